Context: an optimization exercise on an open-source flow, tuned for small area and a short achievable clock period. The choices shown serve that exercise and are no tape-out recipe. RTL that was checked went through simulation tests only; none was proved equivalent to the original. Order is by start time. A run may have started before the one above it ended, and the first run may already hold edits. The series may have gaps, and a smaller design here may also do less where the tests do not look. The RTL of runs 2 to 4, 7 to 12, 19 to 22 and 30 was laid out without a check of its function.

<file path="design/flow/constraint.sdc">
create_clock -name core_clock -period 9.5 [get_ports {clk}]
set_input_delay 1.9000 -clock core_clock [delete_from_list [all_inputs] [get_ports {clk}]]
set_output_delay 1.9000 -clock core_clock [all_outputs]
set_load 0.01 [all_outputs]
</file>
<file path="design/flow/run.sh">
#!/bin/bash
# synth_recipe.tcl (not shown) runs the flow's synth.tcl, then flattens the netlist and writes it again
# the make line also repeats each setting of config.mk as NAME=value (left out here)
make -C /OpenROAD-flow-scripts/flow DESIGN_CONFIG=/design/flow/config.mk WORK_HOME=/design/flow/orfs CLKGATE_MAP_FILE= SYNTH_SCRIPT=/design/flow/synth_recipe.tcl finish
</file>
<file path="design/flow/design.v">
`timescale 1ns/1ns
module datapath(
    input clk , rst , ldW1 , ldW2 , ldX1 , ldX2 , ldT , ldB,
    input signed [6:0] x1in, x2in,
    input signed [1:0] tin,
    output signed [1:0] tout,
    output eq
);
    reg signed [1:0] t ;
    reg signed [6:0] x1 , x2 ;
    reg signed [13:0] w1 , w2 , b ;
    localparam signed [13:0] posAlpha = 14'b00000011000000;
    localparam signed [13:0] negAlpha = 14'b11111101000000;
    wire signed [20:0] m1 , m2 , mw1 , mw2 ;
    wire signed [13:0] s , sw1 , sw2 , sb ;
    wire signed [13:0] alphaT ;
    assign alphaT = t[1] ? negAlpha : posAlpha ;
    assign m1 = x1 * w1 ;
    assign m2 = x2 * w2 ;
    assign s = m1[17:4] + m2[17:4] + b ;
    assign eq = ~(s[13] ^ t[1]) ;
    assign mw1 = x1 * alphaT ;
    assign mw2 = x2 * alphaT ;
    assign sw1 = mw1[17:4] + w1;
    assign sw2 = mw2[17:4] + w2;
    assign sb  = b + alphaT;
    always @(posedge clk, posedge rst) begin
        if (rst) begin
            w1 <= 0 ; w2 <= 0 ; b <= 0 ;
            x1 <= 0 ; x2 <= 0 ; t <= 0 ;
        end
        else begin
            x1 <= ldX1 ? x1in : x1;
            x2 <= ldX2 ? x2in : x2;
            t  <= ldT  ? tin  : t ;
            w1 <= ldW1 ? sw1 : w1 ;
            w2 <= ldW2 ? sw2 : w2 ;
            b  <= ldB  ? sb  : b  ;
        end
    end
    assign tout = { s[13] , 1'b1 } ;
endmodule  
`timescale 1ns/1ns
module controller(
  input clk , rst , eq , start , EOF , EOI ,
  output reg ldW1 , ldW2 , ldX1 , ldX2 , ldT , ldB , updating ,
  output learned
);
    reg [2:0] ns , ps;
    reg _learned ;
    assign learned = _learned ;
    localparam [2:0] idle = 0, starting = 1, toLearn = 2 , getX = 3, upadteWeight = 4 , getTestInput = 5 ;
    always @ (ps , eq , start , EOF , EOI , _learned) begin
        case (ps)
            idle      : ns = start ? starting : idle ;
            starting  : ns = _learned ? getTestInput : toLearn ;
            toLearn   : ns = getX ;
            getX      : begin
                if (EOF) begin
                    ns = starting;
                end else begin
                    if (eq)
                        ns = getX;
                    else
                        ns = upadteWeight;
                end
            end
            upadteWeight : ns = getX ;
            getTestInput : ns = EOI ? idle : getTestInput ;
            default: ns = idle;
        endcase
    end
    always @ (ps , eq) begin
        ldW1 = 0 ; ldW2 = 0 ; ldX1 = 0 ; ldX2 = 0 ; ldT = 0 ; ldB = 0 ; updating = 0 ;
        case (ps)
            getX: begin
                ldX1    = 1 ;
                ldX2    = 1 ;
                ldT     = 1 ;
                if (~eq) begin
                    updating = 1 ;
                end
            end
            upadteWeight: begin
                ldW1    = 1 ;
                ldW2    = 1 ;
                ldB     = 1 ;
            end
            getTestInput: begin
                ldX1 = 1 ;
                ldX2 = 1 ;
            end
            default: ;
        endcase
    end
    always @(posedge clk, posedge rst) begin
        if (rst) _learned <= 1'b0;
        else if (ns == toLearn) _learned <= 1'b1;
        else if (ns == upadteWeight) _learned <= 1'b0;
    end
    always @(posedge clk, posedge rst) begin
        if (rst) ps <= idle;
        else ps <= ns;
    end
endmodule  
`timescale 1ns/1ns
module neuron(
    input clk , rst , start , EOI , EOF ,
    input signed [6:0] x1 , x2 ,
    input signed [1:0] tin ,
    output learned , updating ,
    output signed [1:0] tout
);
    wire ldW1 , ldW2 , ldX1 , ldX2 , ldT , ldB , eq ;
    datapath dp(
        .clk(clk),
        .rst(rst),
        .ldW1(ldW1),
        .ldW2(ldW2),
        .ldX1(ldX1),
        .ldX2(ldX2),
        .ldT(ldT),
        .ldB(ldB),
        .eq(eq),
        .x1in(x1),
        .x2in(x2),
        .tin(tin),
        .tout(tout)
    );
    controller ct(
        .clk(clk),
        .rst(rst),
        .ldW1(ldW1),
        .ldW2(ldW2),
        .ldX1(ldX1),
        .ldX2(ldX2),
        .ldT(ldT),
        .ldB(ldB),
        .eq(eq),
        .EOF(EOF),
        .EOI(EOI),
        .start(start),
        .learned(learned),
        .updating(updating)
    );
endmodule  
</file>
<file path="design/flow/config.mk">
export PLATFORM = sky130hd
export DESIGN_NAME = neuron
export DESIGN_NICKNAME = neuron
export VERILOG_FILES = /design/flow/design.v
export SDC_FILE = /design/flow/constraint.sdc
export NUM_CORES = 4
export LEC_CHECK = 0
export CAP_MARGIN = 20
export CORE_MARGIN = 2
export CORE_UTILIZATION = 40
export SLEW_MARGIN = 20
</file>
==> summary.md, run 1 <==
| Metric | Value |
|---|---|
| Status | complete, no violations |
| Reg2reg setup slack | 2470 ps |
| Final instance area | 12600 um^2 |
| Yosys top cell area share | 30.3% |
| Req. time, crit path | 7600 ps |
| PnR worst setup slack | 477 ps |
| GRT Resource Usage Total | 16.1% |
| Crit path time final | 9020 ps |
| Global route overflow | 0 |
| Syn avg cell area | 9.32 um^2 |
| Final setup vio count | 0 |
| Max-cap violation count | 0 |
| Final period utilization | 95.0% |
| Slew Limit Fails | 0 |
| Die area | 30100 um^2 |
| RSZ-0062 raised after global routing | no |
| Commonest cells after routing, fill and taps aside | 237 x inv_1, 174 x fa_1, 158 x ha_1, 119 x and2_1, 63 x xnor2_1 |
| Synth cell types | 56 |
| Dpl ws | 142 ps |
| DP Wirelength | 18800 um |
| Setup bufs post-CTS | 0 |
| Layout cells sized above 1 | 6.21% |
| H-tree levels | 2 |
| Met2 global-route usage | 26.6% |
| GR met1 Demand/Resource | 23.9% |
| Worst-path fanout max | 10 |
| Initial antenna violation count | 0 |
| DR WL/cell | 13.6 um |
| Area after DPL | 12400 um^2 |
| I/O pin cnt | 25 |
| Clock Tree Buf Depth | 2 |
| Initial DRC Count | 292 |
| Top cells by area, synth | fa_1 30%, ha_1 17%, dfrtp_1 11% |
| Top Family by Delay on Critical Path | adder cells |
| Placer Congestion | 0.794 |
| Most Frequent Cell on Critical Path | fa_1 |
| Worst Skew | 6.66 ps |
| Placeable Area | 28500 um^2 |
| Number of synthesized register bits | 51 |
| Top Usage Layer GRT | met2 |
| Starting Density | 40.4% |
| Vias in the first global route | 8236 |
| Worst R2R End | ct.ps[0] |
| Worst-path clk slew | 70 ps |
| Reg2Reg Depth | 29 |
| First-pass GRT wire length | 40100 um |
| Async SR Flop Fraction | 100% |
| Sequential area share after synthesis | 11.1% |
| Nets | 1625 |
| Ant. Diodes | 0 |
| Reg-to-Reg Start | dp.x2[1] |
| PortBufs | 22 |
| Post-route antenna net violation count | 0 |
| Rows | 62 |
| Most common cell after layout, fill and taps aside | inv_1 |
| Die height | 174 um |
| TritonCTS clock tree | yes |
| CP max stage delay | 500 ps |
| Root Driver | clkbuf_16 |
| Worst path buffer plus inverter count | 7 |
| # hold bufs at CTS | 0 |
| Met3 Use GR | 1.27% |
| Hold Vio Cnt, Final | 0 |
| CTS buffer count | 5 |
| Most used DFF post-synth | dfrtp_1 |
| Detailed Routing Iterations Pass 1 | 6 |
| Worst Setup Start Kind | flop |
| Setup tns final | 0 ps |
| Syn. warnings | 2 |
| Hold_sp | dp.b[13] |
| Synth Cell Area | 11500 um^2 |
| Largest net degree at the start of global routing | 63 |
| Hold EP | dp.b[13] |
| Slew Limit Headroom | 48.2% |
| Worst EP arrival | 7120 ps |
| Post-Route Utilization | 44.1% |
| DRC | 0 |
| Vias/cell | 4.84 |
| Critical path depth | 29 |
| Worst-skew pair later-pin latency | 310 ps |
| Fmax | 0.111 GHz |
| Setup crit end kind | output pin |
| Worst setup path class | flop to output pin |
| Slowest library cell on the worst path | fa_1 |
| Via count | 8012 |
| DRT Wirelength | 22500 um |
| Clock sink total | 51 |
| Hold Crit Class | flop to flop |
| Yosys top cell by area | fa_1 |
| Post-synth EDFFs | 0 |
| Worst-Margin Slew | 775 ps |
| Area grow syn2layout | 9.22% |
| Cells after Synth | 1234 |
| Worst Hold Depth | 1 |
| Die W | 174 um |
[what timing repair did]
item                                    4_1_cts  5_1_grt
hold endpoints to repair                      0        0
endpoints found under the setup margin        2        2
resized for setup                             4        7
pin swaps                                     1        2
[through the flow]
stage,cells,hold slack (ps)
floorplan,1236,467
global placement,1649,481
detailed placement,1649,489
CTS,1657,499
global route,1657,512
finish,1657,502
[Yosys cell counts, drive strengths merged, types with 24 or more instances]
master  instances
a21oi          49
and2          119
clkbuf         24
dfrtp          51
fa            174
ha            158
inv           238
nand2          62
nor2           52
o21ai          48
xnor2          64
xor2           25
[routing by layer]
layer	routed length, um	part of all wire (%)	up-vias
li1	-	-	3992
met1	11500	51	3938
met2	10300	46	74
met3	497	2.2	8
met4	150	0.67	0
met5	0	0	-
[sequential cells by signal (all words and copies together) (netlist names)]
| signal | count |
|---|---|
| dp.x2 | 7 |
| dp.w2 | 12 |
| dp.x1 | 7 |
| dp.t | 1 |
| ct.ps | 3 |
| dp.b | 8 |
| ct._learned | 1 |
| dp.w1 | 12 |
[cells by family after synthesis]
| group | synth area share, % |
|---|---|
| adder cells (fa/ha/maj) | 47.5 |
| AND/OR/NAND/NOR | 13.4 |
| buffers and inverters | 8.78 |
| AO/OA/AOI/OAI | 9.83 |
| XOR/XNOR | 7.15 |
| flip-flops | 11.1 |
| multiplexers | 2.22 |
| other | 0.0326 |
[worst max path at each step]
stage | slack (ps) | start | end
6_report | 480 | dp.x2[1] | updating
5_1_grt | 30 | dp.x2[1] | updating
4_1_cts | 30 | dp.x2[2] | updating
3_5_place_dp | 140 | dp.x1[5] | updating
3_3_place_gp | 170 | dp.x1[5] | updating
2_1_floorplan | 830 | dp.x2[6] | updating
[final cells by class]
class                           count  area [um^2]
Sequential cell                    51         1280
Clock buffer                        8          156
Multi-Input combinational cell    917         9250
Inverter                          240          901
Fill cell                        2799        15900
Tap cell                          384          480
Timing Repair Buffer               57          488
Power of run 1 is left out: the tool's default activity adds up to more than one toggle a clock period on the data nets, which glitch-free logic cannot reach.
==> run 2, diff against run 1 <==
==> design/flow/design.v (replaced) <==
`timescale 1ns/1ns
module datapath(
    input clk , rst , ldW , ldX , ldT ,
    input signed [6:0] x1in , x2in ,
    input signed [1:0] tin ,
    output [1:0] tout ,
    output eq
);
    reg signed [6:0] x1 , x2 ;
    reg t1 ;
    reg signed [11:0] w1h , w2h ;
    reg [7:0] bh ;
    wire signed [18:0] p1 = x1 * w1h ;
    wire signed [18:0] p2 = x2 * w2h ;
    wire [13:0] s = p1[15:2] + p2[15:2] + {bh, 6'b000000} ;
    assign eq = ~(s[13] ^ t1) ;
    assign tout = { s[13] , 1'b1 } ;
    wire signed [11:0] d1 = {{5{x1[6]}}, x1} + {{4{x1[6]}}, x1, 1'b0} ;
    wire signed [11:0] d2 = {{5{x2[6]}}, x2} + {{4{x2[6]}}, x2, 1'b0} ;
    always @(posedge clk, posedge rst) begin
        if (rst) begin
            w1h <= 0 ; w2h <= 0 ; bh <= 0 ;
            x1 <= 0 ; x2 <= 0 ; t1 <= 0 ;
        end
        else begin
            if (ldX) begin x1 <= x1in ; x2 <= x2in ; end
            if (ldT) t1 <= tin[1] ;
            if (ldW) begin
                w1h <= t1 ? w1h - d1 : w1h + d1 ;
                w2h <= t1 ? w2h - d2 : w2h + d2 ;
                bh  <= t1 ? bh - 8'd3 : bh + 8'd3 ;
            end
        end
    end
endmodule
`timescale 1ns/1ns
module controller(
    input clk , rst , eq , start , EOF , EOI ,
    output ldW , ldX , ldT , updating ,
    output reg learned
);
    reg [2:0] ps, ns;
    localparam [2:0] idle = 0, starting = 1, toLearn = 2, getX = 3, update = 4, test = 5;
    always @(*) begin
        case (ps)
            idle     : ns = start ? starting : idle;
            starting : ns = learned ? test : toLearn;
            toLearn  : ns = getX;
            getX     : ns = EOF ? starting : (eq ? getX : update);
            update   : ns = getX;
            test     : ns = EOI ? idle : test;
            default  : ns = idle;
        endcase
    end
    assign ldX = (ps == getX) | (ps == test);
    assign ldT = (ps == getX);
    assign ldW = (ps == update);
    assign updating = (ps == getX) & ~eq;
    always @(posedge clk, posedge rst) begin
        if (rst) learned <= 1'b0;
        else if (ns == toLearn) learned <= 1'b1;
        else if (ns == update) learned <= 1'b0;
    end
    always @(posedge clk, posedge rst) begin
        if (rst) ps <= idle;
        else ps <= ns;
    end
endmodule
`timescale 1ns/1ns
module neuron(
    input clk , rst , start , EOI , EOF ,
    input signed [6:0] x1 , x2 ,
    input signed [1:0] tin ,
    output learned , updating ,
    output signed [1:0] tout
);
    wire ldW, ldX, ldT, eq;
    datapath dp(
        .clk(clk), .rst(rst), .ldW(ldW), .ldX(ldX), .ldT(ldT),
        .x1in(x1), .x2in(x2), .tin(tin), .tout(tout), .eq(eq)
    );
    controller ct(
        .clk(clk), .rst(rst), .eq(eq), .start(start), .EOF(EOF), .EOI(EOI),
        .ldW(ldW), .ldX(ldX), .ldT(ldT), .updating(updating), .learned(learned)
    );
endmodule
==> run 2 against run 1 <==
  * Highest routed layer unchanged
  * Via count fell by 14%
  * Still clean
  * Non-clock buffer count fell by 3
  * Flip-flop and latch count did not move
  * Clock skew barely moved
  * Global-route usage rose by 1.1 points
  * Cell count fell by 15%
  * Largest cell class unchanged
  * Critical endpoint unchanged
==> summary.md, run 2 <==
| Metric | Value |
|---|---|
| Setup crit end kind | output pin |
| Worst-path fanout max | 6 (-4) |
| TritonCTS clock tree | yes |
| Root Driver | clkbuf_16 |
| Slew Limit Headroom | 50.2% (+2.0 points) |
| Cells after Synth | 1049 (-15%) |
| Slew Limit Fails | 0 (unchanged) |
| Ant. Diodes | 0 (unchanged) |
| Clock Tree Buf Depth | 2 (unchanged) |
| Via count | 6893 (-14%) |
| Final instance area | 10500 um^2 (-16%) |
| Most Frequent Cell on Critical Path | inv_1 |
| Initial antenna violation count | 0 (unchanged) |
| Largest net degree at the start of global routing | 52 (-17%) |
| Most used DFF post-synth | dfrtp_1 |
| Starting Density | 40.7% (+0.30 points) |
| Hold Crit Class | flop to flop |
| Yosys top cell area share | 24.7% (-5.6 points) |
| RSZ-0062 raised after global routing | no |
| H-tree levels | 2 (unchanged) |
| Biggest regs | dp.w1h x12, dp.w2h x12, dp.bh x8 |
| Die height | 159 um (-8.7%) |
| First-pass GRT wire length | 34600 um (-14%) |
| DRC | 0 (unchanged) |
| Post-synth EDFFs | 0 (unchanged) |
| Slowest library cell on the worst path | fa_1 |
| Max-cap violation count | 0 (unchanged) |
| I/O pin cnt | 25 (unchanged) |
| Commonest cells after routing, fill and taps aside | 172 x inv_1, 122 x ha_1, 118 x fa_1, 103 x and2_1, 70 x nand2_1 |
| Die W | 159 um (-8.7%) |
| Die area | 25100 um^2 (-17%) |
| M1 wire length | 9720 um (-15%) |
| Top cells by area, synth | fa_1 25%, ha_1 16%, dfrtp_1 13% |
| Commonest cells post-synth | 173 x inv_1, 122 x ha_1, 118 x fa_1 |
| Async SR Flop Fraction | 100% (unchanged) |
| Global route overflow | 0 (unchanged) |
| Worst-path clk slew | 80 ps (about the same) |
| Hold Vio Cnt, Final | 0 (unchanged) |
| Syn avg cell area | 9.10 um^2 (-2.3%) |
| Synth cell types | 61 (+8.9%) |
| Detailed Routing Iterations Pass 1 | 4 (-2) |
| Fmax | 0.111 GHz (+0.12%) |
| Sequential area share after synthesis | 13.4% (+2.3 points) |
| Crit path time final | 9010 ps (-11.1 ps) |
| Placeable Area | 23500 um^2 (-18%) |
| DR WL/cell | 13.9 um (+2.2%) |
| Worst Skew | 6.64 ps (-0.0232 ps) |
| Worst EP arrival | 7110 ps (about the same) |
| Post-route antenna net violation count | 0 (unchanged) |
| CP max stage delay | 530 ps (+30 ps) |
| Number of synthesized register bits | 51 (unchanged) |
| Worst-skew pair later-pin latency | 300 ps (about the same) |
| Worst setup path class | flop to output pin |
| Synth Cell Area | 9550 um^2 (-17%) |
| Nets | 1345 (-17%) |
| DRT Wirelength | 19500 um (-13%) |
| Vias/cell | 4.91 (+1.5%) |
| DP Wirelength | 15800 um (-16%) |
| Initial DRC Count | 250 (-14%) |
| Worst Setup Start Kind | flop |
| Yosys top cell by area | fa_1 |
| Post-route insts no fill | 1404 (-15%) |
| Final period utilization | 94.9% (-0.12 points) |
| Placer Congestion | 0.793 (about the same) |
| Req. time, crit path | 7600 ps (about the same) |
| Rows | 56 (-9.7%) |
| Most common cell after layout, fill and taps aside | inv_1 |
| GRT Resource Usage Total | 17.2% (+1.1 points) |
| # hold bufs at CTS | 0 (unchanged) |
| Setup tns final | 0 ps (unchanged) |
| Syn. warnings | 2 (unchanged) |
| # fillers | 2304 (-18%) |
| Clock sink total | 51 (unchanged) |
| Final setup vio count | 0 (unchanged) |
| DR WL met2 | 8870 um (-14%) |
| Status | complete, no violations |
| Vias in the first global route | 7140 (-13%) |
| Worst-Margin Slew | 746 ps (-28.6 ps) |
| Placed cell count | 1392 (-16%) |
| Area after DPL | 10300 um^2 (-17%) |
| PortBufs | 22 (unchanged) |
| Top sig layer | met4 |
| Layout cells sized above 1 | 7.56% (+1.4 points) |
| Area grow syn2layout | 10.2% |
| CTS buffer count | 5 (unchanged) |
| WL met3 | 725 um (+46%) |
| Most common cell in the netlist | inv_1 |
[run 2: cell types whose count changed in the layout (fill, tap and decap cells not counted), moves of 9 or more]
cell,change
nand2_1,+9
o21ai_1,+9
ha_1,-36
inv_1,-65
fa_1,-56
o21ai_0,-17
and2_1,-16
[run 2: cell type report]
cell class / count / area, um^2 / share of cell area (%)
multi-input cells: 798 / 7540 / 71.6
flip-flops and latches: 51 / 1280 / 12.2
inverters: 174 / 653 / 6.21
repair buffers: 54 / 465 / 4.42
well taps: 319 / 399 / 3.79
clock buffers: 6 / 129 / 1.22
clock inverters: 2 / 60.1 / 0.571
[run 2: kinds of logic (layout without fill, tap and decap cells)]
family,after synthesis,after routing,share of synthesized area (%)
compound gates,158,158,11.1
xor+xnor,92,92,8.67
fa+ha+maj,240,240,40.7
buf+inv,200,236,7.95
flops,51,51,13.4
mux,21,21,2.44
other cells,1,1,0.0393
simple gates,286,286,15.7
[run 2: through the flow]
| stage | utilization [%] | hold slack, ps | worst slack (ps) |
|---|---|---|---|
| 2_1_floorplan | - | 462 | 991 |
| 3_3_place_gp | 43.8 | 492 | 343 |
| 3_5_place_dp | 43.8 | 495 | 249 |
| 4_1_cts | 44.7 | 514 | 32.5 |
| 5_1_grt | 44.8 | 548 | 148 |
| 6_report | 44.8 | 509 | 488 |
[run 2: routing by layer]
layer | up-vias | track usage (%)
li1 | 3433 | -
met1 | 3364 | 25.1
met2 | 88 | 28.2
met3 | 8 | 1.85
met4 | 0 | 2.70
met5 | - | 0
[run 2: path summary, 6_finish.rpt]
check                           startpoint  cells after the start    endpoint  slack, ps
max in group asynchronous              rst                      3   dp.w2h[2]       6830
worst min-delay path              dp.bh[7]                      1    dp.bh[7]        510
worst min register to register    dp.bh[7]                      1    dp.bh[7]        510
min in group asynchronous              rst                      3  ct.learned       2130
worst max register to register    dp.x2[3]                     30  ct.learned       2380
worst max-delay path              dp.x2[3]                     29    updating        490
[run 2: critical path, delay by kind of cell (launching register included)]
kind / cells / cell delay, ps
simple gates: 5 / 610
fa+ha+maj: 7 / 3220
flops: 1 / 460
xor+xnor: 3 / 650
compound gates: 7 / 1390
buf+inv: 7 / 460
[run 2: what timing repair did]
action	in CTS	in global routing
pin swaps	0	1
endpoints found under the setup margin	1	2
cloned	0	0
buffers inserted	1	3
resized for setup	4	7
Power of run 2 is left out for the same reason.
==> run 3, diff against run 2 <==
--- a/design/flow/design.v
+++ b/design/flow/design.v
@@ -9,28 +9,281 @@
     reg signed [6:0] x1 , x2 ;
     reg t1 ;
-    reg signed [11:0] w1h , w2h ;
-    reg [7:0] bh ;
-    wire signed [18:0] p1 = x1 * w1h ;
-    wire signed [18:0] p2 = x2 * w2h ;
-    wire [13:0] s = p1[15:2] + p2[15:2] + {bh, 6'b000000} ;
+    reg [11:0] w1h , w2h , wsum ;
+    reg [7:0] bhp ;
+    reg [7:0] u ;           
+    wire [11:0] m = {12{t1}} ;
+    wire [11:0] x1e = {{5{x1[6]}}, x1} , x2e = {{5{x2[6]}}, x2} , ue = {{4{u[7]}}, u} ;
+    wire [11:0] w1u = ((w1h ^ m) + x1e + {x1e[10:0], 1'b0}) ^ m ;
+    wire [11:0] w2u = ((w2h ^ m) + x2e + {x2e[10:0], 1'b0}) ^ m ;
+    wire [11:0] wsu = ((wsum ^ m) + ue + {ue[10:0], 1'b0}) ^ m ;
+    wire [7:0] bhu = t1 ? bhp - 8'd3 : bhp + 8'd3 ;
+    wire [6:0] x1n = ldX ? x1in : x1 ;
+    wire [6:0] x2n = ldX ? x2in : x2 ;
+    wire [7:0] un = ldX ? {x1in[6], x1in} + {x2in[6], x2in} : u ;
+    wire [11:0] w1n = ldW ? w1u : w1h ;
+    wire [11:0] w2n = ldW ? w2u : w2h ;
+    wire [11:0] wsn = ldW ? wsu : wsum ;
+    wire [7:0] bhn = ldW ? bhu : bhp ;
+    always @(posedge clk, posedge rst) begin
+        if (rst) begin
+            x1 <= 0 ; x2 <= 0 ; u <= 0 ; t1 <= 0 ;
+            w1h <= 0 ; w2h <= 0 ; wsum <= 0 ; bhp <= 8'd16 ;
+        end else begin
+            x1 <= x1n ; x2 <= x2n ; u <= un ;
+            w1h <= w1n ; w2h <= w2n ; wsum <= wsn ; bhp <= bhn ;
+            if (ldT) t1 <= tin[1] ;
+        end
+    end
+    wire sa0 = x1n[0] & ~x2n[0];
+    wire sb0 = ~x1n[0] & x2n[0];
+    wire sc0 = x1n[0] & x2n[0];
+    wire sa1 = x1n[1] & ~x2n[1];
+    wire sb1 = ~x1n[1] & x2n[1];
+    wire sc1 = x1n[1] & x2n[1];
+    wire sa2 = x1n[2] & ~x2n[2];
+    wire sb2 = ~x1n[2] & x2n[2];
+    wire sc2 = x1n[2] & x2n[2];
+    wire sa3 = x1n[3] & ~x2n[3];
+    wire sb3 = ~x1n[3] & x2n[3];
+    wire sc3 = x1n[3] & x2n[3];
+    wire sa4 = x1n[4] & ~x2n[4];
+    wire sb4 = ~x1n[4] & x2n[4];
+    wire sc4 = x1n[4] & x2n[4];
+    wire sa5 = x1n[5] & ~x2n[5];
+    wire sb5 = ~x1n[5] & x2n[5];
+    wire sc5 = x1n[5] & x2n[5];
+    wire sa6 = x1n[6] & ~x2n[6];
+    wire sb6 = ~x1n[6] & x2n[6];
+    wire sc6 = x1n[6] & x2n[6];
+    wire ws12 = (w1n[11] == w2n[11]) ? w1n[11] : wsn[11];
+    wire n1 = (sa0 & w1n[2] | sb0 & w2n[2] | sc0 & wsn[2]);
+    wire n2 = (sa0 & w1n[3] | sb0 & w2n[3] | sc0 & wsn[3]);
+    wire n3 = (sa0 & w1n[4] | sb0 & w2n[4] | sc0 & wsn[4]);
+    wire n4 = (sa0 & w1n[5] | sb0 & w2n[5] | sc0 & wsn[5]);
+    wire n5 = (sa0 & w1n[6] | sb0 & w2n[6] | sc0 & wsn[6]);
+    wire n6 = (sa0 & w1n[7] | sb0 & w2n[7] | sc0 & wsn[7]);
+    wire n7 = (sa0 & w1n[8] | sb0 & w2n[8] | sc0 & wsn[8]);
+    wire n8 = (sa0 & w1n[9] | sb0 & w2n[9] | sc0 & wsn[9]);
+    wire n9 = (sa0 & w1n[10] | sb0 & w2n[10] | sc0 & wsn[10]);
+    wire n10 = (sa0 & w1n[11] | sb0 & w2n[11] | sc0 & wsn[11]);
+    wire n11 = ~(sa0 & w1n[11] | sb0 & w2n[11] | sc0 & ws12);
+    wire n12 = (sa1 & w1n[1] | sb1 & w2n[1] | sc1 & wsn[1]);
+    wire n13 = (sa1 & w1n[2] | sb1 & w2n[2] | sc1 & wsn[2]);
+    wire n14 = (sa1 & w1n[3] | sb1 & w2n[3] | sc1 & wsn[3]);
+    wire n15 = (sa1 & w1n[4] | sb1 & w2n[4] | sc1 & wsn[4]);
+    wire n16 = (sa1 & w1n[5] | sb1 & w2n[5] | sc1 & wsn[5]);
+    wire n17 = (sa1 & w1n[6] | sb1 & w2n[6] | sc1 & wsn[6]);
+    wire n18 = (sa1 & w1n[7] | sb1 & w2n[7] | sc1 & wsn[7]);
+    wire n19 = (sa1 & w1n[8] | sb1 & w2n[8] | sc1 & wsn[8]);
+    wire n20 = (sa1 & w1n[9] | sb1 & w2n[9] | sc1 & wsn[9]);
+    wire n21 = (sa1 & w1n[10] | sb1 & w2n[10] | sc1 & wsn[10]);
+    wire n22 = (sa1 & w1n[11] | sb1 & w2n[11] | sc1 & wsn[11]);
+    wire n23 = ~(sa1 & w1n[11] | sb1 & w2n[11] | sc1 & ws12);
+    wire n24 = (sa2 & w1n[0] | sb2 & w2n[0] | sc2 & wsn[0]);
+    wire n25 = (sa2 & w1n[1] | sb2 & w2n[1] | sc2 & wsn[1]);
+    wire n26 = (sa2 & w1n[2] | sb2 & w2n[2] | sc2 & wsn[2]);
+    wire n27 = (sa2 & w1n[3] | sb2 & w2n[3] | sc2 & wsn[3]);
+    wire n28 = (sa2 & w1n[4] | sb2 & w2n[4] | sc2 & wsn[4]);
+    wire n29 = (sa2 & w1n[5] | sb2 & w2n[5] | sc2 & wsn[5]);
+    wire n30 = (sa2 & w1n[6] | sb2 & w2n[6] | sc2 & wsn[6]);
+    wire n31 = (sa2 & w1n[7] | sb2 & w2n[7] | sc2 & wsn[7]);
+    wire n32 = (sa2 & w1n[8] | sb2 & w2n[8] | sc2 & wsn[8]);
+    wire n33 = (sa2 & w1n[9] | sb2 & w2n[9] | sc2 & wsn[9]);
+    wire n34 = (sa2 & w1n[10] | sb2 & w2n[10] | sc2 & wsn[10]);
+    wire n35 = (sa2 & w1n[11] | sb2 & w2n[11] | sc2 & wsn[11]);
+    wire n36 = ~(sa2 & w1n[11] | sb2 & w2n[11] | sc2 & ws12);
+    wire n37 = (sa3 & w1n[0] | sb3 & w2n[0] | sc3 & wsn[0]);
+    wire n38 = (sa3 & w1n[1] | sb3 & w2n[1] | sc3 & wsn[1]);
+    wire n39 = (sa3 & w1n[2] | sb3 & w2n[2] | sc3 & wsn[2]);
+    wire n40 = (sa3 & w1n[3] | sb3 & w2n[3] | sc3 & wsn[3]);
+    wire n41 = (sa3 & w1n[4] | sb3 & w2n[4] | sc3 & wsn[4]);
+    wire n42 = (sa3 & w1n[5] | sb3 & w2n[5] | sc3 & wsn[5]);
+    wire n43 = (sa3 & w1n[6] | sb3 & w2n[6] | sc3 & wsn[6]);
+    wire n44 = (sa3 & w1n[7] | sb3 & w2n[7] | sc3 & wsn[7]);
+    wire n45 = (sa3 & w1n[8] | sb3 & w2n[8] | sc3 & wsn[8]);
+    wire n46 = (sa3 & w1n[9] | sb3 & w2n[9] | sc3 & wsn[9]);
+    wire n47 = (sa3 & w1n[10] | sb3 & w2n[10] | sc3 & wsn[10]);
+    wire n48 = (sa3 & w1n[11] | sb3 & w2n[11] | sc3 & wsn[11]);
+    wire n49 = ~(sa3 & w1n[11] | sb3 & w2n[11] | sc3 & ws12);
+    wire n50 = (sa4 & w1n[0] | sb4 & w2n[0] | sc4 & wsn[0]);
+    wire n51 = (sa4 & w1n[1] | sb4 & w2n[1] | sc4 & wsn[1]);
+    wire n52 = (sa4 & w1n[2] | sb4 & w2n[2] | sc4 & wsn[2]);
+    wire n53 = (sa4 & w1n[3] | sb4 & w2n[3] | sc4 & wsn[3]);
+    wire n54 = (sa4 & w1n[4] | sb4 & w2n[4] | sc4 & wsn[4]);
+    wire n55 = (sa4 & w1n[5] | sb4 & w2n[5] | sc4 & wsn[5]);
+    wire n56 = (sa4 & w1n[6] | sb4 & w2n[6] | sc4 & wsn[6]);
+    wire n57 = (sa4 & w1n[7] | sb4 & w2n[7] | sc4 & wsn[7]);
+    wire n58 = (sa4 & w1n[8] | sb4 & w2n[8] | sc4 & wsn[8]);
+    wire n59 = (sa4 & w1n[9] | sb4 & w2n[9] | sc4 & wsn[9]);
+    wire n60 = (sa4 & w1n[10] | sb4 & w2n[10] | sc4 & wsn[10]);
+    wire n61 = (sa4 & w1n[11] | sb4 & w2n[11] | sc4 & wsn[11]);
+    wire n62 = (sa5 & w1n[0] | sb5 & w2n[0] | sc5 & wsn[0]);
+    wire n63 = (sa5 & w1n[1] | sb5 & w2n[1] | sc5 & wsn[1]);
+    wire n64 = (sa5 & w1n[2] | sb5 & w2n[2] | sc5 & wsn[2]);
+    wire n65 = (sa5 & w1n[3] | sb5 & w2n[3] | sc5 & wsn[3]);
+    wire n66 = (sa5 & w1n[4] | sb5 & w2n[4] | sc5 & wsn[4]);
+    wire n67 = (sa5 & w1n[5] | sb5 & w2n[5] | sc5 & wsn[5]);
+    wire n68 = (sa5 & w1n[6] | sb5 & w2n[6] | sc5 & wsn[6]);
+    wire n69 = (sa5 & w1n[7] | sb5 & w2n[7] | sc5 & wsn[7]);
+    wire n70 = (sa5 & w1n[8] | sb5 & w2n[8] | sc5 & wsn[8]);
+    wire n71 = (sa5 & w1n[9] | sb5 & w2n[9] | sc5 & wsn[9]);
+    wire n72 = (sa5 & w1n[10] | sb5 & w2n[10] | sc5 & wsn[10]);
+    wire n73 = ~(sa6 & w1n[0] | sb6 & w2n[0] | sc6 & wsn[0]);
+    wire n74 = ~(sa6 & w1n[1] | sb6 & w2n[1] | sc6 & wsn[1]);
+    wire n75 = ~(sa6 & w1n[2] | sb6 & w2n[2] | sc6 & wsn[2]);
+    wire n76 = ~(sa6 & w1n[3] | sb6 & w2n[3] | sc6 & wsn[3]);
+    wire n77 = ~(sa6 & w1n[4] | sb6 & w2n[4] | sc6 & wsn[4]);
+    wire n78 = ~(sa6 & w1n[5] | sb6 & w2n[5] | sc6 & wsn[5]);
+    wire n79 = ~(sa6 & w1n[6] | sb6 & w2n[6] | sc6 & wsn[6]);
+    wire n80 = ~(sa6 & w1n[7] | sb6 & w2n[7] | sc6 & wsn[7]);
+    wire n81 = ~(sa6 & w1n[8] | sb6 & w2n[8] | sc6 & wsn[8]);
+    wire n82 = ~(sa6 & w1n[9] | sb6 & w2n[9] | sc6 & wsn[9]);
+    wire [2:0] tlo = {1'b0, (x1n[0] ? w1n[1:0] : 2'b00) + (x2n[0] ? w2n[1:0] : 2'b00)}
+                   + {1'b0, (x1n[1] & w1n[0]) ^ (x2n[1] & w2n[0]), 1'b0};
+    wire [1:0] m1 = x1n[1:0] * w1n[1:0];
+    wire [1:0] m2 = x2n[1:0] * w2n[1:0];
+    wire [3:0] kq = {1'b0, tlo} + 4'd4 - {2'b0, m1} - {2'b0, m2};
+    wire n83 = 1'b1 ^ n1 ^ n12;
+    wire n84 = 1'b1 & n1 | 1'b1 & n12 | n1 & n12;
+    wire n85 = n24 ^ kq[2] ^ n83;
+    wire n86 = n24 & kq[2] | n24 & n83 | kq[2] & n83;
+    wire n87 = 1'b1 ^ n2 ^ n13;
+    wire n88 = 1'b1 & n2 | 1'b1 & n13 | n2 & n13;
+    wire n89 = n25 ^ n37 ^ kq[3];
+    wire n90 = n25 & n37 | n25 & kq[3] | n37 & kq[3];
+    wire n91 = n84 ^ n87 ^ n89;
+    wire n92 = n84 & n87 | n84 & n89 | n87 & n89;
+    wire n93 = 1'b1 ^ n3 ^ n14;
+    wire n94 = 1'b1 & n3 | 1'b1 & n14 | n3 & n14;
+    wire n95 = n26 ^ n38 ^ n50;
+    wire n96 = n26 & n38 | n26 & n50 | n38 & n50;
+    wire n97 = n88 ^ n93 ^ n95;
+    wire n98 = n88 & n93 | n88 & n95 | n93 & n95;
+    wire n99 = n90 ^ n97 ^ n92;
+    wire n100 = n90 & n97 | n90 & n92 | n97 & n92;
+    wire n101 = 1'b1 ^ n4 ^ n15;
+    wire n102 = 1'b1 & n4 | 1'b1 & n15 | n4 & n15;
+    wire n103 = n27 ^ n39 ^ n51;
+    wire n104 = n27 & n39 | n27 & n51 | n39 & n51;
+    wire n105 = n62 ^ n94 ^ n96;
+    wire n106 = n62 & n94 | n62 & n96 | n94 & n96;
+    wire n107 = n101 ^ n103 ^ n105;
+    wire n108 = n101 & n103 | n101 & n105 | n103 & n105;
+    wire n109 = n98 ^ n107 ^ n100;
+    wire n110 = n98 & n107 | n98 & n100 | n107 & n100;
+    wire n111 = n5 ^ n16 ^ n28;
+    wire n112 = n5 & n16 | n5 & n28 | n16 & n28;
+    wire n113 = n40 ^ n52 ^ n63;
+    wire n114 = n40 & n52 | n40 & n63 | n52 & n63;
+    wire n115 = n73 ^ n102 ^ n104;
+    wire n116 = n73 & n102 | n73 & n104 | n102 & n104;
+    wire n117 = n111 ^ n113 ^ n106;
+    wire n118 = n111 & n113 | n111 & n106 | n113 & n106;
+    wire n119 = n115 ^ n108 ^ n117;
+    wire n120 = n115 & n108 | n115 & n117 | n108 & n117;
+    wire n121 = n6 ^ n17 ^ n29;
+    wire n122 = n6 & n17 | n6 & n29 | n17 & n29;
+    wire n123 = n41 ^ n53 ^ n64;
+    wire n124 = n41 & n53 | n41 & n64 | n53 & n64;
+    wire n125 = n74 ^ n112 ^ n114;
+    wire n126 = n74 & n112 | n74 & n114 | n112 & n114;
+    wire n127 = n121 ^ n123 ^ n116;
+    wire n128 = n121 & n123 | n121 & n116 | n123 & n116;
+    wire n129 = n125 ^ n118 ^ n127;
+    wire n130 = n125 & n118 | n125 & n127 | n118 & n127;
+    wire n131 = bhn[0] ^ n7 ^ n18;
+    wire n132 = bhn[0] & n7 | bhn[0] & n18 | n7 & n18;
+    wire n133 = n30 ^ n42 ^ n54;
+    wire n134 = n30 & n42 | n30 & n54 | n42 & n54;
+    wire n135 = n65 ^ n75 ^ n122;
+    wire n136 = n65 & n75 | n65 & n122 | n75 & n122;
+    wire n137 = n124 ^ n131 ^ n133;
+    wire n138 = n124 & n131 | n124 & n133 | n131 & n133;
+    wire n139 = n126 ^ n135 ^ n137;
+    wire n140 = n126 & n135 | n126 & n137 | n135 & n137;
+    wire n141 = n128 ^ n139 ^ n130;
+    wire n142 = n128 & n139 | n128 & n130 | n139 & n130;
+    wire n143 = bhn[1] ^ n8 ^ n19;
+    wire n144 = bhn[1] & n8 | bhn[1] & n19 | n8 & n19;
+    wire n145 = n31 ^ n43 ^ n55;
+    wire n146 = n31 & n43 | n31 & n55 | n43 & n55;
+    wire n147 = n66 ^ n76 ^ n132;
+    wire n148 = n66 & n76 | n66 & n132 | n76 & n132;
+    wire n149 = n134 ^ n143 ^ n145;
+    wire n150 = n134 & n143 | n134 & n145 | n143 & n145;
+    wire n151 = n136 ^ n147 ^ n138;
+    wire n152 = n136 & n147 | n136 & n138 | n147 & n138;
+    wire n153 = n149 ^ n140 ^ n151;
+    wire n154 = n149 & n140 | n149 & n151 | n140 & n151;
+    wire n155 = bhn[2] ^ n9 ^ n20;
+    wire n156 = bhn[2] & n9 | bhn[2] & n20 | n9 & n20;
+    wire n157 = n32 ^ n44 ^ n56;
+    wire n158 = n32 & n44 | n32 & n56 | n44 & n56;
+    wire n159 = n67 ^ n77 ^ n144;
+    wire n160 = n67 & n77 | n67 & n144 | n77 & n144;
+    wire n161 = n146 ^ n155 ^ n157;
+    wire n162 = n146 & n155 | n146 & n157 | n155 & n157;
+    wire n163 = n148 ^ n159 ^ n150;
+    wire n164 = n148 & n159 | n148 & n150 | n159 & n150;
+    wire n165 = n161 ^ n152 ^ n163;
+    wire n166 = n161 & n152 | n161 & n163 | n152 & n163;
+    wire n167 = bhn[3] ^ n10 ^ n21;
+    wire n168 = bhn[3] & n10 | bhn[3] & n21 | n10 & n21;
+    wire n169 = n33 ^ n45 ^ n57;
+    wire n170 = n33 & n45 | n33 & n57 | n45 & n57;
+    wire n171 = n68 ^ n78 ^ n156;
+    wire n172 = n68 & n78 | n68 & n156 | n78 & n156;
+    wire n173 = n158 ^ n167 ^ n169;
+    wire n174 = n158 & n167 | n158 & n169 | n167 & n169;
+    wire n175 = n160 ^ n171 ^ n162;
+    wire n176 = n160 & n171 | n160 & n162 | n171 & n162;
+    wire n177 = n173 ^ n164 ^ n175;
+    wire n178 = n173 & n164 | n173 & n175 | n164 & n175;
+    wire n179 = bhn[4] ^ n11 ^ n22;
+    wire n180 = bhn[4] & n11 | bhn[4] & n22 | n11 & n22;
+    wire n181 = n34 ^ n46 ^ n58;
+    wire n182 = n34 & n46 | n34 & n58 | n46 & n58;
+    wire n183 = n69 ^ n79 ^ n168;
+    wire n184 = n69 & n79 | n69 & n168 | n79 & n168;
+    wire n185 = n170 ^ n179 ^ n181;
+    wire n186 = n170 & n179 | n170 & n181 | n179 & n181;
+    wire n187 = n172 ^ n183 ^ n174;
+    wire n188 = n172 & n183 | n172 & n174 | n183 & n174;
+    wire n189 = n185 ^ n176 ^ n187;
+    wire n190 = n185 & n176 | n185 & n187 | n176 & n187;
+    wire n191 = bhn[5] ^ n23 ^ n35;
+    wire n192 = bhn[5] & n23 | bhn[5] & n35 | n23 & n35;
+    wire n193 = n47 ^ n59 ^ n70;
+    wire n194 = n47 & n59 | n47 & n70 | n59 & n70;
+    wire n195 = n80 ^ n180 ^ n182;
+    wire n196 = n80 & n180 | n80 & n182 | n180 & n182;
+    wire n197 = n191 ^ n193 ^ n184;
+    wire n198 = n191 & n193 | n191 & n184 | n193 & n184;
+    wire n199 = n195 ^ n186 ^ n188;
+    wire n200 = n195 & n186 | n195 & n188 | n186 & n188;
+    wire n201 = n197 ^ n190 ^ n199;
+    wire n202 = n197 & n190 | n197 & n199 | n190 & n199;
+    wire n203 = bhn[6] ^ n36 ^ n48;
+    wire n204 = bhn[6] & n36 | bhn[6] & n48 | n36 & n48;
+    wire n205 = n60 ^ n71 ^ n81;
+    wire n206 = n60 & n71 | n60 & n81 | n71 & n81;
+    wire n207 = n192 ^ n194 ^ n203;
+    wire n208 = n192 & n194 | n192 & n203 | n194 & n203;
+    wire n209 = n205 ^ n196 ^ n207;
+    wire n210 = n205 & n196 | n205 & n207 | n196 & n207;
+    wire n211 = n198 ^ n209 ^ n200;
+    wire n212 = n198 & n209 | n198 & n200 | n209 & n200;
+    wire n213 = bhn[7] ^ n49 ^ n61;
+    wire n214 = n72 ^ n82 ^ n204;
+    wire n215 = n206 ^ n213 ^ n214;
+    wire n216 = n208 ^ n210 ^ n215;
+    reg [13:0] csa , csb ;
+    always @(posedge clk, posedge rst) begin
+        if (rst) begin csa <= 0 ; csb <= 0 ; end
+        else begin csa <= {n212, n202, n201, n178, n166, n154, n142, n141, n120, n110, n109, n99, n86, n85} ; csb <= {n216, n211, 1'b0, n189, n177, n165, n153, 1'b0, n129, n119, 1'b0, 1'b0, n91, 1'b0} ; end
+    end
+    wire [13:0] s = csa + csb ;
     assign eq = ~(s[13] ^ t1) ;
     assign tout = { s[13] , 1'b1 } ;
-    wire signed [11:0] d1 = {{5{x1[6]}}, x1} + {{4{x1[6]}}, x1, 1'b0} ;
-    wire signed [11:0] d2 = {{5{x2[6]}}, x2} + {{4{x2[6]}}, x2, 1'b0} ;
-    always @(posedge clk, posedge rst) begin
-        if (rst) begin
-            w1h <= 0 ; w2h <= 0 ; bh <= 0 ;
-            x1 <= 0 ; x2 <= 0 ; t1 <= 0 ;
-        end
-        else begin
-            if (ldX) begin x1 <= x1in ; x2 <= x2in ; end
-            if (ldT) t1 <= tin[1] ;
-            if (ldW) begin
-                w1h <= t1 ? w1h - d1 : w1h + d1 ;
-                w2h <= t1 ? w2h - d2 : w2h + d2 ;
-                bh  <= t1 ? bh - 8'd3 : bh + 8'd3 ;
-            end
-        end
-    end
 endmodule
 `timescale 1ns/1ns
--- a/design/flow/config.mk
+++ b/design/flow/config.mk
@@ -9,3 +9,4 @@
 export CORE_MARGIN = 2
 export CORE_UTILIZATION = 40
+export SETUP_SLACK_MARGIN = 5
 export SLEW_MARGIN = 20
==> run 3 against run 2 <==
  * Critical endpoint is now dp.csb[13]
  * Wire length increased by 53%
  * Still clean
  * Cell area up 16%
  * Core utilization increased by 5.1 points
  * Sequential share of layout area increased by 7.0 points
  * Critical path type is now flop to flop
  * Worst hold slack worse by 17 ps
==> summary.md, run 3 <==
| Metric | Value |
|---|---|
| Starting Density | 40.9% (+0.17 points) |
| Yosys top cell area share | 23.1% (-1.6 points) |
| DRT Wirelength | 29700 um (+53%) |
| Final period utilization | 64.2% (-31 points) |
| GRT Resource Usage Total | 23.4% (+6.2 points) |
| Most flops, register | dp.csa |
| Nets | 1377 (+2.4%) |
| # fillers | 2244 (-2.6%) |
| Worst EP arrival | 6340 ps (-770 ps) |
| Post-synth EDFFs | 0 (unchanged) |
| Initial antenna violation count | 0 (unchanged) |
| Clock Tree Buf Depth | 2 (unchanged) |
| DRC | 0 (unchanged) |
| Commonest cells post-synth | 159 x inv_1, 101 x nand2_1, 92 x dfrtp_1 |
| Hold Vio Cnt, Final | 0 (unchanged) |
| Worst Setup Start Kind | flop |
| Req. time, crit path | 9740 ps (+2140 ps) |
| Most common cell after layout, fill and taps aside | inv_1 |
| PnR worst setup slack | 3400 ps (+2910 ps) |
| Vias/cell | 5.44 (+11%) |
| Root Driver | clkbuf_16 |
| Detailed Routing Iterations Pass 1 | 5 (+1) |
| Top cells by area, synth | dfrtp_1 23%, fa_1 17%, ha_1 8.2% |
| Ant. Diodes | 0 (unchanged) |
| Crit path time final | 6100 ps (-2910 ps) |
| Final setup vio count | 0 (unchanged) |
| Setup tns final | 0 ps (unchanged) |
| First-pass GRT wire length | 47000 um (+36%) |
| Worst-path fanout max | 6 (unchanged) |
| Most common cell in the netlist | inv_1 |
| Global route overflow | 0 (unchanged) |
| Post-Route Utilization | 50.0% (+5.1 points) |
| Number of synthesized register bits | 93 (+82%) |
| Placer Congestion | 0.959 (+21%) |
| Async SR Flop Fraction | 100% (unchanged) |
| Max reg flops | 13 |
| Most used DFF post-synth | dfrtp_1 |
| Setup crit end kind | flop |
| Fmax | 0.164 GHz (+48%) |
| Slew Limit Fails | 0 (unchanged) |
| Placed cell count | 1459 (+4.8%) |
| I/O pin cnt | 25 (unchanged) |
| Status | complete, no violations |
| Die W | 162 um (+2.1%) |
| Die height | 162 um (+2.1%) |
| Yosys top cell by area | dfrtp_1 |
| RSZ-0062 raised after global routing | yes |
| TritonCTS clock tree | yes |
| Placeable Area | 24400 um^2 (+3.9%) |
| Slew Limit Headroom | 40.7% (-9.5 points) |
| Dpl ws | 2340 ps (+2090 ps) |
| H-tree levels | 3 (+1) |
| Max-cap violation count | 0 (unchanged) |
| Vias in the first global route | 8279 (+16%) |
| Reg2reg setup slack | 3400 ps (+1020 ps) |
| DR WL/cell | 19.4 um (+40%) |
| Post-route insts no fill | 1535 (+9.3%) |
| Worst-skew pair later-pin latency | 370 ps (+70 ps) |
| Synth Cell Area | 9960 um^2 (+4.3%) |
| Sequential area share after synthesis | 23.4% (+10 points) |
| Largest net degree at the start of global routing | 67 (+29%) |
| Cells after Synth | 1135 (+8.2%) |
| Area grow syn2layout | 22.4% |
| Commonest cells after routing, fill and taps aside | 139 x inv_1, 99 x nand2_1, 91 x dfrtp_1, 76 x xnor2_1, 72 x a21oi_1 |
| Worst setup path class | flop to flop |
| Syn avg cell area | 8.78 um^2 (-3.6%) |
| Clock sink total | 93 (+82%) |
| Die area | 26200 um^2 (+4.2%) |
| CTS buffer count | 9 (+4) |
| Syn. warnings | 2 (unchanged) |
| Post-route antenna net violation count | 0 (unchanged) |
| Worst Skew | 16.4 ps (+9.79 ps) |
| Hold Crit Class | flop to flop |
| Rows | 57 (+1.8%) |
| PortBufs | 22 (unchanged) |
| Worst-Margin Slew | 889 ps (+143 ps) |
| Layout cells sized above 1 | 22.7% (+15 points) |
| Synth cell types | 66 (+8.2%) |
| DP Wirelength | 21100 um (+34%) |
| Via count | 8345 (+21%) |
| Worst-path clk slew | 70 ps (about the same) |
| Initial DRC Count | 853 (+240%) |
==> run 3: cell types whose count changed in the layout (fill, tap and decap cells not counted), sizes merged, moves of 33 or more <==
cell,previous run,this run
and2,103,2
ha,122,65
buf,32,80
a21oi,43,90
dfrtp,51,92
o21ai,40,81
mux2i,3,38
fa,118,85
==> run 3: routing by layer <==
layer  up-vias  global-route usage, %  part of all wire [%]
met5         -                      0                     0
met4         0                   7.72                   2.9
met1      4014                   32.0                    42
li1       3919                      -                     -
met2       359                   37.2                    46
met3        53                   4.98                   8.5
==> run 3: worst max-delay path, stage by stage, from the launching register on <==
cell	delay [ps]
dfrtp_4	560
buf_6	180
buf_4	140
xor2_1	150
ha_1	240
ha_4	180
fa_2	440
a211oi_4	280
o21ai_2	90
a31oi_1	200
xnor2_1	180
nor2_2	90
xnor2_2	240
inv_2	90
ha_4	250
a21oi_4	130
o21ai_2	80
a22oi_2	170
fa_1	450
inv_1	80
fa_1	420
fa_2	360
xnor2_2	140
xnor2_1	170
xnor2_1	150
xnor2_1	140
xnor3_1	240
xnor2_1	130
==> run 3: area by class of cell <==
type,instances,area (um^2),area share (%)
Timing Repair Buffer,99,888,7.29
Clock buffer,10,239,1.96
Multi-Input combinational cell,836,7630,62.6
Clock inverter,6,52.6,0.431
Inverter,167,647,5.31
Tap cell,324,405,3.33
Sequential cell,93,2330,19.1
==> run 3: worst paths after layout <==
kind,from,cells after the start,to
hold / removal,dp.bhp[7],1,dp.bhp[7]
setup reg to reg,dp.t1,27,dp.csb[13]
min in group asynchronous,rst,2,dp.csa[3]
max in group asynchronous,rst,3,dp.t1
hold reg to reg,dp.bhp[7],1,dp.bhp[7]
setup / recovery,dp.t1,27,dp.csb[13]
==> run 3: kinds of logic (layout without fill, tap and decap cells) <==
kind of cell,after synthesis,in the layout,share of synthesized area [%]
other,1,1,0.0376
adder cells (fa/ha/maj),150,150,25.2
AND/OR/NAND/NOR,243,243,10.9
multiplexers,43,43,4.76
AO/OA/AOI/OAI,275,275,16.5
buffers and inverters,206,282,8.14
XOR/XNOR,124,124,11.1
flip-flops,93,93,23.4
==> run 3: through the flow <==
stage	area (um^2)	hold slack (ps)
floorplan	10300	450
global route	12200	510
global placement	10800	468
detailed placement	10800	478
CTS	12000	495
finish	12200	492
==> run 3: what timing repair did <==
item                       in CTS  in global routing
pin swaps                      61                 23
hold buffers                    0                  0
gates resized for setup       118                 38
setup endpoints to repair      24                 22
setup buffers                  54                  6
hold endpoints to repair        0                  0
Power of run 3 is left out for the same reason.
==> run 4, diff against run 3 <==
--- a/design/flow/config.mk
+++ b/design/flow/config.mk
@@ -9,4 +9,3 @@
 export CORE_MARGIN = 2
 export CORE_UTILIZATION = 40
-export SETUP_SLACK_MARGIN = 5
 export SLEW_MARGIN = 20
==> run 4 against run 3 <==
  * Sequential share of layout area increased by 2.3 points
  * Via count decreased by 6.0%
  * Area after synthesis unchanged
  * Flip-flop and latch count unchanged
  * Non-clock buffer count decreased by 59
  * Highest routed layer unchanged
  * Critical path type unchanged
  * Setup slack got worse by 1600 ps
  * Count of clock-buffer cells in the layout unchanged
  * Synthesized cell count unchanged
  * Clock skew decreased by 4.3 ps
  * First-iteration DRC count decreased by 12%
  * Critical path depth decreased by 1
  * Cell area decreased by 11%
==> summary.md, run 4 <==
| Metric | Value |
|---|---|
| Max reg flops | 13 (unchanged) |
| PortBufs | 22 (unchanged) |
| Slew Limit Headroom | 35.2% (-5.5 points) |
| Worst Setup Start Kind | flop |
| Area grow syn2layout | 9.09% |
| Number of synthesized register bits | 93 (unchanged) |
| Sequential area share after synthesis | 23.4% (unchanged) |
| DR WL/cell | 17.8 um (-8.0%) |
| M1 wire length | 11900 um (-5.6%) |
| Top cells by area, synth | dfrtp_1 23%, fa_1 17%, ha_1 8.2% |
| Via count | 7846 (-6.0%) |
| Final setup vio count | 0 (unchanged) |
| Root Driver | clkbuf_16 |
| DR WL met2 | 12400 um (-10%) |
| Placer Congestion | 0.933 (-2.7%) |
| Vias in the first global route | 7584 (-8.4%) |
| Placeable Area | 24400 um^2 (unchanged) |
| CTS buffer count | 9 (unchanged) |
| Syn. warnings | 2 (unchanged) |
| Rows | 57 (unchanged) |
| Ant. Diodes | 0 (unchanged) |
| H-tree levels | 3 (unchanged) |
| Initial antenna violation count | 0 (unchanged) |
| Most used DFF post-synth | dfrtp_1 |
| Req. time, crit path | 9740 ps (about the same) |
| Worst-Margin Slew | 972 ps (+82.4 ps) |
| Most flops, register | dp.csa |
| Most common cell after layout, fill and taps aside | inv_1 |
| Worst Skew | 12.1 ps (-4.32 ps) |
| Layout cells sized above 1 | 5.64% (-17 points) |
| Hold Crit Class | flop to flop |
| DRT Wirelength | 26300 um (-12%) |
| Die area | 26200 um^2 (unchanged) |
| Hold Vio Cnt, Final | 0 (unchanged) |
| Async SR Flop Fraction | 100% (unchanged) |
| Top sig layer | met4 |
| Worst setup path class | flop to flop |
| Hold Slack | 489 ps (-2.56 ps) |
| WL met3 | 1700 um (-32%) |
| Synth Cell Area | 9960 um^2 (unchanged) |
| Yosys top cell area share | 23.1% (unchanged) |
| First-pass GRT wire length | 42900 um (-8.8%) |
| Synth cell types | 66 (unchanged) |
| Setup bufs post-CTS | 0 (-100%) |
| Starting Density | 40.9% (unchanged) |
| Fmax | 0.129 GHz (-21%) |
| Final period utilization | 81.4% (+17 points) |
| GRT Resource Usage Total | 21.1% (-2.3 points) |
| # hold bufs at CTS | 0 (unchanged) |
| Nets | 1318 (-4.3%) |
| Yosys top cell by area | dfrtp_1 |
| Worst-path clk slew | 80 ps (about the same) |
| Syn avg cell area | 8.78 um^2 (unchanged) |
| Cells after Synth | 1135 (unchanged) |
| Global route overflow | 0 (unchanged) |
| Worst EP arrival | 7980 ps (+1640 ps) |
| Crit path time final | 7740 ps (+1630 ps) |
| DP Wirelength | 20500 um (-3.3%) |
| Worst-skew pair later-pin latency | 370 ps (about the same) |
| Gates resized, CTS repair | 0 (-100%) |
| Setup crit end kind | flop |
| Die height | 162 um (unchanged) |
| Most common cell in the netlist | inv_1 |
| Clock Tree Buf Depth | 2 (unchanged) |
| Sequential cell area | 2330 um^2 (unchanged) |
| Post-synth EDFFs | 0 (unchanged) |
| Setup tns final | 0 ps (unchanged) |
| Initial DRC Count | 747 (-12%) |
| Post-route antenna net violation count | 0 (unchanged) |
| Commonest cells post-synth | 159 x inv_1, 101 x nand2_1, 92 x dfrtp_1 |
| I/O pin cnt | 25 (unchanged) |
| DRC | 0 (unchanged) |
| Vias/cell | 5.32 (-2.2%) |
| # fillers | 2402 (+7.0%) |
| Status | complete, no violations |
| Detailed Routing Iterations Pass 1 | 5 (unchanged) |
| Clock sink total | 93 (unchanged) |
| Worst-path fanout max | 47 (+41) |
| Slew Limit Fails | 0 (unchanged) |
| Largest net degree at the start of global routing | 62 (-7.5%) |
| Die W | 162 um (unchanged) |
| Multi-input logic area | 6830 um^2 (-10%) |
| TritonCTS clock tree | yes |
| Max-cap violation count | 0 (unchanged) |
| Commonest cells after routing, fill and taps aside | 158 x inv_1, 100 x nand2_1, 91 x xnor2_1, 91 x dfrtp_1, 89 x a21oi_1 |
| RSZ-0062 raised after global routing | no |
==> run 4: cell type report <==
cell class,instances,share of cell area [%]
repair buffers,40,3.27
clock inverters,6,0.702
multi-input cells,836,62.9
inverters,167,5.79
well taps,324,3.73
flip-flops and latches,93,21.5
clock buffers,10,2.20
==> run 4: logic make-up after synthesis <==
kind of cell             after synthesis  share of synthesized area [%]
AO/OA/AOI/OAI                        275                           16.5
AND/OR/NAND/NOR                      243                           10.9
buffers and inverters                206                           8.14
adder cells (fa/ha/maj)              150                           25.2
XOR/XNOR                             124                           11.1
flip-flops                            93                           23.4
multiplexers                          43                           4.76
other                                  1                         0.0376
==> run 4: worst paths after layout <==
kind | end | depth (start not counted) | start | slack [ps]
worst max register to register | dp.csb[13] | 26 | dp.t1 | 1760
max in group asynchronous | dp.w2h[9] | 3 | rst | 6460
min in group asynchronous | dp.t1 | 2 | rst | 1880
worst max-delay path | dp.csb[13] | 26 | dp.t1 | 1760
worst min-delay path | dp.u[4] | 2 | dp.u[4] | 490
worst min register to register | dp.u[4] | 2 | dp.u[4] | 490
==> run 4: metrics by stage <==
step | setup slack (ps) | utilization, % | instances | instance area, um^2
after floorplan | 1750 | - | 1135 | 9960
final | 1760 | 44.6 | 1476 | 10900
after detailed placement | 1780 | 43.3 | 1460 | 10600
after global placement | 1850 | 43.3 | 1460 | 10600
after global routing | 1190 | 44.6 | 1476 | 10900
after CTS | 1730 | 44.6 | 1476 | 10900
==> run 4: critical path, cell delays in order (launching register included) <==
cell and delay [ps]:
dfrtp_4 940, xnor2_1 210, fa_1 560, inv_1 40
ha_1 220, fa_1 440, a211oi_1 420, o21ai_1 180
a31oi_1 190, xnor2_1 170, nor2_1 80, xnor2_1 470
inv_1 200, ha_1 330, a21oi_1 280, o21ai_0 130
a22oi_1 210, fa_1 450, inv_1 80, fa_1 420
fa_1 390, xnor2_1 180, xnor2_1 150, xnor2_1 160
xnor2_1 140, xnor3_1 410, xnor2_1 130
==> run 4: layer usage <==
| layer | vias to the layer above | track usage, % |
|---|---|---|
| met4 | 0 | 4.10 |
| met1 | 3761 | 29.7 |
| met3 | 29 | 4.09 |
| li1 | 3796 | - |
| met2 | 260 | 34.1 |
| met5 | - | 0 |
Power of run 4 is left out for the same reason.
==> run 5, diff against run 4 <==
==> design/flow/design.v (replaced) <==
`timescale 1ns/1ns
module datapath(
    input clk , rst , ldX , ldT , upd ,
    input signed [6:0] x1in , x2in ,
    input signed [1:0] tin ,
    output [1:0] tout ,
    output eq
);
    reg signed [6:0] x1 , x2 ;
    reg t1 ;
    reg [11:0] w1h , w2h ;
    reg [7:0] bhp ;
    wire [11:0] m = {12{tin[1]}} ;
    wire [11:0] x1e = {{5{x1in[6]}}, x1in} , x2e = {{5{x2in[6]}}, x2in} ;
    wire [11:0] p1 = w1h ^ m , p2 = w2h ^ m ;
    wire [11:0] s1 = p1 ^ x1e ^ {x1e[10:0], 1'b0} ;
    wire [11:0] c1 = p1 & x1e | p1 & {x1e[10:0], 1'b0} | x1e & {x1e[10:0], 1'b0} ;
    wire [11:0] s2 = p2 ^ x2e ^ {x2e[10:0], 1'b0} ;
    wire [11:0] c2 = p2 & x2e | p2 & {x2e[10:0], 1'b0} | x2e & {x2e[10:0], 1'b0} ;
    wire [11:0] w1u = (s1 + {c1[10:0], 1'b0}) ^ m ;
    wire [11:0] w2u = (s2 + {c2[10:0], 1'b0}) ^ m ;
    wire [7:0] bhu = tin[1] ? bhp - 8'd3 : bhp + 8'd3 ;
    wire [6:0] x1n = ldX ? x1in : x1 ;
    wire [6:0] x2n = ldX ? x2in : x2 ;
    wire [12:0] ws = {w1h[11], w1h} + {w2h[11], w2h} ;
    always @(posedge clk, posedge rst) begin
        if (rst) begin
            x1 <= 0 ; x2 <= 0 ; t1 <= 0 ;
            w1h <= 0 ; w2h <= 0 ; bhp <= 8'd16 ;
        end else begin
            x1 <= x1n ; x2 <= x2n ;
            if (ldT) t1 <= tin[1] ;
            if (upd) begin
                w1h <= w1u ; w2h <= w2u ; bhp <= bhu ;
            end
        end
    end
    wire sa0 = x1n[0] & ~x2n[0];
    wire sb0 = ~x1n[0] & x2n[0];
    wire sc0 = x1n[0] & x2n[0];
    wire sa1 = x1n[1] & ~x2n[1];
    wire sb1 = ~x1n[1] & x2n[1];
    wire sc1 = x1n[1] & x2n[1];
    wire sa2 = x1n[2] & ~x2n[2];
    wire sb2 = ~x1n[2] & x2n[2];
    wire sc2 = x1n[2] & x2n[2];
    wire sa3 = x1n[3] & ~x2n[3];
    wire sb3 = ~x1n[3] & x2n[3];
    wire sc3 = x1n[3] & x2n[3];
    wire sa4 = x1n[4] & ~x2n[4];
    wire sb4 = ~x1n[4] & x2n[4];
    wire sc4 = x1n[4] & x2n[4];
    wire sa5 = x1n[5] & ~x2n[5];
    wire sb5 = ~x1n[5] & x2n[5];
    wire sc5 = x1n[5] & x2n[5];
    wire sa6 = x1n[6] & ~x2n[6];
    wire sb6 = ~x1n[6] & x2n[6];
    wire sc6 = x1n[6] & x2n[6];
    wire n1 = (sa0 & w1h[2] | sb0 & w2h[2] | sc0 & ws[2]);
    wire n2 = (sa0 & w1h[3] | sb0 & w2h[3] | sc0 & ws[3]);
    wire n3 = (sa0 & w1h[4] | sb0 & w2h[4] | sc0 & ws[4]);
    wire n4 = (sa0 & w1h[5] | sb0 & w2h[5] | sc0 & ws[5]);
    wire n5 = (sa0 & w1h[6] | sb0 & w2h[6] | sc0 & ws[6]);
    wire n6 = (sa0 & w1h[7] | sb0 & w2h[7] | sc0 & ws[7]);
    wire n7 = (sa0 & w1h[8] | sb0 & w2h[8] | sc0 & ws[8]);
    wire n8 = (sa0 & w1h[9] | sb0 & w2h[9] | sc0 & ws[9]);
    wire n9 = (sa0 & w1h[10] | sb0 & w2h[10] | sc0 & ws[10]);
    wire n10 = (sa0 & w1h[11] | sb0 & w2h[11] | sc0 & ws[11]);
    wire n11 = ~(sa0 & w1h[11] | sb0 & w2h[11] | sc0 & ws[12]);
    wire n12 = (sa1 & w1h[1] | sb1 & w2h[1] | sc1 & ws[1]);
    wire n13 = (sa1 & w1h[2] | sb1 & w2h[2] | sc1 & ws[2]);
    wire n14 = (sa1 & w1h[3] | sb1 & w2h[3] | sc1 & ws[3]);
    wire n15 = (sa1 & w1h[4] | sb1 & w2h[4] | sc1 & ws[4]);
    wire n16 = (sa1 & w1h[5] | sb1 & w2h[5] | sc1 & ws[5]);
    wire n17 = (sa1 & w1h[6] | sb1 & w2h[6] | sc1 & ws[6]);
    wire n18 = (sa1 & w1h[7] | sb1 & w2h[7] | sc1 & ws[7]);
    wire n19 = (sa1 & w1h[8] | sb1 & w2h[8] | sc1 & ws[8]);
    wire n20 = (sa1 & w1h[9] | sb1 & w2h[9] | sc1 & ws[9]);
    wire n21 = (sa1 & w1h[10] | sb1 & w2h[10] | sc1 & ws[10]);
    wire n22 = (sa1 & w1h[11] | sb1 & w2h[11] | sc1 & ws[11]);
    wire n23 = ~(sa1 & w1h[11] | sb1 & w2h[11] | sc1 & ws[12]);
    wire n24 = (sa2 & w1h[0] | sb2 & w2h[0] | sc2 & ws[0]);
    wire n25 = (sa2 & w1h[1] | sb2 & w2h[1] | sc2 & ws[1]);
    wire n26 = (sa2 & w1h[2] | sb2 & w2h[2] | sc2 & ws[2]);
    wire n27 = (sa2 & w1h[3] | sb2 & w2h[3] | sc2 & ws[3]);
    wire n28 = (sa2 & w1h[4] | sb2 & w2h[4] | sc2 & ws[4]);
    wire n29 = (sa2 & w1h[5] | sb2 & w2h[5] | sc2 & ws[5]);
    wire n30 = (sa2 & w1h[6] | sb2 & w2h[6] | sc2 & ws[6]);
    wire n31 = (sa2 & w1h[7] | sb2 & w2h[7] | sc2 & ws[7]);
    wire n32 = (sa2 & w1h[8] | sb2 & w2h[8] | sc2 & ws[8]);
    wire n33 = (sa2 & w1h[9] | sb2 & w2h[9] | sc2 & ws[9]);
    wire n34 = (sa2 & w1h[10] | sb2 & w2h[10] | sc2 & ws[10]);
    wire n35 = (sa2 & w1h[11] | sb2 & w2h[11] | sc2 & ws[11]);
    wire n36 = ~(sa2 & w1h[11] | sb2 & w2h[11] | sc2 & ws[12]);
    wire n37 = (sa3 & w1h[0] | sb3 & w2h[0] | sc3 & ws[0]);
    wire n38 = (sa3 & w1h[1] | sb3 & w2h[1] | sc3 & ws[1]);
    wire n39 = (sa3 & w1h[2] | sb3 & w2h[2] | sc3 & ws[2]);
    wire n40 = (sa3 & w1h[3] | sb3 & w2h[3] | sc3 & ws[3]);
    wire n41 = (sa3 & w1h[4] | sb3 & w2h[4] | sc3 & ws[4]);
    wire n42 = (sa3 & w1h[5] | sb3 & w2h[5] | sc3 & ws[5]);
    wire n43 = (sa3 & w1h[6] | sb3 & w2h[6] | sc3 & ws[6]);
    wire n44 = (sa3 & w1h[7] | sb3 & w2h[7] | sc3 & ws[7]);
    wire n45 = (sa3 & w1h[8] | sb3 & w2h[8] | sc3 & ws[8]);
    wire n46 = (sa3 & w1h[9] | sb3 & w2h[9] | sc3 & ws[9]);
    wire n47 = (sa3 & w1h[10] | sb3 & w2h[10] | sc3 & ws[10]);
    wire n48 = (sa3 & w1h[11] | sb3 & w2h[11] | sc3 & ws[11]);
    wire n49 = ~(sa3 & w1h[11] | sb3 & w2h[11] | sc3 & ws[12]);
    wire n50 = (sa4 & w1h[0] | sb4 & w2h[0] | sc4 & ws[0]);
    wire n51 = (sa4 & w1h[1] | sb4 & w2h[1] | sc4 & ws[1]);
    wire n52 = (sa4 & w1h[2] | sb4 & w2h[2] | sc4 & ws[2]);
    wire n53 = (sa4 & w1h[3] | sb4 & w2h[3] | sc4 & ws[3]);
    wire n54 = (sa4 & w1h[4] | sb4 & w2h[4] | sc4 & ws[4]);
    wire n55 = (sa4 & w1h[5] | sb4 & w2h[5] | sc4 & ws[5]);
    wire n56 = (sa4 & w1h[6] | sb4 & w2h[6] | sc4 & ws[6]);
    wire n57 = (sa4 & w1h[7] | sb4 & w2h[7] | sc4 & ws[7]);
    wire n58 = (sa4 & w1h[8] | sb4 & w2h[8] | sc4 & ws[8]);
    wire n59 = (sa4 & w1h[9] | sb4 & w2h[9] | sc4 & ws[9]);
    wire n60 = (sa4 & w1h[10] | sb4 & w2h[10] | sc4 & ws[10]);
    wire n61 = (sa4 & w1h[11] | sb4 & w2h[11] | sc4 & ws[11]);
    wire n62 = (sa5 & w1h[0] | sb5 & w2h[0] | sc5 & ws[0]);
    wire n63 = (sa5 & w1h[1] | sb5 & w2h[1] | sc5 & ws[1]);
    wire n64 = (sa5 & w1h[2] | sb5 & w2h[2] | sc5 & ws[2]);
    wire n65 = (sa5 & w1h[3] | sb5 & w2h[3] | sc5 & ws[3]);
    wire n66 = (sa5 & w1h[4] | sb5 & w2h[4] | sc5 & ws[4]);
    wire n67 = (sa5 & w1h[5] | sb5 & w2h[5] | sc5 & ws[5]);
    wire n68 = (sa5 & w1h[6] | sb5 & w2h[6] | sc5 & ws[6]);
    wire n69 = (sa5 & w1h[7] | sb5 & w2h[7] | sc5 & ws[7]);
    wire n70 = (sa5 & w1h[8] | sb5 & w2h[8] | sc5 & ws[8]);
    wire n71 = (sa5 & w1h[9] | sb5 & w2h[9] | sc5 & ws[9]);
    wire n72 = (sa5 & w1h[10] | sb5 & w2h[10] | sc5 & ws[10]);
    wire n73 = ~(sa6 & w1h[0] | sb6 & w2h[0] | sc6 & ws[0]);
    wire n74 = ~(sa6 & w1h[1] | sb6 & w2h[1] | sc6 & ws[1]);
    wire n75 = ~(sa6 & w1h[2] | sb6 & w2h[2] | sc6 & ws[2]);
    wire n76 = ~(sa6 & w1h[3] | sb6 & w2h[3] | sc6 & ws[3]);
    wire n77 = ~(sa6 & w1h[4] | sb6 & w2h[4] | sc6 & ws[4]);
    wire n78 = ~(sa6 & w1h[5] | sb6 & w2h[5] | sc6 & ws[5]);
    wire n79 = ~(sa6 & w1h[6] | sb6 & w2h[6] | sc6 & ws[6]);
    wire n80 = ~(sa6 & w1h[7] | sb6 & w2h[7] | sc6 & ws[7]);
    wire n81 = ~(sa6 & w1h[8] | sb6 & w2h[8] | sc6 & ws[8]);
    wire n82 = ~(sa6 & w1h[9] | sb6 & w2h[9] | sc6 & ws[9]);
    wire [1:0] lo1 = {x1n[0] & w1h[1], x1n[0] & w1h[0]} ;
    wire [1:0] lo2 = {x2n[0] & w2h[1], x2n[0] & w2h[0]} ;
    wire [2:0] tlo = {1'b0, lo1 + lo2} + {1'b0, (x1n[1] & w1h[0]) ^ (x2n[1] & w2h[0]), 1'b0} ;
    wire [1:0] m1 = {(x1n[1] & w1h[0]) ^ (x1n[0] & w1h[1]), x1n[0] & w1h[0]} ;
    wire [1:0] m2 = {(x2n[1] & w2h[0]) ^ (x2n[0] & w2h[1]), x2n[0] & w2h[0]} ;
    wire [3:0] kq = {1'b0, tlo} + 4'd4 - {2'b0, m1} - {2'b0, m2} ;
    wire n83 = 1'b1 ^ n1 ^ n12;
    wire n84 = 1'b1 & n1 | 1'b1 & n12 | n1 & n12;
    wire n85 = n24 ^ kq[2] ^ n83;
    wire n86 = n24 & kq[2] | n24 & n83 | kq[2] & n83;
    wire n87 = 1'b1 ^ n2 ^ n13;
    wire n88 = 1'b1 & n2 | 1'b1 & n13 | n2 & n13;
    wire n89 = n25 ^ n37 ^ kq[3];
    wire n90 = n25 & n37 | n25 & kq[3] | n37 & kq[3];
    wire n91 = n84 ^ n87 ^ n89;
    wire n92 = n84 & n87 | n84 & n89 | n87 & n89;
    wire n93 = 1'b1 ^ n3 ^ n14;
    wire n94 = 1'b1 & n3 | 1'b1 & n14 | n3 & n14;
    wire n95 = n26 ^ n38 ^ n50;
    wire n96 = n26 & n38 | n26 & n50 | n38 & n50;
    wire n97 = n88 ^ n93 ^ n95;
    wire n98 = n88 & n93 | n88 & n95 | n93 & n95;
    wire n99 = n90 ^ n97 ^ n92;
    wire n100 = n90 & n97 | n90 & n92 | n97 & n92;
    wire n101 = 1'b1 ^ n4 ^ n15;
    wire n102 = 1'b1 & n4 | 1'b1 & n15 | n4 & n15;
    wire n103 = n27 ^ n39 ^ n51;
    wire n104 = n27 & n39 | n27 & n51 | n39 & n51;
    wire n105 = n62 ^ n94 ^ n96;
    wire n106 = n62 & n94 | n62 & n96 | n94 & n96;
    wire n107 = n101 ^ n103 ^ n105;
    wire n108 = n101 & n103 | n101 & n105 | n103 & n105;
    wire n109 = n98 ^ n107 ^ n100;
    wire n110 = n98 & n107 | n98 & n100 | n107 & n100;
    wire n111 = n5 ^ n16 ^ n28;
    wire n112 = n5 & n16 | n5 & n28 | n16 & n28;
    wire n113 = n40 ^ n52 ^ n63;
    wire n114 = n40 & n52 | n40 & n63 | n52 & n63;
    wire n115 = n73 ^ n102 ^ n104;
    wire n116 = n73 & n102 | n73 & n104 | n102 & n104;
    wire n117 = n111 ^ n113 ^ n106;
    wire n118 = n111 & n113 | n111 & n106 | n113 & n106;
    wire n119 = n115 ^ n108 ^ n117;
    wire n120 = n115 & n108 | n115 & n117 | n108 & n117;
    wire n121 = n6 ^ n17 ^ n29;
    wire n122 = n6 & n17 | n6 & n29 | n17 & n29;
    wire n123 = n41 ^ n53 ^ n64;
    wire n124 = n41 & n53 | n41 & n64 | n53 & n64;
    wire n125 = n74 ^ n112 ^ n114;
    wire n126 = n74 & n112 | n74 & n114 | n112 & n114;
    wire n127 = n121 ^ n123 ^ n116;
    wire n128 = n121 & n123 | n121 & n116 | n123 & n116;
    wire n129 = n125 ^ n118 ^ n127;
    wire n130 = n125 & n118 | n125 & n127 | n118 & n127;
    wire n131 = bhp[0] ^ n7 ^ n18;
    wire n132 = bhp[0] & n7 | bhp[0] & n18 | n7 & n18;
    wire n133 = n30 ^ n42 ^ n54;
    wire n134 = n30 & n42 | n30 & n54 | n42 & n54;
    wire n135 = n65 ^ n75 ^ n122;
    wire n136 = n65 & n75 | n65 & n122 | n75 & n122;
    wire n137 = n124 ^ n131 ^ n133;
    wire n138 = n124 & n131 | n124 & n133 | n131 & n133;
    wire n139 = n126 ^ n135 ^ n137;
    wire n140 = n126 & n135 | n126 & n137 | n135 & n137;
    wire n141 = n128 ^ n139 ^ n130;
    wire n142 = n128 & n139 | n128 & n130 | n139 & n130;
    wire n143 = bhp[1] ^ n8 ^ n19;
    wire n144 = bhp[1] & n8 | bhp[1] & n19 | n8 & n19;
    wire n145 = n31 ^ n43 ^ n55;
    wire n146 = n31 & n43 | n31 & n55 | n43 & n55;
    wire n147 = n66 ^ n76 ^ n132;
    wire n148 = n66 & n76 | n66 & n132 | n76 & n132;
    wire n149 = n134 ^ n143 ^ n145;
    wire n150 = n134 & n143 | n134 & n145 | n143 & n145;
    wire n151 = n136 ^ n147 ^ n138;
    wire n152 = n136 & n147 | n136 & n138 | n147 & n138;
    wire n153 = n149 ^ n140 ^ n151;
    wire n154 = n149 & n140 | n149 & n151 | n140 & n151;
    wire n155 = bhp[2] ^ n9 ^ n20;
    wire n156 = bhp[2] & n9 | bhp[2] & n20 | n9 & n20;
    wire n157 = n32 ^ n44 ^ n56;
    wire n158 = n32 & n44 | n32 & n56 | n44 & n56;
    wire n159 = n67 ^ n77 ^ n144;
    wire n160 = n67 & n77 | n67 & n144 | n77 & n144;
    wire n161 = n146 ^ n155 ^ n157;
    wire n162 = n146 & n155 | n146 & n157 | n155 & n157;
    wire n163 = n148 ^ n159 ^ n150;
    wire n164 = n148 & n159 | n148 & n150 | n159 & n150;
    wire n165 = n161 ^ n152 ^ n163;
    wire n166 = n161 & n152 | n161 & n163 | n152 & n163;
    wire n167 = bhp[3] ^ n10 ^ n21;
    wire n168 = bhp[3] & n10 | bhp[3] & n21 | n10 & n21;
    wire n169 = n33 ^ n45 ^ n57;
    wire n170 = n33 & n45 | n33 & n57 | n45 & n57;
    wire n171 = n68 ^ n78 ^ n156;
    wire n172 = n68 & n78 | n68 & n156 | n78 & n156;
    wire n173 = n158 ^ n167 ^ n169;
    wire n174 = n158 & n167 | n158 & n169 | n167 & n169;
    wire n175 = n160 ^ n171 ^ n162;
    wire n176 = n160 & n171 | n160 & n162 | n171 & n162;
    wire n177 = n173 ^ n164 ^ n175;
    wire n178 = n173 & n164 | n173 & n175 | n164 & n175;
    wire n179 = bhp[4] ^ n11 ^ n22;
    wire n180 = bhp[4] & n11 | bhp[4] & n22 | n11 & n22;
    wire n181 = n34 ^ n46 ^ n58;
    wire n182 = n34 & n46 | n34 & n58 | n46 & n58;
    wire n183 = n69 ^ n79 ^ n168;
    wire n184 = n69 & n79 | n69 & n168 | n79 & n168;
    wire n185 = n170 ^ n179 ^ n181;
    wire n186 = n170 & n179 | n170 & n181 | n179 & n181;
    wire n187 = n172 ^ n183 ^ n174;
    wire n188 = n172 & n183 | n172 & n174 | n183 & n174;
    wire n189 = n185 ^ n176 ^ n187;
    wire n190 = n185 & n176 | n185 & n187 | n176 & n187;
    wire n191 = bhp[5] ^ n23 ^ n35;
    wire n192 = bhp[5] & n23 | bhp[5] & n35 | n23 & n35;
    wire n193 = n47 ^ n59 ^ n70;
    wire n194 = n47 & n59 | n47 & n70 | n59 & n70;
    wire n195 = n80 ^ n180 ^ n182;
    wire n196 = n80 & n180 | n80 & n182 | n180 & n182;
    wire n197 = n191 ^ n193 ^ n184;
    wire n198 = n191 & n193 | n191 & n184 | n193 & n184;
    wire n199 = n195 ^ n186 ^ n188;
    wire n200 = n195 & n186 | n195 & n188 | n186 & n188;
    wire n201 = n197 ^ n190 ^ n199;
    wire n202 = n197 & n190 | n197 & n199 | n190 & n199;
    wire n203 = bhp[6] ^ n36 ^ n48;
    wire n204 = bhp[6] & n36 | bhp[6] & n48 | n36 & n48;
    wire n205 = n60 ^ n71 ^ n81;
    wire n206 = n60 & n71 | n60 & n81 | n71 & n81;
    wire n207 = n192 ^ n194 ^ n203;
    wire n208 = n192 & n194 | n192 & n203 | n194 & n203;
    wire n209 = n205 ^ n196 ^ n207;
    wire n210 = n205 & n196 | n205 & n207 | n196 & n207;
    wire n211 = n198 ^ n209 ^ n200;
    wire n212 = n198 & n209 | n198 & n200 | n209 & n200;
    wire n213 = bhp[7] ^ n49 ^ n61;
    wire n214 = n72 ^ n82 ^ n204;
    wire n215 = n206 ^ n213 ^ n214;
    wire n216 = n208 ^ n210 ^ n215;
    reg [13:0] csa , csb ;
    always @(posedge clk, posedge rst) begin
        if (rst) begin csa <= 0 ; csb <= 0 ; end
        else begin csa <= {n212, n202, n201, n178, n166, n154, n142, n141, n120, n110, n109, n99, n86, n85} ; csb <= {n216, n211, 1'b0, n189, n177, n165, n153, 1'b0, n129, n119, 1'b0, 1'b0, n91, 1'b0} ; end
    end
    wire [13:0] s = csa + csb ;
    assign eq = ~(s[13] ^ t1) ;
    assign tout = { s[13] , 1'b1 } ;
endmodule
`timescale 1ns/1ns
module controller(
    input clk , rst , eq , start , EOF , EOI ,
    output ldX , ldT , upd , updating ,
    output reg learned
);
    reg [2:0] ps, ns;
    localparam [2:0] idle = 0, starting = 1, toLearn = 2, getX = 3, update = 4, test = 5;
    always @(*) begin
        case (ps)
            idle     : ns = start ? starting : idle;
            starting : ns = learned ? test : toLearn;
            toLearn  : ns = getX;
            getX     : ns = EOF ? starting : (eq ? getX : update);
            update   : ns = getX;
            test     : ns = EOI ? idle : test;
            default  : ns = idle;
        endcase
    end
    assign ldX = (ps == getX) | (ps == test);
    assign ldT = (ps == getX);
    assign upd = (ps == getX) & ~EOF & ~eq;
    assign updating = (ps == getX) & ~eq;
    always @(posedge clk, posedge rst) begin
        if (rst) learned <= 1'b0;
        else if (ns == toLearn) learned <= 1'b1;
        else if (ns == update) learned <= 1'b0;
    end
    always @(posedge clk, posedge rst) begin
        if (rst) ps <= idle;
        else ps <= ns;
    end
endmodule
`timescale 1ns/1ns
module neuron(
    input clk , rst , start , EOI , EOF ,
    input signed [6:0] x1 , x2 ,
    input signed [1:0] tin ,
    output learned , updating ,
    output signed [1:0] tout
);
    wire ldX, ldT, upd, eq;
    datapath dp(
        .clk(clk), .rst(rst), .ldX(ldX), .ldT(ldT), .upd(upd),
        .x1in(x1), .x2in(x2), .tin(tin), .tout(tout), .eq(eq)
    );
    controller ct(
        .clk(clk), .rst(rst), .eq(eq), .start(start), .EOF(EOF), .EOI(EOI),
        .ldX(ldX), .ldT(ldT), .upd(upd), .updating(updating), .learned(learned)
    );
endmodule
==> run 5 against run 4 <==
  * Still clean
  * Register-to-register slack gained 2100 ps
  * Cell area shrank 14%
  * Area after synthesis shrank 14%
  * Synthesized cell count shrank 12%
  * Global-route usage shrank 0.71 points
  * Core utilization is essentially flat
  * Largest cell class unchanged
==> summary.md, run 5 <==
| Metric | Value |
|---|---|
| Status | complete, no violations |
| Worst-Margin Slew | 1040 ps (+71.1 ps) |
| Most flops, register | dp.csa |
| I/O pin cnt | 25 (unchanged) |
| Post-route insts no fill | 1270 (-14%) |
| GRT Resource Usage Total | 20.4% (-0.71 points) |
| Setup tns final | 0 ps (unchanged) |
| Syn avg cell area | 8.57 um^2 (-2.4%) |
| Die area | 22600 um^2 (-14%) |
| Detailed Routing Iterations Pass 1 | 5 (unchanged) |
| Hold Crit Class | flop to flop |
| Final setup vio count | 0 (unchanged) |
| Final period utilization | 71.5% (-9.9 points) |
| Worst-path clk slew | 60 ps (-20 ps) |
| Req. time, crit path | 9750 ps (about the same) |
| Slew Limit Fails | 0 (unchanged) |
| Area grow syn2layout | 9.24% |
| Multi-input logic area | 6000 um^2 (-12%) |
| Worst EP arrival | 7040 ps (-940 ps) |
| Worst-path cell chain | clkdlybuf4s50_1, inv_1, nor2_1, a21oi_1, inv_1, nor2_1, nand2_1, o21ai_0, fa_1, inv_1, fa_1, fa_1, xnor2_1, xnor2_1, xnor2_1, or3_1, nand2_1, xnor2_1, xnor2_1 |
| RSZ-0062 raised after global routing | no |
| M1 wire length | 9850 um (-17%) |
| Vias/cell | 5.26 (-1.1%) |
| DR WL/cell | 16.7 um (-6.5%) |
| Top cells by area, synth | dfrtp_1 21%, fa_1 18%, ha_1 8.0% |
| Via count | 6678 (-15%) |
| Top Family by Delay on Critical Path | simple AND/OR/NAND/NOR gates |
| DRC | 0 (unchanged) |
| Placeable Area | 21000 um^2 (-14%) |
| DP Wirelength | 16100 um (-21%) |
| Clock Tree Buf Depth | 2 (unchanged) |
| Placed cell count | 1253 (-14%) |
| Vias in the first global route | 6702 (-12%) |
| # fillers | 2033 (-15%) |
| Syn. warnings | 2 (unchanged) |
| First-pass GRT wire length | 35700 um (-17%) |
| Synth Cell Area | 8570 um^2 (-14%) |
| DR WL met2 | 9680 um (-22%) |
| Yosys top cell by area | dfrtp_1 |
| Post-route antenna net violation count | 0 (unchanged) |
| Sequential cell area | 1830 um^2 (-22%) |
| DRT Wirelength | 21200 um (-20%) |
| Number of synthesized register bits | 73 (-22%) |
| Async SR Flop Fraction | 100% (unchanged) |
| Hold Vio Cnt, Final | 0 (unchanged) |
| Gates resized, CTS repair | 0 (unchanged) |
| Layout cells sized above 1 | 6.03% (+0.39 points) |
| Clock sink total | 73 (-22%) |
| Worst Skew | 8.93 ps (-3.19 ps) |
| Crit path time final | 6790 ps (-941 ps) |
| Max-cap violation count | 0 (unchanged) |
| Die height | 150 um (-7.1%) |
| Slowest library cell on the worst path | a21oi_1 |
| PortBufs | 22 (unchanged) |
| Global route overflow | 0 (unchanged) |
| TritonCTS clock tree | yes |
| Top sig layer | met4 |
| Nets | 1143 (-13%) |
| Commonest cells post-synth | 126 x inv_1, 99 x a21oi_1, 88 x nand2_1 |
| Initial DRC Count | 476 (-36%) |
| H-tree levels | 3 (unchanged) |
| CTS buffer count | 9 (unchanged) |
| Worst path buffer plus inverter count | 4 (+1) |
| Die W | 150 um (-7.1%) |
| CP max stage delay | 800 ps (-140 ps) |
| Sequential area share after synthesis | 21.3% (-2.0 points) |
| Root Driver | clkbuf_16 |
| Initial antenna violation count | 0 (unchanged) |
| Placer Congestion | 0.866 (-7.2%) |
| Synth cell types | 63 (-4.5%) |
| Setup bufs post-CTS | 0 (unchanged) |
| Worst setup path class | input port to flop |
| WL met3 | 1050 um (-38%) |
| Worst Setup Start Kind | input port |
| Max reg flops | 13 (unchanged) |
| Post-synth EDFFs | 0 (unchanged) |
| Yosys top cell area share | 21.0% (-2.1 points) |
| Slew Limit Headroom | 30.5% (-4.7 points) |
| Setup crit end kind | flop |
| Worst-path fanout max | 12 (-74%) |
| Cells after Synth | 1000 (-12%) |
| Fmax | 0.147 GHz (+14%) |
| Most common cell in the netlist | inv_1 |
| Rows | 53 (-7.0%) |
| Starting Density | 40.8% (-0.094 points) |
| Worst-skew pair later-pin latency | 360 ps (about the same) |
| Most used DFF post-synth | dfrtp_1 |
| Commonest cells after routing, fill and taps aside | 125 x inv_1, 98 x a21oi_1, 88 x nand2_1, 78 x nor2_1, 77 x fa_1 |
| Biggest regs | dp.csa x13, dp.w1h x12, dp.w2h x12 |
| # hold bufs at CTS | 0 (unchanged) |
| Most common cell after layout, fill and taps aside | inv_1 |
| Most Frequent Cell on Critical Path | xnor2_1 |
| Largest net degree at the start of global routing | 74 (+19%) |
| Ant. Diodes | 0 (unchanged) |
run 5: cell types whose count changed after synthesis, sizes merged, moves of 12 or more:
cell and change:
a21oi +12, clkbuf +24, dfrtp -20, inv -35
nand2 -12, o22ai -24, xnor2 -24
run 5: final timing paths:
path	startpoint	end	slack, ps	cells after the start
setup / recovery	x1[3]	dp.csb[13]	2710	19
hold / removal	dp.t1	dp.t1	500	2
setup reg to reg	dp.w2h[0]	dp.csb[13]	3900	22
hold reg to reg	dp.t1	dp.t1	500	2
max in group asynchronous	rst	dp.bhp[4]	6890	4
min in group asynchronous	rst	ct.ps[2]	1960	3
run 5: kinds of logic (layout without fill, tap and decap cells):
logic type,after synthesis,in the layout,synth area share [%]
compound gates,242,242,16.6
simple gates,209,209,10.5
buf+inv,191,186,8.79
fa+ha+maj,132,132,26.0
xor+xnor,95,95,9.80
flops,73,73,21.3
mux,57,57,6.94
other cells,1,1,0.0438
run 5: area by class of cell:
cell class	instances	area share, %
Multi-Input combinational cell	736	64.1
Timing Repair Buffer	37	3.72
Clock buffer	9	2.41
Inverter	133	5.33
Clock inverter	7	1.27
Sequential cell	73	19.5
Tap cell	275	3.68
run 5: worst min-delay path, delay by kind of cell (launching register included):
| family | cells | cell delay, ps |
|---|---|---|
| AND/OR/NAND/NOR | 1 | 50 |
| flip-flops | 1 | 350 |
| AO/OA/AOI/OAI | 1 | 60 |
run 5: through the flow:
| step | utilization, % | worst slack [ps] | area (um^2) | hold WS [ps] |
|---|---|---|---|---|
| final | 44.5 | 2710 | 9360 | 498 |
| after detailed placement | 42.7 | 2380 | 8980 | 490 |
| after global placement | 42.7 | 2470 | 8980 | 483 |
| after global routing | 44.5 | 2280 | 9360 | 528 |
| after CTS | 44.4 | 2730 | 9330 | 503 |
| after floorplan | - | 3700 | 8570 | 465 |
run 5: routing by layer:
metal	GRT usage (%)	vias up
li1	-	3253
met1	28.2	3205
met2	32.8	184
met3	2.88	36
met4	7.17	0
met5	0	-
Power of run 5 is left out for the same reason.
==> run 6, diff against run 5 <==
--- a/design/flow/config.mk
+++ b/design/flow/config.mk
@@ -9,3 +9,4 @@
 export CORE_MARGIN = 2
 export CORE_UTILIZATION = 40
+export SETUP_SLACK_MARGIN = 5
 export SLEW_MARGIN = 20
==> run 6 against run 5 <==
  * Still clean on timing, DRC and antenna
  * Sequential share of layout area shrank 2.8 points
  * Flip-flop and latch count unchanged
  * Highest routed layer unchanged
  * Wire length up 15%
  * Setup slack improved by 1600 ps
  * Largest cell class unchanged
  * Cell area grew 17%
  * Count of clock-buffer cells in the layout is 1 higher
  * Core utilization rose by 7.8 points
  * First-iteration DRC count rose by 25%
  * Fmax rose by 32%
  * Area after synthesis unchanged
  * Critical endpoint unchanged
  * Cell count is 7.2% higher
==> summary.md, run 6 <==
| Metric | Value |
|---|---|
| Status | complete, no violations |
| Starting Density | 40.8% (unchanged) |
| Placer Congestion | 0.886 (+2.3%) |
| Worst path buffer plus inverter count | 4 (unchanged) |
| DRT Wirelength | 24200 um (+15%) |
| Async SR Flop Fraction | 100% (unchanged) |
| Syn. warnings | 2 (unchanged) |
| Placeable Area | 21000 um^2 (unchanged) |
| H-tree levels | 3 (unchanged) |
| Hold_sp | dp.bhp[7] |
| Max-cap violation count | 0 (unchanged) |
| PortBufs | 22 (unchanged) |
| Worst Skew | 11.6 ps (+2.71 ps) |
| Global route overflow | 0 (unchanged) |
| Root Driver | clkbuf_16 |
| Largest net degree at the start of global routing | 74 (unchanged) |
| Synth Cell Area | 8570 um^2 (unchanged) |
| DR WL/cell | 17.8 um (+6.9%) |
| Sequential area share after synthesis | 21.3% (unchanged) |
| Die height | 150 um (unchanged) |
| Setup crit end kind | flop |
| Hold EP | dp.bhp[7] |
| Detailed Routing Iterations Pass 1 | 5 (unchanged) |
| Die area | 22600 um^2 (unchanged) |
| Nets | 1233 (+7.9%) |
| Clock Tree Buf Depth | 2 (unchanged) |
| TritonCTS clock tree | yes |
| Slew Limit Headroom | 45.7% (+15 points) |
| Most flops, register | dp.csa |
| Worst-path clk slew | 60 ps (about the same) |
| Die W | 150 um (unchanged) |
| Layout cells sized above 1 | 30.9% (+25 points) |
| Req. time, crit path | 9750 ps (about the same) |
| I/O pin cnt | 25 (unchanged) |
| Reg2reg setup slack | 4510 ps (+610 ps) |
| Reg2Reg Depth | 22 (unchanged) |
| Via count | 7257 (+8.7%) |
| Vias in the first global route | 7335 (+9.4%) |
| Setup tns final | 0 ps (unchanged) |
| DP Wirelength | 16200 um (+0.60%) |
| Synth cell types | 63 (unchanged) |
| Number of synthesized register bits | 73 (unchanged) |
| # hold bufs at CTS | 0 (unchanged) |
| Area grow syn2layout | 28.3% |
| GRT Resource Usage Total | 22.8% (+2.4 points) |
| Crit path time final | 5160 ps (-1640 ps) |
| Worst-Margin Slew | 809 ps (-234 ps) |
| Commonest cells post-synth | 126 x inv_1, 99 x a21oi_1, 88 x nand2_1 |
| Fmax | 0.194 GHz (+32%) |
| Most common cell in the netlist | inv_1 |
| RSZ-0062 raised after global routing | yes |
| Max reg flops | 13 (unchanged) |
| Worst-path fanout max | 2 (-10) |
| Slowest library cell on the worst path | fa_1 |
| Vias/cell | 5.33 (+1.4%) |
| Most common cell after layout, fill and taps aside | inv_1 |
| Worst EP arrival | 5410 ps (-1630 ps) |
| Commonest cells after routing, fill and taps aside | 93 x inv_1, 81 x nand2_1, 77 x buf_4, 70 x a21oi_1, 64 x dfrtp_1 |
| Top cells by area, synth | dfrtp_1 21%, fa_1 18%, ha_1 8.0% |
| Yosys top cell by area | dfrtp_1 |
| Clock sink total | 73 (unchanged) |
| Post-route antenna net violation count | 0 (unchanged) |
| Post-synth EDFFs | 0 (unchanged) |
| Worst-path cell chain | buf_6, inv_4, nor2_2, a21oi_2, buf_4, clkinvlp_4, nor2_4, nand2_2, nand2_2, a31oi_4, fa_2, fa_1, fa_2, xnor2_2, xnor2_1, xnor2_1, or3_1, nand2_2, xnor2_2, xnor2_2 |
| Final setup vio count | 0 (unchanged) |
| Slew Limit Fails | 0 (unchanged) |
| Worst setup path class | input port to flop |
| Biggest regs | dp.csa x13, dp.w1h x12, dp.w2h x12 |
| Worst R2R End | dp.csb[13] |
| Top Family by Delay on Critical Path | adder cells |
| Hold Crit Class | flop to flop |
| Cells after Synth | 1000 (unchanged) |
| CP max stage delay | 500 ps (-300 ps) |
| Worst Hold Depth | 1 (-1) |
| DRC | 0 (unchanged) |
| CTS buffer count | 9 (unchanged) |
| Final period utilization | 54.3% (-17 points) |
| Rows | 53 (unchanged) |
| Syn avg cell area | 8.57 um^2 (unchanged) |
| Initial antenna violation count | 0 (unchanged) |
| Initial DRC Count | 594 (+25%) |
| First-pass GRT wire length | 39400 um (+10%) |
| Reg-to-Reg Start | dp.w2h[0] |
| Worst-skew pair later-pin latency | 350 ps (about the same) |
| Most used DFF post-synth | dfrtp_1 |
| Yosys top cell area share | 21.0% (unchanged) |
| Worst Setup Start Kind | input port |
| Hold Vio Cnt, Final | 0 (unchanged) |
-- run 6: cell count changes in the layout (fill, tap and decap cells not counted), moves of 16 or more --
cell | before | now
inv_1 | 125 | 93
fa_1 | 77 | 42
fa_2 | 0 | 35
a21oi_2 | 4 | 22
clkdlybuf4s50_1 | 21 | 5
inv_2 | 7 | 26
o21ai_0 | 69 | 49
a21oi_1 | 98 | 70
buf_6 | 0 | 21
buf_4 | 14 | 77
-- run 6: worst max path at each step --
| stage | startpoint | endpoint | slack (ps) | cells past startpoint |
|---|---|---|---|---|
| final | x1[2] | dp.csb[13] | 4340 | 20 |
| after global routing | x1[2] | dp.csb[13] | 4240 | 20 |
| after CTS | x1[2] | dp.csb[13] | 4350 | 19 |
| after detailed placement | x1[6] | dp.csb[13] | 2970 | 15 |
| after global placement | x1[6] | dp.csb[13] | 2940 | 15 |
| after floorplan | x1[0] | dp.csa[3] | 4160 | 18 |
-- run 6: kinds of logic after synthesis --
kind of cell | after synthesis | share of synthesized area (%)
xor gates and xnor gates | 95 | 9.80
muxes | 57 | 6.94
adders and majority gates | 132 | 26.0
AOI/OAI and AO/OA | 242 | 16.6
DFF | 73 | 21.3
and+or+nand+nor | 209 | 10.5
other | 1 | 0.0438
buffers and inverters | 191 | 8.79
-- run 6: per-stage QoR --
stage	hold WS (ps)	cells	area (um^2)	setup WS, ps	utilization [%]
after CTS	498	1348	10700	4350	50.9
final	495	1361	11000	4340	52.3
after detailed placement	487	1249	9160	2970	43.6
after global routing	524	1360	11000	4240	52.3
after floorplan	465	1000	8890	4160	-
after global placement	483	1249	9160	2940	43.6
-- run 6: cell type report --
class	count	area [um^2]
diodes	1	2.50
clock buffers	10	229
clock inverters	6	67.6
fillers	1856	10000
inverters	133	573
multi-input cells	736	6740
flip-flops and latches	73	1840
well taps	275	344
repair buffers	127	1200
-- run 6: what timing repair did --
item                                    CTS  global route
endpoints found under the setup margin   31            24
pin swaps                                65            41
cloned                                    1             0
endpoints found under the hold margin     0             0
setup buffers                            82            12
resized for setup                       206            72
-- run 6: routing by layer --
layer / vias to the layer above / GRT usage [%] / share of wire [%]
met5: - / 0 / 0
met4: 0 / 9.29 / 3.8
met3: 78 / 5.27 / 7.9
met2: 260 / 35.0 / 45
met1: 3481 / 31.1 / 44
li1: 3438 / - / -
-- run 6: worst reg2reg max path, delay by kind of cell, from the launching register on --
kind,cells,cell delay (ps)
flops,1,390
fa+ha+maj,5,1920
simple gates,5,780
compound gates,6,960
xor+xnor,5,780
buf+inv,1,60
Power of run 6 is left out for the same reason.
==> run 7, diff against run 6 <==
==> design/flow/design.v (replaced) <==
`timescale 1ns/1ns
module datapath(
    input clk , rst , ldX , ldT , upd ,
    input signed [6:0] x1in , x2in ,
    input signed [1:0] tin ,
    output [1:0] tout ,
    output eq
);
    reg signed [6:0] x1 , x2 ;
    reg t1 ;
    reg [11:0] w1h , w2h ;
    reg [7:0] bhp ;
    wire ng = upd & tin[1] ;
    wire [11:0] w1n , w2n ;
    wire [7:0] bhn = bhp + {{6{ng}}, upd & ~tin[1], upd} ;
    wire [6:0] x1n = ldX ? x1in : x1 ;
    wire [6:0] x2n = ldX ? x2in : x2 ;
    always @(posedge clk, posedge rst) begin
        if (rst) begin
            x1 <= 0 ; x2 <= 0 ; t1 <= 0 ;
            w1h <= 0 ; w2h <= 0 ; bhp <= 8'd16 ;
        end else begin
            x1 <= x1n ; x2 <= x2n ;
            if (ldT) t1 <= tin[1] ;
            w1h <= w1n ; w2h <= w2n ; bhp <= bhn ;
        end
    end
    wire [1:0] lo1 = {x1n[0] & w1h[1], x1n[0] & w1h[0]} ;
    wire [1:0] lo2 = {x2n[0] & w2h[1], x2n[0] & w2h[0]} ;
    wire [2:0] tlo = {1'b0, lo1 + lo2} + {1'b0, (x1n[1] & w1h[0]) ^ (x2n[1] & w2h[0]), 1'b0} ;
    wire [1:0] m1 = {(x1n[1] & w1h[0]) ^ (x1n[0] & w1h[1]), x1n[0] & w1h[0]} ;
    wire [1:0] m2 = {(x2n[1] & w2h[0]) ^ (x2n[0] & w2h[1]), x2n[0] & w2h[0]} ;
    wire [3:0] kq = {1'b0, tlo} + 4'd4 - {2'b0, m1} - {2'b0, m2} ;
    wire n1 = x1in[0] ^ tin[1];
    wire n2 = upd & n1;
    wire n3 = x1in[1] ^ tin[1];
    wire n4 = upd & n3;
    wire n5 = x1in[2] ^ tin[1];
    wire n6 = upd & n5;
    wire n7 = x1in[3] ^ tin[1];
    wire n8 = upd & n7;
    wire n9 = x1in[4] ^ tin[1];
    wire n10 = upd & n9;
    wire n11 = x1in[5] ^ tin[1];
    wire n12 = upd & n11;
    wire n13 = x1in[6] ^ tin[1];
    wire n14 = upd & n13;
    wire n15, n16;
    fa u_n15 (.a(w1h[0]), .b(n2), .c(ng), .s(n15), .co(n16));
    wire n17, n18;
    fa u_n17 (.a(w1h[1]), .b(n4), .c(n2), .s(n17), .co(n18));
    wire n19, n20;
    fa u_n19 (.a(w1h[2]), .b(n6), .c(n4), .s(n19), .co(n20));
    wire n21, n22;
    fa u_n21 (.a(w1h[3]), .b(n8), .c(n6), .s(n21), .co(n22));
    wire n23, n24;
    fa u_n23 (.a(w1h[4]), .b(n10), .c(n8), .s(n23), .co(n24));
    wire n25, n26;
    fa u_n25 (.a(w1h[5]), .b(n12), .c(n10), .s(n25), .co(n26));
    wire n27, n28;
    fa u_n27 (.a(w1h[6]), .b(n14), .c(n12), .s(n27), .co(n28));
    wire n29, n30;
    fa u_n29 (.a(w1h[7]), .b(n14), .c(n14), .s(n29), .co(n30));
    wire n31, n32;
    fa u_n31 (.a(w1h[8]), .b(n14), .c(n14), .s(n31), .co(n32));
    wire n33, n34;
    fa u_n33 (.a(w1h[9]), .b(n14), .c(n14), .s(n33), .co(n34));
    wire n35, n36;
    fa u_n35 (.a(w1h[10]), .b(n14), .c(n14), .s(n35), .co(n36));
    wire n37 = w1h[11] ^ n14 ^ n14;
    wire n38 = n15 & ng;
    wire n39 = n17 & n16;
    wire n40 = n19 & n18;
    wire n41 = n21 & n20;
    wire n42 = n23 & n22;
    wire n43 = n25 & n24;
    wire n44 = n27 & n26;
    wire n45 = n29 & n28;
    wire n46 = n31 & n30;
    wire n47 = n33 & n32;
    wire n48 = n35 & n34;
    wire n49 = n37 & n36;
    wire n50 = n15 ^ ng;
    wire n51 = n17 ^ n16;
    wire n52 = n19 ^ n18;
    wire n53 = n21 ^ n20;
    wire n54 = n23 ^ n22;
    wire n55 = n25 ^ n24;
    wire n56 = n27 ^ n26;
    wire n57 = n29 ^ n28;
    wire n58 = n31 ^ n30;
    wire n59 = n33 ^ n32;
    wire n60 = n35 ^ n34;
    wire n61 = n37 ^ n36;
    wire n62 = n38 | n50 & ng;
    wire n63 = n39 | n51 & n62;
    wire n64 = n51 & n50;
    wire n65 = n41 | n53 & n40;
    wire n66 = n53 & n52;
    wire n67 = n43 | n55 & n42;
    wire n68 = n55 & n54;
    wire n69 = n45 | n57 & n44;
    wire n70 = n57 & n56;
    wire n71 = n47 | n59 & n46;
    wire n72 = n59 & n58;
    wire n73 = n49 | n61 & n48;
    wire n74 = n61 & n60;
    wire n75 = n40 | n52 & n63;
    wire n76 = n52 & n64;
    wire n77 = n65 | n66 & n63;
    wire n78 = n66 & n64;
    wire n79 = n44 | n56 & n67;
    wire n80 = n56 & n68;
    wire n81 = n69 | n70 & n67;
    wire n82 = n70 & n68;
    wire n83 = n48 | n60 & n71;
    wire n84 = n60 & n72;
    wire n85 = n73 | n74 & n71;
    wire n86 = n74 & n72;
    wire n87 = n42 | n54 & n77;
    wire n88 = n54 & n78;
    wire n89 = n67 | n68 & n77;
    wire n90 = n68 & n78;
    wire n91 = n79 | n80 & n77;
    wire n92 = n80 & n78;
    wire n93 = n81 | n82 & n77;
    wire n94 = n82 & n78;
    wire n95 = n46 | n58 & n93;
    wire n96 = n58 & n94;
    wire n97 = n71 | n72 & n93;
    wire n98 = n72 & n94;
    wire n99 = n83 | n84 & n93;
    wire n100 = n84 & n94;
    wire n101 = n85 | n86 & n93;
    wire n102 = n86 & n94;
    wire n103 = n50 ^ ng;
    wire n104 = n51 ^ n62;
    wire n105 = n52 ^ n63;
    wire n106 = n53 ^ n75;
    wire n107 = n54 ^ n77;
    wire n108 = n55 ^ n87;
    wire n109 = n56 ^ n89;
    wire n110 = n57 ^ n91;
    wire n111 = n58 ^ n93;
    wire n112 = n59 ^ n95;
    wire n113 = n60 ^ n97;
    wire n114 = n61 ^ n99;
    wire n115 = x2in[0] ^ tin[1];
    wire n116 = upd & n115;
    wire n117 = x2in[1] ^ tin[1];
    wire n118 = upd & n117;
    wire n119 = x2in[2] ^ tin[1];
    wire n120 = upd & n119;
    wire n121 = x2in[3] ^ tin[1];
    wire n122 = upd & n121;
    wire n123 = x2in[4] ^ tin[1];
    wire n124 = upd & n123;
    wire n125 = x2in[5] ^ tin[1];
    wire n126 = upd & n125;
    wire n127 = x2in[6] ^ tin[1];
    wire n128 = upd & n127;
    wire n129, n130;
    fa u_n129 (.a(w2h[0]), .b(n116), .c(ng), .s(n129), .co(n130));
    wire n131, n132;
    fa u_n131 (.a(w2h[1]), .b(n118), .c(n116), .s(n131), .co(n132));
    wire n133, n134;
    fa u_n133 (.a(w2h[2]), .b(n120), .c(n118), .s(n133), .co(n134));
    wire n135, n136;
    fa u_n135 (.a(w2h[3]), .b(n122), .c(n120), .s(n135), .co(n136));
    wire n137, n138;
    fa u_n137 (.a(w2h[4]), .b(n124), .c(n122), .s(n137), .co(n138));
    wire n139, n140;
    fa u_n139 (.a(w2h[5]), .b(n126), .c(n124), .s(n139), .co(n140));
    wire n141, n142;
    fa u_n141 (.a(w2h[6]), .b(n128), .c(n126), .s(n141), .co(n142));
    wire n143, n144;
    fa u_n143 (.a(w2h[7]), .b(n128), .c(n128), .s(n143), .co(n144));
    wire n145, n146;
    fa u_n145 (.a(w2h[8]), .b(n128), .c(n128), .s(n145), .co(n146));
    wire n147, n148;
    fa u_n147 (.a(w2h[9]), .b(n128), .c(n128), .s(n147), .co(n148));
    wire n149, n150;
    fa u_n149 (.a(w2h[10]), .b(n128), .c(n128), .s(n149), .co(n150));
    wire n151 = w2h[11] ^ n128 ^ n128;
    wire n152 = n129 & ng;
    wire n153 = n131 & n130;
    wire n154 = n133 & n132;
    wire n155 = n135 & n134;
    wire n156 = n137 & n136;
    wire n157 = n139 & n138;
    wire n158 = n141 & n140;
    wire n159 = n143 & n142;
    wire n160 = n145 & n144;
    wire n161 = n147 & n146;
    wire n162 = n149 & n148;
    wire n163 = n151 & n150;
    wire n164 = n129 ^ ng;
    wire n165 = n131 ^ n130;
    wire n166 = n133 ^ n132;
    wire n167 = n135 ^ n134;
    wire n168 = n137 ^ n136;
    wire n169 = n139 ^ n138;
    wire n170 = n141 ^ n140;
    wire n171 = n143 ^ n142;
    wire n172 = n145 ^ n144;
    wire n173 = n147 ^ n146;
    wire n174 = n149 ^ n148;
    wire n175 = n151 ^ n150;
    wire n176 = n152 | n164 & ng;
    wire n177 = n153 | n165 & n176;
    wire n178 = n165 & n164;
    wire n179 = n155 | n167 & n154;
    wire n180 = n167 & n166;
    wire n181 = n157 | n169 & n156;
    wire n182 = n169 & n168;
    wire n183 = n159 | n171 & n158;
    wire n184 = n171 & n170;
    wire n185 = n161 | n173 & n160;
    wire n186 = n173 & n172;
    wire n187 = n163 | n175 & n162;
    wire n188 = n175 & n174;
    wire n189 = n154 | n166 & n177;
    wire n190 = n166 & n178;
    wire n191 = n179 | n180 & n177;
    wire n192 = n180 & n178;
    wire n193 = n158 | n170 & n181;
    wire n194 = n170 & n182;
    wire n195 = n183 | n184 & n181;
    wire n196 = n184 & n182;
    wire n197 = n162 | n174 & n185;
    wire n198 = n174 & n186;
    wire n199 = n187 | n188 & n185;
    wire n200 = n188 & n186;
    wire n201 = n156 | n168 & n191;
    wire n202 = n168 & n192;
    wire n203 = n181 | n182 & n191;
    wire n204 = n182 & n192;
    wire n205 = n193 | n194 & n191;
    wire n206 = n194 & n192;
    wire n207 = n195 | n196 & n191;
    wire n208 = n196 & n192;
    wire n209 = n160 | n172 & n207;
    wire n210 = n172 & n208;
    wire n211 = n185 | n186 & n207;
    wire n212 = n186 & n208;
    wire n213 = n197 | n198 & n207;
    wire n214 = n198 & n208;
    wire n215 = n199 | n200 & n207;
    wire n216 = n200 & n208;
    wire n217 = n164 ^ ng;
    wire n218 = n165 ^ n176;
    wire n219 = n166 ^ n177;
    wire n220 = n167 ^ n189;
    wire n221 = n168 ^ n191;
    wire n222 = n169 ^ n201;
    wire n223 = n170 ^ n203;
    wire n224 = n171 ^ n205;
    wire n225 = n172 ^ n207;
    wire n226 = n173 ^ n209;
    wire n227 = n174 ^ n211;
    wire n228 = n175 ^ n213;
    wire n229 = w1h[0] & w2h[0];
    wire n230 = w1h[1] & w2h[1];
    wire n231 = w1h[2] & w2h[2];
    wire n232 = w1h[3] & w2h[3];
    wire n233 = w1h[4] & w2h[4];
    wire n234 = w1h[5] & w2h[5];
    wire n235 = w1h[6] & w2h[6];
    wire n236 = w1h[7] & w2h[7];
    wire n237 = w1h[8] & w2h[8];
    wire n238 = w1h[9] & w2h[9];
    wire n239 = w1h[10] & w2h[10];
    wire n240 = w1h[11] & w2h[11];
    wire n241 = w1h[11] & w2h[11];
    wire n242 = w1h[0] ^ w2h[0];
    wire n243 = w1h[1] ^ w2h[1];
    wire n244 = w1h[2] ^ w2h[2];
    wire n245 = w1h[3] ^ w2h[3];
    wire n246 = w1h[4] ^ w2h[4];
    wire n247 = w1h[5] ^ w2h[5];
    wire n248 = w1h[6] ^ w2h[6];
    wire n249 = w1h[7] ^ w2h[7];
    wire n250 = w1h[8] ^ w2h[8];
    wire n251 = w1h[9] ^ w2h[9];
    wire n252 = w1h[10] ^ w2h[10];
    wire n253 = w1h[11] ^ w2h[11];
    wire n254 = w1h[11] ^ w2h[11];
    wire n255 = n230 | n243 & n229;
    wire n256 = n243 & n242;
    wire n257 = n232 | n245 & n231;
    wire n258 = n245 & n244;
    wire n259 = n234 | n247 & n233;
    wire n260 = n247 & n246;
    wire n261 = n236 | n249 & n235;
    wire n262 = n249 & n248;
    wire n263 = n238 | n251 & n237;
    wire n264 = n251 & n250;
    wire n265 = n240 | n253 & n239;
    wire n266 = n253 & n252;
    wire n267 = n231 | n244 & n255;
    wire n268 = n244 & n256;
    wire n269 = n257 | n258 & n255;
    wire n270 = n258 & n256;
    wire n271 = n235 | n248 & n259;
    wire n272 = n248 & n260;
    wire n273 = n261 | n262 & n259;
    wire n274 = n262 & n260;
    wire n275 = n239 | n252 & n263;
    wire n276 = n252 & n264;
    wire n277 = n265 | n266 & n263;
    wire n278 = n266 & n264;
    wire n279 = n233 | n246 & n269;
    wire n280 = n246 & n270;
    wire n281 = n259 | n260 & n269;
    wire n282 = n260 & n270;
    wire n283 = n271 | n272 & n269;
    wire n284 = n272 & n270;
    wire n285 = n273 | n274 & n269;
    wire n286 = n274 & n270;
    wire n287 = n241 | n254 & n277;
    wire n288 = n254 & n278;
    wire n289 = n237 | n250 & n285;
    wire n290 = n250 & n286;
    wire n291 = n263 | n264 & n285;
    wire n292 = n264 & n286;
    wire n293 = n275 | n276 & n285;
    wire n294 = n276 & n286;
    wire n295 = n277 | n278 & n285;
    wire n296 = n278 & n286;
    wire n297 = n287 | n288 & n285;
    wire n298 = n288 & n286;
    wire n299 = n243 ^ n229;
    wire n300 = n244 ^ n255;
    wire n301 = n245 ^ n267;
    wire n302 = n246 ^ n269;
    wire n303 = n247 ^ n279;
    wire n304 = n248 ^ n281;
    wire n305 = n249 ^ n283;
    wire n306 = n250 ^ n285;
    wire n307 = n251 ^ n289;
    wire n308 = n252 ^ n291;
    wire n309 = n253 ^ n293;
    wire n310 = n254 ^ n295;
    wire n311 = x1n[0] ? (x2n[0] ? n300 : w1h[2]) : (x2n[0] & w2h[2]);
    wire n312 = x1n[0] ? (x2n[0] ? n301 : w1h[3]) : (x2n[0] & w2h[3]);
    wire n313 = x1n[0] ? (x2n[0] ? n302 : w1h[4]) : (x2n[0] & w2h[4]);
    wire n314 = x1n[0] ? (x2n[0] ? n303 : w1h[5]) : (x2n[0] & w2h[5]);
    wire n315 = x1n[0] ? (x2n[0] ? n304 : w1h[6]) : (x2n[0] & w2h[6]);
    wire n316 = x1n[0] ? (x2n[0] ? n305 : w1h[7]) : (x2n[0] & w2h[7]);
    wire n317 = x1n[0] ? (x2n[0] ? n306 : w1h[8]) : (x2n[0] & w2h[8]);
    wire n318 = x1n[0] ? (x2n[0] ? n307 : w1h[9]) : (x2n[0] & w2h[9]);
    wire n319 = x1n[0] ? (x2n[0] ? n308 : w1h[10]) : (x2n[0] & w2h[10]);
    wire n320 = x1n[0] ? (x2n[0] ? n309 : w1h[11]) : (x2n[0] & w2h[11]);
    wire n321 = x1n[0] ? (x2n[0] ? n310 : w1h[11]) : (x2n[0] & w2h[11]);
    wire n322 = ~n321;
    wire n323 = x1n[1] ? (x2n[1] ? n299 : w1h[1]) : (x2n[1] & w2h[1]);
    wire n324 = x1n[1] ? (x2n[1] ? n300 : w1h[2]) : (x2n[1] & w2h[2]);
    wire n325 = x1n[1] ? (x2n[1] ? n301 : w1h[3]) : (x2n[1] & w2h[3]);
    wire n326 = x1n[1] ? (x2n[1] ? n302 : w1h[4]) : (x2n[1] & w2h[4]);
    wire n327 = x1n[1] ? (x2n[1] ? n303 : w1h[5]) : (x2n[1] & w2h[5]);
    wire n328 = x1n[1] ? (x2n[1] ? n304 : w1h[6]) : (x2n[1] & w2h[6]);
    wire n329 = x1n[1] ? (x2n[1] ? n305 : w1h[7]) : (x2n[1] & w2h[7]);
    wire n330 = x1n[1] ? (x2n[1] ? n306 : w1h[8]) : (x2n[1] & w2h[8]);
    wire n331 = x1n[1] ? (x2n[1] ? n307 : w1h[9]) : (x2n[1] & w2h[9]);
    wire n332 = x1n[1] ? (x2n[1] ? n308 : w1h[10]) : (x2n[1] & w2h[10]);
    wire n333 = x1n[1] ? (x2n[1] ? n309 : w1h[11]) : (x2n[1] & w2h[11]);
    wire n334 = x1n[1] ? (x2n[1] ? n310 : w1h[11]) : (x2n[1] & w2h[11]);
    wire n335 = ~n334;
    wire n336 = x1n[2] ? (x2n[2] ? n242 : w1h[0]) : (x2n[2] & w2h[0]);
    wire n337 = x1n[2] ? (x2n[2] ? n299 : w1h[1]) : (x2n[2] & w2h[1]);
    wire n338 = x1n[2] ? (x2n[2] ? n300 : w1h[2]) : (x2n[2] & w2h[2]);
    wire n339 = x1n[2] ? (x2n[2] ? n301 : w1h[3]) : (x2n[2] & w2h[3]);
    wire n340 = x1n[2] ? (x2n[2] ? n302 : w1h[4]) : (x2n[2] & w2h[4]);
    wire n341 = x1n[2] ? (x2n[2] ? n303 : w1h[5]) : (x2n[2] & w2h[5]);
    wire n342 = x1n[2] ? (x2n[2] ? n304 : w1h[6]) : (x2n[2] & w2h[6]);
    wire n343 = x1n[2] ? (x2n[2] ? n305 : w1h[7]) : (x2n[2] & w2h[7]);
    wire n344 = x1n[2] ? (x2n[2] ? n306 : w1h[8]) : (x2n[2] & w2h[8]);
    wire n345 = x1n[2] ? (x2n[2] ? n307 : w1h[9]) : (x2n[2] & w2h[9]);
    wire n346 = x1n[2] ? (x2n[2] ? n308 : w1h[10]) : (x2n[2] & w2h[10]);
    wire n347 = x1n[2] ? (x2n[2] ? n309 : w1h[11]) : (x2n[2] & w2h[11]);
    wire n348 = x1n[2] ? (x2n[2] ? n310 : w1h[11]) : (x2n[2] & w2h[11]);
    wire n349 = ~n348;
    wire n350 = x1n[3] ? (x2n[3] ? n242 : w1h[0]) : (x2n[3] & w2h[0]);
    wire n351 = x1n[3] ? (x2n[3] ? n299 : w1h[1]) : (x2n[3] & w2h[1]);
    wire n352 = x1n[3] ? (x2n[3] ? n300 : w1h[2]) : (x2n[3] & w2h[2]);
    wire n353 = x1n[3] ? (x2n[3] ? n301 : w1h[3]) : (x2n[3] & w2h[3]);
    wire n354 = x1n[3] ? (x2n[3] ? n302 : w1h[4]) : (x2n[3] & w2h[4]);
    wire n355 = x1n[3] ? (x2n[3] ? n303 : w1h[5]) : (x2n[3] & w2h[5]);
    wire n356 = x1n[3] ? (x2n[3] ? n304 : w1h[6]) : (x2n[3] & w2h[6]);
    wire n357 = x1n[3] ? (x2n[3] ? n305 : w1h[7]) : (x2n[3] & w2h[7]);
    wire n358 = x1n[3] ? (x2n[3] ? n306 : w1h[8]) : (x2n[3] & w2h[8]);
    wire n359 = x1n[3] ? (x2n[3] ? n307 : w1h[9]) : (x2n[3] & w2h[9]);
    wire n360 = x1n[3] ? (x2n[3] ? n308 : w1h[10]) : (x2n[3] & w2h[10]);
    wire n361 = x1n[3] ? (x2n[3] ? n309 : w1h[11]) : (x2n[3] & w2h[11]);
    wire n362 = x1n[3] ? (x2n[3] ? n310 : w1h[11]) : (x2n[3] & w2h[11]);
    wire n363 = ~n362;
    wire n364 = x1n[4] ? (x2n[4] ? n242 : w1h[0]) : (x2n[4] & w2h[0]);
    wire n365 = x1n[4] ? (x2n[4] ? n299 : w1h[1]) : (x2n[4] & w2h[1]);
    wire n366 = x1n[4] ? (x2n[4] ? n300 : w1h[2]) : (x2n[4] & w2h[2]);
    wire n367 = x1n[4] ? (x2n[4] ? n301 : w1h[3]) : (x2n[4] & w2h[3]);
    wire n368 = x1n[4] ? (x2n[4] ? n302 : w1h[4]) : (x2n[4] & w2h[4]);
    wire n369 = x1n[4] ? (x2n[4] ? n303 : w1h[5]) : (x2n[4] & w2h[5]);
    wire n370 = x1n[4] ? (x2n[4] ? n304 : w1h[6]) : (x2n[4] & w2h[6]);
    wire n371 = x1n[4] ? (x2n[4] ? n305 : w1h[7]) : (x2n[4] & w2h[7]);
    wire n372 = x1n[4] ? (x2n[4] ? n306 : w1h[8]) : (x2n[4] & w2h[8]);
    wire n373 = x1n[4] ? (x2n[4] ? n307 : w1h[9]) : (x2n[4] & w2h[9]);
    wire n374 = x1n[4] ? (x2n[4] ? n308 : w1h[10]) : (x2n[4] & w2h[10]);
    wire n375 = x1n[4] ? (x2n[4] ? n309 : w1h[11]) : (x2n[4] & w2h[11]);
    wire n376 = x1n[5] ? (x2n[5] ? n242 : w1h[0]) : (x2n[5] & w2h[0]);
    wire n377 = x1n[5] ? (x2n[5] ? n299 : w1h[1]) : (x2n[5] & w2h[1]);
    wire n378 = x1n[5] ? (x2n[5] ? n300 : w1h[2]) : (x2n[5] & w2h[2]);
    wire n379 = x1n[5] ? (x2n[5] ? n301 : w1h[3]) : (x2n[5] & w2h[3]);
    wire n380 = x1n[5] ? (x2n[5] ? n302 : w1h[4]) : (x2n[5] & w2h[4]);
    wire n381 = x1n[5] ? (x2n[5] ? n303 : w1h[5]) : (x2n[5] & w2h[5]);
    wire n382 = x1n[5] ? (x2n[5] ? n304 : w1h[6]) : (x2n[5] & w2h[6]);
    wire n383 = x1n[5] ? (x2n[5] ? n305 : w1h[7]) : (x2n[5] & w2h[7]);
    wire n384 = x1n[5] ? (x2n[5] ? n306 : w1h[8]) : (x2n[5] & w2h[8]);
    wire n385 = x1n[5] ? (x2n[5] ? n307 : w1h[9]) : (x2n[5] & w2h[9]);
    wire n386 = x1n[5] ? (x2n[5] ? n308 : w1h[10]) : (x2n[5] & w2h[10]);
    wire n387 = x1n[6] ? (x2n[6] ? n242 : w1h[0]) : (x2n[6] & w2h[0]);
    wire n388 = ~n387;
    wire n389 = x1n[6] ? (x2n[6] ? n299 : w1h[1]) : (x2n[6] & w2h[1]);
    wire n390 = ~n389;
    wire n391 = x1n[6] ? (x2n[6] ? n300 : w1h[2]) : (x2n[6] & w2h[2]);
    wire n392 = ~n391;
    wire n393 = x1n[6] ? (x2n[6] ? n301 : w1h[3]) : (x2n[6] & w2h[3]);
    wire n394 = ~n393;
    wire n395 = x1n[6] ? (x2n[6] ? n302 : w1h[4]) : (x2n[6] & w2h[4]);
    wire n396 = ~n395;
    wire n397 = x1n[6] ? (x2n[6] ? n303 : w1h[5]) : (x2n[6] & w2h[5]);
    wire n398 = ~n397;
    wire n399 = x1n[6] ? (x2n[6] ? n304 : w1h[6]) : (x2n[6] & w2h[6]);
    wire n400 = ~n399;
    wire n401 = x1n[6] ? (x2n[6] ? n305 : w1h[7]) : (x2n[6] & w2h[7]);
    wire n402 = ~n401;
    wire n403 = x1n[6] ? (x2n[6] ? n306 : w1h[8]) : (x2n[6] & w2h[8]);
    wire n404 = ~n403;
    wire n405 = x1n[6] ? (x2n[6] ? n307 : w1h[9]) : (x2n[6] & w2h[9]);
    wire n406 = ~n405;
    wire n407 = 1'b1;
    wire n408 = 1'b1;
    wire n409 = 1'b1;
    wire n410 = 1'b1;
    wire n411, n412;
    fa u_n411 (.a(n407), .b(n311), .c(n323), .s(n411), .co(n412));
    wire n413, n414;
    fa u_n413 (.a(n336), .b(kq[2]), .c(n411), .s(n413), .co(n414));
    wire n415, n416;
    fa u_n415 (.a(n408), .b(n312), .c(n324), .s(n415), .co(n416));
    wire n417, n418;
    fa u_n417 (.a(n337), .b(n350), .c(kq[3]), .s(n417), .co(n418));
    wire n419, n420;
    fa u_n419 (.a(n412), .b(n415), .c(n417), .s(n419), .co(n420));
    wire n421, n422;
    fa u_n421 (.a(n409), .b(n313), .c(n325), .s(n421), .co(n422));
    wire n423, n424;
    fa u_n423 (.a(n338), .b(n351), .c(n364), .s(n423), .co(n424));
    wire n425, n426;
    fa u_n425 (.a(n416), .b(n421), .c(n423), .s(n425), .co(n426));
    wire n427, n428;
    fa u_n427 (.a(n418), .b(n425), .c(n420), .s(n427), .co(n428));
    wire n429, n430;
    fa u_n429 (.a(n410), .b(n314), .c(n326), .s(n429), .co(n430));
    wire n431, n432;
    fa u_n431 (.a(n339), .b(n352), .c(n365), .s(n431), .co(n432));
    wire n433, n434;
    fa u_n433 (.a(n376), .b(n422), .c(n424), .s(n433), .co(n434));
    wire n435, n436;
    fa u_n435 (.a(n429), .b(n431), .c(n433), .s(n435), .co(n436));
    wire n437, n438;
    fa u_n437 (.a(n426), .b(n435), .c(n428), .s(n437), .co(n438));
    wire n439, n440;
    fa u_n439 (.a(n315), .b(n327), .c(n340), .s(n439), .co(n440));
    wire n441, n442;
    fa u_n441 (.a(n353), .b(n366), .c(n377), .s(n441), .co(n442));
    wire n443, n444;
    fa u_n443 (.a(n388), .b(n430), .c(n432), .s(n443), .co(n444));
    wire n445, n446;
    fa u_n445 (.a(n439), .b(n441), .c(n434), .s(n445), .co(n446));
    wire n447, n448;
    fa u_n447 (.a(n443), .b(n436), .c(n445), .s(n447), .co(n448));
    wire n449, n450;
    fa u_n449 (.a(n316), .b(n328), .c(n341), .s(n449), .co(n450));
    wire n451, n452;
    fa u_n451 (.a(n354), .b(n367), .c(n378), .s(n451), .co(n452));
    wire n453, n454;
    fa u_n453 (.a(n390), .b(n440), .c(n442), .s(n453), .co(n454));
    wire n455, n456;
    fa u_n455 (.a(n449), .b(n451), .c(n444), .s(n455), .co(n456));
    wire n457, n458;
    fa u_n457 (.a(n453), .b(n446), .c(n455), .s(n457), .co(n458));
    wire n459, n460;
    fa u_n459 (.a(bhp[0]), .b(n317), .c(n329), .s(n459), .co(n460));
    wire n461, n462;
    fa u_n461 (.a(n342), .b(n355), .c(n368), .s(n461), .co(n462));
    wire n463, n464;
    fa u_n463 (.a(n379), .b(n392), .c(n450), .s(n463), .co(n464));
    wire n465, n466;
    fa u_n465 (.a(n452), .b(n459), .c(n461), .s(n465), .co(n466));
    wire n467, n468;
    fa u_n467 (.a(n454), .b(n463), .c(n465), .s(n467), .co(n468));
    wire n469, n470;
    fa u_n469 (.a(n456), .b(n467), .c(n458), .s(n469), .co(n470));
    wire n471, n472;
    fa u_n471 (.a(bhp[1]), .b(n318), .c(n330), .s(n471), .co(n472));
    wire n473, n474;
    fa u_n473 (.a(n343), .b(n356), .c(n369), .s(n473), .co(n474));
    wire n475, n476;
    fa u_n475 (.a(n380), .b(n394), .c(n460), .s(n475), .co(n476));
    wire n477, n478;
    fa u_n477 (.a(n462), .b(n471), .c(n473), .s(n477), .co(n478));
    wire n479, n480;
    fa u_n479 (.a(n464), .b(n475), .c(n466), .s(n479), .co(n480));
    wire n481, n482;
    fa u_n481 (.a(n477), .b(n468), .c(n479), .s(n481), .co(n482));
    wire n483, n484;
    fa u_n483 (.a(bhp[2]), .b(n319), .c(n331), .s(n483), .co(n484));
    wire n485, n486;
    fa u_n485 (.a(n344), .b(n357), .c(n370), .s(n485), .co(n486));
    wire n487, n488;
    fa u_n487 (.a(n381), .b(n396), .c(n472), .s(n487), .co(n488));
    wire n489, n490;
    fa u_n489 (.a(n474), .b(n483), .c(n485), .s(n489), .co(n490));
    wire n491, n492;
    fa u_n491 (.a(n476), .b(n487), .c(n478), .s(n491), .co(n492));
    wire n493, n494;
    fa u_n493 (.a(n489), .b(n480), .c(n491), .s(n493), .co(n494));
    wire n495, n496;
    fa u_n495 (.a(bhp[3]), .b(n320), .c(n332), .s(n495), .co(n496));
    wire n497, n498;
    fa u_n497 (.a(n345), .b(n358), .c(n371), .s(n497), .co(n498));
    wire n499, n500;
    fa u_n499 (.a(n382), .b(n398), .c(n484), .s(n499), .co(n500));
    wire n501, n502;
    fa u_n501 (.a(n486), .b(n495), .c(n497), .s(n501), .co(n502));
    wire n503, n504;
    fa u_n503 (.a(n488), .b(n499), .c(n490), .s(n503), .co(n504));
    wire n505, n506;
    fa u_n505 (.a(n501), .b(n492), .c(n503), .s(n505), .co(n506));
    wire n507, n508;
    fa u_n507 (.a(bhp[4]), .b(n322), .c(n333), .s(n507), .co(n508));
    wire n509, n510;
    fa u_n509 (.a(n346), .b(n359), .c(n372), .s(n509), .co(n510));
    wire n511, n512;
    fa u_n511 (.a(n383), .b(n400), .c(n496), .s(n511), .co(n512));
    wire n513, n514;
    fa u_n513 (.a(n498), .b(n507), .c(n509), .s(n513), .co(n514));
    wire n515, n516;
    fa u_n515 (.a(n500), .b(n511), .c(n502), .s(n515), .co(n516));
    wire n517, n518;
    fa u_n517 (.a(n513), .b(n504), .c(n515), .s(n517), .co(n518));
    wire n519, n520;
    fa u_n519 (.a(bhp[5]), .b(n335), .c(n347), .s(n519), .co(n520));
    wire n521, n522;
    fa u_n521 (.a(n360), .b(n373), .c(n384), .s(n521), .co(n522));
    wire n523, n524;
    fa u_n523 (.a(n402), .b(n508), .c(n510), .s(n523), .co(n524));
    wire n525, n526;
    fa u_n525 (.a(n519), .b(n521), .c(n512), .s(n525), .co(n526));
    wire n527, n528;
    fa u_n527 (.a(n523), .b(n514), .c(n516), .s(n527), .co(n528));
    wire n529, n530;
    fa u_n529 (.a(n525), .b(n518), .c(n527), .s(n529), .co(n530));
    wire n531, n532;
    fa u_n531 (.a(bhp[6]), .b(n349), .c(n361), .s(n531), .co(n532));
    wire n533, n534;
    fa u_n533 (.a(n374), .b(n385), .c(n404), .s(n533), .co(n534));
    wire n535, n536;
    fa u_n535 (.a(n520), .b(n522), .c(n531), .s(n535), .co(n536));
    wire n537, n538;
    fa u_n537 (.a(n533), .b(n524), .c(n535), .s(n537), .co(n538));
    wire n539, n540;
    fa u_n539 (.a(n526), .b(n537), .c(n528), .s(n539), .co(n540));
    wire n541 = bhp[7] ^ n363 ^ n375;
    wire n542 = n386 ^ n406 ^ n532;
    wire n543 = n534 ^ n541 ^ n542;
    wire n544 = n536 ^ n538 ^ n543;
    assign w1n = {n114, n113, n112, n111, n110, n109, n108, n107, n106, n105, n104, n103} ;
    assign w2n = {n228, n227, n226, n225, n224, n223, n222, n221, n220, n219, n218, n217} ;
    reg [22:0] cs ;
    always @(posedge clk, posedge rst) begin
        if (rst) cs <= 23'b11101101010101010101011 ;
        else cs <= {n529, n469, n437, n413, n427, n544, n540, n539, n530, n517, n506, n505, n494, n493, n482, n481, n470, n457, n448, n447, n438, n419, n414} ;
    end
    wire n545 = cs[0] & cs[1];
    wire n546 = cs[0] ^ cs[1];
    wire n547 = cs[2] & cs[3];
    wire n548 = cs[2] ^ cs[3];
    wire n549 = cs[4] & cs[5];
    wire n550 = cs[4] ^ cs[5];
    wire n551 = cs[6] & cs[7];
    wire n552 = cs[6] ^ cs[7];
    wire n553 = cs[8] & cs[9];
    wire n554 = cs[8] ^ cs[9];
    wire n555 = cs[10] & cs[11];
    wire n556 = cs[10] ^ cs[11];
    wire n557 = cs[12] & cs[13];
    wire n558 = cs[12] ^ cs[13];
    wire n559 = cs[14] & cs[15];
    wire n560 = cs[14] ^ cs[15];
    wire n561 = cs[16] & cs[17];
    wire n562 = cs[16] ^ cs[17];
    wire n563 = cs[18] & n545;
    wire n564 = cs[18] & n546;
    wire n565 = n564 & cs[19];
    wire n566 = n549 | n550 & n547;
    wire n567 = n550 & n548;
    wire n568 = n567 & cs[20];
    wire n569 = n566 | n568 & n563;
    wire n570 = n568 & n565;
    wire n571 = n553 | n554 & n551;
    wire n572 = n554 & n552;
    wire n573 = n572 & cs[21];
    wire n574 = n557 | n558 & n555;
    wire n575 = n558 & n556;
    wire n576 = n560 & cs[22];
    wire n577 = n559 | n576 & n574;
    wire n578 = n576 & n575;
    wire n579 = n577 | n578 & n571;
    wire n580 = n578 & n573;
    wire n581 = n579 | n580 & n569;
    wire n582 = n580 & n570;
    wire n583 = cs[16] ^ cs[17] ^ n581;
    assign eq = ~(n583 ^ t1) ;
    assign tout = { n583 , 1'b1 } ;
endmodule
module fa(input a, b, c, output s, co);
    assign s = a ^ b ^ c ;
    assign co = a & b | a & c | b & c ;
endmodule
`timescale 1ns/1ns
module controller(
    input clk , rst , eq , start , EOF , EOI ,
    output ldX , ldT , upd , updating ,
    output reg learned
);
    reg [2:0] ps, ns;
    localparam [2:0] idle = 0, starting = 1, toLearn = 2, getX = 3, update = 4, test = 5;
    always @(*) begin
        case (ps)
            idle     : ns = start ? starting : idle;
            starting : ns = learned ? test : toLearn;
            toLearn  : ns = getX;
            getX     : ns = EOF ? starting : (eq ? getX : update);
            update   : ns = getX;
            test     : ns = EOI ? idle : test;
            default  : ns = idle;
        endcase
    end
    assign ldX = (ps == getX) | (ps == test);
    assign ldT = (ps == getX);
    assign upd = (ps == getX) & ~EOF & ~eq;
    assign updating = (ps == getX) & ~eq;
    always @(posedge clk, posedge rst) begin
        if (rst) learned <= 1'b0;
        else if (ns == toLearn) learned <= 1'b1;
        else if (ns == update) learned <= 1'b0;
    end
    always @(posedge clk, posedge rst) begin
        if (rst) ps <= idle;
        else ps <= ns;
    end
endmodule
`timescale 1ns/1ns
module neuron(
    input clk , rst , start , EOI , EOF ,
    input signed [6:0] x1 , x2 ,
    input signed [1:0] tin ,
    output learned , updating ,
    output signed [1:0] tout
);
    wire ldX, ldT, upd, eq;
    datapath dp(
        .clk(clk), .rst(rst), .ldX(ldX), .ldT(ldT), .upd(upd),
        .x1in(x1), .x2in(x2), .tin(tin), .tout(tout), .eq(eq)
    );
    controller ct(
        .clk(clk), .rst(rst), .eq(eq), .start(start), .EOF(EOF), .EOI(EOI),
        .ldX(ldX), .ldT(ldT), .upd(upd), .updating(updating), .learned(learned)
    );
endmodule
--- a/design/flow/config.mk
+++ b/design/flow/config.mk
@@ -11,2 +11,3 @@
 export SETUP_SLACK_MARGIN = 5
 export SLEW_MARGIN = 20
+export SYNTH_HIERARCHICAL = 1
==> run 7 against run 6 <==
  * Highest routed layer unchanged
  * Critical path depth decreased by 5
  * Flip-flop and latch count did not move
  * Via count decreased by 11%
  * Count of clock-buffer cells in the layout is 1 lower
  * Die area fell by 9.9%
  * Critical path type unchanged
  * Still clean on timing, DRC and antenna
==> summary.md, run 7 <==
| Metric | Value |
|---|---|
| Worst-skew pair later-pin latency | 360 ps (about the same) |
| Starting Density | 41.0% (+0.27 points) |
| Worst setup path class | input port to flop |
| Placeable Area | 18800 um^2 (-11%) |
| Hold Crit Class | flop to flop |
| Synth cell types | 59 (-6.3%) |
| Vias/cell | 5.83 (+9.3%) |
| Worst Setup Start Kind | input port |
| Most common cell after layout, fill and taps aside | buf_4 |
| Post-route insts no fill | 1111 (-18%) |
| TritonCTS clock tree | yes |
| Syn avg cell area | 10.3 um^2 (+20%) |
| Status | complete, no violations |
| Yosys top cell by area | fa_1 |
| Sequential area share after synthesis | 24.0% (+2.6 points) |
| Crit path time final | 5060 ps (-102 ps) |
| Layout cells sized above 1 | 37.3% (+6.4 points) |
| Final period utilization | 53.2% (-1.1 points) |
| Post-synth EDFFs | 0 (unchanged) |
| Clock Tree Buf Depth | 2 (unchanged) |
| Cells after Synth | 751 (-25%) |
| Post-route antenna net violation count | 0 (unchanged) |
| Placer Congestion | 0.890 (+0.46%) |
| Die W | 143 um (-5.1%) |
| Vias in the first global route | 6761 (-7.8%) |
| Ant. Diodes | 0 (-1) |
| Nets | 1039 (-16%) |
| Biggest regs | dp.cs x22, dp.w1h x12, dp.w2h x12 |
| Hold Vio Cnt, Final | 0 (unchanged) |
| Async SR Flop Fraction | 100% (unchanged) |
| Top Usage Layer GRT | met2 |
| Req. time, crit path | 9800 ps (+50 ps) |
| Placed cell count | 972 (-22%) |
| Fmax | 0.198 GHz (+2.0%) |
| Via count | 6477 (-11%) |
| Clock sink total | 73 (unchanged) |
| Most used DFF post-synth | dfrtp_1 |
| Final setup vio count | 0 (unchanged) |
| Setup crit end kind | flop |
| Worst-path clk slew | 60 ps (about the same) |
| GR met1 Demand/Resource | 35.6% (+4.5 points) |
| Top cells by area, synth | fa_1 26%, dfrtp_1 19%, ha_1 7.3% |
| Area grow syn2layout | 33.0% |
| Largest net degree at the start of global routing | 70 (-5.4%) |
| Initial DRC Count | 681 (+15%) |
| DR WL/cell | 22.7 um (+27%) |
| DRC | 0 (unchanged) |
| PortBufs | 22 (unchanged) |
| I/O pin cnt | 25 (unchanged) |
| Synth Cell Area | 7700 um^2 (-10%) |
| Commonest cells post-synth | 101 x fa_1, 91 x nand2_1, 58 x dfrtp_1 |
| Slew Limit Headroom | 37.2% (-8.5 points) |
| Max-cap violation count | 0 (unchanged) |
| Worst-path fanout max | 3 (+1) |
| RSZ-0062 raised after global routing | yes |
| DRT Wirelength | 25200 um (+3.8%) |
| Worst-Margin Slew | 942 ps (+134 ps) |
| Worst EP arrival | 5350 ps (-60 ps) |
| Detailed Routing Iterations Pass 1 | 6 (+1) |
| GRT Resource Usage Total | 26.4% (+3.6 points) |
| Worst Skew | 13.7 ps (+2.07 ps) |
| Most common cell in the netlist | fa_1 |
| Number of synthesized register bits | 73 (unchanged) |
| Syn. warnings | 8 (+6) |
| Setup tns final | 0 ps (unchanged) |
| # fillers | 1551 (-16%) |
| H-tree levels | 3 (unchanged) |
| Met3 Use GR | 4.69% (-0.58 points) |
| Yosys top cell area share | 26.3% (+5.2 points) |
| Global route overflow | 0 (unchanged) |
| CTS buffer count | 9 (unchanged) |
| Commonest cells after routing, fill and taps aside | 96 x buf_4, 84 x nand2_1, 55 x fa_1, 52 x a22o_1, 46 x fa_2 |
| Die area | 20400 um^2 (-9.9%) |
| DP Wirelength | 15200 um (-6.4%) |
| Max reg flops | 22 (+9) |
| Initial antenna violation count | 0 (unchanged) |
| Root Driver | clkbuf_16 |
| First-pass GRT wire length | 39800 um (+0.84%) |
| Rows | 50 (-5.7%) |
| Slew Limit Fails | 0 (unchanged) |
| Most flops, register | dp.cs |
| Met2 global-route usage | 42.6% (+7.6 points) |
| Die height | 143 um (-5.1%) |
## run 7: cell count changes in the layout (fill, tap and decap cells not counted), sizes merged, moves of 11 or more
cell / previous run / this run
a21oi: 102 / 28
o21ai: 71 / 82
and2: 1 / 17
mux2i: 48 / 15
xnor2: 68 / 21
fa: 77 / 101
dfrtp: 72 / 58
a22o: 5 / 52
buf: 112 / 131
nor2: 80 / 22
dfstp: 1 / 15
inv: 130 / 38
## run 7: per-layer routing
layer | vias to the layer above | share of wire (%)
met1 | 3219 | 41
met3 | 96 | 7.8
met5 | - | 0
met4 | 0 | 4.6
li1 | 2829 | -
met2 | 333 | 47
## run 7: what timing repair did
item | CTS | global route
gates resized for setup | 172 | 52
hold endpoints to repair | 0 | 0
gates cloned | 9 | 0
hold buffers | 0 | 0
pin swaps | 54 | 50
buffers inserted | 91 | 23
setup endpoints to repair | 51 | 32
## run 7: cell families (layout without fill, tap and decap cells)
| family | Yosys count | after routing | share of synthesized area [%] |
|---|---|---|---|
| other | 1 | 5 | 0.0487 |
| DFF | 73 | 73 | 24.0 |
| and+or+nand+nor | 159 | 159 | 9.51 |
| buffers and inverters | 78 | 195 | 3.96 |
| muxes | 21 | 26 | 3.07 |
| AOI/OAI and AO/OA | 214 | 214 | 18.6 |
| xor gates and xnor gates | 59 | 59 | 7.23 |
| adders and majority gates | 146 | 146 | 33.6 |
## run 7: through the flow
step	instance area [um^2]	setup WS (ps)	utilization, %	hold WS [ps]
after floorplan	8110	4110	-	502
after global placement	8330	2910	44.4	514
after detailed placement	8330	2880	44.4	518
after CTS	9890	4360	52.7	569
after global routing	10200	4340	54.6	594
final	10200	4440	54.6	560
## run 7: layout make-up
cell class | count | area [um^2] | share of cell area [%]
Timing Repair Buffer | 145 | 1390 | 13.5
Clock buffer | 9 | 225 | 2.20
Sequential cell | 73 | 1860 | 18.2
Clock inverter | 7 | 83.8 | 0.819
Tap cell | 234 | 293 | 2.86
Multi-Input combinational cell | 609 | 6260 | 61.1
Inverter | 34 | 133 | 1.30
## run 7: critical path, stage by stage
cell     delay (ps)
buf_4           150
mux2i_4         170
inv_2            70
nand2_2          80
xnor2_1          80
ha_1            290
inv_2            40
fa_2            510
nor2b_4         150
a21oi_2          80
xnor2_2         140
fa_1            510
fa_2            350
fa_2            350
fa_1            490
## run 7: path summary, 6_finish.rpt
check	slack, ps	from	endpoint	depth (start not counted)
max	4440	x2[1]	dp.cs[20]	15
min	560	dp.bhp[0]	dp.bhp[0]	1
max reg2reg	4660	ct.ps[2]	dp.cs[20]	17
min reg2reg	560	dp.bhp[0]	dp.bhp[0]	1
max in group asynchronous	6640	rst	dp.w2h[7]	3
min in group asynchronous	1780	rst	ct.ps[2]	2
## run 7: modules after synthesis (local to each module, per instance), a selection
module | area [um^2] | times used | flops+latches | cells inside
controller | 263 | 1 | 4 | 31
datapath | 5700 | 1 | 69 | 633
fa | 20.0 | 87 | 0 | 1
Power of run 7 is left out for the same reason.
==> run 8, diff against run 7 <==
==> design/flow/design.v (replaced) <==
`timescale 1ns/1ns
module datapath(
    input clk , rst , ldX , ldT , upd ,
    input signed [6:0] x1in , x2in ,
    input signed [1:0] tin ,
    output [1:0] tout ,
    output eq
);
    reg signed [6:0] x1 , x2 ;
    reg t1 ;
    reg [11:0] w1h , w2h ;
    reg [7:0] bhp ;
    wire ng = tin[1] ;
    wire [11:0] w1n , w2n ;
    wire [7:0] bhn = bhp + {{6{ng}}, ~tin[1], 1'b1} ;
    wire [6:0] x1n = ldX ? x1in : x1 ;
    wire [6:0] x2n = ldX ? x2in : x2 ;
    always @(posedge clk, posedge rst) begin
        if (rst) begin
            x1 <= 0 ; x2 <= 0 ; t1 <= 0 ;
            w1h <= 0 ; w2h <= 0 ; bhp <= 8'd16 ;
        end else begin
            x1 <= x1n ; x2 <= x2n ;
            if (ldT) t1 <= tin[1] ;
            if (upd) begin w1h <= w1n ; w2h <= w2n ; bhp <= bhn ; end
        end
    end
    wire [1:0] lo1 = {x1n[0] & w1h[1], x1n[0] & w1h[0]} ;
    wire [1:0] lo2 = {x2n[0] & w2h[1], x2n[0] & w2h[0]} ;
    wire [2:0] tlo = {1'b0, lo1 + lo2} + {1'b0, (x1n[1] & w1h[0]) ^ (x2n[1] & w2h[0]), 1'b0} ;
    wire [1:0] m1 = {(x1n[1] & w1h[0]) ^ (x1n[0] & w1h[1]), x1n[0] & w1h[0]} ;
    wire [1:0] m2 = {(x2n[1] & w2h[0]) ^ (x2n[0] & w2h[1]), x2n[0] & w2h[0]} ;
    wire [3:0] kq = {1'b0, tlo} + 4'd4 - {2'b0, m1} - {2'b0, m2} ;
    wire n1 = x1in[0] ^ tin[1];
    wire n2 = x1in[1] ^ tin[1];
    wire n3 = x1in[2] ^ tin[1];
    wire n4 = x1in[3] ^ tin[1];
    wire n5 = x1in[4] ^ tin[1];
    wire n6 = x1in[5] ^ tin[1];
    wire n7 = x1in[6] ^ tin[1];
    wire n8, n9;
    fa u_n8 (.a(w1h[0]), .b(n1), .c(ng), .s(n8), .co(n9));
    wire n10, n11;
    fa u_n10 (.a(w1h[1]), .b(n2), .c(n1), .s(n10), .co(n11));
    wire n12, n13;
    fa u_n12 (.a(w1h[2]), .b(n3), .c(n2), .s(n12), .co(n13));
    wire n14, n15;
    fa u_n14 (.a(w1h[3]), .b(n4), .c(n3), .s(n14), .co(n15));
    wire n16, n17;
    fa u_n16 (.a(w1h[4]), .b(n5), .c(n4), .s(n16), .co(n17));
    wire n18, n19;
    fa u_n18 (.a(w1h[5]), .b(n6), .c(n5), .s(n18), .co(n19));
    wire n20, n21;
    fa u_n20 (.a(w1h[6]), .b(n7), .c(n6), .s(n20), .co(n21));
    wire n22, n23;
    fa u_n22 (.a(w1h[7]), .b(n7), .c(n7), .s(n22), .co(n23));
    wire n24, n25;
    fa u_n24 (.a(w1h[8]), .b(n7), .c(n7), .s(n24), .co(n25));
    wire n26, n27;
    fa u_n26 (.a(w1h[9]), .b(n7), .c(n7), .s(n26), .co(n27));
    wire n28, n29;
    fa u_n28 (.a(w1h[10]), .b(n7), .c(n7), .s(n28), .co(n29));
    wire n30 = w1h[11] ^ n7 ^ n7;
    wire n31 = n8 & ng;
    wire n32 = n10 & n9;
    wire n33 = n12 & n11;
    wire n34 = n14 & n13;
    wire n35 = n16 & n15;
    wire n36 = n18 & n17;
    wire n37 = n20 & n19;
    wire n38 = n22 & n21;
    wire n39 = n24 & n23;
    wire n40 = n26 & n25;
    wire n41 = n28 & n27;
    wire n42 = n30 & n29;
    wire n43 = n8 ^ ng;
    wire n44 = n10 ^ n9;
    wire n45 = n12 ^ n11;
    wire n46 = n14 ^ n13;
    wire n47 = n16 ^ n15;
    wire n48 = n18 ^ n17;
    wire n49 = n20 ^ n19;
    wire n50 = n22 ^ n21;
    wire n51 = n24 ^ n23;
    wire n52 = n26 ^ n25;
    wire n53 = n28 ^ n27;
    wire n54 = n30 ^ n29;
    wire n55 = n31 | n43 & ng;
    wire n56 = n32 | n44 & n55;
    wire n57 = n44 & n43;
    wire n58 = n34 | n46 & n33;
    wire n59 = n46 & n45;
    wire n60 = n36 | n48 & n35;
    wire n61 = n48 & n47;
    wire n62 = n38 | n50 & n37;
    wire n63 = n50 & n49;
    wire n64 = n40 | n52 & n39;
    wire n65 = n52 & n51;
    wire n66 = n42 | n54 & n41;
    wire n67 = n54 & n53;
    wire n68 = n33 | n45 & n56;
    wire n69 = n45 & n57;
    wire n70 = n58 | n59 & n56;
    wire n71 = n59 & n57;
    wire n72 = n37 | n49 & n60;
    wire n73 = n49 & n61;
    wire n74 = n62 | n63 & n60;
    wire n75 = n63 & n61;
    wire n76 = n41 | n53 & n64;
    wire n77 = n53 & n65;
    wire n78 = n66 | n67 & n64;
    wire n79 = n67 & n65;
    wire n80 = n35 | n47 & n70;
    wire n81 = n47 & n71;
    wire n82 = n60 | n61 & n70;
    wire n83 = n61 & n71;
    wire n84 = n72 | n73 & n70;
    wire n85 = n73 & n71;
    wire n86 = n74 | n75 & n70;
    wire n87 = n75 & n71;
    wire n88 = n39 | n51 & n86;
    wire n89 = n51 & n87;
    wire n90 = n64 | n65 & n86;
    wire n91 = n65 & n87;
    wire n92 = n76 | n77 & n86;
    wire n93 = n77 & n87;
    wire n94 = n78 | n79 & n86;
    wire n95 = n79 & n87;
    wire n96 = n43 ^ ng;
    wire n97 = n44 ^ n55;
    wire n98 = n45 ^ n56;
    wire n99 = n46 ^ n68;
    wire n100 = n47 ^ n70;
    wire n101 = n48 ^ n80;
    wire n102 = n49 ^ n82;
    wire n103 = n50 ^ n84;
    wire n104 = n51 ^ n86;
    wire n105 = n52 ^ n88;
    wire n106 = n53 ^ n90;
    wire n107 = n54 ^ n92;
    wire n108 = x2in[0] ^ tin[1];
    wire n109 = x2in[1] ^ tin[1];
    wire n110 = x2in[2] ^ tin[1];
    wire n111 = x2in[3] ^ tin[1];
    wire n112 = x2in[4] ^ tin[1];
    wire n113 = x2in[5] ^ tin[1];
    wire n114 = x2in[6] ^ tin[1];
    wire n115, n116;
    fa u_n115 (.a(w2h[0]), .b(n108), .c(ng), .s(n115), .co(n116));
    wire n117, n118;
    fa u_n117 (.a(w2h[1]), .b(n109), .c(n108), .s(n117), .co(n118));
    wire n119, n120;
    fa u_n119 (.a(w2h[2]), .b(n110), .c(n109), .s(n119), .co(n120));
    wire n121, n122;
    fa u_n121 (.a(w2h[3]), .b(n111), .c(n110), .s(n121), .co(n122));
    wire n123, n124;
    fa u_n123 (.a(w2h[4]), .b(n112), .c(n111), .s(n123), .co(n124));
    wire n125, n126;
    fa u_n125 (.a(w2h[5]), .b(n113), .c(n112), .s(n125), .co(n126));
    wire n127, n128;
    fa u_n127 (.a(w2h[6]), .b(n114), .c(n113), .s(n127), .co(n128));
    wire n129, n130;
    fa u_n129 (.a(w2h[7]), .b(n114), .c(n114), .s(n129), .co(n130));
    wire n131, n132;
    fa u_n131 (.a(w2h[8]), .b(n114), .c(n114), .s(n131), .co(n132));
    wire n133, n134;
    fa u_n133 (.a(w2h[9]), .b(n114), .c(n114), .s(n133), .co(n134));
    wire n135, n136;
    fa u_n135 (.a(w2h[10]), .b(n114), .c(n114), .s(n135), .co(n136));
    wire n137 = w2h[11] ^ n114 ^ n114;
    wire n138 = n115 & ng;
    wire n139 = n117 & n116;
    wire n140 = n119 & n118;
    wire n141 = n121 & n120;
    wire n142 = n123 & n122;
    wire n143 = n125 & n124;
    wire n144 = n127 & n126;
    wire n145 = n129 & n128;
    wire n146 = n131 & n130;
    wire n147 = n133 & n132;
    wire n148 = n135 & n134;
    wire n149 = n137 & n136;
    wire n150 = n115 ^ ng;
    wire n151 = n117 ^ n116;
    wire n152 = n119 ^ n118;
    wire n153 = n121 ^ n120;
    wire n154 = n123 ^ n122;
    wire n155 = n125 ^ n124;
    wire n156 = n127 ^ n126;
    wire n157 = n129 ^ n128;
    wire n158 = n131 ^ n130;
    wire n159 = n133 ^ n132;
    wire n160 = n135 ^ n134;
    wire n161 = n137 ^ n136;
    wire n162 = n138 | n150 & ng;
    wire n163 = n139 | n151 & n162;
    wire n164 = n151 & n150;
    wire n165 = n141 | n153 & n140;
    wire n166 = n153 & n152;
    wire n167 = n143 | n155 & n142;
    wire n168 = n155 & n154;
    wire n169 = n145 | n157 & n144;
    wire n170 = n157 & n156;
    wire n171 = n147 | n159 & n146;
    wire n172 = n159 & n158;
    wire n173 = n149 | n161 & n148;
    wire n174 = n161 & n160;
    wire n175 = n140 | n152 & n163;
    wire n176 = n152 & n164;
    wire n177 = n165 | n166 & n163;
    wire n178 = n166 & n164;
    wire n179 = n144 | n156 & n167;
    wire n180 = n156 & n168;
    wire n181 = n169 | n170 & n167;
    wire n182 = n170 & n168;
    wire n183 = n148 | n160 & n171;
    wire n184 = n160 & n172;
    wire n185 = n173 | n174 & n171;
    wire n186 = n174 & n172;
    wire n187 = n142 | n154 & n177;
    wire n188 = n154 & n178;
    wire n189 = n167 | n168 & n177;
    wire n190 = n168 & n178;
    wire n191 = n179 | n180 & n177;
    wire n192 = n180 & n178;
    wire n193 = n181 | n182 & n177;
    wire n194 = n182 & n178;
    wire n195 = n146 | n158 & n193;
    wire n196 = n158 & n194;
    wire n197 = n171 | n172 & n193;
    wire n198 = n172 & n194;
    wire n199 = n183 | n184 & n193;
    wire n200 = n184 & n194;
    wire n201 = n185 | n186 & n193;
    wire n202 = n186 & n194;
    wire n203 = n150 ^ ng;
    wire n204 = n151 ^ n162;
    wire n205 = n152 ^ n163;
    wire n206 = n153 ^ n175;
    wire n207 = n154 ^ n177;
    wire n208 = n155 ^ n187;
    wire n209 = n156 ^ n189;
    wire n210 = n157 ^ n191;
    wire n211 = n158 ^ n193;
    wire n212 = n159 ^ n195;
    wire n213 = n160 ^ n197;
    wire n214 = n161 ^ n199;
    wire n215 = w1h[0] & w2h[0];
    wire n216 = w1h[1] & w2h[1];
    wire n217 = w1h[2] & w2h[2];
    wire n218 = w1h[3] & w2h[3];
    wire n219 = w1h[4] & w2h[4];
    wire n220 = w1h[5] & w2h[5];
    wire n221 = w1h[6] & w2h[6];
    wire n222 = w1h[7] & w2h[7];
    wire n223 = w1h[8] & w2h[8];
    wire n224 = w1h[9] & w2h[9];
    wire n225 = w1h[10] & w2h[10];
    wire n226 = w1h[11] & w2h[11];
    wire n227 = w1h[11] & w2h[11];
    wire n228 = w1h[0] ^ w2h[0];
    wire n229 = w1h[1] ^ w2h[1];
    wire n230 = w1h[2] ^ w2h[2];
    wire n231 = w1h[3] ^ w2h[3];
    wire n232 = w1h[4] ^ w2h[4];
    wire n233 = w1h[5] ^ w2h[5];
    wire n234 = w1h[6] ^ w2h[6];
    wire n235 = w1h[7] ^ w2h[7];
    wire n236 = w1h[8] ^ w2h[8];
    wire n237 = w1h[9] ^ w2h[9];
    wire n238 = w1h[10] ^ w2h[10];
    wire n239 = w1h[11] ^ w2h[11];
    wire n240 = w1h[11] ^ w2h[11];
    wire n241 = n216 | n229 & n215;
    wire n242 = n229 & n228;
    wire n243 = n218 | n231 & n217;
    wire n244 = n231 & n230;
    wire n245 = n220 | n233 & n219;
    wire n246 = n233 & n232;
    wire n247 = n222 | n235 & n221;
    wire n248 = n235 & n234;
    wire n249 = n224 | n237 & n223;
    wire n250 = n237 & n236;
    wire n251 = n226 | n239 & n225;
    wire n252 = n239 & n238;
    wire n253 = n217 | n230 & n241;
    wire n254 = n230 & n242;
    wire n255 = n243 | n244 & n241;
    wire n256 = n244 & n242;
    wire n257 = n221 | n234 & n245;
    wire n258 = n234 & n246;
    wire n259 = n247 | n248 & n245;
    wire n260 = n248 & n246;
    wire n261 = n225 | n238 & n249;
    wire n262 = n238 & n250;
    wire n263 = n251 | n252 & n249;
    wire n264 = n252 & n250;
    wire n265 = n219 | n232 & n255;
    wire n266 = n232 & n256;
    wire n267 = n245 | n246 & n255;
    wire n268 = n246 & n256;
    wire n269 = n257 | n258 & n255;
    wire n270 = n258 & n256;
    wire n271 = n259 | n260 & n255;
    wire n272 = n260 & n256;
    wire n273 = n227 | n240 & n263;
    wire n274 = n240 & n264;
    wire n275 = n223 | n236 & n271;
    wire n276 = n236 & n272;
    wire n277 = n249 | n250 & n271;
    wire n278 = n250 & n272;
    wire n279 = n261 | n262 & n271;
    wire n280 = n262 & n272;
    wire n281 = n263 | n264 & n271;
    wire n282 = n264 & n272;
    wire n283 = n273 | n274 & n271;
    wire n284 = n274 & n272;
    wire n285 = n229 ^ n215;
    wire n286 = n230 ^ n241;
    wire n287 = n231 ^ n253;
    wire n288 = n232 ^ n255;
    wire n289 = n233 ^ n265;
    wire n290 = n234 ^ n267;
    wire n291 = n235 ^ n269;
    wire n292 = n236 ^ n271;
    wire n293 = n237 ^ n275;
    wire n294 = n238 ^ n277;
    wire n295 = n239 ^ n279;
    wire n296 = n240 ^ n281;
    wire n297 = x1n[0] ? (x2n[0] ? n286 : w1h[2]) : (x2n[0] & w2h[2]);
    wire n298 = x1n[0] ? (x2n[0] ? n287 : w1h[3]) : (x2n[0] & w2h[3]);
    wire n299 = x1n[0] ? (x2n[0] ? n288 : w1h[4]) : (x2n[0] & w2h[4]);
    wire n300 = x1n[0] ? (x2n[0] ? n289 : w1h[5]) : (x2n[0] & w2h[5]);
    wire n301 = x1n[0] ? (x2n[0] ? n290 : w1h[6]) : (x2n[0] & w2h[6]);
    wire n302 = x1n[0] ? (x2n[0] ? n291 : w1h[7]) : (x2n[0] & w2h[7]);
    wire n303 = x1n[0] ? (x2n[0] ? n292 : w1h[8]) : (x2n[0] & w2h[8]);
    wire n304 = x1n[0] ? (x2n[0] ? n293 : w1h[9]) : (x2n[0] & w2h[9]);
    wire n305 = x1n[0] ? (x2n[0] ? n294 : w1h[10]) : (x2n[0] & w2h[10]);
    wire n306 = x1n[0] ? (x2n[0] ? n295 : w1h[11]) : (x2n[0] & w2h[11]);
    wire n307 = x1n[0] ? (x2n[0] ? n296 : w1h[11]) : (x2n[0] & w2h[11]);
    wire n308 = ~n307;
    wire n309 = x1n[1] ? (x2n[1] ? n285 : w1h[1]) : (x2n[1] & w2h[1]);
    wire n310 = x1n[1] ? (x2n[1] ? n286 : w1h[2]) : (x2n[1] & w2h[2]);
    wire n311 = x1n[1] ? (x2n[1] ? n287 : w1h[3]) : (x2n[1] & w2h[3]);
    wire n312 = x1n[1] ? (x2n[1] ? n288 : w1h[4]) : (x2n[1] & w2h[4]);
    wire n313 = x1n[1] ? (x2n[1] ? n289 : w1h[5]) : (x2n[1] & w2h[5]);
    wire n314 = x1n[1] ? (x2n[1] ? n290 : w1h[6]) : (x2n[1] & w2h[6]);
    wire n315 = x1n[1] ? (x2n[1] ? n291 : w1h[7]) : (x2n[1] & w2h[7]);
    wire n316 = x1n[1] ? (x2n[1] ? n292 : w1h[8]) : (x2n[1] & w2h[8]);
    wire n317 = x1n[1] ? (x2n[1] ? n293 : w1h[9]) : (x2n[1] & w2h[9]);
    wire n318 = x1n[1] ? (x2n[1] ? n294 : w1h[10]) : (x2n[1] & w2h[10]);
    wire n319 = x1n[1] ? (x2n[1] ? n295 : w1h[11]) : (x2n[1] & w2h[11]);
    wire n320 = x1n[1] ? (x2n[1] ? n296 : w1h[11]) : (x2n[1] & w2h[11]);
    wire n321 = ~n320;
    wire n322 = x1n[2] ? (x2n[2] ? n228 : w1h[0]) : (x2n[2] & w2h[0]);
    wire n323 = x1n[2] ? (x2n[2] ? n285 : w1h[1]) : (x2n[2] & w2h[1]);
    wire n324 = x1n[2] ? (x2n[2] ? n286 : w1h[2]) : (x2n[2] & w2h[2]);
    wire n325 = x1n[2] ? (x2n[2] ? n287 : w1h[3]) : (x2n[2] & w2h[3]);
    wire n326 = x1n[2] ? (x2n[2] ? n288 : w1h[4]) : (x2n[2] & w2h[4]);
    wire n327 = x1n[2] ? (x2n[2] ? n289 : w1h[5]) : (x2n[2] & w2h[5]);
    wire n328 = x1n[2] ? (x2n[2] ? n290 : w1h[6]) : (x2n[2] & w2h[6]);
    wire n329 = x1n[2] ? (x2n[2] ? n291 : w1h[7]) : (x2n[2] & w2h[7]);
    wire n330 = x1n[2] ? (x2n[2] ? n292 : w1h[8]) : (x2n[2] & w2h[8]);
    wire n331 = x1n[2] ? (x2n[2] ? n293 : w1h[9]) : (x2n[2] & w2h[9]);
    wire n332 = x1n[2] ? (x2n[2] ? n294 : w1h[10]) : (x2n[2] & w2h[10]);
    wire n333 = x1n[2] ? (x2n[2] ? n295 : w1h[11]) : (x2n[2] & w2h[11]);
    wire n334 = x1n[2] ? (x2n[2] ? n296 : w1h[11]) : (x2n[2] & w2h[11]);
    wire n335 = ~n334;
    wire n336 = x1n[3] ? (x2n[3] ? n228 : w1h[0]) : (x2n[3] & w2h[0]);
    wire n337 = x1n[3] ? (x2n[3] ? n285 : w1h[1]) : (x2n[3] & w2h[1]);
    wire n338 = x1n[3] ? (x2n[3] ? n286 : w1h[2]) : (x2n[3] & w2h[2]);
    wire n339 = x1n[3] ? (x2n[3] ? n287 : w1h[3]) : (x2n[3] & w2h[3]);
    wire n340 = x1n[3] ? (x2n[3] ? n288 : w1h[4]) : (x2n[3] & w2h[4]);
    wire n341 = x1n[3] ? (x2n[3] ? n289 : w1h[5]) : (x2n[3] & w2h[5]);
    wire n342 = x1n[3] ? (x2n[3] ? n290 : w1h[6]) : (x2n[3] & w2h[6]);
    wire n343 = x1n[3] ? (x2n[3] ? n291 : w1h[7]) : (x2n[3] & w2h[7]);
    wire n344 = x1n[3] ? (x2n[3] ? n292 : w1h[8]) : (x2n[3] & w2h[8]);
    wire n345 = x1n[3] ? (x2n[3] ? n293 : w1h[9]) : (x2n[3] & w2h[9]);
    wire n346 = x1n[3] ? (x2n[3] ? n294 : w1h[10]) : (x2n[3] & w2h[10]);
    wire n347 = x1n[3] ? (x2n[3] ? n295 : w1h[11]) : (x2n[3] & w2h[11]);
    wire n348 = x1n[3] ? (x2n[3] ? n296 : w1h[11]) : (x2n[3] & w2h[11]);
    wire n349 = ~n348;
    wire n350 = x1n[4] ? (x2n[4] ? n228 : w1h[0]) : (x2n[4] & w2h[0]);
    wire n351 = x1n[4] ? (x2n[4] ? n285 : w1h[1]) : (x2n[4] & w2h[1]);
    wire n352 = x1n[4] ? (x2n[4] ? n286 : w1h[2]) : (x2n[4] & w2h[2]);
    wire n353 = x1n[4] ? (x2n[4] ? n287 : w1h[3]) : (x2n[4] & w2h[3]);
    wire n354 = x1n[4] ? (x2n[4] ? n288 : w1h[4]) : (x2n[4] & w2h[4]);
    wire n355 = x1n[4] ? (x2n[4] ? n289 : w1h[5]) : (x2n[4] & w2h[5]);
    wire n356 = x1n[4] ? (x2n[4] ? n290 : w1h[6]) : (x2n[4] & w2h[6]);
    wire n357 = x1n[4] ? (x2n[4] ? n291 : w1h[7]) : (x2n[4] & w2h[7]);
    wire n358 = x1n[4] ? (x2n[4] ? n292 : w1h[8]) : (x2n[4] & w2h[8]);
    wire n359 = x1n[4] ? (x2n[4] ? n293 : w1h[9]) : (x2n[4] & w2h[9]);
    wire n360 = x1n[4] ? (x2n[4] ? n294 : w1h[10]) : (x2n[4] & w2h[10]);
    wire n361 = x1n[4] ? (x2n[4] ? n295 : w1h[11]) : (x2n[4] & w2h[11]);
    wire n362 = x1n[5] ? (x2n[5] ? n228 : w1h[0]) : (x2n[5] & w2h[0]);
    wire n363 = x1n[5] ? (x2n[5] ? n285 : w1h[1]) : (x2n[5] & w2h[1]);
    wire n364 = x1n[5] ? (x2n[5] ? n286 : w1h[2]) : (x2n[5] & w2h[2]);
    wire n365 = x1n[5] ? (x2n[5] ? n287 : w1h[3]) : (x2n[5] & w2h[3]);
    wire n366 = x1n[5] ? (x2n[5] ? n288 : w1h[4]) : (x2n[5] & w2h[4]);
    wire n367 = x1n[5] ? (x2n[5] ? n289 : w1h[5]) : (x2n[5] & w2h[5]);
    wire n368 = x1n[5] ? (x2n[5] ? n290 : w1h[6]) : (x2n[5] & w2h[6]);
    wire n369 = x1n[5] ? (x2n[5] ? n291 : w1h[7]) : (x2n[5] & w2h[7]);
    wire n370 = x1n[5] ? (x2n[5] ? n292 : w1h[8]) : (x2n[5] & w2h[8]);
    wire n371 = x1n[5] ? (x2n[5] ? n293 : w1h[9]) : (x2n[5] & w2h[9]);
    wire n372 = x1n[5] ? (x2n[5] ? n294 : w1h[10]) : (x2n[5] & w2h[10]);
    wire n373 = x1n[6] ? (x2n[6] ? n228 : w1h[0]) : (x2n[6] & w2h[0]);
    wire n374 = ~n373;
    wire n375 = x1n[6] ? (x2n[6] ? n285 : w1h[1]) : (x2n[6] & w2h[1]);
    wire n376 = ~n375;
    wire n377 = x1n[6] ? (x2n[6] ? n286 : w1h[2]) : (x2n[6] & w2h[2]);
    wire n378 = ~n377;
    wire n379 = x1n[6] ? (x2n[6] ? n287 : w1h[3]) : (x2n[6] & w2h[3]);
    wire n380 = ~n379;
    wire n381 = x1n[6] ? (x2n[6] ? n288 : w1h[4]) : (x2n[6] & w2h[4]);
    wire n382 = ~n381;
    wire n383 = x1n[6] ? (x2n[6] ? n289 : w1h[5]) : (x2n[6] & w2h[5]);
    wire n384 = ~n383;
    wire n385 = x1n[6] ? (x2n[6] ? n290 : w1h[6]) : (x2n[6] & w2h[6]);
    wire n386 = ~n385;
    wire n387 = x1n[6] ? (x2n[6] ? n291 : w1h[7]) : (x2n[6] & w2h[7]);
    wire n388 = ~n387;
    wire n389 = x1n[6] ? (x2n[6] ? n292 : w1h[8]) : (x2n[6] & w2h[8]);
    wire n390 = ~n389;
    wire n391 = x1n[6] ? (x2n[6] ? n293 : w1h[9]) : (x2n[6] & w2h[9]);
    wire n392 = ~n391;
    wire n393 = 1'b1;
    wire n394 = 1'b1;
    wire n395 = 1'b1;
    wire n396 = 1'b1;
    wire n397, n398;
    fa u_n397 (.a(n393), .b(n297), .c(n309), .s(n397), .co(n398));
    wire n399, n400;
    fa u_n399 (.a(n322), .b(kq[2]), .c(n397), .s(n399), .co(n400));
    wire n401, n402;
    fa u_n401 (.a(n394), .b(n298), .c(n310), .s(n401), .co(n402));
    wire n403, n404;
    fa u_n403 (.a(n323), .b(n336), .c(kq[3]), .s(n403), .co(n404));
    wire n405, n406;
    fa u_n405 (.a(n398), .b(n401), .c(n403), .s(n405), .co(n406));
    wire n407, n408;
    fa u_n407 (.a(n395), .b(n299), .c(n311), .s(n407), .co(n408));
    wire n409, n410;
    fa u_n409 (.a(n324), .b(n337), .c(n350), .s(n409), .co(n410));
    wire n411, n412;
    fa u_n411 (.a(n402), .b(n407), .c(n409), .s(n411), .co(n412));
    wire n413, n414;
    fa u_n413 (.a(n404), .b(n411), .c(n406), .s(n413), .co(n414));
    wire n415, n416;
    fa u_n415 (.a(n396), .b(n300), .c(n312), .s(n415), .co(n416));
    wire n417, n418;
    fa u_n417 (.a(n325), .b(n338), .c(n351), .s(n417), .co(n418));
    wire n419, n420;
    fa u_n419 (.a(n362), .b(n408), .c(n410), .s(n419), .co(n420));
    wire n421, n422;
    fa u_n421 (.a(n415), .b(n417), .c(n419), .s(n421), .co(n422));
    wire n425, n426;
    fa u_n425 (.a(n301), .b(n313), .c(n326), .s(n425), .co(n426));
    wire n427, n428;
    fa u_n427 (.a(n339), .b(n352), .c(n363), .s(n427), .co(n428));
    wire n429, n430;
    fa u_n429 (.a(n374), .b(n416), .c(n418), .s(n429), .co(n430));
    wire n431, n432;
    fa u_n431 (.a(n425), .b(n427), .c(n420), .s(n431), .co(n432));
    wire n433, n434;
    fa u_n433 (.a(n429), .b(n422), .c(n431), .s(n433), .co(n434));
    wire n435, n436;
    fa u_n435 (.a(n302), .b(n314), .c(n327), .s(n435), .co(n436));
    wire n437, n438;
    fa u_n437 (.a(n340), .b(n353), .c(n364), .s(n437), .co(n438));
    wire n439, n440;
    fa u_n439 (.a(n376), .b(n426), .c(n428), .s(n439), .co(n440));
    wire n441, n442;
    fa u_n441 (.a(n435), .b(n437), .c(n430), .s(n441), .co(n442));
    wire n443, n444;
    fa u_n443 (.a(n439), .b(n432), .c(n441), .s(n443), .co(n444));
    wire n445, n446;
    fa u_n445 (.a(bhp[0]), .b(n303), .c(n315), .s(n445), .co(n446));
    wire n447, n448;
    fa u_n447 (.a(n328), .b(n341), .c(n354), .s(n447), .co(n448));
    wire n449, n450;
    fa u_n449 (.a(n365), .b(n378), .c(n436), .s(n449), .co(n450));
    wire n451, n452;
    fa u_n451 (.a(n438), .b(n445), .c(n447), .s(n451), .co(n452));
    wire n453, n454;
    fa u_n453 (.a(n440), .b(n449), .c(n451), .s(n453), .co(n454));
    wire n457, n458;
    fa u_n457 (.a(bhp[1]), .b(n304), .c(n316), .s(n457), .co(n458));
    wire n459, n460;
    fa u_n459 (.a(n329), .b(n342), .c(n355), .s(n459), .co(n460));
    wire n461, n462;
    fa u_n461 (.a(n366), .b(n380), .c(n446), .s(n461), .co(n462));
    wire n463, n464;
    fa u_n463 (.a(n448), .b(n457), .c(n459), .s(n463), .co(n464));
    wire n465, n466;
    fa u_n465 (.a(n450), .b(n461), .c(n452), .s(n465), .co(n466));
    wire n467, n468;
    fa u_n467 (.a(n463), .b(n454), .c(n465), .s(n467), .co(n468));
    wire n469, n470;
    fa u_n469 (.a(bhp[2]), .b(n305), .c(n317), .s(n469), .co(n470));
    wire n471, n472;
    fa u_n471 (.a(n330), .b(n343), .c(n356), .s(n471), .co(n472));
    wire n473, n474;
    fa u_n473 (.a(n367), .b(n382), .c(n458), .s(n473), .co(n474));
    wire n475, n476;
    fa u_n475 (.a(n460), .b(n469), .c(n471), .s(n475), .co(n476));
    wire n477, n478;
    fa u_n477 (.a(n462), .b(n473), .c(n464), .s(n477), .co(n478));
    wire n479, n480;
    fa u_n479 (.a(n475), .b(n466), .c(n477), .s(n479), .co(n480));
    wire n481, n482;
    fa u_n481 (.a(bhp[3]), .b(n306), .c(n318), .s(n481), .co(n482));
    wire n483, n484;
    fa u_n483 (.a(n331), .b(n344), .c(n357), .s(n483), .co(n484));
    wire n485, n486;
    fa u_n485 (.a(n368), .b(n384), .c(n470), .s(n485), .co(n486));
    wire n487, n488;
    fa u_n487 (.a(n472), .b(n481), .c(n483), .s(n487), .co(n488));
    wire n489, n490;
    fa u_n489 (.a(n474), .b(n485), .c(n476), .s(n489), .co(n490));
    wire n491, n492;
    fa u_n491 (.a(n487), .b(n478), .c(n489), .s(n491), .co(n492));
    wire n493, n494;
    fa u_n493 (.a(bhp[4]), .b(n308), .c(n319), .s(n493), .co(n494));
    wire n495, n496;
    fa u_n495 (.a(n332), .b(n345), .c(n358), .s(n495), .co(n496));
    wire n497, n498;
    fa u_n497 (.a(n369), .b(n386), .c(n482), .s(n497), .co(n498));
    wire n499, n500;
    fa u_n499 (.a(n484), .b(n493), .c(n495), .s(n499), .co(n500));
    wire n501, n502;
    fa u_n501 (.a(n486), .b(n497), .c(n488), .s(n501), .co(n502));
    wire n503, n504;
    fa u_n503 (.a(n499), .b(n490), .c(n501), .s(n503), .co(n504));
    wire n505, n506;
    fa u_n505 (.a(bhp[5]), .b(n321), .c(n333), .s(n505), .co(n506));
    wire n507, n508;
    fa u_n507 (.a(n346), .b(n359), .c(n370), .s(n507), .co(n508));
    wire n509, n510;
    fa u_n509 (.a(n388), .b(n494), .c(n496), .s(n509), .co(n510));
    wire n511, n512;
    fa u_n511 (.a(n505), .b(n507), .c(n498), .s(n511), .co(n512));
    wire n513, n514;
    fa u_n513 (.a(n509), .b(n500), .c(n502), .s(n513), .co(n514));
    wire n517, n518;
    fa u_n517 (.a(bhp[6]), .b(n335), .c(n347), .s(n517), .co(n518));
    wire n519, n520;
    fa u_n519 (.a(n360), .b(n371), .c(n390), .s(n519), .co(n520));
    wire n521, n522;
    fa u_n521 (.a(n506), .b(n508), .c(n517), .s(n521), .co(n522));
    wire n523, n524;
    fa u_n523 (.a(n519), .b(n510), .c(n521), .s(n523), .co(n524));
    wire n527 = bhp[7] ^ n349 ^ n361;
    wire n528 = n372 ^ n392 ^ n518;
    wire n529 = n520 ^ n527 ^ n528;
    wire n530 = n522 ^ n524 ^ n529;
    assign w1n = {n107, n106, n105, n104, n103, n102, n101, n100, n99, n98, n97, n96} ;
    assign w2n = {n214, n213, n212, n211, n210, n209, n208, n207, n206, n205, n204, n203} ;
    reg [26:0] cs ;
    always @(posedge clk, posedge rst) begin
        if (rst) cs <= 27'b011101010110111010001010010 ;
        else cs <= {n399, n413, n530, n503, n492, n491, n480, n479, n468, n467, n443, n434, n433, n405, n400, n514, n523, n512, n513, n504, n511, n444, n453, n442, n414, n421, n412} ;
    end
    wire n423, n424;
    fa u_n423 (.a(cs[0]), .b(cs[1]), .c(cs[2]), .s(n423), .co(n424));
    wire n455, n456;
    fa u_n455 (.a(cs[3]), .b(cs[4]), .c(cs[5]), .s(n455), .co(n456));
    wire n515, n516;
    fa u_n515 (.a(cs[6]), .b(cs[7]), .c(cs[8]), .s(n515), .co(n516));
    wire n525, n526;
    fa u_n525 (.a(cs[9]), .b(cs[10]), .c(cs[11]), .s(n525), .co(n526));
    wire n531 = cs[12] & cs[13];
    wire n532 = cs[12] ^ cs[13];
    wire n533 = n424 & cs[14];
    wire n534 = n424 ^ cs[14];
    wire n535 = cs[15] & cs[16];
    wire n536 = cs[15] ^ cs[16];
    wire n537 = n456 & cs[17];
    wire n538 = n456 ^ cs[17];
    wire n539 = cs[18] & cs[19];
    wire n540 = cs[18] ^ cs[19];
    wire n541 = cs[20] & cs[21];
    wire n542 = cs[20] ^ cs[21];
    wire n543 = cs[22] & cs[23];
    wire n544 = cs[22] ^ cs[23];
    wire n545 = n516 & n525;
    wire n546 = n516 ^ n525;
    wire n547 = n526 & cs[24];
    wire n548 = n526 ^ cs[24];
    wire n549 = cs[25] & n531;
    wire n550 = cs[25] & n532;
    wire n551 = n550 & cs[26];
    wire n552 = n535 | n536 & n533;
    wire n553 = n536 & n534;
    wire n554 = n553 & n423;
    wire n555 = n552 | n554 & n549;
    wire n556 = n554 & n551;
    wire n557 = n539 | n540 & n537;
    wire n558 = n540 & n538;
    wire n559 = n558 & n455;
    wire n560 = n543 | n544 & n541;
    wire n561 = n544 & n542;
    wire n562 = n546 & n515;
    wire n563 = n545 | n562 & n560;
    wire n564 = n562 & n561;
    wire n565 = n563 | n564 & n557;
    wire n566 = n564 & n559;
    wire n567 = n565 | n566 & n555;
    wire n568 = n566 & n556;
    wire n569 = n526 ^ cs[24] ^ n567;
    assign eq = ~(n569 ^ t1) ;
    assign tout = { n569 , 1'b1 } ;
endmodule
module fa(input a, b, c, output s, co);
    assign s = a ^ b ^ c ;
    assign co = a & b | a & c | b & c ;
endmodule
`timescale 1ns/1ns
module controller(
    input clk , rst , eq , start , EOF , EOI ,
    output ldX , ldT , upd , updating ,
    output reg learned
);
    reg [2:0] ps, ns;
    localparam [2:0] idle = 0, starting = 1, toLearn = 2, getX = 3, update = 4, test = 5;
    always @(*) begin
        case (ps)
            idle     : ns = start ? starting : idle;
            starting : ns = learned ? test : toLearn;
            toLearn  : ns = getX;
            getX     : ns = EOF ? starting : (eq ? getX : update);
            update   : ns = getX;
            test     : ns = EOI ? idle : test;
            default  : ns = idle;
        endcase
    end
    assign ldX = (ps == getX) | (ps == test);
    assign ldT = (ps == getX);
    assign upd = (ps == getX) & ~EOF & ~eq;
    assign updating = (ps == getX) & ~eq;
    always @(posedge clk, posedge rst) begin
        if (rst) learned <= 1'b0;
        else if (ns == toLearn) learned <= 1'b1;
        else if (ns == update) learned <= 1'b0;
    end
    always @(posedge clk, posedge rst) begin
        if (rst) ps <= idle;
        else ps <= ns;
    end
endmodule
`timescale 1ns/1ns
module neuron(
    input clk , rst , start , EOI , EOF ,
    input signed [6:0] x1 , x2 ,
    input signed [1:0] tin ,
    output learned , updating ,
    output signed [1:0] tout
);
    wire ldX, ldT, upd, eq;
    datapath dp(
        .clk(clk), .rst(rst), .ldX(ldX), .ldT(ldT), .upd(upd),
        .x1in(x1), .x2in(x2), .tin(tin), .tout(tout), .eq(eq)
    );
    controller ct(
        .clk(clk), .rst(rst), .eq(eq), .start(start), .EOF(EOF), .EOI(EOI),
        .ldX(ldX), .ldT(ldT), .upd(upd), .updating(updating), .learned(learned)
    );
endmodule
==> run 8 against run 7 <==
  * Critical path type unchanged
  * Global-route usage shrank 3.2 points
  * Fmax grew 0.55%
  * Area after synthesis grew 7.8%
  * First-iteration DRC count shrank 29%
  * Wire length shrank 5.6%
  * Core utilization shrank 3.1 points
  * Cell area grew 2.0%
  * Flip-flop and latch count grew 4
  * Sequential share of layout area grew 0.51 points
==> summary.md, run 8 <==
| Metric | Value |
|---|---|
| Worst setup path class | input port to flop |
| Post-route antenna net violation count | 0 (unchanged) |
| Detailed Routing Iterations Pass 1 | 5 (-1) |
| GRT Resource Usage Total | 23.2% (-3.2 points) |
| Most common cell in the netlist | fa_1 |
| Setup tns final | 0 ps (unchanged) |
| Sequential area share after synthesis | 23.4% (-0.52 points) |
| Area grow syn2layout | 25.8% |
| Final setup vio count | 0 (unchanged) |
| Slew Limit Fails | 0 (unchanged) |
| Cells after Synth | 868 (+16%) |
| DRC | 0 (unchanged) |
| Most used DFF post-synth | dfrtp_1 |
| Crit path time final | 5030 ps (-27.9 ps) |
| Layout cells sized above 1 | 31.2% (-6.1 points) |
| Worst Setup Start Kind | input port |
| Commonest cells after routing, fill and taps aside | 96 x nand2_1, 77 x buf_4, 68 x o21ai_0, 65 x a21oi_1, 64 x nor2_1 |
| # fillers | 1831 (+18%) |
| First-pass GRT wire length | 39100 um (-1.6%) |
| Number of synthesized register bits | 77 (+5.5%) |
| Worst-Margin Slew | 992 ps (+49.4 ps) |
| Top Usage Layer GRT | met2 |
| Die height | 148 um (+3.7%) |
| Synth cell types | 63 (+6.8%) |
| PortBufs | 22 (unchanged) |
| CTS buffer count | 9 (unchanged) |
| Worst-skew pair later-pin latency | 350 ps (about the same) |
| Die area | 21900 um^2 (+7.6%) |
| GR met1 Demand/Resource | 30.5% (-5.1 points) |
| Hold Crit Class | flop to flop |
| Clock sink total | 77 (+5.5%) |
| I/O pin cnt | 25 (unchanged) |
| Worst Skew | 8.23 ps (-5.48 ps) |
| Worst-path clk slew | 60 ps (about the same) |
| Via count | 6825 (+5.4%) |
| Biggest regs | dp.cs x26, dp.w1h x12, dp.w2h x12 |
| DRT Wirelength | 23800 um (-5.6%) |
| Ant. Diodes | 0 (unchanged) |
| Syn avg cell area | 9.56 um^2 (-6.7%) |
| Initial antenna violation count | 0 (unchanged) |
| Yosys top cell by area | fa_1 |
| Yosys top cell area share | 24.4% (-1.9 points) |
| Initial DRC Count | 486 (-29%) |
| Slew Limit Headroom | 33.9% (-3.3 points) |
| Setup crit end kind | flop |
| Placer Congestion | 0.876 (-1.6%) |
| Root Driver | clkbuf_16 |
| Largest net degree at the start of global routing | 74 (+5.7%) |
| Syn. warnings | 8 (unchanged) |
| Met2 global-route usage | 37.3% (-5.3 points) |
| Most common cell after layout, fill and taps aside | nand2_1 |
| Clock Tree Buf Depth | 2 (unchanged) |
| Max reg flops | 26 (+18%) |
| TritonCTS clock tree | yes |
| Final period utilization | 52.9% (-0.29 points) |
| Hold Vio Cnt, Final | 0 (unchanged) |
| Worst EP arrival | 5280 ps (-70 ps) |
| Post-Route Utilization | 51.4% (-3.1 points) |
| Status | complete, no violations |
| RSZ-0062 raised after global routing | yes |
| Placeable Area | 20300 um^2 (+8.2%) |
| Vias/cell | 5.59 (-4.1%) |
| DR WL/cell | 19.5 um (-14%) |
| # hold bufs at CTS | 0 (unchanged) |
| Rows | 52 (+4.0%) |
| Synth Cell Area | 8300 um^2 (+7.8%) |
| Top cells by area, synth | fa_1 24%, dfrtp_1 19%, ha_1 7.2% |
| Die W | 148 um (+3.7%) |
| Starting Density | 40.9% (-0.14 points) |
| DP Wirelength | 15500 um (+1.9%) |
| H-tree levels | 3 (unchanged) |
| Post-synth EDFFs | 0 (unchanged) |
| Max-cap violation count | 0 (unchanged) |
| Req. time, crit path | 9750 ps (-50 ps) |
| Worst-path fanout max | 4 (+1) |
| Nets | 1116 (+7.4%) |
| Vias in the first global route | 7153 (+5.8%) |
| Async SR Flop Fraction | 100% (unchanged) |
| Global route overflow | 0 (unchanged) |
| Met3 Use GR | 4.26% (-0.44 points) |
| Most flops, register | dp.cs |
| Fmax | 0.199 GHz (+0.55%) |
| Commonest cells post-synth | 101 x fa_1, 99 x nand2_1, 88 x o21ai_0 |
run 8: cell types whose count changed after synthesis, moves of 14 or more:
cell	previous run	this run
nor2_1	21	73
o21ai_0	41	88
a21oi_1	28	69
a22o_1	52	13
o21ai_1	38	1
xnor2_1	19	39
xor2_1	37	23
run 8: metrics by stage:
stage	hold WS (ps)	instance area, um^2	worst slack, ps	cells
final	506	10400	4470	1221
after global routing	545	10400	4330	1221
after CTS	513	10200	4490	1209
after detailed placement	502	8840	2880	1113
after global placement	503	8840	2860	1113
after floorplan	465	8660	4110	872
run 8: final timing paths:
check / startpoint / end / slack, ps / depth (start not counted)
min in group asynchronous: rst / ct.learned / 1790 / 2
min reg2reg: dp.bhp[7] / dp.bhp[7] / 510 / 1
min: dp.bhp[7] / dp.bhp[7] / 510 / 1
max reg2reg: dp.w1h[0] / dp.cs[24] / 4540 / 21
max in group asynchronous: rst / dp.w1h[1] / 6590 / 3
max: x2[2] / dp.cs[24] / 4470 / 16
run 8: worst max-delay path: stages:
cell and delay (ps):
clkdlybuf4s15_2 220, mux2i_4 190, inv_4 70, nor2_4 120, nand2_2 80, a21boi_4 170
fa_1 470, fa_1 520, fa_2 390, xnor2_2 140, xnor2_1 130, xnor2_1 220
xnor2_1 170, xnor2_1 160, xnor2_1 150, xnor2_1 180
run 8: modules after synthesis (local to each module, per instance), excerpt:
module / cells / flip-flops and latches
controller: 31 / 4
datapath: 750 / 73
fa: 1 / 0
run 8: what timing repair did:
item / 4_1_cts / 5_1_grt
endpoints found under the setup margin: 48 / 33
gates cloned: 8 / 0
setup buffers: 72 / 12
gates resized for setup: 173 / 38
pin swaps: 69 / 41
hold endpoints to repair: 0 / 0
run 8: layout make-up:
| cell class | instances | area (um^2) | area share, % |
|---|---|---|---|
| Timing Repair Buffer | 115 | 1040 | 10.0 |
| Inverter | 35 | 140 | 1.34 |
| Clock inverter | 2 | 10.0 | 0.0959 |
| Sequential cell | 77 | 1950 | 18.7 |
| Clock buffer | 14 | 254 | 2.43 |
| Multi-Input combinational cell | 708 | 6700 | 64.2 |
| Tap cell | 270 | 338 | 3.24 |
run 8: routing by layer:
layer  wire (um)  vias up
met2       11100      303
met1        9840     3330
met5           0        -
met3        1730       89
li1            -     3103
met4        1100        0
run 8: kinds of logic after synthesis:
group | count (synthesis) | share of synthesized area (%)
XOR/XNOR | 62 | 6.54
adder cells (fa/ha/maj) | 149 | 31.6
AO/OA/AOI/OAI | 235 | 17.7
flip-flops | 77 | 23.4
buffers and inverters | 93 | 4.67
AND/OR/NAND/NOR | 217 | 11.4
other | 1 | 0.0452
multiplexers | 34 | 4.58
Power of run 8 is left out for the same reason.
==> run 9, diff against run 8 <==
==> design/flow/design.v (replaced) <==
`timescale 1ns/1ns
module datapath(
    input clk , rst , ldX , ldT , upd ,
    input signed [6:0] x1in , x2in ,
    input signed [1:0] tin ,
    output [1:0] tout ,
    output eq
);
    reg signed [6:0] x1 , x2 ;
    reg t1 ;
    reg [11:0] w1h , w2h ;
    reg [7:0] bhp ;
    wire ng = upd & tin[1] ;
    wire [11:0] w1n , w2n ;
    wire [7:0] bhn = bhp + {{6{ng}}, upd & ~tin[1], upd} ;
    wire [6:0] x1n = ldX ? x1in : x1 ;
    wire [6:0] x2n = ldX ? x2in : x2 ;
    always @(posedge clk, posedge rst) begin
        if (rst) begin
            x1 <= 0 ; x2 <= 0 ; t1 <= 0 ;
            w1h <= 0 ; w2h <= 0 ; bhp <= 8'd16 ;
        end else begin
            x1 <= x1n ; x2 <= x2n ;
            if (ldT) t1 <= tin[1] ;
            w1h <= w1n ; w2h <= w2n ; bhp <= bhn ;
        end
    end
    wire [1:0] lo1 = {x1n[0] & w1h[1], x1n[0] & w1h[0]} ;
    wire [1:0] lo2 = {x2n[0] & w2h[1], x2n[0] & w2h[0]} ;
    wire [2:0] tlo = {1'b0, lo1 + lo2} + {1'b0, (x1n[1] & w1h[0]) ^ (x2n[1] & w2h[0]), 1'b0} ;
    wire [1:0] m1 = {(x1n[1] & w1h[0]) ^ (x1n[0] & w1h[1]), x1n[0] & w1h[0]} ;
    wire [1:0] m2 = {(x2n[1] & w2h[0]) ^ (x2n[0] & w2h[1]), x2n[0] & w2h[0]} ;
    wire [3:0] kq = {1'b0, tlo} + 4'd4 - {2'b0, m1} - {2'b0, m2} ;
    wire n1 = x1in[0] ^ tin[1];
    wire n2 = upd & n1;
    wire n3 = x1in[1] ^ tin[1];
    wire n4 = upd & n3;
    wire n5 = x1in[2] ^ tin[1];
    wire n6 = upd & n5;
    wire n7 = x1in[3] ^ tin[1];
    wire n8 = upd & n7;
    wire n9 = x1in[4] ^ tin[1];
    wire n10 = upd & n9;
    wire n11 = x1in[5] ^ tin[1];
    wire n12 = upd & n11;
    wire n13 = x1in[6] ^ tin[1];
    wire n14 = upd & n13;
    wire n15, n16;
    fa u_n15 (.a(w1h[0]), .b(n2), .c(ng), .s(n15), .co(n16));
    wire n17, n18;
    fa u_n17 (.a(w1h[1]), .b(n4), .c(n2), .s(n17), .co(n18));
    wire n19, n20;
    fa u_n19 (.a(w1h[2]), .b(n6), .c(n4), .s(n19), .co(n20));
    wire n21, n22;
    fa u_n21 (.a(w1h[3]), .b(n8), .c(n6), .s(n21), .co(n22));
    wire n23, n24;
    fa u_n23 (.a(w1h[4]), .b(n10), .c(n8), .s(n23), .co(n24));
    wire n25, n26;
    fa u_n25 (.a(w1h[5]), .b(n12), .c(n10), .s(n25), .co(n26));
    wire n27, n28;
    fa u_n27 (.a(w1h[6]), .b(n14), .c(n12), .s(n27), .co(n28));
    wire n29, n30;
    fa u_n29 (.a(w1h[7]), .b(n14), .c(n14), .s(n29), .co(n30));
    wire n31, n32;
    fa u_n31 (.a(w1h[8]), .b(n14), .c(n14), .s(n31), .co(n32));
    wire n33, n34;
    fa u_n33 (.a(w1h[9]), .b(n14), .c(n14), .s(n33), .co(n34));
    wire n35, n36;
    fa u_n35 (.a(w1h[10]), .b(n14), .c(n14), .s(n35), .co(n36));
    wire n37 = w1h[11] ^ n14 ^ n14;
    wire n38 = n15 & ng;
    wire n39 = n17 & n16;
    wire n40 = n19 & n18;
    wire n41 = n21 & n20;
    wire n42 = n23 & n22;
    wire n43 = n25 & n24;
    wire n44 = n27 & n26;
    wire n45 = n29 & n28;
    wire n46 = n31 & n30;
    wire n47 = n33 & n32;
    wire n48 = n35 & n34;
    wire n49 = n37 & n36;
    wire n50 = n15 ^ ng;
    wire n51 = n17 ^ n16;
    wire n52 = n19 ^ n18;
    wire n53 = n21 ^ n20;
    wire n54 = n23 ^ n22;
    wire n55 = n25 ^ n24;
    wire n56 = n27 ^ n26;
    wire n57 = n29 ^ n28;
    wire n58 = n31 ^ n30;
    wire n59 = n33 ^ n32;
    wire n60 = n35 ^ n34;
    wire n61 = n37 ^ n36;
    wire n62 = n38 | n50 & ng;
    wire n63 = n39 | n51 & n62;
    wire n64 = n51 & n50;
    wire n65 = n41 | n53 & n40;
    wire n66 = n53 & n52;
    wire n67 = n43 | n55 & n42;
    wire n68 = n55 & n54;
    wire n69 = n45 | n57 & n44;
    wire n70 = n57 & n56;
    wire n71 = n47 | n59 & n46;
    wire n72 = n59 & n58;
    wire n73 = n49 | n61 & n48;
    wire n74 = n61 & n60;
    wire n75 = n40 | n52 & n63;
    wire n76 = n52 & n64;
    wire n77 = n65 | n66 & n63;
    wire n78 = n66 & n64;
    wire n79 = n44 | n56 & n67;
    wire n80 = n56 & n68;
    wire n81 = n69 | n70 & n67;
    wire n82 = n70 & n68;
    wire n83 = n48 | n60 & n71;
    wire n84 = n60 & n72;
    wire n85 = n73 | n74 & n71;
    wire n86 = n74 & n72;
    wire n87 = n42 | n54 & n77;
    wire n88 = n54 & n78;
    wire n89 = n67 | n68 & n77;
    wire n90 = n68 & n78;
    wire n91 = n79 | n80 & n77;
    wire n92 = n80 & n78;
    wire n93 = n81 | n82 & n77;
    wire n94 = n82 & n78;
    wire n95 = n46 | n58 & n93;
    wire n96 = n58 & n94;
    wire n97 = n71 | n72 & n93;
    wire n98 = n72 & n94;
    wire n99 = n83 | n84 & n93;
    wire n100 = n84 & n94;
    wire n101 = n85 | n86 & n93;
    wire n102 = n86 & n94;
    wire n103 = n50 ^ ng;
    wire n104 = n51 ^ n62;
    wire n105 = n52 ^ n63;
    wire n106 = n53 ^ n75;
    wire n107 = n54 ^ n77;
    wire n108 = n55 ^ n87;
    wire n109 = n56 ^ n89;
    wire n110 = n57 ^ n91;
    wire n111 = n58 ^ n93;
    wire n112 = n59 ^ n95;
    wire n113 = n60 ^ n97;
    wire n114 = n61 ^ n99;
    wire n115 = x2in[0] ^ tin[1];
    wire n116 = upd & n115;
    wire n117 = x2in[1] ^ tin[1];
    wire n118 = upd & n117;
    wire n119 = x2in[2] ^ tin[1];
    wire n120 = upd & n119;
    wire n121 = x2in[3] ^ tin[1];
    wire n122 = upd & n121;
    wire n123 = x2in[4] ^ tin[1];
    wire n124 = upd & n123;
    wire n125 = x2in[5] ^ tin[1];
    wire n126 = upd & n125;
    wire n127 = x2in[6] ^ tin[1];
    wire n128 = upd & n127;
    wire n129, n130;
    fa u_n129 (.a(w2h[0]), .b(n116), .c(ng), .s(n129), .co(n130));
    wire n131, n132;
    fa u_n131 (.a(w2h[1]), .b(n118), .c(n116), .s(n131), .co(n132));
    wire n133, n134;
    fa u_n133 (.a(w2h[2]), .b(n120), .c(n118), .s(n133), .co(n134));
    wire n135, n136;
    fa u_n135 (.a(w2h[3]), .b(n122), .c(n120), .s(n135), .co(n136));
    wire n137, n138;
    fa u_n137 (.a(w2h[4]), .b(n124), .c(n122), .s(n137), .co(n138));
    wire n139, n140;
    fa u_n139 (.a(w2h[5]), .b(n126), .c(n124), .s(n139), .co(n140));
    wire n141, n142;
    fa u_n141 (.a(w2h[6]), .b(n128), .c(n126), .s(n141), .co(n142));
    wire n143, n144;
    fa u_n143 (.a(w2h[7]), .b(n128), .c(n128), .s(n143), .co(n144));
    wire n145, n146;
    fa u_n145 (.a(w2h[8]), .b(n128), .c(n128), .s(n145), .co(n146));
    wire n147, n148;
    fa u_n147 (.a(w2h[9]), .b(n128), .c(n128), .s(n147), .co(n148));
    wire n149, n150;
    fa u_n149 (.a(w2h[10]), .b(n128), .c(n128), .s(n149), .co(n150));
    wire n151 = w2h[11] ^ n128 ^ n128;
    wire n152 = n129 & ng;
    wire n153 = n131 & n130;
    wire n154 = n133 & n132;
    wire n155 = n135 & n134;
    wire n156 = n137 & n136;
    wire n157 = n139 & n138;
    wire n158 = n141 & n140;
    wire n159 = n143 & n142;
    wire n160 = n145 & n144;
    wire n161 = n147 & n146;
    wire n162 = n149 & n148;
    wire n163 = n151 & n150;
    wire n164 = n129 ^ ng;
    wire n165 = n131 ^ n130;
    wire n166 = n133 ^ n132;
    wire n167 = n135 ^ n134;
    wire n168 = n137 ^ n136;
    wire n169 = n139 ^ n138;
    wire n170 = n141 ^ n140;
    wire n171 = n143 ^ n142;
    wire n172 = n145 ^ n144;
    wire n173 = n147 ^ n146;
    wire n174 = n149 ^ n148;
    wire n175 = n151 ^ n150;
    wire n176 = n152 | n164 & ng;
    wire n177 = n153 | n165 & n176;
    wire n178 = n165 & n164;
    wire n179 = n155 | n167 & n154;
    wire n180 = n167 & n166;
    wire n181 = n157 | n169 & n156;
    wire n182 = n169 & n168;
    wire n183 = n159 | n171 & n158;
    wire n184 = n171 & n170;
    wire n185 = n161 | n173 & n160;
    wire n186 = n173 & n172;
    wire n187 = n163 | n175 & n162;
    wire n188 = n175 & n174;
    wire n189 = n154 | n166 & n177;
    wire n190 = n166 & n178;
    wire n191 = n179 | n180 & n177;
    wire n192 = n180 & n178;
    wire n193 = n158 | n170 & n181;
    wire n194 = n170 & n182;
    wire n195 = n183 | n184 & n181;
    wire n196 = n184 & n182;
    wire n197 = n162 | n174 & n185;
    wire n198 = n174 & n186;
    wire n199 = n187 | n188 & n185;
    wire n200 = n188 & n186;
    wire n201 = n156 | n168 & n191;
    wire n202 = n168 & n192;
    wire n203 = n181 | n182 & n191;
    wire n204 = n182 & n192;
    wire n205 = n193 | n194 & n191;
    wire n206 = n194 & n192;
    wire n207 = n195 | n196 & n191;
    wire n208 = n196 & n192;
    wire n209 = n160 | n172 & n207;
    wire n210 = n172 & n208;
    wire n211 = n185 | n186 & n207;
    wire n212 = n186 & n208;
    wire n213 = n197 | n198 & n207;
    wire n214 = n198 & n208;
    wire n215 = n199 | n200 & n207;
    wire n216 = n200 & n208;
    wire n217 = n164 ^ ng;
    wire n218 = n165 ^ n176;
    wire n219 = n166 ^ n177;
    wire n220 = n167 ^ n189;
    wire n221 = n168 ^ n191;
    wire n222 = n169 ^ n201;
    wire n223 = n170 ^ n203;
    wire n224 = n171 ^ n205;
    wire n225 = n172 ^ n207;
    wire n226 = n173 ^ n209;
    wire n227 = n174 ^ n211;
    wire n228 = n175 ^ n213;
    wire n229 = w1h[0] & w2h[0];
    wire n230 = w1h[1] & w2h[1];
    wire n231 = w1h[2] & w2h[2];
    wire n232 = w1h[3] & w2h[3];
    wire n233 = w1h[4] & w2h[4];
    wire n234 = w1h[5] & w2h[5];
    wire n235 = w1h[6] & w2h[6];
    wire n236 = w1h[7] & w2h[7];
    wire n237 = w1h[8] & w2h[8];
    wire n238 = w1h[9] & w2h[9];
    wire n239 = w1h[10] & w2h[10];
    wire n240 = w1h[11] & w2h[11];
    wire n241 = w1h[11] & w2h[11];
    wire n242 = w1h[0] ^ w2h[0];
    wire n243 = w1h[1] ^ w2h[1];
    wire n244 = w1h[2] ^ w2h[2];
    wire n245 = w1h[3] ^ w2h[3];
    wire n246 = w1h[4] ^ w2h[4];
    wire n247 = w1h[5] ^ w2h[5];
    wire n248 = w1h[6] ^ w2h[6];
    wire n249 = w1h[7] ^ w2h[7];
    wire n250 = w1h[8] ^ w2h[8];
    wire n251 = w1h[9] ^ w2h[9];
    wire n252 = w1h[10] ^ w2h[10];
    wire n253 = w1h[11] ^ w2h[11];
    wire n254 = w1h[11] ^ w2h[11];
    wire n255 = n230 | n243 & n229;
    wire n256 = n243 & n242;
    wire n257 = n232 | n245 & n231;
    wire n258 = n245 & n244;
    wire n259 = n234 | n247 & n233;
    wire n260 = n247 & n246;
    wire n261 = n236 | n249 & n235;
    wire n262 = n249 & n248;
    wire n263 = n238 | n251 & n237;
    wire n264 = n251 & n250;
    wire n265 = n240 | n253 & n239;
    wire n266 = n253 & n252;
    wire n267 = n231 | n244 & n255;
    wire n268 = n244 & n256;
    wire n269 = n257 | n258 & n255;
    wire n270 = n258 & n256;
    wire n271 = n235 | n248 & n259;
    wire n272 = n248 & n260;
    wire n273 = n261 | n262 & n259;
    wire n274 = n262 & n260;
    wire n275 = n239 | n252 & n263;
    wire n276 = n252 & n264;
    wire n277 = n265 | n266 & n263;
    wire n278 = n266 & n264;
    wire n279 = n233 | n246 & n269;
    wire n280 = n246 & n270;
    wire n281 = n259 | n260 & n269;
    wire n282 = n260 & n270;
    wire n283 = n271 | n272 & n269;
    wire n284 = n272 & n270;
    wire n285 = n273 | n274 & n269;
    wire n286 = n274 & n270;
    wire n287 = n241 | n254 & n277;
    wire n288 = n254 & n278;
    wire n289 = n237 | n250 & n285;
    wire n290 = n250 & n286;
    wire n291 = n263 | n264 & n285;
    wire n292 = n264 & n286;
    wire n293 = n275 | n276 & n285;
    wire n294 = n276 & n286;
    wire n295 = n277 | n278 & n285;
    wire n296 = n278 & n286;
    wire n297 = n287 | n288 & n285;
    wire n298 = n288 & n286;
    wire n299 = n243 ^ n229;
    wire n300 = n244 ^ n255;
    wire n301 = n245 ^ n267;
    wire n302 = n246 ^ n269;
    wire n303 = n247 ^ n279;
    wire n304 = n248 ^ n281;
    wire n305 = n249 ^ n283;
    wire n306 = n250 ^ n285;
    wire n307 = n251 ^ n289;
    wire n308 = n252 ^ n291;
    wire n309 = n253 ^ n293;
    wire n310 = n254 ^ n295;
    wire n311 = x1n[0] ? (x2n[0] ? n300 : w1h[2]) : (x2n[0] & w2h[2]);
    wire n312 = x1n[0] ? (x2n[0] ? n301 : w1h[3]) : (x2n[0] & w2h[3]);
    wire n313 = x1n[0] ? (x2n[0] ? n302 : w1h[4]) : (x2n[0] & w2h[4]);
    wire n314 = x1n[0] ? (x2n[0] ? n303 : w1h[5]) : (x2n[0] & w2h[5]);
    wire n315 = x1n[0] ? (x2n[0] ? n304 : w1h[6]) : (x2n[0] & w2h[6]);
    wire n316 = x1n[0] ? (x2n[0] ? n305 : w1h[7]) : (x2n[0] & w2h[7]);
    wire n317 = x1n[0] ? (x2n[0] ? n306 : w1h[8]) : (x2n[0] & w2h[8]);
    wire n318 = x1n[0] ? (x2n[0] ? n307 : w1h[9]) : (x2n[0] & w2h[9]);
    wire n319 = x1n[0] ? (x2n[0] ? n308 : w1h[10]) : (x2n[0] & w2h[10]);
    wire n320 = x1n[0] ? (x2n[0] ? n309 : w1h[11]) : (x2n[0] & w2h[11]);
    wire n321 = x1n[0] ? (x2n[0] ? n310 : w1h[11]) : (x2n[0] & w2h[11]);
    wire n322 = ~n321;
    wire n323 = x1n[1] ? (x2n[1] ? n299 : w1h[1]) : (x2n[1] & w2h[1]);
    wire n324 = x1n[1] ? (x2n[1] ? n300 : w1h[2]) : (x2n[1] & w2h[2]);
    wire n325 = x1n[1] ? (x2n[1] ? n301 : w1h[3]) : (x2n[1] & w2h[3]);
    wire n326 = x1n[1] ? (x2n[1] ? n302 : w1h[4]) : (x2n[1] & w2h[4]);
    wire n327 = x1n[1] ? (x2n[1] ? n303 : w1h[5]) : (x2n[1] & w2h[5]);
    wire n328 = x1n[1] ? (x2n[1] ? n304 : w1h[6]) : (x2n[1] & w2h[6]);
    wire n329 = x1n[1] ? (x2n[1] ? n305 : w1h[7]) : (x2n[1] & w2h[7]);
    wire n330 = x1n[1] ? (x2n[1] ? n306 : w1h[8]) : (x2n[1] & w2h[8]);
    wire n331 = x1n[1] ? (x2n[1] ? n307 : w1h[9]) : (x2n[1] & w2h[9]);
    wire n332 = x1n[1] ? (x2n[1] ? n308 : w1h[10]) : (x2n[1] & w2h[10]);
    wire n333 = x1n[1] ? (x2n[1] ? n309 : w1h[11]) : (x2n[1] & w2h[11]);
    wire n334 = x1n[1] ? (x2n[1] ? n310 : w1h[11]) : (x2n[1] & w2h[11]);
    wire n335 = ~n334;
    wire n336 = x1n[2] ? (x2n[2] ? n242 : w1h[0]) : (x2n[2] & w2h[0]);
    wire n337 = x1n[2] ? (x2n[2] ? n299 : w1h[1]) : (x2n[2] & w2h[1]);
    wire n338 = x1n[2] ? (x2n[2] ? n300 : w1h[2]) : (x2n[2] & w2h[2]);
    wire n339 = x1n[2] ? (x2n[2] ? n301 : w1h[3]) : (x2n[2] & w2h[3]);
    wire n340 = x1n[2] ? (x2n[2] ? n302 : w1h[4]) : (x2n[2] & w2h[4]);
    wire n341 = x1n[2] ? (x2n[2] ? n303 : w1h[5]) : (x2n[2] & w2h[5]);
    wire n342 = x1n[2] ? (x2n[2] ? n304 : w1h[6]) : (x2n[2] & w2h[6]);
    wire n343 = x1n[2] ? (x2n[2] ? n305 : w1h[7]) : (x2n[2] & w2h[7]);
    wire n344 = x1n[2] ? (x2n[2] ? n306 : w1h[8]) : (x2n[2] & w2h[8]);
    wire n345 = x1n[2] ? (x2n[2] ? n307 : w1h[9]) : (x2n[2] & w2h[9]);
    wire n346 = x1n[2] ? (x2n[2] ? n308 : w1h[10]) : (x2n[2] & w2h[10]);
    wire n347 = x1n[2] ? (x2n[2] ? n309 : w1h[11]) : (x2n[2] & w2h[11]);
    wire n348 = x1n[2] ? (x2n[2] ? n310 : w1h[11]) : (x2n[2] & w2h[11]);
    wire n349 = ~n348;
    wire n350 = x1n[3] ? (x2n[3] ? n242 : w1h[0]) : (x2n[3] & w2h[0]);
    wire n351 = x1n[3] ? (x2n[3] ? n299 : w1h[1]) : (x2n[3] & w2h[1]);
    wire n352 = x1n[3] ? (x2n[3] ? n300 : w1h[2]) : (x2n[3] & w2h[2]);
    wire n353 = x1n[3] ? (x2n[3] ? n301 : w1h[3]) : (x2n[3] & w2h[3]);
    wire n354 = x1n[3] ? (x2n[3] ? n302 : w1h[4]) : (x2n[3] & w2h[4]);
    wire n355 = x1n[3] ? (x2n[3] ? n303 : w1h[5]) : (x2n[3] & w2h[5]);
    wire n356 = x1n[3] ? (x2n[3] ? n304 : w1h[6]) : (x2n[3] & w2h[6]);
    wire n357 = x1n[3] ? (x2n[3] ? n305 : w1h[7]) : (x2n[3] & w2h[7]);
    wire n358 = x1n[3] ? (x2n[3] ? n306 : w1h[8]) : (x2n[3] & w2h[8]);
    wire n359 = x1n[3] ? (x2n[3] ? n307 : w1h[9]) : (x2n[3] & w2h[9]);
    wire n360 = x1n[3] ? (x2n[3] ? n308 : w1h[10]) : (x2n[3] & w2h[10]);
    wire n361 = x1n[3] ? (x2n[3] ? n309 : w1h[11]) : (x2n[3] & w2h[11]);
    wire n362 = x1n[3] ? (x2n[3] ? n310 : w1h[11]) : (x2n[3] & w2h[11]);
    wire n363 = ~n362;
    wire n364 = x1n[4] ? (x2n[4] ? n242 : w1h[0]) : (x2n[4] & w2h[0]);
    wire n365 = x1n[4] ? (x2n[4] ? n299 : w1h[1]) : (x2n[4] & w2h[1]);
    wire n366 = x1n[4] ? (x2n[4] ? n300 : w1h[2]) : (x2n[4] & w2h[2]);
    wire n367 = x1n[4] ? (x2n[4] ? n301 : w1h[3]) : (x2n[4] & w2h[3]);
    wire n368 = x1n[4] ? (x2n[4] ? n302 : w1h[4]) : (x2n[4] & w2h[4]);
    wire n369 = x1n[4] ? (x2n[4] ? n303 : w1h[5]) : (x2n[4] & w2h[5]);
    wire n370 = x1n[4] ? (x2n[4] ? n304 : w1h[6]) : (x2n[4] & w2h[6]);
    wire n371 = x1n[4] ? (x2n[4] ? n305 : w1h[7]) : (x2n[4] & w2h[7]);
    wire n372 = x1n[4] ? (x2n[4] ? n306 : w1h[8]) : (x2n[4] & w2h[8]);
    wire n373 = x1n[4] ? (x2n[4] ? n307 : w1h[9]) : (x2n[4] & w2h[9]);
    wire n374 = x1n[4] ? (x2n[4] ? n308 : w1h[10]) : (x2n[4] & w2h[10]);
    wire n375 = x1n[4] ? (x2n[4] ? n309 : w1h[11]) : (x2n[4] & w2h[11]);
    wire n376 = x1n[5] ? (x2n[5] ? n242 : w1h[0]) : (x2n[5] & w2h[0]);
    wire n377 = x1n[5] ? (x2n[5] ? n299 : w1h[1]) : (x2n[5] & w2h[1]);
    wire n378 = x1n[5] ? (x2n[5] ? n300 : w1h[2]) : (x2n[5] & w2h[2]);
    wire n379 = x1n[5] ? (x2n[5] ? n301 : w1h[3]) : (x2n[5] & w2h[3]);
    wire n380 = x1n[5] ? (x2n[5] ? n302 : w1h[4]) : (x2n[5] & w2h[4]);
    wire n381 = x1n[5] ? (x2n[5] ? n303 : w1h[5]) : (x2n[5] & w2h[5]);
    wire n382 = x1n[5] ? (x2n[5] ? n304 : w1h[6]) : (x2n[5] & w2h[6]);
    wire n383 = x1n[5] ? (x2n[5] ? n305 : w1h[7]) : (x2n[5] & w2h[7]);
    wire n384 = x1n[5] ? (x2n[5] ? n306 : w1h[8]) : (x2n[5] & w2h[8]);
    wire n385 = x1n[5] ? (x2n[5] ? n307 : w1h[9]) : (x2n[5] & w2h[9]);
    wire n386 = x1n[5] ? (x2n[5] ? n308 : w1h[10]) : (x2n[5] & w2h[10]);
    wire n387 = x1n[6] ? (x2n[6] ? n242 : w1h[0]) : (x2n[6] & w2h[0]);
    wire n388 = ~n387;
    wire n389 = x1n[6] ? (x2n[6] ? n299 : w1h[1]) : (x2n[6] & w2h[1]);
    wire n390 = ~n389;
    wire n391 = x1n[6] ? (x2n[6] ? n300 : w1h[2]) : (x2n[6] & w2h[2]);
    wire n392 = ~n391;
    wire n393 = x1n[6] ? (x2n[6] ? n301 : w1h[3]) : (x2n[6] & w2h[3]);
    wire n394 = ~n393;
    wire n395 = x1n[6] ? (x2n[6] ? n302 : w1h[4]) : (x2n[6] & w2h[4]);
    wire n396 = ~n395;
    wire n397 = x1n[6] ? (x2n[6] ? n303 : w1h[5]) : (x2n[6] & w2h[5]);
    wire n398 = ~n397;
    wire n399 = x1n[6] ? (x2n[6] ? n304 : w1h[6]) : (x2n[6] & w2h[6]);
    wire n400 = ~n399;
    wire n401 = x1n[6] ? (x2n[6] ? n305 : w1h[7]) : (x2n[6] & w2h[7]);
    wire n402 = ~n401;
    wire n403 = x1n[6] ? (x2n[6] ? n306 : w1h[8]) : (x2n[6] & w2h[8]);
    wire n404 = ~n403;
    wire n405 = x1n[6] ? (x2n[6] ? n307 : w1h[9]) : (x2n[6] & w2h[9]);
    wire n406 = ~n405;
    wire n407 = 1'b1;
    wire n408 = 1'b1;
    wire n409 = 1'b1;
    wire n410 = 1'b1;
    wire n411, n412;
    fa u_n411 (.a(n407), .b(n311), .c(n323), .s(n411), .co(n412));
    wire n413, n414;
    fa u_n413 (.a(n336), .b(kq[2]), .c(n411), .s(n413), .co(n414));
    wire n415, n416;
    fa u_n415 (.a(n408), .b(n312), .c(n324), .s(n415), .co(n416));
    wire n417, n418;
    fa u_n417 (.a(n337), .b(n350), .c(kq[3]), .s(n417), .co(n418));
    wire n419, n420;
    fa u_n419 (.a(n412), .b(n415), .c(n417), .s(n419), .co(n420));
    wire n421, n422;
    fa u_n421 (.a(n409), .b(n313), .c(n325), .s(n421), .co(n422));
    wire n423, n424;
    fa u_n423 (.a(n338), .b(n351), .c(n364), .s(n423), .co(n424));
    wire n425, n426;
    fa u_n425 (.a(n416), .b(n421), .c(n423), .s(n425), .co(n426));
    wire n427, n428;
    fa u_n427 (.a(n418), .b(n425), .c(n420), .s(n427), .co(n428));
    wire n429, n430;
    fa u_n429 (.a(n410), .b(n314), .c(n326), .s(n429), .co(n430));
    wire n431, n432;
    fa u_n431 (.a(n339), .b(n352), .c(n365), .s(n431), .co(n432));
    wire n433, n434;
    fa u_n433 (.a(n376), .b(n422), .c(n424), .s(n433), .co(n434));
    wire n435, n436;
    fa u_n435 (.a(n429), .b(n431), .c(n433), .s(n435), .co(n436));
    wire n439, n440;
    fa u_n439 (.a(n315), .b(n327), .c(n340), .s(n439), .co(n440));
    wire n441, n442;
    fa u_n441 (.a(n353), .b(n366), .c(n377), .s(n441), .co(n442));
    wire n443, n444;
    fa u_n443 (.a(n388), .b(n430), .c(n432), .s(n443), .co(n444));
    wire n445, n446;
    fa u_n445 (.a(n439), .b(n441), .c(n434), .s(n445), .co(n446));
    wire n447, n448;
    fa u_n447 (.a(n443), .b(n436), .c(n445), .s(n447), .co(n448));
    wire n449, n450;
    fa u_n449 (.a(n316), .b(n328), .c(n341), .s(n449), .co(n450));
    wire n451, n452;
    fa u_n451 (.a(n354), .b(n367), .c(n378), .s(n451), .co(n452));
    wire n453, n454;
    fa u_n453 (.a(n390), .b(n440), .c(n442), .s(n453), .co(n454));
    wire n455, n456;
    fa u_n455 (.a(n449), .b(n451), .c(n444), .s(n455), .co(n456));
    wire n457, n458;
    fa u_n457 (.a(n453), .b(n446), .c(n455), .s(n457), .co(n458));
    wire n459, n460;
    fa u_n459 (.a(bhp[0]), .b(n317), .c(n329), .s(n459), .co(n460));
    wire n461, n462;
    fa u_n461 (.a(n342), .b(n355), .c(n368), .s(n461), .co(n462));
    wire n463, n464;
    fa u_n463 (.a(n379), .b(n392), .c(n450), .s(n463), .co(n464));
    wire n465, n466;
    fa u_n465 (.a(n452), .b(n459), .c(n461), .s(n465), .co(n466));
    wire n467, n468;
    fa u_n467 (.a(n454), .b(n463), .c(n465), .s(n467), .co(n468));
    wire n471, n472;
    fa u_n471 (.a(bhp[1]), .b(n318), .c(n330), .s(n471), .co(n472));
    wire n473, n474;
    fa u_n473 (.a(n343), .b(n356), .c(n369), .s(n473), .co(n474));
    wire n475, n476;
    fa u_n475 (.a(n380), .b(n394), .c(n460), .s(n475), .co(n476));
    wire n477, n478;
    fa u_n477 (.a(n462), .b(n471), .c(n473), .s(n477), .co(n478));
    wire n479, n480;
    fa u_n479 (.a(n464), .b(n475), .c(n466), .s(n479), .co(n480));
    wire n481, n482;
    fa u_n481 (.a(n477), .b(n468), .c(n479), .s(n481), .co(n482));
    wire n483, n484;
    fa u_n483 (.a(bhp[2]), .b(n319), .c(n331), .s(n483), .co(n484));
    wire n485, n486;
    fa u_n485 (.a(n344), .b(n357), .c(n370), .s(n485), .co(n486));
    wire n487, n488;
    fa u_n487 (.a(n381), .b(n396), .c(n472), .s(n487), .co(n488));
    wire n489, n490;
    fa u_n489 (.a(n474), .b(n483), .c(n485), .s(n489), .co(n490));
    wire n491, n492;
    fa u_n491 (.a(n476), .b(n487), .c(n478), .s(n491), .co(n492));
    wire n493, n494;
    fa u_n493 (.a(n489), .b(n480), .c(n491), .s(n493), .co(n494));
    wire n495, n496;
    fa u_n495 (.a(bhp[3]), .b(n320), .c(n332), .s(n495), .co(n496));
    wire n497, n498;
    fa u_n497 (.a(n345), .b(n358), .c(n371), .s(n497), .co(n498));
    wire n499, n500;
    fa u_n499 (.a(n382), .b(n398), .c(n484), .s(n499), .co(n500));
    wire n501, n502;
    fa u_n501 (.a(n486), .b(n495), .c(n497), .s(n501), .co(n502));
    wire n503, n504;
    fa u_n503 (.a(n488), .b(n499), .c(n490), .s(n503), .co(n504));
    wire n505, n506;
    fa u_n505 (.a(n501), .b(n492), .c(n503), .s(n505), .co(n506));
    wire n507, n508;
    fa u_n507 (.a(bhp[4]), .b(n322), .c(n333), .s(n507), .co(n508));
    wire n509, n510;
    fa u_n509 (.a(n346), .b(n359), .c(n372), .s(n509), .co(n510));
    wire n511, n512;
    fa u_n511 (.a(n383), .b(n400), .c(n496), .s(n511), .co(n512));
    wire n513, n514;
    fa u_n513 (.a(n498), .b(n507), .c(n509), .s(n513), .co(n514));
    wire n515, n516;
    fa u_n515 (.a(n500), .b(n511), .c(n502), .s(n515), .co(n516));
    wire n517, n518;
    fa u_n517 (.a(n513), .b(n504), .c(n515), .s(n517), .co(n518));
    wire n519, n520;
    fa u_n519 (.a(bhp[5]), .b(n335), .c(n347), .s(n519), .co(n520));
    wire n521, n522;
    fa u_n521 (.a(n360), .b(n373), .c(n384), .s(n521), .co(n522));
    wire n523, n524;
    fa u_n523 (.a(n402), .b(n508), .c(n510), .s(n523), .co(n524));
    wire n525, n526;
    fa u_n525 (.a(n519), .b(n521), .c(n512), .s(n525), .co(n526));
    wire n527, n528;
    fa u_n527 (.a(n523), .b(n514), .c(n516), .s(n527), .co(n528));
    wire n531, n532;
    fa u_n531 (.a(bhp[6]), .b(n349), .c(n361), .s(n531), .co(n532));
    wire n533, n534;
    fa u_n533 (.a(n374), .b(n385), .c(n404), .s(n533), .co(n534));
    wire n535, n536;
    fa u_n535 (.a(n520), .b(n522), .c(n531), .s(n535), .co(n536));
    wire n537, n538;
    fa u_n537 (.a(n533), .b(n524), .c(n535), .s(n537), .co(n538));
    wire n541 = bhp[7] ^ n363 ^ n375;
    wire n542 = n386 ^ n406 ^ n532;
    wire n543 = n534 ^ n541 ^ n542;
    wire n544 = n536 ^ n538 ^ n543;
    assign w1n = {n114, n113, n112, n111, n110, n109, n108, n107, n106, n105, n104, n103} ;
    assign w2n = {n228, n227, n226, n225, n224, n223, n222, n221, n220, n219, n218, n217} ;
    reg [26:0] cs ;
    always @(posedge clk, posedge rst) begin
        if (rst) cs <= 27'b011101010110111010001010010 ;
        else cs <= {n413, n427, n544, n517, n506, n505, n494, n493, n482, n481, n457, n448, n447, n419, n414, n528, n537, n526, n527, n518, n525, n458, n467, n456, n428, n435, n426} ;
    end
    wire n437, n438;
    fa u_n437 (.a(cs[0]), .b(cs[1]), .c(cs[2]), .s(n437), .co(n438));
    wire n469, n470;
    fa u_n469 (.a(cs[3]), .b(cs[4]), .c(cs[5]), .s(n469), .co(n470));
    wire n529, n530;
    fa u_n529 (.a(cs[6]), .b(cs[7]), .c(cs[8]), .s(n529), .co(n530));
    wire n539, n540;
    fa u_n539 (.a(cs[9]), .b(cs[10]), .c(cs[11]), .s(n539), .co(n540));
    wire n545 = cs[12] & cs[13];
    wire n546 = cs[12] ^ cs[13];
    wire n547 = n438 & cs[14];
    wire n548 = n438 ^ cs[14];
    wire n549 = cs[15] & cs[16];
    wire n550 = cs[15] ^ cs[16];
    wire n551 = n470 & cs[17];
    wire n552 = n470 ^ cs[17];
    wire n553 = cs[18] & cs[19];
    wire n554 = cs[18] ^ cs[19];
    wire n555 = cs[20] & cs[21];
    wire n556 = cs[20] ^ cs[21];
    wire n557 = cs[22] & cs[23];
    wire n558 = cs[22] ^ cs[23];
    wire n559 = n530 & n539;
    wire n560 = n530 ^ n539;
    wire n561 = n540 & cs[24];
    wire n562 = n540 ^ cs[24];
    wire n563 = cs[25] & n545;
    wire n564 = cs[25] & n546;
    wire n565 = n564 & cs[26];
    wire n566 = n549 | n550 & n547;
    wire n567 = n550 & n548;
    wire n568 = n567 & n437;
    wire n569 = n566 | n568 & n563;
    wire n570 = n568 & n565;
    wire n571 = n553 | n554 & n551;
    wire n572 = n554 & n552;
    wire n573 = n572 & n469;
    wire n574 = n557 | n558 & n555;
    wire n575 = n558 & n556;
    wire n576 = n560 & n529;
    wire n577 = n559 | n576 & n574;
    wire n578 = n576 & n575;
    wire n579 = n577 | n578 & n571;
    wire n580 = n578 & n573;
    wire n581 = n579 | n580 & n569;
    wire n582 = n580 & n570;
    wire n583 = n540 ^ cs[24] ^ n581;
    assign eq = ~(n583 ^ t1) ;
    assign tout = { n583 , 1'b1 } ;
endmodule
module fa(input a, b, c, output s, co);
    assign s = a ^ b ^ c ;
    assign co = a & b | a & c | b & c ;
endmodule
`timescale 1ns/1ns
module controller(
    input clk , rst , eq , start , EOF , EOI ,
    output ldX , ldT , upd , updating ,
    output reg learned
);
    reg [2:0] ps, ns;
    localparam [2:0] idle = 0, starting = 1, toLearn = 2, getX = 3, update = 4, test = 5;
    always @(*) begin
        case (ps)
            idle     : ns = start ? starting : idle;
            starting : ns = learned ? test : toLearn;
            toLearn  : ns = getX;
            getX     : ns = EOF ? starting : (eq ? getX : update);
            update   : ns = getX;
            test     : ns = EOI ? idle : test;
            default  : ns = idle;
        endcase
    end
    assign ldX = (ps == getX) | (ps == test);
    assign ldT = (ps == getX);
    assign upd = (ps == getX) & ~EOF & ~eq;
    assign updating = (ps == getX) & ~eq;
    always @(posedge clk, posedge rst) begin
        if (rst) learned <= 1'b0;
        else if (ns == toLearn) learned <= 1'b1;
        else if (ns == update) learned <= 1'b0;
    end
    always @(posedge clk, posedge rst) begin
        if (rst) ps <= idle;
        else ps <= ns;
    end
endmodule
`timescale 1ns/1ns
module neuron(
    input clk , rst , start , EOI , EOF ,
    input signed [6:0] x1 , x2 ,
    input signed [1:0] tin ,
    output learned , updating ,
    output signed [1:0] tout
);
    wire ldX, ldT, upd, eq;
    datapath dp(
        .clk(clk), .rst(rst), .ldX(ldX), .ldT(ldT), .upd(upd),
        .x1in(x1), .x2in(x2), .tin(tin), .tout(tout), .eq(eq)
    );
    controller ct(
        .clk(clk), .rst(rst), .eq(eq), .start(start), .EOF(EOF), .EOI(EOI),
        .ldX(ldX), .ldT(ldT), .upd(upd), .updating(updating), .learned(learned)
    );
endmodule
==> run 9 against run 8 <==
  * Flip-flop and latch count unchanged
  * Cell area down 3.5%
  * Critical path type is now flop to output pin
  * First-iteration DRC count up 5.8%
  * Worst hold slack better by 51 ps
  * Sequential share of layout area up 0.74 points
  * Area after synthesis down 6.0%
  * Register-to-register slack worse by 180 ps
  * Synthesized cell count down 13%
  * Count of clock-buffer cells in the layout down 4
  * Via count down 5.5%
  * Clock skew up 3.2 ps
  * Non-clock buffer count up 5
==> summary.md, run 9 <==
| Metric | Value |
|---|---|
| Async SR Flop Fraction | 100% (unchanged) |
| Max-cap violation count | 0 (unchanged) |
| Synth cell types | 59 (-6.3%) |
| Post-route insts no fill | 1120 (-8.3%) |
| Worst-skew pair later-pin latency | 360 ps (about the same) |
| Syn avg cell area | 10.3 um^2 (+8.1%) |
| Die height | 144 um (-3.0%) |
| Worst setup path class | flop to output pin |
| Clock Tree Buf Depth | 2 (unchanged) |
| # hold bufs at CTS | 0 (unchanged) |
| DR WL/cell | 21.2 um (+9.0%) |
| Setup crit end kind | output pin |
| Final setup vio count | 0 (unchanged) |
| Crit path time final | 5140 ps (+116 ps) |
| Vias/cell | 5.76 (+3.0%) |
| Post-route antenna net violation count | 0 (unchanged) |
| Syn. warnings | 8 (unchanged) |
| Worst R2R End | dp.w2h[9] |
| Final instance area | 10100 um^2 (-3.5%) |
| TritonCTS clock tree | yes |
| Biggest regs | dp.cs x26, dp.w1h x12, dp.w2h x12 |
| Commonest cells post-synth | 101 x fa_1, 91 x nand2_1, 62 x dfrtp_1 |
| Most common cell after layout, fill and taps aside | nand2_1 |
| Die area | 20600 um^2 (-5.9%) |
| Worst-path fanout max | 2 (-2) |
| Post-synth EDFFs | 0 (unchanged) |
| Die W | 144 um (-3.0%) |
| DRC | 0 (unchanged) |
| Hold Vio Cnt, Final | 0 (unchanged) |
| # fillers | 1691 (-7.6%) |
| Starting Density | 40.5% (-0.41 points) |
| Status | complete, no violations |
| Worst-path clk slew | 70 ps (about the same) |
| Sequential area share after synthesis | 24.9% (+1.5 points) |
| Worst Setup Start Kind | flop |
| Area after DPL | 8450 um^2 (-4.5%) |
| Global route overflow | 0 (unchanged) |
| Reg2reg setup slack | 4360 ps (-180 ps) |
| GRT Resource Usage Total | 24.5% (+1.3 points) |
| Rows | 51 (-1.9%) |
| Reg-to-Reg Start | dp.cs[0] |
| Layout cells sized above 1 | 34.9% (+3.6 points) |
| Placer Congestion | 0.872 (-0.47%) |
| Initial DRC Count | 514 (+5.8%) |
| Slew Limit Headroom | 35.9% (+2.0 points) |
| Area grow syn2layout | 29.2% |
| DP Wirelength | 15200 um (-1.4%) |
| CTS buffer count | 9 (unchanged) |
| Most common cell in the netlist | fa_1 |
| Worst-Margin Slew | 961 ps (-30.4 ps) |
| Largest net degree at the start of global routing | 74 (unchanged) |
| Hold_sp | dp.bhp[0] |
| Hold Crit Class | flop to flop |
| Worst Hold Depth | 1 (unchanged) |
| H-tree levels | 3 (unchanged) |
| Cells after Synth | 755 (-13%) |
| RSZ-0062 raised after global routing | yes |
| Clock sink total | 77 (unchanged) |
| Fmax | 0.194 GHz (-2.3%) |
| Worst Skew | 11.4 ps (+3.21 ps) |
| Placed cell count | 1007 (-9.5%) |
| Max reg flops | 26 (unchanged) |
| Top cells by area, synth | fa_1 26%, dfrtp_1 20%, ha_1 7.2% |
| Synth Cell Area | 7800 um^2 (-6.0%) |
| Hold Slack | 557 ps (+51.1 ps) |
| PortBufs | 22 (unchanged) |
| Req. time, crit path | 7600 ps (-2150 ps) |
| Root Driver | clkbuf_16 |
| Placeable Area | 19300 um^2 (-5.1%) |
| Hold EP | dp.bhp[0] |
| First-pass GRT wire length | 37800 um (-3.4%) |
| Slew Limit Fails | 0 (unchanged) |
| Most flops, register | dp.cs |
| Vias in the first global route | 6835 (-4.4%) |
| Worst EP arrival | 3240 ps (-2040 ps) |
| Ant. Diodes | 0 (unchanged) |
| Most used DFF post-synth | dfrtp_1 |
| I/O pin cnt | 25 (unchanged) |
| Yosys top cell by area | fa_1 |
| Detailed Routing Iterations Pass 1 | 6 (+1) |
| Number of synthesized register bits | 77 (unchanged) |
| Final period utilization | 54.2% (+1.2 points) |
| Via count | 6449 (-5.5%) |
| DRT Wirelength | 23800 um (about the same) |
| Commonest cells after routing, fill and taps aside | 87 x nand2_1, 69 x buf_4, 52 x fa_2, 51 x dfrtp_1 |
| Reg2Reg Depth | 22 (+4.8%) |
| Setup tns final | 0 ps (unchanged) |
| Initial antenna violation count | 0 (unchanged) |
| Nets | 1017 (-8.9%) |
| Yosys top cell area share | 25.9% (+1.6 points) |
-- run 9: cell count changes in the layout (fill, tap and decap cells not counted), sizes merged, moves of 5 or more --
cell,previous run,this run
a21oi,71,28
nand2,99,91
a22o,13,52
xor2,23,37
and2,4,17
o21ai,91,82
nor2,74,22
mux2i,21,14
mux2,19,11
a21boi,6,1
xnor2,39,21
-- run 9: routing by layer --
layer,part of all wire [%],up-vias,track usage (%)
li1,-,2811,-
met5,0,-,0
met4,5.0,0,14.1
met1,40,3220,31.6
met3,7.9,92,4.07
met2,47,326,39.1
-- run 9: kinds of logic (layout without fill, tap and decap cells) --
group,Yosys count,in the layout,synth area share (%)
AO/OA/AOI/OAI,214,214,18.4
flip-flops,77,77,24.9
XOR/XNOR,59,59,7.14
multiplexers,21,25,3.03
adder cells (fa/ha/maj),146,146,33.1
AND/OR/NAND/NOR,159,159,9.38
buffers and inverters,78,170,3.91
other,1,5,0.0481
-- run 9: cell type report --
| class | instances | area, um^2 | area share (%) |
|---|---|---|---|
| multi-input combinational | 608 | 6230 | 61.8 |
| tap | 265 | 332 | 3.29 |
| sequential | 77 | 1960 | 19.4 |
| inverter | 34 | 136 | 1.35 |
| clock inverter | 6 | 38.8 | 0.385 |
| clock buffer | 10 | 239 | 2.37 |
| timing repair buffer | 120 | 1140 | 11.3 |
-- run 9: through the flow --
step	util (%)	setup slack, ps
3_3_place_gp	43.8	2940
4_1_cts	50.6	4260
5_1_grt	52.3	4080
2_1_floorplan	-	4450
6_report	52.3	4360
3_5_place_dp	43.8	2920
-- run 9: Yosys stat by module, one instance, submodules excluded, a selection --
module,area [um^2],flip-flops and latches
datapath,5800,73
fa,20.0,0
controller,263,4
-- run 9: critical path, stage by stage, from the launching register on --
cell,delay (ps)
dfrtp_1,380
fa_1,420
ha_1,280
a31o_1,220
a21oi_2,150
o21ai_2,80
a21o_1,220
a31oi_4,160
xnor2_2,140
buf_6,170
xnor2_4,80
buf_4,140
buf_6,100
buf_4,120
nor2_1,80
buf_2,140
-- run 9: repair_timing --
action                                  in CTS  in global routing
pin swaps                                   41                 44
cloned                                       6                  0
endpoints found under the setup margin      58                 42
gates resized for setup                    143                 65
buffers inserted                            71                 20
-- run 9: how the worst max path moves through the flow --
stage	from	end	slack, ps	cells past startpoint
detailed placement	x2[3]	dp.cs[24]	2920	14
global placement	x2[3]	dp.cs[24]	2940	14
floorplan	x2[0]	dp.cs[25]	4450	13
finish	dp.cs[0]	updating	4360	15
CTS	dp.cs[0]	dp.w2h[9]	4260	22
global route	dp.cs[1]	dp.w2h[9]	4080	22
Power of run 9 is left out for the same reason.
==> run 10, diff against run 9 <==
--- a/design/flow/design.v
+++ b/design/flow/design.v
@@ -68,5 +68,6 @@
     wire n35, n36;
     fa u_n35 (.a(w1h[10]), .b(n14), .c(n14), .s(n35), .co(n36));
-    wire n37 = w1h[11] ^ n14 ^ n14;
+    wire n37, n37_nc;
+    fa u_n37 (.a(w1h[11]), .b(n14), .c(n14), .s(n37), .co(n37_nc));
     wire n38 = n15 & ng;
     wire n39 = n17 & n16;
@@ -93,44 +94,65 @@
     wire n60 = n35 ^ n34;
     wire n61 = n37 ^ n36;
-    wire n62 = n38 | n50 & ng;
-    wire n63 = n39 | n51 & n62;
+    wire n62;
+    ao21 u_n62 (.g(n38), .p(n50), .c(ng), .y(n62));
+    wire n63;
+    ao21 u_n63 (.g(n39), .p(n51), .c(n62), .y(n63));
     wire n64 = n51 & n50;
-    wire n65 = n41 | n53 & n40;
+    wire n65;
+    ao21 u_n65 (.g(n41), .p(n53), .c(n40), .y(n65));
     wire n66 = n53 & n52;
-    wire n67 = n43 | n55 & n42;
+    wire n67;
+    ao21 u_n67 (.g(n43), .p(n55), .c(n42), .y(n67));
     wire n68 = n55 & n54;
-    wire n69 = n45 | n57 & n44;
+    wire n69;
+    ao21 u_n69 (.g(n45), .p(n57), .c(n44), .y(n69));
     wire n70 = n57 & n56;
-    wire n71 = n47 | n59 & n46;
+    wire n71;
+    ao21 u_n71 (.g(n47), .p(n59), .c(n46), .y(n71));
     wire n72 = n59 & n58;
-    wire n73 = n49 | n61 & n48;
+    wire n73;
+    ao21 u_n73 (.g(n49), .p(n61), .c(n48), .y(n73));
     wire n74 = n61 & n60;
-    wire n75 = n40 | n52 & n63;
+    wire n75;
+    ao21 u_n75 (.g(n40), .p(n52), .c(n63), .y(n75));
     wire n76 = n52 & n64;
-    wire n77 = n65 | n66 & n63;
+    wire n77;
+    ao21 u_n77 (.g(n65), .p(n66), .c(n63), .y(n77));
     wire n78 = n66 & n64;
-    wire n79 = n44 | n56 & n67;
+    wire n79;
+    ao21 u_n79 (.g(n44), .p(n56), .c(n67), .y(n79));
     wire n80 = n56 & n68;
-    wire n81 = n69 | n70 & n67;
+    wire n81;
+    ao21 u_n81 (.g(n69), .p(n70), .c(n67), .y(n81));
     wire n82 = n70 & n68;
-    wire n83 = n48 | n60 & n71;
+    wire n83;
+    ao21 u_n83 (.g(n48), .p(n60), .c(n71), .y(n83));
     wire n84 = n60 & n72;
-    wire n85 = n73 | n74 & n71;
+    wire n85;
+    ao21 u_n85 (.g(n73), .p(n74), .c(n71), .y(n85));
     wire n86 = n74 & n72;
-    wire n87 = n42 | n54 & n77;
+    wire n87;
+    ao21 u_n87 (.g(n42), .p(n54), .c(n77), .y(n87));
     wire n88 = n54 & n78;
-    wire n89 = n67 | n68 & n77;
+    wire n89;
+    ao21 u_n89 (.g(n67), .p(n68), .c(n77), .y(n89));
     wire n90 = n68 & n78;
-    wire n91 = n79 | n80 & n77;
+    wire n91;
+    ao21 u_n91 (.g(n79), .p(n80), .c(n77), .y(n91));
     wire n92 = n80 & n78;
-    wire n93 = n81 | n82 & n77;
+    wire n93;
+    ao21 u_n93 (.g(n81), .p(n82), .c(n77), .y(n93));
     wire n94 = n82 & n78;
-    wire n95 = n46 | n58 & n93;
+    wire n95;
+    ao21 u_n95 (.g(n46), .p(n58), .c(n93), .y(n95));
     wire n96 = n58 & n94;
-    wire n97 = n71 | n72 & n93;
+    wire n97;
+    ao21 u_n97 (.g(n71), .p(n72), .c(n93), .y(n97));
     wire n98 = n72 & n94;
-    wire n99 = n83 | n84 & n93;
+    wire n99;
+    ao21 u_n99 (.g(n83), .p(n84), .c(n93), .y(n99));
     wire n100 = n84 & n94;
-    wire n101 = n85 | n86 & n93;
+    wire n101;
+    ao21 u_n101 (.g(n85), .p(n86), .c(n93), .y(n101));
     wire n102 = n86 & n94;
     wire n103 = n50 ^ ng;
@@ -182,5 +204,6 @@
     wire n149, n150;
     fa u_n149 (.a(w2h[10]), .b(n128), .c(n128), .s(n149), .co(n150));
-    wire n151 = w2h[11] ^ n128 ^ n128;
+    wire n151, n151_nc;
+    fa u_n151 (.a(w2h[11]), .b(n128), .c(n128), .s(n151), .co(n151_nc));
     wire n152 = n129 & ng;
     wire n153 = n131 & n130;
@@ -207,44 +230,65 @@
     wire n174 = n149 ^ n148;
     wire n175 = n151 ^ n150;
-    wire n176 = n152 | n164 & ng;
-    wire n177 = n153 | n165 & n176;
+    wire n176;
+    ao21 u_n176 (.g(n152), .p(n164), .c(ng), .y(n176));
+    wire n177;
+    ao21 u_n177 (.g(n153), .p(n165), .c(n176), .y(n177));
     wire n178 = n165 & n164;
-    wire n179 = n155 | n167 & n154;
+    wire n179;
+    ao21 u_n179 (.g(n155), .p(n167), .c(n154), .y(n179));
     wire n180 = n167 & n166;
-    wire n181 = n157 | n169 & n156;
+    wire n181;
+    ao21 u_n181 (.g(n157), .p(n169), .c(n156), .y(n181));
     wire n182 = n169 & n168;
-    wire n183 = n159 | n171 & n158;
+    wire n183;
+    ao21 u_n183 (.g(n159), .p(n171), .c(n158), .y(n183));
     wire n184 = n171 & n170;
-    wire n185 = n161 | n173 & n160;
+    wire n185;
+    ao21 u_n185 (.g(n161), .p(n173), .c(n160), .y(n185));
     wire n186 = n173 & n172;
-    wire n187 = n163 | n175 & n162;
+    wire n187;
+    ao21 u_n187 (.g(n163), .p(n175), .c(n162), .y(n187));
     wire n188 = n175 & n174;
-    wire n189 = n154 | n166 & n177;
+    wire n189;
+    ao21 u_n189 (.g(n154), .p(n166), .c(n177), .y(n189));
     wire n190 = n166 & n178;
-    wire n191 = n179 | n180 & n177;
+    wire n191;
+    ao21 u_n191 (.g(n179), .p(n180), .c(n177), .y(n191));
     wire n192 = n180 & n178;
-    wire n193 = n158 | n170 & n181;
+    wire n193;
+    ao21 u_n193 (.g(n158), .p(n170), .c(n181), .y(n193));
     wire n194 = n170 & n182;
-    wire n195 = n183 | n184 & n181;
+    wire n195;
+    ao21 u_n195 (.g(n183), .p(n184), .c(n181), .y(n195));
     wire n196 = n184 & n182;
-    wire n197 = n162 | n174 & n185;
+    wire n197;
+    ao21 u_n197 (.g(n162), .p(n174), .c(n185), .y(n197));
     wire n198 = n174 & n186;
-    wire n199 = n187 | n188 & n185;
+    wire n199;
+    ao21 u_n199 (.g(n187), .p(n188), .c(n185), .y(n199));
     wire n200 = n188 & n186;
-    wire n201 = n156 | n168 & n191;
+    wire n201;
+    ao21 u_n201 (.g(n156), .p(n168), .c(n191), .y(n201));
     wire n202 = n168 & n192;
-    wire n203 = n181 | n182 & n191;
+    wire n203;
+    ao21 u_n203 (.g(n181), .p(n182), .c(n191), .y(n203));
     wire n204 = n182 & n192;
-    wire n205 = n193 | n194 & n191;
+    wire n205;
+    ao21 u_n205 (.g(n193), .p(n194), .c(n191), .y(n205));
     wire n206 = n194 & n192;
-    wire n207 = n195 | n196 & n191;
+    wire n207;
+    ao21 u_n207 (.g(n195), .p(n196), .c(n191), .y(n207));
     wire n208 = n196 & n192;
-    wire n209 = n160 | n172 & n207;
+    wire n209;
+    ao21 u_n209 (.g(n160), .p(n172), .c(n207), .y(n209));
     wire n210 = n172 & n208;
-    wire n211 = n185 | n186 & n207;
+    wire n211;
+    ao21 u_n211 (.g(n185), .p(n186), .c(n207), .y(n211));
     wire n212 = n186 & n208;
-    wire n213 = n197 | n198 & n207;
+    wire n213;
+    ao21 u_n213 (.g(n197), .p(n198), .c(n207), .y(n213));
     wire n214 = n198 & n208;
-    wire n215 = n199 | n200 & n207;
+    wire n215;
+    ao21 u_n215 (.g(n199), .p(n200), .c(n207), .y(n215));
     wire n216 = n200 & n208;
     wire n217 = n164 ^ ng;
@@ -286,47 +330,69 @@
     wire n253 = w1h[11] ^ w2h[11];
     wire n254 = w1h[11] ^ w2h[11];
-    wire n255 = n230 | n243 & n229;
+    wire n255;
+    ao21 u_n255 (.g(n230), .p(n243), .c(n229), .y(n255));
     wire n256 = n243 & n242;
-    wire n257 = n232 | n245 & n231;
+    wire n257;
+    ao21 u_n257 (.g(n232), .p(n245), .c(n231), .y(n257));
     wire n258 = n245 & n244;
-    wire n259 = n234 | n247 & n233;
+    wire n259;
+    ao21 u_n259 (.g(n234), .p(n247), .c(n233), .y(n259));
     wire n260 = n247 & n246;
-    wire n261 = n236 | n249 & n235;
+    wire n261;
+    ao21 u_n261 (.g(n236), .p(n249), .c(n235), .y(n261));
     wire n262 = n249 & n248;
-    wire n263 = n238 | n251 & n237;
+    wire n263;
+    ao21 u_n263 (.g(n238), .p(n251), .c(n237), .y(n263));
     wire n264 = n251 & n250;
-    wire n265 = n240 | n253 & n239;
+    wire n265;
+    ao21 u_n265 (.g(n240), .p(n253), .c(n239), .y(n265));
     wire n266 = n253 & n252;
-    wire n267 = n231 | n244 & n255;
+    wire n267;
+    ao21 u_n267 (.g(n231), .p(n244), .c(n255), .y(n267));
     wire n268 = n244 & n256;
-    wire n269 = n257 | n258 & n255;
+    wire n269;
+    ao21 u_n269 (.g(n257), .p(n258), .c(n255), .y(n269));
     wire n270 = n258 & n256;
-    wire n271 = n235 | n248 & n259;
+    wire n271;
+    ao21 u_n271 (.g(n235), .p(n248), .c(n259), .y(n271));
     wire n272 = n248 & n260;
-    wire n273 = n261 | n262 & n259;
+    wire n273;
+    ao21 u_n273 (.g(n261), .p(n262), .c(n259), .y(n273));
     wire n274 = n262 & n260;
-    wire n275 = n239 | n252 & n263;
+    wire n275;
+    ao21 u_n275 (.g(n239), .p(n252), .c(n263), .y(n275));
     wire n276 = n252 & n264;
-    wire n277 = n265 | n266 & n263;
+    wire n277;
+    ao21 u_n277 (.g(n265), .p(n266), .c(n263), .y(n277));
     wire n278 = n266 & n264;
-    wire n279 = n233 | n246 & n269;
+    wire n279;
+    ao21 u_n279 (.g(n233), .p(n246), .c(n269), .y(n279));
     wire n280 = n246 & n270;
-    wire n281 = n259 | n260 & n269;
+    wire n281;
+    ao21 u_n281 (.g(n259), .p(n260), .c(n269), .y(n281));
     wire n282 = n260 & n270;
-    wire n283 = n271 | n272 & n269;
+    wire n283;
+    ao21 u_n283 (.g(n271), .p(n272), .c(n269), .y(n283));
     wire n284 = n272 & n270;
-    wire n285 = n273 | n274 & n269;
+    wire n285;
+    ao21 u_n285 (.g(n273), .p(n274), .c(n269), .y(n285));
     wire n286 = n274 & n270;
-    wire n287 = n241 | n254 & n277;
+    wire n287;
+    ao21 u_n287 (.g(n241), .p(n254), .c(n277), .y(n287));
     wire n288 = n254 & n278;
-    wire n289 = n237 | n250 & n285;
+    wire n289;
+    ao21 u_n289 (.g(n237), .p(n250), .c(n285), .y(n289));
     wire n290 = n250 & n286;
-    wire n291 = n263 | n264 & n285;
+    wire n291;
+    ao21 u_n291 (.g(n263), .p(n264), .c(n285), .y(n291));
     wire n292 = n264 & n286;
-    wire n293 = n275 | n276 & n285;
+    wire n293;
+    ao21 u_n293 (.g(n275), .p(n276), .c(n285), .y(n293));
     wire n294 = n276 & n286;
-    wire n295 = n277 | n278 & n285;
+    wire n295;
+    ao21 u_n295 (.g(n277), .p(n278), .c(n285), .y(n295));
     wire n296 = n278 & n286;
-    wire n297 = n287 | n288 & n285;
+    wire n297;
+    ao21 u_n297 (.g(n287), .p(n288), .c(n285), .y(n297));
     wire n298 = n288 & n286;
     wire n299 = n243 ^ n229;
@@ -468,4 +534,6 @@
     wire n435, n436;
     fa u_n435 (.a(n429), .b(n431), .c(n433), .s(n435), .co(n436));
+    wire n437, n438;
+    fa u_n437 (.a(n426), .b(n435), .c(n428), .s(n437), .co(n438));
     wire n439, n440;
     fa u_n439 (.a(n315), .b(n327), .c(n340), .s(n439), .co(n440));
@@ -498,4 +566,6 @@
     wire n467, n468;
     fa u_n467 (.a(n454), .b(n463), .c(n465), .s(n467), .co(n468));
+    wire n469, n470;
+    fa u_n469 (.a(n456), .b(n467), .c(n458), .s(n469), .co(n470));
     wire n471, n472;
     fa u_n471 (.a(bhp[1]), .b(n318), .c(n330), .s(n471), .co(n472));
@@ -556,4 +626,6 @@
     wire n527, n528;
     fa u_n527 (.a(n523), .b(n514), .c(n516), .s(n527), .co(n528));
+    wire n529, n530;
+    fa u_n529 (.a(n525), .b(n518), .c(n527), .s(n529), .co(n530));
     wire n531, n532;
     fa u_n531 (.a(bhp[6]), .b(n349), .c(n361), .s(n531), .co(n532));
@@ -564,65 +636,74 @@
     wire n537, n538;
     fa u_n537 (.a(n533), .b(n524), .c(n535), .s(n537), .co(n538));
-    wire n541 = bhp[7] ^ n363 ^ n375;
-    wire n542 = n386 ^ n406 ^ n532;
-    wire n543 = n534 ^ n541 ^ n542;
-    wire n544 = n536 ^ n538 ^ n543;
+    wire n539, n540;
+    fa u_n539 (.a(n526), .b(n537), .c(n528), .s(n539), .co(n540));
+    wire n541, n541_nc;
+    fa u_n541 (.a(bhp[7]), .b(n363), .c(n375), .s(n541), .co(n541_nc));
+    wire n542, n542_nc;
+    fa u_n542 (.a(n386), .b(n406), .c(n532), .s(n542), .co(n542_nc));
+    wire n543, n543_nc;
+    fa u_n543 (.a(n534), .b(n541), .c(n542), .s(n543), .co(n543_nc));
+    wire n544, n544_nc;
+    fa u_n544 (.a(n536), .b(n538), .c(n543), .s(n544), .co(n544_nc));
     assign w1n = {n114, n113, n112, n111, n110, n109, n108, n107, n106, n105, n104, n103} ;
     assign w2n = {n228, n227, n226, n225, n224, n223, n222, n221, n220, n219, n218, n217} ;
-    reg [26:0] cs ;
+    reg [22:0] cs ;
     always @(posedge clk, posedge rst) begin
-        if (rst) cs <= 27'b011101010110111010001010010 ;
-        else cs <= {n413, n427, n544, n517, n506, n505, n494, n493, n482, n481, n457, n448, n447, n419, n414, n528, n537, n526, n527, n518, n525, n458, n467, n456, n428, n435, n426} ;
+        if (rst) cs <= 23'b11101101010101010101011 ;
+        else cs <= {n529, n469, n437, n413, n427, n544, n540, n539, n530, n517, n506, n505, n494, n493, n482, n481, n470, n457, n448, n447, n438, n419, n414} ;
     end
-    wire n437, n438;
-    fa u_n437 (.a(cs[0]), .b(cs[1]), .c(cs[2]), .s(n437), .co(n438));
-    wire n469, n470;
-    fa u_n469 (.a(cs[3]), .b(cs[4]), .c(cs[5]), .s(n469), .co(n470));
-    wire n529, n530;
-    fa u_n529 (.a(cs[6]), .b(cs[7]), .c(cs[8]), .s(n529), .co(n530));
-    wire n539, n540;
-    fa u_n539 (.a(cs[9]), .b(cs[10]), .c(cs[11]), .s(n539), .co(n540));
-    wire n545 = cs[12] & cs[13];
-    wire n546 = cs[12] ^ cs[13];
-    wire n547 = n438 & cs[14];
-    wire n548 = n438 ^ cs[14];
-    wire n549 = cs[15] & cs[16];
-    wire n550 = cs[15] ^ cs[16];
-    wire n551 = n470 & cs[17];
-    wire n552 = n470 ^ cs[17];
-    wire n553 = cs[18] & cs[19];
-    wire n554 = cs[18] ^ cs[19];
-    wire n555 = cs[20] & cs[21];
-    wire n556 = cs[20] ^ cs[21];
-    wire n557 = cs[22] & cs[23];
-    wire n558 = cs[22] ^ cs[23];
-    wire n559 = n530 & n539;
-    wire n560 = n530 ^ n539;
-    wire n561 = n540 & cs[24];
-    wire n562 = n540 ^ cs[24];
-    wire n563 = cs[25] & n545;
-    wire n564 = cs[25] & n546;
-    wire n565 = n564 & cs[26];
-    wire n566 = n549 | n550 & n547;
+    wire n545 = cs[0] & cs[1];
+    wire n546 = cs[0] ^ cs[1];
+    wire n547 = cs[2] & cs[3];
+    wire n548 = cs[2] ^ cs[3];
+    wire n549 = cs[4] & cs[5];
+    wire n550 = cs[4] ^ cs[5];
+    wire n551 = cs[6] & cs[7];
+    wire n552 = cs[6] ^ cs[7];
+    wire n553 = cs[8] & cs[9];
+    wire n554 = cs[8] ^ cs[9];
+    wire n555 = cs[10] & cs[11];
+    wire n556 = cs[10] ^ cs[11];
+    wire n557 = cs[12] & cs[13];
+    wire n558 = cs[12] ^ cs[13];
+    wire n559 = cs[14] & cs[15];
+    wire n560 = cs[14] ^ cs[15];
+    wire n561 = cs[16] & cs[17];
+    wire n562 = cs[16] ^ cs[17];
+    wire n563 = cs[18] & n545;
+    wire n564 = cs[18] & n546;
+    wire n565 = n564 & cs[19];
+    wire n566;
+    ao21 u_n566 (.g(n549), .p(n550), .c(n547), .y(n566));
     wire n567 = n550 & n548;
-    wire n568 = n567 & n437;
-    wire n569 = n566 | n568 & n563;
+    wire n568 = n567 & cs[20];
+    wire n569;
+    ao21 u_n569 (.g(n566), .p(n568), .c(n563), .y(n569));
     wire n570 = n568 & n565;
-    wire n571 = n553 | n554 & n551;
+    wire n571;
+    ao21 u_n571 (.g(n553), .p(n554), .c(n551), .y(n571));
     wire n572 = n554 & n552;
-    wire n573 = n572 & n469;
-    wire n574 = n557 | n558 & n555;
+    wire n573 = n572 & cs[21];
+    wire n574;
+    ao21 u_n574 (.g(n557), .p(n558), .c(n555), .y(n574));
     wire n575 = n558 & n556;
-    wire n576 = n560 & n529;
-    wire n577 = n559 | n576 & n574;
+    wire n576 = n560 & cs[22];
+    wire n577;
+    ao21 u_n577 (.g(n559), .p(n576), .c(n574), .y(n577));
     wire n578 = n576 & n575;
-    wire n579 = n577 | n578 & n571;
+    wire n579;
+    ao21 u_n579 (.g(n577), .p(n578), .c(n571), .y(n579));
     wire n580 = n578 & n573;
-    wire n581 = n579 | n580 & n569;
+    wire n581;
+    ao21 u_n581 (.g(n579), .p(n580), .c(n569), .y(n581));
     wire n582 = n580 & n570;
-    wire n583 = n540 ^ cs[24] ^ n581;
+    wire n583, n583_nc;
+    fa u_n583 (.a(cs[16]), .b(cs[17]), .c(n581), .s(n583), .co(n583_nc));
     assign eq = ~(n583 ^ t1) ;
     assign tout = { n583 , 1'b1 } ;
 endmodule
+module ao21(input g, p, c, output y);
+    assign y = g | p & c ;
+endmodule
 module fa(input a, b, c, output s, co);
     assign s = a ^ b ^ c ;
==> run 10 against run 9 <==
  * Synthesized cell count grew 12%
  * Count of clock-buffer cells in the layout grew 2
  * Global-route usage shrank 1.7 points
  * Cell area grew 1.5%
  * Non-clock buffer count grew 5
  * Core utilization grew 0.085 points
  * Worst hold slack gained 27 ps
  * Area after synthesis grew 2.4%
  * Clock skew shrank 6.4 ps
==> summary.md, run 10 <==
| Metric | Value |
|---|---|
| Setup crit end kind | flop |
| Top cells by area, synth | fa_1 24%, dfrtp_1 18%, ha_1 7.8% |
| Placeable Area | 19500 um^2 (+1.3%) |
| Initial antenna violation count | 0 (unchanged) |
| Worst-path clk slew | 60 ps (about the same) |
| Reg-to-Reg Start | ct.ps[2] |
| Fmax | 0.184 GHz (-5.5%) |
| Worst R2R End | dp.cs[20] |
| Commonest cells after routing, fill and taps aside | 85 x nand2_1, 80 x buf_4, 71 x nor2_1, 70 x o21ai_0, 65 x a21oi_1 |
| Worst EP arrival | 5740 ps (+2500 ps) |
| Setup tns final | 0 ps (unchanged) |
| Global route overflow | 0 (unchanged) |
| I/O pin cnt | 25 (unchanged) |
| Async SR Flop Fraction | 100% (unchanged) |
| Hold Crit Class | flop to flop |
| Worst Hold Depth | 1 (unchanged) |
| Biggest regs | dp.cs x22, dp.w1h x12, dp.w2h x12 |
| DP Wirelength | 15600 um (+2.3%) |
| H-tree levels | 3 (unchanged) |
| Initial DRC Count | 709 (+38%) |
| Worst-path fanout max | 2 (unchanged) |
| Ant. Diodes | 0 (unchanged) |
| Via count | 6735 (+4.4%) |
| Die area | 21100 um^2 (+2.3%) |
| Sequential area share after synthesis | 23.1% (-1.8 points) |
| Rows | 51 (unchanged) |
| DR WL/cell | 19.2 um (-9.4%) |
| Synth Cell Area | 7980 um^2 (+2.4%) |
| Max reg flops | 22 (-15%) |
| PortBufs | 22 (unchanged) |
| Root Driver | clkbuf_16 |
| Top Family by Delay on Critical Path | adder cells |
| Most Frequent Cell on Critical Path | fa_2 |
| Nets | 1119 (+10%) |
| Final setup vio count | 0 (unchanged) |
| Synth cell types | 52 (-12%) |
| Worst-skew pair later-pin latency | 350 ps (about the same) |
| Most flops, register | dp.cs |
| Worst-path cell chain | buf_8, mux2i_4, inv_2, nand2_2, xor2_1, ha_1, fa_2, inv_2, ha_4, inv_2, nor2_2, a41oi_2, o31a_1, xnor2_1, fa_1, fa_2, fa_2, fa_2 |
| CTS buffer count | 9 (unchanged) |
| Clock sink total | 73 (-5.2%) |
| Commonest cells post-synth | 96 x fa_1, 93 x nand2_1, 89 x o21ai_0 |
| # fillers | 1751 (+3.5%) |
| Worst Skew | 5.01 ps (-6.44 ps) |
| Layout cells sized above 1 | 28.9% (-5.9 points) |
| Req. time, crit path | 9790 ps (+2190 ps) |
| Worst-Margin Slew | 952 ps (-9.66 ps) |
| Post-route antenna net violation count | 0 (unchanged) |
| Detailed Routing Iterations Pass 1 | 5 (-1) |
| Most common cell after layout, fill and taps aside | nand2_1 |
| Vias in the first global route | 6800 (-0.51%) |
| Largest net degree at the start of global routing | 70 (-5.4%) |
| Cells after Synth | 848 (+12%) |
| Die height | 145 um (+1.1%) |
| Starting Density | 40.9% (+0.41 points) |
| Final period utilization | 57.3% (+3.1 points) |
| TritonCTS clock tree | yes |
| Syn avg cell area | 9.41 um^2 (-8.9%) |
| DRT Wirelength | 23500 um (-1.1%) |
| Worst path buffer plus inverter count | 4 (-1) |
| Reg2reg setup slack | 4300 ps (-60 ps) |
| Hold Vio Cnt, Final | 0 (unchanged) |
| Area grow syn2layout | 28.1% |
| RSZ-0062 raised after global routing | yes |
| Crit path time final | 5440 ps (+298 ps) |
| Vias/cell | 5.51 (-4.3%) |
| Yosys top cell by area | fa_1 |
| Reg2Reg Depth | 20 (-9.1%) |
| First-pass GRT wire length | 37200 um (-1.6%) |
| # hold bufs at CTS | 0 (unchanged) |
| Worst setup path class | input port to flop |
| DRC | 0 (unchanged) |
| Yosys top cell area share | 24.1% (-1.9 points) |
| Placer Congestion | 0.890 (+2.1%) |
| Max-cap violation count | 0 (unchanged) |
| GRT Resource Usage Total | 22.8% (-1.7 points) |
| Clock Tree Buf Depth | 2 (unchanged) |
| Status | complete, no violations |
| Die W | 145 um (+1.1%) |
| Slew Limit Fails | 0 (unchanged) |
| Hold EP | dp.bhp[0] |
| CP max stage delay | 520 ps (+100 ps) |
| Number of synthesized register bits | 73 (-5.2%) |
| Most used DFF post-synth | dfrtp_1 |
| Slowest library cell on the worst path | fa_2 |
| Slew Limit Headroom | 36.6% (+0.64 points) |
| Worst Setup Start Kind | input port |
| Post-synth EDFFs | 0 (unchanged) |
| Syn. warnings | 8 (unchanged) |
| Most common cell in the netlist | fa_1 |
| Hold_sp | dp.bhp[0] |
[run 10: cell count changes after synthesis, moves of 11 or more]
| cell | change |
|---|---|
| clkbuf_1 | -16 |
| o21ai_1 | -37 |
| buf_2 | +11 |
| o21ai_0 | +48 |
| a21oi_1 | +37 |
| a22oi_1 | -11 |
| a22o_1 | -51 |
| nor2_1 | +57 |
| a21o_1 | +51 |
| and2_1 | +17 |
[run 10: worst max path at each step]
stage           from   endpoint  depth (start not counted)
2_1_floorplan  x1[1]  dp.cs[20]                         17
3_3_place_gp   x1[1]  dp.cs[20]                         18
3_5_place_dp   x1[1]  dp.cs[20]                         18
4_1_cts        x2[1]  dp.cs[20]                         18
5_1_grt        x2[1]  dp.cs[20]                         18
6_report       x2[1]  dp.cs[20]                         18
[run 10: layer usage]
layer	track usage, %	vias to the layer above	routed length [um]
met4	11.3	0	1220
li1	-	3083	-
met1	29.8	3300	9630
met5	0	-	0
met3	4.59	76	1690
met2	36.2	276	11000
[run 10: stage by stage]
stage               instances  util [%]  area [um^2]  hold slack (ps)  setup slack, ps
finish                   1222      52.4        10200              584             4060
global route             1222      52.4        10200              599             3960
CTS                      1208      50.9         9940              586             4130
detailed placement       1110      43.7         8530              560             2740
global placement         1110      43.7         8530              552             2780
floorplan                 852         -         8120              478             3990
[run 10: Yosys stat by module, one instance, submodules excluded, a selection]
module,cells,area (um^2),flip-flops and latches
datapath,660,5370,69
controller,31,263,4
fa,1,20.0,0
ao21,1,7.51,0
[run 10: final cells by class]
type | count | area (um^2) | share of cell area [%]
clock buffers | 12 | 267 | 2.61
clock inverters | 4 | 73.8 | 0.722
inverters | 28 | 120 | 1.17
multi-input cells | 715 | 6470 | 63.2
flip-flops and latches | 73 | 1850 | 18.1
well taps | 265 | 332 | 3.24
repair buffers | 125 | 1110 | 10.9
[run 10: worst reg2reg max path, delay by kind of cell, from the launching register on]
| kind | cells | cell delay [ps] |
|---|---|---|
| compound gates | 2 | 340 |
| xor+xnor | 3 | 480 |
| fa+ha+maj | 7 | 2480 |
| buf+inv | 4 | 670 |
| flops | 1 | 490 |
| mux | 1 | 390 |
| simple gates | 3 | 280 |
[run 10: timing repair]
| action | in CTS | in global routing |
|---|---|---|
| endpoints found under the setup margin | 52 | 45 |
| cloned | 4 | 0 |
| setup buffers | 78 | 14 |
| pin swaps | 42 | 39 |
| resized for setup | 177 | 43 |
[run 10: cells by family after synthesis]
kind of cell | Yosys count | synth area share, %
and+or+nand+nor | 233 | 13.0
xor gates and xnor gates | 64 | 7.02
AOI/OAI and AO/OA | 245 | 18.3
DFF | 73 | 23.1
other | 1 | 0.0470
buffers and inverters | 66 | 3.67
adders and majority gates | 146 | 31.9
muxes | 20 | 2.95
Power of run 10 is left out for the same reason.
==> run 11, diff against run 10 <==
--- a/design/flow/design.v
+++ b/design/flow/design.v
@@ -534,6 +534,4 @@
     wire n435, n436;
     fa u_n435 (.a(n429), .b(n431), .c(n433), .s(n435), .co(n436));
-    wire n437, n438;
-    fa u_n437 (.a(n426), .b(n435), .c(n428), .s(n437), .co(n438));
     wire n439, n440;
     fa u_n439 (.a(n315), .b(n327), .c(n340), .s(n439), .co(n440));
@@ -566,6 +564,4 @@
     wire n467, n468;
     fa u_n467 (.a(n454), .b(n463), .c(n465), .s(n467), .co(n468));
-    wire n469, n470;
-    fa u_n469 (.a(n456), .b(n467), .c(n458), .s(n469), .co(n470));
     wire n471, n472;
     fa u_n471 (.a(bhp[1]), .b(n318), .c(n330), .s(n471), .co(n472));
@@ -626,6 +622,4 @@
     wire n527, n528;
     fa u_n527 (.a(n523), .b(n514), .c(n516), .s(n527), .co(n528));
-    wire n529, n530;
-    fa u_n529 (.a(n525), .b(n518), .c(n527), .s(n529), .co(n530));
     wire n531, n532;
     fa u_n531 (.a(bhp[6]), .b(n349), .c(n361), .s(n531), .co(n532));
@@ -636,6 +630,4 @@
     wire n537, n538;
     fa u_n537 (.a(n533), .b(n524), .c(n535), .s(n537), .co(n538));
-    wire n539, n540;
-    fa u_n539 (.a(n526), .b(n537), .c(n528), .s(n539), .co(n540));
     wire n541, n541_nc;
     fa u_n541 (.a(bhp[7]), .b(n363), .c(n375), .s(n541), .co(n541_nc));
@@ -648,34 +640,42 @@
     assign w1n = {n114, n113, n112, n111, n110, n109, n108, n107, n106, n105, n104, n103} ;
     assign w2n = {n228, n227, n226, n225, n224, n223, n222, n221, n220, n219, n218, n217} ;
-    reg [22:0] cs ;
+    reg [26:0] cs ;
     always @(posedge clk, posedge rst) begin
-        if (rst) cs <= 23'b11101101010101010101011 ;
-        else cs <= {n529, n469, n437, n413, n427, n544, n540, n539, n530, n517, n506, n505, n494, n493, n482, n481, n470, n457, n448, n447, n438, n419, n414} ;
+        if (rst) cs <= 27'b011101010110111010001010010 ;
+        else cs <= {n413, n427, n544, n517, n506, n505, n494, n493, n482, n481, n457, n448, n447, n419, n414, n528, n537, n526, n527, n518, n525, n458, n467, n456, n428, n435, n426} ;
     end
-    wire n545 = cs[0] & cs[1];
-    wire n546 = cs[0] ^ cs[1];
-    wire n547 = cs[2] & cs[3];
-    wire n548 = cs[2] ^ cs[3];
-    wire n549 = cs[4] & cs[5];
-    wire n550 = cs[4] ^ cs[5];
-    wire n551 = cs[6] & cs[7];
-    wire n552 = cs[6] ^ cs[7];
-    wire n553 = cs[8] & cs[9];
-    wire n554 = cs[8] ^ cs[9];
-    wire n555 = cs[10] & cs[11];
-    wire n556 = cs[10] ^ cs[11];
-    wire n557 = cs[12] & cs[13];
-    wire n558 = cs[12] ^ cs[13];
-    wire n559 = cs[14] & cs[15];
-    wire n560 = cs[14] ^ cs[15];
-    wire n561 = cs[16] & cs[17];
-    wire n562 = cs[16] ^ cs[17];
-    wire n563 = cs[18] & n545;
-    wire n564 = cs[18] & n546;
-    wire n565 = n564 & cs[19];
+    wire n437, n438;
+    fa u_n437 (.a(cs[0]), .b(cs[1]), .c(cs[2]), .s(n437), .co(n438));
+    wire n469, n470;
+    fa u_n469 (.a(cs[3]), .b(cs[4]), .c(cs[5]), .s(n469), .co(n470));
+    wire n529, n530;
+    fa u_n529 (.a(cs[6]), .b(cs[7]), .c(cs[8]), .s(n529), .co(n530));
+    wire n539, n540;
+    fa u_n539 (.a(cs[9]), .b(cs[10]), .c(cs[11]), .s(n539), .co(n540));
+    wire n545 = cs[12] & cs[13];
+    wire n546 = cs[12] ^ cs[13];
+    wire n547 = n438 & cs[14];
+    wire n548 = n438 ^ cs[14];
+    wire n549 = cs[15] & cs[16];
+    wire n550 = cs[15] ^ cs[16];
+    wire n551 = n470 & cs[17];
+    wire n552 = n470 ^ cs[17];
+    wire n553 = cs[18] & cs[19];
+    wire n554 = cs[18] ^ cs[19];
+    wire n555 = cs[20] & cs[21];
+    wire n556 = cs[20] ^ cs[21];
+    wire n557 = cs[22] & cs[23];
+    wire n558 = cs[22] ^ cs[23];
+    wire n559 = n530 & n539;
+    wire n560 = n530 ^ n539;
+    wire n561 = n540 & cs[24];
+    wire n562 = n540 ^ cs[24];
+    wire n563 = cs[25] & n545;
+    wire n564 = cs[25] & n546;
+    wire n565 = n564 & cs[26];
     wire n566;
     ao21 u_n566 (.g(n549), .p(n550), .c(n547), .y(n566));
     wire n567 = n550 & n548;
-    wire n568 = n567 & cs[20];
+    wire n568 = n567 & n437;
     wire n569;
     ao21 u_n569 (.g(n566), .p(n568), .c(n563), .y(n569));
@@ -684,9 +684,9 @@
     ao21 u_n571 (.g(n553), .p(n554), .c(n551), .y(n571));
     wire n572 = n554 & n552;
-    wire n573 = n572 & cs[21];
+    wire n573 = n572 & n469;
     wire n574;
     ao21 u_n574 (.g(n557), .p(n558), .c(n555), .y(n574));
     wire n575 = n558 & n556;
-    wire n576 = n560 & cs[22];
+    wire n576 = n560 & n529;
     wire n577;
     ao21 u_n577 (.g(n559), .p(n576), .c(n574), .y(n577));
@@ -699,5 +699,5 @@
     wire n582 = n580 & n570;
     wire n583, n583_nc;
-    fa u_n583 (.a(cs[16]), .b(cs[17]), .c(n581), .s(n583), .co(n583_nc));
+    fa u_n583 (.a(n540), .b(cs[24]), .c(n581), .s(n583), .co(n583_nc));
     assign eq = ~(n583 ^ t1) ;
     assign tout = { n583 , 1'b1 } ;
==> run 11 against run 10 <==
  * Fmax increased by 4.0%
  * Wire length increased by 6.1%
  * Highest routed layer unchanged
  * Still clean on timing, DRC and antenna
  * Global-route usage about the same
  * Register-to-register slack got worse by 30 ps
  * Worst hold slack got worse by 25 ps
  * Flip-flop and latch count increased by 4
  * Setup slack improved by 210 ps
  * Die area increased by 1.2%
  * Via count increased by 4.5%
  * Non-clock buffer count increased by 17
==> summary.md, run 11 <==
| Metric | Value |
|---|---|
| PnR worst setup slack | 4270 ps (+211 ps) |
| Worst EP arrival | 5470 ps (-270 ps) |
| Clock Tree Buf Depth | 2 (unchanged) |
| Slew Limit Fails | 0 (unchanged) |
| # hold bufs at CTS | 0 (unchanged) |
| Worst-skew pair later-pin latency | 360 ps (about the same) |
| Critical path depth | 21 (+3) |
| GRT Resource Usage Total | 22.8% (-0.049 points) |
| Syn avg cell area | 9.49 um^2 (+0.78%) |
| Reg-to-Reg Start | dp.cs[10] |
| Rows | 52 (+2.0%) |
| Nets | 1145 (+2.3%) |
| Worst-path fanout max | 4 (+2) |
| First-pass GRT wire length | 37500 um (+0.82%) |
| Sequential area share after synthesis | 24.1% (+0.95 points) |
| Max-cap violation count | 0 (unchanged) |
| Placer Congestion | 0.901 (+1.2%) |
| Die height | 146 um (+0.61%) |
| Yosys top cell by area | fa_1 |
| Yosys top cell area share | 23.8% (-0.30 points) |
| RSZ-0062 raised after global routing | yes |
| Hold Vio Cnt, Final | 0 (unchanged) |
| CTS buffer count | 9 (unchanged) |
| Detailed Routing Iterations Pass 1 | 6 (+1) |
| Synth cell types | 52 (unchanged) |
| Cells after Synth | 852 (+0.47%) |
| Top cells by area, synth | fa_1 24%, dfrtp_1 19%, ha_1 7.7% |
| GR met1 Demand/Resource | 31.1% (+1.4 points) |
| Met3 Use GR | 3.28% (-1.3 points) |
| Crit path time final | 5230 ps (-211 ps) |
| H-tree levels | 3 (unchanged) |
| Root Driver | clkbuf_16 |
| Post-synth EDFFs | 0 (unchanged) |
| Worst R2R End | dp.w1h[11] |
| Worst path buffer plus inverter count | 2 (-2) |
| Final setup vio count | 0 (unchanged) |
| Slew Limit Headroom | 45.0% (+8.4 points) |
| Most flops, register | dp.cs |
| Die W | 146 um (+0.61%) |
| CP max stage delay | 660 ps (+140 ps) |
| Vias in the first global route | 6760 (-0.59%) |
| Worst Setup Start Kind | flop |
| Critical Path End | dp.w1h[11] |
| TritonCTS clock tree | yes |
| Most common cell after layout, fill and taps aside | buf_4 |
| Top Usage Layer GRT | met2 |
| Initial DRC Count | 810 (+14%) |
| DR WL/cell | 19.9 um (+3.6%) |
| Post-Route Utilization | 53.4% (+1.0 points) |
| Area grow syn2layout | 32.4% |
| Dpl ws | 3080 ps (+339 ps) |
| Ant. Diodes | 0 (unchanged) |
| Worst-path clk slew | 60 ps (about the same) |
| Reg2Reg Depth | 21 (+5.0%) |
| Worst setup path class | flop to flop |
| DP Wirelength | 15600 um (+0.23%) |
| Worst Skew | 13.6 ps (+8.64 ps) |
| Layout cells sized above 1 | 32.0% (+3.0 points) |
| PortBufs | 22 (unchanged) |
| Die area | 21400 um^2 (+1.2%) |
| Most Frequent Cell on Critical Path | a21o_1 |
| I/O pin cnt | 25 (unchanged) |
| Hold Slack | 559 ps (-25.2 ps) |
| Slowest library cell on the worst path | fa_2 |
| Max reg flops | 26 (+18%) |
| Post-route antenna net violation count | 0 (unchanged) |
| Placeable Area | 20000 um^2 (+2.6%) |
| Worst-Margin Slew | 819 ps (-133 ps) |
| Starting Density | 40.3% (-0.55 points) |
| Req. time, crit path | 9740 ps (-50 ps) |
| Largest net degree at the start of global routing | 74 (+5.7%) |
| Vias/cell | 5.62 (+2.0%) |
| Setup tns final | 0 ps (unchanged) |
| Top Family by Delay on Critical Path | adder cells |
| Clock sink total | 77 (+5.5%) |
| Most used DFF post-synth | dfrtp_1 |
| Fmax | 0.191 GHz (+4.0%) |
| Number of synthesized register bits | 77 (+5.5%) |
| Commonest cells after routing, fill and taps aside | 93 x buf_4, 84 x nand2_1, 73 x o21ai_0, 73 x fa_1, 72 x nor2_1 |
| Met2 global-route usage | 36.8% (+0.54 points) |
| Syn. warnings | 8 (unchanged) |
| Hold Crit Class | flop to flop |
| Reg2reg setup slack | 4270 ps (-30 ps) |
| Biggest regs | dp.cs x26, dp.w1h x12, dp.w2h x12 |
| Setup crit end kind | flop |
| Worst setup path startpoint | dp.cs[10] |
| Final period utilization | 55.1% (-2.2 points) |
| Via count | 7039 (+4.5%) |
| Status | complete, no violations |
| Most common cell in the netlist | fa_1 |
| Synth Cell Area | 8080 um^2 (+1.3%) |
| Commonest cells post-synth | 96 x fa_1, 93 x nand2_1, 89 x o21ai_0 |
| Async SR Flop Fraction | 100% (unchanged) |
| # fillers | 1772 (+1.2%) |
| DRC | 0 (unchanged) |
| Worst-path cell chain | fa_1, ha_1, and2_4, and3_4, and4_1, a21o_1, fa_2, xnor2_4, nor3_4, buf_6, nand2_4, inv_8, fa_1, ha_4, a21o_1, a21o_1, a21o_4, a21o_1, a21o_1, xnor2_2, xnor2_1 |
| Global route overflow | 0 (unchanged) |
| Initial antenna violation count | 0 (unchanged) |
| DRT Wirelength | 24900 um (+6.1%) |
run 11: cell types whose count changed after synthesis:
cell	change
dfrtp_1	+4
run 11: layout make-up:
type | count | area, um^2 | area share (%)
Multi-Input combinational cell | 720 | 6670 | 62.4
Sequential cell | 77 | 1960 | 18.4
Timing Repair Buffer | 142 | 1310 | 12.2
Tap cell | 270 | 338 | 3.16
Clock buffer | 10 | 239 | 2.23
Inverter | 28 | 119 | 1.11
Clock inverter | 5 | 60.1 | 0.561
run 11: what timing repair did:
action,in CTS,in global routing
setup buffers,74,37
gates cloned,8,3
pin swaps,54,48
gates resized for setup,159,87
setup endpoints to repair,59,46
run 11: metrics by stage:
step | area [um^2] | cells
after floorplan | 8260 | 856
after global placement | 8620 | 1114
after detailed placement | 8620 | 1114
after CTS | 10100 | 1211
after global routing | 10700 | 1252
final | 10700 | 1252
run 11: worst min-delay path by stage:
stage	to	cells after the start	from
after detailed placement	dp.bhp[0]	1	dp.bhp[0]
after floorplan	dp.x2[5]	2	dp.x2[5]
after global routing	dp.x2[4]	2	dp.x2[4]
after global placement	dp.bhp[0]	1	dp.bhp[0]
final	dp.x2[4]	2	dp.x2[4]
after CTS	dp.x2[1]	2	dp.x2[1]
run 11: logic make-up (layout without fill, tap and decap cells):
kind of cell | count (synthesis) | in the layout | synth area share [%]
xor+xnor | 64 | 64 | 6.93
buf+inv | 66 | 185 | 3.62
fa+ha+maj | 146 | 146 | 31.5
compound gates | 245 | 245 | 18.0
flops | 77 | 77 | 24.1
mux | 20 | 26 | 2.91
simple gates | 233 | 234 | 12.9
other cells | 1 | 5 | 0.0464
run 11: layer usage:
layer / wire length (um) / part of all wire [%]
met1: 10200 / 41
met2: 11600 / 46
met3: 2010 / 8.0
met4: 1200 / 4.8
met5: 0 / 0
run 11: worst reg2reg max path: stages, from the launching register on:
cell and delay (ps):
dfstp_2 520, fa_1 400, ha_1 280, and2_4 140, and3_4 160, and4_1 150
a21o_1 170, fa_2 660, xnor2_4 110, nor3_4 150, buf_6 150, nand2_4 100
inv_8 100, fa_1 450, ha_4 250, a21o_1 200, a21o_1 230, a21o_4 230
a21o_1 200, a21o_1 200, xnor2_2 140, xnor2_1 120
run 11: modules after synthesis (local to each module, per instance), excerpt:
module	flip-flops and latches	cell area (um^2)
datapath	73	5470
controller	4	263
fa	0	20.0
ao21	0	7.51
Power of run 11 is left out for the same reason.
==> run 12, diff against run 11 <==
--- a/design/flow/design.v
+++ b/design/flow/design.v
@@ -26,10 +26,4 @@
         end
     end
-    wire [1:0] lo1 = {x1n[0] & w1h[1], x1n[0] & w1h[0]} ;
-    wire [1:0] lo2 = {x2n[0] & w2h[1], x2n[0] & w2h[0]} ;
-    wire [2:0] tlo = {1'b0, lo1 + lo2} + {1'b0, (x1n[1] & w1h[0]) ^ (x2n[1] & w2h[0]), 1'b0} ;
-    wire [1:0] m1 = {(x1n[1] & w1h[0]) ^ (x1n[0] & w1h[1]), x1n[0] & w1h[0]} ;
-    wire [1:0] m2 = {(x2n[1] & w2h[0]) ^ (x2n[0] & w2h[1]), x2n[0] & w2h[0]} ;
-    wire [3:0] kq = {1'b0, tlo} + 4'd4 - {2'b0, m1} - {2'b0, m2} ;
     wire n1 = x1in[0] ^ tin[1];
     wire n2 = upd & n1;
@@ -504,138 +498,156 @@
     wire n405 = x1n[6] ? (x2n[6] ? n307 : w1h[9]) : (x2n[6] & w2h[9]);
     wire n406 = ~n405;
-    wire n407 = 1'b1;
-    wire n408 = 1'b1;
-    wire n409 = 1'b1;
-    wire n410 = 1'b1;
-    wire n411, n412;
-    fa u_n411 (.a(n407), .b(n311), .c(n323), .s(n411), .co(n412));
-    wire n413, n414;
-    fa u_n413 (.a(n336), .b(kq[2]), .c(n411), .s(n413), .co(n414));
-    wire n415, n416;
-    fa u_n415 (.a(n408), .b(n312), .c(n324), .s(n415), .co(n416));
-    wire n417, n418;
-    fa u_n417 (.a(n337), .b(n350), .c(kq[3]), .s(n417), .co(n418));
-    wire n419, n420;
-    fa u_n419 (.a(n412), .b(n415), .c(n417), .s(n419), .co(n420));
-    wire n421, n422;
-    fa u_n421 (.a(n409), .b(n313), .c(n325), .s(n421), .co(n422));
-    wire n423, n424;
-    fa u_n423 (.a(n338), .b(n351), .c(n364), .s(n423), .co(n424));
+    wire n407 = x1n[0] & w1h[0];
+    wire n408 = x2n[0] & w2h[0];
+    wire n409 = x1n[1] & w1h[0];
+    wire n410 = x1n[0] & w1h[1];
+    wire n411 = x2n[1] & w2h[0];
+    wire n412 = x2n[0] & w2h[1];
+    wire n413 = n409 & n410;
+    wire n414 = n411 & n412;
+    wire n415 = n409 & n411;
+    wire n416 = ~n415;
+    wire n417 = n410 & n412;
+    wire n418 = ~n417;
+    wire n419 = n410 ^ n412;
+    wire n420 = n407 & n408 & n419;
+    wire n421 = ~n420;
+    wire n422 = 1'b1;
+    wire n423 = 1'b1;
+    wire n424 = 1'b1;
     wire n425, n426;
-    fa u_n425 (.a(n416), .b(n421), .c(n423), .s(n425), .co(n426));
+    fa u_n425 (.a(n422), .b(n311), .c(n323), .s(n425), .co(n426));
     wire n427, n428;
-    fa u_n427 (.a(n418), .b(n425), .c(n420), .s(n427), .co(n428));
+    fa u_n427 (.a(n336), .b(n413), .c(n414), .s(n427), .co(n428));
     wire n429, n430;
-    fa u_n429 (.a(n410), .b(n314), .c(n326), .s(n429), .co(n430));
+    fa u_n429 (.a(n416), .b(n418), .c(n421), .s(n429), .co(n430));
     wire n431, n432;
-    fa u_n431 (.a(n339), .b(n352), .c(n365), .s(n431), .co(n432));
+    fa u_n431 (.a(n425), .b(n427), .c(n429), .s(n431), .co(n432));
     wire n433, n434;
-    fa u_n433 (.a(n376), .b(n422), .c(n424), .s(n433), .co(n434));
+    fa u_n433 (.a(n312), .b(n324), .c(n337), .s(n433), .co(n434));
     wire n435, n436;
-    fa u_n435 (.a(n429), .b(n431), .c(n433), .s(n435), .co(n436));
+    fa u_n435 (.a(n350), .b(n426), .c(n428), .s(n435), .co(n436));
+    wire n437, n438;
+    fa u_n437 (.a(n430), .b(n433), .c(n435), .s(n437), .co(n438));
     wire n439, n440;
-    fa u_n439 (.a(n315), .b(n327), .c(n340), .s(n439), .co(n440));
+    fa u_n439 (.a(n423), .b(n313), .c(n325), .s(n439), .co(n440));
     wire n441, n442;
-    fa u_n441 (.a(n353), .b(n366), .c(n377), .s(n441), .co(n442));
+    fa u_n441 (.a(n338), .b(n351), .c(n364), .s(n441), .co(n442));
     wire n443, n444;
-    fa u_n443 (.a(n388), .b(n430), .c(n432), .s(n443), .co(n444));
+    fa u_n443 (.a(n434), .b(n439), .c(n441), .s(n443), .co(n444));
     wire n445, n446;
-    fa u_n445 (.a(n439), .b(n441), .c(n434), .s(n445), .co(n446));
+    fa u_n445 (.a(n436), .b(n443), .c(n438), .s(n445), .co(n446));
     wire n447, n448;
-    fa u_n447 (.a(n443), .b(n436), .c(n445), .s(n447), .co(n448));
+    fa u_n447 (.a(n424), .b(n314), .c(n326), .s(n447), .co(n448));
     wire n449, n450;
-    fa u_n449 (.a(n316), .b(n328), .c(n341), .s(n449), .co(n450));
+    fa u_n449 (.a(n339), .b(n352), .c(n365), .s(n449), .co(n450));
     wire n451, n452;
-    fa u_n451 (.a(n354), .b(n367), .c(n378), .s(n451), .co(n452));
+    fa u_n451 (.a(n376), .b(n440), .c(n442), .s(n451), .co(n452));
     wire n453, n454;
-    fa u_n453 (.a(n390), .b(n440), .c(n442), .s(n453), .co(n454));
-    wire n455, n456;
-    fa u_n455 (.a(n449), .b(n451), .c(n444), .s(n455), .co(n456));
+    fa u_n453 (.a(n447), .b(n449), .c(n451), .s(n453), .co(n454));
     wire n457, n458;
-    fa u_n457 (.a(n453), .b(n446), .c(n455), .s(n457), .co(n458));
+    fa u_n457 (.a(n315), .b(n327), .c(n340), .s(n457), .co(n458));
     wire n459, n460;
-    fa u_n459 (.a(bhp[0]), .b(n317), .c(n329), .s(n459), .co(n460));
+    fa u_n459 (.a(n353), .b(n366), .c(n377), .s(n459), .co(n460));
     wire n461, n462;
-    fa u_n461 (.a(n342), .b(n355), .c(n368), .s(n461), .co(n462));
+    fa u_n461 (.a(n388), .b(n448), .c(n450), .s(n461), .co(n462));
     wire n463, n464;
-    fa u_n463 (.a(n379), .b(n392), .c(n450), .s(n463), .co(n464));
+    fa u_n463 (.a(n457), .b(n459), .c(n452), .s(n463), .co(n464));
     wire n465, n466;
-    fa u_n465 (.a(n452), .b(n459), .c(n461), .s(n465), .co(n466));
+    fa u_n465 (.a(n461), .b(n454), .c(n463), .s(n465), .co(n466));
     wire n467, n468;
-    fa u_n467 (.a(n454), .b(n463), .c(n465), .s(n467), .co(n468));
+    fa u_n467 (.a(n316), .b(n328), .c(n341), .s(n467), .co(n468));
+    wire n469, n470;
+    fa u_n469 (.a(n354), .b(n367), .c(n378), .s(n469), .co(n470));
     wire n471, n472;
-    fa u_n471 (.a(bhp[1]), .b(n318), .c(n330), .s(n471), .co(n472));
+    fa u_n471 (.a(n390), .b(n458), .c(n460), .s(n471), .co(n472));
     wire n473, n474;
-    fa u_n473 (.a(n343), .b(n356), .c(n369), .s(n473), .co(n474));
+    fa u_n473 (.a(n467), .b(n469), .c(n462), .s(n473), .co(n474));
     wire n475, n476;
-    fa u_n475 (.a(n380), .b(n394), .c(n460), .s(n475), .co(n476));
+    fa u_n475 (.a(n471), .b(n464), .c(n473), .s(n475), .co(n476));
     wire n477, n478;
-    fa u_n477 (.a(n462), .b(n471), .c(n473), .s(n477), .co(n478));
+    fa u_n477 (.a(bhp[0]), .b(n317), .c(n329), .s(n477), .co(n478));
     wire n479, n480;
-    fa u_n479 (.a(n464), .b(n475), .c(n466), .s(n479), .co(n480));
+    fa u_n479 (.a(n342), .b(n355), .c(n368), .s(n479), .co(n480));
     wire n481, n482;
-    fa u_n481 (.a(n477), .b(n468), .c(n479), .s(n481), .co(n482));
+    fa u_n481 (.a(n379), .b(n392), .c(n468), .s(n481), .co(n482));
     wire n483, n484;
-    fa u_n483 (.a(bhp[2]), .b(n319), .c(n331), .s(n483), .co(n484));
+    fa u_n483 (.a(n470), .b(n477), .c(n479), .s(n483), .co(n484));
     wire n485, n486;
-    fa u_n485 (.a(n344), .b(n357), .c(n370), .s(n485), .co(n486));
-    wire n487, n488;
-    fa u_n487 (.a(n381), .b(n396), .c(n472), .s(n487), .co(n488));
+    fa u_n485 (.a(n472), .b(n481), .c(n483), .s(n485), .co(n486));
     wire n489, n490;
-    fa u_n489 (.a(n474), .b(n483), .c(n485), .s(n489), .co(n490));
+    fa u_n489 (.a(bhp[1]), .b(n318), .c(n330), .s(n489), .co(n490));
     wire n491, n492;
-    fa u_n491 (.a(n476), .b(n487), .c(n478), .s(n491), .co(n492));
+    fa u_n491 (.a(n343), .b(n356), .c(n369), .s(n491), .co(n492));
     wire n493, n494;
-    fa u_n493 (.a(n489), .b(n480), .c(n491), .s(n493), .co(n494));
+    fa u_n493 (.a(n380), .b(n394), .c(n478), .s(n493), .co(n494));
     wire n495, n496;
-    fa u_n495 (.a(bhp[3]), .b(n320), .c(n332), .s(n495), .co(n496));
+    fa u_n495 (.a(n480), .b(n489), .c(n491), .s(n495), .co(n496));
     wire n497, n498;
-    fa u_n497 (.a(n345), .b(n358), .c(n371), .s(n497), .co(n498));
+    fa u_n497 (.a(n482), .b(n493), .c(n484), .s(n497), .co(n498));
     wire n499, n500;
-    fa u_n499 (.a(n382), .b(n398), .c(n484), .s(n499), .co(n500));
+    fa u_n499 (.a(n495), .b(n486), .c(n497), .s(n499), .co(n500));
     wire n501, n502;
-    fa u_n501 (.a(n486), .b(n495), .c(n497), .s(n501), .co(n502));
+    fa u_n501 (.a(bhp[2]), .b(n319), .c(n331), .s(n501), .co(n502));
     wire n503, n504;
-    fa u_n503 (.a(n488), .b(n499), .c(n490), .s(n503), .co(n504));
+    fa u_n503 (.a(n344), .b(n357), .c(n370), .s(n503), .co(n504));
     wire n505, n506;
-    fa u_n505 (.a(n501), .b(n492), .c(n503), .s(n505), .co(n506));
+    fa u_n505 (.a(n381), .b(n396), .c(n490), .s(n505), .co(n506));
     wire n507, n508;
-    fa u_n507 (.a(bhp[4]), .b(n322), .c(n333), .s(n507), .co(n508));
+    fa u_n507 (.a(n492), .b(n501), .c(n503), .s(n507), .co(n508));
     wire n509, n510;
-    fa u_n509 (.a(n346), .b(n359), .c(n372), .s(n509), .co(n510));
+    fa u_n509 (.a(n494), .b(n505), .c(n496), .s(n509), .co(n510));
     wire n511, n512;
-    fa u_n511 (.a(n383), .b(n400), .c(n496), .s(n511), .co(n512));
+    fa u_n511 (.a(n507), .b(n498), .c(n509), .s(n511), .co(n512));
     wire n513, n514;
-    fa u_n513 (.a(n498), .b(n507), .c(n509), .s(n513), .co(n514));
+    fa u_n513 (.a(bhp[3]), .b(n320), .c(n332), .s(n513), .co(n514));
     wire n515, n516;
-    fa u_n515 (.a(n500), .b(n511), .c(n502), .s(n515), .co(n516));
+    fa u_n515 (.a(n345), .b(n358), .c(n371), .s(n515), .co(n516));
     wire n517, n518;
-    fa u_n517 (.a(n513), .b(n504), .c(n515), .s(n517), .co(n518));
+    fa u_n517 (.a(n382), .b(n398), .c(n502), .s(n517), .co(n518));
     wire n519, n520;
-    fa u_n519 (.a(bhp[5]), .b(n335), .c(n347), .s(n519), .co(n520));
+    fa u_n519 (.a(n504), .b(n513), .c(n515), .s(n519), .co(n520));
     wire n521, n522;
-    fa u_n521 (.a(n360), .b(n373), .c(n384), .s(n521), .co(n522));
+    fa u_n521 (.a(n506), .b(n517), .c(n508), .s(n521), .co(n522));
     wire n523, n524;
-    fa u_n523 (.a(n402), .b(n508), .c(n510), .s(n523), .co(n524));
+    fa u_n523 (.a(n519), .b(n510), .c(n521), .s(n523), .co(n524));
     wire n525, n526;
-    fa u_n525 (.a(n519), .b(n521), .c(n512), .s(n525), .co(n526));
+    fa u_n525 (.a(bhp[4]), .b(n322), .c(n333), .s(n525), .co(n526));
     wire n527, n528;
-    fa u_n527 (.a(n523), .b(n514), .c(n516), .s(n527), .co(n528));
+    fa u_n527 (.a(n346), .b(n359), .c(n372), .s(n527), .co(n528));
+    wire n529, n530;
+    fa u_n529 (.a(n383), .b(n400), .c(n514), .s(n529), .co(n530));
     wire n531, n532;
-    fa u_n531 (.a(bhp[6]), .b(n349), .c(n361), .s(n531), .co(n532));
+    fa u_n531 (.a(n516), .b(n525), .c(n527), .s(n531), .co(n532));
     wire n533, n534;
-    fa u_n533 (.a(n374), .b(n385), .c(n404), .s(n533), .co(n534));
+    fa u_n533 (.a(n518), .b(n529), .c(n520), .s(n533), .co(n534));
     wire n535, n536;
-    fa u_n535 (.a(n520), .b(n522), .c(n531), .s(n535), .co(n536));
+    fa u_n535 (.a(n531), .b(n522), .c(n533), .s(n535), .co(n536));
     wire n537, n538;
-    fa u_n537 (.a(n533), .b(n524), .c(n535), .s(n537), .co(n538));
-    wire n541, n541_nc;
-    fa u_n541 (.a(bhp[7]), .b(n363), .c(n375), .s(n541), .co(n541_nc));
-    wire n542, n542_nc;
-    fa u_n542 (.a(n386), .b(n406), .c(n532), .s(n542), .co(n542_nc));
-    wire n543, n543_nc;
-    fa u_n543 (.a(n534), .b(n541), .c(n542), .s(n543), .co(n543_nc));
-    wire n544, n544_nc;
-    fa u_n544 (.a(n536), .b(n538), .c(n543), .s(n544), .co(n544_nc));
+    fa u_n537 (.a(bhp[5]), .b(n335), .c(n347), .s(n537), .co(n538));
+    wire n539, n540;
+    fa u_n539 (.a(n360), .b(n373), .c(n384), .s(n539), .co(n540));
+    wire n541, n542;
+    fa u_n541 (.a(n402), .b(n526), .c(n528), .s(n541), .co(n542));
+    wire n543, n544;
+    fa u_n543 (.a(n537), .b(n539), .c(n530), .s(n543), .co(n544));
+    wire n545, n546;
+    fa u_n545 (.a(n541), .b(n532), .c(n534), .s(n545), .co(n546));
+    wire n549, n550;
+    fa u_n549 (.a(bhp[6]), .b(n349), .c(n361), .s(n549), .co(n550));
+    wire n551, n552;
+    fa u_n551 (.a(n374), .b(n385), .c(n404), .s(n551), .co(n552));
+    wire n553, n554;
+    fa u_n553 (.a(n538), .b(n540), .c(n549), .s(n553), .co(n554));
+    wire n555, n556;
+    fa u_n555 (.a(n551), .b(n542), .c(n553), .s(n555), .co(n556));
+    wire n559, n559_nc;
+    fa u_n559 (.a(bhp[7]), .b(n363), .c(n375), .s(n559), .co(n559_nc));
+    wire n560, n560_nc;
+    fa u_n560 (.a(n386), .b(n406), .c(n550), .s(n560), .co(n560_nc));
+    wire n561, n561_nc;
+    fa u_n561 (.a(n552), .b(n559), .c(n560), .s(n561), .co(n561_nc));
+    wire n562, n562_nc;
+    fa u_n562 (.a(n554), .b(n556), .c(n561), .s(n562), .co(n562_nc));
     assign w1n = {n114, n113, n112, n111, n110, n109, n108, n107, n106, n105, n104, n103} ;
     assign w2n = {n228, n227, n226, n225, n224, n223, n222, n221, n220, n219, n218, n217} ;
@@ -643,63 +655,63 @@
     always @(posedge clk, posedge rst) begin
         if (rst) cs <= 27'b011101010110111010001010010 ;
-        else cs <= {n413, n427, n544, n517, n506, n505, n494, n493, n482, n481, n457, n448, n447, n419, n414, n528, n537, n526, n527, n518, n525, n458, n467, n456, n428, n435, n426} ;
+        else cs <= {n431, n445, n562, n535, n524, n523, n512, n511, n500, n499, n475, n466, n465, n437, n432, n546, n555, n544, n545, n536, n543, n476, n485, n474, n446, n453, n444} ;
     end
-    wire n437, n438;
-    fa u_n437 (.a(cs[0]), .b(cs[1]), .c(cs[2]), .s(n437), .co(n438));
-    wire n469, n470;
-    fa u_n469 (.a(cs[3]), .b(cs[4]), .c(cs[5]), .s(n469), .co(n470));
-    wire n529, n530;
-    fa u_n529 (.a(cs[6]), .b(cs[7]), .c(cs[8]), .s(n529), .co(n530));
-    wire n539, n540;
-    fa u_n539 (.a(cs[9]), .b(cs[10]), .c(cs[11]), .s(n539), .co(n540));
-    wire n545 = cs[12] & cs[13];
-    wire n546 = cs[12] ^ cs[13];
-    wire n547 = n438 & cs[14];
-    wire n548 = n438 ^ cs[14];
-    wire n549 = cs[15] & cs[16];
-    wire n550 = cs[15] ^ cs[16];
-    wire n551 = n470 & cs[17];
-    wire n552 = n470 ^ cs[17];
-    wire n553 = cs[18] & cs[19];
-    wire n554 = cs[18] ^ cs[19];
-    wire n555 = cs[20] & cs[21];
-    wire n556 = cs[20] ^ cs[21];
-    wire n557 = cs[22] & cs[23];
-    wire n558 = cs[22] ^ cs[23];
-    wire n559 = n530 & n539;
-    wire n560 = n530 ^ n539;
-    wire n561 = n540 & cs[24];
-    wire n562 = n540 ^ cs[24];
-    wire n563 = cs[25] & n545;
-    wire n564 = cs[25] & n546;
-    wire n565 = n564 & cs[26];
-    wire n566;
-    ao21 u_n566 (.g(n549), .p(n550), .c(n547), .y(n566));
-    wire n567 = n550 & n548;
-    wire n568 = n567 & n437;
-    wire n569;
-    ao21 u_n569 (.g(n566), .p(n568), .c(n563), .y(n569));
-    wire n570 = n568 & n565;
-    wire n571;
-    ao21 u_n571 (.g(n553), .p(n554), .c(n551), .y(n571));
-    wire n572 = n554 & n552;
-    wire n573 = n572 & n469;
-    wire n574;
-    ao21 u_n574 (.g(n557), .p(n558), .c(n555), .y(n574));
-    wire n575 = n558 & n556;
-    wire n576 = n560 & n529;
-    wire n577;
-    ao21 u_n577 (.g(n559), .p(n576), .c(n574), .y(n577));
-    wire n578 = n576 & n575;
-    wire n579;
-    ao21 u_n579 (.g(n577), .p(n578), .c(n571), .y(n579));
-    wire n580 = n578 & n573;
-    wire n581;
-    ao21 u_n581 (.g(n579), .p(n580), .c(n569), .y(n581));
-    wire n582 = n580 & n570;
-    wire n583, n583_nc;
-    fa u_n583 (.a(n540), .b(cs[24]), .c(n581), .s(n583), .co(n583_nc));
-    assign eq = ~(n583 ^ t1) ;
-    assign tout = { n583 , 1'b1 } ;
+    wire n455, n456;
+    fa u_n455 (.a(cs[0]), .b(cs[1]), .c(cs[2]), .s(n455), .co(n456));
+    wire n487, n488;
+    fa u_n487 (.a(cs[3]), .b(cs[4]), .c(cs[5]), .s(n487), .co(n488));
+    wire n547, n548;
+    fa u_n547 (.a(cs[6]), .b(cs[7]), .c(cs[8]), .s(n547), .co(n548));
+    wire n557, n558;
+    fa u_n557 (.a(cs[9]), .b(cs[10]), .c(cs[11]), .s(n557), .co(n558));
+    wire n563 = cs[12] & cs[13];
+    wire n564 = cs[12] ^ cs[13];
+    wire n565 = n456 & cs[14];
+    wire n566 = n456 ^ cs[14];
+    wire n567 = cs[15] & cs[16];
+    wire n568 = cs[15] ^ cs[16];
+    wire n569 = n488 & cs[17];
+    wire n570 = n488 ^ cs[17];
+    wire n571 = cs[18] & cs[19];
+    wire n572 = cs[18] ^ cs[19];
+    wire n573 = cs[20] & cs[21];
+    wire n574 = cs[20] ^ cs[21];
+    wire n575 = cs[22] & cs[23];
+    wire n576 = cs[22] ^ cs[23];
+    wire n577 = n548 & n557;
+    wire n578 = n548 ^ n557;
+    wire n579 = n558 & cs[24];
+    wire n580 = n558 ^ cs[24];
+    wire n581 = cs[25] & n563;
+    wire n582 = cs[25] & n564;
+    wire n583 = n582 & cs[26];
+    wire n584;
+    ao21 u_n584 (.g(n567), .p(n568), .c(n565), .y(n584));
+    wire n585 = n568 & n566;
+    wire n586 = n585 & n455;
+    wire n587;
+    ao21 u_n587 (.g(n584), .p(n586), .c(n581), .y(n587));
+    wire n588 = n586 & n583;
+    wire n589;
+    ao21 u_n589 (.g(n571), .p(n572), .c(n569), .y(n589));
+    wire n590 = n572 & n570;
+    wire n591 = n590 & n487;
+    wire n592;
+    ao21 u_n592 (.g(n575), .p(n576), .c(n573), .y(n592));
+    wire n593 = n576 & n574;
+    wire n594 = n578 & n547;
+    wire n595;
+    ao21 u_n595 (.g(n577), .p(n594), .c(n592), .y(n595));
+    wire n596 = n594 & n593;
+    wire n597;
+    ao21 u_n597 (.g(n595), .p(n596), .c(n589), .y(n597));
+    wire n598 = n596 & n591;
+    wire n599;
+    ao21 u_n599 (.g(n597), .p(n598), .c(n587), .y(n599));
+    wire n600 = n598 & n588;
+    wire n601, n601_nc;
+    fa u_n601 (.a(n558), .b(cs[24]), .c(n599), .s(n601), .co(n601_nc));
+    assign eq = ~(n601 ^ t1) ;
+    assign tout = { n601 , 1'b1 } ;
 endmodule
 module ao21(input g, p, c, output y);
==> run 12 against run 11 <==
  * Via count down 9.0%
  * Register-to-register slack worse by 90 ps
  * Clock skew decreased by 2.4 ps
  * Still clean on timing, DRC and antenna
  * Global-route usage is 1.2 points lower
  * Worst hold slack got worse by 50 ps
  * Critical endpoint is now dp.w2h[11]
  * Flip-flop and latch count did not move
  * Area after synthesis down 0.85%
  * First-iteration DRC count decreased by 40%
  * Largest cell class unchanged
  * Synthesized cell count is 4.0% lower
  * Setup slack worse by 87 ps
  * Core utilization down 1.5 points
  * Wire length down 9.2%
==> summary.md, run 12 <==
| Metric | Value |
|---|---|
| Clock sink total | 77 (unchanged) |
| Vias/cell | 5.39 (-4.1%) |
| Reg-to-Reg Start | dp.cs[10] |
| Placeable Area | 19600 um^2 (-2.2%) |
| # hold bufs at CTS | 0 (unchanged) |
| Starting Density | 40.9% (+0.57 points) |
| Most common cell in the netlist | fa_1 |
| Global route overflow | 0 (unchanged) |
| Initial antenna violation count | 0 (unchanged) |
| Worst-Margin Slew | 914 ps (+95.0 ps) |
| Biggest regs | dp.cs x26, dp.w1h x12, dp.w2h x12 |
| Layout cells sized above 1 | 29.8% (-2.2 points) |
| RSZ-0062 raised after global routing | yes |
| Met2 global-route usage | 33.4% (-3.4 points) |
| Sequential cell area | 1960 um^2 (unchanged) |
| Hold_sp | dp.bhp[7] |
| Slew Limit Headroom | 39.1% (-5.9 points) |
| Slowest library cell on the worst path | fa_2 |
| Sequential area share after synthesis | 24.3% (+0.21 points) |
| Hold Vio Cnt, Final | 0 (unchanged) |
| Slew Limit Fails | 0 (unchanged) |
| Vias in the first global route | 6529 (-3.4%) |
| Met3 Use GR | 3.13% (-0.15 points) |
| Req. time, crit path | 9740 ps (about the same) |
| Worst Setup Start Kind | flop |
| Worst-path cell chain | fa_1, ha_1, and2_4, and3_4, and4_1, a21o_1, fa_2, xnor2_4, nor3_4, buf_8, buf_12, and2_4, fa_1, ha_4, a21o_1, a21o_1, a21o_1, a21o_1, a21o_1, xnor2_2, xnor2_1 |
| Placer Congestion | 0.911 (+1.2%) |
| Yosys top cell area share | 24.2% (+0.45 points) |
| Synth Cell Area | 8020 um^2 (-0.85%) |
| PnR worst setup slack | 4180 ps (-86.6 ps) |
| CTS buffer count | 9 (unchanged) |
| Worst EP arrival | 5560 ps (+90 ps) |
| Setup crit end kind | flop |
| Commonest cells after routing, fill and taps aside | 78 x nand2_1, 78 x fa_1, 71 x buf_4, 69 x nor2_1, 62 x a21o_1 |
| GR met1 Demand/Resource | 29.2% (-2.0 points) |
| Post-route antenna net violation count | 0 (unchanged) |
| Worst path buffer plus inverter count | 2 (unchanged) |
| Die height | 146 um (-0.41%) |
| Worst setup path class | flop to flop |
| Worst-path clk slew | 60 ps (about the same) |
| Largest net degree at the start of global routing | 74 (unchanged) |
| GRT Resource Usage Total | 21.6% (-1.2 points) |
| Number of synthesized register bits | 77 (unchanged) |
| Final period utilization | 56.0% (+0.91 points) |
| Final setup vio count | 0 (unchanged) |
| Die W | 146 um (-0.41%) |
| Cells after Synth | 818 (-4.0%) |
| Most Frequent Cell on Critical Path | a21o_1 |
| Worst setup path startpoint | dp.cs[10] |
| Top Family by Delay on Critical Path | adder cells |
| Clock Tree Buf Depth | 2 (unchanged) |
| Placed cell count | 1079 (-3.1%) |
| Max reg flops | 26 (unchanged) |
| DR WL/cell | 19.1 um (-4.4%) |
| Fmax | 0.188 GHz (-1.6%) |
| Multi-input logic area | 6380 um^2 (-4.5%) |
| Hold Crit Class | flop to flop |
| Nets | 1080 (-5.7%) |
| Area after DPL | 8440 um^2 (-2.2%) |
| Top cells by area, synth | fa_1 24%, dfrtp_1 19%, ha_1 6.9% |
| Dpl ws | 3520 ps (+445 ps) |
| Most flops, register | dp.cs |
| Syn. warnings | 8 (unchanged) |
| Ant. Diodes | 0 (unchanged) |
| DP Wirelength | 15200 um (-2.9%) |
| H-tree levels | 3 (unchanged) |
| First-pass GRT wire length | 35600 um (-5.1%) |
| Rows | 51 (-1.9%) |
| Initial DRC Count | 490 (-40%) |
| Yosys top cell by area | fa_1 |
| DRC | 0 (unchanged) |
| Post-route insts no fill | 1188 (-5.1%) |
| # fillers | 1763 (-0.51%) |
| Area grow syn2layout | 26.9% |
| Post-synth EDFFs | 0 (unchanged) |
| Die area | 21200 um^2 (-0.83%) |
| Max-cap violation count | 0 (unchanged) |
| Top Usage Layer GRT | met2 |
| DRT Wirelength | 22600 um (-9.2%) |
| Commonest cells post-synth | 97 x fa_1, 81 x nand2_1, 74 x nor2_1 |
| Detailed Routing Iterations Pass 1 | 5 (-1) |
| Final instance area | 10200 um^2 (-5.0%) |
| Most used DFF post-synth | dfrtp_1 |
| Status | complete, no violations |
| Async SR Flop Fraction | 100% (unchanged) |
| I/O pin cnt | 25 (unchanged) |
| Via count | 6405 (-9.0%) |
| Worst Skew | 11.3 ps (-2.39 ps) |
| Synth cell types | 48 (-7.7%) |
| Worst-path fanout max | 4 (unchanged) |
| TritonCTS clock tree | yes |
| Root Driver | clkbuf_16 |
| Setup tns final | 0 ps (unchanged) |
| Worst-skew pair later-pin latency | 350 ps (about the same) |
| CP max stage delay | 620 ps (-40 ps) |
| Syn avg cell area | 9.80 um^2 (+3.3%) |
| Crit path time final | 5320 ps (+86.6 ps) |
| PortBufs | 22 (unchanged) |
run 12: changes by cell type after synthesis, moves of 5 or more:
cell      delta
nand2_1     -12
inv_1       -10
o21ai_1     +23
mux2i_1      +5
buf_6        +5
clkbuf_1     -8
ha_1         -6
buf_4        +5
o21ai_0     -29
run 12: layout make-up:
cell class,count,share of cell area (%)
clock buffers,9,2.21
well taps,265,3.26
multi-input cells,690,62.7
repair buffers,118,10.8
inverters,22,1.03
clock inverters,7,0.652
flip-flops and latches,77,19.3
run 12: logic make-up after synthesis:
family	count (synthesis)	share of synthesized area (%)
and+or+nand+nor	222	12.8
AOI/OAI and AO/OA	231	17.1
muxes	26	4.00
xor gates and xnor gates	61	6.67
other	1	0.0468
buffers and inverters	59	4.04
adders and majority gates	141	31.1
DFF	77	24.3
run 12: Yosys stat by module (local to each module, per instance), excerpt:
module	cell area (um^2)	cells	flops+latches	copies in the design
ao21	7.51	1	0	63
controller	263	31	4	1
fa	20.0	1	0	96
datapath	5360	628	73	1
run 12: path summary, 6_finish.rpt:
kind,to,cells after the start,slack (ps)
max,dp.w2h[11],21,4180
min,dp.bhp[7],1,510
max reg2reg,dp.w2h[11],21,4180
min reg2reg,dp.bhp[7],1,510
max in group asynchronous,dp.w2h[6],3,6670
min in group asynchronous,ct.learned,2,1790
run 12: through the flow:
step | hold slack (ps) | utilization [%]
final | 508 | 51.9
after global placement | 503 | 43.1
after detailed placement | 499 | 43.1
after CTS | 511 | 49.1
after floorplan | 480 | -
after global routing | 535 | 51.9
run 12: routing by layer:
layer / wire length [um] / vias up
li1: - / 2982
met1: 9700 / 3109
met2: 10500 / 246
met3: 1350 / 68
met4: 1060 / 0
met5: 0 / -
run 12: timing repair:
action | 4_1_cts | 5_1_grt
pin swaps | 43 | 46
cloned | 8 | 2
gates resized for setup | 106 | 106
buffers inserted | 58 | 25
setup endpoints to repair | 54 | 44
endpoints found under the hold margin | 0 | 0
Power of run 12 is left out for the same reason.
==> run 13, diff against run 12 <==
--- a/design/flow/design.v
+++ b/design/flow/design.v
@@ -546,4 +546,6 @@
     wire n453, n454;
     fa u_n453 (.a(n447), .b(n449), .c(n451), .s(n453), .co(n454));
+    wire n455, n456;
+    fa u_n455 (.a(n444), .b(n453), .c(n446), .s(n455), .co(n456));
     wire n457, n458;
     fa u_n457 (.a(n315), .b(n327), .c(n340), .s(n457), .co(n458));
@@ -576,4 +578,6 @@
     wire n485, n486;
     fa u_n485 (.a(n472), .b(n481), .c(n483), .s(n485), .co(n486));
+    wire n487, n488;
+    fa u_n487 (.a(n474), .b(n485), .c(n476), .s(n487), .co(n488));
     wire n489, n490;
     fa u_n489 (.a(bhp[1]), .b(n318), .c(n330), .s(n489), .co(n490));
@@ -634,4 +638,6 @@
     wire n545, n546;
     fa u_n545 (.a(n541), .b(n532), .c(n534), .s(n545), .co(n546));
+    wire n547, n548;
+    fa u_n547 (.a(n543), .b(n536), .c(n545), .s(n547), .co(n548));
     wire n549, n550;
     fa u_n549 (.a(bhp[6]), .b(n349), .c(n361), .s(n549), .co(n550));
@@ -642,4 +648,6 @@
     wire n555, n556;
     fa u_n555 (.a(n551), .b(n542), .c(n553), .s(n555), .co(n556));
+    wire n557, n558;
+    fa u_n557 (.a(n544), .b(n555), .c(n546), .s(n557), .co(n558));
     wire n559, n559_nc;
     fa u_n559 (.a(bhp[7]), .b(n363), .c(n375), .s(n559), .co(n559_nc));
@@ -652,42 +660,34 @@
     assign w1n = {n114, n113, n112, n111, n110, n109, n108, n107, n106, n105, n104, n103} ;
     assign w2n = {n228, n227, n226, n225, n224, n223, n222, n221, n220, n219, n218, n217} ;
-    reg [26:0] cs ;
+    reg [22:0] cs ;
     always @(posedge clk, posedge rst) begin
-        if (rst) cs <= 27'b011101010110111010001010010 ;
-        else cs <= {n431, n445, n562, n535, n524, n523, n512, n511, n500, n499, n475, n466, n465, n437, n432, n546, n555, n544, n545, n536, n543, n476, n485, n474, n446, n453, n444} ;
+        if (rst) cs <= 23'b11101101010101010101011 ;
+        else cs <= {n547, n487, n455, n431, n445, n562, n558, n557, n548, n535, n524, n523, n512, n511, n500, n499, n488, n475, n466, n465, n456, n437, n432} ;
     end
-    wire n455, n456;
-    fa u_n455 (.a(cs[0]), .b(cs[1]), .c(cs[2]), .s(n455), .co(n456));
-    wire n487, n488;
-    fa u_n487 (.a(cs[3]), .b(cs[4]), .c(cs[5]), .s(n487), .co(n488));
-    wire n547, n548;
-    fa u_n547 (.a(cs[6]), .b(cs[7]), .c(cs[8]), .s(n547), .co(n548));
-    wire n557, n558;
-    fa u_n557 (.a(cs[9]), .b(cs[10]), .c(cs[11]), .s(n557), .co(n558));
-    wire n563 = cs[12] & cs[13];
-    wire n564 = cs[12] ^ cs[13];
-    wire n565 = n456 & cs[14];
-    wire n566 = n456 ^ cs[14];
-    wire n567 = cs[15] & cs[16];
-    wire n568 = cs[15] ^ cs[16];
-    wire n569 = n488 & cs[17];
-    wire n570 = n488 ^ cs[17];
-    wire n571 = cs[18] & cs[19];
-    wire n572 = cs[18] ^ cs[19];
-    wire n573 = cs[20] & cs[21];
-    wire n574 = cs[20] ^ cs[21];
-    wire n575 = cs[22] & cs[23];
-    wire n576 = cs[22] ^ cs[23];
-    wire n577 = n548 & n557;
-    wire n578 = n548 ^ n557;
-    wire n579 = n558 & cs[24];
-    wire n580 = n558 ^ cs[24];
-    wire n581 = cs[25] & n563;
-    wire n582 = cs[25] & n564;
-    wire n583 = n582 & cs[26];
+    wire n563 = cs[0] & cs[1];
+    wire n564 = cs[0] ^ cs[1];
+    wire n565 = cs[2] & cs[3];
+    wire n566 = cs[2] ^ cs[3];
+    wire n567 = cs[4] & cs[5];
+    wire n568 = cs[4] ^ cs[5];
+    wire n569 = cs[6] & cs[7];
+    wire n570 = cs[6] ^ cs[7];
+    wire n571 = cs[8] & cs[9];
+    wire n572 = cs[8] ^ cs[9];
+    wire n573 = cs[10] & cs[11];
+    wire n574 = cs[10] ^ cs[11];
+    wire n575 = cs[12] & cs[13];
+    wire n576 = cs[12] ^ cs[13];
+    wire n577 = cs[14] & cs[15];
+    wire n578 = cs[14] ^ cs[15];
+    wire n579 = cs[16] & cs[17];
+    wire n580 = cs[16] ^ cs[17];
+    wire n581 = cs[18] & n563;
+    wire n582 = cs[18] & n564;
+    wire n583 = n582 & cs[19];
     wire n584;
     ao21 u_n584 (.g(n567), .p(n568), .c(n565), .y(n584));
     wire n585 = n568 & n566;
-    wire n586 = n585 & n455;
+    wire n586 = n585 & cs[20];
     wire n587;
     ao21 u_n587 (.g(n584), .p(n586), .c(n581), .y(n587));
@@ -696,9 +696,9 @@
     ao21 u_n589 (.g(n571), .p(n572), .c(n569), .y(n589));
     wire n590 = n572 & n570;
-    wire n591 = n590 & n487;
+    wire n591 = n590 & cs[21];
     wire n592;
     ao21 u_n592 (.g(n575), .p(n576), .c(n573), .y(n592));
     wire n593 = n576 & n574;
-    wire n594 = n578 & n547;
+    wire n594 = n578 & cs[22];
     wire n595;
     ao21 u_n595 (.g(n577), .p(n594), .c(n592), .y(n595));
@@ -711,5 +711,5 @@
     wire n600 = n598 & n588;
     wire n601, n601_nc;
-    fa u_n601 (.a(n558), .b(cs[24]), .c(n599), .s(n601), .co(n601_nc));
+    fa u_n601 (.a(cs[16]), .b(cs[17]), .c(n599), .s(n601), .co(n601_nc));
     assign eq = ~(n601 ^ t1) ;
     assign tout = { n601 , 1'b1 } ;
==> run 13 against run 12 <==
  * Register-to-register slack better by 640 ps
  * Critical path depth is 8 lower
  * Setup slack better by 630 ps
  * Synthesized cell count is 0.49% lower
  * Via count is 4.4% higher
  * First-iteration DRC count is 1.4% higher
  * Clock skew is 0.67 ps lower
  * Core utilization is 2.9 points higher
  * Global-route usage is 2.0 points higher
  * Die area is 1.2% lower
  * Count of clock-buffer cells in the layout is 3 higher
==> summary.md, run 13 <==
| Metric | Value |
|---|---|
| Status | complete, no violations |
| Max reg flops | 22 (-15%) |
| Worst EP arrival | 4930 ps (-630 ps) |
| Root Driver | clkbuf_16 |
| Initial DRC Count | 497 (+1.4%) |
| Die height | 145 um (-0.61%) |
| Die W | 145 um (-0.61%) |
| Multi-input logic area | 6680 um^2 (+4.7%) |
| Yosys top cell area share | 24.5% (+0.31 points) |
| Worst-Margin Slew | 918 ps (+3.90 ps) |
| TritonCTS clock tree | yes |
| First-pass GRT wire length | 36700 um (+3.2%) |
| Syn avg cell area | 9.72 um^2 (-0.76%) |
| Worst Skew | 10.6 ps (-0.667 ps) |
| Area grow syn2layout | 34.9% |
| CP max stage delay | 500 ps (-120 ps) |
| DRC | 0 (unchanged) |
| Initial antenna violation count | 0 (unchanged) |
| Vias in the first global route | 6632 (+1.6%) |
| PnR worst setup slack | 4810 ps (+633 ps) |
| H-tree levels | 3 (unchanged) |
| PortBufs | 22 (unchanged) |
| Number of synthesized register bits | 73 (-5.2%) |
| Nets | 1113 (+3.1%) |
| Placeable Area | 19500 um^2 (-0.65%) |
| Most flops, register | dp.cs |
| Worst-path clk slew | 60 ps (about the same) |
| Rows | 51 (unchanged) |
| Detailed Routing Iterations Pass 1 | 5 (unchanged) |
| Via count | 6690 (+4.4%) |
| CTS buffer count | 9 (unchanged) |
| Most Frequent Cell on Critical Path | a21o_1 |
| Worst-path fanout max | 10 (+6) |
| Most used DFF post-synth | dfrtp_1 |
| Req. time, crit path | 9740 ps (about the same) |
| Setup tns final | 0 ps (unchanged) |
| Worst path buffer plus inverter count | 3 (+1) |
| # hold bufs at CTS | 0 (unchanged) |
| RSZ-0062 raised after global routing | yes |
| DP Wirelength | 15200 um (+0.41%) |
| Post-route insts no fill | 1221 (+2.8%) |
| Commonest cells post-synth | 97 x fa_1, 81 x nand2_1, 74 x nor2_1 |
| Synth cell types | 48 (unchanged) |
| Largest net degree at the start of global routing | 70 (-5.4%) |
| Global route overflow | 0 (unchanged) |
| Synth Cell Area | 7920 um^2 (-1.2%) |
| Starting Density | 40.7% (-0.25 points) |
| Slowest library cell on the worst path | clkdlybuf4s50_1 |
| Worst setup path class | input port to flop |
| Dpl ws | 3470 ps (-48.2 ps) |
| Async SR Flop Fraction | 100% (unchanged) |
| Post-synth EDFFs | 0 (unchanged) |
| DRT Wirelength | 23700 um (+4.8%) |
| Max-cap violation count | 0 (unchanged) |
| Commonest cells after routing, fill and taps aside | 98 x buf_4, 76 x nand2_1, 67 x nor2_1, 62 x a21o_1, 60 x fa_1 |
| I/O pin cnt | 25 (unchanged) |
| Hold Vio Cnt, Final | 0 (unchanged) |
| Final setup vio count | 0 (unchanged) |
| Most common cell after layout, fill and taps aside | buf_4 |
| Layout cells sized above 1 | 36.6% (+6.8 points) |
| Yosys top cell by area | fa_1 |
| Crit path time final | 4690 ps (-633 ps) |
| Ant. Diodes | 0 (unchanged) |
| Most common cell in the netlist | fa_1 |
| Vias/cell | 5.48 (+1.6%) |
| DR WL/cell | 19.4 um (+1.9%) |
| Slew Limit Fails | 0 (unchanged) |
| Top cells by area, synth | fa_1 25%, dfrtp_1 18%, ha_1 7.0% |
| Placed cell count | 1072 (-0.65%) |
| Top Family by Delay on Critical Path | buffers and inverters |
| Clock Tree Buf Depth | 2 (unchanged) |
| Die area | 20900 um^2 (-1.2%) |
| Post-route antenna net violation count | 0 (unchanged) |
| Worst Setup Start Kind | input port |
| Sequential cell area | 1870 um^2 (-5.0%) |
| Placer Congestion | 0.918 (+0.75%) |
| Syn. warnings | 8 (unchanged) |
| Setup crit end kind | flop |
| Worst-path cell chain | clkdlybuf4s50_1, buf_12, buf_4, xor2_1, and2_4, fa_1, ha_4, a21o_1, a21o_1, a21o_1, a21o_1, xnor2_2, xnor2_1 |
| Final period utilization | 49.3% (-6.7 points) |
| Sequential area share after synthesis | 23.3% (-0.96 points) |
| Biggest regs | dp.cs x22, dp.w1h x12, dp.w2h x12 |
| # fillers | 1698 (-3.7%) |
| Hold Crit Class | flop to flop |
| Fmax | 0.213 GHz (+14%) |
| Worst-skew pair later-pin latency | 350 ps (about the same) |
| Clock sink total | 73 (-5.2%) |
| Cells after Synth | 814 (-0.49%) |
| GRT Resource Usage Total | 23.6% (+2.0 points) |
| Slew Limit Headroom | 38.8% (-0.26 points) |
-- run 13: cell types whose count changed after synthesis --
cell / before / now
dfrtp_1: 62 / 58
-- run 13: repair_timing --
| action | 4_1_cts | 5_1_grt |
|---|---|---|
| cloned | 7 | 3 |
| buffers inserted | 78 | 45 |
| pin swaps | 60 | 55 |
| setup endpoints to repair | 46 | 32 |
| gates resized for setup | 176 | 88 |
-- run 13: layer usage --
metal  up-vias  global-route usage (%)  part of all wire [%]
met3        72                    3.69                   5.9
met4         0                    11.0                   4.4
met1      3297                    30.7                    41
met5         -                       0                     0
li1       3049                       -                     -
met2       272                    38.8                    48
-- run 13: Yosys stat by module, one instance, submodules excluded, excerpt --
module,flops+latches,copies in the design,area (um^2),cells
controller,4,1,263,31
fa,0,96,20.0,1
datapath,69,1,5260,624
ao21,0,63,7.51,1
-- run 13: area by class of cell --
cell class | count | share of cell area [%]
Tap cell | 265 | 3.11
Clock buffer | 12 | 2.31
Sequential cell | 73 | 17.5
Timing Repair Buffer | 151 | 13.2
Multi-Input combinational cell | 694 | 62.5
Clock inverter | 4 | 0.492
Inverter | 22 | 0.891
-- run 13: path summary, 6_finish.rpt --
check / startpoint / to / slack [ps] / depth (start not counted)
setup / recovery: tin[1] / dp.w2h[11] / 4810 / 13
min in group asynchronous: rst / ct.ps[1] / 1790 / 2
max in group asynchronous: rst / dp.w1h[7] / 6660 / 3
hold / removal: dp.bhp[7] / dp.bhp[7] / 520 / 1
hold reg to reg: dp.bhp[7] / dp.bhp[7] / 520 / 1
setup reg to reg: dp.cs[13] / dp.w2h[11] / 4820 / 20
-- run 13: logic make-up (layout without fill, tap and decap cells) --
logic type,Yosys count,after routing,share of synthesized area [%]
and+or+nand+nor,222,222,12.9
AOI/OAI and AO/OA,231,231,17.3
muxes,26,35,4.05
other,1,4,0.0474
adders and majority gates,141,141,31.5
DFF,73,73,23.3
buffers and inverters,59,189,4.09
xor gates and xnor gates,61,61,6.75
-- run 13: per-stage QoR --
stage	util, %	instance area, um^2	hold WS, ps
6_report	54.8	10700	516
5_1_grt	54.8	10700	555
4_1_cts	51.2	9970	511
3_5_place_dp	43.4	8450	500
3_3_place_gp	43.4	8450	503
2_1_floorplan	-	8160	480
Power of run 13 is left out for the same reason.
==> run 14, diff against run 13 <==
--- a/design/flow/config.mk
+++ b/design/flow/config.mk
@@ -12,2 +12,3 @@
 export SLEW_MARGIN = 20
 export SYNTH_HIERARCHICAL = 1
+export TNS_END_PERCENT = 5
==> run 14 against run 13 <==
  * Still clean
  * Synthesized cell count unchanged
  * Sequential share of layout area increased by 1.3 points
  * Count of clock-buffer cells in the layout increased by 1
  * Wire length decreased by 4.9%
  * Clock skew increased by 2.0 ps
  * Flip-flop and latch count unchanged
  * Non-clock buffer count decreased by 29
  * First-iteration DRC count increased by 21%
  * Cell count decreased by 2.8%
  * Core utilization decreased by 4.0 points
==> summary.md, run 14 <==
| Metric | Value |
|---|---|
| Placer Congestion | 0.893 (-2.8%) |
| Slowest library cell on the worst path | fa_2 |
| Reg2Reg Depth | 20 (unchanged) |
| H-tree levels | 3 (unchanged) |
| Ant. Diodes | 0 (unchanged) |
| TritonCTS clock tree | yes |
| Synth Cell Area | 7920 um^2 (unchanged) |
| Layout cells sized above 1 | 25.8% (-11 points) |
| Worst Setup Start Kind | flop |
| First-pass GRT wire length | 36300 um (-1.3%) |
| Hold Vio Cnt, Final | 0 (unchanged) |
| # hold bufs at CTS | 0 (unchanged) |
| Largest net degree at the start of global routing | 70 (unchanged) |
| Worst Skew | 12.6 ps (+2.03 ps) |
| Crit path time final | 4780 ps (+95.0 ps) |
| Max-cap violation count | 0 (unchanged) |
| Biggest regs | dp.cs x22, dp.w1h x12, dp.w2h x12 |
| Top cells by area, synth | fa_1 25%, dfrtp_1 18%, ha_1 7.0% |
| Post-synth EDFFs | 0 (unchanged) |
| Final setup vio count | 0 (unchanged) |
| Area grow syn2layout | 25.1% |
| Most used DFF post-synth | dfrtp_1 |
| Nets | 1079 (-3.1%) |
| Worst-skew pair later-pin latency | 350 ps (about the same) |
| Reg2reg setup slack | 4760 ps (-60 ps) |
| Hold EP | dp.bhp[7] |
| DRC | 0 (unchanged) |
| Async SR Flop Fraction | 100% (unchanged) |
| Initial DRC Count | 603 (+21%) |
| Commonest cells post-synth | 97 x fa_1, 81 x nand2_1, 74 x nor2_1 |
| Synth cell types | 48 (unchanged) |
| Reg-to-Reg Start | dp.cs[15] |
| Die W | 145 um (unchanged) |
| Post-Route Utilization | 50.9% (-4.0 points) |
| Setup tns final | 0 ps (unchanged) |
| DP Wirelength | 15200 um (about the same) |
| Worst EP arrival | 2880 ps (-2050 ps) |
| PortBufs | 22 (unchanged) |
| Vias in the first global route | 6491 (-2.1%) |
| Status | complete, no violations |
| Cells after Synth | 814 (unchanged) |
| Worst-path fanout max | 2 (-8) |
| Syn avg cell area | 9.72 um^2 (unchanged) |
| Post-route antenna net violation count | 0 (unchanged) |
| Hold_sp | dp.bhp[7] |
| Worst R2R End | dp.w2h[9] |
| Placeable Area | 19500 um^2 (unchanged) |
| Worst setup path class | flop to output pin |
| DR WL/cell | 19.0 um (-2.2%) |
| Most common cell in the netlist | fa_1 |
| Worst-path cell chain | ha_4, and2_4, a21o_1, a21o_1, a21o_1, fa_2, clkdlybuf4s50_1 |
| Hold Crit Class | flop to flop |
| Sequential cell area | 1860 um^2 (-0.54%) |
| Setup crit end kind | output pin |
| Max reg flops | 22 (unchanged) |
| Final period utilization | 50.3% (+1.0 points) |
| Global route overflow | 0 (unchanged) |
| DRT Wirelength | 22600 um (-4.9%) |
| CP max stage delay | 610 ps (+110 ps) |
| Most common cell after layout, fill and taps aside | buf_4 |
| # fillers | 1814 (+6.8%) |
| Clock Tree Buf Depth | 2 (unchanged) |
| Detailed Routing Iterations Pass 1 | 5 (unchanged) |
| Initial antenna violation count | 0 (unchanged) |
| Req. time, crit path | 7600 ps (-2140 ps) |
| Slew Limit Headroom | 39.5% (+0.69 points) |
| Yosys top cell area share | 24.5% (unchanged) |
| I/O pin cnt | 25 (unchanged) |
| Clock sink total | 73 (unchanged) |
| Dpl ws | 3270 ps (-203 ps) |
| Number of synthesized register bits | 73 (unchanged) |
| Root Driver | clkbuf_16 |
| Via count | 6392 (-4.5%) |
| Most Frequent Cell on Critical Path | a21o_1 |
| Hold Slack | 520 ps (+3.86 ps) |
| Syn. warnings | 8 (unchanged) |
| Vias/cell | 5.39 (-1.7%) |
| Worst-path clk slew | 60 ps (about the same) |
| Commonest cells after routing, fill and taps aside | 84 x buf_4, 83 x fa_1, 78 x nand2_1, 70 x nor2_1, 63 x a21o_1 |
| PnR worst setup slack | 4720 ps (-95.0 ps) |
| Worst-Margin Slew | 908 ps (-10.3 ps) |
| RSZ-0062 raised after global routing | yes |
| Yosys top cell by area | fa_1 |
| CTS buffer count | 9 (unchanged) |
| GRT Resource Usage Total | 23.2% (-0.35 points) |
| Multi-input logic area | 6280 um^2 (-5.8%) |
| Slew Limit Fails | 0 (unchanged) |
| Worst Hold Depth | 1 (unchanged) |
| Sequential area share after synthesis | 23.3% (unchanged) |
| Die area | 20900 um^2 (unchanged) |
| Most flops, register | dp.cs |
| Die height | 145 um (unchanged) |
| Rows | 51 (unchanged) |
| Fmax | 0.209 GHz (-2.0%) |
| Starting Density | 40.7% (unchanged) |
-- run 14: cell count changes in the layout (fill, tap and decap cells not counted), moves of 7 or more --
cell     delta
buf_12      -8
fa_1       +23
buf_6      -15
o21ai_0    +20
dfrtp_2     -8
ha_1        +7
buf_4      -14
o21ai_2    -17
dfrtp_1     +8
ha_4        -7
fa_2       -23
-- run 14: final cells by class --
class	instances	share of cell area, %
Clock buffer	13	2.43
Tap cell	265	3.35
Inverter	22	1.09
Multi-Input combinational cell	689	63.5
Timing Repair Buffer	122	10.5
Sequential cell	73	18.7
Clock inverter	3	0.442
-- run 14: critical path, delay by kind of cell (launching register included) --
kind | cells | cell delay [ps]
simple gates | 1 | 150
buf+inv | 1 | 560
fa+ha+maj | 2 | 800
flops | 1 | 540
compound gates | 3 | 480
-- run 14: through the flow --
step / area (um^2) / std cells
floorplan: 8040 / 817
global placement: 8390 / 1076
detailed placement: 8390 / 1076
CTS: 9670 / 1176
global route: 9900 / 1187
finish: 9900 / 1187
-- run 14: modules after synthesis (local to each module, per instance), excerpt --
module	area [um^2]	flops+latches
ao21	7.51	0
datapath	5260	69
fa	20.0	0
controller	263	4
-- run 14: logic make-up after synthesis --
| logic type | Yosys count | synth area share [%] |
|---|---|---|
| buf+inv | 59 | 4.09 |
| mux | 26 | 4.05 |
| xor+xnor | 61 | 6.75 |
| simple gates | 222 | 12.9 |
| flops | 73 | 23.3 |
| fa+ha+maj | 141 | 31.5 |
| compound gates | 231 | 17.3 |
| other cells | 1 | 0.0474 |
-- run 14: worst max-delay path by stage --
stage | end | start | depth (start not counted) | slack (ps)
after floorplan | dp.w1h[11] | dp.cs[15] | 20 | 4690
after global placement | dp.cs[22] | x2[1] | 11 | 3270
after detailed placement | dp.cs[22] | x2[1] | 11 | 3270
after CTS | dp.w2h[11] | dp.cs[15] | 20 | 4600
after global routing | dp.w2h[10] | dp.cs[15] | 20 | 4600
final | tout[1] | dp.cs[15] | 7 | 4720
-- run 14: timing repair --
item                                    4_1_cts  5_1_grt
endpoints found under the setup margin       46       37
resized for setup                           130       24
buffers inserted                             73       11
gates cloned                                 11        0
pin swaps                                    42       18
-- run 14: per-layer routing --
metal | global-route usage (%) | up-vias | routed length (um)
met3 | 3.42 | 61 | 1440
met2 | 36.6 | 255 | 10500
met5 | 0 | - | 0
li1 | - | 2978 | -
met4 | 10.8 | 0 | 951
met1 | 31.7 | 3098 | 9690
Power of run 14 is left out for the same reason.
==> run 15, diff against run 14 <==
--- a/design/flow/config.mk
+++ b/design/flow/config.mk
@@ -9,5 +9,5 @@
 export CORE_MARGIN = 2
 export CORE_UTILIZATION = 40
-export SETUP_SLACK_MARGIN = 5
+export SETUP_SLACK_MARGIN = 4.5
 export SLEW_MARGIN = 20
 export SYNTH_HIERARCHICAL = 1
==> run 15 against run 14 <==
  * Synthesized cell count unchanged
  * Still clean on timing, DRC and antenna
  * Critical path type is now input port to flop
  * Core utilization down 2.0 points
  * Via count down 1.5%
  * Worst hold slack worse by 9.1 ps
  * Critical endpoint is now dp.w2h[11]
==> summary.md, run 15 <==
| Metric | Value |
|---|---|
| Status | complete, no violations |
| GRT Resource Usage Total | 22.5% (-0.70 points) |
| Cells after Synth | 814 (unchanged) |
| Placeable Area | 19500 um^2 (unchanged) |
| TritonCTS clock tree | yes |
| Dpl ws | 2960 ps (-308 ps) |
| First-pass GRT wire length | 35300 um (-2.5%) |
| RSZ-0062 raised after global routing | yes |
| Clock sink total | 73 (unchanged) |
| Sequential area share after synthesis | 23.3% (unchanged) |
| H-tree levels | 3 (unchanged) |
| Reg2reg setup slack | 4660 ps (-100 ps) |
| Most common cell in the netlist | fa_1 |
| Worst-path cell chain | clkdlybuf4s50_1, buf_4, xor2_1, and2_4, fa_1, ha_4, a21o_1, a21o_1, a21o_4, a21o_4, a21o_1, xnor2_2, xnor2_1 |
| Die W | 145 um (unchanged) |
| Worst EP arrival | 5160 ps (+2280 ps) |
| Syn. warnings | 8 (unchanged) |
| Clock Tree Buf Depth | 2 (unchanged) |
| Hold Slack | 510 ps (-9.09 ps) |
| Root Driver | clkbuf_16 |
| Detailed Routing Iterations Pass 1 | 5 (unchanged) |
| Synth cell types | 48 (unchanged) |
| Vias/cell | 5.41 (+0.41%) |
| Hold EP | dp.bhp[7] |
| Worst Hold Depth | 1 (unchanged) |
| Setup crit end kind | flop |
| Commonest cells post-synth | 97 x fa_1, 81 x nand2_1, 74 x nor2_1 |
| Commonest cells after routing, fill and taps aside | 82 x fa_1, 79 x nand2_1, 72 x nor2_1, 63 x a21oi_1, 62 x buf_4 |
| Ant. Diodes | 0 (unchanged) |
| Fmax | 0.203 GHz (-2.8%) |
| Nets | 1056 (-2.1%) |
| Worst R2R End | dp.w2h[11] |
| Worst setup path class | input port to flop |
| PortBufs | 22 (unchanged) |
| Most used DFF post-synth | dfrtp_1 |
| Vias in the first global route | 6285 (-3.2%) |
| Initial antenna violation count | 0 (unchanged) |
| PnR worst setup slack | 4580 ps (-135 ps) |
| Reg-to-Reg Start | dp.cs[13] |
| Starting Density | 40.7% (unchanged) |
| Biggest regs | dp.cs x22, dp.w1h x12, dp.w2h x12 |
| Placer Congestion | 0.898 (+0.65%) |
| Post-route antenna net violation count | 0 (unchanged) |
| DRT Wirelength | 21700 um (-3.7%) |
| Worst path buffer plus inverter count | 2 (+1) |
| Hold Vio Cnt, Final | 0 (unchanged) |
| CTS buffer count | 9 (unchanged) |
| Worst-skew pair later-pin latency | 350 ps (about the same) |
| Synth Area in Compound Gates | 17.3% (unchanged) |
| Hold Crit Class | flop to flop |
| Rows | 51 (unchanged) |
| Global route overflow | 0 (unchanged) |
| Largest family of logic cells by synthesized area | adder cells |
| Slew Limit Headroom | 40.6% (+1.1 points) |
| Worst-path fanout max | 19 (+17) |
| Post-Synth Simple-Gate Area | 12.9% (unchanged) |
| Setup tns final | 0 ps (unchanged) |
| Syn avg cell area | 9.72 um^2 (unchanged) |
| Req. time, crit path | 9740 ps (+2140 ps) |
| Largest net degree at the start of global routing | 70 (unchanged) |
| Die area | 20900 um^2 (unchanged) |
| Via count | 6294 (-1.5%) |
| Slowest library cell on the worst path | fa_1 |
| Die height | 145 um (unchanged) |
| Worst Skew | 17.0 ps (+4.41 ps) |
| Reg2Reg Depth | 20 (unchanged) |
| Max reg flops | 22 (unchanged) |
| Worst-Margin Slew | 891 ps (-16.8 ps) |
| Top Family by Delay on Critical Path | compound AO/OA/AOI/OAI gates |
| Multiplexer area fraction after synthesis | 4.05% (unchanged) |
| Initial DRC Count | 594 (-1.5%) |
| Yosys top cell by area | fa_1 |
| Post-synth EDFFs | 0 (unchanged) |
| Area grow syn2layout | 20.1% |
| Post-Route Utilization | 48.8% (-2.0 points) |
| Post-Synth Adder-Cell Area | 31.5% (unchanged) |
| DRC | 0 (unchanged) |
| Layout cells sized above 1 | 21.4% (-4.5 points) |
| Worst-path clk slew | 60 ps (about the same) |
| Most common cell after layout, fill and taps aside | fa_1 |
| Hold_sp | dp.bhp[7] |
| Synth Area in XOR/XNOR | 6.75% (unchanged) |
| Most flops, register | dp.cs |
| I/O pin cnt | 25 (unchanged) |
| Synth Cell Area | 7920 um^2 (unchanged) |
| Number of synthesized register bits | 73 (unchanged) |
| Async SR Flop Fraction | 100% (unchanged) |
| CP max stage delay | 460 ps (-150 ps) |
| Slew Limit Fails | 0 (unchanged) |
| Max-cap violation count | 0 (unchanged) |
| Most Frequent Cell on Critical Path | a21o_1 |
| # fillers | 1808 (-0.33%) |
| Crit path time final | 4920 ps (+135 ps) |
| DR WL/cell | 18.7 um (-1.8%) |
| Final period utilization | 51.7% (+1.4 points) |
| Yosys top cell area share | 24.5% (unchanged) |
| Top cells by area, synth | fa_1 25%, dfrtp_1 18%, ha_1 7.0% |
| Final setup vio count | 0 (unchanged) |
| DP Wirelength | 15200 um (about the same) |
| Worst Setup Start Kind | input port |
==> run 15: how the worst max path moves through the flow <==
stage,cells after the start,to,startpoint
5_1_grt,20,dp.w2h[11],dp.cs[13]
4_1_cts,20,dp.w2h[11],dp.cs[15]
3_5_place_dp,11,dp.cs[22],x2[1]
6_report,13,dp.w2h[11],tin[1]
3_3_place_gp,11,dp.cs[22],x2[1]
2_1_floorplan,11,dp.cs[22],x2[3]
==> run 15: layer usage <==
| metal | part of all wire (%) | wire, um | track usage, % | vias to the layer above |
|---|---|---|---|---|
| met5 | 0 | 0 | 0 | - |
| met4 | 3.3 | 714 | 8.99 | 0 |
| met3 | 6.7 | 1470 | 3.82 | 54 |
| met2 | 47 | 10200 | 36.0 | 267 |
| met1 | 43 | 9360 | 30.7 | 3045 |
| li1 | - | - | - | 2928 |
==> run 15: through the flow <==
step,instances,area (um^2)
3_3_place_gp,1079,8330
6_report,1164,9510
3_5_place_dp,1079,8330
2_1_floorplan,817,7930
5_1_grt,1164,9510
4_1_cts,1133,9040
==> run 15: area by class of cell <==
| class | count | area [um^2] | area share, % |
|---|---|---|---|
| flip-flops and latches | 73 | 1850 | 19.5 |
| inverters | 22 | 101 | 1.07 |
| clock buffers | 11 | 243 | 2.55 |
| repair buffers | 100 | 838 | 8.82 |
| clock inverters | 5 | 37.5 | 0.395 |
| well taps | 265 | 332 | 3.49 |
| multi-input cells | 688 | 6100 | 64.2 |
==> run 15: cells by family (layout without fill, tap and decap cells) <==
family	count (synthesis)	count (layout)
AOI/OAI and AO/OA	231	231
xor gates and xnor gates	61	61
adders and majority gates	141	141
buffers and inverters	59	138
DFF	73	73
muxes	26	28
other	1	4
and+or+nand+nor	222	223
==> run 15: timing repair <==
| action | 4_1_cts | 5_1_grt |
|---|---|---|
| gates resized for setup | 43 | 77 |
| pin swaps | 8 | 31 |
| endpoints found under the setup margin | 41 | 19 |
| hold buffers | 0 | 0 |
| buffers inserted | 30 | 29 |
| cloned | 8 | 2 |
==> run 15: Yosys stat by module (local to each module, per instance), excerpt <==
module,cells,flip-flops and latches,cell area [um^2]
ao21,1,0,7.51
controller,31,4,263
fa,1,0,20.0
datapath,624,69,5260
Power of run 15 is left out for the same reason.
==> run 16, diff against run 15 <==
--- a/design/flow/config.mk
+++ b/design/flow/config.mk
@@ -8,5 +8,5 @@
 export CAP_MARGIN = 20
 export CORE_MARGIN = 2
-export CORE_UTILIZATION = 40
+export CORE_UTILIZATION = 60
 export SETUP_SLACK_MARGIN = 4.5
 export SLEW_MARGIN = 20
==> run 16 against run 15 <==
  * Wire length is 8.1% higher
  * Cell count is 7.5% lower
  * Clock skew is 11 ps lower
  * Setup slack worse by 21 ps
  * Fmax is 0.43% lower
  * Via count is 5.9% higher
  * Worst hold slack better by 40 ps
  * Synthesized cell count stayed put
  * Critical path depth is 1 higher
  * Die area is 33% lower
==> summary.md, run 16 <==
| Metric | Value |
|---|---|
| Largest family of logic cells by synthesized area | adder cells |
| Async SR Flop Fraction | 100% (unchanged) |
| Post-route antenna net violation count | 0 (unchanged) |
| Slew Limit Headroom | 39.0% (-1.6 points) |
| CP max stage delay | 520 ps (+60 ps) |
| Worst setup path class | flop to flop |
| CTS buffer count | 9 (unchanged) |
| Yosys top cell by area | fa_1 |
| RSZ-0062 raised after global routing | yes |
| Reg-to-Reg Start | dp.w1h[1] |
| PortBufs | 22 (unchanged) |
| Commonest cells after routing, fill and taps aside | 82 x fa_1, 80 x nand2_1, 72 x nor2_1, 69 x buf_4, 64 x a21oi_1 |
| Rows | 41 (-20%) |
| Final period utilization | 52.0% (+0.22 points) |
| Detailed Routing Iterations Pass 1 | 7 (+2) |
| Most common cell after layout, fill and taps aside | fa_1 |
| Die W | 119 um (-18%) |
| Clock sink total | 73 (unchanged) |
| Via count | 6665 (+5.9%) |
| Synth Area in XOR/XNOR | 6.75% (unchanged) |
| Max reg flops | 22 (unchanged) |
| DP Wirelength | 15400 um (+1.1%) |
| Nets | 1062 (+0.57%) |
| GRT Resource Usage Total | 34.1% (+12 points) |
| Worst Setup Start Kind | flop |
| Synth Cell Area | 7920 um^2 (unchanged) |
| Hold_sp | dp.bhp[7] |
| Initial antenna violation count | 0 (unchanged) |
| Syn. warnings | 8 (unchanged) |
| Top Family by Delay on Critical Path | adder cells |
| Worst setup path startpoint | dp.w1h[1] |
| Ant. Diodes | 0 (unchanged) |
| Placer Congestion | 0.962 (+7.1%) |
| Max-cap violation count | 0 (unchanged) |
| Commonest cells post-synth | 97 x fa_1, 81 x nand2_1, 74 x nor2_1 |
| Worst EP arrival | 5230 ps (+70 ps) |
| Synth Area in Compound Gates | 17.3% (unchanged) |
| Multiplexer area fraction after synthesis | 4.05% (unchanged) |
| Clock Tree Buf Depth | 2 (unchanged) |
| Largest net degree at the start of global routing | 70 (unchanged) |
| Cells after Synth | 814 (unchanged) |
| Sequential area share after synthesis | 23.3% (unchanged) |
| Worst path buffer plus inverter count | 0 (-2) |
| Most common cell in the netlist | fa_1 |
| Vias/cell | 6.19 (+14%) |
| TritonCTS clock tree | yes |
| Hold Vio Cnt, Final | 0 (unchanged) |
| Worst-path clk slew | 60 ps (about the same) |
| Placeable Area | 12800 um^2 (-34%) |
| Die height | 119 um (-18%) |
| Synth cell types | 48 (unchanged) |
| DRC | 0 (unchanged) |
| Worst-path cell chain | ha_1, a21o_1, a21o_1, a21o_1, a21o_1, xnor2_2, nor2_1, a21oi_1, o21ai_2, fa_1, fa_1, fa_1, fa_1, fa_1 |
| Slowest library cell on the worst path | dfrtp_1 |
| First-pass GRT wire length | 36700 um (+3.7%) |
| Final setup vio count | 0 (unchanged) |
| Post-Synth Adder-Cell Area | 31.5% (unchanged) |
| Worst-skew pair later-pin latency | 350 ps (about the same) |
| I/O pin cnt | 25 (unchanged) |
| Hold Crit Class | flop to flop |
| Number of synthesized register bits | 73 (unchanged) |
| Worst Skew | 6.36 ps (-10.7 ps) |
| Initial DRC Count | 733 (+23%) |
| H-tree levels | 3 (unchanged) |
| Area grow syn2layout | 20.3% |
| DR WL/cell | 21.8 um (+17%) |
| Reg2reg setup slack | 4560 ps (-100 ps) |
| Crit path time final | 4940 ps (+21.2 ps) |
| Fmax | 0.203 GHz (-0.43%) |
| Syn avg cell area | 9.72 um^2 (unchanged) |
| Starting Density | 62.0% (+21 points) |
| Global route overflow | 0 (unchanged) |
| Most used DFF post-synth | dfrtp_1 |
| Slew Limit Fails | 0 (unchanged) |
| DRT Wirelength | 23500 um (+8.1%) |
| Biggest regs | dp.cs x22, dp.w1h x12, dp.w2h x12 |
| Req. time, crit path | 9790 ps (+50 ps) |
| Most flops, register | dp.cs |
| Root Driver | clkbuf_16 |
| Vias in the first global route | 6718 (+6.9%) |
| Setup tns final | 0 ps (unchanged) |
| Worst-Margin Slew | 915 ps (+24.3 ps) |
| Setup crit end kind | flop |
| Status | complete, no violations |
| Worst-path fanout max | 9 (-10) |
| Most Frequent Cell on Critical Path | fa_1 |
| Post-Synth Simple-Gate Area | 12.9% (unchanged) |
| Top cells by area, synth | fa_1 25%, dfrtp_1 18%, ha_1 7.0% |
| Layout cells sized above 1 | 22.2% (+0.85 points) |
| Yosys top cell area share | 24.5% (unchanged) |
| Die area | 14100 um^2 (-33%) |
| Post-synth EDFFs | 0 (unchanged) |
## run 16: final timing paths
kind / to / depth (start not counted)
worst max-delay path: dp.cs[22] / 14
worst min-delay path: dp.bhp[7] / 1
worst max register to register: dp.cs[22] / 14
worst min register to register: dp.bhp[7] / 1
max in group asynchronous: dp.w2h[3] / 3
min in group asynchronous: ct.ps[0] / 2
## run 16: cell type report
type                            count  area (um^2)
Clock buffer                        9          225
Clock inverter                      7         98.8
Fill cell                         900         3250
Inverter                           22         92.6
Multi-Input combinational cell    687         6120
Sequential cell                    73         1850
Tap cell                          172          215
Timing Repair Buffer              107          917
## run 16: cell families after synthesis
| group | Yosys count |
|---|---|
| AOI/OAI and AO/OA | 231 |
| and+or+nand+nor | 222 |
| adders and majority gates | 141 |
| DFF | 73 |
| xor gates and xnor gates | 61 |
| buffers and inverters | 59 |
| muxes | 26 |
| other | 1 |
## run 16: per-module statistics from Yosys, one instance, submodules excluded, a selection
module / cells inside / cell area [um^2] / copies in the design
datapath: 624 / 5260 / 1
controller: 31 / 263 / 1
fa: 1 / 20.0 / 96
ao21: 1 / 7.51 / 63
## run 16: repair_timing
action	4_1_cts	5_1_grt
hold buffers	0	0
pin swaps	10	25
endpoints found under the setup margin	38	21
gates cloned	6	2
resized for setup	44	75
setup buffers	36	31
## run 16: metal layers
metal / routed length [um] / global-route usage (%) / up-vias
met5: 0 / 0 / -
met4: 1350 / 17.0 / 0
met3: 2450 / 9.20 / 120
met2: 10700 / 53.6 / 417
met1: 8940 / 43.8 / 3183
li1: - / - / 2945
## run 16: stage by stage
stage / util, % / hold slack (ps) / area [um^2] / instances / setup slack [ps]
2_1_floorplan: - / 480 / 7930 / 817 / 4510
3_3_place_gp: 64.3 / 501 / 8220 / 986 / 3030
3_5_place_dp: 64.3 / 503 / 8220 / 986 / 2890
4_1_cts: 70.6 / 512 / 9020 / 1044 / 4350
5_1_grt: 74.6 / 567 / 9520 / 1077 / 4420
6_report: 74.6 / 550 / 9520 / 1077 / 4560
## run 16: worst reg2reg max path, cell delays in order (launching register included)
cell and delay (ps):
dfrtp_1 520, ha_1 400, a21o_1 230, a21o_1 280, a21o_1 280, a21o_1 210, xnor2_2 330, nor2_1 70
a21oi_1 160, o21ai_2 80, fa_1 460, fa_1 470, fa_1 420, fa_1 460, fa_1 510
Power of run 16 is left out for the same reason.
==> run 17, diff against run 16 <==
--- a/design/flow/config.mk
+++ b/design/flow/config.mk
@@ -8,6 +8,6 @@
 export CAP_MARGIN = 20
 export CORE_MARGIN = 2
-export CORE_UTILIZATION = 60
-export SETUP_SLACK_MARGIN = 4.5
+export CORE_UTILIZATION = 40
+export SETUP_SLACK_MARGIN = 4.0
 export SLEW_MARGIN = 20
 export SYNTH_HIERARCHICAL = 1
==> run 17 against run 16 <==
  * Via count shrank 13%
  * Highest routed layer unchanged
  * Critical endpoint unchanged
  * Synthesized cell count is the same
  * Cell count grew 3.1%
  * Still clean on timing, DRC and antenna
  * Wire length shrank 16%
==> summary.md, run 17 <==
| Metric | Value |
|---|---|
| Root Driver | clkbuf_16 |
| Commonest cells post-synth | 97 x fa_1, 81 x nand2_1, 74 x nor2_1 |
| Starting Density | 40.7% (-21 points) |
| Worst EP arrival | 5650 ps (+420 ps) |
| Worst-path clk slew | 60 ps (about the same) |
| Synth Cell Area | 7920 um^2 (unchanged) |
| Post-route antenna net violation count | 0 (unchanged) |
| Commonest cells after routing, fill and taps aside | 97 x fa_1, 81 x nand2_1, 73 x nor2_1, 64 x a21oi_1, 63 x a21o_1 |
| Hold Crit Class | flop to flop |
| Synth cell types | 48 (unchanged) |
| Reg2Reg Depth | 21 (+7) |
| Reg2reg setup slack | 4220 ps (-340 ps) |
| Worst Skew | 8.01 ps (+1.65 ps) |
| Hold_sp | dp.bhp[7] |
| Syn avg cell area | 9.72 um^2 (unchanged) |
| Setup crit end kind | flop |
| Async SR Flop Fraction | 100% (unchanged) |
| DP Wirelength | 15000 um (-2.6%) |
| Top cells by area, synth | fa_1 25%, dfrtp_1 18%, ha_1 7.0% |
| Area grow syn2layout | 11.5% |
| Die W | 145 um (+22%) |
| Worst R2R End | dp.w2h[11] |
| Initial antenna violation count | 0 (unchanged) |
| RSZ-0062 raised after global routing | yes |
| Worst setup path class | input port to flop |
| Hold Vio Cnt, Final | 0 (unchanged) |
| Placer Congestion | 0.903 (-6.1%) |
| Largest net degree at the start of global routing | 70 (unchanged) |
| Nets | 1002 (-5.6%) |
| DRT Wirelength | 19600 um (-16%) |
| Layout cells sized above 1 | 9.70% (-13 points) |
| Vias/cell | 5.24 (-15%) |
| Syn. warnings | 8 (unchanged) |
| Reg-to-Reg Start | dp.cs[15] |
| CTS buffer count | 9 (unchanged) |
| First-pass GRT wire length | 32800 um (-10%) |
| PortBufs | 22 (unchanged) |
| I/O pin cnt | 25 (unchanged) |
| Initial DRC Count | 471 (-36%) |
| DRC | 0 (unchanged) |
| Vias in the first global route | 5997 (-11%) |
| Worst-Margin Slew | 915 ps (-0.198 ps) |
| Slew Limit Fails | 0 (unchanged) |
| Sequential area share after synthesis | 23.3% (unchanged) |
| H-tree levels | 3 (unchanged) |
| Hold EP | dp.bhp[7] |
| # fillers | 1854 (+110%) |
| Worst Setup Start Kind | input port |
| Clock Tree Buf Depth | 2 (unchanged) |
| Setup tns final | 0 ps (unchanged) |
| Yosys top cell area share | 24.5% (unchanged) |
| Worst Hold Depth | 1 (unchanged) |
| Biggest regs | dp.cs x22, dp.w1h x12, dp.w2h x12 |
| Most common cell in the netlist | fa_1 |
| Worst-path fanout max | 12 (+3) |
| Rows | 51 (+24%) |
| Yosys top cell by area | fa_1 |
| Die area | 20900 um^2 (+48%) |
| Req. time, crit path | 9780 ps (about the same) |
| Max-cap violation count | 0 (unchanged) |
| Worst-skew pair later-pin latency | 350 ps (about the same) |
| Status | complete, no violations |
| Post-synth EDFFs | 0 (unchanged) |
| Most used DFF post-synth | dfrtp_1 |
| Via count | 5815 (-13%) |
| Placeable Area | 19500 um^2 (+52%) |
| Most flops, register | dp.cs |
| Max reg flops | 22 (unchanged) |
| Global route overflow | 0 (unchanged) |
| Slew Limit Headroom | 39.0% (about the same) |
| Final period utilization | 56.5% (+4.5 points) |
| Fmax | 0.186 GHz (-8.0%) |
| Cells after Synth | 814 (unchanged) |
| GRT Resource Usage Total | 20.7% (-13 points) |
| Number of synthesized register bits | 73 (unchanged) |
| Final setup vio count | 0 (unchanged) |
| Crit path time final | 5370 ps (+430 ps) |
| Detailed Routing Iterations Pass 1 | 5 (-2) |
| TritonCTS clock tree | yes |
| DR WL/cell | 17.7 um (-19%) |
| Ant. Diodes | 0 (unchanged) |
| Die height | 145 um (+22%) |
| Clock sink total | 73 (unchanged) |
| Most common cell after layout, fill and taps aside | fa_1 |
run 17: cell counts after synthesis:
Identical to the previous run, type by type.
run 17: modules after synthesis (local to each module, per instance), excerpt:
module,times used,flip-flops and latches,cells,cell area (um^2)
datapath,1,69,624,5260
controller,1,4,31,263
fa,96,0,1,20.0
ao21,63,0,1,7.51
run 17: logic make-up after synthesis:
logic type | Yosys count | share of synthesized area [%]
XOR/XNOR | 61 | 6.75
multiplexers | 26 | 4.05
AND/OR/NAND/NOR | 222 | 12.9
adder cells (fa/ha/maj) | 141 | 31.5
buffers and inverters | 59 | 4.09
flip-flops | 73 | 23.3
other | 1 | 0.0474
AO/OA/AOI/OAI | 231 | 17.3
run 17: worst max-delay path: stages:
cell and delay (ps):
clkdlybuf4s50_1 570, mux2i_4 400, nor2_1 70, buf_4 190
nand2_1 70, o21ai_0 120, fa_1 480, fa_1 450
fa_1 460, fa_1 400, fa_1 520
run 17: final cells by class:
class / instances / area (um^2) / area share [%]
clock buffers: 13 / 250 / 2.84
multi-input cells: 686 / 5840 / 66.2
inverters: 22 / 90.1 / 1.02
flip-flops and latches: 73 / 1850 / 20.9
well taps: 265 / 332 / 3.76
clock inverters: 3 / 40.0 / 0.454
repair buffers: 48 / 423 / 4.79
run 17: worst max path at each step:
stage	start	endpoint	slack [ps]	cells past startpoint
after floorplan	dp.cs[15]	dp.w2h[11]	4450	19
after global routing	dp.cs[15]	dp.w2h[11]	3910	21
after CTS	dp.cs[15]	dp.w2h[11]	3910	21
after detailed placement	x2[1]	dp.cs[22]	2970	11
after global placement	x2[0]	dp.cs[22]	3040	11
final	x1[3]	dp.cs[22]	4130	11
run 17: per-stage QoR:
step / std cells / hold slack [ps] / utilization (%) / setup slack, ps / cell area [um^2]
2_1_floorplan: 817 / 480 / - / 4450 / 7930
3_3_place_gp: 1079 / 504 / 42.8 / 3040 / 8330
3_5_place_dp: 1079 / 505 / 42.8 / 2970 / 8330
4_1_cts: 1096 / 517 / 44.6 / 3910 / 8690
5_1_grt: 1110 / 541 / 45.3 / 3910 / 8820
6_report: 1110 / 507 / 45.3 / 4130 / 8820
run 17: repair_timing:
action,4_1_cts,5_1_grt
cloned,0,1
pin swaps,0,1
hold buffers,0,0
gates resized for setup,10,6
setup buffers,1,13
setup endpoints to repair,18,16
run 17: per-layer routing:
| metal | track usage (%) | wire length [um] | up-vias |
|---|---|---|---|
| met5 | 0 | 0 | - |
| met4 | 8.23 | 587 | 0 |
| met3 | 2.86 | 967 | 28 |
| met2 | 31.8 | 8890 | 164 |
| met1 | 29.7 | 9190 | 2815 |
| li1 | - | - | 2808 |
Power of run 17 is left out for the same reason.
==> run 18, diff against run 17 <==
==> design/flow/flow/run.sh (new file) <==
#!/bin/bash
# The standard layout (standard.sh: standard synthesis, ORFS floorplan to finish),
# with one change: the buffers ORFS puts on the input and output ports are buf_4 cells
# instead of the delay-buffer cell that buffer_ports picks by default.
set -euo pipefail
export BUFFER_PORTS_ARGS="-buffer_cell sky130_fd_sc_hd__buf_4"
bash standard.sh finish > standard_flow.log 2>&1
==> design/flow/standard.sh (new file) <==
#!/bin/bash
# synth_recipe.tcl (not shown) runs the flow's synth.tcl, then flattens the netlist and writes it again
# the make line also repeats each setting of config.mk as NAME=value (left out here)
make -C /OpenROAD-flow-scripts/flow DESIGN_CONFIG=/design/flow/config.mk WORK_HOME=/design/flow/orfs CLKGATE_MAP_FILE= SYNTH_SCRIPT=/design/flow/synth_recipe.tcl "${@:-finish}"
--- a/design/flow/config.mk
+++ b/design/flow/config.mk
@@ -9,5 +9,5 @@
 export CORE_MARGIN = 2
 export CORE_UTILIZATION = 40
-export SETUP_SLACK_MARGIN = 4.0
+export SETUP_SLACK_MARGIN = 4.5
 export SLEW_MARGIN = 20
 export SYNTH_HIERARCHICAL = 1
removed: design/flow/run.sh
==> run 18 against run 17 <==
  * Core utilization is 1.3 points higher
  * Critical path type unchanged
  * First-iteration DRC count is 11% lower
  * Global-route usage is 1.0 points higher
  * Non-clock buffer count is 23 higher
  * Via count is 4.9% higher
  * Fmax is 7.2% higher
  * Wire length is 6.6% higher
  * Area after synthesis stayed put
  * Largest cell class unchanged
  * Count of clock-buffer cells in the layout stayed put
  * Still clean
==> summary.md, run 18 <==
| Metric | Value |
|---|---|
| Layout cells sized above 1 | 17.5% (+7.8 points) |
| DP Wirelength | 15100 um (+0.37%) |
| Most common cell after layout, fill and taps aside | fa_1 |
| Worst-Margin Slew | 909 ps (-5.90 ps) |
| Slew Limit Headroom | 39.4% (+0.39 points) |
| I/O pin cnt | 25 (unchanged) |
| Largest net degree at the start of global routing | 70 (unchanged) |
| Synth cell types | 48 (unchanged) |
| Final period utilization | 52.7% (-3.8 points) |
| Placer Congestion | 0.912 (+0.99%) |
| Yosys top cell area share | 24.5% (unchanged) |
| Vias/cell | 5.38 (+2.7%) |
| Synth Cell Area | 7920 um^2 (unchanged) |
| Worst path buffer plus inverter count | 3 (+1) |
| Hold Vio Cnt, Final | 0 (unchanged) |
| Worst-skew pair later-pin latency | 340 ps (about the same) |
| PortBufs | 22 (unchanged) |
| Commonest cells post-synth | 97 x fa_1, 81 x nand2_1, 74 x nor2_1 |
| Detailed Routing Iterations Pass 1 | 8 (+3) |
| CTS buffer count | 9 (unchanged) |
| Area after DPL | 8270 um^2 (-0.74%) |
| Die height | 145 um (unchanged) |
| Hold Crit Class | flop to flop |
| GRT Resource Usage Total | 21.7% (+1.0 points) |
| Post-synth EDFFs | 0 (unchanged) |
| # fillers | 1833 (-1.1%) |
| Max reg flops | 22 (unchanged) |
| Via count | 6102 (+4.9%) |
| Syn. warnings | 8 (unchanged) |
| Yosys top cell by area | fa_1 |
| Most common cell in the netlist | fa_1 |
| Worst Skew | 9.93 ps (+1.92 ps) |
| CP max stage delay | 520 ps (-50 ps) |
| RSZ-0062 raised after global routing | yes |
| Number of synthesized register bits | 73 (unchanged) |
| Top cells by area, synth | fa_1 25%, dfrtp_1 18%, ha_1 7.0% |
| Worst setup path class | input port to flop |
| Placeable Area | 19500 um^2 (unchanged) |
| Setup crit end kind | flop |
| Worst-path fanout max | 8 (-4) |
| Most used DFF post-synth | dfrtp_1 |
| Setup tns final | 0 ps (unchanged) |
| Post-route antenna net violation count | 0 (unchanged) |
| Worst EP arrival | 5280 ps (-370 ps) |
| Sequential cell area | 1850 um^2 (+0.27%) |
| DRT Wirelength | 20900 um (+6.6%) |
| H-tree levels | 3 (unchanged) |
| Max-cap violation count | 0 (unchanged) |
| Fmax | 0.200 GHz (+7.2%) |
| Area grow syn2layout | 14.7% |
| Initial antenna violation count | 0 (unchanged) |
| Top Family by Delay on Critical Path | adder cells |
| DR WL/cell | 18.4 um (+4.3%) |
| Worst-path cell chain | buf_4, mux2i_2, buf_6, clkinv_2, nand2_1, o21ai_0, o21ai_0, fa_1, fa_1, fa_1, fa_1, fa_1 |
| Status | complete, no violations |
| Most Frequent Cell on Critical Path | fa_1 |
| Biggest regs | dp.cs x22, dp.w1h x12, dp.w2h x12 |
| Global route overflow | 0 (unchanged) |
| Reg2reg setup slack | 4620 ps (+400 ps) |
| Vias in the first global route | 6122 (+2.1%) |
| Clock sink total | 73 (unchanged) |
| Final setup vio count | 0 (unchanged) |
| Syn avg cell area | 9.72 um^2 (unchanged) |
| Worst-path clk slew | 60 ps (about the same) |
| Most flops, register | dp.cs |
| Final instance area | 9080 um^2 (+2.9%) |
| Starting Density | 40.7% (unchanged) |
| TritonCTS clock tree | yes |
| Die area | 20900 um^2 (unchanged) |
| Async SR Flop Fraction | 100% (unchanged) |
| Worst Setup Start Kind | input port |
| Root Driver | clkbuf_16 |
| Slew Limit Fails | 0 (unchanged) |
| Clock Tree Buf Depth | 2 (unchanged) |
| Req. time, crit path | 9780 ps (about the same) |
| Hold Slack | 510 ps (+3.09 ps) |
| Post-Route Utilization | 46.7% (+1.3 points) |
| Rows | 51 (unchanged) |
| DRC | 0 (unchanged) |
| # hold bufs at CTS | 0 (unchanged) |
| Crit path time final | 5010 ps (-359 ps) |
| First-pass GRT wire length | 34300 um (+4.5%) |
| Multi-input logic area | 5970 um^2 (+2.1%) |
| Nets | 1026 (+2.4%) |
| Die W | 145 um (unchanged) |
| Sequential area share after synthesis | 23.3% (unchanged) |
| Ant. Diodes | 0 (unchanged) |
| Cells after Synth | 814 (unchanged) |
| Slowest library cell on the worst path | fa_1 |
| Initial DRC Count | 421 (-11%) |
| Commonest cells after routing, fill and taps aside | 96 x fa_1, 80 x nand2_1, 72 x nor2_1, 64 x a21oi_1 |
run 18: layout make-up:
cell class                      count  share of cell area, %
Clock inverter                      3                  0.441
Tap cell                          265                   3.65
Sequential cell                    73                   20.4
Multi-Input combinational cell    687                   65.7
Inverter                           22                   1.01
Clock buffer                       13                   2.76
Timing Repair Buffer               71                   6.06
run 18: routing by layer:
| layer | wire, um | part of all wire [%] | global-route usage, % | vias to the layer above |
|---|---|---|---|---|
| met2 | 9220 | 44 | 33.0 | 215 |
| met4 | 1030 | 4.9 | 9.25 | 0 |
| met3 | 1430 | 6.8 | 3.75 | 57 |
| met1 | 9240 | 44 | 30.7 | 2972 |
| met5 | 0 | 0 | 0 | - |
| li1 | - | - | - | 2858 |
run 18: worst register-to-register path, stage by stage, from the launching register on:
cell	delay (ps)
dfstp_2	510
ha_1	220
and2_4	160
and3_4	170
and4_1	140
a21o_1	200
fa_2	610
xnor2_4	90
nor3_4	210
buf_6	160
nand2_2	60
buf_6	140
clkinvlp_4	140
fa_1	480
ha_4	260
a21o_1	170
a21o_1	210
a21o_1	190
a21o_1	190
a21o_1	210
xnor2_2	130
xnor2_1	120
run 18: path summary, 6_finish.rpt:
| path | startpoint | to | depth (start not counted) |
|---|---|---|---|
| min reg2reg | dp.bhp[7] | dp.bhp[7] | 1 |
| max | x1[1] | dp.cs[22] | 12 |
| max reg2reg | dp.cs[15] | dp.w2h[11] | 21 |
| max in group asynchronous | rst | dp.w2h[3] | 3 |
| min | dp.bhp[7] | dp.bhp[7] | 1 |
| min in group asynchronous | rst | ct.learned | 2 |
run 18: Yosys stat by module, one instance, submodules excluded, excerpt:
| module | copies in the design | area, um^2 | flops+latches | cells |
|---|---|---|---|---|
| ao21 | 63 | 7.51 | 0 | 1 |
| datapath | 1 | 5260 | 69 | 624 |
| fa | 96 | 20.0 | 0 | 1 |
| controller | 1 | 263 | 4 | 31 |
run 18: what timing repair did:
action | 4_1_cts | 5_1_grt
buffers inserted | 17 | 18
pin swaps | 18 | 22
gates cloned | 3 | 2
resized for setup | 27 | 22
setup endpoints to repair | 38 | 15
run 18: cells by family after synthesis:
kind of cell,after synthesis,synth area share (%)
DFF,73,23.3
adders and majority gates,141,31.5
AOI/OAI and AO/OA,231,17.3
xor gates and xnor gates,61,6.75
other,1,0.0474
muxes,26,4.05
and+or+nand+nor,222,12.9
buffers and inverters,59,4.09
run 18: through the flow:
step / instances / setup WS (ps)
2_1_floorplan: 817 / 4510
3_3_place_gp: 1078 / 3330
3_5_place_dp: 1078 / 3300
4_1_cts: 1114 / 4480
5_1_grt: 1134 / 4410
6_report: 1134 / 4490
Power of run 18 is left out for the same reason.
## Run 19: large edit since run 18, in outline
design/flow/design.v: 774 -> 770 lines; modules unchanged: 4
  datapath: edited, 715 -> 707 lines, shown in part
  ha: new, 4 lines
==> module datapath, changes in run 19, first 58 of 1238 lines <==
@@ -53,663 +53,655 @@
     wire n27, n28;
     fa u_n27 (.a(w1h[6]), .b(n14), .c(n12), .s(n27), .co(n28));
-    wire n29, n30;
-    fa u_n29 (.a(w1h[7]), .b(n14), .c(n14), .s(n29), .co(n30));
-    wire n31, n32;
-    fa u_n31 (.a(w1h[8]), .b(n14), .c(n14), .s(n31), .co(n32));
-    wire n33, n34;
-    fa u_n33 (.a(w1h[9]), .b(n14), .c(n14), .s(n33), .co(n34));
-    wire n35, n36;
-    fa u_n35 (.a(w1h[10]), .b(n14), .c(n14), .s(n35), .co(n36));
-    wire n37, n37_nc;
-    fa u_n37 (.a(w1h[11]), .b(n14), .c(n14), .s(n37), .co(n37_nc));
-    wire n38 = n15 & ng;
-    wire n39 = n17 & n16;
-    wire n40 = n19 & n18;
-    wire n41 = n21 & n20;
-    wire n42 = n23 & n22;
-    wire n43 = n25 & n24;
-    wire n44 = n27 & n26;
-    wire n45 = n29 & n28;
-    wire n46 = n31 & n30;
-    wire n47 = n33 & n32;
-    wire n48 = n35 & n34;
-    wire n49 = n37 & n36;
-    wire n50 = n15 ^ ng;
-    wire n51 = n17 ^ n16;
-    wire n52 = n19 ^ n18;
-    wire n53 = n21 ^ n20;
-    wire n54 = n23 ^ n22;
-    wire n55 = n25 ^ n24;
-    wire n56 = n27 ^ n26;
-    wire n57 = n29 ^ n28;
-    wire n58 = n31 ^ n30;
-    wire n59 = n33 ^ n32;
-    wire n60 = n35 ^ n34;
-    wire n61 = n37 ^ n36;
+    wire n29 = n15 & ng;
+    wire n30 = n17 & n16;
+    wire n31 = n19 & n18;
+    wire n32 = n21 & n20;
+    wire n33 = n23 & n22;
+    wire n34 = n25 & n24;
+    wire n35 = n27 & n26;
+    wire n36 = w1h[7] & n28;
+    wire n37 = w1h[8] & n14;
+    wire n38 = w1h[9] & n14;
+    wire n39 = w1h[10] & n14;
+    wire n40 = w1h[11] & n14;
+    wire n41 = n15 ^ ng;
+    wire n42 = n17 ^ n16;
+    wire n43 = n19 ^ n18;
+    wire n44 = n21 ^ n20;
+    wire n45 = n23 ^ n22;
+    wire n46 = n25 ^ n24;
+    wire n47 = n27 ^ n26;
+    wire n48 = w1h[7] ^ n28;
+    wire n49 = w1h[8] ^ n14;
==> module ha as of run 19 <==
module ha(input a, b, output s, co);
    assign s = a ^ b ;
    assign co = a & b ;
endmodule
removed: design/flow/flow/run.sh
removed: design/flow/standard.sh
==> design/flow/run.sh (new file) <==
#!/bin/bash
# synth_recipe.tcl (not shown) runs the flow's synth.tcl, then flattens the netlist and writes it again
# the make line also repeats each setting of config.mk as NAME=value (left out here)
make -C /OpenROAD-flow-scripts/flow DESIGN_CONFIG=/design/flow/config.mk WORK_HOME=/design/flow/orfs CLKGATE_MAP_FILE= SYNTH_SCRIPT=/design/flow/synth_recipe.tcl finish
==> run 19 against run 18 <==
  * Count of clock-buffer cells in the layout decreased by 3
  * Die area shrank 1.5%
  * Register-to-register slack worse by 90 ps
  * Cell count fell by 2.5%
  * Largest cell class unchanged
  * Global-route usage down 1.4 points
  * Critical path type unchanged
  * Setup slack better by 23 ps
  * Highest routed layer unchanged
  * Clock skew up 1.6 ps
  * Flip-flop and latch count increased by 1
  * Critical endpoint is now dp.cs[15]
==> summary.md, run 19 <==
| Metric | Value |
|---|---|
| H-tree levels | 3 (unchanged) |
| Ant. Diodes | 0 (unchanged) |
| Initial DRC Count | 337 (-20%) |
| Worst setup path class | input port to flop |
| Worst-skew pair later-pin latency | 350 ps (about the same) |
| Via count | 5913 (-3.1%) |
| Max reg flops | 23 (+4.5%) |
| Req. time, crit path | 9780 ps (about the same) |
| Slew Limit Fails | 0 (unchanged) |
| Most common cell after layout, fill and taps aside | fa_1 |
| Syn avg cell area | 9.59 um^2 (-1.4%) |
| Async SR Flop Fraction | 100% (unchanged) |
| DRT Wirelength | 19700 um (-5.7%) |
| Slew Limit Headroom | 38.8% (-0.65 points) |
| Hold Vio Cnt, Final | 0 (unchanged) |
| Most common cell in the netlist | fa_1 |
| Placer Congestion | 0.914 (+0.18%) |
| Yosys top cell by area | fa_1 |
| Reg2reg setup slack | 4530 ps (-90 ps) |
| DR WL/cell | 17.8 um (-3.3%) |
| Met3 Use GR | 3.60% (-0.15 points) |
| Met2 global-route usage | 31.0% (-2.1 points) |
| Biggest regs | dp.cs x23, dp.w1h x12, dp.w2h x12 |
| Number of synthesized register bits | 74 (+1.4%) |
| Detailed Routing Iterations Pass 1 | 8 (unchanged) |
| Worst Skew | 11.5 ps (+1.59 ps) |
| PortBufs | 22 (unchanged) |
| DRC | 0 (unchanged) |
| Die area | 20600 um^2 (-1.5%) |
| Crit path time final | 4980 ps (-23.4 ps) |
| Slowest library cell on the worst path | fa_1 |
| Worst EP arrival | 5270 ps (about the same) |
| Max-cap violation count | 0 (unchanged) |
| Most flops, register | dp.cs |
| Sequential area share after synthesis | 24.0% (+0.64 points) |
| Dpl ws | 3270 ps (-31.5 ps) |
| Clock sink total | 74 (+1.4%) |
| Worst-path clk slew | 60 ps (about the same) |
| Commonest cells after routing, fill and taps aside | 82 x fa_1, 81 x nand2_1, 71 x nor2_1, 67 x a21o_1, 63 x a21oi_1 |
| Yosys top cell area share | 21.3% (-3.2 points) |
| Worst Setup Start Kind | input port |
| Starting Density | 40.5% (-0.21 points) |
| CTS buffer count | 9 (unchanged) |
| Initial antenna violation count | 0 (unchanged) |
| Vias/cell | 5.35 (-0.64%) |
| I/O pin cnt | 25 (unchanged) |
| Die W | 144 um (-0.73%) |
| Top Usage Layer GRT | met2 |
| Final period utilization | 52.5% (-0.25 points) |
| TritonCTS clock tree | yes |
| Hold Crit Class | flop to flop |
| # hold bufs at CTS | 0 (unchanged) |
| First-pass GRT wire length | 31800 um (-7.2%) |
| RSZ-0062 raised after global routing | yes |
| Syn. warnings | 8 (unchanged) |
| Worst-Margin Slew | 919 ps (+9.71 ps) |
| Setup crit end kind | flop |
| GRT Resource Usage Total | 20.3% (-1.4 points) |
| Worst-path cell chain | clkdlybuf4s50_1, mux2i_1, buf_4, clkinvlp_4, nand2_1, o21ai_0, o21ai_1, fa_1, fa_1, fa_1, fa_1 |
| Largest net degree at the start of global routing | 71 (+1.4%) |
| PnR worst setup slack | 4520 ps (+23.4 ps) |
| Final setup vio count | 0 (unchanged) |
| Setup tns final | 0 ps (unchanged) |
| Cells after Synth | 813 (-0.12%) |
| Most Frequent Cell on Critical Path | fa_1 |
| Post-route antenna net violation count | 0 (unchanged) |
| Post-synth EDFFs | 0 (unchanged) |
| Root Driver | clkbuf_16 |
| Most used DFF post-synth | dfrtp_1 |
| Placeable Area | 19300 um^2 (-0.98%) |
| Area grow syn2layout | 12.6% |
| Die height | 144 um (-0.73%) |
| Worst-path fanout max | 20 (+12) |
| CP max stage delay | 490 ps (-30 ps) |
| Status | complete, no violations |
| DP Wirelength | 14900 um (-0.70%) |
| Top cells by area, synth | fa_1 21%, dfrtp_1 20%, ha_1 8.3% |
| Global route overflow | 0 (unchanged) |
| Fmax | 0.201 GHz (+0.47%) |
| Rows | 51 (unchanged) |
| Synth cell types | 45 (-6.3%) |
| Synth Cell Area | 7800 um^2 (-1.5%) |
| Vias in the first global route | 5713 (-6.7%) |
| Commonest cells post-synth | 83 x fa_1, 82 x nand2_1, 72 x nor2_1 |
| Layout cells sized above 1 | 10.1% (-7.4 points) |
| Clock Tree Buf Depth | 2 (unchanged) |
| GR met1 Demand/Resource | 29.2% (-1.5 points) |
| Nets | 992 (-3.3%) |
## run 19: changes by cell type in the layout (fill, tap and decap cells not counted), sizes merged, moves of 3 or more
cell and delta:
inv +3, clkbuf -3, a21o +5, ha +8, and2 +4, dfrtp +3, fa -14, buf -51
nor2 -3, clkdlybuf4s50 +20
## run 19: worst paths after layout
check | cells past startpoint | end | start
worst max-delay path | 11 | dp.cs[15] | x1[1]
worst min-delay path | 1 | dp.bhp[7] | dp.bhp[7]
worst max register to register | 20 | dp.w1h[11] | dp.cs[7]
worst min register to register | 1 | dp.bhp[7] | dp.bhp[7]
max in group asynchronous | 3 | dp.bhp[5] | rst
min in group asynchronous | 2 | ct.ps[2] | rst
## run 19: per-module statistics from Yosys (local to each module, per instance), excerpt
module / cells / cell area [um^2]
controller: 31 / 263
ao21: 1 / 7.51
fa: 1 / 20.0
datapath: 629 / 5340
ha: 1 / 12.5
## run 19: logic make-up after synthesis
logic type	share of synthesized area (%)
buf+inv	4.09
simple gates	13.5
compound gates	17.9
mux	3.96
other cells	0.0481
fa+ha+maj	29.7
xor+xnor	6.85
flops	24.0
## run 19: critical path, delay by kind of cell
family                     cells  cell delay (ps)
muxes                          1              150
AOI/OAI and AO/OA              2              240
buffers and inverters          3             1020
and+or+nand+nor                1              100
adders and majority gates      4             1840
## run 19: per-layer routing
| layer | routed length [um] | vias up | part of all wire, % |
|---|---|---|---|
| met5 | 0 | - | 0 |
| met4 | 567 | 0 | 2.9 |
| met3 | 1140 | 22 | 5.8 |
| met2 | 8930 | 180 | 45 |
| met1 | 9080 | 2894 | 46 |
| li1 | - | 2817 | - |
## run 19: layout make-up
class	count	area (um^2)
fill	1893	10500
multi-input combinational	687	5770
sequential	74	1870
timing repair buffer	42	400
tap	265	332
clock buffer	10	229
inverter	22	91.3
clock inverter	6	90.1
## run 19: what timing repair did
item	CTS	global route
pin swaps	0	3
buffers inserted	6	4
gates resized for setup	21	11
cloned	1	1
endpoints found under the setup margin	42	25
## run 19: metrics by stage
step	instances	hold slack, ps	utilization, %	area [um^2]
after floorplan	816	480	-	7810
after global placement	1078	501	42.6	8200
after detailed placement	1078	505	42.6	8200
after CTS	1101	517	45.1	8680
after global routing	1106	558	45.6	8780
final	1106	511	45.6	8780
Power of run 19 is left out for the same reason.
==> run 20, diff against run 19 <==
==> design/flow/flow/run.sh (new file) <==
#!/bin/bash
# The standard layout (standard.sh: standard synthesis, ORFS floorplan to finish),
# with one change: the buffers ORFS puts on the input and output ports are buf_4 cells
# instead of the delay-buffer cell that buffer_ports picks by default.
set -euo pipefail
export BUFFER_PORTS_ARGS="-buffer_cell sky130_fd_sc_hd__buf_4"
bash standard.sh finish > standard_flow.log 2>&1
==> design/flow/standard.sh (new file) <==
#!/bin/bash
# synth_recipe.tcl (not shown) runs the flow's synth.tcl, then flattens the netlist and writes it again
# the make line also repeats each setting of config.mk as NAME=value (left out here)
make -C /OpenROAD-flow-scripts/flow DESIGN_CONFIG=/design/flow/config.mk WORK_HOME=/design/flow/orfs CLKGATE_MAP_FILE= SYNTH_SCRIPT=/design/flow/synth_recipe.tcl "${@:-finish}"
removed: design/flow/run.sh
==> run 20 against run 19 <==
  * Fmax increased by 1.6%
  * Area after synthesis unchanged
  * Critical path type is now flop to flop
  * Synthesized cell count unchanged
  * Highest routed layer unchanged
  * Cell area increased by 0.40%
  * Count of clock-buffer cells in the layout unchanged
  * Critical path depth increased by 8
==> summary.md, run 20 <==
| Metric | Value |
|---|---|
| Most flops, register | dp.cs |
| Async SR Flop Fraction | 100% (unchanged) |
| DRC | 0 (unchanged) |
| Layout cells sized above 1 | 14.6% (+4.5 points) |
| Crit path time final | 4910 ps (-77.3 ps) |
| DRT Wirelength | 19500 um (-0.89%) |
| Vias in the first global route | 5845 (+2.3%) |
| Syn. warnings | 8 (unchanged) |
| Yosys top cell by area | fa_1 |
| Worst setup path class | flop to flop |
| Slew Limit Headroom | 39.0% (+0.28 points) |
| # hold bufs at CTS | 0 (unchanged) |
| Commonest cells post-synth | 83 x fa_1, 82 x nand2_1, 72 x nor2_1 |
| Worst-path fanout max | 8 (-60%) |
| Via count | 5820 (-1.6%) |
| Req. time, crit path | 9730 ps (-50 ps) |
| # fillers | 1878 (-0.79%) |
| Die W | 144 um (unchanged) |
| Vias/cell | 5.26 (-1.7%) |
| Hold Crit Class | flop to flop |
| Max reg flops | 23 (unchanged) |
| TritonCTS clock tree | yes |
| CTS buffer count | 9 (unchanged) |
| Final period utilization | 51.6% (-0.81 points) |
| Placeable Area | 19300 um^2 (unchanged) |
| Status | complete, no violations |
| Post-Route Utilization | 45.7% (+0.18 points) |
| Max-cap violation count | 0 (unchanged) |
| Worst Skew | 12.0 ps (+0.468 ps) |
| Detailed Routing Iterations Pass 1 | 5 (-3) |
| I/O pin cnt | 25 (unchanged) |
| Commonest cells after routing, fill and taps aside | 82 x fa_1, 81 x nand2_1, 70 x nor2_1, 67 x a21o_1, 63 x a21oi_1 |
| DP Wirelength | 14900 um (-0.50%) |
| Synth Cell Area | 7800 um^2 (unchanged) |
| Ant. Diodes | 0 (unchanged) |
| Clock Tree Buf Depth | 2 (unchanged) |
| Rows | 51 (unchanged) |
| Initial antenna violation count | 0 (unchanged) |
| Top cells by area, synth | fa_1 21%, dfrtp_1 20%, ha_1 8.3% |
| Die area | 20600 um^2 (unchanged) |
| H-tree levels | 3 (unchanged) |
| Placer Congestion | 0.917 (+0.31%) |
| Yosys top cell area share | 21.3% (unchanged) |
| Sequential area share after synthesis | 24.0% (unchanged) |
| Most common cell in the netlist | fa_1 |
| RSZ-0062 raised after global routing | yes |
| Final setup vio count | 0 (unchanged) |
| Worst-skew pair later-pin latency | 350 ps (about the same) |
| Clock sink total | 74 (unchanged) |
| Initial DRC Count | 411 (+22%) |
| Hold Vio Cnt, Final | 0 (unchanged) |
| Slew Limit Fails | 0 (unchanged) |
| Fmax | 0.204 GHz (+1.6%) |
| Worst-path clk slew | 50 ps (about the same) |
| Root Driver | clkbuf_16 |
| Worst-Margin Slew | 914 ps (-4.23 ps) |
| Post-synth EDFFs | 0 (unchanged) |
| DR WL/cell | 17.7 um (-0.98%) |
| Reg2Reg Depth | 19 (-5.0%) |
| Post-route antenna net violation count | 0 (unchanged) |
| Worst EP arrival | 5130 ps (-140 ps) |
| PortBufs | 22 (unchanged) |
| Area grow syn2layout | 13.1% |
| Die height | 144 um (unchanged) |
| Cells after Synth | 813 (unchanged) |
| GRT Resource Usage Total | 20.2% (-0.047 points) |
| Setup crit end kind | flop |
| Worst Setup Start Kind | flop |
| Worst Hold Depth | 1 (unchanged) |
| Biggest regs | dp.cs x23, dp.w1h x12, dp.w2h x12 |
| Nets | 993 (+0.10%) |
| Dpl ws | 3690 ps (+416 ps) |
| Largest net degree at the start of global routing | 71 (unchanged) |
| Starting Density | 40.5% (unchanged) |
| Global route overflow | 0 (unchanged) |
| Most common cell after layout, fill and taps aside | fa_1 |
| Synth cell types | 45 (unchanged) |
| PnR worst setup slack | 4590 ps (+77.3 ps) |
| Number of synthesized register bits | 74 (unchanged) |
| Setup tns final | 0 ps (unchanged) |
| Syn avg cell area | 9.59 um^2 (unchanged) |
| First-pass GRT wire length | 31900 um (about the same) |
| Most used DFF post-synth | dfrtp_1 |
-- run 20: cell count changes in the layout (fill, tap and decap cells not counted), moves of 2 or more --
cell / delta
ha_4: +6
and2_1: -8
nor2_4: -3
clkdlybuf4s50_1: -20
mux2i_4: -2
buf_4: +25
nor2_2: +4
and2_4: +9
ha_1: -6
-- run 20: area by class of cell --
| type | instances | area, um^2 | share of cell area (%) |
|---|---|---|---|
| multi-input combinational | 685 | 5820 | 66.1 |
| inverter | 22 | 90.1 | 1.02 |
| timing repair buffer | 45 | 352 | 3.99 |
| clock inverter | 6 | 111 | 1.26 |
| tap | 265 | 332 | 3.76 |
| clock buffer | 10 | 239 | 2.71 |
| sequential | 74 | 1870 | 21.2 |
-- run 20: critical path, stage by stage, from the launching register on --
cell,delay (ps)
dfstp_2,540
ha_4,190
a21o_1,170
a21o_1,140
a21o_1,170
a21o_1,200
fa_2,630
xnor2_4,100
nor3_2,200
buf_6,210
and2_4,200
fa_1,460
ha_4,240
a21o_1,190
a21o_1,190
a21o_1,240
a21o_1,250
a21o_1,190
xnor2_1,130
xnor2_1,130
-- run 20: metal layers --
| metal | GRT usage [%] | vias to the layer above | routed length, um |
|---|---|---|---|
| li1 | - | 2816 | - |
| met1 | 29.0 | 2847 | 9270 |
| met2 | 31.6 | 137 | 9100 |
| met3 | 3.13 | 20 | 860 |
| met4 | 6.50 | 0 | 314 |
| met5 | 0 | - | 0 |
-- run 20: cells by family (layout without fill, tap and decap cells) --
kind of cell,count (synthesis),in the layout,share of synthesized area [%]
fa+ha+maj,135,135,29.7
simple gates,226,226,13.5
flops,74,74,24.0
mux,24,24,3.96
xor+xnor,61,61,6.85
buf+inv,57,83,4.09
compound gates,235,235,17.9
other cells,1,4,0.0481
-- run 20: final timing paths --
path	startpoint	to	slack [ps]
min in group asynchronous	rst	ct.ps[1]	1450
setup / recovery	dp.cs[7]	dp.w1h[11]	4590
max in group asynchronous	rst	dp.w1h[11]	7060
setup reg to reg	dp.cs[7]	dp.w1h[11]	4590
hold / removal	dp.bhp[7]	dp.bhp[7]	510
hold reg to reg	dp.bhp[7]	dp.bhp[7]	510
-- run 20: per-stage QoR --
step | instance area [um^2] | hold slack [ps] | cells
after global placement | 8130 | 503 | 1076
final | 8810 | 508 | 1107
after global routing | 8810 | 548 | 1107
after CTS | 8560 | 514 | 1097
after floorplan | 7810 | 480 | 816
after detailed placement | 8140 | 505 | 1077
-- run 20: Yosys stat by module (local to each module, per instance), excerpt --
| module | cells inside | flip-flops and latches |
|---|---|---|
| ao21 | 1 | 0 |
| controller | 31 | 4 |
| fa | 1 | 0 |
| datapath | 629 | 70 |
| ha | 1 | 0 |
-- run 20: timing repair --
item	4_1_cts	5_1_grt
buffers inserted	4	10
endpoints found under the setup margin	40	25
gates resized for setup	14	31
pin swaps	1	18
Power of run 20 is left out for the same reason.
## Run 21: large edit since run 20, in outline
design/flow/design.v: 770 -> 757 lines; modules unchanged: 5
  datapath: edited, 707 -> 694 lines, shown in part
==> module datapath, changes in run 21, first 52 of 1307 lines <==
@@ -10,9 +10,10 @@
     reg [11:0] w1h , w2h ;
     reg [7:0] bhp ;
-    wire ng = upd & tin[1] ;
+    wire ng = tin[1] ;
     wire [11:0] w1n , w2n ;
-    wire [7:0] bhn = bhp + {{6{ng}}, upd & ~tin[1], upd} ;
+    wire [7:0] bhn = bhp + {{6{ng}}, ~tin[1], 1'b1} ;
     wire [6:0] x1n = ldX ? x1in : x1 ;
     wire [6:0] x2n = ldX ? x2in : x2 ;
+    wire t1n = ldT ? tin[1] : t1 ;
     always @(posedge clk, posedge rst) begin
         if (rst) begin
@@ -21,687 +22,673 @@
         end else begin
             x1 <= x1n ; x2 <= x2n ;
-            if (ldT) t1 <= tin[1] ;
-            w1h <= w1n ; w2h <= w2n ; bhp <= bhn ;
+            t1 <= t1n ;
+            if (upd) begin w1h <= w1n ; w2h <= w2n ; bhp <= bhn ; end
         end
     end
     wire n1 = x1in[0] ^ tin[1];
-    wire n2 = upd & n1;
-    wire n3 = x1in[1] ^ tin[1];
-    wire n4 = upd & n3;
-    wire n5 = x1in[2] ^ tin[1];
-    wire n6 = upd & n5;
-    wire n7 = x1in[3] ^ tin[1];
-    wire n8 = upd & n7;
-    wire n9 = x1in[4] ^ tin[1];
-    wire n10 = upd & n9;
-    wire n11 = x1in[5] ^ tin[1];
-    wire n12 = upd & n11;
-    wire n13 = x1in[6] ^ tin[1];
-    wire n14 = upd & n13;
-    wire n15, n16;
-    fa u_n15 (.a(w1h[0]), .b(n2), .c(ng), .s(n15), .co(n16));
-    wire n17, n18;
-    fa u_n17 (.a(w1h[1]), .b(n4), .c(n2), .s(n17), .co(n18));
-    wire n19, n20;
-    fa u_n19 (.a(w1h[2]), .b(n6), .c(n4), .s(n19), .co(n20));
-    wire n21, n22;
-    fa u_n21 (.a(w1h[3]), .b(n8), .c(n6), .s(n21), .co(n22));
-    wire n23, n24;
-    fa u_n23 (.a(w1h[4]), .b(n10), .c(n8), .s(n23), .co(n24));
-    wire n25, n26;
-    fa u_n25 (.a(w1h[5]), .b(n12), .c(n10), .s(n25), .co(n26));
-    wire n27, n28;
-    fa u_n27 (.a(w1h[6]), .b(n14), .c(n12), .s(n27), .co(n28));
-    wire n29 = n15 & ng;
-    wire n30 = n17 & n16;
removed: design/flow/flow/run.sh
removed: design/flow/standard.sh
==> design/flow/run.sh (new file) <==
#!/bin/bash
# synth_recipe.tcl (not shown) runs the flow's synth.tcl, then flattens the netlist and writes it again
# the make line also repeats each setting of config.mk as NAME=value (left out here)
make -C /OpenROAD-flow-scripts/flow DESIGN_CONFIG=/design/flow/config.mk WORK_HOME=/design/flow/orfs CLKGATE_MAP_FILE= SYNTH_SCRIPT=/design/flow/synth_recipe.tcl finish
==> run 21 against run 20 <==
  * Setup slack worse by 160 ps
  * Register-to-register slack better by 140 ps
  * Fmax is 3.1% lower
  * Critical path type is now input port to flop
  * Critical endpoint is now dp.cs[11]
==> summary.md, run 21 <==
| Metric | Value |
|---|---|
| Setup crit end kind | flop |
| Max reg flops | 23 (unchanged) |
| Worst-Margin Slew | 890 ps (-24.5 ps) |
| First-pass GRT wire length | 33600 um (+5.6%) |
| Die area | 21700 um^2 (+5.1%) |
| GRT Resource Usage Total | 20.2% (-0.066 points) |
| DRT Wirelength | 22100 um (+13%) |
| Yosys top cell area share | 20.2% (-1.1 points) |
| Worst setup path class | input port to flop |
| Fmax | 0.197 GHz (-3.1%) |
| Dpl ws | 3570 ps (-119 ps) |
| Biggest regs | dp.cs x23, dp.w1h x12, dp.w2h x12 |
| DRC | 0 (unchanged) |
| Die W | 147 um (+2.5%) |
| PortBufs | 22 (unchanged) |
| Synth Cell Area | 8210 um^2 (+5.3%) |
| Crit path time final | 5060 ps (+158 ps) |
| Rows | 52 (+2.0%) |
| # hold bufs at CTS | 0 (unchanged) |
| Placer Congestion | 0.884 (-3.5%) |
| Worst Skew | 10.3 ps (-1.73 ps) |
| PnR worst setup slack | 4440 ps (-158 ps) |
| Worst-path clk slew | 60 ps (about the same) |
| Root Driver | clkbuf_16 |
| Starting Density | 40.7% (+0.23 points) |
| Via count | 6425 (+10%) |
| Syn avg cell area | 9.15 um^2 (-4.6%) |
| Yosys top cell by area | fa_1 |
| Syn. warnings | 8 (unchanged) |
| Most flops, register | dp.cs |
| Final period utilization | 53.3% (+1.7 points) |
| Post-route insts no fill | 1175 (+6.1%) |
| RSZ-0062 raised after global routing | yes |
| Hold Crit Class | flop to flop |
| Met2 global-route usage | 32.0% (+0.43 points) |
| I/O pin cnt | 25 (unchanged) |
| Clock sink total | 74 (unchanged) |
| Worst Setup Start Kind | input port |
| Placeable Area | 20200 um^2 (+4.7%) |
| Number of synthesized register bits | 74 (unchanged) |
| Top cells by area, synth | fa_1 20%, dfrtp_1 19%, ha_1 8.5% |
| Most used DFF post-synth | dfrtp_1 |
| Async SR Flop Fraction | 100% (unchanged) |
| Commonest cells post-synth | 97 x nor2_1, 88 x nand2_1, 86 x a21oi_1 |
| Nets | 1060 (+6.7%) |
| Sequential area share after synthesis | 22.8% (-1.2 points) |
| Worst-skew pair later-pin latency | 360 ps (about the same) |
| Cells after Synth | 897 (+10%) |
| # fillers | 1996 (+6.3%) |
| Top Usage Layer GRT | met2 |
| Layout cells sized above 1 | 9.83% (-4.8 points) |
| Synth cell types | 52 (+16%) |
| CTS buffer count | 9 (unchanged) |
| Most common cell in the netlist | nor2_1 |
| Vias in the first global route | 6039 (+3.3%) |
| Ant. Diodes | 0 (unchanged) |
| Vias/cell | 5.47 (+4.0%) |
| Global route overflow | 0 (unchanged) |
| Setup tns final | 0 ps (unchanged) |
| Most common cell after layout, fill and taps aside | nor2_1 |
| H-tree levels | 3 (unchanged) |
| GR met1 Demand/Resource | 28.2% (-0.79 points) |
| Multi-input logic area | 6050 um^2 (+3.8%) |
| Max-cap violation count | 0 (unchanged) |
| Status | complete, no violations |
| Met3 Use GR | 3.94% (+0.81 points) |
| Worst-path fanout max | 11 (+3) |
| DP Wirelength | 15800 um (+6.0%) |
| Post-Route Utilization | 44.7% (-1.1 points) |
| Sequential cell area | 1870 um^2 (unchanged) |
| Die height | 147 um (+2.5%) |
| Initial DRC Count | 436 (+6.1%) |
| Area grow syn2layout | 9.77% |
| Hold Vio Cnt, Final | 0 (unchanged) |
| Placed cell count | 1143 (+6.1%) |
| Largest net degree at the start of global routing | 67 (-5.6%) |
| Initial antenna violation count | 0 (unchanged) |
| Post-route antenna net violation count | 0 (unchanged) |
| Commonest cells after routing, fill and taps aside | 96 x nor2_1, 88 x nand2_1, 86 x a21oi_1, 85 x o21ai_1, 82 x fa_1 |
| Worst EP arrival | 5330 ps (+200 ps) |
| TritonCTS clock tree | yes |
| Final setup vio count | 0 (unchanged) |
| Detailed Routing Iterations Pass 1 | 5 (unchanged) |
| DR WL/cell | 18.8 um (+6.3%) |
| Post-synth EDFFs | 0 (unchanged) |
| Slew Limit Headroom | 40.7% (+1.6 points) |
| Clock Tree Buf Depth | 2 (unchanged) |
| Slew Limit Fails | 0 (unchanged) |
| Req. time, crit path | 9770 ps (+40 ps) |
run 21: changes by cell type in the layout (fill, tap and decap cells not counted), sizes merged, moves of 15 or more:
cell	previous run	this run
xor2	37	20
clkdlybuf4s50	0	19
xnor2	24	39
a21oi	63	87
buf	45	20
nor2	75	103
and2	40	25
run 21: repair_timing:
action,in CTS,in global routing
resized for setup,7,6
pin swaps,1,2
setup buffers,1,10
cloned,0,5
endpoints found under the setup margin,25,23
run 21: metrics by stage:
stage,instance area [um^2],hold WS (ps)
detailed placement,8530,500
global route,9010,546
floorplan,8220,495
finish,9010,514
CTS,8820,515
global placement,8520,491
run 21: worst paths after layout:
path | startpoint | end | slack [ps] | depth (start not counted)
max in group asynchronous | rst | dp.w1h[9] | 6650 | 3
worst min-delay path | dp.x2[5] | dp.x2[5] | 510 | 2
worst max register to register | dp.w2h[1] | dp.cs[11] | 4730 | 13
worst min register to register | dp.x2[5] | dp.x2[5] | 510 | 2
min in group asynchronous | rst | dp.x2[1] | 1770 | 2
worst max-delay path | x1[1] | dp.cs[11] | 4440 | 9
run 21: routing by layer:
| metal | up-vias | share of wire, % |
|---|---|---|
| met1 | 3073 | 44 |
| met2 | 244 | 46 |
| li1 | 3071 | - |
| met5 | - | 0 |
| met4 | 0 | 2.4 |
| met3 | 37 | 7.7 |
run 21: worst max-delay path, cell delays in order:
cell	delay, ps
clkdlybuf4s50_1	590
mux2i_2	690
nor2_1	120
a21oi_1	150
o21ai_1	100
fa_1	380
fa_1	420
fa_1	560
fa_1	410
run 21: layout make-up:
cell class	count	area share, %
multi-input combinational	748	67.1
clock buffer	13	2.78
inverter	25	1.08
timing repair buffer	42	4.38
sequential	74	20.7
tap	270	3.75
clock inverter	3	0.167
run 21: kinds of logic (layout without fill, tap and decap cells):
group | count (synthesis) | count (layout) | share of synthesized area, %
simple gates | 241 | 242 | 12.9
fa+ha+maj | 139 | 139 | 28.8
buf+inv | 83 | 83 | 5.05
compound gates | 276 | 276 | 20.2
xor+xnor | 59 | 59 | 6.30
flops | 74 | 74 | 22.8
other cells | 1 | 4 | 0.0457
mux | 24 | 28 | 3.96
run 21: per-module statistics from Yosys (local to each module, per instance), excerpt:
module	times used	flops+latches
datapath	1	70
ao21	67	0
ha	4	0
fa	82	0
controller	1	4
Power of run 21 is left out for the same reason.
==> run 22, diff against run 21 <==
--- a/design/flow/config.mk
+++ b/design/flow/config.mk
@@ -9,5 +9,5 @@
 export CORE_MARGIN = 2
 export CORE_UTILIZATION = 40
-export SETUP_SLACK_MARGIN = 4.5
+export SETUP_SLACK_MARGIN = 5
 export SLEW_MARGIN = 20
 export SYNTH_HIERARCHICAL = 1
==> run 22 against run 21 <==
  * Setup slack better by 410 ps
  * Critical endpoint is now dp.cs[7]
  * Cell count up 2.4%
  * Highest routed layer unchanged
  * Register-to-register slack better by 240 ps
  * Wire length up 2.2%
  * Area after synthesis unchanged
==> summary.md, run 22 <==
| Metric | Value |
|---|---|
| Die height | 147 um (unchanged) |
| Root Driver | clkbuf_16 |
| Largest net degree at the start of global routing | 71 (+6.0%) |
| Final period utilization | 49.0% (-4.3 points) |
| Clock Tree Buf Depth | 2 (unchanged) |
| Max reg flops | 23 (unchanged) |
| Worst setup path class | input port to flop |
| First-pass GRT wire length | 36200 um (+7.5%) |
| Detailed Routing Iterations Pass 1 | 5 (unchanged) |
| Cells after Synth | 897 (unchanged) |
| Synth Cell Area | 8210 um^2 (unchanged) |
| Area grow syn2layout | 16.4% |
| Worst EP arrival | 4940 ps (-390 ps) |
| Nets | 1088 (+2.6%) |
| Clock sink total | 74 (unchanged) |
| Worst path buffer plus inverter count | 3 (+2) |
| Layout cells sized above 1 | 16.3% (+6.5 points) |
| Slowest library cell on the worst path | fa_1 |
| Syn. warnings | 8 (unchanged) |
| Worst-path clk slew | 60 ps (about the same) |
| Slew Limit Fails | 0 (unchanged) |
| Vias in the first global route | 6377 (+5.6%) |
| Worst Skew | 9.78 ps (-0.478 ps) |
| Hold Vio Cnt, Final | 0 (unchanged) |
| PortBufs | 22 (unchanged) |
| Synth cell types | 52 (unchanged) |
| CP max stage delay | 520 ps (-170 ps) |
| Number of synthesized register bits | 74 (unchanged) |
| Crit path time final | 4650 ps (-409 ps) |
| Reg2reg setup slack | 4970 ps (+240 ps) |
| DP Wirelength | 15700 um (-0.34%) |
| Biggest regs | dp.cs x23, dp.w1h x12, dp.w2h x12 |
| Die W | 147 um (unchanged) |
| Commonest cells after routing, fill and taps aside | 95 x nor2_1, 88 x nand2_1, 86 x a21oi_1, 78 x fa_1, 74 x o21ai_1 |
| Async SR Flop Fraction | 100% (unchanged) |
| Rows | 52 (unchanged) |
| Top Family by Delay on Critical Path | adder cells |
| # hold bufs at CTS | 0 (unchanged) |
| Worst-Margin Slew | 970 ps (+79.8 ps) |
| Max-cap violation count | 0 (unchanged) |
| Most common cell in the netlist | nor2_1 |
| Initial antenna violation count | 0 (unchanged) |
| Placeable Area | 20200 um^2 (unchanged) |
| Status | complete, no violations |
| H-tree levels | 3 (unchanged) |
| Worst-path fanout max | 9 (-2) |
| Yosys top cell area share | 20.2% (unchanged) |
| Most common cell after layout, fill and taps aside | nor2_1 |
| Fmax | 0.215 GHz (+8.8%) |
| DRC | 0 (unchanged) |
| Vias/cell | 5.48 (+0.21%) |
| Setup tns final | 0 ps (unchanged) |
| Slew Limit Headroom | 35.3% (-5.3 points) |
| Syn avg cell area | 9.15 um^2 (unchanged) |
| Top cells by area, synth | fa_1 20%, dfrtp_1 19%, ha_1 8.5% |
| Placer Congestion | 0.890 (+0.61%) |
| Initial DRC Count | 591 (+36%) |
| Commonest cells post-synth | 97 x nor2_1, 88 x nand2_1, 86 x a21oi_1 |
| CTS buffer count | 9 (unchanged) |
| Most flops, register | dp.cs |
| Final setup vio count | 0 (unchanged) |
| RSZ-0062 raised after global routing | yes |
| Starting Density | 40.7% (unchanged) |
| Hold Crit Class | flop to flop |
| Req. time, crit path | 9790 ps (+20 ps) |
| DRT Wirelength | 22500 um (+2.2%) |
| Worst-skew pair later-pin latency | 350 ps (about the same) |
| Sequential area share after synthesis | 22.8% (unchanged) |
| Most Frequent Cell on Critical Path | fa_1 |
| Post-synth EDFFs | 0 (unchanged) |
| Global route overflow | 0 (unchanged) |
| TritonCTS clock tree | yes |
| Die area | 21700 um^2 (unchanged) |
| Yosys top cell by area | fa_1 |
| GRT Resource Usage Total | 21.6% (+1.5 points) |
| Via count | 6592 (+2.6%) |
| Worst Setup Start Kind | input port |
| Most used DFF post-synth | dfrtp_1 |
| I/O pin cnt | 25 (unchanged) |
| Ant. Diodes | 0 (unchanged) |
| Post-route antenna net violation count | 0 (unchanged) |
| Worst-path cell chain | clkdlybuf4s15_1, mux2i_4, buf_12, nor2_4, buf_4, nand2_1, o21ai_2, fa_1, fa_1, fa_1, fa_1 |
| Setup crit end kind | flop |
| DR WL/cell | 18.7 um (-0.13%) |
run 22: worst register-to-register path, cell delays in order, from the launching register on:
cell     delay [ps]
dfrtp_1         610
ha_1            340
a21o_1          220
a21o_1          230
a21o_1          260
xnor2_1         580
nor2_1           90
a21oi_1         140
o21ai_1         120
fa_1            440
fa_1            420
fa_1            480
fa_1            540
run 22: per-stage QoR:
step | cell area, um^2 | hold slack, ps | std cells | utilization, % | worst slack (ps)
2_1_floorplan | 8280 | 495 | 900 | - | 4990
3_3_place_gp | 8570 | 556 | 1144 | 42.5 | 3660
3_5_place_dp | 8570 | 561 | 1144 | 42.5 | 3620
4_1_cts | 9360 | 570 | 1196 | 46.4 | 4770
5_1_grt | 9560 | 592 | 1203 | 47.4 | 4760
6_report | 9560 | 567 | 1203 | 47.4 | 4850
run 22: per-module statistics from Yosys (local to each module, per instance), excerpt:
module | times used | cells inside | flops+latches | area, um^2
fa | 82 | 1 | 0 | 20.0
datapath | 1 | 713 | 70 | 5750
ha | 4 | 1 | 0 | 12.5
controller | 1 | 31 | 4 | 263
ao21 | 67 | 1 | 0 | 7.51
run 22: final cells by class:
| class | count | area, um^2 |
|---|---|---|
| Clock buffer | 12 | 256 |
| Clock inverter | 4 | 97.6 |
| Fill cell | 1901 | 10600 |
| Inverter | 25 | 100 |
| Multi-Input combinational cell | 750 | 6270 |
| Sequential cell | 74 | 1870 |
| Tap cell | 270 | 338 |
| Timing Repair Buffer | 68 | 624 |
run 22: cell families (layout without fill, tap and decap cells):
| kind of cell | count (synthesis) | count (layout) | share of synthesized area (%) |
|---|---|---|---|
| AND/OR/NAND/NOR | 241 | 244 | 12.9 |
| AO/OA/AOI/OAI | 276 | 276 | 20.2 |
| XOR/XNOR | 59 | 59 | 6.30 |
| adder cells (fa/ha/maj) | 139 | 139 | 28.8 |
| buffers and inverters | 83 | 109 | 5.05 |
| multiplexers | 24 | 28 | 3.96 |
| other | 1 | 4 | 0.0457 |
| flip-flops | 74 | 74 | 22.8 |
run 22: path summary, 6_finish.rpt:
path,startpoint,endpoint,cells after the start
max,x1[1],dp.cs[7],11
min,dp.bhp[4],dp.bhp[4],1
max reg2reg,dp.w2h[1],dp.cs[13],12
min reg2reg,dp.bhp[4],dp.bhp[4],1
max in group asynchronous,rst,dp.x2[3],3
min in group asynchronous,rst,ct.ps[0],2
run 22: timing repair:
item | 4_1_cts | 5_1_grt
resized for setup | 42 | 32
pin swaps | 12 | 16
setup endpoints to repair | 38 | 32
setup buffers | 29 | 7
cloned | 7 | 0
run 22: routing by layer:
metal	global-route usage (%)	up-vias	part of all wire, %	wire length [um]
met5	0	-	0	0
li1	-	3128	-	-
met1	30.7	3147	45	10000
met3	3.17	51	7.1	1610
met4	7.60	0	3.1	696
met2	33.9	266	45	10200
Power of run 22 is left out for the same reason.
## Run 23: large edit since run 22, in outline
design/flow/design.v: 757 -> 737 lines; modules unchanged: 5
  datapath: edited, 694 -> 674 lines, shown in part
==> module datapath, changes in run 23, first 60 of 1200 lines <==
@@ -16,4 +16,7 @@
     wire [6:0] x2n = ldX ? x2in : x2 ;
     wire t1n = ldT ? tin[1] : t1 ;
+    wire [6:0] sa = ldX ? x1in & ~x2in : x1 & ~x2 ;
+    wire [6:0] sb = ldX ? ~x1in & x2in : ~x1 & x2 ;
+    wire [6:0] sc = ldX ? x1in & x2in : x1 & x2 ;
     always @(posedge clk, posedge rst) begin
         if (rst) begin
@@ -47,647 +50,624 @@
     wire n20, n21;
     fa u_n20 (.a(w1h[6]), .b(n7), .c(n6), .s(n20), .co(n21));
-    wire n22 = n8 & ng;
-    wire n23 = n10 & n9;
-    wire n24 = n12 & n11;
-    wire n25 = n14 & n13;
-    wire n26 = n16 & n15;
-    wire n27 = n18 & n17;
-    wire n28 = n20 & n19;
-    wire n29 = w1h[7] & n21;
-    wire n30 = w1h[8] & n7;
-    wire n31 = w1h[9] & n7;
-    wire n32 = w1h[10] & n7;
-    wire n33 = w1h[11] & n7;
-    wire n34 = n8 ^ ng;
-    wire n35 = n10 ^ n9;
-    wire n36 = n12 ^ n11;
-    wire n37 = n14 ^ n13;
-    wire n38 = n16 ^ n15;
-    wire n39 = n18 ^ n17;
-    wire n40 = n20 ^ n19;
-    wire n41 = w1h[7] ^ n21;
-    wire n42 = w1h[8] ^ n7;
-    wire n43 = w1h[9] ^ n7;
-    wire n44 = w1h[10] ^ n7;
-    wire n45 = w1h[11] ^ n7;
-    wire n46;
-    ao21 u_n46 (.g(n22), .p(n34), .c(ng), .y(n46));
+    wire n22 = n10 & n9;
+    wire n23 = n12 & n11;
+    wire n24 = n14 & n13;
+    wire n25 = n16 & n15;
+    wire n26 = n18 & n17;
+    wire n27 = n20 & n19;
+    wire n28 = w1h[7] & n21;
+    wire n29 = w1h[8] & n7;
+    wire n30 = w1h[9] & n7;
+    wire n31 = w1h[10] & n7;
+    wire n32 = w1h[11] & n7;
+    wire n33 = n10 ^ n9;
+    wire n34 = n12 ^ n11;
+    wire n35 = n14 ^ n13;
+    wire n36 = n16 ^ n15;
+    wire n37 = n18 ^ n17;
+    wire n38 = n20 ^ n19;
+    wire n39 = w1h[7] ^ n21;
+    wire n40 = w1h[8] ^ n7;
+    wire n41 = w1h[9] ^ n7;
+    wire n42 = w1h[10] ^ n7;
+    wire n43 = w1h[11] ^ n7;
+    wire n44;
--- a/design/flow/config.mk
+++ b/design/flow/config.mk
@@ -9,5 +9,5 @@
 export CORE_MARGIN = 2
 export CORE_UTILIZATION = 40
-export SETUP_SLACK_MARGIN = 5
+export SETUP_SLACK_MARGIN = 4.5
 export SLEW_MARGIN = 20
 export SYNTH_HIERARCHICAL = 1
==> run 23 against run 22 <==
  * Core utilization decreased by 2.7 points
  * Area after synthesis decreased by 4.2%
  * Flip-flop and latch count unchanged
==> summary.md, run 23 <==
| Metric | Value |
|---|---|
| Status | complete, no violations |
| Clock sink total | 74 (unchanged) |
| Rows | 51 (-1.9%) |
| # hold bufs at CTS | 0 (unchanged) |
| Post-Synth Adder-Cell Area | 29.6% (+0.84 points) |
| Reg2Reg Depth | 11 (-1) |
| Worst Skew | 10.7 ps (+0.945 ps) |
| RSZ-0062 raised after global routing | yes |
| Worst Setup Start Kind | input port |
| Synth Cell Area | 7860 um^2 (-4.2%) |
| Initial DRC Count | 488 (-17%) |
| Worst-path clk slew | 60 ps (about the same) |
| Final setup vio count | 0 (unchanged) |
| Worst setup path class | input port to flop |
| GRT Resource Usage Total | 19.7% (-1.9 points) |
| PortBufs | 22 (unchanged) |
| Max reg flops | 23 (unchanged) |
| Ant. Diodes | 0 (unchanged) |
| Post-route antenna net violation count | 0 (unchanged) |
| Most used DFF post-synth | dfrtp_1 |
| Global route overflow | 0 (unchanged) |
| Commonest cells post-synth | 82 x fa_1, 72 x o21ai_0, 67 x a22oi_1 |
| Placer Congestion | 0.862 (-3.2%) |
| Synth Area in XOR/XNOR | 6.46% (+0.16 points) |
| GR met1 Demand/Resource | 28.2% (-2.5 points) |
| Setup crit end kind | flop |
| Crit path time final | 4970 ps (+315 ps) |
| Die height | 144 um (-2.1%) |
| Starting Density | 40.5% (-0.15 points) |
| Worst-skew pair later-pin latency | 360 ps (about the same) |
| Hold Vio Cnt, Final | 0 (unchanged) |
| Worst Hold Depth | 2 (+1) |
| Synth cell types | 61 (+17%) |
| Root Driver | clkbuf_16 |
| Most common cell after layout, fill and taps aside | fa_1 |
| DRT Wirelength | 19100 um (-16%) |
| Yosys top cell by area | fa_1 |
| Slew Limit Headroom | 27.2% (-8.1 points) |
| Hold Crit Class | flop to flop |
| Post-Route Utilization | 44.6% (-2.7 points) |
| Largest family of logic cells by synthesized area | adder cells |
| First-pass GRT wire length | 32100 um (-11%) |
| Vias in the first global route | 6074 (-4.8%) |
| Met2 global-route usage | 30.9% (-3.0 points) |
| Slew Limit Fails | 0 (unchanged) |
| Placeable Area | 19400 um^2 (-3.8%) |
| Number of synthesized register bits | 74 (unchanged) |
| Worst-Margin Slew | 1090 ps (+115 ps) |
| Detailed Routing Iterations Pass 1 | 7 (+2) |
| I/O pin cnt | 25 (unchanged) |
| CP max stage delay | 570 ps (+50 ps) |
| Setup tns final | 0 ps (unchanged) |
| Layout cells sized above 1 | 9.42% (-6.9 points) |
| Final period utilization | 52.3% (+3.3 points) |
| Clock Tree Buf Depth | 2 (unchanged) |
| Via count | 6037 (-8.4%) |
| Vias/cell | 5.80 (+5.9%) |
| Fmax | 0.201 GHz (-6.3%) |
| Most Frequent Cell on Critical Path | fa_1 |
| Biggest regs | dp.cs x23, dp.w1h x12, dp.w2h x12 |
| Top Usage Layer GRT | met2 |
| Max-cap violation count | 0 (unchanged) |
| Syn. warnings | 8 (unchanged) |
| Synth Area in Compound Gates | 25.9% (+5.7 points) |
| Most common cell in the netlist | fa_1 |
| Die area | 20800 um^2 (-4.1%) |
| Worst-path cell chain | clkdlybuf4s50_1, nand2_1, o22ai_4, a22oi_1, o21ai_0, fa_1, fa_1, fa_1, fa_1 |
| TritonCTS clock tree | yes |
| DP Wirelength | 14100 um (-10%) |
| Post-synth EDFFs | 0 (unchanged) |
| Most flops, register | dp.cs |
| Sequential area share after synthesis | 23.8% (+0.99 points) |
| Syn avg cell area | 10.2 um^2 (+11%) |
| DR WL/cell | 18.3 um (-2.3%) |
| Met3 Use GR | 2.81% (-0.35 points) |
| DRC | 0 (unchanged) |
| Worst-path fanout max | 12 (+3) |
| Multiplexer area fraction after synthesis | 1.15% (-2.8 points) |
| Cells after Synth | 774 (-14%) |
| Async SR Flop Fraction | 100% (unchanged) |
| Nets | 928 (-15%) |
| Commonest cells after routing, fill and taps aside | 82 x fa_1, 72 x o21ai_0, 67 x a22oi_1, 66 x a21o_1, 61 x dfrtp_1 |
| Initial antenna violation count | 0 (unchanged) |
| Area grow syn2layout | 10.1% |
| Post-Synth Simple-Gate Area | 8.31% (-4.6 points) |
| Req. time, crit path | 9790 ps (about the same) |
| Worst EP arrival | 5260 ps (+320 ps) |
| Top cells by area, synth | fa_1 21%, dfrtp_1 19%, ha_1 8.8% |
| Yosys top cell area share | 20.9% (+0.63 points) |
| Die W | 144 um (-2.1%) |
| Slowest library cell on the worst path | clkdlybuf4s50_1 |
| Largest net degree at the start of global routing | 71 (unchanged) |
| H-tree levels | 3 (unchanged) |
| CTS buffer count | 9 (unchanged) |
## run 23: cell types whose count changed after synthesis, sizes merged, moves of 7 or more
cell	change
a22oi	+66
nor2	-66
a21oi	-64
nand2	-63
mux2i	-19
buf	-12
a222oi	+10
a211oi	-9
nand2b	+7
o22ai	+7
## run 23: Yosys stat by module, one instance, submodules excluded, excerpt
module | times used | flip-flops and latches
ao21 | 63 | 0
controller | 1 | 4
datapath | 1 | 70
fa | 81 | 0
ha | 5 | 0
## run 23: path summary, 6_finish.rpt
check	start	to	slack (ps)
setup / recovery	x1[4]	dp.cs[15]	4530
hold / removal	dp.x1[5]	dp.x1[5]	550
setup reg to reg	dp.w2h[1]	dp.cs[11]	4920
hold reg to reg	dp.x1[5]	dp.x1[5]	550
max in group asynchronous	rst	dp.x2[4]	6730
min in group asynchronous	rst	ct.ps[2]	1780
## run 23: kinds of logic after synthesis
| group | after synthesis |
|---|---|
| simple gates | 124 |
| flops | 74 |
| other cells | 1 |
| fa+ha+maj | 137 |
| compound gates | 290 |
| mux | 8 |
| xor+xnor | 58 |
| buf+inv | 82 |
## run 23: worst max-delay path: cells and delay by family
family	cells	cell delay, ps
fa+ha+maj	4	1870
compound gates	3	780
simple gates	1	140
buf+inv	1	570
## run 23: stage by stage
step | instance area, um^2 | hold WS, ps | instances | worst slack (ps)
2_1_floorplan | 7880 | 495 | 777 | 4700
3_3_place_gp | 8250 | 514 | 1022 | 3800
3_5_place_dp | 8250 | 529 | 1022 | 3800
4_1_cts | 8600 | 546 | 1038 | 4500
5_1_grt | 8660 | 590 | 1040 | 4400
6_report | 8660 | 548 | 1040 | 4530
## run 23: per-layer routing
metal  vias up  part of all wire [%]
li1       2782                     -
met1      2999                    46
met2       229                    45
met3        27                   6.0
met4         0                   2.2
met5         -                     0
## run 23: layout make-up
class / count / area, um^2
fillers: 1847 / 10700
multi-input cells: 622 / 5730
flip-flops and latches: 74 / 1870
well taps: 265 / 332
repair buffers: 32 / 308
clock buffers: 9 / 225
inverters: 31 / 116
clock inverters: 7 / 77.6
## run 23: repair_timing
action,4_1_cts,5_1_grt
pin swaps,0,2
resized for setup,6,6
cloned,0,1
setup endpoints to repair,18,21
setup buffers,0,1
Power of run 23 is left out for the same reason.
==> run 24, diff against run 23 <==
==> design/flow/flow/run.sh (new file) <==
#!/bin/bash
# The standard layout (standard.sh: standard synthesis, ORFS floorplan to finish),
# with one change: the buffers ORFS puts on the input and output ports are buf_4 cells
# instead of the delay-buffer cell that buffer_ports picks by default.
set -euo pipefail
export BUFFER_PORTS_ARGS="-buffer_cell sky130_fd_sc_hd__buf_4"
bash standard.sh finish > standard_flow.log 2>&1
==> design/flow/standard.sh (new file) <==
#!/bin/bash
# synth_recipe.tcl (not shown) runs the flow's synth.tcl, then flattens the netlist and writes it again
# the make line also repeats each setting of config.mk as NAME=value (left out here)
make -C /OpenROAD-flow-scripts/flow DESIGN_CONFIG=/design/flow/config.mk WORK_HOME=/design/flow/orfs CLKGATE_MAP_FILE= SYNTH_SCRIPT=/design/flow/synth_recipe.tcl "${@:-finish}"
removed: design/flow/run.sh
==> run 24 against run 23 <==
  * Setup slack improved by 290 ps
  * Flip-flop and latch count is the same
  * Sequential share of layout area increased by 0.41 points
  * Critical endpoint is now dp.w2h[11]
  * First-iteration DRC count is 5.3% lower
  * Largest cell class unchanged
  * Via count fell by 1.9%
  * Wire length decreased by 1.9%
  * Clock skew increased by 1.6 ps
  * Cell count shrank 0.19%
  * Die area unchanged
  * Critical path depth rose by 3
  * Critical path type unchanged
  * Worst hold slack better by 2.9 ps
  * Highest routed layer unchanged
  * Area after synthesis stayed put
==> summary.md, run 24 <==
| Metric | Value |
|---|---|
| Status | complete, no violations |
| Critical path depth | 12 (+3) |
| Post-Synth Adder-Cell Area | 29.6% (unchanged) |
| Gates resized, CTS repair | 0 (-6) |
| Largest family of logic cells by synthesized area | adder cells |
| Starting Density | 40.5% (unchanged) |
| Post-route antenna net violation count | 0 (unchanged) |
| Vias/cell | 5.71 (-1.7%) |
| Worst path buffer plus inverter count | 1 (unchanged) |
| Detailed Routing Iterations Pass 1 | 6 (-1) |
| Top Family by Delay on Critical Path | compound AO/OA/AOI/OAI gates |
| Commonest cells post-synth | 82 x fa_1, 72 x o21ai_0, 67 x a22oi_1 |
| Initial antenna violation count | 0 (unchanged) |
| Yosys top cell area share | 20.9% (unchanged) |
| Hold Vio Cnt, Final | 0 (unchanged) |
| Worst R2R End | dp.cs[11] |
| Worst-path clk slew | 70 ps (about the same) |
| Placeable Area | 19400 um^2 (unchanged) |
| Slew Limit Headroom | 28.8% (+1.6 points) |
| First-pass GRT wire length | 31300 um (-2.5%) |
| Most common cell in the netlist | fa_1 |
| Synth cell types | 61 (unchanged) |
| Worst EP arrival | 4910 ps (-350 ps) |
| Most flops, register | dp.cs |
| Worst Hold Depth | 2 (unchanged) |
| DRT Wirelength | 18700 um (-1.9%) |
| Worst-Margin Slew | 1060 ps (-23.4 ps) |
| Vias in the first global route | 5874 (-3.3%) |
| Crit path time final | 4680 ps (-290 ps) |
| Multiplexer area fraction after synthesis | 1.15% (unchanged) |
| Reg-to-Reg Start | dp.w2h[1] |
| Hold_sp | dp.x1[5] |
| Final setup vio count | 0 (unchanged) |
| Via count | 5925 (-1.9%) |
| Top cells by area, synth | fa_1 21%, dfrtp_1 19%, ha_1 8.8% |
| CTS buffer count | 9 (unchanged) |
| Sequential cell area | 1870 um^2 (unchanged) |
| Fmax | 0.214 GHz (+6.2%) |
| Setup crit end kind | flop |
| Largest net degree at the start of global routing | 71 (unchanged) |
| RSZ-0062 raised after global routing | no |
| Reg2Reg Depth | 11 (unchanged) |
| Post-Synth Simple-Gate Area | 8.31% (unchanged) |
| Die height | 144 um (unchanged) |
| Synth Cell Area | 7860 um^2 (unchanged) |
| Die area | 20800 um^2 (unchanged) |
| Post-synth EDFFs | 0 (unchanged) |
| Slew Limit Fails | 0 (unchanged) |
| Worst Setup Start Kind | input port |
| Worst-skew pair later-pin latency | 360 ps (about the same) |
| Max reg flops | 23 (unchanged) |
| Layout cells sized above 1 | 11.5% (+2.1 points) |
| Max-cap violation count | 0 (unchanged) |
| Setup bufs post-CTS | 0 (unchanged) |
| Hold EP | dp.x1[5] |
| Number of synthesized register bits | 74 (unchanged) |
| Reg2reg setup slack | 4910 ps (about the same) |
| Die W | 144 um (unchanged) |
| Most Frequent Cell on Critical Path | a21o_1 |
| Multi-input logic area | 5660 um^2 (-1.3%) |
| Synth Area in Compound Gates | 25.9% (unchanged) |
| Commonest cells after routing, fill and taps aside | 82 x fa_1, 72 x o21ai_0, 67 x a22oi_1, 66 x a21o_1, 61 x dfrtp_1 |
| Initial DRC Count | 462 (-5.3%) |
| Ant. Diodes | 0 (unchanged) |
| CP max stage delay | 490 ps (-80 ps) |
| Hold Crit Class | flop to flop |
| DP Wirelength | 14000 um (-0.83%) |
| Clock Tree Buf Depth | 2 (unchanged) |
| Setup tns final | 0 ps (unchanged) |
| Clock sink total | 74 (unchanged) |
| PortBufs | 22 (unchanged) |
| Worst setup path class | input port to flop |
| I/O pin cnt | 25 (unchanged) |
| DRC | 0 (unchanged) |
| Worst Skew | 12.4 ps (+1.63 ps) |
| Yosys top cell by area | fa_1 |
| Sequential area share after synthesis | 23.8% (unchanged) |
| Biggest regs | dp.cs x23, dp.w1h x12, dp.w2h x12 |
| # fillers | 1874 (+1.5%) |
| Nets | 926 (-0.22%) |
| Placer Congestion | 0.851 (-1.3%) |
| Root Driver | clkbuf_16 |
| Syn avg cell area | 10.2 um^2 (unchanged) |
| Worst-path cell chain | buf_4, xor2_1, fa_1, ha_1, a21o_1, a21o_1, a21o_1, a21o_1, a21o_1, xor2_1, nand2_1, xnor2_1 |
| GRT Resource Usage Total | 19.4% (-0.37 points) |
| Synth Area in XOR/XNOR | 6.46% (unchanged) |
| Worst-path fanout max | 29 (+17) |
| Area grow syn2layout | 8.08% |
| H-tree levels | 3 (unchanged) |
| Rows | 51 (unchanged) |
| Cells after Synth | 774 (unchanged) |
| # hold bufs at CTS | 0 (unchanged) |
| Most common cell after layout, fill and taps aside | fa_1 |
| TritonCTS clock tree | yes |
| DR WL/cell | 18.0 um (-1.7%) |
| Req. time, crit path | 9740 ps (-50 ps) |
| Global route overflow | 0 (unchanged) |
| Most used DFF post-synth | dfrtp_1 |
| Final period utilization | 49.3% (-3.1 points) |
| Syn. warnings | 8 (unchanged) |
| Slowest library cell on the worst path | fa_1 |
| Async SR Flop Fraction | 100% (unchanged) |
==> run 24: cell counts after synthesis <==
No cell type changed its count.
==> run 24: how the worst max path moves through the flow <==
stage	from	end
2_1_floorplan	tin[1]	dp.w1h[11]
3_3_place_gp	x2[2]	dp.cs[15]
3_5_place_dp	x1[3]	dp.cs[13]
4_1_cts	x1[3]	dp.cs[13]
5_1_grt	tin[1]	dp.w2h[11]
6_report	tin[1]	dp.w2h[11]
==> run 24: cells by family after synthesis <==
kind of cell / Yosys count
compound gates: 290
xor+xnor: 58
fa+ha+maj: 137
buf+inv: 82
flops: 74
mux: 8
other cells: 1
simple gates: 124
==> run 24: stage by stage <==
| stage | hold slack, ps | setup slack, ps | cells | instance area (um^2) | utilization, % |
|---|---|---|---|---|---|
| after floorplan | 495 | 4700 | 777 | 7880 | - |
| after global placement | 535 | 4250 | 1022 | 8200 | 42.2 |
| after detailed placement | 537 | 4240 | 1022 | 8200 | 42.2 |
| after CTS | 554 | 4630 | 1038 | 8490 | 43.8 |
| after global routing | 583 | 4650 | 1038 | 8500 | 43.8 |
| final | 551 | 4820 | 1038 | 8500 | 43.8 |
==> run 24: layer usage <==
metal	share of wire, %	global-route usage, %
met5	0	0
met4	2.7	7.72
met3	6.0	2.91
met2	45	29.2
met1	47	28.1
==> run 24: Yosys stat by module, one instance, submodules excluded, a selection <==
module / cells / flops+latches / times used / cell area [um^2]
ha: 1 / 0 / 5 / 12.5
ao21: 1 / 0 / 63 / 7.51
controller: 31 / 4 / 1 / 263
datapath: 594 / 70 / 1 / 5440
fa: 1 / 0 / 81 / 20.0
==> run 24: area by class of cell <==
class | instances | area share [%]
multi-input combinational | 621 | 66.6
sequential | 74 | 22.0
tap | 265 | 3.90
timing repair buffer | 31 | 2.74
clock buffer | 9 | 2.65
inverter | 31 | 1.37
clock inverter | 7 | 0.780
==> run 24: worst min-delay path, delay by kind of cell, from the launching register on <==
kind	cells	cell delay, ps
and+or+nand+nor	2	160
DFF	1	350
Power of run 24 is left out for the same reason.
==> run 25: too many edits to list; what changed since run 24 <==
design/flow/design.v: 737 -> 729 lines; modules unchanged: 5
  datapath: edited, 674 -> 666 lines, shown in part
==> module datapath, changes in run 25, first 50 of 1081 lines <==
@@ -75,599 +75,591 @@
     ao21 u_n44 (.g(n22), .p(n33), .c(ng), .y(n44));
     wire n45;
-    ao21 u_n45 (.g(n23), .p(n34), .c(n44), .y(n45));
-    wire n46 = n34 & n33;
+    ao21 u_n45 (.g(n24), .p(n35), .c(n23), .y(n45));
+    wire n46 = n35 & n34;
     wire n47;
-    ao21 u_n47 (.g(n25), .p(n36), .c(n24), .y(n47));
-    wire n48 = n36 & n35;
+    ao21 u_n47 (.g(n26), .p(n37), .c(n25), .y(n47));
+    wire n48 = n37 & n36;
     wire n49;
-    ao21 u_n49 (.g(n27), .p(n38), .c(n26), .y(n49));
-    wire n50 = n38 & n37;
+    ao21 u_n49 (.g(n28), .p(n39), .c(n27), .y(n49));
+    wire n50 = n39 & n38;
     wire n51;
-    ao21 u_n51 (.g(n29), .p(n40), .c(n28), .y(n51));
-    wire n52 = n40 & n39;
+    ao21 u_n51 (.g(n30), .p(n41), .c(n29), .y(n51));
+    wire n52 = n41 & n40;
     wire n53;
-    ao21 u_n53 (.g(n31), .p(n42), .c(n30), .y(n53));
-    wire n54 = n42 & n41;
+    ao21 u_n53 (.g(n32), .p(n43), .c(n31), .y(n53));
+    wire n54 = n43 & n42;
     wire n55;
-    ao21 u_n55 (.g(n24), .p(n35), .c(n45), .y(n55));
-    wire n56 = n35 & n46;
+    ao21 u_n55 (.g(n23), .p(n34), .c(n44), .y(n55));
+    wire n56;
+    ao21 u_n56 (.g(n45), .p(n46), .c(n44), .y(n56));
     wire n57;
-    ao21 u_n57 (.g(n47), .p(n48), .c(n45), .y(n57));
-    wire n58 = n48 & n46;
+    ao21 u_n57 (.g(n27), .p(n38), .c(n47), .y(n57));
+    wire n58 = n38 & n48;
     wire n59;
-    ao21 u_n59 (.g(n28), .p(n39), .c(n49), .y(n59));
-    wire n60 = n39 & n50;
+    ao21 u_n59 (.g(n49), .p(n50), .c(n47), .y(n59));
+    wire n60 = n50 & n48;
     wire n61;
-    ao21 u_n61 (.g(n51), .p(n52), .c(n49), .y(n61));
-    wire n62 = n52 & n50;
+    ao21 u_n61 (.g(n31), .p(n42), .c(n51), .y(n61));
+    wire n62 = n42 & n52;
     wire n63;
-    ao21 u_n63 (.g(n32), .p(n43), .c(n53), .y(n63));
==> run 25 against run 24 <==
  * Still clean on timing, DRC and antenna
  * Register-to-register slack lost 20 ps
  * Via count shrank 0.86%
  * Die area grew 0.28%
  * Flip-flop and latch count is the same
  * Wire length grew 2.5%
  * Count of clock-buffer cells in the layout grew 1
  * Worst hold slack lost 10 ps
  * Largest cell class unchanged
  * Highest routed layer unchanged
==> summary.md, run 25 <==
| Metric | Value |
|---|---|
| Layout cells sized above 1 | 11.7% (+0.14 points) |
| Worst Skew | 12.1 ps (-0.219 ps) |
| Post-route antenna net violation count | 0 (unchanged) |
| Detailed Routing Iterations Pass 1 | 6 (unchanged) |
| Hold Crit Class | flop to flop |
| Req. time, crit path | 9780 ps (+40 ps) |
| Vias/cell | 5.66 (-0.77%) |
| Global route overflow | 0 (unchanged) |
| DRT Wirelength | 19200 um (+2.5%) |
| Sequential area share after synthesis | 23.7% (-0.068 points) |
| Syn avg cell area | 10.2 um^2 (+0.42%) |
| Slew Limit Headroom | 31.9% (+3.1 points) |
| Top cells by area, synth | fa_1 21%, dfrtp_1 19%, ha_1 8.7% |
| Die area | 20900 um^2 (+0.28%) |
| Placer Congestion | 0.898 (+5.6%) |
| DP Wirelength | 14300 um (+2.4%) |
| DRC | 0 (unchanged) |
| Area grow syn2layout | 8.15% (about the same) |
| Final instance area | 8530 um^2 (+0.35%) |
| Yosys top cell area share | 20.8% (-0.060 points) |
| Synth Cell Area | 7890 um^2 (+0.29%) |
| Initial antenna violation count | 0 (unchanged) |
| GRT Resource Usage Total | 19.8% (+0.44 points) |
| Worst Setup Start Kind | input port |
| Max reg flops | 23 (unchanged) |
| Worst-path cell chain | buf_4, a31oi_1, o21ai_0, fa_1, fa_1, fa_1, fa_1 |
| Area after DPL | 8190 um^2 (-0.12%) |
| Slew Limit Fails | 0 (unchanged) |
| Synth cell types | 56 (-8.2%) |
| CTS buffer count | 9 (unchanged) |
| Async SR Flop Fraction | 100% (unchanged) |
| Commonest cells after routing, fill and taps aside | 82 x fa_1, 71 x o21ai_0, 67 x a22oi_1, 67 x a21o_1, 61 x dfrtp_1 |
| Hold Slack | 541 ps (-10.0 ps) |
| Status | complete, no violations |
| Most flops, register | dp.cs |
| Die height | 144 um (+0.14%) |
| Initial DRC Count | 467 (+1.1%) |
| Setup crit end kind | flop |
| Largest net degree at the start of global routing | 71 (unchanged) |
| Final setup vio count | 0 (unchanged) |
| Worst EP arrival | 5030 ps (+120 ps) |
| Nets | 925 (-0.11%) |
| Most common cell after layout, fill and taps aside | fa_1 |
| I/O pin cnt | 25 (unchanged) |
| Most Frequent Cell on Critical Path | fa_1 |
| Starting Density | 40.7% (+0.12 points) |
| Syn. warnings | 8 (unchanged) |
| Slowest library cell on the worst path | a31oi_1 |
| Most common cell in the netlist | fa_1 |
| Most used DFF post-synth | dfrtp_1 |
| Worst setup path class | input port to flop |
| PortBufs | 22 (unchanged) |
| Setup tns final | 0 ps (unchanged) |
| Crit path time final | 4750 ps (+68.9 ps) |
| Yosys top cell by area | fa_1 |
| Worst-path fanout max | 12 (-59%) |
| TritonCTS clock tree | yes |
| Fmax | 0.211 GHz (-1.5%) |
| Commonest cells post-synth | 82 x fa_1, 71 x o21ai_0, 67 x a21o_1, 67 x a22oi_1, 61 x dfrtp_1 |
| Worst-Margin Slew | 1020 ps (-46.1 ps) |
| RSZ-0062 raised after global routing | no |
| Rows | 51 (unchanged) |
| Clock sink total | 74 (unchanged) |
| Vias in the first global route | 6033 (+2.7%) |
| Final period utilization | 50.0% (+0.73 points) |
| Cells after Synth | 773 (-0.13%) |
| Number of synthesized register bits | 74 (unchanged) |
| Post-synth EDFFs | 0 (unchanged) |
| Clock Tree Buf Depth | 2 (unchanged) |
| CP max stage delay | 800 ps (+310 ps) |
| Placeable Area | 19400 um^2 (unchanged) |
| Die W | 144 um (+0.14%) |
| Ant. Diodes | 0 (unchanged) |
| Via count | 5874 (-0.86%) |
| Max-cap violation count | 0 (unchanged) |
| Worst-path clk slew | 60 ps (about the same) |
| Hold Vio Cnt, Final | 0 (unchanged) |
| Root Driver | clkbuf_16 |
| First-pass GRT wire length | 32000 um (+2.3%) |
| Worst-skew pair later-pin latency | 350 ps (about the same) |
| DR WL/cell | 18.5 um (+2.6%) |
| Biggest regs | dp.cs x23, dp.w1h x12, dp.w2h x12 |
| H-tree levels | 3 (unchanged) |
[run 25: through the flow]
step / setup WS [ps] / cells / utilization, %
5_1_grt: 4570 / 1037 / 44.0
4_1_cts: 4520 / 1037 / 43.9
3_3_place_gp: 4160 / 1021 / 42.2
3_5_place_dp: 4170 / 1021 / 42.2
6_report: 4750 / 1037 / 44.0
2_1_floorplan: 4930 / 776 / -
[run 25: path summary, 6_finish.rpt]
| kind | slack, ps | endpoint | startpoint | cells after the start |
|---|---|---|---|---|
| max in group asynchronous | 7040 | dp.bhp[3] | rst | 3 |
| max reg2reg | 4890 | dp.cs[11] | dp.w2h[1] | 11 |
| min | 540 | dp.x1[5] | dp.x1[5] | 2 |
| min reg2reg | 540 | dp.x1[5] | dp.x1[5] | 2 |
| max | 4750 | dp.cs[11] | x1[4] | 7 |
| min in group asynchronous | 1440 | ct.learned | rst | 2 |
[run 25: critical path: cells and delay by family]
family / cells / cell delay, ps
AO/OA/AOI/OAI: 2 / 1130
adder cells (fa/ha/maj): 4 / 1880
buffers and inverters: 1 / 130
[run 25: logic make-up after synthesis]
| family | count (synthesis) | share of synthesized area [%] |
|---|---|---|
| flops | 74 | 23.7 |
| compound gates | 289 | 25.7 |
| xor+xnor | 60 | 6.66 |
| buf+inv | 81 | 5.03 |
| simple gates | 122 | 8.03 |
| fa+ha+maj | 137 | 29.5 |
| other cells | 1 | 0.0476 |
| mux | 9 | 1.27 |
[run 25: what timing repair did]
action,4_1_cts,5_1_grt
resized for setup,0,1
buffers inserted,0,0
hold buffers,0,0
hold endpoints to repair,0,0
setup endpoints to repair,0,4
[run 25: final cells by class]
class / count / area (um^2)
fill: 1930 / 10900
multi-input combinational: 621 / 5660
sequential: 74 / 1870
tap: 265 / 332
clock buffer: 10 / 239
timing repair buffer: 31 / 233
inverter: 30 / 113
clock inverter: 6 / 90.1
[run 25: Yosys stat by module, one instance, submodules excluded, excerpt]
module / area [um^2] / times used / flops+latches
ao21: 7.51 / 65 / 0
fa: 20.0 / 81 / 0
datapath: 5450 / 1 / 70
ha: 12.5 / 5 / 0
controller: 263 / 1 / 4
[run 25: layer usage]
layer  up-vias  track usage (%)  share of wire (%)
met5         -                0                  0
met4         0             5.37                1.9
met3        36             3.31                5.9
met2       182             31.6                 46
met1      2892             28.0                 46
li1       2764                -                  -
Power of run 25 is left out for the same reason.
==> run 26, diff against run 25 <==
==> design/flow/flow/run.sh (replaced) <==
#!/bin/bash
# The standard layout (standard.sh: standard synthesis, ORFS floorplan to finish),
# with two changes: the buffers ORFS puts on the input and output ports are buf_4 cells
# instead of the delay-buffer cell that buffer_ports picks by default, and timing repair
# aims for 5.5 ns of setup slack at the design's clock period.
set -euo pipefail
export BUFFER_PORTS_ARGS="-buffer_cell sky130_fd_sc_hd__buf_4"
bash standard.sh SETUP_SLACK_MARGIN=5.5 finish > standard_flow.log 2>&1
--- a/design/flow/config.mk
+++ b/design/flow/config.mk
@@ -9,5 +9,4 @@
 export CORE_MARGIN = 2
 export CORE_UTILIZATION = 40
-export SETUP_SLACK_MARGIN = 4.5
 export SLEW_MARGIN = 20
 export SYNTH_HIERARCHICAL = 1
==> run 26 against run 25 <==
  * Fmax increased by 9.0%
  * Register-to-register slack improved by 360 ps
  * Clock skew about the same
  * Worst hold slack got worse by 2.5 ps
  * Sequential share of layout area decreased by 1.6 points
  * Global-route usage increased by 0.56 points
  * Cell count increased by 2.5%
  * Flip-flop and latch count unchanged
  * Die area unchanged
  * Cell area increased by 8.4%
  * Via count increased by 4.6%
  * Setup slack improved by 390 ps
  * Critical endpoint is now dp.cs[13]
  * Highest routed layer unchanged
==> summary.md, run 26 <==
| Metric | Value |
|---|---|
| Status | complete, no violations |
| DRC | 0 (unchanged) |
| Syn avg cell area | 10.2 um^2 (unchanged) |
| Worst-path fanout max | 11 (-1) |
| Die W | 144 um (unchanged) |
| Die area | 20900 um^2 (unchanged) |
| GRT Resource Usage Total | 20.4% (+0.56 points) |
| Via count | 6142 (+4.6%) |
| RSZ-0062 raised after global routing | yes |
| Reg-to-Reg Start | dp.w1h[1] |
| Global route overflow | 0 (unchanged) |
| Clock sink total | 74 (unchanged) |
| Vias in the first global route | 6031 (-0.033%) |
| Hold EP | dp.x1[5] |
| Max reg flops | 23 (unchanged) |
| Setup crit end kind | flop |
| Detailed Routing Iterations Pass 1 | 6 (unchanged) |
| Clock Tree Buf Depth | 2 (unchanged) |
| Worst Hold Depth | 2 (unchanged) |
| Die height | 144 um (unchanged) |
| Worst-path clk slew | 60 ps (about the same) |
| Crit path time final | 4350 ps (-394 ps) |
| Worst-path cell chain | buf_4, nand2_1, o22ai_1, buf_4, a22oi_1, o21ai_0, fa_2, fa_2, fa_2, fa_1 |
| # fillers | 1811 (-6.2%) |
| Req. time, crit path | 9760 ps (-20 ps) |
| TritonCTS clock tree | yes |
| Largest family of logic cells by synthesized area | adder cells |
| Hold Crit Class | flop to flop |
| Vias/cell | 5.78 (+2.0%) |
| H-tree levels | 3 (unchanged) |
| Final instance area | 9250 um^2 (+8.4%) |
| First-pass GRT wire length | 32600 um (+1.8%) |
| Yosys top cell by area | fa_1 |
| WL met3 | 1130 um (-0.53%) |
| Slowest library cell on the worst path | fa_2 |
| Yosys top cell area share | 20.8% (unchanged) |
| Slew Limit Headroom | 40.0% (+8.1 points) |
| Worst R2R End | dp.cs[13] |
| Worst-skew pair later-pin latency | 350 ps (about the same) |
| Async SR Flop Fraction | 100% (unchanged) |
| PortBufs | 22 (unchanged) |
| Most used DFF post-synth | dfrtp_1 |
| Setup tns final | 0 ps (unchanged) |
| Worst setup path class | input port to flop |
| Most Frequent Cell on Critical Path | fa_2 |
| Rows | 51 (unchanged) |
| Worst path buffer plus inverter count | 2 (+1) |
| Max-cap violation count | 0 (unchanged) |
| Area grow syn2layout | 17.3% |
| Hold Vio Cnt, Final | 0 (unchanged) |
| CTS buffer count | 9 (unchanged) |
| Synth cell types | 56 (unchanged) |
| Most common cell in the netlist | fa_1 |
| Placer Congestion | 0.838 (-6.6%) |
| Multiplexer area fraction after synthesis | 1.27% (unchanged) |
| Ant. Diodes | 0 (unchanged) |
| Reg2reg setup slack | 5250 ps (+360 ps) |
| Worst-Margin Slew | 900 ps (-115 ps) |
| Synth Cell Area | 7890 um^2 (unchanged) |
| Post-Synth Adder-Cell Area | 29.5% (unchanged) |
| Post-route insts no fill | 1063 (+2.5%) |
| Area after DPL | 8330 um^2 (+1.7%) |
| Largest net degree at the start of global routing | 71 (unchanged) |
| Starting Density | 40.7% (unchanged) |
| Fmax | 0.230 GHz (+9.0%) |
| Post-route antenna net violation count | 0 (unchanged) |
| Biggest regs | dp.cs x23, dp.w1h x12, dp.w2h x12 |
| Initial antenna violation count | 0 (unchanged) |
| Top Family by Delay on Critical Path | adder cells |
| DRT Wirelength | 20400 um (+6.5%) |
| I/O pin cnt | 25 (unchanged) |
| Initial DRC Count | 588 (+26%) |
| Hold_sp | dp.x1[5] |
| Commonest cells after routing, fill and taps aside | 67 x a21o_1, 65 x fa_1, 57 x a22oi_1, 54 x ha_1, 51 x dfrtp_1 |
| Final setup vio count | 0 (unchanged) |
| Nets | 951 (+2.8%) |
| Sequential area share after synthesis | 23.7% (unchanged) |
| Worst Skew | 12.3 ps (+0.197 ps) |
| Final period utilization | 45.8% (-4.1 points) |
| Root Driver | clkbuf_16 |
| Most flops, register | dp.cs |
| Placeable Area | 19400 um^2 (unchanged) |
| Placed cell count | 1025 (+0.39%) |
| Top cells by area, synth | fa_1 21%, dfrtp_1 19%, ha_1 8.7% |
| Slew Limit Fails | 0 (unchanged) |
| Layout cells sized above 1 | 23.6% (+12 points) |
| Number of synthesized register bits | 74 (unchanged) |
| Synth Area in Compound Gates | 25.7% (unchanged) |
| DR WL/cell | 19.2 um (+3.9%) |
| Post-Synth Simple-Gate Area | 8.03% (unchanged) |
| Worst Setup Start Kind | input port |
| Post-synth EDFFs | 0 (unchanged) |
| M1 wire length | 9080 um (+2.8%) |
| Worst EP arrival | 4620 ps (-410 ps) |
| DR WL met2 | 9270 um (+5.0%) |
| Syn. warnings | 8 (unchanged) |
| Synth Area in XOR/XNOR | 6.66% (unchanged) |
| CP max stage delay | 540 ps (-260 ps) |
| Cells after Synth | 773 (unchanged) |
| Most common cell after layout, fill and taps aside | a21o_1 |
| Top sig layer | met4 |
| Reg2Reg Depth | 11 (unchanged) |
| Post-Route Utilization | 47.7% (+3.7 points) |
| Commonest cells post-synth | 82 x fa_1, 71 x o21ai_0, 67 x a21o_1, 67 x a22oi_1, 61 x dfrtp_1 |
| DP Wirelength | 14200 um (-1.1%) |
run 26: cell counts after synthesis:
No cell type changed its count.
run 26: logic make-up after synthesis:
group / Yosys count
buffers and inverters: 81
flip-flops: 74
AO/OA/AOI/OAI: 289
multiplexers: 9
AND/OR/NAND/NOR: 122
other: 1
adder cells (fa/ha/maj): 137
XOR/XNOR: 60
run 26: worst register-to-register path: stages (launching register included):
cell	delay [ps]
dfrtp_2	500
ha_1	350
a21o_1	230
a21o_1	230
a21o_1	260
a21o_1	210
xnor2_2	340
o21ai_0	220
fa_2	380
fa_1	520
fa_2	450
fa_1	480
run 26: per-stage QoR:
stage               hold WS [ps]  setup slack, ps
floorplan                    495             5090
global placement             522             4380
detailed placement           520             4410
CTS                          540             5180
global route                 574             5090
finish                       538             5150
run 26: modules after synthesis (local to each module, per instance), excerpt:
module,cells,flops+latches,cell area (um^2)
datapath,591,70,5450
controller,31,4,263
fa,1,0,20.0
ha,1,0,12.5
ao21,1,0,7.51
run 26: worst max path at each step:
stage	start	to	slack, ps	cells past startpoint
3_5_place_dp	tin[1]	dp.w2h[11]	4410	11
5_1_grt	dp.w1h[1]	dp.cs[15]	5090	11
6_report	x1[1]	dp.cs[13]	5150	10
3_3_place_gp	x1[5]	dp.cs[17]	4380	7
2_1_floorplan	tin[1]	dp.w2h[11]	5090	12
4_1_cts	x2[0]	dp.cs[17]	5180	9
run 26: routing by layer:
metal | vias up | track usage (%)
met2 | 264 | 31.0
met4 | 0 | 10.4
li1 | 2825 | -
met5 | - | 0
met1 | 2995 | 28.7
met3 | 58 | 2.32
run 26: final cells by class:
type                            instances  area, um^2  share of cell area, %
Inverter                               30         113                   1.22
Multi-Input combinational cell        625        6140                   66.4
Clock inverter                          7        77.6                  0.839
Tap cell                              265         332                   3.58
Timing Repair Buffer                   53         480                   5.19
Clock buffer                            9         225                   2.44
Sequential cell                        74        1880                   20.3
run 26: repair_timing:
| action | CTS | global route |
|---|---|---|
| hold buffers | 0 | 0 |
| gates cloned | 3 | 2 |
| buffers inserted | 6 | 11 |
| gates resized for setup | 39 | 71 |
| setup endpoints to repair | 40 | 32 |
| pin swaps | 12 | 24 |
Power of run 26 is left out for the same reason.
==> run 27, diff against run 26 <==
==> design/flow/flow/run.sh (replaced) <==
#!/bin/bash
# The standard layout (standard.sh: standard synthesis, ORFS floorplan to finish),
# with two changes: the buffers ORFS puts on the input and output ports are buf_4 cells
# instead of the delay-buffer cell that buffer_ports picks by default, and timing repair
# aims for 6.0 ns of setup slack at the design's clock period.
set -euo pipefail
export BUFFER_PORTS_ARGS="-buffer_cell sky130_fd_sc_hd__buf_4"
bash standard.sh SETUP_SLACK_MARGIN=6.0 finish > standard_flow.log 2>&1
==> run 27 against run 26 <==
  * Still clean
  * Worst hold slack better by 1.8 ps
  * Register-to-register slack worse by 40 ps
  * Cell area is 1.9% higher
  * Die area stayed put
  * Core utilization is 0.88 points higher
  * Flip-flop and latch count stayed put
  * Critical path depth stayed put
  * Count of clock-buffer cells in the layout stayed put
  * First-iteration DRC count is 7.5% higher
  * Fmax is 0.58% lower
  * Sequential share of layout area is 0.38 points lower
  * Global-route usage is 0.71 points higher
  * Critical path type unchanged
  * Critical endpoint unchanged
  * Largest cell class unchanged
==> summary.md, run 27 <==
| Metric | Value |
|---|---|
| Reg2Reg Depth | 11 (unchanged) |
| Via count | 6161 (+0.31%) |
| Root Driver | clkbuf_16 |
| Slowest library cell on the worst path | fa_2 |
| Max reg flops | 23 (unchanged) |
| TritonCTS clock tree | yes |
| Worst Hold Depth | 2 (unchanged) |
| Worst-skew pair later-pin latency | 350 ps (about the same) |
| Vias in the first global route | 6276 (+4.1%) |
| Nets | 951 (unchanged) |
| Post-Synth Adder-Cell Area | 29.5% (unchanged) |
| Post-synth EDFFs | 0 (unchanged) |
| DP Wirelength | 14300 um (+1.3%) |
| Most flops, register | dp.cs |
| Die area | 20900 um^2 (unchanged) |
| Crit path time final | 4380 ps (+25.4 ps) |
| Worst-path fanout max | 4 (-7) |
| Status | complete, no violations |
| Slew Limit Headroom | 37.8% (-2.2 points) |
| Synth Area in Compound Gates | 25.7% (unchanged) |
| Final period utilization | 46.1% (+0.27 points) |
| Worst Setup Start Kind | input port |
| Cells after Synth | 773 (unchanged) |
| DR WL/cell | 19.4 um (+1.4%) |
| Most used DFF post-synth | dfrtp_1 |
| Placer Congestion | 0.808 (-3.7%) |
| Most common cell after layout, fill and taps aside | a21o_1 |
| Worst path buffer plus inverter count | 2 (unchanged) |
| Post-route antenna net violation count | 0 (unchanged) |
| Most common cell in the netlist | fa_1 |
| Synth Area in XOR/XNOR | 6.66% (unchanged) |
| Setup tns final | 0 ps (unchanged) |
| Yosys top cell area share | 20.8% (unchanged) |
| Vias/cell | 5.80 (+0.31%) |
| H-tree levels | 3 (unchanged) |
| Clock Tree Buf Depth | 2 (unchanged) |
| Hold_sp | dp.x1[5] |
| Synth cell types | 56 (unchanged) |
| Number of synthesized register bits | 74 (unchanged) |
| Top Family by Delay on Critical Path | adder cells |
| Most Frequent Cell on Critical Path | fa_2 |
| Fmax | 0.228 GHz (-0.58%) |
| Hold Vio Cnt, Final | 0 (unchanged) |
| Final setup vio count | 0 (unchanged) |
| Multiplexer area fraction after synthesis | 1.27% (unchanged) |
| Hold EP | dp.x1[5] |
| Sequential area share after synthesis | 23.7% (unchanged) |
| DRC | 0 (unchanged) |
| Syn avg cell area | 10.2 um^2 (unchanged) |
| DRT Wirelength | 20700 um (+1.4%) |
| Yosys top cell by area | fa_1 |
| Reg2reg setup slack | 5210 ps (-40 ps) |
| Rows | 51 (unchanged) |
| Commonest cells after routing, fill and taps aside | 67 x a21o_1, 65 x fa_1, 57 x a22oi_1, 54 x ha_1, 52 x dfrtp_1 |
| GRT Resource Usage Total | 21.1% (+0.71 points) |
| Synth Cell Area | 7890 um^2 (unchanged) |
| Worst-Margin Slew | 933 ps (+32.3 ps) |
| Largest family of logic cells by synthesized area | adder cells |
| Global route overflow | 0 (unchanged) |
| Area grow syn2layout | 19.5% |
| Worst-path clk slew | 60 ps (about the same) |
| Starting Density | 40.7% (unchanged) |
| Async SR Flop Fraction | 100% (unchanged) |
| Max-cap violation count | 0 (unchanged) |
| Top cells by area, synth | fa_1 21%, dfrtp_1 19%, ha_1 8.7% |
| Worst-path cell chain | buf_4, nand3b_1, o31ai_4, buf_6, a22oi_1, o21ai_1, fa_2, fa_2, fa_2, fa_1 |
| Initial antenna violation count | 0 (unchanged) |
| Clock sink total | 74 (unchanged) |
| Biggest regs | dp.cs x23, dp.w1h x12, dp.w2h x12 |
| First-pass GRT wire length | 33800 um (+3.7%) |
| Req. time, crit path | 9760 ps (about the same) |
| Placeable Area | 19400 um^2 (unchanged) |
| PortBufs | 22 (unchanged) |
| Hold Crit Class | flop to flop |
| Setup crit end kind | flop |
| RSZ-0062 raised after global routing | yes |
| CTS buffer count | 9 (unchanged) |
| Worst setup path class | input port to flop |
| Detailed Routing Iterations Pass 1 | 13 (+7) |
| Worst Skew | 11.5 ps (-0.798 ps) |
| Post-Synth Simple-Gate Area | 8.03% (unchanged) |
| Layout cells sized above 1 | 24.1% (+0.50 points) |
| # hold bufs at CTS | 0 (unchanged) |
| Worst R2R End | dp.cs[15] |
| Die height | 144 um (unchanged) |
| Initial DRC Count | 632 (+7.5%) |
| Slew Limit Fails | 0 (unchanged) |
| Die W | 144 um (unchanged) |
| Worst EP arrival | 4640 ps (+20 ps) |
| I/O pin cnt | 25 (unchanged) |
| Reg-to-Reg Start | dp.w1h[1] |
| Commonest cells post-synth | 82 x fa_1, 71 x o21ai_0, 67 x a21o_1, 67 x a22oi_1, 61 x dfrtp_1 |
| Syn. warnings | 8 (unchanged) |
| Largest net degree at the start of global routing | 71 (unchanged) |
| CP max stage delay | 540 ps (about the same) |
| # fillers | 1800 (-0.61%) |
| Ant. Diodes | 0 (unchanged) |
==> run 27: cell counts after synthesis <==
No cell type changed its count.
==> run 27: kinds of logic (layout without fill, tap and decap cells) <==
group | Yosys count | count (layout)
flip-flops | 74 | 74
multiplexers | 9 | 9
other | 1 | 4
XOR/XNOR | 60 | 60
buffers and inverters | 81 | 100
adder cells (fa/ha/maj) | 137 | 137
AO/OA/AOI/OAI | 289 | 292
AND/OR/NAND/NOR | 122 | 122
==> run 27: cell type report <==
cell class / instances / area (um^2) / area share (%)
Tap cell: 265 / 332 / 3.52
Timing Repair Buffer: 54 / 559 / 5.94
Multi-Input combinational cell: 624 / 6220 / 66.0
Clock inverter: 7 / 93.8 / 0.996
Clock buffer: 9 / 225 / 2.39
Inverter: 30 / 113 / 1.20
Sequential cell: 74 / 1880 / 19.9
==> run 27: worst max-delay path by stage <==
stage,cells past startpoint,from,end
after global placement,7,x2[2],dp.cs[15]
final,10,x1[1],dp.cs[13]
after global routing,11,x2[2],dp.cs[20]
after floorplan,12,tin[1],dp.w2h[11]
after detailed placement,7,x2[2],dp.cs[15]
after CTS,9,x1[2],dp.cs[17]
==> run 27: metrics by stage <==
step	setup WS, ps	hold WS, ps	instances	cell area, um^2	util, %
6_report	5120	540	1063	9420	48.6
5_1_grt	5070	582	1063	9420	48.6
4_1_cts	5180	539	1057	9150	47.2
3_3_place_gp	4230	524	1020	8290	42.7
3_5_place_dp	4220	523	1020	8290	42.7
2_1_floorplan	5090	495	776	8040	-
==> run 27: Yosys stat by module (local to each module, per instance), excerpt <==
module	copies in the design	cells	area, um^2
datapath	1	591	5450
controller	1	31	263
fa	81	1	20.0
ha	5	1	12.5
ao21	65	1	7.51
==> run 27: what timing repair did <==
| action | CTS | global route |
|---|---|---|
| pin swaps | 22 | 24 |
| setup endpoints to repair | 50 | 46 |
| setup buffers | 18 | 4 |
| endpoints found under the hold margin | 0 | 0 |
| gates cloned | 3 | 2 |
| resized for setup | 79 | 63 |
==> run 27: worst reg2reg max path: cells and delay by family, from the launching register on <==
kind	cells	cell delay (ps)
xor+xnor	1	350
flops	1	510
fa+ha+maj	5	2250
compound gates	5	1130
==> run 27: per-layer routing <==
metal | share of wire (%) | global-route usage [%] | up-vias
met4 | 2.9 | 8.89 | 0
met1 | 43 | 29.7 | 2999
met5 | 0 | 0 | -
met2 | 46 | 32.8 | 297
li1 | - | - | 2818
met3 | 7.5 | 2.85 | 47
Power of run 27 is left out for the same reason.
==> run 28, diff against run 27 <==
==> design/flow/flow/run.sh (replaced) <==
#!/bin/bash
# The standard layout (standard.sh: standard synthesis, ORFS floorplan to finish),
# with one change: the buffers ORFS puts on the input and output ports are buf_4 cells
# instead of the delay-buffer cell that buffer_ports picks by default.
set -euo pipefail
export BUFFER_PORTS_ARGS="-buffer_cell sky130_fd_sc_hd__buf_4"
bash standard.sh finish > standard_flow.log 2>&1
--- a/design/flow/config.mk
+++ b/design/flow/config.mk
@@ -9,4 +9,5 @@
 export CORE_MARGIN = 2
 export CORE_UTILIZATION = 40
+export SETUP_SLACK_MARGIN = 5
 export SLEW_MARGIN = 20
 export SYNTH_HIERARCHICAL = 1
==> run 28 against run 27 <==
  * Highest routed layer unchanged
  * Cell count down 1.5%
  * Flip-flop and latch count did not move
  * Area after synthesis is the same
  * Global-route usage shrank 1.5 points
  * Sequential share of layout area grew 1.5 points
  * Clock skew barely moved
  * First-iteration DRC count decreased by 6.3%
  * Synthesized cell count unchanged
  * Still clean on timing, DRC and antenna
  * Setup slack got worse by 78 ps
  * Worst hold slack better by 10 ps
  * Critical endpoint is now dp.cs[17]
==> summary.md, run 28 <==
| Metric | Value |
|---|---|
| Worst Setup Start Kind | input port |
| Synth Cell Area | 7890 um^2 (unchanged) |
| Vias/cell | 5.70 (-1.7%) |
| Async SR Flop Fraction | 100% (unchanged) |
| Worst Skew | 11.3 ps (-0.201 ps) |
| PortBufs | 22 (unchanged) |
| Ant. Diodes | 0 (unchanged) |
| Initial DRC Count | 592 (-6.3%) |
| Post-route antenna net violation count | 0 (unchanged) |
| Placed cell count | 1023 (+0.29%) |
| Post-synth EDFFs | 0 (unchanged) |
| Crit path time final | 4460 ps (+77.6 ps) |
| M1 wire length | 9000 um (+0.42%) |
| Critical Path End | dp.cs[17] |
| Worst EP arrival | 4710 ps (+70 ps) |
| Max reg flops | 23 (unchanged) |
| Max-cap violation count | 0 (unchanged) |
| Worst-Margin Slew | 929 ps (-3.52 ps) |
| Cells after Synth | 773 (unchanged) |
| Most flops, register | dp.cs |
| Final instance area | 8710 um^2 (-7.6%) |
| Biggest regs | dp.cs x23, dp.w1h x12, dp.w2h x12 |
| # fillers | 1887 (+4.8%) |
| CP max stage delay | 560 ps (+20 ps) |
| Setup tns final | 0 ps (unchanged) |
| DR WL/cell | 18.7 um (-3.7%) |
| Top sig layer | met4 |
| Worst-skew pair later-pin latency | 340 ps (about the same) |
| H-tree levels | 3 (unchanged) |
| Final setup vio count | 0 (unchanged) |
| Worst setup path class | input port to flop |
| Reg2Reg Depth | 10 (-1) |
| Most common cell after layout, fill and taps aside | fa_1 |
| Area grow syn2layout | 10.4% |
| Via count | 5968 (-3.1%) |
| Post-route insts no fill | 1047 (-1.5%) |
| Die height | 144 um (unchanged) |
| Detailed Routing Iterations Pass 1 | 13 (unchanged) |
| First-pass GRT wire length | 31600 um (-6.6%) |
| Synth Area in Compound Gates | 25.7% (unchanged) |
| Commonest cells post-synth | 82 x fa_1, 71 x o21ai_0, 67 x a21o_1, 67 x a22oi_1, 61 x dfrtp_1 |
| GRT Resource Usage Total | 19.6% (-1.5 points) |
| Post-Synth Adder-Cell Area | 29.5% (unchanged) |
| Worst setup path startpoint | x1[4] |
| DP Wirelength | 14300 um (-0.45%) |
| Die W | 144 um (unchanged) |
| # hold bufs at CTS | 0 (unchanged) |
| Root Driver | clkbuf_16 |
| Slew Limit Fails | 0 (unchanged) |
| Sequential area share after synthesis | 23.7% (unchanged) |
| Die area | 20900 um^2 (unchanged) |
| DRC | 0 (unchanged) |
| Vias in the first global route | 5942 (-5.3%) |
| Worst-path fanout max | 8 (+4) |
| RSZ-0062 raised after global routing | yes |
| Largest net degree at the start of global routing | 71 (unchanged) |
| Global route overflow | 0 (unchanged) |
| Reg2reg setup slack | 5080 ps (-130 ps) |
| I/O pin cnt | 25 (unchanged) |
| Synth cell types | 56 (unchanged) |
| Multiplexer area fraction after synthesis | 1.27% (unchanged) |
| Req. time, crit path | 9750 ps (about the same) |
| Placeable Area | 19400 um^2 (unchanged) |
| Commonest cells after routing, fill and taps aside | 82 x fa_1, 70 x o21ai_0, 67 x a22oi_1, 67 x a21o_1, 60 x dfrtp_1 |
| Syn avg cell area | 10.2 um^2 (unchanged) |
| Hold Slack | 550 ps (+10.3 ps) |
| Clock sink total | 74 (unchanged) |
| Syn. warnings | 8 (unchanged) |
| Most Frequent Cell on Critical Path | fa_1 |
| Worst-path clk slew | 60 ps (about the same) |
| Status | complete, no violations |
| Area after DPL | 8200 um^2 (-1.1%) |
| Yosys top cell by area | fa_1 |
| Placer Congestion | 0.936 (+16%) |
| Worst R2R End | dp.cs[5] |
| Most common cell in the netlist | fa_1 |
| DRT Wirelength | 19600 um (-5.1%) |
| Most used DFF post-synth | dfrtp_1 |
| Worst-path cell chain | buf_4, nand2_1, o22ai_4, buf_4, a22oi_1, o21ai_0, fa_1, ha_1, fa_1, fa_1 |
| Reg-to-Reg Start | dp.w1h[2] |
| Post-Synth Simple-Gate Area | 8.03% (unchanged) |
| Slowest library cell on the worst path | fa_1 |
| Clock Tree Buf Depth | 2 (unchanged) |
| Largest family of logic cells by synthesized area | adder cells |
| Final period utilization | 46.9% (+0.82 points) |
| Hold Vio Cnt, Final | 0 (unchanged) |
| Slew Limit Headroom | 38.1% (+0.23 points) |
| Setup crit end kind | flop |
| Yosys top cell area share | 20.8% (unchanged) |
| Rows | 51 (unchanged) |
| Worst Hold Depth | 2 (unchanged) |
| Initial antenna violation count | 0 (unchanged) |
| WL met3 | 1500 um (-3.8%) |
| Starting Density | 40.7% (unchanged) |
| Layout cells sized above 1 | 14.2% (-9.9 points) |
| Number of synthesized register bits | 74 (unchanged) |
| CTS buffer count | 9 (unchanged) |
| Top cells by area, synth | fa_1 21%, dfrtp_1 19%, ha_1 8.7% |
| DR WL met2 | 8600 um (-10%) |
| Hold Crit Class | flop to flop |
| TritonCTS clock tree | yes |
| Synth Area in XOR/XNOR | 6.66% (unchanged) |
| Nets | 935 (-1.7%) |
| Fmax | 0.224 GHz (-1.7%) |
-- run 28: cell counts after synthesis --
Identical to the previous run, type by type.
-- run 28: critical path, delay by kind of cell --
kind                     cells  cell delay (ps)
adder cells (fa/ha/maj)      4             1770
buffers and inverters        2              330
AND/OR/NAND/NOR              1              100
AO/OA/AOI/OAI                3              610
-- run 28: cell type report --
| class | instances | area (um^2) | share of cell area, % |
|---|---|---|---|
| clock buffer | 14 | 264 | 3.03 |
| clock inverter | 2 | 12.5 | 0.144 |
| timing repair buffer | 40 | 307 | 3.52 |
| sequential | 74 | 1870 | 21.5 |
| tap | 265 | 332 | 3.81 |
| inverter | 30 | 113 | 1.29 |
| multi-input combinational | 622 | 5810 | 66.7 |
-- run 28: cell families (layout without fill, tap and decap cells) --
| logic type | Yosys count | after routing |
|---|---|---|
| AO/OA/AOI/OAI | 289 | 290 |
| adder cells (fa/ha/maj) | 137 | 137 |
| AND/OR/NAND/NOR | 122 | 122 |
| buffers and inverters | 81 | 86 |
| flip-flops | 74 | 74 |
| XOR/XNOR | 60 | 60 |
| multiplexers | 9 | 9 |
| other | 1 | 4 |
-- run 28: how the worst min path moves through the flow --
stage | from | endpoint | slack [ps]
final | dp.x1[5] | dp.x1[5] | 550
after global routing | ct.learned | ct.learned | 600
after CTS | dp.x1[5] | dp.x1[5] | 560
after detailed placement | dp.x1[5] | dp.x1[5] | 540
after global placement | dp.x1[5] | dp.x1[5] | 530
after floorplan | dp.x1[5] | dp.x1[5] | 490
-- run 28: metal layers --
layer | up-vias | track usage, %
li1 | 2782 | -
met1 | 2865 | 28.1
met2 | 291 | 29.6
met3 | 30 | 3.38
met4 | 0 | 7.66
met5 | - | 0
-- run 28: metrics by stage --
stage / utilization (%) / setup WS, ps
final: 44.9 / 5040
after floorplan: - / 4990
after global placement: 42.3 / 4140
after CTS: 44.1 / 4950
after global routing: 44.9 / 4950
after detailed placement: 42.3 / 4190
-- run 28: per-module statistics from Yosys, one instance, submodules excluded, a selection --
module      cells  cell area, um^2  times used  flip-flops and latches
ha              1             12.5           5                       0
fa              1             20.0          81                       0
datapath      591             5450           1                      70
ao21            1             7.51          65                       0
controller     31              263           1                       4
-- run 28: timing repair --
| action | in CTS | in global routing |
|---|---|---|
| pin swaps | 0 | 3 |
| buffers inserted | 0 | 7 |
| setup endpoints to repair | 27 | 23 |
| resized for setup | 11 | 15 |
| cloned | 0 | 1 |
Power of run 28 is left out for the same reason.
==> run 29, diff against run 28 <==
--- a/design/flow/config.mk
+++ b/design/flow/config.mk
@@ -12,3 +12,3 @@
 export SLEW_MARGIN = 20
 export SYNTH_HIERARCHICAL = 1
-export TNS_END_PERCENT = 5
+export TNS_END_PERCENT = 20
==> run 29 against run 28 <==
  * Global-route usage hardly changed
  * Still clean
  * Core utilization about the same
  * Via count fell by 0.44%
  * Fmax about the same
  * Wire length decreased by 0.13%
  * Count of clock-buffer cells in the layout is the same
  * Critical path depth is the same
  * First-iteration DRC count is 15% higher
  * Largest cell class unchanged
  * Critical endpoint unchanged
==> summary.md, run 29 <==
| Metric | Value |
|---|---|
| Die height | 144 um (unchanged) |
| I/O pin cnt | 25 (unchanged) |
| CTS buffer count | 9 (unchanged) |
| Post-synth EDFFs | 0 (unchanged) |
| Most used DFF post-synth | dfrtp_1 |
| Area grow syn2layout | 10.5% (about the same) |
| Vias/cell | 5.68 (-0.44%) |
| Synth Cell Area | 7890 um^2 (unchanged) |
| Clock sink total | 74 (unchanged) |
| TritonCTS clock tree | yes |
| Biggest regs | dp.cs x23, dp.w1h x12, dp.w2h x12 |
| Starting Density | 40.7% (unchanged) |
| GRT Resource Usage Total | 19.6% (about the same) |
| Synth cell types | 56 (unchanged) |
| Hold Vio Cnt, Final | 0 (unchanged) |
| Async SR Flop Fraction | 100% (unchanged) |
| Initial antenna violation count | 0 (unchanged) |
| Worst-skew pair later-pin latency | 340 ps (about the same) |
| Yosys top cell by area | fa_1 |
| Hold Crit Class | flop to flop |
| Worst-path cell chain | buf_4, nand2_1, o22ai_1, buf_4, a22oi_1, o21ai_0, fa_1, fa_1, fa_1, fa_1 |
| Ant. Diodes | 0 (unchanged) |
| Final instance area | 8710 um^2 (about the same) |
| Worst EP arrival | 4730 ps (+20 ps) |
| Most Frequent Cell on Critical Path | fa_1 |
| Slew Limit Headroom | 38.3% (+0.26 points) |
| Worst Skew | 11.5 ps (+0.153 ps) |
| Hold_sp | dp.x1[5] |
| Multi-input logic area | 5810 um^2 (about the same) |
| Largest net degree at the start of global routing | 71 (unchanged) |
| Worst-path clk slew | 60 ps (about the same) |
| Die W | 144 um (unchanged) |
| Area after DPL | 8200 um^2 (unchanged) |
| Cells after Synth | 773 (unchanged) |
| Worst Setup Start Kind | input port |
| RSZ-0062 raised after global routing | yes |
| Die area | 20900 um^2 (unchanged) |
| First-pass GRT wire length | 31600 um (about the same) |
| Syn. warnings | 8 (unchanged) |
| Sequential area share after synthesis | 23.7% (unchanged) |
| Sequential cell area | 1870 um^2 (about the same) |
| DRC | 0 (unchanged) |
| Top cells by area, synth | fa_1 21%, dfrtp_1 19%, ha_1 8.7% |
| Post-route insts no fill | 1047 (unchanged) |
| Rows | 51 (unchanged) |
| Commonest cells after routing, fill and taps aside | 82 x fa_1, 68 x o21ai_0, 67 x a22oi_1, 67 x a21o_1, 59 x dfrtp_1 |
| Via count | 5942 (-0.44%) |
| DRT Wirelength | 19600 um (-0.13%) |
| Final setup vio count | 0 (unchanged) |
| Crit path time final | 4450 ps (-3.20 ps) |
| PortBufs | 22 (unchanged) |
| # hold bufs at CTS | 0 (unchanged) |
| Fmax | 0.224 GHz (about the same) |
| Setup crit end kind | flop |
| Yosys top cell area share | 20.8% (unchanged) |
| Initial DRC Count | 679 (+15%) |
| Setup tns final | 0 ps (unchanged) |
| Final period utilization | 46.9% (about the same) |
| Req. time, crit path | 9780 ps (+30 ps) |
| Nets | 935 (unchanged) |
| DP Wirelength | 14300 um (unchanged) |
| Placed cell count | 1023 (unchanged) |
| Worst setup path class | input port to flop |
| Status | complete, no violations |
| Root Driver | clkbuf_16 |
| Max reg flops | 23 (unchanged) |
| H-tree levels | 3 (unchanged) |
| CP max stage delay | 530 ps (-30 ps) |
| Worst setup path startpoint | x1[1] |
| PnR worst setup slack | 5050 ps (+3.20 ps) |
| Syn avg cell area | 10.2 um^2 (unchanged) |
| Detailed Routing Iterations Pass 1 | 11 (-2) |
| Most flops, register | dp.cs |
| Number of synthesized register bits | 74 (unchanged) |
| Worst-Margin Slew | 925 ps (-3.92 ps) |
| Vias in the first global route | 5941 (-0.017%) |
| Most common cell after layout, fill and taps aside | fa_1 |
| Reg-to-Reg Start | dp.w1h[3] |
| Layout cells sized above 1 | 14.5% (+0.26 points) |
| Max-cap violation count | 0 (unchanged) |
| DR WL/cell | 18.7 um (-0.13%) |
| Slowest library cell on the worst path | fa_1 |
| Worst-path fanout max | 11 (+3) |
| Most common cell in the netlist | fa_1 |
| Placer Congestion | 0.936 (unchanged) |
| Dpl ws | 4190 ps (unchanged) |
| Placeable Area | 19400 um^2 (unchanged) |
| Commonest cells post-synth | 82 x fa_1, 71 x o21ai_0, 67 x a21o_1, 67 x a22oi_1, 61 x dfrtp_1 |
| Slew Limit Fails | 0 (unchanged) |
| Post-route antenna net violation count | 0 (unchanged) |
| # fillers | 1886 (-0.053%) |
| Clock Tree Buf Depth | 2 (unchanged) |
| Global route overflow | 0 (unchanged) |
[run 29: cell counts after synthesis]
Identical to the previous run, type by type.
[run 29: kinds of logic (layout without fill, tap and decap cells)]
kind of cell	Yosys count	in the layout	share of synthesized area [%]
fa+ha+maj	137	137	29.5
buf+inv	81	86	5.03
xor+xnor	60	60	6.66
simple gates	122	122	8.03
compound gates	289	290	25.7
mux	9	9	1.27
flops	74	74	23.7
other cells	1	4	0.0476
[run 29: modules after synthesis (local to each module, per instance), a selection]
module / cell area, um^2 / flops+latches / times used / cells
controller: 263 / 4 / 1 / 31
datapath: 5450 / 70 / 1 / 591
ao21: 7.51 / 0 / 65 / 1
ha: 12.5 / 0 / 5 / 1
fa: 20.0 / 0 / 81 / 1
[run 29: path summary, 6_finish.rpt]
check	to	slack, ps	depth (start not counted)
min in group asynchronous	ct.learned	1460	2
worst min-delay path	dp.x1[5]	550	2
max in group asynchronous	dp.w2h[1]	6980	3
worst max register to register	dp.cs[15]	5120	11
worst min register to register	dp.x1[5]	550	2
worst max-delay path	dp.cs[17]	5050	10
[run 29: critical path, delay by kind of cell]
family | cells | cell delay (ps)
simple gates | 1 | 90
compound gates | 3 | 530
fa+ha+maj | 4 | 1880
buf+inv | 2 | 330
[run 29: cell type report]
class,count,area share (%)
inverter,30,1.29
clock inverter,2,0.144
tap,265,3.81
sequential,74,21.5
timing repair buffer,40,3.56
multi-input combinational,622,66.7
clock buffer,14,3.03
[run 29: timing repair]
action | 4_1_cts | 5_1_grt
pin swaps | 0 | 3
gates cloned | 0 | 1
endpoints found under the setup margin | 27 | 23
buffers inserted | 0 | 7
resized for setup | 12 | 20
[run 29: layer usage]
metal	wire length, um	global-route usage, %	up-vias
met2	8570	29.6	246
met4	512	7.66	0
met1	8960	28.1	2882
met3	1540	3.38	34
li1	-	-	2780
met5	0	0	-
[run 29: metrics by stage]
| stage | hold slack (ps) | util [%] |
|---|---|---|
| 6_report | 549 | 44.9 |
| 5_1_grt | 599 | 44.9 |
| 4_1_cts | 561 | 44.2 |
| 3_5_place_dp | 543 | 42.3 |
| 3_3_place_gp | 529 | 42.3 |
| 2_1_floorplan | 495 | - |
Power of run 29 is left out for the same reason.
==> run 30, diff against run 29 <==
--- a/design/flow/design.v
+++ b/design/flow/design.v
@@ -601,64 +601,64 @@
     wire n504 = n478 & n479;
     wire n505 = n478 ^ n479;
-    wire n506;
-    ao21 u_n506 (.g(n504), .p(n505), .c(n502), .y(n506));
-    wire n507 = n505 & n503;
-    wire n508 = n507 & n475;
+    wire n506 = n480 & n481;
+    wire n507 = n480 ^ n481;
+    wire n508 = n503 & n475;
+    wire n509;
+    ao21 u_n509 (.g(n506), .p(n507), .c(n504), .y(n509));
+    wire n510 = n507 & n505;
+    wire n511;
+    ao21 u_n511 (.g(n509), .p(n510), .c(n502), .y(n511));
+    wire n512 = n510 & n508;
     assign w1n = {n83, n82, n81, n80, n79, n78, n77, n76, n75, n74, n73, n8} ;
     assign w2n = {n166, n165, n164, n163, n162, n161, n160, n159, n158, n157, n156, n91} ;
-    reg [22:0] cs ;
+    reg [20:0] cs ;
     always @(posedge clk, posedge rst) begin
-        if (rst) cs <= 23'b10110101010101010101010 ;
-        else cs <= {n501, n500, n506, n499, n498, n497, n496, n495, n494, n493, n492, n491, n490, n489, n488, n487, n486, n485, n484, n483, n482, n481, n480} ;
+        if (rst) cs <= 21'b101101010101010101010 ;
+        else cs <= {n501, n500, n511, n499, n498, n497, n496, n495, n494, n493, n492, n491, n490, n489, n488, n487, n486, n485, n484, n483, n482} ;
     end
-    wire n509 = cs[0] & cs[1];
-    wire n510 = cs[0] ^ cs[1];
-    wire n511 = cs[2] & cs[3];
-    wire n512 = cs[2] ^ cs[3];
-    wire n513 = cs[4] & cs[5];
-    wire n514 = cs[4] ^ cs[5];
-    wire n515 = cs[6] & cs[7];
-    wire n516 = cs[6] ^ cs[7];
-    wire n517 = cs[8] & cs[9];
-    wire n518 = cs[8] ^ cs[9];
-    wire n519 = cs[10] & cs[11];
-    wire n520 = cs[10] ^ cs[11];
-    wire n521 = cs[12] & cs[13];
-    wire n522 = cs[12] ^ cs[13];
-    wire n523 = cs[14] & cs[15];
-    wire n524 = cs[14] ^ cs[15];
-    wire n525 = cs[16] & cs[17];
-    wire n526 = cs[16] ^ cs[17];
-    wire n527 = cs[18] & cs[19];
-    wire n528 = cs[18] ^ cs[19];
-    wire n529;
-    ao21 u_n529 (.g(n509), .p(n510), .c(cs[20]), .y(n529));
-    wire n530;
-    ao21 u_n530 (.g(n515), .p(n516), .c(n513), .y(n530));
-    wire n531 = n516 & n514;
+    wire n513 = cs[0] & cs[1];
+    wire n514 = cs[0] ^ cs[1];
+    wire n515 = cs[2] & cs[3];
+    wire n516 = cs[2] ^ cs[3];
+    wire n517 = cs[4] & cs[5];
+    wire n518 = cs[4] ^ cs[5];
+    wire n519 = cs[6] & cs[7];
+    wire n520 = cs[6] ^ cs[7];
+    wire n521 = cs[8] & cs[9];
+    wire n522 = cs[8] ^ cs[9];
+    wire n523 = cs[10] & cs[11];
+    wire n524 = cs[10] ^ cs[11];
+    wire n525 = cs[12] & cs[13];
+    wire n526 = cs[12] ^ cs[13];
+    wire n527 = cs[14] & cs[15];
+    wire n528 = cs[14] ^ cs[15];
+    wire n529 = cs[16] & cs[17];
+    wire n530 = cs[16] ^ cs[17];
+    wire n531;
+    ao21 u_n531 (.g(n513), .p(n514), .c(cs[18]), .y(n531));
     wire n532;
-    ao21 u_n532 (.g(n530), .p(n531), .c(n511), .y(n532));
-    wire n533 = n531 & n512;
+    ao21 u_n532 (.g(n519), .p(n520), .c(n517), .y(n532));
+    wire n533 = n520 & n518;
     wire n534;
-    ao21 u_n534 (.g(n532), .p(n533), .c(n529), .y(n534));
-    wire n535;
-    ao21 u_n535 (.g(n521), .p(n522), .c(n519), .y(n535));
-    wire n536 = n522 & n520;
+    ao21 u_n534 (.g(n532), .p(n533), .c(n515), .y(n534));
+    wire n535 = n533 & n516;
+    wire n536;
+    ao21 u_n536 (.g(n534), .p(n535), .c(n531), .y(n536));
     wire n537;
-    ao21 u_n537 (.g(n535), .p(n536), .c(n517), .y(n537));
-    wire n538 = n536 & n518;
+    ao21 u_n537 (.g(n523), .p(n524), .c(n521), .y(n537));
+    wire n538 = n524 & n522;
     wire n539;
-    ao21 u_n539 (.g(n527), .p(n528), .c(n525), .y(n539));
-    wire n540 = n528 & n526;
+    ao21 u_n539 (.g(n529), .p(n530), .c(n527), .y(n539));
+    wire n540 = n530 & n528;
     wire n541;
-    ao21 u_n541 (.g(n539), .p(n540), .c(n523), .y(n541));
-    wire n542 = n540 & n524;
+    ao21 u_n541 (.g(n539), .p(n540), .c(n525), .y(n541));
+    wire n542 = n540 & n526;
     wire n543;
     ao21 u_n543 (.g(n541), .p(n542), .c(n537), .y(n543));
     wire n544 = n542 & n538;
     wire n545;
-    ao21 u_n545 (.g(n543), .p(n544), .c(n534), .y(n545));
+    ao21 u_n545 (.g(n543), .p(n544), .c(n536), .y(n545));
     wire n546, n546_nc;
-    ha u_n546 (.a(cs[21]), .b(cs[22]), .s(n546), .co(n546_nc));
+    ha u_n546 (.a(cs[19]), .b(cs[20]), .s(n546), .co(n546_nc));
     wire n547 = n546 ^ n545;
     wire ne = n547 ;
--- a/design/flow/config.mk
+++ b/design/flow/config.mk
@@ -12,3 +12,3 @@
 export SLEW_MARGIN = 20
 export SYNTH_HIERARCHICAL = 1
-export TNS_END_PERCENT = 20
+export TNS_END_PERCENT = 5
==> run 30 against run 29 <==
  * Critical endpoint is now dp.cs[18]
  * Largest cell class unchanged
  * Still clean
  * Sequential share of layout area fell by 1.5 points
  * Critical path type unchanged
  * Area after synthesis rose by 1.3%
  * Fmax down 1.0%
  * Count of clock-buffer cells in the layout fell by 2
  * Critical path depth is 2 higher
==> summary.md, run 30 <==
| Metric | Value |
|---|---|
| Biggest regs | dp.cs x21, dp.w1h x12, dp.w2h x12 |
| Multiplexer area fraction after synthesis | 1.25% (-0.016 points) |
| Initial DRC Count | 639 (-5.9%) |
| CTS buffer count | 9 (unchanged) |
| Commonest cells after routing, fill and taps aside | 79 x fa_1, 67 x a21o_1, 55 x ha_1, 55 x dfrtp_1, 53 x a22oi_1 |
| Layout cells sized above 1 | 21.6% (+7.1 points) |
| Worst-path clk slew | 60 ps (about the same) |
| Hold Vio Cnt, Final | 0 (unchanged) |
| Slew Limit Fails | 0 (unchanged) |
| Placeable Area | 19500 um^2 (+0.66%) |
| Synth cell types | 59 (+5.4%) |
| Syn. warnings | 8 (unchanged) |
| Post-route insts no fill | 1063 (+1.5%) |
| Vias in the first global route | 5903 (-0.64%) |
| Synth Area in XOR/XNOR | 6.58% (-0.086 points) |
| GRT Resource Usage Total | 19.1% (-0.51 points) |
| Worst Setup Start Kind | input port |
| DP Wirelength | 14300 um (+0.49%) |
| Synth Area in Compound Gates | 27.0% (+1.2 points) |
| Clock sink total | 72 (-2.7%) |
| Sequential area share after synthesis | 22.7% (-0.95 points) |
| Rows | 51 (unchanged) |
| Req. time, crit path | 9790 ps (about the same) |
| Die W | 145 um (+0.63%) |
| DR WL/cell | 19.1 um (+2.2%) |
| Via count | 6112 (+2.9%) |
| Hold EP | dp.x2[5] |
| # fillers | 1912 (+1.4%) |
| Die height | 145 um (+0.63%) |
| Worst-Margin Slew | 909 ps (-16.1 ps) |
| H-tree levels | 3 (unchanged) |
| Most common cell after layout, fill and taps aside | fa_1 |
| Hold_sp | dp.x2[5] |
| Largest family of logic cells by synthesized area | adder cells |
| I/O pin cnt | 25 (unchanged) |
| RSZ-0062 raised after global routing | yes |
| Max reg flops | 21 (-8.7%) |
| Reg2reg setup slack | 5100 ps (-20 ps) |
| Reg2Reg Depth | 11 (unchanged) |
| Placer Congestion | 0.849 (-9.2%) |
| Fmax | 0.222 GHz (-1.0%) |
| Worst-skew pair later-pin latency | 360 ps (+20 ps) |
| # hold bufs at CTS | 0 (unchanged) |
| Post-route antenna net violation count | 0 (unchanged) |
| Commonest cells post-synth | 82 x fa_1, 67 x a21o_1, 60 x dfrtp_1, 60 x o21ai_0, 57 x a22oi_1 |
| Largest net degree at the start of global routing | 69 (-2.8%) |
| DRC | 0 (unchanged) |
| Synth Cell Area | 7990 um^2 (+1.3%) |
| Ant. Diodes | 0 (unchanged) |
| GR met1 Demand/Resource | 27.3% (-0.79 points) |
| Yosys top cell by area | fa_1 |
| Clock Tree Buf Depth | 2 (unchanged) |
| Post-synth EDFFs | 0 (unchanged) |
| Vias/cell | 5.75 (+1.3%) |
| Cells after Synth | 771 (-0.26%) |
| Final setup vio count | 0 (unchanged) |
| Yosys top cell area share | 20.5% (-0.27 points) |
| Crit path time final | 4500 ps (+45.8 ps) |
| Setup tns final | 0 ps (unchanged) |
| Max-cap violation count | 0 (unchanged) |
| Post-Synth Adder-Cell Area | 29.2% (-0.38 points) |
| Most used DFF post-synth | dfrtp_1 |
| Starting Density | 40.9% (+0.26 points) |
| Setup crit end kind | flop |
| Die area | 21100 um^2 (+1.3%) |
| Most flops, register | dp.cs |
| Worst setup path class | input port to flop |
| Nets | 951 (+1.7%) |
| Reg-to-Reg Start | dp.w2h[5] |
| Post-Synth Simple-Gate Area | 8.10% (+0.069 points) |
| Placed cell count | 1020 (-0.29%) |
| TritonCTS clock tree | yes |
| Root Driver | clkbuf_16 |
| First-pass GRT wire length | 32300 um (+2.2%) |
| Number of synthesized register bits | 72 (-2.7%) |
| Slew Limit Headroom | 39.4% (+1.1 points) |
| Worst R2R End | dp.cs[9] |
| Final period utilization | 47.4% (+0.48 points) |
| Worst Skew | 11.7 ps (+0.206 ps) |
| Global route overflow | 0 (unchanged) |
| Worst-path fanout max | 6 (-5) |
| Hold Crit Class | flop to flop |
| Most common cell in the netlist | fa_1 |
| Worst Hold Depth | 2 (unchanged) |
| Status | complete, no violations |
| Top Usage Layer GRT | met2 |
| DRT Wirelength | 20300 um (+3.7%) |
| Syn avg cell area | 10.4 um^2 (+1.6%) |
| Async SR Flop Fraction | 100% (unchanged) |
| Initial antenna violation count | 0 (unchanged) |
| Met2 global-route usage | 29.2% (-0.39 points) |
| PortBufs | 22 (unchanged) |
| Top cells by area, synth | fa_1 21%, dfrtp_1 19%, ha_1 8.6% |
| Worst EP arrival | 4790 ps (+60 ps) |
| Area grow syn2layout | 14.5% |
| Detailed Routing Iterations Pass 1 | 8 (-3) |
| Met3 Use GR | 3.93% (+0.55 points) |
==> run 30: worst max path at each step <==
stage              from        end  slack, ps  cells past startpoint
5_1_grt           x2[0]  dp.cs[15]       4920                     10
4_1_cts        dp.cs[7]    tout[1]       4880                      8
2_1_floorplan     x2[2]  dp.cs[18]       4910                     11
3_3_place_gp      x1[2]  dp.cs[18]       4150                      9
6_report          x2[2]  dp.cs[18]       5000                     12
3_5_place_dp      x1[2]  dp.cs[18]       4130                      9
==> run 30: Yosys stat by module, one instance, submodules excluded, a selection <==
module      cells inside  copies in the design  area (um^2)
fa                     1                    81         20.0
controller            31                     1          263
ao21                   1                    65         7.51
ha                     1                     5         12.5
datapath             589                     1         5550
==> run 30: timing repair <==
| item | 4_1_cts | 5_1_grt |
|---|---|---|
| gates resized for setup | 12 | 50 |
| buffers inserted | 2 | 22 |
| pin swaps | 1 | 18 |
| cloned | 0 | 3 |
| setup endpoints to repair | 26 | 25 |
==> run 30: kinds of logic (layout without fill, tap and decap cells) <==
logic type | count (synthesis) | in the layout
AOI/OAI and AO/OA | 289 | 291
buffers and inverters | 81 | 103
other | 1 | 4
adders and majority gates | 137 | 137
xor gates and xnor gates | 60 | 60
DFF | 72 | 72
muxes | 9 | 9
and+or+nand+nor | 122 | 122
==> run 30: stage by stage <==
step | hold WS (ps) | cell area, um^2 | worst slack, ps | utilization, %
2_1_floorplan | 513 | 8010 | 4910 | -
3_3_place_gp | 547 | 8280 | 4150 | 42.4
3_5_place_dp | 549 | 8280 | 4130 | 42.4
4_1_cts | 569 | 8750 | 4880 | 44.8
5_1_grt | 595 | 9150 | 4920 | 46.9
6_report | 564 | 9150 | 5000 | 46.9
==> run 30: layer usage <==
metal | routed length, um | share of wire, % | up-vias
met5 | 0 | 0 | -
met4 | 745 | 3.7 | 0
met3 | 1360 | 6.7 | 48
met2 | 9350 | 46 | 251
met1 | 8870 | 44 | 2992
li1 | - | - | 2821
==> run 30: layout make-up <==
| type | count | area, um^2 | area share, % |
|---|---|---|---|
| inverters | 30 | 113 | 1.23 |
| repair buffers | 57 | 517 | 5.65 |
| clock buffers | 12 | 256 | 2.80 |
| clock inverters | 4 | 98.8 | 1.08 |
| well taps | 265 | 332 | 3.62 |
| multi-input cells | 623 | 6010 | 65.7 |
| flip-flops and latches | 72 | 1820 | 19.9 |
==> run 30: critical path: stages <==
cell	delay, ps
buf_12	100
nand3b_1	190
o31ai_4	120
buf_6	190
a22oi_2	70
o21ai_1	110
fa_1	480
fa_1	550
fa_1	430
ha_1	320
a21o_1	160
a21o_1	150
Power of run 30 is left out for the same reason.
==> run 31, diff against run 30 <==
==> design/flow/design.v: back to that of run 25 <==
--- a/design/flow/config.mk
+++ b/design/flow/config.mk
@@ -8,5 +8,5 @@
 export CAP_MARGIN = 20
 export CORE_MARGIN = 2
-export CORE_UTILIZATION = 40
+export CORE_UTILIZATION = 50
 export SETUP_SLACK_MARGIN = 5
 export SLEW_MARGIN = 20
==> run 31 against run 30 <==
  * Clock skew down 1.4 ps
  * Worst hold slack improved by 23 ps
  * Still clean
  * Register-to-register slack is essentially flat
  * Critical endpoint is now dp.cs[17]
  * Cell area shrank 5.9%
==> summary.md, run 31 <==
| Metric | Value |
|---|---|
| RSZ-0062 raised after global routing | yes |
| TritonCTS clock tree | yes |
| Commonest cells after routing, fill and taps aside | 82 x fa_1, 70 x o21ai_0, 67 x a22oi_1, 67 x a21o_1, 56 x dfrtp_1 |
| Die height | 130 um (-11%) |
| Cells after Synth | 773 (+0.26%) |
| Sequential area share after synthesis | 23.7% (+0.95 points) |
| Final setup vio count | 0 (unchanged) |
| Worst-path clk slew | 60 ps (about the same) |
| Slew Limit Headroom | 30.7% (-8.7 points) |
| First-pass GRT wire length | 32900 um (+1.9%) |
| I/O pin cnt | 25 (unchanged) |
| DRC | 0 (unchanged) |
| Hold Vio Cnt, Final | 0 (unchanged) |
| Post-synth EDFFs | 0 (unchanged) |
| Post-route antenna net violation count | 0 (unchanged) |
| Placer Congestion | 0.936 (+10%) |
| Most common cell after layout, fill and taps aside | fa_1 |
| Global route overflow | 0 (unchanged) |
| Top cells by area, synth | fa_1 21%, dfrtp_1 19%, ha_1 8.7% |
| Worst Setup Start Kind | input port |
| Rows | 45 (-12%) |
| DR WL/cell | 20.7 um (+8.4%) |
| Ant. Diodes | 0 (unchanged) |
| CTS buffer count | 9 (unchanged) |
| Worst setup path class | input port to flop |
| Synth cell types | 56 (-5.1%) |
| Most used DFF post-synth | dfrtp_1 |
| Most Frequent Cell on Critical Path | fa_1 |
| Clock Tree Buf Depth | 2 (unchanged) |
| DRT Wirelength | 20500 um (+1.1%) |
| Worst Skew | 10.3 ps (-1.39 ps) |
| Syn. warnings | 8 (unchanged) |
| Worst path buffer plus inverter count | 1 (-1) |
| Setup tns final | 0 ps (unchanged) |
| Most flops, register | dp.cs |
| Biggest regs | dp.cs x23, dp.w1h x12, dp.w2h x12 |
| Vias/cell | 6.23 (+8.4%) |
| Worst-path fanout max | 10 (+4) |
| Number of synthesized register bits | 74 (+2.8%) |
| Status | complete, no violations |
| Crit path time final | 4450 ps (-51.0 ps) |
| Max reg flops | 23 (+9.5%) |
| Nets | 933 (-1.9%) |
| Layout cells sized above 1 | 14.2% (-7.3 points) |
| Hold Crit Class | flop to flop |
| Top Family by Delay on Critical Path | adder cells |
| H-tree levels | 3 (unchanged) |
| Area grow syn2layout | 9.19% |
| Root Driver | clkbuf_16 |
| Yosys top cell area share | 20.8% (+0.27 points) |
| Yosys top cell by area | fa_1 |
| Synth Cell Area | 7890 um^2 (-1.3%) |
| Starting Density | 51.5% (+11 points) |
| Final period utilization | 46.8% (-0.54 points) |
| Max-cap violation count | 0 (unchanged) |
| Worst-path cell chain | buf_4, nand2_2, o22ai_4, a22oi_2, a21boi_1, fa_1, fa_1, fa_1, fa_1 |
| Setup crit end kind | flop |
| Detailed Routing Iterations Pass 1 | 5 (-3) |
| Slew Limit Fails | 0 (unchanged) |
| CP max stage delay | 540 ps (about the same) |
| Worst EP arrival | 4740 ps (-50 ps) |
| Vias in the first global route | 6240 (+5.7%) |
| Die area | 16800 um^2 (-20%) |
| Initial antenna violation count | 0 (unchanged) |
| Placeable Area | 15300 um^2 (-22%) |
| Via count | 6175 (+1.0%) |
| Req. time, crit path | 9790 ps (about the same) |
| Worst-skew pair later-pin latency | 350 ps (about the same) |
| Commonest cells post-synth | 82 x fa_1, 71 x o21ai_0, 67 x a21o_1, 67 x a22oi_1, 61 x dfrtp_1 |
| Async SR Flop Fraction | 100% (unchanged) |
| PortBufs | 22 (unchanged) |
| Die W | 130 um (-11%) |
| DP Wirelength | 15100 um (+5.2%) |
| Clock sink total | 74 (+2.8%) |
| Fmax | 0.225 GHz (+1.1%) |
| Syn avg cell area | 10.2 um^2 (-1.5%) |
| Slowest library cell on the worst path | fa_1 |
| GRT Resource Usage Total | 25.3% (+6.2 points) |
| Worst-Margin Slew | 1030 ps (+124 ps) |
| Largest net degree at the start of global routing | 71 (+2.9%) |
| Most common cell in the netlist | fa_1 |
| Initial DRC Count | 623 (-2.5%) |
[run 31: cell types whose count changed in the layout (fill, tap and decap cells not counted), sizes merged]
cell | before | now
buf | 56 | 38
clkbuf | 13 | 10
clkinv | 0 | 3
bufinv | 3 | 1
a32o | 4 | 3
clkinvlp | 0 | 1
dfrtp | 60 | 61
dfstp | 12 | 13
[run 31: final timing paths]
path                                 start    endpoint  slack, ps  cells past startpoint
worst max-delay path                 x2[0]   dp.cs[17]       5050                      9
worst min-delay path            ct.learned  ct.learned        590                      2
worst max register to register   dp.w1h[2]    dp.cs[9]       5090                     10
worst min register to register  ct.learned  ct.learned        590                      2
max in group asynchronous              rst   dp.w1h[3]       7000                      3
min in group asynchronous              rst    ct.ps[0]       1440                      2
[run 31: routing by layer]
layer | global-route usage (%) | vias to the layer above | routed length, um
met3 | 3.76 | 24 | 1510
met4 | 9.30 | 0 | 410
met1 | 36.5 | 3081 | 9220
li1 | - | 2787 | -
met2 | 39.1 | 283 | 9400
met5 | 0 | - | 0
[run 31: worst reg2reg max path, cell delays in order (launching register included)]
cell and delay (ps):
dfrtp_1 620, ha_1 350, and2_1 170, a21o_1 250, a21o_1 260, xnor2_1 540, o21ai_0 270, fa_1 460
fa_1 510, fa_1 430, fa_1 490
[run 31: layout make-up]
| cell class | count | area [um^2] |
|---|---|---|
| clock buffers | 10 | 239 |
| clock inverters | 6 | 65.1 |
| fillers | 1355 | 6700 |
| inverters | 30 | 113 |
| multi-input cells | 622 | 5770 |
| flip-flops and latches | 74 | 1870 |
| well taps | 211 | 264 |
| repair buffers | 38 | 289 |
[run 31: repair_timing]
action,4_1_cts,5_1_grt
cloned,0,1
buffers inserted,0,7
endpoints found under the setup margin,26,24
hold buffers,0,0
resized for setup,7,17
pin swaps,0,3
[run 31: cells by family (layout without fill, tap and decap cells)]
family                   after synthesis  in the layout  synth area share, %
adder cells (fa/ha/maj)              137            137                 29.5
multiplexers                           9              9                 1.27
flip-flops                            74             74                 23.7
AND/OR/NAND/NOR                      122            122                 8.03
XOR/XNOR                              60             60                 6.66
buffers and inverters                 81             84                 5.03
AO/OA/AOI/OAI                        289            290                 25.7
other                                  1              4               0.0476
[run 31: metrics by stage]
step	instances	utilization, %	area, um^2	hold slack, ps	setup slack, ps
global route	991	56.2	8610	616	4950
finish	991	56.2	8610	587	5050
CTS	983	55.3	8470	566	4930
detailed placement	967	53.1	8130	534	4290
global placement	967	53.0	8120	509	4360
floorplan	776	-	7900	495	4990
[run 31: modules after synthesis, one instance, submodules excluded, excerpt]
module / times used / cell area, um^2 / cells
controller: 1 / 263 / 31
datapath: 1 / 5450 / 591
fa: 81 / 20.0 / 1
ao21: 65 / 7.51 / 1
ha: 5 / 12.5 / 1
Power of run 31 is left out for the same reason.

-- re-timing with driven ports --
Ports are ideal in the flow. The routed layouts listed here were re-timed in OpenROAD.
Step 1 (the two cells are an assumption about what drives the block):
set clk [get_ports {clk}]
set_driving_cell -lib_cell sky130_fd_sc_hd__clkbuf_16 $clk
set_driving_cell -lib_cell sky130_fd_sc_hd__buf_2 [delete_from_list [all_inputs] $clk]
Step 2 moves the port delays by t, midway between the first and last clock arrival at a register: inputs arrive t later, outputs are due t later. That takes back most of the time a late clock gives input paths.
Slacks: no drivers / after step 1 / after step 2; pairs: no drivers / after step 1.
run | shift t [ns] | setup WS [ns] | worst register clock-pin slew, ns | pins driven straight from the clock port
run 1 | 0.345 | 0.477 / 0.436 / 0.781 | 0.08 / 0.08 | 1
run 2 | 0.335 | 0.488 / 0.450 / 0.785 | 0.08 / 0.08 | 1
run 3 | 0.405 | 3.398 / 3.398 / 3.212 | 0.08 / 0.08 | 1
run 4 | 0.409 | 1.764 / 1.764 / 1.764 | 0.08 / 0.08 | 1
run 5 | 0.399 | 2.705 / 2.731 / 2.332 | 0.06 / 0.06 | 1
run 6 | 0.394 | 4.342 / 4.357 / 3.963 | 0.07 / 0.07 | 1
run 7 | 0.396 | 4.444 / 4.466 / 4.070 | 0.07 / 0.07 | 1
run 8 | 0.385 | 4.472 / 4.422 / 4.037 | 0.06 / 0.06 | 1
run 9 | 0.397 | 4.356 / 4.312 / 4.137 | 0.07 / 0.07 | 1
run 10 | 0.390 | 4.058 / 4.051 / 3.661 | 0.06 / 0.06 | 1
run 11 | 0.391 | 4.269 / 4.248 / 4.106 | 0.07 / 0.07 | 1
run 12 | 0.394 | 4.182 / 4.182 / 4.182 | 0.06 / 0.06 | 1
run 13 | 0.394 | 4.815 / 4.801 / 4.436 | 0.06 / 0.06 | 1
run 14 | 0.389 | 4.720 / 4.677 / 4.351 | 0.06 / 0.06 | 1
run 15 | 0.392 | 4.585 / 4.606 / 4.215 | 0.07 / 0.07 | 1
run 16 | 0.394 | 4.563 / 4.538 / 4.195 | 0.06 / 0.06 | 1
run 17 | 0.387 | 4.134 / 4.156 / 3.769 | 0.06 / 0.06 | 1
run 18 | 0.385 | 4.493 / 4.512 / 4.127 | 0.06 / 0.06 | 1
run 19 | 0.392 | 4.516 / 4.530 / 4.151 | 0.06 / 0.06 | 1
run 20 | 0.389 | 4.594 / 4.594 / 4.280 | 0.06 / 0.06 | 1
run 21 | 0.394 | 4.436 / 4.458 / 4.064 | 0.06 / 0.06 | 1
run 22 | 0.385 | 4.845 / 4.812 / 4.471 | 0.06 / 0.06 | 1
run 23 | 0.393 | 4.531 / 4.523 / 4.156 | 0.07 / 0.07 | 1
run 24 | 0.390 | 4.821 / 4.838 / 4.449 | 0.07 / 0.07 | 1
run 25 | 0.389 | 4.752 / 4.766 / 4.377 | 0.06 / 0.06 | 1
run 26 | 0.392 | 5.145 / 5.158 / 4.766 | 0.07 / 0.07 | 1
run 27 | 0.381 | 5.120 / 5.125 / 4.745 | 0.06 / 0.06 | 1
run 28 | 0.378 | 5.042 / 5.049 / 4.671 | 0.06 / 0.06 | 1
run 29 | 0.379 | 5.046 / 5.046 / 4.667 | 0.06 / 0.06 | 1
run 30 | 0.397 | 5.000 / 4.995 / 4.598 | 0.06 / 0.06 | 1
run 31 | 0.387 | 5.051 / 5.060 / 4.674 | 0.06 / 0.06 | 1
After both steps every run listed still meets setup and hold. For run 8, which loses most, drivers alone change the setup slack by -0.050 ns; drivers and shift together by -0.435 ns.
